Source: an optimization exercise on an open RTL-to-GDS flow (aim: small area and a short achievable clock period). Production flows keep margins and buffers that such runs may drop.
Where RTL was checked, it was by simulation tests only, not by an equivalence proof against the original.
Runs are listed by start time; runs that overlapped did not see each other's results, and the first one shown may already differ from the original design.
Not every run is shown, and edits may drop behaviour that the tests do not exercise.
Only the layout flow was run in runs 2 to 7, 15, 17, 30, 46 and 47; the RTL was not checked for function there.
Power figures rest on the tool's default switching activity, not on a simulated workload.

==> flow/design.v <==
module  fir(
	input clk,
	input rst_n,			
	input enable,
	input [2:0] tap,		 
	input [15:0] data_in,		
	output [17:0] data_out,		
	output complete
);
localparam
a0 = 16'd1,	 
a1 = 16'd2,
a2 = 16'd2,
a3 = 16'd3,
a4 = 16'd3,
a5 = 16'd3;
reg [15:0] data_reg_0;	 
reg [15:0] data_reg_1;
reg [15:0] data_reg_2;
reg [15:0] data_reg_3;
reg [15:0] data_reg_4;
reg [15:0] data_reg_5;
reg [15:0] multiplication_0;	 
reg [15:0] multiplication_1;
reg [15:0] multiplication_2;
reg [15:0] multiplication_3;
reg [15:0] multiplication_4;
reg [15:0] multiplication_5;
reg [16:0] sum_1;	 
reg [16:0] sum_2;
reg [16:0] sum_3;
reg [17:0] result;  
reg mul_stage, add_stage1, add_stage2, output_stage;	 
always @ (posedge clk or negedge rst_n)
    begin
        if(!rst_n)
        	begin
        		mul_stage <= 1'b0;
        		add_stage1 <= 1'b0;
        		add_stage2 <= 1'b0;
				output_stage <= 1'b0;
        	end
        else
        	begin
        			mul_stage <= enable;
        			add_stage1 <= mul_stage;
        			add_stage2 <= add_stage1;
        			output_stage <= add_stage2;
        	end
    end
always @ (posedge clk or negedge rst_n)
    begin
        if(!rst_n)
        	begin
        		data_reg_0 <= 0;
        		data_reg_1 <= 0;
        		data_reg_2 <= 0;
        		data_reg_3 <= 0;
			data_reg_4 <= 0;
        		data_reg_5 <= 0;
        	end
        else
        	begin
				case (tap)
					3'd2:
					begin
						if (enable) 
							begin
								data_reg_0 <= data_in;
								data_reg_1 <= data_reg_0;
							end
						else 
							begin
								data_reg_0 <= data_reg_0;
								data_reg_1 <= data_reg_1;
							end
					end
					3'd3:
					begin
						if (enable) 
							begin
								data_reg_0 <= data_in;
								data_reg_1 <= data_reg_0;
								data_reg_2 <= data_reg_1;
							end
						else 
							begin
								data_reg_0 <= data_reg_0;
								data_reg_1 <= data_reg_1;
								data_reg_2 <= data_reg_2;
							end
					end
					3'd4:
					begin
						if (enable) 
							begin
								data_reg_0 <= data_in;
								data_reg_1 <= data_reg_0;
								data_reg_2 <= data_reg_1;
								data_reg_3 <= data_reg_2;
							end
						else 
							begin
								data_reg_0 <= data_reg_0;
								data_reg_1 <= data_reg_1;
								data_reg_2 <= data_reg_2;
								data_reg_3 <= data_reg_3;
							end
					end
					3'd5:
					begin
						if (enable) 
							begin
								data_reg_0 <= data_in;
								data_reg_1 <= data_reg_0;
								data_reg_2 <= data_reg_1;
								data_reg_3 <= data_reg_2;
								data_reg_4 <= data_reg_3;
							end
						else 
							begin
								data_reg_0 <= data_reg_0;
								data_reg_1 <= data_reg_1;
								data_reg_2 <= data_reg_2;
								data_reg_3 <= data_reg_3;
								data_reg_4 <= data_reg_4;
							end
					end
					3'd6:
					begin
						if (enable) 
							begin
								data_reg_0 <= data_in;
								data_reg_1 <= data_reg_0;
								data_reg_2 <= data_reg_1;
								data_reg_3 <= data_reg_2;
								data_reg_4 <= data_reg_3;
								data_reg_5 <= data_reg_4;
							end
						else 
							begin
								data_reg_0 <= data_reg_0;
								data_reg_1 <= data_reg_1;
								data_reg_2 <= data_reg_2;
								data_reg_3 <= data_reg_3;
								data_reg_4 <= data_reg_4;
								data_reg_5 <= data_reg_5;
							end
					end
				endcase
        	end
    end
always @ (posedge clk or negedge rst_n)
    begin
        if(!rst_n)
        	begin
        		multiplication_0 <= 0;
        		multiplication_1 <= 0;
        		multiplication_2 <= 0;
        		multiplication_3 <= 0;
			multiplication_4 <= 0;
        		multiplication_5 <= 0;
        	end
        else
        	begin
				case (tap)
					3'd2:
					begin
						if(mul_stage)
							begin
								multiplication_0 <= a0 * data_reg_0;
								multiplication_1 <= a1 * data_reg_1;
							end
						else 
							begin
								multiplication_0 <= multiplication_0;
								multiplication_1 <= multiplication_1;
							end
					end
					3'd3:
					begin
						if(mul_stage)
							begin
								multiplication_0 <= a0 * data_reg_0;
								multiplication_1 <= a1 * data_reg_1;
								multiplication_2 <= a2 * data_reg_2;
							end
						else 
							begin
								multiplication_0 <= multiplication_0;
								multiplication_1 <= multiplication_1;
								multiplication_2 <= multiplication_2;
							end
					end
					3'd4:
					begin
						if(mul_stage)
							begin
								multiplication_0 <= a0 * data_reg_0;
								multiplication_1 <= a1 * data_reg_1;
								multiplication_2 <= a2 * data_reg_2;
								multiplication_3 <= a3 * data_reg_3;
							end
						else 
							begin
								multiplication_0 <= multiplication_0;
								multiplication_1 <= multiplication_1;
								multiplication_2 <= multiplication_2;
								multiplication_3 <= multiplication_3;
							end
					end
					3'd5:
					begin
						if(mul_stage)
							begin
								multiplication_0 <= a0 * data_reg_0;
								multiplication_1 <= a1 * data_reg_1;
								multiplication_2 <= a2 * data_reg_2;
								multiplication_3 <= a3 * data_reg_3;
								multiplication_4 <= a4 * data_reg_4;
							end
						else 
							begin
								multiplication_0 <= multiplication_0;
								multiplication_1 <= multiplication_1;
								multiplication_2 <= multiplication_2;
								multiplication_3 <= multiplication_3;
								multiplication_4 <= multiplication_4;
							end
					end
					3'd6:
					begin
						if(mul_stage)
							begin
								multiplication_0 <= a0 * data_reg_0;
								multiplication_1 <= a1 * data_reg_1;
								multiplication_2 <= a2 * data_reg_2;
								multiplication_3 <= a3 * data_reg_3;
								multiplication_4 <= a4 * data_reg_4;
								multiplication_5 <= a5 * data_reg_5;
							end
						else 
							begin
								multiplication_0 <= multiplication_0;
								multiplication_1 <= multiplication_1;
								multiplication_2 <= multiplication_2;
								multiplication_3 <= multiplication_3;
								multiplication_4 <= multiplication_4;
								multiplication_5 <= multiplication_5;
							end
					end
				endcase
        	end
    end
always @ (posedge clk or negedge rst_n)
    begin
        if(!rst_n)
        	begin
        		sum_1 <= 0;
        		sum_2 <= 0;
			sum_3 <= 0;
        	end
        else
        	begin
				case (tap)
					3'd2:
					begin
						if (add_stage1) 
							begin
								sum_1 <= multiplication_0 + multiplication_1;
								sum_2 <= 0;
							end
						else 
							begin
								sum_1 <= sum_1;
								sum_2 <= sum_2;
							end
					end
					3'd3:
					begin
						if (add_stage1) 
							begin
								sum_1 <= multiplication_0 + multiplication_1;
								sum_2 <= multiplication_2; 
							end
						else 
							begin
								sum_1 <= sum_1;
								sum_2 <= sum_2;
							end
					end
					3'd4:
					begin
						if (add_stage1) 
							begin
								sum_1 <= multiplication_0 + multiplication_1;
								sum_2 <= multiplication_2 + multiplication_3; 
							end
						else 
							begin
								sum_1 <= sum_1;
								sum_2 <= sum_2;
							end
					end
					3'd5:
					begin
						if (add_stage1) 
							begin
								sum_1 <= multiplication_0 + multiplication_1;
								sum_2 <= multiplication_2 + multiplication_3; 
								sum_3 <= multiplication_4;
							end
						else 
							begin
								sum_1 <= sum_1;
								sum_2 <= sum_2;
								sum_3 <= sum_3;
							end
					end
					3'd6:
					begin
						if (add_stage1) 
							begin
								sum_1 <= multiplication_0 + multiplication_1;
								sum_2 <= multiplication_2 + multiplication_3; 
								sum_3 <= multiplication_4 + multiplication_5; 
							end
						else 
							begin
								sum_1 <= sum_1;
								sum_2 <= sum_2;
								sum_3 <= sum_3;
							end
					end
				endcase
        	end
    end
always @ (posedge clk or negedge rst_n)
      begin
          if(!rst_n)
          	begin
          		result <= 0;
          	end
          else
          	begin
				case (tap)
					3'd2:
					begin
						if (add_stage2) 
							begin
								result <= sum_2 + sum_1;
							end
						else 
							begin
								result <= result;
							end
					end
					3'd3:
					begin
						if (add_stage2) 
							begin
								result <= sum_2 + sum_1;
							end
						else 
							begin
								result <= result;
							end
					end
					3'd4:
					begin
						if (add_stage2) 
							begin
								result <= sum_2 + sum_1;
							end
						else 
							begin
								result <= result;
							end
					end
					3'd5:
					begin
						if (add_stage2) 
							begin
								result <= sum_2 + sum_1 + sum_3;
							end
						else 
							begin
								result <= result;
							end
					end
					3'd6:
					begin
						if (add_stage2) 
							begin
								result <= sum_2 + sum_1 + sum_3;
							end
						else 
							begin
								result <= result;
							end
					end
				endcase
          	end
      end
assign data_out = result;	 
assign complete = output_stage;
endmodule
==> flow/run.sh <==
#!/bin/bash
# synth_recipe.tcl (not shown) runs the flow's synth.tcl, then flattens the netlist and writes it again
# the make line also repeats each setting of config.mk as NAME=value (left out here)
make -C /OpenROAD-flow-scripts/flow DESIGN_CONFIG=/design/flow/config.mk WORK_HOME=/design/flow/orfs CLKGATE_MAP_FILE= SYNTH_SCRIPT=/design/flow/synth_recipe.tcl finish
==> flow/config.mk <==
export PLATFORM = sky130hd
export DESIGN_NAME = fir
export DESIGN_NICKNAME = fir
export VERILOG_FILES = /design/flow/design.v
export SDC_FILE = /design/flow/constraint.sdc
export NUM_CORES = 4
export LEC_CHECK = 0
export CAP_MARGIN = 20
export CORE_MARGIN = 2
export CORE_UTILIZATION = 40
export SLEW_MARGIN = 20
==> flow/constraint.sdc <==
create_clock -name core_clock -period 4.0 [get_ports {clk}]
set_input_delay 0.8000 -clock core_clock [delete_from_list [all_inputs] [get_ports {clk}]]
set_output_delay 0.8000 -clock core_clock [all_outputs]
set_load 0.01 [all_outputs]
==> results of run 1 <==
-- cell type report --
cell class                 instances  area (um^2)
fill                            3366        19600
clock buffer                      36          812
clock inverter                    18          298
inverter                          39          146
timing repair buffer              61          588
multi-input combinational       1059         8120
tap                              468          586
sequential                       263         6580
-- state kept, by name, summed over array words and instances (netlist names), 15 cells and up --
signal            count
data_reg_3           16
data_reg_2           16
result               18
sum_3                17
sum_1                17
sum_2                17
data_reg_5           16
multiplication_4     16
data_reg_0           16
multiplication_1     15
multiplication_2     15
multiplication_0     16
data_reg_4           16
multiplication_5     16
multiplication_3     16
data_reg_1           16
-- power breakdown --
part	internal (W)	leakage, nW	switching (W)
Clock	0.00190	0.535	0.00114
Sequential	0.00378	3.22	0.00104
Combinational	0.00424	3.98	0.00476
-- metal layers --
layer,vias to the layer above,global-route usage [%]
li1,5136,-
met2,147,28.7
met4,0,5.46
met5,-,0
met3,51,2.36
met1,4965,24.0
-- kinds of logic after synthesis --
kind of cell               after synthesis  share of synthesized area, %
adders and majority gates              130                          11.3
DFF                                    263                          44.0
AOI/OAI and AO/OA                      369                          15.8
muxes                                  157                          11.8
and+or+nand+nor                        302                          8.93
xor gates and xnor gates               101                          5.92
buffers and inverters                   84                          2.33
-- metrics by stage --
step | cell area, um^2 | TNS [ns] | instances | hold slack (ns)
final | 17100 | 0 | 1944 | 0.249
after global routing | 17100 | -0.0520 | 1944 | 0.306
after CTS | 17000 | 0 | 1942 | 0.272
after detailed placement | 15900 | -0.0663 | 1888 | 0.373
after global placement | 15900 | 0 | 1888 | 0.365
after floorplan | 15000 | 0 | 1406 | 0.354
-- worst register-to-register path: stages, from the launching register on --
cell	delay [ns]
dfrtp_1	0.42
ha_4	0.19
inv_1	0.07
fa_2	0.22
nor2b_2	0.05
o31a_2	0.33
o21ai_4	0.19
nor2b_4	0.16
xnor2_1	0.09
ha_2	0.20
or3_1	0.34
a311oi_4	0.37
o31ai_4	0.10
o41ai_4	0.33
buf_4	0.18
o21ai_1	0.08
xnor2_1	0.14
nor2_1	0.05
a21oi_1	0.15
o21ai_1	0.07
-- synth_stat cells, types with 15 or more instances --
cell type,count
nand2_1,145
dfrtp_1,263
a21o_1,31
nand2b_1,15
o21a_1,15
clkbuf_1,31
ha_1,122
o21ai_0,119
nor2_1,65
o21ai_1,27
mux2_2,149
a21oi_1,79
xnor2_1,47
xor2_1,54
inv_1,39
nor3_1,23
-- worst min path at each step --
stage | start | to | slack, ns
floorplan | add_stage2$_DFF_PN0_ | output_stage$_DFF_PN0_ | 0.35
global placement | add_stage2$_DFF_PN0_ | output_stage$_DFF_PN0_ | 0.36
detailed placement | add_stage2$_DFF_PN0_ | output_stage$_DFF_PN0_ | 0.37
CTS | rst_n | data_reg_3[5]$_DFFE_PN0P_ | 0.27
global route | rst_n | data_reg_5[7]$_DFFE_PN0P_ | 0.31
finish | rst_n | data_reg_5[7]$_DFFE_PN0P_ | 0.25
-- cell usage in the layout (no fill, tap or decap), types with 7 or more instances in the layout --
cell type        synthesis  routed
a21o_1                  31      31
a21oi_1                 79      78
a22oi_1                 10      10
a31oi_1                 11      11
buf_4                    0      19
bufinv_16                0       7
clkbuf_16                0      29
clkdlybuf4s50_1          0      39
dfrtp_1                263     263
fa_1                     8       7
ha_1                   122     120
inv_1                   39      39
mux2_2                 149     149
mux2i_1                  8       8
nand2_1                145     145
nand2b_1                15      15
nand3_1                 12      12
nor2_1                  65      64
nor2b_1                 13      12
nor3_1                  23      23
o21a_1                  15      15
o21ai_0                119     119
o21ai_1                 27      26
o21bai_1                14      14
xnor2_1                 47      47
xor2_1                  54      54
-- repair_timing --
item,4_1_cts,5_1_grt
pin swaps,0,7
setup buffers,0,2
hold buffers,0,0
gates resized for setup,1,17
endpoints found under the setup margin,2,8
==> notes.md, run 1 <==
outcome finished clean; Pleak 7.74 nW; worst skew pair latency 0.58 ns; Port Buffers 40; CTS tree yes; 1st-iter DRT viols 495; final setup vio count 0; area growth from synthesis to layout 14.6%; CTS H-tree depth 1; Power, Total 0.0169 W; Vias 10300; R2R Setup Slk 0.16 ns; max frequency 261 MHz; diodes inserted 0; die area 38900 um^2; CP top delay family compound AO/OA/AOI/OAI gates; clk root buf clkbuf_16; largest net degree at the start of global routing 91; nets 1605; Post-synth ARST share 100%; Buf/Inv on CP 2; cell type with the largest total area after synthesis dfrtp_1; clk sink count 263; worst hold path type in2async; post-detail-place hpwl 24.8 mm; Crit. path cell count 19; # DRC 0; slowest CP cell dfrtp_1; count of cell types in the netlist 68; core area 36700 um^2; Mapped Cells 1406; DRT met1 WL 15.5 mm; worst slew pin tran 0.755 ns; Synth Register Bits 263; reg2reg start sum_2[0]$_DFFE_PN0P_; top sig layer met4; Crit. Startpoint sum_2[0]$_DFFE_PN0P_; slowest stage delay, CP 0.42 ns; fin crit period 3.84 ns; critical path arrival 4.29 ns; GRT Total Usage 17.5%; clock slew seen by the registers of the worst setup and hold paths 0.06 ns; number of synthesized flops with an enable pin 0; max-slew violations 0; first-pass GRT wire length 54.8 mm; CTS max path bufs 3; drt first pass iters 5; Post-Syn Area 15000 um^2; worst slack, placed -0.0448 ns; number of synthesis warnings 1; final setup margin 0.162 ns; syn avg cell area 10.6 um^2; Post-Route Utilization 46.7%; CP max FO 3; power density cells 984 nW/um^2; share of layout cells above drive strength 1 17.7%; Row Count 70; critical path startpoint category register; crit-path cells ha_4, inv_1, fa_2, nor2b_2, o31a_2, o21ai_4, nor2b_4, xnor2_1, ha_2, or3_1, a311oi_4, o31ai_4, o41ai_4, buf_4, o21ai_1, xnor2_1, nor2_1, a21oi_1, o21ai_1; routed wire length 32.6 mm; Hold Violations, Final 0; CTS buffer count 29; die height 197 um; top_reg_cell synth dfrtp_1; routability cong. 0.854; sequential area share after synthesis 44.0%; Critical Path Sink result[16]$_DFFE_PN0P_; met2 wire len 15.1 mm; grt ovf 0; Worst Clk Skew 0.0318 ns; crit share post-route 96.0%; worst vdd ir 428 uV; Post-Syn Nets 1558; Initial Utilization 40.7%; antenna-violating nets left 0; Critical Path RT 4.46 ns; average wire per standard cell 16.8 um; Slew HR 49.5%; met3 WL 1.08 mm; routed vias/inst 5.30; Die X 197 um; vias in the first global route 10500; top-area cell type share of the netlist area 44.0%; crit path capture type register; FF-to-FF End result[16]$_DFFE_PN0P_; top cells by area, synth dfrtp_1 44%, mux2_2 11%, ha_1 10%, o21ai_0 4.0%, nand2_1 3.6%; I/O pins 41; initial antenna violation count 0; Max Cap Viol 0; Worst Reg2Reg Path Length in Cells 19; Setup CP Type reg2reg
==> run 2: changes to the inputs <==
==> flow/design.v (replaced) <==
module  fir(
	input clk,
	input rst_n,
	input enable,
	input [2:0] tap,		 
	input [15:0] data_in,
	output [17:0] data_out,
	output complete
);
reg [15:0] d1, d2, d3;		 
reg v1, v2, v3, done;		 
reg [17:0] z1, z2, z3;		 
reg [16:0] z4;
reg [15:0] z5;
reg [17:0] result;
always @(posedge clk) begin
	d1 <= data_in;
	d2 <= d1;
	d3 <= d2;
end
always @(posedge clk or negedge rst_n) begin
	if (!rst_n) begin
		v1 <= 1'b0;
		v2 <= 1'b0;
		v3 <= 1'b0;
		done <= 1'b0;
	end else begin
		v1 <= enable;
		v2 <= v1;
		v3 <= v2;
		done <= v3;
	end
end
wire [15:0] x2 = {d3[14:0], 1'b0};	 
wire [15:0] x3 = d3 + x2;		 
always @(posedge clk or negedge rst_n) begin
	if (!rst_n) begin
		z1 <= 0;
		z2 <= 0;
		z3 <= 0;
		z4 <= 0;
		z5 <= 0;
		result <= 0;
	end else if (v3) begin
		result <= d3 + z1;
		z1 <= x2 + z2;
		if (tap > 3'd2) z2 <= x2 + z3;
		if (tap > 3'd3) z3 <= x3 + z4;
		if (tap > 3'd4) z4 <= x3 + z5;
		if (tap > 3'd5) z5 <= x3;
	end
end
assign data_out = result;
assign complete = done;
endmodule
--- a/flow/config.mk
+++ b/flow/config.mk
@@ -7,2 +7,3 @@
 export LEC_CHECK = 0
+export ABC_CLOCK_PERIOD_IN_PS = 1500
 export CAP_MARGIN = 20
==> run 2 against run 1 <==
- still clean
- sequential cell count decreased by 106
- non-clock buffer count down 15
- power decreased by 52%
- core utilization decreased by 0.31 points
- register-to-register slack improved by 0.09 ns
- die area is 38% lower
- synthesized cell count is 35% lower
- sequential power fell by about 50%
- clock skew decreased by 0.019 ns
- cell count is 35% lower
- critical endpoint is now z4[15]$_DFFE_PN0P_
==> notes.md, run 2 <==
outcome finished clean; syn avg cell area 9.94 um^2 (-6.6%); Row Count 55 (-21%); postcts setup bufs 0 (unchanged); critical path arrival 4.04 ns (-0.25 ns); most frequent cells in the layout 108 x dfrtp_1, 93 x nand2_1, 93 x ha_1; Post-Syn Area 9100 um^2 (-39%); Hold Violations, Final 0 (unchanged); I/O pins 41 (unchanged); cell type with the largest total area after synthesis dfrtp_1; 1st-iter DRT viols 201 (-59%); Hold EP d2[2]$_DFF_P_; clk sink count 157 (-40%); Mapped Cells 916 (-35%); area growth from synthesis to layout 14.7% (about the same); CTS H-tree depth 4 (+3); die area 24000 um^2 (-38%); routed wire length 17.6 mm (-46%); final hold slack 0.321 ns (+0.0721 ns); FF-to-FF End z4[15]$_DFFE_PN0P_; Sequential Area 3690 um^2 (-44%); Multi-input gate area 5260 um^2 (-35%); min-delay src d1[2]$_DFF_P_; max frequency 267 MHz (+2.4%); average wire per standard cell 14.0 um (-17%); number of synthesized flops with an enable pin 0 (unchanged); antenna-violating nets left 0 (unchanged); top-area cell type share of the netlist area 30.0% (-14 points); largest net degree at the start of global routing 59 (-35%); core area 22500 um^2 (-39%); complex-gate fraction of the synthesized area 18.8% (+3.0 points); reg2reg start d3[1]$_DFF_P_; Critical Path RT 4.29 ns (-0.17 ns); most common cell after layout, fill and taps aside dfrtp_1; Port Buffers 40 (unchanged); worst slew pin tran 0.905 ns (+0.150 ns); count of cell types in the netlist 60 (-12%); most frequent cell after synthesis dfrtp_1; post-detail-place hpwl 13.5 mm (-45%); grt ovf 0 (unchanged); mux share of post-synthesis cell area 6.08% (-5.7 points); clk root buf clkbuf_16; sequential area share after synthesis 40.5% (-3.5 points); Pleak 4.57 nW (-41%); critical path startpoint category register; fin crit period 3.75 ns (-0.0886 ns); worst hold path type reg2reg; Post-synth ARST share 69.4% (-31 points); worst skew pair latency 0.43 ns (-0.15 ns); R2R Setup Slk 0.25 ns (+0.09 ns); CTS buffer count 17 (-41%); max-slew violations 0 (unchanged); number of synthesis warnings 1 (unchanged); drt first pass iters 4 (-1); Die X 155 um (-22%); routed vias/inst 5.13 (-3.1%); Initial Utilization 40.4% (-0.30 points); CTS tree yes; XOR/XNOR share of the synthesized area 7.31% (+1.4 points); hold buffer count at CTS 0 (unchanged); worst vdd ir 272 uV (-36%); final setup vio count 0 (unchanged); Setup CP Type reg2reg; RSZ-0062 raised after global routing false; routability cong. 0.873 (+2.3%); power density cells 775 nW/um^2 (-21%); nets 1081 (-33%); Worst Clk Skew 0.0128 ns (-0.0190 ns); initial antenna violation count 0 (unchanged); Vias 6456 (-37%); CP max FO 7 (+4); Max Cap Viol 0 (unchanged); CTS resizes 0 (-1); Slew HR 39.5% (-10 points); die height 155 um (-22%); Synth Register Bits 157 (-40%); Worst Reg2Reg Path Length in Cells 16 (-3); Cells on Worst Hold Path 0; share of layout cells above drive strength 1 12.4% (-5.2 points); CTS max path bufs 2 (-1); vias in the first global route 6276 (-40%); diodes inserted 0 (unchanged); first-pass GRT wire length 29.6 mm (-46%); top_reg_cell synth dfrtp_1; GRT Total Usage 15.4% (-2.0 points); Filler cells 2151 (-36%); Post-Syn Nets 1037 (-33%); Setup TNS Final 0 ns (unchanged); top cells by count, synth 109 x dfrtp_1, 94 x nand2_1, 93 x ha_1, 67 x a21oi_1; Post-Synth Adder-Cell Area 14.1% (+2.8 points); Post-Synth Simple-Gate Area 11.3% (+2.4 points); top cells by area, synth dfrtp_1 30%, ha_1 13%, dfxtp_1 11%, mux2_2 5.7%, xnor2_1 4.9%; crit share post-route 93.7% (-2.2 points); # DRC 0 (unchanged); largest family of logic cells by synthesized area compound AO/OA/AOI/OAI gates; crit path capture type register; clock slew seen by the registers of the worst setup and hold paths 0.07 ns (about the same)
-- run 2: cells by family after synthesis --
kind of cell	after synthesis
AND/OR/NAND/NOR	229
XOR/XNOR	76
adder cells (fa/ha/maj)	99
multiplexers	49
AO/OA/AOI/OAI	262
flip-flops	157
buffers and inverters	44
-- run 2: layer usage --
| metal | share of wire [%] | track usage (%) | up-vias |
|---|---|---|---|
| met5 | 0 | 0 | - |
| met3 | 2.0 | 3.11 | 22 |
| met1 | 49 | 19.6 | 2979 |
| met4 | 2.0 | 6.13 | 0 |
| li1 | - | - | 3388 |
| met2 | 47 | 25.8 | 67 |
-- run 2: power by group --
group	internal [W]	switching, W
Clock	0.000893	0.000707
Sequential	0.00210	0.000294
Combinational	0.00198	0.00212
-- run 2: worst max-delay path by stage --
stage / start / end / slack, ns
6_report: d3[1]$_DFF_P_ / z4[15]$_DFFE_PN0P_ / 0.25
3_5_place_dp: d3[1]$_DFF_P_ / z4[15]$_DFFE_PN0P_ / 0.17
3_3_place_gp: d3[1]$_DFF_P_ / z4[16]$_DFFE_PN0P_ / 0.26
4_1_cts: d3[1]$_DFF_P_ / z4[15]$_DFFE_PN0P_ / 0.17
2_1_floorplan: d3[1]$_DFF_P_ / z4[16]$_DFFE_PN0P_ / 0.57
5_1_grt: d3[1]$_DFF_P_ / z4[15]$_DFFE_PN0P_ / 0.005
-- run 2: cell type report --
| type | instances | share of cell area [%] |
|---|---|---|
| inverters | 23 | 0.827 |
| clock inverters | 13 | 1.10 |
| clock buffers | 19 | 4.56 |
| multi-input cells | 715 | 50.4 |
| well taps | 285 | 3.42 |
| repair buffers | 46 | 4.36 |
| flip-flops and latches | 157 | 35.4 |
-- run 2: stage by stage --
| stage | utilization [%] | instances | area, um^2 | worst slack [ns] | power [W] |
|---|---|---|---|---|---|
| floorplan | - | 916 | 9100 | 0.572 | 0.00560 |
| global placement | 43.7 | 1226 | 9830 | 0.259 | 0.00646 |
| detailed placement | 43.7 | 1226 | 9830 | 0.172 | 0.00653 |
| CTS | 46.3 | 1258 | 10400 | 0.169 | 0.00818 |
| global route | 46.4 | 1258 | 10400 | 0.00527 | 0.00881 |
| finish | 46.4 | 1258 | 10400 | 0.250 | 0.00809 |
-- run 2: critical path, stage by stage (launching register included) --
cell      delay (ns)
dfxtp_2         0.37
ha_1            0.25
fa_1            0.45
a211oi_2        0.25
o21bai_1        0.12
a21oi_2         0.18
o21bai_1        0.08
a21oi_1         0.18
xnor2_1         0.22
ha_1            0.34
nor3_1          0.20
nor2_1          0.09
a211oi_1        0.23
a21oi_1         0.13
o31ai_1         0.27
xor2_1          0.18
o21ai_0         0.09
==> run 3: changes to the inputs <==
--- a/flow/config.mk
+++ b/flow/config.mk
@@ -7,3 +7,2 @@
 export LEC_CHECK = 0
-export ABC_CLOCK_PERIOD_IN_PS = 1500
 export CAP_MARGIN = 20
==> run 3 against run 2 <==
- area after synthesis unchanged
- combinational power about the same
- sequential share of layout area unchanged
- first-iteration DRC count unchanged
- via count unchanged
- still clean
- register-to-register slack about the same
- global-route usage unchanged
- sequential power about the same
- die area unchanged
- fmax unchanged
- non-clock buffer count unchanged
- clock power about the same
- critical path type unchanged
==> notes.md, run 3 <==
1st-iter DRT viols 201 (unchanged); internal power 0.00497 W (unchanged); Sw Share 38.5% (unchanged); top_reg_cell synth dfrtp_1; Hold Violations, Final 0 (unchanged); max frequency 267 MHz (unchanged); power density cells 775 nW/um^2 (unchanged); top-area cell type share of the netlist area 30.0% (unchanged); worst slack, placed 0.172 ns (unchanged); sequential area share after synthesis 40.5% (unchanged); most common cell after layout, fill and taps aside dfrtp_1; CTS H-tree depth 4 (unchanged); vias in the first global route 6276 (unchanged); top sig layer met4; syn avg cell area 9.94 um^2 (unchanged); crit-path cells ha_1, fa_1, a211oi_2, o21bai_1, a21oi_2, o21bai_1, a21oi_1, xnor2_1, ha_1, nor3_1, nor2_1, a211oi_1, a21oi_1, o31ai_1, xor2_1, o21ai_0; # DRC 0 (unchanged); Worst Reg2Reg Path Length in Cells 16 (unchanged); cell type with the largest total area after synthesis dfrtp_1; die area 24000 um^2 (unchanged); number of synthesized flops with an enable pin 0 (unchanged); routed wire length 17.6 mm (unchanged); Critical Path RT 4.29 ns (about the same); slowest stage delay, CP 0.45 ns (about the same); max-slew violations 0 (unchanged); postcts setup bufs 0 (unchanged); Slew HR 39.5% (unchanged); Hold EP d2[2]$_DFF_P_; average wire per standard cell 14.0 um (unchanged); FF-to-FF End z4[15]$_DFFE_PN0P_; Buf/Inv on CP 0 (unchanged); critical path startpoint category register; Initial Utilization 40.4% (unchanged); largest net degree at the start of global routing 59 (unchanged); diodes inserted 0 (unchanged); drt first pass iters 4 (unchanged); Post-synth ARST share 69.4% (unchanged); CP top delay family compound AO/OA/AOI/OAI gates; CTS max path bufs 2 (unchanged); largest family of logic cells by synthesized area compound AO/OA/AOI/OAI gates; mux share of post-synthesis cell area 6.08% (unchanged); clk sink count 157 (unchanged); clock slew seen by the registers of the worst setup and hold paths 0.07 ns (about the same); count of cell types in the netlist 60 (unchanged); min-delay src d1[2]$_DFF_P_; reg2reg start d3[1]$_DFF_P_; GRT Total Usage 15.4% (unchanged); die height 155 um (unchanged); final setup margin 0.250 ns (unchanged); worst skew pair latency 0.43 ns (about the same); Post-Synth Simple-Gate Area 11.3% (unchanged); Max Cap Viol 0 (unchanged); RSZ-0062 raised after global routing false; Switch Pwr 0.00312 W (unchanged); nets 1081 (unchanged); post-detail-place hpwl 13.5 mm (unchanged); complex-gate fraction of the synthesized area 18.8% (unchanged); DRT met1 WL 8.67 mm (unchanged); antenna-violating nets left 0 (unchanged); Mapped Cells 916 (unchanged); CTS buffer count 17 (unchanged); Die X 155 um (unchanged); Vias 6456 (unchanged); CTS tree yes; DP Area 9830 um^2 (unchanged); outcome finished clean; Port Buffers 40 (unchanged); CP max FO 7 (unchanged); share of layout cells above drive strength 1 12.4% (unchanged); I/O pins 41 (unchanged); Power, Total 0.00809 W (unchanged); top cells by area, synth dfrtp_1 30%, ha_1 13%, dfxtp_1 11%, mux2_2 5.7%, xnor2_1 4.9%; critical path arrival 4.04 ns (about the same); top cells by count, synth 109 x dfrtp_1, 94 x nand2_1, 93 x ha_1, 67 x a21oi_1; slowest CP cell fa_1; Setup TNS Final 0 ns (unchanged); final setup vio count 0 (unchanged); R2R Setup Slk 0.25 ns (about the same); Row Count 55 (unchanged); Clk pwr share 19.8% (about the same); met3 WL 359 um (unchanged); routed vias/inst 5.13 (unchanged); number of synthesis warnings 1 (unchanged); grt ovf 0 (unchanged); initial antenna violation count 0 (unchanged); area growth from synthesis to layout 14.7% (unchanged); clk root buf clkbuf_16; worst slew pin tran 0.905 ns (unchanged); fin crit period 3.75 ns (unchanged); Cells on Worst Hold Path 0 (unchanged); core area 22500 um^2 (unchanged); Synth Register Bits 157 (unchanged); crit path capture type register; Logic pwr share 50.6% (about the same); XOR/XNOR share of the synthesized area 7.31% (unchanged); Pleak 4.57 nW (unchanged); Post-Syn Area 9100 um^2 (unchanged); Setup CP Type reg2reg; Crit. path cell count 16 (unchanged); worst hold path type reg2reg; Post-Synth Adder-Cell Area 14.1% (unchanged); most frequent cells in the layout 108 x dfrtp_1, 93 x nand2_1, 93 x ha_1; routability cong. 0.873 (unchanged); Post-Route Utilization 46.4% (unchanged); design area 10400 um^2 (unchanged); Worst Clk Skew 0.0128 ns (unchanged); first-pass GRT wire length 29.6 mm (unchanged); met2 wire len 8.25 mm (unchanged); Post-Syn Nets 1037 (unchanged); worst vdd ir 272 uV (unchanged); most frequent cell after synthesis dfrtp_1; sequential share of power 29.6% (about the same); crit share post-route 93.7% (unchanged)
## run 3: cell counts after synthesis
No cell type changed its count.
## run 3: final cells by class
class | instances | area (um^2)
well taps | 285 | 357
fillers | 2151 | 12100
flip-flops and latches | 157 | 3690
multi-input cells | 715 | 5260
repair buffers | 46 | 455
clock inverters | 13 | 115
clock buffers | 19 | 475
inverters | 23 | 86.3
## run 3: how the worst max path moves through the flow
stage,from,end,slack (ns)
CTS,d3[1]$_DFF_P_,z4[15]$_DFFE_PN0P_,0.17
global route,d3[1]$_DFF_P_,z4[15]$_DFFE_PN0P_,0.005
detailed placement,d3[1]$_DFF_P_,z4[15]$_DFFE_PN0P_,0.17
global placement,d3[1]$_DFF_P_,z4[16]$_DFFE_PN0P_,0.26
finish,d3[1]$_DFF_P_,z4[15]$_DFFE_PN0P_,0.25
floorplan,d3[1]$_DFF_P_,z4[16]$_DFFE_PN0P_,0.57
## run 3: cells by family (layout without fill, tap and decap cells)
family | after synthesis | count (layout)
and+or+nand+nor | 229 | 229
adders and majority gates | 99 | 99
DFF | 157 | 157
muxes | 49 | 49
AOI/OAI and AO/OA | 262 | 262
buffers and inverters | 44 | 101
xor gates and xnor gates | 76 | 76
## run 3: repair_timing
item                                    4_1_cts  5_1_grt
hold buffers                                  0        0
gates resized for setup                       0        2
endpoints found under the setup margin        0        4
## run 3: power groups by stage
stage	Sequential, W	Clock [W]	Combinational, W
detailed placement	0.00244	0	0.00409
CTS	0.00241	0.00166	0.00411
finish	0.00240	0.00160	0.00409
floorplan	0.00240	0	0.00320
global placement	0.00242	0	0.00404
global route	0.00247	0.00172	0.00461
## run 3: per-layer routing
metal  up-vias  track usage (%)
li1       3388                -
met1      2979             19.6
met2        67             25.8
met3        22             3.11
met4         0             6.13
met5         -                0
## run 3: per-stage QoR
stage | std cells | hold WS (ns)
2_1_floorplan | 916 | 0.310
3_3_place_gp | 1226 | 0.312
3_5_place_dp | 1226 | 0.312
4_1_cts | 1258 | 0.325
5_1_grt | 1258 | 0.327
6_report | 1258 | 0.321
==> run 4: changes to the inputs <==
--- a/flow/config.mk
+++ b/flow/config.mk
@@ -10,2 +10,3 @@
 export CORE_UTILIZATION = 40
+export SETUP_SLACK_MARGIN = 1.5
 export SLEW_MARGIN = 20
==> run 4 against run 3 <==
- still clean on timing, DRC and antenna
- cell count up 2.6%
- worst setup slack better by 0.30 ns
- sequential power up 2%
- count of clock-buffer cells in the layout unchanged
- area after synthesis unchanged
- global-route usage up 1.1 points
- critical path depth up 1
- worst hold slack better by 0.0051 ns
- power up 9.4%
- routed wire length up 11%
- fmax up 8.8%
==> notes.md, run 4 <==
top-area cell type share of the netlist area 30.0% (unchanged); crit path capture type register; diodes inserted 0 (unchanged); most common cell after layout, fill and taps aside dfrtp_1; Row Count 55 (unchanged); worst skew pair latency 0.44 ns (about the same); Hold Violations, Final 0 (unchanged); # DRC 0 (unchanged); 1st-iter DRT viols 228 (+13%); Max Cap Viol 0 (unchanged); routed wire length 19.5 mm (+11%); Post-Syn Area 9100 um^2 (unchanged); most frequent cells in the layout 108 x dfrtp_1, 92 x nand2_1, 76 x ha_1; initial antenna violation count 0 (unchanged); final setup vio count 0 (unchanged); Worst Clk Skew 0.0142 ns (+0.00139 ns); slowest CP cell dfxtp_4; critical path arrival 3.75 ns (-0.29 ns); grt ovf 0 (unchanged); most frequent CP cell a21oi_2; max-slew violations 0 (unchanged); final hold slack 0.326 ns (+0.00505 ns); Setup CP Type reg2reg; vias in the first global route 6766 (+7.8%); routability cong. 0.870 (-0.38%); cell type with the largest total area after synthesis dfrtp_1; crit share post-route 86.1% (-7.6 points); sequential area share after synthesis 40.5% (unchanged); worst vdd ir 313 uV (+15%); clk root buf clkbuf_16; critical path startpoint category register; share of layout cells above drive strength 1 23.9% (+11 points); fin crit period 3.45 ns (-0.304 ns); most frequent cell after synthesis dfrtp_1; CTS max path bufs 2 (unchanged); average wire per standard cell 15.1 um (+7.9%); number of synthesis warnings 1 (unchanged); Slew HR 37.8% (-1.7 points); number of synthesized flops with an enable pin 0 (unchanged); Setup TNS Final 0 ns (unchanged); Vias 6736 (+4.3%); top cells by count, synth 109 x dfrtp_1, 94 x nand2_1, 93 x ha_1, 67 x a21oi_1; CTS tree yes; Pleak 4.83 nW (+5.7%); Synth Register Bits 157 (unchanged); Post-Syn Nets 1037 (unchanged); drt first pass iters 4 (unchanged); outcome finished clean; CP max FO 4 (-3); area growth from synthesis to layout 24.0%; worst slew pin tran 0.931 ns (+0.0258 ns); clock slew seen by the registers of the worst setup and hold paths 0.06 ns (about the same); Initial Utilization 40.4% (unchanged); Mapped Cells 916 (unchanged); GRT Total Usage 16.6% (+1.1 points); routed vias/inst 5.22 (+1.7%); post-detail-place hpwl 14.1 mm (+4.2%); worst hold path type reg2reg; max frequency 290 MHz (+8.8%); die height 155 um (unchanged); top cells by area, synth dfrtp_1 30%, ha_1 13%, dfxtp_1 11%, mux2_2 5.7%, xnor2_1 4.9%; Die X 155 um (unchanged); core area 22500 um^2 (unchanged); CTS buffer count 17 (unchanged); largest net degree at the start of global routing 61 (+3.4%); RSZ-0062 raised after global routing true; Port Buffers 40 (unchanged); slowest stage delay, CP 0.37 ns (-0.08 ns); hold buffer count at CTS 0 (unchanged); nets 1114 (+3.1%); power density cells 784 nW/um^2 (+1.1%); antenna-violating nets left 0 (unchanged); Post-Route Utilization 50.2% (+3.8 points); syn avg cell area 9.94 um^2 (unchanged); count of cell types in the netlist 60 (unchanged); crit-path cells ha_4, fa_2, a211oi_4, o21bai_1, a21oi_2, o21bai_1, a21oi_2, xnor2_2, buf_4, ha_4, nand4_1, a31oi_1, o21ba_2, a211o_1, a21oi_2, xor2_1, o21ai_1; Critical Path RT 4.31 ns (+0.02 ns); I/O pins 41 (unchanged); die area 24000 um^2 (unchanged); Post-synth ARST share 69.4% (unchanged); first-pass GRT wire length 31.8 mm (+7.3%); top_reg_cell synth dfrtp_1; CTS H-tree depth 4 (unchanged); clk sink count 157 (unchanged)
==> run 4: worst max-delay path: cells and delay by family, from the launching register on <==
family / cells / cell delay, ns
xor gates and xnor gates: 2 / 0.35
AOI/OAI and AO/OA: 10 / 1.58
and+or+nand+nor: 1 / 0.11
buffers and inverters: 1 / 0.18
DFF: 1 / 0.37
adders and majority gates: 3 / 0.73
==> run 4: worst paths after layout <==
check,to,slack [ns],depth (start not counted),from
max reg2reg,z3[16]$_DFFE_PN0P_,0.55,17,d3[1]$_DFF_P_
min,d2[14]$_DFF_P_,0.33,0,d1[14]$_DFF_P_
min in group asynchronous,result[2]$_DFFE_PN0P_,0.42,1,rst_n
max,z3[16]$_DFFE_PN0P_,0.55,17,d3[1]$_DFF_P_
min reg2reg,d2[14]$_DFF_P_,0.33,0,d1[14]$_DFF_P_
max in group asynchronous,z2[13]$_DFFE_PN0P_,2.69,2,rst_n
==> run 4: cells by family after synthesis <==
family / synth area share (%)
simple gates: 11.3
compound gates: 18.8
flops: 40.5
fa+ha+maj: 14.1
mux: 6.08
buf+inv: 1.83
xor+xnor: 7.31
==> run 4: cell type report <==
class | instances | area, um^2
Tap cell | 285 | 357
Multi-Input combinational cell | 715 | 5840
Clock buffer | 19 | 453
Clock inverter | 13 | 129
Fill cell | 2042 | 11200
Inverter | 23 | 90.1
Timing Repair Buffer | 79 | 713
Sequential cell | 157 | 3710
==> run 4: stage by stage <==
stage | worst slack, ns | area, um^2 | instances | power, W
after floorplan | 0.758 | 9180 | 916 | 0.00566
after global placement | 0.489 | 9900 | 1226 | 0.00654
after detailed placement | 0.437 | 9900 | 1226 | 0.00661
after CTS | 0.645 | 10900 | 1276 | 0.00855
after global routing | 0.363 | 11300 | 1291 | 0.00957
final | 0.554 | 11300 | 1291 | 0.00885
==> run 4: repair_timing <==
| item | 4_1_cts | 5_1_grt |
|---|---|---|
| pin swaps | 34 | 40 |
| endpoints found under the hold margin | 0 | 0 |
| setup endpoints to repair | 28 | 37 |
| gates resized for setup | 55 | 57 |
| buffers inserted | 18 | 15 |
==> run 4: power breakdown <==
part | internal, W | switching (W) | leakage (nW)
Sequential | 0.00210 | 0.000343 | 1.71
Combinational | 0.00241 | 0.00240 | 2.83
Clock | 0.000902 | 0.000691 | 0.287
Total | 0.00541 | 0.00344 | 4.83
==> run 4: layer usage <==
| layer | global-route usage (%) | up-vias | wire length (um) |
|---|---|---|---|
| li1 | - | 3459 | - |
| met1 | 20.8 | 3172 | 9270 |
| met2 | 28.2 | 72 | 9400 |
| met3 | 2.86 | 33 | 366 |
| met4 | 6.92 | 0 | 481 |
| met5 | 0 | - | 0 |
==> run 5: changes to the inputs <==
--- a/flow/config.mk
+++ b/flow/config.mk
@@ -10,3 +10,3 @@
 export CORE_UTILIZATION = 40
-export SETUP_SLACK_MARGIN = 1.5
+export SETUP_SLACK_MARGIN = 2.2
 export SLEW_MARGIN = 20
==> run 5 against run 4 <==
- still clean on timing, DRC and antenna
- largest cell class unchanged
- register-to-register slack barely moved
- cell area increased by 7.7%
- power up 7.6%
==> notes.md, run 5 <==
core area 22500 um^2 (unchanged); fin crit period 3.44 ns (-0.00575 ns); Vias 7065 (+4.9%); CTS buffer count 17 (unchanged); worst skew pair latency 0.43 ns (about the same); first-pass GRT wire length 33.7 mm (+6.1%); Synth Register Bits 157 (unchanged); slowest CP cell dfxtp_4; reg2reg start d3[1]$_DFF_P_; routing usage on met3 2.83% (-0.028 points); crit-path cells ha_4, fa_2, a211oi_2, o21bai_1, a21oi_2, o21bai_1, a21oi_2, xnor2_4, ha_4, buf_12, nand2_4, o21ai_2, a21oi_2, o221ai_2, a31oi_2, o21bai_1, a31o_2; met1 Track Usage GR 21.6% (+0.78 points); die height 155 um (unchanged); top cells by count, synth 109 x dfrtp_1, 94 x nand2_1, 93 x ha_1, 67 x a21oi_1; Post-Route Utilization 54.0% (+3.9 points); CTS tree yes; syn avg cell area 9.94 um^2 (unchanged); most crowded layer after global routing met2; Row Count 55 (unchanged); Multi-input gate area 6400 um^2 (+9.7%); nets 1151 (+3.3%); Slew HR 58.6% (+21 points); Pleak 5.17 nW (+6.9%); Hold Violations, Final 0 (unchanged); Cells on Worst Hold Path 0 (unchanged); Worst Reg2Reg Path Length in Cells 17 (unchanged); min-delay src d2[15]$_DFF_P_; area growth from synthesis to layout 33.6%; critical path arrival 3.76 ns (about the same); 1st-iter DRT viols 239 (+4.8%); final setup vio count 0 (unchanged); Post-Syn Nets 1037 (unchanged); critical path startpoint category register; initial antenna violation count 0 (unchanged); CP max FO 4 (unchanged); most common cell after layout, fill and taps aside dfrtp_1; crit path capture type register; Filler cells 1959 (-4.1%); share of layout cells above drive strength 1 35.2% (+11 points); clock slew seen by the registers of the worst setup and hold paths 0.06 ns (about the same); antenna-violating nets left 0 (unchanged); Initial Utilization 40.4% (unchanged); post-detail-place hpwl 13.8 mm (-2.4%); top cells by area, synth dfrtp_1 30%, ha_1 13%, dfxtp_1 11%, mux2_2 5.7%, xnor2_1 4.9%; worst hold path type reg2reg; Post-synth ARST share 69.4% (unchanged); routed wire length 20.9 mm (+7.1%); largest net degree at the start of global routing 110 (+80%); CTS H-tree depth 4 (unchanged); Mapped Cells 916 (unchanged); clk root buf clkbuf_16; clk sink count 157 (unchanged); top_reg_cell synth dfrtp_1; cell type with the largest total area after synthesis dfrtp_1; routability cong. 0.864 (-0.68%); Die X 155 um (unchanged); GRT Total Usage 17.7% (+1.1 points); routed vias/inst 5.32 (+2.0%); Setup TNS Final 0 ns (unchanged); most frequent cells in the layout 108 x dfrtp_1, 88 x nand2_1, 62 x ha_1; diodes inserted 0 (unchanged); max-slew violations 0 (unchanged); top-area cell type share of the netlist area 30.0% (unchanged); power density cells 783 nW/um^2 (-0.11%); vias in the first global route 7068 (+4.5%); Max Cap Viol 0 (unchanged); Worst Clk Skew 0.0105 ns (-0.00368 ns); Setup CP Type reg2reg; max frequency 291 MHz (+0.17%); met2 usage 31.3% (+3.1 points); RSZ-0062 raised after global routing true; most frequent cell after synthesis dfrtp_1; slowest stage delay, CP 0.37 ns (about the same); Crit. Startpoint d3[1]$_DFF_P_; worst vdd ir 308 uV (-1.5%); die area 24000 um^2 (unchanged); Post-Syn Area 9100 um^2 (unchanged); sequential area share after synthesis 40.5% (unchanged); I/O pins 41 (unchanged); count of cell types in the netlist 60 (unchanged); crit share post-route 86.0% (-0.14 points); # DRC 0 (unchanged); worst slew pin tran 0.620 ns (-0.311 ns); average wire per standard cell 15.7 um (+4.1%); number of synthesis warnings 1 (unchanged); Critical Path RT 4.32 ns (about the same); number of synthesized flops with an enable pin 0 (unchanged); drt first pass iters 4 (unchanged); grt ovf 0 (unchanged); outcome finished clean; Port Buffers 40 (unchanged); CTS max path bufs 2 (unchanged); Sequential Area 3720 um^2 (+0.40%)
==> run 5: path summary, 6_finish.rpt <==
| check | endpoint | slack, ns |
|---|---|---|
| max | z4[16]$_DFFE_PN0P_ | 0.56 |
| min | d3[15]$_DFF_P_ | 0.32 |
| max in group asynchronous | v3$_DFF_PN0_ | 3.07 |
| min in group asynchronous | result[3]$_DFFE_PN0P_ | 0.43 |
| max reg2reg | z4[16]$_DFFE_PN0P_ | 0.56 |
| min reg2reg | d3[15]$_DFF_P_ | 0.32 |
==> run 5: per-layer routing <==
metal	wire length, um	up-vias
met5	0	-
met4	527	0
met3	358	33
met2	10400	86
met1	9600	3424
li1	-	3522
==> run 5: critical path: cells and delay by family, from the launching register on <==
| family | cells | cell delay (ns) |
|---|---|---|
| DFF | 1 | 0.37 |
| xor gates and xnor gates | 1 | 0.20 |
| and+or+nand+nor | 1 | 0.08 |
| AOI/OAI and AO/OA | 11 | 1.78 |
| buffers and inverters | 1 | 0.13 |
| adders and majority gates | 3 | 0.78 |
==> run 5: report_power, final <==
part | leakage, nW | switching (W) | internal [W]
logic | 3.18 | 0.00271 | 0.00278
clock network | 0.274 | 0.000675 | 0.000894
registers | 1.72 | 0.000360 | 0.00210
total | 5.17 | 0.00375 | 0.00577
==> run 5: logic make-up after synthesis <==
family	synth area share, %
flip-flops	40.5
AO/OA/AOI/OAI	18.8
adder cells (fa/ha/maj)	14.1
multiplexers	6.08
buffers and inverters	1.83
XOR/XNOR	7.31
AND/OR/NAND/NOR	11.3
==> run 5: final cells by class <==
cell class	instances	share of cell area (%)
multi-input cells	715	52.7
clock buffers	20	3.76
repair buffers	116	8.31
flip-flops and latches	157	30.6
inverters	23	0.762
well taps	285	2.93
clock inverters	12	0.916
==> run 5: what timing repair did <==
| action | 4_1_cts | 5_1_grt |
|---|---|---|
| cloned | 0 | 0 |
| hold buffers | 0 | 0 |
| resized for setup | 207 | 87 |
| setup endpoints to repair | 107 | 95 |
| pin swaps | 100 | 73 |
| setup buffers | 56 | 17 |
==> run 5: through the flow <==
step / setup WS, ns / cell area, um^2 / hold WS (ns) / power (W) / instances
after detailed placement: 0.433 / 10100 / 0.312 / 0.00676 / 1223
after floorplan: 0.758 / 9380 / 0.309 / 0.00581 / 916
final: 0.560 / 12200 / 0.323 / 0.00952 / 1328
after global routing: 0.418 / 12200 / 0.331 / 0.0102 / 1328
after CTS: 0.684 / 11600 / 0.322 / 0.00900 / 1311
after global placement: 0.474 / 10100 / 0.311 / 0.00670 / 1223
==> run 6: changes to the inputs <==
==> flow/design.v (replaced) <==
module  fir(
	input clk,
	input rst_n,
	input enable,
	input [2:0] tap,		 
	input [15:0] data_in,
	output [17:0] data_out,
	output complete
);
reg [15:0] d1, d2;		 
reg v1, v2, v3, done;		 
reg [15:0] h1, h2;		 
reg [15:0] h3, h4, h5;		 
reg [17:0] s3, c3;		 
reg [17:0] result;
always @(posedge clk) begin
	d1 <= data_in;
	d2 <= d1;
end
always @(posedge clk or negedge rst_n) begin
	if (!rst_n) begin
		v1 <= 1'b0;
		v2 <= 1'b0;
		v3 <= 1'b0;
		done <= 1'b0;
	end else begin
		v1 <= enable;
		v2 <= v1;
		v3 <= v2;
		done <= v3;
	end
end
wire [15:0] h2x3 = h2 + {h2[14:0], 1'b0};	 
always @(posedge clk or negedge rst_n) begin
	if (!rst_n) begin
		h1 <= 0;
		h2 <= 0;
		h3 <= 0;
		h4 <= 0;
		h5 <= 0;
	end else if (v2) begin
		h1 <= d2;
		if (tap > 3'd2) h2 <= h1;
		if (tap > 3'd3) h3 <= h2x3;
		if (tap > 3'd4) h4 <= h3;
		if (tap > 3'd5) h5 <= h4;
	end
end
wire [17:0] o0 = {2'b0, d2};
wire [17:0] o1 = {2'b0, h1[14:0], 1'b0};
wire [17:0] o2 = {2'b0, h2[14:0], 1'b0};
wire [17:0] o3 = {2'b0, h3};
wire [17:0] o4 = {2'b0, h4};
wire [17:0] o5 = {2'b0, h5};
wire [17:0] a_s = o0 ^ o1 ^ o2;
wire [17:0] a_c = ((o0 & o1) | (o0 & o2) | (o1 & o2)) << 1;
wire [17:0] b_s = o3 ^ o4 ^ o5;
wire [17:0] b_c = ((o3 & o4) | (o3 & o5) | (o4 & o5)) << 1;
wire [17:0] e_s = a_s ^ a_c ^ b_s;
wire [17:0] e_c = ((a_s & a_c) | (a_s & b_s) | (a_c & b_s)) << 1;
wire [17:0] f_s = e_s ^ e_c ^ b_c;
wire [17:0] f_c = ((e_s & e_c) | (e_s & b_c) | (e_c & b_c)) << 1;
always @(posedge clk) begin
	s3 <= f_s;
	c3 <= f_c;
end
always @(posedge clk or negedge rst_n) begin
	if (!rst_n)
		result <= 0;
	else if (v3)
		result <= s3 + c3;
end
assign data_out = result;
assign complete = done;
endmodule
--- a/flow/config.mk
+++ b/flow/config.mk
@@ -10,3 +10,2 @@
 export CORE_UTILIZATION = 40
-export SETUP_SLACK_MARGIN = 2.2
 export SLEW_MARGIN = 20
==> run 6 against run 5 <==
- cell count fell by 33%
- sequential cell count rose by 10
- global-route usage fell by 2.3 points
- die area fell by 15%
- clock power rose by 9%
- sequential power rose by 11%
- highest routed layer unchanged
- sequential share of layout area rose by 12 points
- largest power group unchanged
- area after synthesis fell by 15%
- count of clock-buffer cells in the layout fell by 3
- combinational power fell by 29%
- core utilization fell by 6.2 points
==> notes.md, run 6 <==
outcome finished clean; grt ovf 0 (unchanged); sequential area share after synthesis 50.0% (+9.5 points); cell type with the largest total area after synthesis dfrtp_1; critical path arrival 2.75 ns (-1.01 ns); sequential share of power 32.9% (+7.0 points); Post-Syn Area 7710 um^2 (-15%); worst slew pin tran 0.904 ns (+0.284 ns); Initial Utilization 40.9% (+0.50 points); clock slew seen by the registers of the worst setup and hold paths 0.06 ns (about the same); Sw Share 37.0% (-2.3 points); Top Registers result x18, s3 x17; power density cells 923 nW/um^2 (+18%); reg2reg start h2[1]$_DFFE_PN0P_; core area 18800 um^2 (-16%); top cells by area, synth dfrtp_1 33%, dfxtp_1 17%, fa_1 16%, mux2_2 11%, ha_1 5.0%; syn avg cell area 13.7 um^2 (+38%); # DRC 0 (unchanged); CTS resizes 0 (-100%); Worst Clk Skew 0.00707 ns (-0.00345 ns); Post-Syn Nets 679 (-35%); Mapped Cells 563 (-39%); crit share post-route 62.2% (-24 points); routability cong. 0.840 (-2.8%); largest net degree at the start of global routing 88 (-20%); average wire per standard cell 16.0 um (+1.9%); Switch Pwr 0.00308 W (-18%); share of layout cells above drive strength 1 18.9% (-16 points); Clk pwr share 20.5% (+4.0 points); CTS buffer count 17 (unchanged); count of cell types in the netlist 55 (-8.3%); Synth Register Bits 167 (+6.4%); top cells by count, synth 102 x dfrtp_1, 75 x mux2_2, 65 x dfxtp_1, 63 x fa_1, 34 x nand2_1; hold buffer count at CTS 0 (unchanged); worst vdd ir 413 uV (+34%); nets 728 (-37%); most frequent cell after synthesis dfrtp_1; number of synthesis warnings 1 (unchanged); Logic pwr share 46.6% (-11 points); top-area cell type share of the netlist area 33.1% (+3.1 points); postcts setup bufs 0 (-100%); CP max FO 5 (+1); most frequent cells in the layout 102 x dfrtp_1, 75 x mux2_2, 65 x dfxtp_1; min-delay src d1[0]$_DFF_P_; Setup CP Type reg2reg; Slew HR 39.6% (-19 points); Port Buffers 40 (unchanged); Post-synth ARST share 61.1% (-8.3 points); Critical Path RT 4.26 ns (-0.06 ns); Hold Violations, Final 0 (unchanged); Pleak 3.87 nW (-25%); critical path startpoint category register; design area 9010 um^2 (-26%); RSZ-0062 raised after global routing false; internal power 0.00524 W (-9.2%); I/O pins 41 (unchanged); clk root buf clkbuf_16; Vias 4443 (-37%); Crit. Startpoint h2[1]$_DFFE_PN0P_; initial antenna violation count 0 (unchanged); CTS H-tree depth 4 (unchanged); post-detail-place hpwl 10.4 mm (-24%); crit path capture type register; die area 20400 um^2 (-15%); antenna-violating nets left 0 (unchanged); Row Count 50 (-9.1%); clk sink count 167 (+6.4%); most common cell after layout, fill and taps aside dfrtp_1; fin crit period 2.49 ns (-0.951 ns); max frequency 402 MHz (+38%); Reg with most FFs result; CTS tree yes; GRT Total Usage 15.4% (-2.3 points); worst slack, placed 1.24 ns (+0.807 ns); Die X 143 um (-7.8%); Max Cap Viol 0 (unchanged); vias in the first global route 4649 (-34%); CTS max path bufs 2 (unchanged); first-pass GRT wire length 24.0 mm (-29%); worst hold path type reg2reg; final setup vio count 0 (unchanged); final setup margin 1.51 ns (+0.951 ns); max reg flops 18; die height 143 um (-7.8%); 1st-iter DRT viols 238 (-0.42%); diodes inserted 0 (unchanged); routed wire length 14.2 mm (-32%); area growth from synthesis to layout 16.9%; routed vias/inst 5.02 (-5.6%); worst skew pair latency 0.43 ns (about the same); top_reg_cell synth dfrtp_1; number of synthesized flops with an enable pin 0 (unchanged); Setup TNS Final 0 ns (unchanged); DP Area 8400 um^2 (-17%); drt first pass iters 4 (unchanged); max-slew violations 0 (unchanged)
run 6: layout make-up:
cell class / instances / area [um^2]
multi-input cells: 369 / 3740
repair buffers: 44 / 432
clock buffers: 17 / 425
flip-flops and latches: 167 / 3850
clock inverters: 15 / 189
well taps: 260 / 325
inverters: 13 / 48.8
fillers: 1688 / 9820
run 6: kinds of logic (layout without fill, tap and decap cells):
family / count (synthesis) / count (layout) / synth area share, %
mux: 77 / 77 / 11.2
flops: 167 / 167 / 50.0
compound gates: 92 / 92 / 7.98
simple gates: 87 / 87 / 5.76
buf+inv: 27 / 89 / 1.51
fa+ha+maj: 94 / 94 / 21.4
xor+xnor: 19 / 19 / 2.16
run 6: worst paths after layout:
| check | to | slack, ns | cells after the start |
|---|---|---|---|
| max | h3[9]$_DFFE_PN0P_ | 1.51 | 7 |
| min | d2[0]$_DFF_P_ | 0.33 | 0 |
| max reg2reg | h3[9]$_DFFE_PN0P_ | 1.51 | 7 |
| min reg2reg | d2[0]$_DFF_P_ | 0.33 | 0 |
| max in group asynchronous | result[9]$_DFFE_PN0P_ | 2.81 | 2 |
| min in group asynchronous | h4[3]$_DFFE_PN0P_ | 0.44 | 1 |
run 6: per-stage QoR:
step | instances | total power, W | hold WS, ns | utilization, %
2_1_floorplan | 563 | 0.00535 | 0.310 | -
3_3_place_gp | 853 | 0.00659 | 0.311 | 44.6
3_5_place_dp | 853 | 0.00668 | 0.312 | 44.6
4_1_cts | 885 | 0.00844 | 0.328 | 47.8
5_1_grt | 885 | 0.00909 | 0.331 | 47.9
6_report | 885 | 0.00832 | 0.328 | 47.9
run 6: power groups by stage:
stage | clock network, W | logic (W) | registers [W]
final | 0.00171 | 0.00388 | 0.00274
after global routing | 0.00183 | 0.00443 | 0.00283
after CTS | 0.00175 | 0.00393 | 0.00275
after detailed placement | 0 | 0.00390 | 0.00278
after global placement | 0 | 0.00383 | 0.00275
after floorplan | 0 | 0.00264 | 0.00271
run 6: critical path: stages (launching register included):
cell	delay [ns]
dfrtp_1	0.46
ha_1	0.26
fa_1	0.41
a21oi_1	0.28
o211ai_1	0.24
a311oi_1	0.38
xor2_1	0.18
o21ai_0	0.10
run 6: metal layers:
metal / track usage, % / vias to the layer above / wire, um
met3: 3.59 / 19 / 446
met4: 5.21 / 0 / 258
met5: 0 / - / 0
li1: - / 2092 / -
met2: 23.5 / 84 / 6490
met1: 21.7 / 2248 / 6990
==> run 7: changes to the inputs <==
--- a/flow/config.mk
+++ b/flow/config.mk
@@ -10,2 +10,3 @@
 export CORE_UTILIZATION = 40
+export SETUP_SLACK_MARGIN = 2.2
 export SLEW_MARGIN = 20
==> run 7 against run 6 <==
- global-route usage rose by 1.5 points
- core utilization rose by 5.8 points
- sequential power rose by 3%
- sequential share of layout area fell by 4.3 points
- combinational power rose by 27%
- critical path depth rose by 1
- cell count rose by 7.1%
- area after synthesis did not move
- clock skew fell by 0.0016 ns
- synthesized cell count did not move
- critical endpoint unchanged
==> notes.md, run 7 <==
outcome finished clean; Reg with most FFs result; sequential area share after synthesis 50.0% (unchanged); worst hold path type reg2reg; clock slew seen by the registers of the worst setup and hold paths 0.06 ns (about the same); CTS buffer count 17 (unchanged); worst vdd ir 393 uV (-4.9%); GRT Total Usage 16.9% (+1.5 points); Power, Total 0.00946 W (+14%); cell type with the largest total area after synthesis dfrtp_1; fin cells 948 (+7.1%); CTS tree yes; Vias 4701 (+5.8%); vias in the first global route 5001 (+7.6%); Cells after DPL 853 (unchanged); drt first pass iters 4 (unchanged); most frequent cells in the layout 87 x dfrtp_1, 72 x mux2_2, 58 x buf_4; Synth Register Bits 167 (unchanged); Die X 143 um (unchanged); Pleak 4.21 nW (+8.8%); share of layout cells above drive strength 1 44.8% (+26 points); hold buffer count at CTS 0 (unchanged); top cells by count, synth 102 x dfrtp_1, 75 x mux2_2, 65 x dfxtp_1, 63 x fa_1, 34 x nand2_1; I/O pins 41 (unchanged); FF-to-FF End h3[9]$_DFFE_PN0P_; Worst Clk Skew 0.00552 ns (-0.00155 ns); 1st-iter DRT viols 191 (-20%); Critical Path RT 4.29 ns (+0.03 ns); top_reg_cell synth dfrtp_1; Max Cap Viol 0 (unchanged); complex-gate fraction of the synthesized area 7.98% (unchanged); RSZ-0062 raised after global routing true; average wire per standard cell 17.4 um (+8.3%); critical path startpoint category register; max reg flops 18 (unchanged); Post-Syn Nets 679 (unchanged); clk root buf clkbuf_16; Setup TNS Final 0 ns (unchanged); area growth from synthesis to layout 31.0%; Initial Utilization 40.9% (unchanged); max frequency 436 MHz (+8.6%); Worst Reg2Reg Path Length in Cells 8 (+1); most frequent cell after synthesis dfrtp_1; Post-Synth Adder-Cell Area 21.4% (unchanged); Post-Route Utilization 53.6% (+5.8 points); antenna-violating nets left 0 (unchanged); Hold Violations, Final 0 (unchanged); Hold EP d2[2]$_DFF_P_; XOR/XNOR share of the synthesized area 2.16% (unchanged); R2R Setup Slk 1.71 ns (+0.20 ns); Buf/Inv on CP 2 (+2); initial antenna violation count 0 (unchanged); max-slew violations 0 (unchanged); die area 20400 um^2 (unchanged); routed vias/inst 4.96 (-1.2%); clk sink count 167 (unchanged); crit path capture type register; syn avg cell area 13.7 um^2 (unchanged); Post-Syn Area 7710 um^2 (unchanged); number of synthesis warnings 1 (unchanged); diodes inserted 0 (unchanged); slowest stage delay, CP 0.44 ns (-0.02 ns); Cells on Worst Hold Path 0 (unchanged); min-delay src d1[2]$_DFF_P_; power density cells 936 nW/um^2 (+1.4%); count of cell types in the netlist 55 (unchanged); most common cell after layout, fill and taps aside dfrtp_1; reg2reg start h2[1]$_DFFE_PN0P_; Post-Synth Simple-Gate Area 5.76% (unchanged); Slew HR 45.1% (+5.6 points); CTS H-tree depth 4 (unchanged); grt ovf 0 (unchanged); Setup CP Type reg2reg; final setup vio count 0 (unchanged); # DRC 0 (unchanged); largest net degree at the start of global routing 64 (-27%); crit share post-route 57.3% (-4.9 points); first-pass GRT wire length 26.2 mm (+9.0%); Row Count 50 (unchanged); core area 18800 um^2 (unchanged); top cells by area, synth dfrtp_1 33%, dfxtp_1 17%, fa_1 16%, mux2_2 11%, ha_1 5.0%; fin crit period 2.29 ns (-0.196 ns); worst skew pair latency 0.42 ns (about the same); top-area cell type share of the netlist area 33.1% (unchanged); worst slew pin tran 0.823 ns (-0.0813 ns); routed wire length 16.5 mm (+16%); Mapped Cells 563 (unchanged); DP Area 8480 um^2 (+1.0%); crit-path cells buf_6, fa_2, a21oi_2, o211ai_1, buf_4, a311oi_2, xor2_1, o21ai_1; post-detail-place hpwl 11.1 mm (+6.7%); CTS max path bufs 2 (unchanged); largest family of logic cells by synthesized area adder cells; critical path arrival 2.58 ns (-0.17 ns); CP top delay family compound AO/OA/AOI/OAI gates; design area 10100 um^2 (+12%); nets 791 (+8.7%); mux share of post-synthesis cell area 11.2% (unchanged); CP max FO 4 (-1); Top Registers result x18, s3 x17; die height 143 um (unchanged); Port Buffers 40 (unchanged); slowest CP cell dfrtp_2; number of synthesized flops with an enable pin 0 (unchanged); Post-synth ARST share 61.1% (unchanged); routability cong. 0.866 (+3.1%)
run 7: cell counts after synthesis:
No cell type changed its count.
run 7: worst max-delay path by stage:
stage,from,end,slack (ns),cells after the start
4_1_cts,h2[1]$_DFFE_PN0P_,h3[13]$_DFFE_PN0P_,1.72,7
5_1_grt,h2[1]$_DFFE_PN0P_,h3[13]$_DFFE_PN0P_,1.67,7
3_3_place_gp,tap[2],h3[12]$_DFFE_PN0P_,1.51,5
6_report,h2[1]$_DFFE_PN0P_,h3[9]$_DFFE_PN0P_,1.71,8
2_1_floorplan,s3[2]$_DFF_P_,result[12]$_DFFE_PN0P_,2.00,7
3_5_place_dp,tap[2],h3[12]$_DFFE_PN0P_,1.50,5
run 7: layout make-up:
cell class / count / area, um^2
Clock buffer: 21 / 450
Clock inverter: 11 / 174
Fill cell: 1536 / 8730
Inverter: 13 / 51.3
Multi-Input combinational cell: 370 / 4370
Sequential cell: 167 / 3890
Tap cell: 260 / 325
Timing Repair Buffer: 106 / 842
run 7: per-stage QoR:
step,hold WS [ns],setup WS (ns)
5_1_grt,0.332,1.67
6_report,0.322,1.71
3_5_place_dp,0.312,1.50
4_1_cts,0.322,1.72
3_3_place_gp,0.310,1.51
2_1_floorplan,0.310,2.00
run 7: kinds of logic after synthesis:
group	after synthesis
DFF	167
muxes	77
adders and majority gates	94
buffers and inverters	27
xor gates and xnor gates	19
AOI/OAI and AO/OA	92
and+or+nand+nor	87
run 7: routing by layer:
layer / share of wire, % / up-vias / wire length (um) / global-route usage [%]
li1: - / 2219 / - / -
met3: 3.0 / 20 / 496 / 3.09
met4: 1.8 / 0 / 298 / 5.89
met1: 48 / 2388 / 7940 / 23.8
met5: 0 / - / 0 / 0
met2: 47 / 74 / 7720 / 26.5
run 7: repair_timing:
item | in CTS | in global routing
cloned | 0 | 1
resized for setup | 176 | 27
buffers inserted | 42 | 20
pin swaps | 52 | 36
setup endpoints to repair | 123 | 88
run 7: worst register-to-register path: stages, from the launching register on:
cell	delay, ns
dfrtp_2	0.44
buf_6	0.14
fa_2	0.42
a21oi_2	0.20
o211ai_1	0.26
buf_4	0.24
a311oi_2	0.21
xor2_1	0.18
o21ai_1	0.07
run 7: power breakdown:
part           internal, W  total (W)  switching (W)
combinational      0.00262    0.00492        0.00230
clock              0.00106    0.00172       0.000652
sequential         0.00235    0.00282       0.000468
total              0.00603    0.00946        0.00342
==> run 8: changes to the inputs <==
--- a/flow/design.v
+++ b/flow/design.v
@@ -11,3 +11,5 @@
 reg v1, v2, v3, done;		 
+reg [5:2] ld;			 
 reg [15:0] h1, h2;		 
+reg [2:0] h2c;			 
 reg [15:0] h3, h4, h5;		 
@@ -25,2 +27,3 @@
 		done <= 1'b0;
+		ld <= 4'b0;
 	end else begin
@@ -30,5 +33,17 @@
 		done <= v3;
+		ld[2] <= v1 & (tap > 3'd2);
+		ld[3] <= v1 & (tap > 3'd3);
+		ld[4] <= v1 & (tap > 3'd4);
+		ld[5] <= v1 & (tap > 3'd5);
 	end
 end
-wire [15:0] h2x3 = h2 + {h2[14:0], 1'b0};	 
+wire [12:0] h1x3_lo = {1'b0, h1[11:0]} + {h1[10:0], 1'b0};
+wire [4:0] h1x3_c4 = {1'b0, h1[3:0]} + {h1[2:0], 1'b0};
+wire [8:0] h1x3_c8 = {1'b0, h1[7:0]} + {h1[6:0], 1'b0};
+wire [2:0] h1c = {h1x3_lo[12], h1x3_c8[8], h1x3_c4[4]};
+wire [3:0] t0 = h2[3:0] + {h2[2:0], 1'b0};
+wire [3:0] t1 = h2[7:4] + h2[6:3] + h2c[0];
+wire [3:0] t2 = h2[11:8] + h2[10:7] + h2c[1];
+wire [3:0] t3 = h2[15:12] + h2[14:11] + h2c[2];
+wire [15:0] h2x3 = {t3, t2, t1, t0};
 always @(posedge clk or negedge rst_n) begin
@@ -37,2 +52,3 @@
 		h2 <= 0;
+		h2c <= 0;
 		h3 <= 0;
@@ -40,8 +56,11 @@
 		h5 <= 0;
-	end else if (v2) begin
-		h1 <= d2;
-		if (tap > 3'd2) h2 <= h1;
-		if (tap > 3'd3) h3 <= h2x3;
-		if (tap > 3'd4) h4 <= h3;
-		if (tap > 3'd5) h5 <= h4;
+	end else begin
+		if (v2) h1 <= d2;
+		if (ld[2]) begin
+			h2 <= h1;
+			h2c <= h1c;
+		end
+		if (ld[3]) h3 <= h2x3;
+		if (ld[4]) h4 <= h3;
+		if (ld[5]) h5 <= h4;
 	end
--- a/flow/config.mk
+++ b/flow/config.mk
@@ -10,3 +10,2 @@
 export CORE_UTILIZATION = 40
-export SETUP_SLACK_MARGIN = 2.2
 export SLEW_MARGIN = 20
==> run 8 against run 7 <==
- die area up 2.9%
- worst hold slack improved by 0.0076 ns
- cell count fell by 5.6%
- worst setup slack better by 0.13 ns
- sequential cell count is 7 higher
- core utilization shrank 6.3 points
- cell area fell by 8.8%
- via count shrank 8.3%
- register-to-register slack gained 0.14 ns
- largest cell class is now flip-flops and latches
==> notes.md, run 8 <==
FF-to-FF End result[15]$_DFFE_PN0P_; Sequential Area 4030 um^2 (+3.7%); CTS tree yes; hold buffer count at CTS 0 (unchanged); CP max FO 3 (-1); drt first pass iters 5 (+1); cell type with the largest total area after synthesis dfrtp_1; most frequent cells in the layout 108 x dfrtp_1, 69 x fa_1, 68 x mux2_2; Post-Syn Nets 699 (+2.9%); Hold Violations, Final 0 (unchanged); CTS max path bufs 2 (unchanged); RSZ-0062 raised after global routing false; initial antenna violation count 0 (unchanged); area growth from synthesis to layout 16.1%; worst vdd ir 412 uV (+4.7%); most common cell after layout, fill and taps aside dfrtp_1; max reg flops 18 (unchanged); Top Registers result x18, s3 x17; largest family of logic cells by synthesized area adder cells; share of layout cells above drive strength 1 17.1% (-28 points); Row Count 51 (+2.0%); diodes inserted 0 (unchanged); worst slew pin tran 0.996 ns (+0.173 ns); Mapped Cells 574 (+2.0%); power density cells 879 nW/um^2 (-6.0%); crit share post-route 54.2% (-3.2 points); count of cell types in the netlist 49 (-11%); routability cong. 0.779 (-10%); XOR/XNOR share of the synthesized area 2.32% (+0.16 points); mux share of post-synthesis cell area 10.8% (-0.43 points); clock slew seen by the registers of the worst setup and hold paths 0.07 ns (about the same); top cells by area, synth dfrtp_1 34%, fa_1 17%, dfxtp_1 16%, mux2_2 9.6%, ha_1 5.4%; worst hold path type reg2reg; Initial Utilization 40.8% (-0.16 points); GRT Total Usage 14.9% (-2.0 points); complex-gate fraction of the synthesized area 6.72% (-1.3 points); final setup vio count 0 (unchanged); CP top delay family buffers and inverters; number of synthesized flops with an enable pin 0 (unchanged); clk sink count 174 (+4.2%); average wire per standard cell 15.7 um (-9.5%); top cells by count, synth 109 x dfrtp_1, 69 x fa_1, 68 x mux2_2, 65 x dfxtp_1, 35 x inv_1; Filler cells 1672 (+8.9%); core area 19500 um^2 (+3.4%); post-detail-place hpwl 10.2 mm (-8.3%); Setup TNS Final 0 ns (unchanged); first-pass GRT wire length 23.6 mm (-9.9%); Pleak 3.94 nW (-6.4%); Post-synth ARST share 62.6% (+1.6 points); min-delay src d1[5]$_DFF_P_; R2R Setup Slk 1.85 ns (+0.14 ns); crit-path cells clkdlybuf4s50_1; Cells after DPL 863 (+1.2%); CTS buffer count 17 (unchanged); Die X 145 um (+1.4%); grt ovf 0 (unchanged); Vias 4312 (-8.3%); crit path capture type primary output; die area 21000 um^2 (+2.9%); # DRC 0 (unchanged); I/O pins 41 (unchanged); Cells on Worst Hold Path 0 (unchanged); slowest stage delay, CP 0.56 ns (+0.12 ns); Worst Clk Skew 0.00833 ns (+0.00281 ns); Port Buffers 40 (unchanged); routed vias/inst 4.82 (-2.8%); Hold EP d2[5]$_DFF_P_; slowest CP cell clkdlybuf4s50_1; max frequency 461 MHz (+5.8%); DRT met1 WL 6.78 mm (-15%); max-slew violations 0 (unchanged); Post-Synth Simple-Gate Area 4.05% (-1.7 points); nets 742 (-6.2%); routed wire length 14.1 mm (-15%); CTS resizes 0 (-100%); critical path startpoint category register; Synth Register Bits 174 (+4.2%); met2 wire len 6.52 mm (-16%); Reg with most FFs result; met3 WL 424 um (-15%); worst skew pair latency 0.44 ns (+0.02 ns); largest net degree at the start of global routing 64 (unchanged); clk root buf clkbuf_16; Critical Path RT 3.20 ns (-1.09 ns); vias in the first global route 4695 (-6.1%); sequential area share after synthesis 50.8% (+0.77 points); number of synthesis warnings 1 (unchanged); reg2reg start s3[3]$_DFF_P_; Multi-input gate area 3700 um^2 (-15%); top-area cell type share of the netlist area 34.4% (+1.3 points); die height 145 um (+1.4%); outcome finished clean; Post-Syn Area 7940 um^2 (+3.0%); top sig layer met4; Setup CP Type reg2out; top_reg_cell synth dfrtp_1; fin crit period 2.17 ns (-0.126 ns); syn avg cell area 13.8 um^2 (+0.98%); antenna-violating nets left 0 (unchanged); critical path arrival 1.37 ns (-1.21 ns); Post-Synth Adder-Cell Area 22.8% (+1.4 points); Buf/Inv on CP 1 (-1); Slew HR 33.6% (-12 points); 1st-iter DRT viols 215 (+13%); Worst Reg2Reg Path Length in Cells 6 (-2); postcts setup bufs 0 (-100%); most frequent cell after synthesis dfrtp_1; fin cells 895 (-5.6%); Max Cap Viol 0 (unchanged); CTS H-tree depth 4 (unchanged)
-- run 8: cells by family after synthesis --
logic type	after synthesis
flip-flops	174
AO/OA/AOI/OAI	81
multiplexers	77
XOR/XNOR	21
buffers and inverters	53
AND/OR/NAND/NOR	65
adder cells (fa/ha/maj)	103
-- run 8: layer usage --
| layer | vias up | GRT usage, % |
|---|---|---|
| met5 | - | 0 |
| met4 | 0 | 6.49 |
| met3 | 27 | 3.09 |
| met2 | 79 | 23.6 |
| met1 | 2169 | 20.0 |
| li1 | 2037 | - |
-- run 8: power breakdown --
part           total, W  internal, W  switching, W
Clock           0.00168     0.000941      0.000739
Sequential      0.00284      0.00241      0.000428
Combinational   0.00359      0.00182       0.00176
Total           0.00811      0.00518       0.00293
-- run 8: worst max-delay path by stage --
stage	to	from	slack [ns]	cells past startpoint
after global placement	s3[6]$_DFF_P_	h1[5]$_DFFE_PN0P_	1.90	3
after global routing	data_out[14]	result[14]$_DFFE_PN0P_	1.77	1
after floorplan	s3[10]$_DFF_P_	h1[9]$_DFFE_PN0P_	2.00	3
after detailed placement	s3[6]$_DFF_P_	h1[5]$_DFFE_PN0P_	1.87	3
final	data_out[14]	result[14]$_DFFE_PN0P_	1.83	1
after CTS	data_out[14]	result[14]$_DFFE_PN0P_	1.81	1
-- run 8: stage by stage --
stage               area [um^2]  hold WS, ns  utilization, %  power [W]  setup slack [ns]
floorplan                  7940        0.310               -    0.00536              2.00
global placement           8620        0.312            44.3    0.00636              1.90
detailed placement         8620        0.313            44.3    0.00654              1.87
CTS                        9220        0.331            47.4    0.00825              1.81
global route               9220        0.332            47.4    0.00888              1.77
finish                     9220        0.330            47.4    0.00811              1.83
-- run 8: layout make-up --
| type | count | area share [%] |
|---|---|---|
| clock inverter | 15 | 1.87 |
| multi-input combinational | 347 | 40.2 |
| clock buffer | 17 | 4.62 |
| inverter | 35 | 1.43 |
| tap | 265 | 3.60 |
| sequential | 174 | 43.7 |
| timing repair buffer | 42 | 4.62 |
==> run 9: changes to the inputs <==
--- a/flow/config.mk
+++ b/flow/config.mk
@@ -10,2 +10,3 @@
 export CORE_UTILIZATION = 40
+export SETUP_SLACK_MARGIN = 1.9
 export SLEW_MARGIN = 20
==> run 9 against run 8 <==
- still clean
- worst setup slack gained 0.089 ns
- count of clock-buffer cells in the layout is the same
- sequential power is essentially flat
- cell count grew 0.89%
- global-route usage grew 0.083 points
- clock skew shrank 0.0013 ns
- combinational power grew 1%
- via count grew 0.79%
- sequential cell count is the same
- critical path type is now reg2reg
==> notes.md, run 9 <==
outcome finished clean; sequential share of power 34.8% (-0.2 points); Switch Pwr 0.00297 W (+1.5%); Setup CP Type reg2reg; fin crit period 2.08 ns (-0.0893 ns); first-pass GRT wire length 23.7 mm (+0.58%); core area 19500 um^2 (unchanged); top cells by area, synth dfrtp_1 34%, fa_1 17%, dfxtp_1 16%, mux2_2 9.6%, ha_1 5.4%; power density cells 876 nW/um^2 (-0.39%); number of synthesized flops with an enable pin 0 (unchanged); sequential area share after synthesis 50.8% (unchanged); Vias 4346 (+0.79%); Buf/Inv on CP 0 (-1); Multi-input gate area 3740 um^2 (+1.0%); worst skew pair latency 0.44 ns (about the same); Pleak 4.00 nW (+1.5%); diodes inserted 0 (unchanged); most frequent cells in the layout 96 x dfrtp_1, 68 x mux2_2, 68 x fa_1; top cells by count, synth 109 x dfrtp_1, 69 x fa_1, 68 x mux2_2, 65 x dfxtp_1, 35 x inv_1; Logic pwr share 44.5% (+0.3 points); Cells on Worst Hold Path 0 (unchanged); Mapped Cells 574 (unchanged); CTS max path bufs 2 (unchanged); reg2reg start h1[6]$_DFFE_PN0P_; most frequent CP cell fa_1; CTS buffer count 17 (unchanged); max-slew violations 0 (unchanged); RSZ-0062 raised after global routing true; clock slew seen by the registers of the worst setup and hold paths 0.07 ns (about the same); Hold EP d2[5]$_DFF_P_; Top Registers result x18, s3 x17; max reg flops 18 (unchanged); Port Buffers 40 (unchanged); most common cell after layout, fill and taps aside dfrtp_1; antenna-violating nets left 0 (unchanged); min-delay src d1[5]$_DFF_P_; Post-synth ARST share 62.6% (unchanged); Setup TNS Final 0 ns (unchanged); nets 750 (+1.1%); CP top delay family adder cells; share of layout cells above drive strength 1 21.6% (+4.5 points); clk root buf clkbuf_16; slowest CP cell fa_1; Worst Reg2Reg Path Length in Cells 3 (-3); Die X 145 um (unchanged); hold buffer count at CTS 0 (unchanged); worst hold path type reg2reg; die area 21000 um^2 (unchanged); Reg with most FFs result; Crit. path cell count 3 (+2); die height 145 um (unchanged); Synth Register Bits 174 (unchanged); most frequent cell after synthesis dfrtp_1; I/O pins 41 (unchanged); drt first pass iters 4 (-1); slowest stage delay, CP 0.59 ns (+0.03 ns); syn avg cell area 13.8 um^2 (unchanged); cell type with the largest total area after synthesis dfrtp_1; FF-to-FF End s3[7]$_DFF_P_; vias in the first global route 4703 (+0.17%); Max Cap Viol 0 (unchanged); Clk pwr share 20.6% (about the same); critical path startpoint category register; Sequential Area 4050 um^2 (+0.37%); number of synthesis warnings 1 (unchanged); GRT Total Usage 15.0% (+0.083 points); CTS tree yes; Power, Total 0.00816 W (+0.61%); average wire per standard cell 15.9 um (+1.0%); final setup vio count 0 (unchanged); Post-Route Utilization 47.8% (+0.48 points); routability cong. 0.779 (unchanged); count of cell types in the netlist 49 (unchanged); post-detail-place hpwl 10.2 mm (unchanged); Slew HR 32.0% (-1.6 points); Initial Utilization 40.8% (unchanged); largest net degree at the start of global routing 64 (unchanged); crit-path cells fa_1, fa_1, fa_1; Row Count 51 (unchanged); R2R Setup Slk 1.92 ns (+0.07 ns); CTS H-tree depth 4 (unchanged); Post-Syn Area 7940 um^2 (unchanged); internal power 0.00518 W (+0.12%); # DRC 0 (unchanged); Critical Path RT 4.31 ns (+1.11 ns); Sw Share 36.5% (+0.31 points); Crit. Startpoint h1[6]$_DFFE_PN0P_; initial antenna violation count 0 (unchanged); Worst Clk Skew 0.00708 ns (-0.00125 ns); Post-Syn Nets 699 (unchanged); routed wire length 14.3 mm (+1.9%); grt ovf 0 (unchanged); 1st-iter DRT viols 206 (-4.2%); critical path arrival 2.38 ns (+1.01 ns); Filler cells 1667 (-0.30%); Hold Violations, Final 0 (unchanged); top_reg_cell synth dfrtp_1; crit share post-route 51.9% (-2.2 points); worst vdd ir 415 uV (+0.74%); routed vias/inst 4.81 (-0.10%); worst slew pin tran 1.02 ns (+0.0242 ns); clk sink count 174 (unchanged); CP max FO 2 (-1); max frequency 481 MHz (+4.3%); crit path capture type register; top-area cell type share of the netlist area 34.4% (unchanged); area growth from synthesis to layout 17.3%
## run 9: cell counts after synthesis
Identical to the previous run, type by type.
## run 9: cell type report
cell class                      instances  area share, %
Timing Repair Buffer                   50           5.00
Clock buffer                           17           4.57
Tap cell                              265           3.56
Clock inverter                         15           1.85
Sequential cell                       174           43.4
Inverter                               35           1.41
Multi-Input combinational cell        347           40.2
## run 9: logic make-up after synthesis
kind of cell | after synthesis | synth area share, %
AOI/OAI and AO/OA | 81 | 6.72
xor gates and xnor gates | 21 | 2.32
adders and majority gates | 103 | 22.8
buffers and inverters | 53 | 2.62
DFF | 174 | 50.8
muxes | 77 | 10.8
and+or+nand+nor | 65 | 4.05
## run 9: repair_timing
item,CTS,global route
buffers inserted,3,5
setup endpoints to repair,23,23
hold endpoints to repair,0,0
pin swaps,5,26
gates resized for setup,23,19
## run 9: worst register-to-register path: stages (launching register included)
cell and delay (ns):
dfrtp_2 0.42, fa_1 0.59, fa_1 0.45, fa_1 0.49
## run 9: metrics by stage
step	hold WS (ns)	cells	instance area (um^2)	setup WS (ns)
2_1_floorplan	0.310	574	7940	2.00
3_3_place_gp	0.312	863	8620	1.90
3_5_place_dp	0.313	863	8620	1.87
4_1_cts	0.331	898	9220	1.90
5_1_grt	0.332	903	9310	1.86
6_report	0.330	903	9310	1.92
## run 9: how the worst max path moves through the flow
stage | to | slack [ns]
final | s3[7]$_DFF_P_ | 1.92
after global placement | s3[6]$_DFF_P_ | 1.90
after floorplan | s3[10]$_DFF_P_ | 2.00
after global routing | s3[7]$_DFF_P_ | 1.86
after CTS | s3[6]$_DFF_P_ | 1.90
after detailed placement | s3[6]$_DFF_P_ | 1.87
## run 9: power groups by stage
| stage | Clock [W] | Sequential [W] | Combinational [W] |
|---|---|---|---|
| 2_1_floorplan | 0 | 0.00280 | 0.00257 |
| 3_3_place_gp | 0 | 0.00285 | 0.00351 |
| 3_5_place_dp | 0 | 0.00289 | 0.00366 |
| 4_1_cts | 0.00172 | 0.00285 | 0.00363 |
| 5_1_grt | 0.00180 | 0.00293 | 0.00421 |
| 6_report | 0.00168 | 0.00284 | 0.00363 |
## run 9: per-layer routing
metal	wire (um)	GRT usage [%]	vias to the layer above	share of wire (%)
met1	6930	20.2	2191	48
met5	0	0	-	0
met4	330	6.49	0	2.3
li1	-	-	2054	-
met3	444	3.09	19	3.1
met2	6630	23.7	82	46
==> run 10: changes to the inputs <==
--- a/flow/config.mk
+++ b/flow/config.mk
@@ -10,2 +10,5 @@
 export CORE_UTILIZATION = 40
+export CTS_BUF_LIST = sky130_fd_sc_hd__clkbuf_8
+export CTS_CLUSTER_DIAMETER = 100
+export CTS_CLUSTER_SIZE = 40
 export SETUP_SLACK_MARGIN = 1.9
==> run 10 against run 9 <==
- still clean
- clock power fell by 24%
- worst hold slack barely moved
- power down 5.0%
- cell area down 1.6%
- area after synthesis did not move
- worst setup slack worse by 0.0085 ns
- die area did not move
- core utilization shrank 0.76 points
- sequential power barely moved
==> notes.md, run 10 <==
CTS H-tree depth 4 (unchanged); 1st-iter DRT viols 222 (+7.8%); min-delay src d1[0]$_DFF_P_; Reg with most FFs result; Setup TNS Final 0 ns (unchanged); number of synthesized flops with an enable pin 0 (unchanged); average wire per standard cell 15.7 um (-1.4%); max-slew violations 0 (unchanged); Initial Utilization 40.8% (unchanged); reg2reg start h1[5]$_DFFE_PN0P_; worst hold path type reg2reg; worst slew pin tran 1.01 ns (-0.0126 ns); max frequency 479 MHz (-0.41%); drt first pass iters 5 (+1); CP max FO 2 (unchanged); top-area cell type share of the netlist area 34.4% (unchanged); sequential area share after synthesis 50.8% (unchanged); Slew HR 32.8% (+0.84 points); Mapped Cells 574 (unchanged); Pleak 3.93 nW (-1.5%); routed vias/inst 4.78 (-0.61%); Row Count 51 (unchanged); Post-Syn Area 7940 um^2 (unchanged); Worst Clk Skew 0.00886 ns (+0.00178 ns); crit share post-route 52.2% (+0.21 points); grt ovf 0 (unchanged); final setup vio count 0 (unchanged); top cells by count, synth 109 x dfrtp_1, 69 x fa_1, 68 x mux2_2, 65 x dfxtp_1, 35 x inv_1; Cells after DPL 863 (unchanged); CTS max path bufs 2 (unchanged); critical path startpoint category register; # DRC 0 (unchanged); crit-path cells fa_1, fa_1, fa_1; share of layout cells above drive strength 1 22.5% (+0.89 points); critical path arrival 2.42 ns (+0.04 ns); fin cells 909 (+0.66%); count of cell types in the netlist 49 (unchanged); clk sink count 174 (unchanged); most frequent cell after synthesis dfrtp_1; initial antenna violation count 0 (unchanged); die area 21000 um^2 (unchanged); Max Cap Viol 0 (unchanged); Synth Register Bits 174 (unchanged); top_reg_cell synth dfrtp_1; Die X 145 um (unchanged); Power, Total 0.00775 W (-5.0%); fin crit period 2.09 ns (+0.00853 ns); diodes inserted 0 (unchanged); crit path capture type register; I/O pins 41 (unchanged); antenna-violating nets left 0 (unchanged); worst vdd ir 299 uV (-28%); vias in the first global route 4674 (-0.62%); Critical Path RT 4.34 ns (+0.03 ns); design area 9160 um^2 (-1.6%); RSZ-0062 raised after global routing true; Buf/Inv on CP 0 (unchanged); Port Buffers 40 (unchanged); area growth from synthesis to layout 15.4%; DP Area 8620 um^2 (unchanged); post-detail-place hpwl 10.2 mm (unchanged); slowest stage delay, CP 0.57 ns (-0.02 ns); most frequent CP cell fa_1; Hold EP d2[0]$_DFF_P_; Setup CP Type reg2reg; power density cells 845 nW/um^2 (-3.5%); cell type with the largest total area after synthesis dfrtp_1; max reg flops 18 (unchanged); nets 756 (+0.80%); Worst Reg2Reg Path Length in Cells 3 (unchanged); worst skew pair latency 0.48 ns (+0.04 ns); syn avg cell area 13.8 um^2 (unchanged); GRT Total Usage 15.0% (-0.066 points); Post-synth ARST share 62.6% (unchanged); final setup margin 1.91 ns (-0.00853 ns); core area 19500 um^2 (unchanged); slowest CP cell fa_1; Cells on Worst Hold Path 0 (unchanged); Hold Violations, Final 0 (unchanged); largest net degree at the start of global routing 64 (unchanged); Crit. Startpoint h1[5]$_DFFE_PN0P_; die height 145 um (unchanged); outcome finished clean; R2R Setup Slk 1.91 ns (about the same); clock slew seen by the registers of the worst setup and hold paths 0.09 ns (+0.02 ns); worst slack, placed 1.87 ns (unchanged); Post-Syn Nets 699 (unchanged); Vias 4348 (+0.046%); CTS tree yes; most frequent cells in the layout 96 x dfrtp_1, 68 x mux2_2, 67 x fa_1; first-pass GRT wire length 23.5 mm (-0.79%); top cells by area, synth dfrtp_1 34%, fa_1 17%, dfxtp_1 16%, mux2_2 9.6%, ha_1 5.4%; CP top delay family adder cells; CTS buffer count 17 (unchanged); number of synthesis warnings 1 (unchanged); FF-to-FF End s3[6]$_DFF_P_; routability cong. 0.779 (unchanged); routed wire length 14.2 mm (-0.71%); most common cell after layout, fill and taps aside dfrtp_1; Top Registers result x18, s3 x17; clk root buf clkbuf_8; Filler cells 1686 (+1.1%)
## run 10: cell counts after synthesis
No cell type changed its count.
## run 10: worst reg2reg max path, stage by stage, from the launching register on
cell     delay, ns
dfrtp_2       0.43
fa_1          0.49
fa_1          0.57
fa_1          0.46
## run 10: layer usage
metal  GRT usage, %  vias to the layer above  share of wire, %
met5              0                        -                 0
met4           5.88                        0               2.0
met3           3.78                       18               3.0
met2           23.6                       66                47
met1           20.0                     2196                48
li1               -                     2068                 -
## run 10: final cells by class
| type | instances | area [um^2] | area share (%) |
|---|---|---|---|
| multi-input cells | 347 | 3740 | 40.8 |
| well taps | 265 | 332 | 3.62 |
| inverters | 35 | 131 | 1.43 |
| flip-flops and latches | 174 | 4050 | 44.2 |
| clock inverters | 15 | 173 | 1.88 |
| repair buffers | 56 | 507 | 5.53 |
| clock buffers | 17 | 234 | 2.55 |
## run 10: report_power, final
part / internal, W / leakage, nW / switching, W
registers: 0.00241 / 1.83 / 0.000422
logic: 0.00183 / 1.91 / 0.00181
clock network: 0.000575 / 0.197 / 0.000690
## run 10: logic make-up (layout without fill, tap and decap cells)
kind of cell,Yosys count,count (layout),share of synthesized area [%]
simple gates,65,65,4.05
fa+ha+maj,103,103,22.8
mux,77,77,10.8
flops,174,174,50.8
xor+xnor,21,21,2.32
buf+inv,53,123,2.62
compound gates,81,81,6.72
## run 10: timing repair
item | in CTS | in global routing
setup buffers | 3 | 11
endpoints found under the setup margin | 24 | 23
pin swaps | 4 | 20
gates cloned | 0 | 0
hold buffers | 0 | 0
gates resized for setup | 24 | 21
## run 10: how the worst max path moves through the flow
stage / to / cells past startpoint
floorplan: s3[10]$_DFF_P_ / 3
global placement: s3[6]$_DFF_P_ / 3
detailed placement: s3[6]$_DFF_P_ / 3
CTS: s3[9]$_DFF_P_ / 3
global route: s3[7]$_DFF_P_ / 3
finish: s3[6]$_DFF_P_ / 3
## run 10: metrics by stage
step                hold slack [ns]  util (%)
global placement              0.312      44.3
global route                  0.339      47.1
finish                        0.329      47.1
floorplan                     0.310         -
CTS                           0.337      46.4
detailed placement            0.313      44.3
==> run 11: changes to the inputs <==
--- a/flow/config.mk
+++ b/flow/config.mk
@@ -9,3 +9,3 @@
 export CORE_MARGIN = 2
-export CORE_UTILIZATION = 40
+export CORE_UTILIZATION = 65
 export CTS_BUF_LIST = sky130_fd_sc_hd__clkbuf_8
==> run 11 against run 10 <==
- combinational power down 1%
- cell count down 13%
- first-iteration DRC count up 56%
==> notes.md, run 11 <==
Post-Synth Adder-Cell Area 22.8% (unchanged); clock slew seen by the registers of the worst setup and hold paths 0.08 ns (about the same); routed vias/inst 5.52 (+15%); Sw Share 37.6% (-0.20 points); post-detail-place hpwl 9.45 mm (-7.5%); Top Registers result x18, s3 x17; share of layout cells above drive strength 1 21.7% (-0.80 points); Reg with most FFs result; CTS H-tree depth 4 (unchanged); max frequency 475 MHz (-0.94%); CTS buffer count 17 (unchanged); top_reg_cell synth dfrtp_1; Row Count 40 (-22%); top cells by count, synth 109 x dfrtp_1, 69 x fa_1, 68 x mux2_2, 65 x dfxtp_1, 35 x inv_1; Worst Clk Skew 0.00867 ns (-0.000187 ns); worst hold path type reg2reg; fin crit period 2.11 ns (+0.0199 ns); max reg flops 18 (unchanged); most frequent cells in the layout 99 x dfrtp_1, 68 x mux2_2, 68 x fa_1; Buf/Inv on CP 1 (+1); Post-Synth Simple-Gate Area 4.05% (unchanged); final setup vio count 0 (unchanged); I/O pins 41 (unchanged); core area 12000 um^2 (-39%); worst vdd ir 507 uV (+69%); area growth from synthesis to layout 13.2%; clk sink count 174 (unchanged); Max Cap Viol 0 (unchanged); Hold Violations, Final 0 (unchanged); top cells by area, synth dfrtp_1 34%, fa_1 17%, dfxtp_1 16%, mux2_2 9.6%, ha_1 5.4%; first-pass GRT wire length 22.2 mm (-5.9%); crit path capture type register; Vias 4344 (-0.092%); cell type with the largest total area after synthesis dfrtp_1; design area 8980 um^2 (-2.0%); most common cell after layout, fill and taps aside dfrtp_1; Slew HR 28.8% (-4.1 points); crit-path cells ha_4, inv_2, fa_2, nor2b_2, o2111a_1, o31a_1, a221oi_2, mux2i_1; # DRC 0 (unchanged); DP Area 8460 um^2 (-1.8%); internal power 0.00476 W (-1.2%); Setup CP Type reg2reg; complex-gate fraction of the synthesized area 6.72% (unchanged); Mapped Cells 574 (unchanged); Clk pwr share 15.5% (-0.8 points); Initial Utilization 66.4% (+26 points); 1st-iter DRT viols 346 (+56%); most frequent cell after synthesis dfrtp_1; Die X 115 um (-21%); power density cells 849 nW/um^2 (+0.43%); vias in the first global route 4556 (-2.5%); routability cong. 0.875 (+12%); syn avg cell area 13.8 um^2 (unchanged); nets 752 (-0.53%); initial antenna violation count 0 (unchanged); Setup TNS Final 0 ns (unchanged); clk root buf clkbuf_8; Critical Path RT 4.38 ns (+0.04 ns); slowest CP cell o31a_1; critical path startpoint category register; crit share post-route 52.6% (+0.50 points); XOR/XNOR share of the synthesized area 2.32% (unchanged); Switch Pwr 0.00287 W (-2.1%); Post-Route Utilization 75.1% (+28 points); largest net degree at the start of global routing 63 (-1.6%); Pleak 3.92 nW (-0.39%); Port Buffers 40 (unchanged); Post-Syn Area 7940 um^2 (unchanged); Post-synth ARST share 62.6% (unchanged); grt ovf 0 (unchanged); Logic pwr share 47.2% (about the same); antenna-violating nets left 0 (unchanged); CP top delay family compound AO/OA/AOI/OAI gates; top-area cell type share of the netlist area 34.4% (unchanged); number of synthesized flops with an enable pin 0 (unchanged); count of cell types in the netlist 49 (unchanged); mux share of post-synthesis cell area 10.8% (unchanged); slowest stage delay, CP 0.39 ns (-0.18 ns); die height 115 um (-21%); worst skew pair latency 0.46 ns (-0.02 ns); die area 13100 um^2 (-38%); average wire per standard cell 17.3 um (+10%); max-slew violations 0 (unchanged); CP max FO 5 (+3); number of synthesis warnings 1 (unchanged); GRT Total Usage 22.7% (+7.7 points); Crit. Startpoint s3[2]$_DFF_P_; min-delay src d1[3]$_DFF_P_; reg2reg start s3[2]$_DFF_P_; critical path arrival 2.49 ns (+0.07 ns); outcome finished clean; CTS max path bufs 2 (unchanged); routed wire length 13.6 mm (-4.6%); Synth Register Bits 174 (unchanged); diodes inserted 0 (unchanged); worst slew pin tran 1.07 ns (+0.0611 ns); drt first pass iters 4 (-1); Post-Syn Nets 699 (unchanged); sequential area share after synthesis 50.8% (unchanged); RSZ-0062 raised after global routing true; CTS tree yes; sequential share of power 37.3% (+0.7 points); hold buffer count at CTS 0 (unchanged); largest family of logic cells by synthesized area adder cells
run 11: worst paths after layout:
kind	slack (ns)	end	depth (start not counted)
setup reg to reg	1.89	result[14]$_DFFE_PN0P_	8
hold / removal	0.33	d2[3]$_DFF_P_	0
hold reg to reg	0.33	d2[3]$_DFF_P_	0
setup / recovery	1.89	result[14]$_DFFE_PN0P_	8
max in group asynchronous	2.86	ld[2]$_DFF_PN0_	2
min in group asynchronous	0.36	result[0]$_DFFE_PN0P_	1
run 11: through the flow:
stage | cells | power [W] | hold slack, ns | setup WS [ns]
final | 787 | 0.00763 | 0.332 | 1.89
after global routing | 787 | 0.00834 | 0.338 | 1.86
after CTS | 778 | 0.00759 | 0.334 | 1.90
after detailed placement | 744 | 0.00644 | 0.313 | 1.89
after global placement | 744 | 0.00630 | 0.310 | 1.91
after floorplan | 574 | 0.00536 | 0.310 | 2.00
run 11: power groups by stage:
stage	clock [W]	combinational (W)	sequential, W
detailed placement	0	0.00356	0.00288
CTS	0.00122	0.00353	0.00284
global route	0.00128	0.00413	0.00293
finish	0.00118	0.00360	0.00285
floorplan	0	0.00257	0.00280
global placement	0	0.00345	0.00285
run 11: metal layers:
metal	part of all wire [%]	GRT usage, %	vias to the layer above	routed length, um
li1	-	-	2055	-
met1	49	32.4	2171	6590
met2	46	34.1	96	6240
met3	3.4	4.76	22	462
met4	2.1	9.67	0	286
met5	0	0	-	0
run 11: layout make-up:
class	count	area, um^2
clock inverter	13	126
timing repair buffer	52	477
tap	147	184
fill	799	2980
sequential	174	4040
inverter	35	131
multi-input combinational	347	3760
clock buffer	19	262
run 11: timing repair:
| action | CTS | global route |
|---|---|---|
| buffers inserted | 2 | 9 |
| setup endpoints to repair | 22 | 21 |
| pin swaps | 3 | 28 |
| resized for setup | 20 | 23 |
| cloned | 0 | 0 |
run 11: logic make-up after synthesis:
| kind of cell | Yosys count |
|---|---|
| buffers and inverters | 53 |
| and+or+nand+nor | 65 |
| muxes | 77 |
| AOI/OAI and AO/OA | 81 |
| adders and majority gates | 103 |
| xor gates and xnor gates | 21 |
| DFF | 174 |
==> run 12: changes to the inputs <==
--- a/flow/config.mk
+++ b/flow/config.mk
@@ -9,6 +9,4 @@
 export CORE_MARGIN = 2
-export CORE_UTILIZATION = 65
+export CORE_UTILIZATION = 40
 export CTS_BUF_LIST = sky130_fd_sc_hd__clkbuf_8
-export CTS_CLUSTER_DIAMETER = 100
-export CTS_CLUSTER_SIZE = 40
 export SETUP_SLACK_MARGIN = 1.9
==> run 12 against run 11 <==
- still clean on timing, DRC and antenna
- global-route usage down 7.7 points
- routed wire length increased by 4.8%
- largest cell class unchanged
- area after synthesis unchanged
- worst hold slack worse by 0.0029 ns
- count of clock-buffer cells in the layout is 2 lower
- sequential cell count did not move
- critical path depth shrank 5
- combinational power up 1%
- first-iteration DRC count is 36% lower
- sequential share of layout area is 0.82 points lower
==> notes.md, run 12 <==
outcome finished clean; Crit. Startpoint h1[5]$_DFFE_PN0P_; cell type with the largest total area after synthesis dfrtp_1; CTS max path bufs 2 (unchanged); area growth from synthesis to layout 15.4%; routed vias/inst 4.78 (-13%); clock slew seen by the registers of the worst setup and hold paths 0.09 ns (about the same); syn avg cell area 13.8 um^2 (unchanged); post-detail-place hpwl 10.2 mm (+8.1%); top cells by count, synth 109 x dfrtp_1, 69 x fa_1, 68 x mux2_2, 65 x dfxtp_1, 35 x inv_1; crit-path cells fa_1, fa_1, fa_1; 1st-iter DRT viols 222 (-36%); slowest stage delay, CP 0.57 ns (+0.18 ns); Buf/Inv on CP 0 (-1); antenna-violating nets left 0 (unchanged); CTS H-tree depth 4 (unchanged); Hold Violations, Final 0 (unchanged); Switch Pwr 0.00293 W (+2.1%); Synth Register Bits 174 (unchanged); fin crit period 2.09 ns (-0.0199 ns); CP max FO 2 (-3); diodes inserted 0 (unchanged); critical path startpoint category register; sequential area share after synthesis 50.8% (unchanged); grt ovf 0 (unchanged); Mapped Cells 574 (unchanged); die area 21000 um^2 (+60%); Worst Clk Skew 0.00886 ns (+0.000187 ns); most frequent cell after synthesis dfrtp_1; CTS tree yes; Vias 4348 (+0.092%); max reg flops 18 (unchanged); count of cell types in the netlist 49 (unchanged); Sw Share 37.8% (+0.20 points); CP top delay family adder cells; I/O pins 41 (unchanged); most frequent cells in the layout 96 x dfrtp_1, 68 x mux2_2, 67 x fa_1; internal power 0.00482 W (+1.2%); FF-to-FF End s3[6]$_DFF_P_; Post-Syn Nets 699 (unchanged); critical path arrival 2.42 ns (-0.07 ns); GRT Total Usage 15.0% (-7.7 points); clk sink count 174 (unchanged); min-delay src d1[0]$_DFF_P_; nets 756 (+0.53%); routed wire length 14.2 mm (+4.8%); Setup CP Type reg2reg; Initial Utilization 40.8% (-26 points); Worst Reg2Reg Path Length in Cells 3 (-5); RSZ-0062 raised after global routing true; initial antenna violation count 0 (unchanged); die height 145 um (+27%); top cells by area, synth dfrtp_1 34%, fa_1 17%, dfxtp_1 16%, mux2_2 9.6%, ha_1 5.4%; sequential share of power 36.6% (-0.7 points); Die X 145 um (+27%); drt first pass iters 5 (+1); max-slew violations 0 (unchanged); Setup TNS Final 0 ns (unchanged); Pleak 3.93 nW (+0.39%); max frequency 479 MHz (+0.95%); share of layout cells above drive strength 1 22.5% (+0.80 points); largest net degree at the start of global routing 64 (+1.6%); Clk pwr share 16.3% (+0.8 points); R2R Setup Slk 1.91 ns (+0.02 ns); most common cell after layout, fill and taps aside dfrtp_1; average wire per standard cell 15.7 um (-9.3%); Reg with most FFs result; Port Buffers 40 (unchanged); Top Registers result x18, s3 x17; routability cong. 0.779 (-11%); power density cells 845 nW/um^2 (-0.43%); worst hold path type reg2reg; Critical Path Sink s3[6]$_DFF_P_; Critical Path RT 4.34 ns (-0.04 ns); Crit. path cell count 3 (-5); Row Count 51 (+28%); Post-synth ARST share 62.6% (unchanged); Post-Route Utilization 47.1% (-28 points); CTS buffer count 17 (unchanged); reg2reg start h1[5]$_DFFE_PN0P_; number of synthesis warnings 1 (unchanged); clk root buf clkbuf_8; slowest CP cell fa_1; Logic pwr share 47.1% (about the same); crit share post-route 52.2% (-0.50 points); top-area cell type share of the netlist area 34.4% (unchanged); top_reg_cell synth dfrtp_1; hold buffer count at CTS 0 (unchanged); worst vdd ir 299 uV (-41%); worst slew pin tran 1.01 ns (-0.0611 ns); Slew HR 32.8% (+4.1 points); most frequent CP cell fa_1; final setup vio count 0 (unchanged); worst skew pair latency 0.48 ns (+0.02 ns); crit path capture type register; core area 19500 um^2 (+63%); # DRC 0 (unchanged); first-pass GRT wire length 23.5 mm (+6.2%); number of synthesized flops with an enable pin 0 (unchanged); Post-Syn Area 7940 um^2 (unchanged); vias in the first global route 4674 (+2.6%); Max Cap Viol 0 (unchanged)
[run 12: cell types whose count changed in the layout (fill, tap and decap cells not counted), moves of 3 or more]
cell / change
inv_6: +3
dfrtp_1: -3
dfrtp_2: +3
buf_4: +4
[run 12: logic make-up after synthesis]
kind of cell / count (synthesis) / share of synthesized area (%)
flip-flops: 174 / 50.8
adder cells (fa/ha/maj): 103 / 22.8
AO/OA/AOI/OAI: 81 / 6.72
multiplexers: 77 / 10.8
AND/OR/NAND/NOR: 65 / 4.05
buffers and inverters: 53 / 2.62
XOR/XNOR: 21 / 2.32
[run 12: stage by stage]
step / setup slack (ns) / power, W / instances / instance area (um^2) / hold WS [ns]
after floorplan: 2.00 / 0.00536 / 574 / 7940 / 0.310
after global placement: 1.90 / 0.00636 / 863 / 8620 / 0.312
after detailed placement: 1.87 / 0.00654 / 863 / 8620 / 0.313
final: 1.91 / 0.00775 / 909 / 9160 / 0.329
after CTS: 1.90 / 0.00777 / 898 / 9030 / 0.337
after global routing: 1.86 / 0.00853 / 909 / 9160 / 0.339
[run 12: area by class of cell]
cell class / count / area [um^2]
timing repair buffer: 56 / 507
inverter: 35 / 131
fill: 1686 / 10300
multi-input combinational: 347 / 3740
sequential: 174 / 4050
clock inverter: 15 / 173
tap: 265 / 332
clock buffer: 17 / 234
[run 12: routing by layer]
layer	wire length (um)	share of wire, %	vias up	global-route usage [%]
met5	0	0	-	0
met4	282	2.0	0	5.88
met3	427	3.0	18	3.78
met2	6640	47	66	23.6
met1	6880	48	2196	20.0
li1	-	-	2068	-
[run 12: power groups by stage]
stage               clock, W  combinational (W)  sequential (W)
floorplan                  0            0.00257         0.00280
global placement           0            0.00351         0.00285
detailed placement         0            0.00366         0.00289
CTS                  0.00130            0.00362         0.00284
global route         0.00138            0.00423         0.00293
finish               0.00127            0.00365         0.00283
[run 12: worst min-delay path by stage]
stage,slack (ns),end,depth (start not counted)
4_1_cts,0.34,d2[0]$_DFF_P_,0
3_3_place_gp,0.31,d2[12]$_DFF_P_,0
6_report,0.33,d2[0]$_DFF_P_,0
2_1_floorplan,0.31,d2[0]$_DFF_P_,0
5_1_grt,0.34,d2[11]$_DFF_P_,0
3_5_place_dp,0.31,d2[11]$_DFF_P_,0
[run 12: what timing repair did]
| item | 4_1_cts | 5_1_grt |
|---|---|---|
| gates cloned | 0 | 0 |
| setup endpoints to repair | 24 | 23 |
| pin swaps | 4 | 20 |
| setup buffers | 3 | 11 |
| gates resized for setup | 24 | 21 |
==> run 13: changes to the inputs <==
--- a/flow/config.mk
+++ b/flow/config.mk
@@ -11,3 +11,3 @@
 export CTS_BUF_LIST = sky130_fd_sc_hd__clkbuf_8
-export SETUP_SLACK_MARGIN = 1.9
+export SETUP_SLACK_MARGIN = 2.1
 export SLEW_MARGIN = 20
==> run 13 against run 12 <==
- sequential power about the same
- first-iteration DRC count decreased by 17%
- clock power decreased by 6%
- worst setup slack improved by 0.034 ns
- cell count increased by 4.3%
==> notes.md, run 13 <==
Max Cap Viol 0 (unchanged); Worst Clk Skew 0.0135 ns (+0.00468 ns); clk root buf clkbuf_8; max reg flops 18 (unchanged); clk sink count 174 (unchanged); Synth Register Bits 174 (unchanged); most frequent CP cell fa_2; Critical Path RT 4.35 ns (about the same); crit share post-route 51.3% (-0.85 points); CP max FO 2 (unchanged); slowest stage delay, CP 0.57 ns (about the same); Pleak 4.10 nW (+4.2%); most common cell after layout, fill and taps aside dfrtp_1; clock slew seen by the registers of the worst setup and hold paths 0.09 ns (about the same); top cells by area, synth dfrtp_1 34%, fa_1 17%, dfxtp_1 16%, mux2_2 9.6%, ha_1 5.4%; max frequency 487 MHz (+1.7%); vias in the first global route 4807 (+2.8%); count of cell types in the netlist 49 (unchanged); Filler cells 1674 (-0.71%); routed vias/inst 4.77 (-0.28%); Top Registers result x18, s3 x17; max-slew violations 0 (unchanged); Reg with most FFs result; CTS tree yes; post-detail-place hpwl 10.2 mm (+0.31%); worst hold path type reg2reg; GRT Total Usage 15.3% (+0.37 points); largest net degree at the start of global routing 70 (+9.4%); top-area cell type share of the netlist area 34.4% (unchanged); slowest CP cell fa_2; CTS buffer count 17 (unchanged); initial antenna violation count 0 (unchanged); Post-synth ARST share 62.6% (unchanged); I/O pins 41 (unchanged); die area 21000 um^2 (unchanged); sequential area share after synthesis 50.8% (unchanged); Post-Syn Area 7940 um^2 (unchanged); critical path arrival 2.40 ns (-0.02 ns); 1st-iter DRT viols 184 (-17%); worst skew pair latency 0.46 ns (-0.02 ns); top_reg_cell synth dfrtp_1; routability cong. 0.761 (-2.3%); first-pass GRT wire length 24.5 mm (+4.1%); core area 19500 um^2 (unchanged); Sequential Area 4050 um^2 (about the same); CTS max path bufs 2 (unchanged); final setup vio count 0 (unchanged); Port Buffers 40 (unchanged); average wire per standard cell 15.5 um (-0.73%); Initial Utilization 40.8% (unchanged); number of synthesis warnings 1 (unchanged); outcome finished clean; Setup CP Type reg2reg; Vias 4522 (+4.0%); critical path startpoint category register; hold buffer count at CTS 0 (unchanged); routed wire length 14.7 mm (+3.5%); crit-path cells fa_1, fa_2, fa_2; Slew HR 39.4% (+6.6 points); most frequent cell after synthesis dfrtp_1; antenna-violating nets left 0 (unchanged); most frequent cells in the layout 101 x dfrtp_1, 67 x mux2_2, 55 x dfxtp_1; RSZ-0062 raised after global routing true; worst slew pin tran 0.908 ns (-0.0991 ns); syn avg cell area 13.8 um^2 (unchanged); area growth from synthesis to layout 20.6%; power density cells 859 nW/um^2 (+1.7%); top cells by count, synth 109 x dfrtp_1, 69 x fa_1, 68 x mux2_2, 65 x dfxtp_1, 35 x inv_1; crit path capture type register; nets 795 (+5.2%); cell type with the largest total area after synthesis dfrtp_1; Multi-input gate area 3950 um^2 (+5.6%); diodes inserted 0 (unchanged); Row Count 51 (unchanged); number of synthesized flops with an enable pin 0 (unchanged); worst vdd ir 302 uV (+1.0%); Setup TNS Final 0 ns (unchanged); grt ovf 0 (unchanged); die height 145 um (unchanged); drt first pass iters 4 (-1); Mapped Cells 574 (unchanged); share of layout cells above drive strength 1 35.7% (+13 points); Post-Syn Nets 699 (unchanged); final hold slack 0.333 ns (+0.00349 ns); # DRC 0 (unchanged); Hold Violations, Final 0 (unchanged); CTS H-tree depth 4 (unchanged); Power, Total 0.00822 W (+6.2%); Die X 145 um (unchanged); fin crit period 2.05 ns (-0.0341 ns)
-- run 13: cell count changes in the layout (fill, tap and decap cells not counted), sizes merged --
cell,before,now
buf,17,68
clkinvlp,3,1
inv,44,42
clkdlybuf4s15,0,1
clkbuf,17,23
clkinv,1,5
dlygate4sd2,19,0
-- run 13: stage by stage --
stage / setup slack (ns) / utilization, % / area [um^2] / std cells
2_1_floorplan: 2.05 / - / 7950 / 574
3_3_place_gp: 1.96 / 44.3 / 8610 / 864
3_5_place_dp: 1.93 / 44.3 / 8610 / 864
4_1_cts: 1.96 / 48.6 / 9460 / 935
5_1_grt: 1.89 / 49.2 / 9570 / 948
6_report: 1.95 / 49.2 / 9570 / 948
-- run 13: cells by family (layout without fill, tap and decap cells) --
family / after synthesis / in the layout / synth area share [%]
AOI/OAI and AO/OA: 81 / 81 / 6.72
xor gates and xnor gates: 21 / 21 / 2.32
adders and majority gates: 103 / 103 / 22.8
buffers and inverters: 53 / 162 / 2.62
DFF: 174 / 174 / 50.8
muxes: 77 / 77 / 10.8
and+or+nand+nor: 65 / 65 / 4.05
-- run 13: worst paths after layout --
path / startpoint / end / slack [ns] / depth (start not counted)
min in group asynchronous: rst_n / h5[4]$_DFFE_PN0P_ / 0.46 / 1
setup reg to reg: h1[14]$_DFFE_PN0P_ / s3[15]$_DFF_P_ / 1.95 / 3
max in group asynchronous: rst_n / h1[2]$_DFFE_PN0P_ / 2.71 / 2
hold / removal: d1[2]$_DFF_P_ / d2[2]$_DFF_P_ / 0.33 / 0
setup / recovery: h1[14]$_DFFE_PN0P_ / s3[15]$_DFF_P_ / 1.95 / 3
hold reg to reg: d1[2]$_DFF_P_ / d2[2]$_DFF_P_ / 0.33 / 0
-- run 13: what timing repair did --
action                     CTS  global route
resized for setup          102            46
pin swaps                   41            28
buffers inserted            39            13
setup endpoints to repair   62            60
-- run 13: report_power, final --
group	switching, W	internal (W)
Combinational	0.00196	0.00220
Sequential	0.000441	0.00242
Clock	0.000645	0.000554
Total	0.00305	0.00518
-- run 13: cell type report --
class                           count  share of cell area [%]
Sequential cell                   174                    42.3
Clock buffer                       17                    2.45
Timing Repair Buffer               95                    7.61
Multi-Input combinational cell    347                    41.3
Tap cell                          265                    3.46
Clock inverter                     15                    1.52
Inverter                           35                    1.37
-- run 13: layer usage --
metal	track usage (%)	part of all wire [%]	up-vias
li1	-	-	2149
met1	21.7	50	2277
met2	23.3	45	74
met3	3.52	3.3	22
met4	5.16	1.7	0
met5	0	0	-
-- run 13: critical path, delay by kind of cell (launching register included) --
kind,cells,cell delay (ns)
adder cells (fa/ha/maj),3,1.53
flip-flops,1,0.42
==> run 14: changes to the inputs <==
--- a/flow/config.mk
+++ b/flow/config.mk
@@ -11,3 +11,3 @@
 export CTS_BUF_LIST = sky130_fd_sc_hd__clkbuf_8
-export SETUP_SLACK_MARGIN = 2.1
+export SETUP_SLACK_MARGIN = 1.7
 export SLEW_MARGIN = 20
==> run 14 against run 13 <==
- clock skew decreased by 0.0061 ns
- routed wire length decreased by 4.8%
- worst setup slack got worse by 0.13 ns
- power decreased by 6.6%
- area after synthesis unchanged
- sequential cell count unchanged
- sequential power about the same
==> notes.md, run 14 <==
outcome finished clean; Vias 4293 (-5.1%); Cells on Worst Hold Path 0 (unchanged); most frequent cell after synthesis dfrtp_1; antenna-violating nets left 0 (unchanged); CTS max path bufs 2 (unchanged); top_reg_cell synth dfrtp_1; min-delay src d1[0]$_DFF_P_; crit-path cells clkdlybuf4s50_1; Worst Reg2Reg Path Length in Cells 6 (+3); I/O pins 41 (unchanged); Reg with most FFs result; Mapped Cells 574 (unchanged); Synth Register Bits 174 (unchanged); sequential area share after synthesis 50.8% (unchanged); crit path capture type primary output; most frequent cells in the layout 108 x dfrtp_1, 69 x fa_1, 68 x mux2_2; reg2reg start s3[3]$_DFF_P_; CTS H-tree depth 4 (unchanged); worst hold path type reg2reg; number of synthesized flops with an enable pin 0 (unchanged); worst skew pair latency 0.47 ns (about the same); worst vdd ir 299 uV (-0.98%); clk sink count 174 (unchanged); Post-Route Utilization 46.4% (-2.8 points); final setup vio count 0 (unchanged); Initial Utilization 40.8% (unchanged); 1st-iter DRT viols 200 (+8.7%); Crit. path cell count 1 (-2); CTS buffer count 17 (unchanged); postcts setup bufs 0 (-100%); critical path startpoint category register; Buf/Inv on CP 1 (+1); area growth from synthesis to layout 13.7%; fin crit period 2.18 ns (+0.130 ns); largest net degree at the start of global routing 64 (-8.6%); CP top delay family buffers and inverters; Port Buffers 40 (unchanged); Critical Path RT 3.20 ns (-1.15 ns); crit share post-route 54.6% (+3.3 points); Row Count 51 (unchanged); RSZ-0062 raised after global routing false; die area 21000 um^2 (unchanged); GRT Total Usage 14.9% (-0.43 points); share of layout cells above drive strength 1 17.1% (-19 points); routed vias/inst 4.80 (+0.56%); Post-synth ARST share 62.6% (unchanged); routed wire length 14.0 mm (-4.8%); max reg flops 18 (unchanged); initial antenna violation count 0 (unchanged); Top Registers result x18, s3 x17; core area 19500 um^2 (unchanged); top-area cell type share of the netlist area 34.4% (unchanged); count of cell types in the netlist 49 (unchanged); power density cells 851 nW/um^2 (-0.98%); nets 742 (-6.7%); max frequency 458 MHz (-6.0%); routability cong. 0.779 (+2.4%); Post-Syn Area 7940 um^2 (unchanged); critical path arrival 1.38 ns (-1.02 ns); slowest stage delay, CP 0.54 ns (-0.03 ns); drt first pass iters 4 (unchanged); cell type with the largest total area after synthesis dfrtp_1; DP Area 8620 um^2 (about the same); diodes inserted 0 (unchanged); first-pass GRT wire length 23.5 mm (-4.3%); clk root buf clkbuf_8; Post-Syn Nets 699 (unchanged); post-detail-place hpwl 10.2 mm (-0.31%); Pleak 3.86 nW (-5.9%); most common cell after layout, fill and taps aside dfrtp_1; design area 9030 um^2 (-5.6%); Worst Clk Skew 0.00746 ns (-0.00608 ns); average wire per standard cell 15.7 um (+0.80%); die height 145 um (unchanged); Hold Violations, Final 0 (unchanged); final hold slack 0.332 ns (-0.00110 ns); Setup CP Type reg2out; hold buffer count at CTS 0 (unchanged); Power, Total 0.00768 W (-6.6%); Crit. Startpoint result[2]$_DFFE_PN0P_; slowest CP cell clkdlybuf4s50_1; clock slew seen by the registers of the worst setup and hold paths 0.09 ns (about the same); worst slew pin tran 1.02 ns (+0.108 ns); top cells by count, synth 109 x dfrtp_1, 69 x fa_1, 68 x mux2_2, 65 x dfxtp_1, 35 x inv_1; CTS resizes 0 (-100%); Slew HR 32.3% (-7.2 points); Die X 145 um (unchanged); Setup TNS Final 0 ns (unchanged); # DRC 0 (unchanged); Filler cells 1690 (+0.96%); top cells by area, synth dfrtp_1 34%, fa_1 17%, dfxtp_1 16%, mux2_2 9.6%, ha_1 5.4%; syn avg cell area 13.8 um^2 (unchanged); vias in the first global route 4669 (-2.9%); Max Cap Viol 0 (unchanged); max-slew violations 0 (unchanged); grt ovf 0 (unchanged); CTS tree yes; CP max FO 2 (unchanged); number of synthesis warnings 1 (unchanged)
[run 14: cell families (layout without fill, tap and decap cells)]
kind of cell / after synthesis / count (layout) / share of synthesized area [%]
fa+ha+maj: 103 / 103 / 22.8
buf+inv: 53 / 109 / 2.62
xor+xnor: 21 / 21 / 2.32
flops: 174 / 174 / 50.8
mux: 77 / 77 / 10.8
simple gates: 65 / 65 / 4.05
compound gates: 81 / 81 / 6.72
[run 14: path summary, 6_finish.rpt]
path	end	slack, ns
max in group asynchronous	h5[11]$_DFFE_PN0P_	2.89
min in group asynchronous	h3[4]$_DFFE_PN0P_	0.34
setup reg to reg	result[15]$_DFFE_PN0P_	1.86
hold / removal	d2[0]$_DFF_P_	0.33
setup / recovery	data_out[2]	1.82
hold reg to reg	d2[0]$_DFF_P_	0.33
[run 14: layout make-up]
type                            count  area, um^2  share of cell area, %
Clock buffer                       17         234                   2.59
Clock inverter                     15         173                   1.91
Inverter                           35         131                   1.46
Multi-Input combinational cell    347        3700                   41.0
Sequential cell                   174        4030                   44.6
Tap cell                          265         332                   3.67
Timing Repair Buffer               42         428                   4.74
[run 14: power by group]
| part | internal (W) | switching, W |
|---|---|---|
| combinational | 0.00182 | 0.00176 |
| sequential | 0.00241 | 0.000426 |
| clock | 0.000575 | 0.000689 |
| total | 0.00481 | 0.00288 |
[run 14: metal layers]
layer | vias up | routed length (um) | track usage [%]
met5 | - | 0 | 0
met4 | 0 | 271 | 5.88
met3 | 18 | 451 | 3.78
met2 | 75 | 6560 | 23.5
met1 | 2159 | 6740 | 19.8
li1 | 2041 | - | -
[run 14: through the flow]
step / worst slack (ns) / cells
global placement: 1.90 / 863
global route: 1.74 / 895
CTS: 1.75 / 895
detailed placement: 1.87 / 863
floorplan: 2.00 / 574
finish: 1.82 / 895
[run 14: worst register-to-register path: stages, from the launching register on]
cell and delay [ns]:
dfxtp_1 0.33, ha_1 0.31, a211oi_1 0.31, o211ai_1 0.22, a21boi_0 0.44, nor4_1 0.11, o32a_1 0.31
==> run 15: changes to the inputs <==
--- a/flow/design.v
+++ b/flow/design.v
@@ -13,3 +13,3 @@
 reg [15:0] h1, h2;		 
-reg [2:0] h2c;			 
+reg h2c;			 
 reg [15:0] h3, h4, h5;		 
@@ -39,11 +39,7 @@
 end
-wire [12:0] h1x3_lo = {1'b0, h1[11:0]} + {h1[10:0], 1'b0};
-wire [4:0] h1x3_c4 = {1'b0, h1[3:0]} + {h1[2:0], 1'b0};
-wire [8:0] h1x3_c8 = {1'b0, h1[7:0]} + {h1[6:0], 1'b0};
-wire [2:0] h1c = {h1x3_lo[12], h1x3_c8[8], h1x3_c4[4]};
-wire [3:0] t0 = h2[3:0] + {h2[2:0], 1'b0};
-wire [3:0] t1 = h2[7:4] + h2[6:3] + h2c[0];
-wire [3:0] t2 = h2[11:8] + h2[10:7] + h2c[1];
-wire [3:0] t3 = h2[15:12] + h2[14:11] + h2c[2];
-wire [15:0] h2x3 = {t3, t2, t1, t0};
+wire [8:0] h1x3_lo = {1'b0, h1[7:0]} + {h1[6:0], 1'b0};
+wire h1c = h1x3_lo[8];
+wire [7:0] t0 = h2[7:0] + {h2[6:0], 1'b0};
+wire [7:0] t1 = h2[15:8] + h2[14:7] + h2c;
+wire [15:0] h2x3 = {t1, t0};
 always @(posedge clk or negedge rst_n) begin
--- a/flow/config.mk
+++ b/flow/config.mk
@@ -11,3 +11,3 @@
 export CTS_BUF_LIST = sky130_fd_sc_hd__clkbuf_8
-export SETUP_SLACK_MARGIN = 1.7
+export SETUP_SLACK_MARGIN = 1.9
 export SLEW_MARGIN = 20
==> run 15 against run 14 <==
- first-iteration DRC count rose by 18%
- count of clock-buffer cells in the layout did not move
- highest routed layer unchanged
- routed wire length rose by 3.2%
- sequential share of layout area fell by 1.3 points
- worst hold slack improved by 0.00065 ns
- worst setup slack improved by 0.10 ns
==> notes.md, run 15 <==
GRT Total Usage 15.1% (+0.20 points); crit path capture type register; core area 19400 um^2 (-0.33%); worst vdd ir 360 uV (+20%); grt ovf 0 (unchanged); share of layout cells above drive strength 1 26.7% (+9.5 points); initial antenna violation count 0 (unchanged); max frequency 481 MHz (+5.0%); most frequent cells in the layout 92 x dfrtp_1, 79 x mux2_2, 63 x dfxtp_1; worst hold path type reg2reg; DP Area 8590 um^2 (-0.32%); worst slew pin tran 1.09 ns (+0.0744 ns); top cells by count, synth 107 x dfrtp_1, 80 x mux2_2, 65 x dfxtp_1, 65 x fa_1, 35 x ha_1; worst skew pair latency 0.46 ns (about the same); fin crit period 2.08 ns (-0.104 ns); CP max FO 2 (unchanged); Critical Path RT 4.34 ns (+1.14 ns); mux share of post-synthesis cell area 11.8% (+0.99 points); Post-Syn Area 7910 um^2 (-0.39%); XOR/XNOR share of the synthesized area 1.66% (-0.66 points); number of synthesized flops with an enable pin 0 (unchanged); average wire per standard cell 15.8 um (+1.1%); hold buffer count at CTS 0 (unchanged); Slew HR 27.3% (-5.0 points); outcome finished clean; largest net degree at the start of global routing 66 (+3.1%); first-pass GRT wire length 23.9 mm (+1.8%); most common cell after layout, fill and taps aside dfrtp_1; critical path startpoint category register; Worst Clk Skew 0.0117 ns (+0.00419 ns); routed wire length 14.5 mm (+3.2%); max reg flops 18 (unchanged); Post-Synth Adder-Cell Area 22.0% (-0.76 points); post-detail-place hpwl 10.2 mm (-0.24%); RSZ-0062 raised after global routing true; Hold Violations, Final 0 (unchanged); cell type with the largest total area after synthesis dfrtp_1; max-slew violations 0 (unchanged); Max Cap Viol 0 (unchanged); top cells by area, synth dfrtp_1 34%, dfxtp_1 16%, fa_1 16%, mux2_2 11%, ha_1 5.5%; clock slew seen by the registers of the worst setup and hold paths 0.09 ns (about the same); critical path arrival 2.42 ns (+1.04 ns); Filler cells 1728 (+2.2%); CTS H-tree depth 4 (unchanged); most frequent cell after synthesis dfrtp_1; sequential area share after synthesis 50.3% (-0.43 points); Setup CP Type reg2reg; Post-Synth Simple-Gate Area 5.03% (+0.98 points); Initial Utilization 40.8% (about the same); Mapped Cells 572 (-0.35%); nets 758 (+2.2%); final setup vio count 0 (unchanged); Post-synth ARST share 62.2% (-0.43 points); clk root buf clkbuf_8; Post-Syn Nets 694 (-0.72%); clk sink count 172 (-1.1%); Setup TNS Final 0 ns (unchanged); routability cong. 0.805 (+3.4%); die area 20900 um^2 (-0.39%); CTS buffer count 17 (unchanged); diodes inserted 0 (unchanged); complex-gate fraction of the synthesized area 7.60% (+0.88 points); Synth Register Bits 172 (-1.1%); die height 145 um (-0.19%); crit share post-route 51.9% (-2.6 points); top_reg_cell synth dfrtp_1; Die X 145 um (-0.19%); drt first pass iters 4 (unchanged); count of cell types in the netlist 57 (+16%); design area 9240 um^2 (+2.3%); Top Registers result x18, s3 x17; antenna-violating nets left 0 (unchanged); Vias 4532 (+5.6%); number of synthesis warnings 1 (unchanged); CTS max path bufs 2 (unchanged); # DRC 0 (unchanged); power density cells 885 nW/um^2 (+3.9%); CTS tree yes; Port Buffers 40 (unchanged); 1st-iter DRT viols 235 (+18%); top-area cell type share of the netlist area 33.9% (-0.50 points); I/O pins 41 (unchanged); largest family of logic cells by synthesized area adder cells; syn avg cell area 13.8 um^2 (about the same); Reg with most FFs result; area growth from synthesis to layout 16.8%; vias in the first global route 4625 (-0.94%); Row Count 51 (unchanged); routed vias/inst 4.96 (+3.4%); Pleak 3.88 nW (+0.56%)
[run 15: cell count changes in the layout (fill, tap and decap cells not counted), moves of 7 or more]
cell	before	now
buf_4	2	21
clkdlybuf4s50_1	38	20
dfrtp_1	108	92
dfrtp_2	1	15
dlygate4sd2_1	0	19
fa_1	69	60
inv_1	35	17
mux2_2	68	79
o21ai_0	22	12
xnor2_1	18	11
[run 15: where the power goes]
| group | total (W) | switching (W) | internal, W |
|---|---|---|---|
| Combinational | 0.00400 | 0.00203 | 0.00198 |
| Clock | 0.00135 | 0.000655 | 0.000691 |
| Sequential | 0.00282 | 0.000424 | 0.00240 |
[run 15: path summary, 6_finish.rpt]
check | slack (ns) | depth (start not counted) | endpoint | startpoint
min reg2reg | 0.33 | 0 | d2[14]$_DFF_P_ | d1[14]$_DFF_P_
max in group asynchronous | 2.69 | 2 | h2[9]$_DFFE_PN0P_ | rst_n
max | 1.92 | 3 | s3[3]$_DFF_P_ | h1[2]$_DFFE_PN0P_
min | 0.33 | 0 | d2[14]$_DFF_P_ | d1[14]$_DFF_P_
min in group asynchronous | 0.45 | 1 | v2$_DFF_PN0_ | rst_n
max reg2reg | 1.92 | 3 | s3[3]$_DFF_P_ | h1[2]$_DFFE_PN0P_
[run 15: worst max-delay path, cell delays in order, from the launching register on]
cell	delay, ns
dfrtp_1	0.41
fa_1	0.59
fa_1	0.46
fa_1	0.49
[run 15: area by class of cell]
cell class                      count  area (um^2)  area share (%)
Tap cell                          265          332            3.59
Timing Repair Buffer               60          524            5.68
Inverter                           18         67.6           0.731
Clock buffer                       17          234            2.53
Multi-Input combinational cell    367         3870            41.9
Sequential cell                   172         4000            43.3
Clock inverter                     15          209            2.26
[run 15: through the flow]
| step | util (%) | total power, W | setup slack (ns) | hold slack (ns) | std cells |
|---|---|---|---|---|---|
| final | 47.6 | 0.00817 | 1.92 | 0.332 | 914 |
| after CTS | 46.7 | 0.00810 | 1.90 | 0.334 | 901 |
| after detailed placement | 44.3 | 0.00673 | 1.81 | 0.312 | 864 |
| after global routing | 47.6 | 0.00893 | 1.85 | 0.339 | 914 |
| after floorplan | - | 0.00554 | 1.96 | 0.310 | 572 |
| after global placement | 44.3 | 0.00659 | 1.84 | 0.312 | 864 |
[run 15: routing by layer]
metal | vias to the layer above | GRT usage [%] | part of all wire [%]
li1 | 2131 | - | -
met1 | 2280 | 21.1 | 49
met2 | 96 | 23.4 | 45
met3 | 25 | 2.88 | 4.1
met4 | 0 | 5.88 | 1.9
met5 | - | 0 | 0
[run 15: what timing repair did]
action,in CTS,in global routing
pin swaps,11,37
buffers inserted,5,13
setup endpoints to repair,33,29
endpoints found under the hold margin,0,0
resized for setup,28,27
==> run 16: changes to the inputs <==
--- a/flow/design.v
+++ b/flow/design.v
@@ -13,3 +13,3 @@
 reg [15:0] h1, h2;		 
-reg h2c;			 
+reg [2:0] h2c;			 
 reg [15:0] h3, h4, h5;		 
@@ -39,7 +39,11 @@
 end
-wire [8:0] h1x3_lo = {1'b0, h1[7:0]} + {h1[6:0], 1'b0};
-wire h1c = h1x3_lo[8];
-wire [7:0] t0 = h2[7:0] + {h2[6:0], 1'b0};
-wire [7:0] t1 = h2[15:8] + h2[14:7] + h2c;
-wire [15:0] h2x3 = {t1, t0};
+wire [12:0] h1x3_lo = {1'b0, h1[11:0]} + {h1[10:0], 1'b0};
+wire [4:0] h1x3_c4 = {1'b0, h1[3:0]} + {h1[2:0], 1'b0};
+wire [8:0] h1x3_c8 = {1'b0, h1[7:0]} + {h1[6:0], 1'b0};
+wire [2:0] h1c = {h1x3_lo[12], h1x3_c8[8], h1x3_c4[4]};
+wire [3:0] t0 = h2[3:0] + {h2[2:0], 1'b0};
+wire [3:0] t1 = h2[7:4] + h2[6:3] + h2c[0];
+wire [3:0] t2 = h2[11:8] + h2[10:7] + h2c[1];
+wire [3:0] t3 = h2[15:12] + h2[14:11] + h2c[2];
+wire [15:0] h2x3 = {t3, t2, t1, t0};
 always @(posedge clk or negedge rst_n) begin
==> flow/flow/run.sh (new file) <==
#!/bin/bash
# The standard ORFS layout (same make targets and settings as standard.sh),
# except that the port buffers are buf_2 cells instead of the delay cells
# buffer_ports picks by itself.  Each tool's output goes to a log here.
set -euo pipefail
W=$(pwd)
make -C "$FLOW_HOME" DESIGN_CONFIG="$W/config.mk" WORK_HOME="$W/orfs" CLKGATE_MAP_FILE= \
  SYNTH_SCRIPT="$W/synth_recipe.tcl" \
  BUFFER_PORTS_ARGS="-buffer_cell sky130_fd_sc_hd__buf_2" \
  finish > "$W/make.log" 2>&1
R="$W/orfs/results/$FLOW_PLATFORM/fir/base"
: # left out here: write the final layout as DEF
==> flow/standard.sh (new file) <==
#!/bin/bash
# synth_recipe.tcl (not shown) runs the flow's synth.tcl, then flattens the netlist and writes it again
# the make line also repeats each setting of config.mk as NAME=value (left out here)
make -C /OpenROAD-flow-scripts/flow DESIGN_CONFIG=/design/flow/config.mk WORK_HOME=/design/flow/orfs CLKGATE_MAP_FILE= SYNTH_SCRIPT=/design/flow/synth_recipe.tcl "${@:-finish}"
removed: flow/run.sh
==> run 16 against run 15 <==
- still clean
- synthesized cell count is 0.35% higher
- count of clock-buffer cells in the layout stayed put
- combinational power fell by 8.5%
- die area is 0.39% higher
- highest routed layer unchanged
- area after synthesis increased by 0.40%
==> notes.md, run 16 <==
outcome finished clean; CTS H-tree depth 4 (unchanged); Setup CP Type reg2reg; top cells by count, synth 109 x dfrtp_1, 69 x fa_1, 68 x mux2_2, 65 x dfxtp_1, 35 x inv_1; crit share post-route 52.2% (+0.22 points); Port Buffers 40 (unchanged); top cells by area, synth dfrtp_1 34%, fa_1 17%, dfxtp_1 16%, mux2_2 9.6%, ha_1 5.4%; most frequent CP cell fa_1; routed vias/inst 4.82 (-2.8%); Sequential Area 4050 um^2 (+1.1%); Cells on Worst Hold Path 0 (unchanged); number of synthesized flops with an enable pin 0 (unchanged); nets 755 (-0.40%); Post-Syn Nets 699 (+0.72%); most frequent cells in the layout 98 x dfrtp_1, 68 x mux2_2, 67 x fa_1; average wire per standard cell 15.7 um (-1.1%); min-delay src d1[13]$_DFF_P_; GRT Total Usage 15.0% (-0.083 points); Top Registers result x18, s3 x17; Initial Utilization 40.8% (about the same); Logic pwr share 47.8% (-1.2 points); Post-synth ARST share 62.6% (+0.43 points); slowest CP cell fa_1; Multi-input gate area 3750 um^2 (-3.2%); largest net degree at the start of global routing 110 (+67%); die area 21000 um^2 (+0.39%); clock slew seen by the registers of the worst setup and hold paths 0.09 ns (about the same); Filler cells 1725 (-0.17%); slowest stage delay, CP 0.55 ns (-0.04 ns); area growth from synthesis to layout 12.8%; max-slew violations 0 (unchanged); final setup vio count 0 (unchanged); FF-to-FF End s3[14]$_DFF_P_; Row Count 51 (unchanged); crit-path cells fa_1, fa_1, fa_1; die height 145 um (+0.19%); worst slew pin tran 1.00 ns (-0.0865 ns); clk sink count 174 (+1.2%); Synth Register Bits 174 (+1.2%); routability cong. 0.803 (-0.35%); diodes inserted 0 (unchanged); first-pass GRT wire length 23.8 mm (-0.14%); # DRC 0 (unchanged); vias in the first global route 4627 (+0.043%); CTS tree yes; internal power 0.00474 W (-6.4%); Post-Syn Area 7940 um^2 (+0.40%); Vias 4378 (-3.4%); worst hold path type reg2reg; top-area cell type share of the netlist area 34.4% (+0.50 points); CP max FO 2 (unchanged); CTS max path bufs 2 (unchanged); fin crit period 2.09 ns (+0.00872 ns); max frequency 479 MHz (-0.42%); Clk pwr share 15.1% (-1.4 points); antenna-violating nets left 0 (unchanged); Hold EP d2[13]$_DFF_P_; sequential area share after synthesis 50.8% (+0.43 points); Setup TNS Final 0 ns (unchanged); Worst Clk Skew 0.0135 ns (+0.00183 ns); Critical Path RT 4.33 ns (about the same); R2R Setup Slk 1.91 ns (about the same); Sw Share 38.1% (+0.097 points); count of cell types in the netlist 49 (-14%); initial antenna violation count 0 (unchanged); top_reg_cell synth dfrtp_1; Post-Route Utilization 46.0% (-1.6 points); Worst Reg2Reg Path Length in Cells 3 (unchanged); critical path startpoint category register; power density cells 855 nW/um^2 (-3.3%); number of synthesis warnings 1 (unchanged); Mapped Cells 574 (+0.35%); Hold Violations, Final 0 (unchanged); Slew HR 33.1% (+5.8 points); CTS buffer count 17 (unchanged); routed wire length 14.2 mm (-1.7%); Die X 145 um (+0.19%); Reg with most FFs result; most frequent cell after synthesis dfrtp_1; worst skew pair latency 0.46 ns (about the same); worst vdd ir 239 uV (-34%); sequential share of power 37.1% (+2.6 points); post-detail-place hpwl 10.2 mm (about the same); cell type with the largest total area after synthesis dfrtp_1; syn avg cell area 13.8 um^2 (about the same); max reg flops 18 (unchanged); most common cell after layout, fill and taps aside dfrtp_1; RSZ-0062 raised after global routing true; core area 19500 um^2 (+0.33%); Switch Pwr 0.00292 W (-6.0%); reg2reg start h3[14]$_DFFE_PN0P_; share of layout cells above drive strength 1 28.5% (+1.8 points); I/O pins 41 (unchanged); Pleak 3.89 nW (+0.23%); crit path capture type register; critical path arrival 2.42 ns (about the same); Max Cap Viol 0 (unchanged); clk root buf clkbuf_8; 1st-iter DRT viols 281 (+20%); drt first pass iters 4 (unchanged); grt ovf 0 (unchanged)
run 16: cell count changes after synthesis, moves of 6 or more:
cell	before	now
nor3_1	8	2
o21ai_0	13	22
xnor2_1	11	18
inv_1	17	35
mux2_2	80	68
mux2i_1	3	9
run 16: timing repair:
| item | 4_1_cts | 5_1_grt |
|---|---|---|
| gates cloned | 0 | 0 |
| buffers inserted | 3 | 10 |
| setup endpoints to repair | 6 | 26 |
| hold buffers | 0 | 0 |
| pin swaps | 4 | 35 |
| resized for setup | 8 | 19 |
run 16: cell type report:
cell class | instances | share of cell area, %
Tap cell | 265 | 3.70
Inverter | 35 | 1.47
Clock inverter | 15 | 1.54
Clock buffer | 17 | 2.61
Multi-Input combinational cell | 347 | 41.9
Sequential cell | 174 | 45.2
Timing Repair Buffer | 55 | 3.66
run 16: stage by stage:
step	hold WS, ns	instance area (um^2)	total power, W	setup WS [ns]	std cells
after floorplan	0.310	7940	0.00536	2.00	574
after global placement	0.311	8420	0.00626	1.91	863
after detailed placement	0.312	8420	0.00644	1.87	863
after CTS	0.331	8840	0.00765	1.89	898
after global routing	0.338	8960	0.00846	1.87	908
final	0.333	8960	0.00766	1.91	908
run 16: logic make-up after synthesis:
logic type,after synthesis,share of synthesized area (%)
buf+inv,53,2.62
compound gates,81,6.72
mux,77,10.8
xor+xnor,21,2.32
fa+ha+maj,103,22.8
flops,174,50.8
simple gates,65,4.05
run 16: routing by layer:
metal  GRT usage (%)  up-vias  routed length [um]
met1            21.2     2211                7080
met5               0        -                   0
met3            2.90       14                 459
met4            6.13        0                 225
met2            22.8       88                6460
li1                -     2065                   -
run 16: worst max path at each step:
stage,startpoint,to,depth (start not counted)
after detailed placement,h1[9]$_DFFE_PN0P_,s3[10]$_DFF_P_,3
after floorplan,h1[9]$_DFFE_PN0P_,s3[10]$_DFF_P_,3
final,h3[14]$_DFFE_PN0P_,s3[14]$_DFF_P_,3
after global placement,h1[6]$_DFFE_PN0P_,s3[7]$_DFF_P_,3
after CTS,h1[9]$_DFFE_PN0P_,s3[10]$_DFF_P_,3
after global routing,h5[7]$_DFFE_PN0P_,s3[7]$_DFF_P_,3
run 16: critical path, delay by kind of cell, from the launching register on:
kind	cells	cell delay, ns
fa+ha+maj	3	1.55
flops	1	0.41
run 16: power groups by stage:
stage               logic [W]  clock network, W  registers, W
floorplan             0.00257                 0       0.00280
global route          0.00426           0.00127       0.00293
finish                0.00366           0.00115       0.00284
detailed placement    0.00356                 0       0.00288
CTS                   0.00360           0.00120       0.00285
global placement      0.00341                 0       0.00286
==> run 17: changes to the inputs <==
--- a/flow/design.v
+++ b/flow/design.v
@@ -15,3 +15,3 @@
 reg [15:0] h3, h4, h5;		 
-reg [17:0] s3, c3;		 
+reg [17:0] p3, g3;		 
 reg [17:0] result;
@@ -82,5 +82,17 @@
 always @(posedge clk) begin
-	s3 <= f_s;
-	c3 <= f_c;
+	p3 <= f_s ^ f_c;
+	g3 <= f_s & f_c;
 end
+wire [17:0] gg0 = g3;
+wire [17:0] pp0 = p3;
+wire [17:0] gg1 = gg0 | (pp0 & {gg0[16:0], 1'b0});
+wire [17:0] pp1 = pp0 & {pp0[16:0], 1'b0};
+wire [17:0] gg2 = gg1 | (pp1 & {gg1[15:0], 2'b0});
+wire [17:0] pp2 = pp1 & {pp1[15:0], 2'b0};
+wire [17:0] gg3 = gg2 | (pp2 & {gg2[13:0], 4'b0});
+wire [17:0] pp3 = pp2 & {pp2[13:0], 4'b0};
+wire [17:0] gg4 = gg3 | (pp3 & {gg3[9:0], 8'b0});
+wire [17:0] pp4 = pp3 & {pp3[9:0], 8'b0};
+wire [17:0] gg5 = gg4 | (pp4 & {gg4[1:0], 16'b0});
+wire [17:0] sum3 = p3 ^ {gg5[16:0], 1'b0};
 always @(posedge clk or negedge rst_n) begin
@@ -89,3 +101,3 @@
 	else if (v3)
-		result <= s3 + c3;
+		result <= sum3;
 end
==> flow/flow/run.sh (replaced) <==
#!/bin/bash
# The standard ORFS layout (same make targets and settings as standard.sh),
# with these changes: port buffers are buf_2 cells instead of the delay
# cells buffer_ports picks by itself; Yosys synth runs with -noabc, and full and half adders map to xor2/maj3/and2 gates (flow/adders_fast2.v) instead of fa/ha cells.
# Each tool's output goes to a log file here.
set -euo pipefail
W=$(pwd)
make -C "$FLOW_HOME" DESIGN_CONFIG="$W/config.mk" WORK_HOME="$W/orfs" CLKGATE_MAP_FILE= \
  SYNTH_SCRIPT="$W/synth_recipe.tcl" \
  BUFFER_PORTS_ARGS="-buffer_cell sky130_fd_sc_hd__buf_2" SYNTH_ARGS=-noabc ADDER_MAP_FILE="$W/flow/adders_fast2.v" \
  finish > "$W/make.log" 2>&1
R="$W/orfs/results/$FLOW_PLATFORM/fir/base"
: # left out here: write the final layout as DEF
==> flow/flow/adders_fast2.v (new file) <==
// $fa mapped to separate gates: SUM through two xor2, COUT through maj3;
// a half adder (one input tied to 0) to xor2 and and2.
(* techmap_celltype = "$fa" *)
module _tech_fa (A, B, C, X, Y);
  parameter WIDTH = 1;
  (* force_downto *)
  input [WIDTH-1 : 0] A, B, C;
  (* force_downto *)
  output [WIDTH-1 : 0] X, Y;

  parameter _TECHMAP_CONSTVAL_A_ = WIDTH'bx;
  parameter _TECHMAP_CONSTVAL_B_ = WIDTH'bx;
  parameter _TECHMAP_CONSTVAL_C_ = WIDTH'bx;

  genvar i;
  generate for (i = 0; i < WIDTH; i = i + 1) begin
    if (_TECHMAP_CONSTVAL_A_[i] === 1'b0 || _TECHMAP_CONSTVAL_B_[i] === 1'b0 || _TECHMAP_CONSTVAL_C_[i] === 1'b0) begin
      wire p, q;
      if (_TECHMAP_CONSTVAL_C_[i] === 1'b0) begin
        assign p = A[i]; assign q = B[i];
      end else if (_TECHMAP_CONSTVAL_B_[i] === 1'b0) begin
        assign p = A[i]; assign q = C[i];
      end else begin
        assign p = B[i]; assign q = C[i];
      end
      sky130_fd_sc_hd__xor2_1 hx (.A(p), .B(q), .X(Y[i]));
      sky130_fd_sc_hd__and2_1 ha (.A(p), .B(q), .X(X[i]));
    end else begin
      wire ab;
      sky130_fd_sc_hd__xor2_1 x1 (.A(A[i]), .B(B[i]), .X(ab));
      sky130_fd_sc_hd__xor2_1 x2 (.A(ab), .B(C[i]), .X(Y[i]));
      sky130_fd_sc_hd__maj3_1 m (.A(A[i]), .B(B[i]), .C(C[i]), .X(X[i]));
    end
  end endgenerate
endmodule
==> run 17 against run 16 <==
- still clean on timing, DRC and antenna
- core utilization increased by 0.73 points
- sequential power increased by 8.5%
- global-route usage decreased by 0.69 points
- routed wire length increased by 8.5%
- area after synthesis increased by 7.7%
- cell area increased by 9.7%
- first-iteration DRC count decreased by 30%
- critical path type unchanged
- largest cell class is now multi-input combinational cells
- largest power group unchanged
==> notes.md, run 17 <==
average wire per standard cell 14.0 um (-10%); Post-Syn Area 8550 um^2 (+7.7%); die area 22500 um^2 (+7.4%); cell type with the largest total area after synthesis dfrtp_1; CTS H-tree depth 4 (unchanged); nets 834 (+10%); die height 150 um (+3.7%); RSZ-0062 raised after global routing true; core area 21000 um^2 (+8.0%); worst slew pin tran 0.962 ns (-0.0423 ns); CTS buffer count 17 (unchanged); share of layout cells above drive strength 1 29.1% (+0.63 points); critical path startpoint category register; Setup TNS Final 0 ns (unchanged); most frequent cell after synthesis xor2_1; 1st-iter DRT viols 197 (-30%); sequential area share after synthesis 47.1% (-3.6 points); met3 WL 487 um (+6.1%); Cells after DPL 1028 (+19%); outcome finished clean; Crit. path cell count 6 (+3); Post-Route Utilization 46.7% (+0.73 points); fin crit period 2.03 ns (-0.0517 ns); max-slew violations 0 (unchanged); crit-path cells maj3_1, xor2_1, xor2_1, buf_4, maj3_1, and2_1; slowest CP cell dfrtp_2; Top Registers p3 x18, result x18; final setup vio count 0 (unchanged); CP max FO 6 (+4); met2 wire len 7.06 mm (+9.2%); number of synthesis warnings 1 (unchanged); routability cong. 0.822 (+2.4%); DRT met1 WL 7.61 mm (+7.5%); Initial Utilization 40.7% (-0.13 points); Cells on Worst Hold Path 0 (unchanged); worst vdd ir 325 uV (+36%); CTS max path bufs 2 (unchanged); Worst Clk Skew 0.0127 ns (-0.000758 ns); max frequency 491 MHz (+2.5%); Buf/Inv on CP 1 (+1); GRT Total Usage 14.3% (-0.69 points); slowest stage delay, CP 0.46 ns (-0.09 ns); top cells by count, synth 171 x xor2_1, 109 x dfrtp_1, 80 x mux2_2, 68 x maj3_1, 65 x dfxtp_1; top_reg_cell synth dfrtp_1; syn avg cell area 11.7 um^2 (-15%); power density cells 925 nW/um^2 (+8.1%); Worst Reg2Reg Path Length in Cells 6 (+3); largest net degree at the start of global routing 62 (-44%); Die X 150 um (+3.7%); # DRC 0 (unchanged); post-detail-place hpwl 10.9 mm (+6.6%); routed vias/inst 4.82 (about the same); Setup CP Type reg2reg; fin cells 1100 (+21%); Vias 5304 (+21%); Post-synth ARST share 62.6% (unchanged); count of cell types in the netlist 54 (+10%); Slew HR 35.9% (+2.8 points); I/O pins 41 (unchanged); Max Cap Viol 0 (unchanged); number of synthesized flops with an enable pin 0 (unchanged); Pleak 4.11 nW (+5.7%); top-area cell type share of the netlist area 31.9% (-2.4 points); worst hold path type reg2reg; clock slew seen by the registers of the worst setup and hold paths 0.10 ns (about the same); top cells by area, synth dfrtp_1 32%, xor2_1 18%, dfxtp_1 15%, mux2_2 11%, maj3_1 8.0%; Port Buffers 40 (unchanged); CTS tree yes; clk sink count 174 (unchanged); critical path arrival 2.41 ns (about the same); crit share post-route 50.9% (-1.3 points); vias in the first global route 5271 (+14%); worst skew pair latency 0.47 ns (about the same); most frequent cells in the layout 159 x xor2_1, 87 x dfrtp_1, 80 x mux2_2; antenna-violating nets left 0 (unchanged); Row Count 53 (+3.9%); routed wire length 15.4 mm (+8.5%); final setup margin 1.97 ns (+0.0517 ns); most common cell after layout, fill and taps aside xor2_1; diodes inserted 0 (unchanged); worst slack, placed 1.91 ns (+0.0380 ns); Synth Register Bits 174 (unchanged); top sig layer met4; Critical Path RT 4.37 ns (+0.04 ns); crit path capture type register; initial antenna violation count 0 (unchanged); CP top delay family adder cells; grt ovf 0 (unchanged); area growth from synthesis to layout 15.0%; drt first pass iters 4 (unchanged); Post-Syn Nets 750 (+7.3%); Mapped Cells 728 (+27%); first-pass GRT wire length 25.6 mm (+7.5%); Filler cells 1914 (+11%); clk root buf clkbuf_8; Hold Violations, Final 0 (unchanged)
[run 17: cell count changes in the layout (fill, tap and decap cells not counted), moves of 10 or more]
cell and change:
inv_1 -28, buf_4 +29, nor2_1 +10, ha_1 -29
maj3_1 +68, mux2_2 +12, o21ai_0 -15, xor2_1 +156
and2_1 +34, dfrtp_2 +11, fa_1 -67, dfrtp_1 -11
xor2_2 +12
[run 17: timing repair]
item | CTS | global route
resized for setup | 2 | 32
endpoints found under the hold margin | 0 | 0
hold buffers | 0 | 0
setup endpoints to repair | 4 | 28
setup buffers | 0 | 40
pin swaps | 0 | 34
[run 17: stage by stage]
step / hold slack, ns / power [W] / instance area, um^2
final: 0.334 / 0.00909 / 9830
after CTS: 0.335 / 0.00903 / 9410
after detailed placement: 0.312 / 0.00781 / 9030
after global placement: 0.310 / 0.00765 / 9030
after global routing: 0.342 / 0.00992 / 9830
after floorplan: 0.310 / 0.00697 / 8550
[run 17: power breakdown]
part	total [W]	switching [W]	internal [W]
Clock	0.00119	0.000726	0.000464
Combinational	0.00482	0.00234	0.00247
Sequential	0.00308	0.000633	0.00245
[run 17: worst paths after layout]
kind | from | to | slack, ns
max in group asynchronous | rst_n | h1[2]$_DFFE_PN0P_ | 2.73
min | d1[2]$_DFF_P_ | d2[2]$_DFF_P_ | 0.33
max reg2reg | h2[0]$_DFFE_PN0P_ | g3[3]$_DFF_P_ | 1.97
max | h2[0]$_DFFE_PN0P_ | g3[3]$_DFF_P_ | 1.97
min reg2reg | d1[2]$_DFF_P_ | d2[2]$_DFF_P_ | 0.33
min in group asynchronous | rst_n | h2[4]$_DFFE_PN0P_ | 0.41
[run 17: per-layer routing]
metal  GRT usage (%)  vias to the layer above
met1            19.4                     2538
met3            3.00                       22
met2            22.5                       85
met5               0                        -
met4            5.66                        0
li1                -                     2659
[run 17: layout make-up]
type	instances	area [um^2]	share of cell area (%)
clock buffers	17	234	2.38
clock inverters	15	143	1.45
repair buffers	83	526	5.35
inverters	6	22.5	0.229
well taps	275	344	3.50
flip-flops and latches	174	4060	41.3
multi-input cells	530	4500	45.8
[run 17: logic make-up (layout without fill, tap and decap cells)]
| logic type | Yosys count | after routing | synth area share, % |
|---|---|---|---|
| muxes | 85 | 85 | 11.1 |
| xor gates and xnor gates | 185 | 185 | 19.0 |
| AOI/OAI and AO/OA | 81 | 81 | 6.57 |
| DFF | 174 | 174 | 47.1 |
| adders and majority gates | 68 | 68 | 7.96 |
| and+or+nand+nor | 111 | 111 | 7.00 |
| buffers and inverters | 24 | 121 | 1.23 |
==> run 18: changes to the inputs <==
--- a/flow/design.v
+++ b/flow/design.v
@@ -15,3 +15,3 @@
 reg [15:0] h3, h4, h5;		 
-reg [17:0] p3, g3;		 
+reg [17:0] s3, c3;		 
 reg [17:0] result;
@@ -82,17 +82,5 @@
 always @(posedge clk) begin
-	p3 <= f_s ^ f_c;
-	g3 <= f_s & f_c;
+	s3 <= f_s;
+	c3 <= f_c;
 end
-wire [17:0] gg0 = g3;
-wire [17:0] pp0 = p3;
-wire [17:0] gg1 = gg0 | (pp0 & {gg0[16:0], 1'b0});
-wire [17:0] pp1 = pp0 & {pp0[16:0], 1'b0};
-wire [17:0] gg2 = gg1 | (pp1 & {gg1[15:0], 2'b0});
-wire [17:0] pp2 = pp1 & {pp1[15:0], 2'b0};
-wire [17:0] gg3 = gg2 | (pp2 & {gg2[13:0], 4'b0});
-wire [17:0] pp3 = pp2 & {pp2[13:0], 4'b0};
-wire [17:0] gg4 = gg3 | (pp3 & {gg3[9:0], 8'b0});
-wire [17:0] pp4 = pp3 & {pp3[9:0], 8'b0};
-wire [17:0] gg5 = gg4 | (pp4 & {gg4[1:0], 16'b0});
-wire [17:0] sum3 = p3 ^ {gg5[16:0], 1'b0};
 always @(posedge clk or negedge rst_n) begin
@@ -101,3 +89,3 @@
 	else if (v3)
-		result <= sum3;
+		result <= s3 + c3;
 end
==> flow/flow/run.sh (replaced) <==
#!/bin/bash
# The standard ORFS layout (same make targets and settings as standard.sh),
# with these changes: port buffers are buf_2 cells instead of the delay
# cells buffer_ports picks by itself; Yosys synth runs with -noabc, so its generic abc pass does not run before extract_fa.
# Each tool's output goes to a log file here.
set -euo pipefail
W=$(pwd)
make -C "$FLOW_HOME" DESIGN_CONFIG="$W/config.mk" WORK_HOME="$W/orfs" CLKGATE_MAP_FILE= \
  SYNTH_SCRIPT="$W/synth_recipe.tcl" \
  BUFFER_PORTS_ARGS="-buffer_cell sky130_fd_sc_hd__buf_2" SYNTH_ARGS=-noabc \
  finish > "$W/make.log" 2>&1
R="$W/orfs/results/$FLOW_PLATFORM/fir/base"
: # left out here: write the final layout as DEF
--- a/flow/config.mk
+++ b/flow/config.mk
@@ -7,3 +7,3 @@
 export LEC_CHECK = 0
-export CAP_MARGIN = 20
+export CAP_MARGIN = 5
 export CORE_MARGIN = 2
@@ -12,2 +12,2 @@
 export SETUP_SLACK_MARGIN = 1.9
-export SLEW_MARGIN = 20
+export SLEW_MARGIN = 5
removed: flow/flow/adders_fast2.v
==> run 18 against run 17 <==
- non-clock buffer count is 12 lower
- fmax is 1.6% lower
- first-iteration DRC count is 14% lower
- count of clock-buffer cells in the layout stayed put
- critical path type unchanged
- sequential cell count stayed put
- power is 13% lower
==> notes.md, run 18 <==
outcome finished clean; internal power 0.00491 W (-8.8%); sequential area share after synthesis 51.8% (+4.6 points); Power, Total 0.00787 W (-13%); Max Cap Viol 0 (unchanged); crit path capture type register; Switch Pwr 0.00296 W (-20%); Slew HR 31.9% (-4.0 points); reg2reg start h1[6]$_DFFE_PN0P_; largest family of logic cells by synthesized area adder cells; Sw Share 37.6% (-3.1 points); antenna-violating nets left 0 (unchanged); share of layout cells above drive strength 1 36.0% (+6.9 points); routed wire length 14.0 mm (-9.3%); Logic pwr share 47.1% (-5.9 points); CTS buffer count 17 (unchanged); Vias 4203 (-21%); complex-gate fraction of the synthesized area 5.84% (-0.74 points); Initial Utilization 40.4% (-0.26 points); Post-Synth Simple-Gate Area 3.30% (-3.7 points); worst vdd ir 355 uV (+9.2%); power density cells 876 nW/um^2 (-5.2%); mux share of post-synthesis cell area 12.7% (+1.6 points); Post-Synth Adder-Cell Area 23.2% (+15 points); Reg with most FFs result; # DRC 0 (unchanged); CTS max path bufs 2 (unchanged); Worst Clk Skew 0.0111 ns (-0.00162 ns); 1st-iter DRT viols 170 (-14%); R2R Setup Slk 1.93 ns (-0.03 ns); max reg flops 18; Post-synth ARST share 62.6% (unchanged); Mapped Cells 525 (-28%); top cells by area, synth dfrtp_1 35%, fa_1 18%, dfxtp_1 17%, mux2_2 13%, ha_1 5.5%; min-delay src d1[1]$_DFF_P_; I/O pins 41 (unchanged); core area 19300 um^2 (-8.3%); fin crit period 2.07 ns (+0.0340 ns); final hold slack 0.329 ns (-0.00528 ns); syn avg cell area 14.8 um^2 (+26%); count of cell types in the netlist 39 (-28%); Synth Register Bits 174 (unchanged); top-area cell type share of the netlist area 35.0% (+3.1 points); nets 726 (-13%); critical path arrival 2.41 ns (about the same); Hold EP d2[1]$_DFF_P_; post-detail-place hpwl 9.87 mm (-9.1%); top cells by count, synth 109 x dfrtp_1, 88 x mux2_2, 69 x fa_1, 65 x dfxtp_1, 34 x ha_1; largest net degree at the start of global routing 66 (+6.5%); max frequency 483 MHz (-1.6%); die area 20600 um^2 (-8.7%); GRT Total Usage 14.7% (+0.34 points); Post-Syn Nets 650 (-13%); number of synthesized flops with an enable pin 0 (unchanged); Worst Reg2Reg Path Length in Cells 3 (-3); area growth from synthesis to layout 15.4%; worst hold path type reg2reg; clock slew seen by the registers of the worst setup and hold paths 0.10 ns (about the same); Hold Violations, Final 0 (unchanged); hold buffer count at CTS 0 (unchanged); final setup margin 1.93 ns (-0.0340 ns); Critical Path RT 4.34 ns (-0.03 ns); Top Registers result x18, s3 x17; Cells after DPL 818 (-20%); Post-Syn Area 7780 um^2 (-8.9%); fin cells 879 (-20%); worst slack, placed 1.82 ns (-0.0945 ns); clk sink count 174 (unchanged); vias in the first global route 4520 (-14%); RSZ-0062 raised after global routing true; CTS H-tree depth 4 (unchanged); first-pass GRT wire length 23.2 mm (-9.6%); initial antenna violation count 0 (unchanged); number of synthesis warnings 1 (unchanged); most frequent cell after synthesis dfrtp_1; Die X 143 um (-4.4%); routed vias/inst 4.78 (-0.83%); drt first pass iters 4 (unchanged); crit share post-route 51.7% (+0.85 points); sequential share of power 36.4% (+2.5 points); Cells on Worst Hold Path 0 (unchanged); die height 143 um (-4.4%); Pleak 3.83 nW (-6.7%); cell type with the largest total area after synthesis dfrtp_1; grt ovf 0 (unchanged); Setup TNS Final 0 ns (unchanged); Clk pwr share 16.5% (+3.4 points); most frequent cells in the layout 91 x dfrtp_1, 87 x mux2_2, 68 x fa_1; Port Buffers 40 (unchanged); Row Count 51 (-3.8%); worst skew pair latency 0.46 ns (about the same); CP max FO 2 (-4); diodes inserted 0 (unchanged); final setup vio count 0 (unchanged); CTS tree yes; clk root buf clkbuf_8; average wire per standard cell 15.9 um (+14%); top_reg_cell synth dfrtp_1; critical path startpoint category register; XOR/XNOR share of the synthesized area 2.25% (-17 points); most common cell after layout, fill and taps aside dfrtp_1; FF-to-FF End s3[7]$_DFF_P_; Setup CP Type reg2reg; routability cong. 0.872 (+6.1%); worst slew pin tran 1.02 ns (+0.0599 ns); max-slew violations 0 (unchanged)
## run 18: cell types whose count changed in the layout (fill, tap and decap cells not counted), moves of 13 or more
cell / delta
xor2_1: -159
buf_4: -13
and2_1: -35
fa_1: +68
ha_1: +33
maj3_1: -68
## run 18: what timing repair did
item | CTS | global route
pin swaps | 5 | 26
buffers inserted | 6 | 23
resized for setup | 12 | 16
endpoints found under the hold margin | 0 | 0
endpoints found under the setup margin | 13 | 19
## run 18: per-layer routing
metal | up-vias | part of all wire (%) | global-route usage, %
li1 | 1990 | - | -
met1 | 2143 | 50 | 20.3
met2 | 59 | 46 | 23.0
met3 | 11 | 2.7 | 3.53
met4 | 0 | 1.2 | 4.64
met5 | - | 0 | 0
## run 18: metrics by stage
step / util (%) / instance area, um^2
4_1_cts: 45.5 / 8780
6_report: 46.6 / 8980
3_3_place_gp: 43.0 / 8290
3_5_place_dp: 43.0 / 8290
5_1_grt: 46.6 / 8980
2_1_floorplan: - / 7790
## run 18: worst max-delay path: stages, from the launching register on
cell and delay, ns:
dfrtp_2 0.43, fa_1 0.52, fa_1 0.59, fa_1 0.42
## run 18: cell type report
cell class / count / area [um^2]
Timing Repair Buffer: 71 / 448
Fill cell: 1756 / 10300
Clock buffer: 17 / 234
Sequential cell: 174 / 4050
Inverter: 3 / 11.3
Multi-Input combinational cell: 334 / 3710
Tap cell: 265 / 332
Clock inverter: 15 / 195
## run 18: how the worst max path moves through the flow
stage / startpoint / to / slack (ns) / cells after the start
floorplan: s3[2]$_DFF_P_ / result[10]$_DFFE_PN0P_ / 1.92 / 7
global placement: s3[2]$_DFF_P_ / result[10]$_DFFE_PN0P_ / 1.84 / 7
detailed placement: s3[2]$_DFF_P_ / result[10]$_DFFE_PN0P_ / 1.82 / 7
CTS: h2[13]$_DFFE_PN0P_ / s3[14]$_DFF_P_ / 1.90 / 3
global route: c3[2]$_DFF_P_ / result[12]$_DFFE_PN0P_ / 1.87 / 7
finish: h1[6]$_DFFE_PN0P_ / s3[7]$_DFF_P_ / 1.93 / 3
## run 18: power by group through the flow
stage	logic (W)	registers, W	clock network [W]
after global placement	0.00341	0.00289	0
final	0.00371	0.00287	0.00130
after global routing	0.00422	0.00296	0.00142
after CTS	0.00361	0.00289	0.00135
after detailed placement	0.00357	0.00293	0
after floorplan	0.00256	0.00284	0
==> run 19: changes to the inputs <==
--- a/flow/flow/run.sh
+++ b/flow/flow/run.sh
@@ -9,3 +9,3 @@
   SYNTH_SCRIPT="$W/synth_recipe.tcl" \
-  BUFFER_PORTS_ARGS="-buffer_cell sky130_fd_sc_hd__buf_2" SYNTH_ARGS=-noabc \
+  BUFFER_PORTS_ARGS="-buffer_cell sky130_fd_sc_hd__buf_2" SYNTH_ARGS=-noabc CTS_ARGS="-sink_clustering_enable -repair_clock_nets -buf_list sky130_fd_sc_hd__clkbuf_8 -sink_clustering_size 40 -sink_clustering_max_diameter 150 -sink_clustering_levels 1" \
   finish > "$W/make.log" 2>&1
--- a/flow/config.mk
+++ b/flow/config.mk
@@ -7,3 +7,3 @@
 export LEC_CHECK = 0
-export CAP_MARGIN = 5
+export CAP_MARGIN = 20
 export CORE_MARGIN = 2
@@ -12,2 +12,2 @@
 export SETUP_SLACK_MARGIN = 1.9
-export SLEW_MARGIN = 5
+export SLEW_MARGIN = 20
==> run 19 against run 18 <==
- sequential power about the same
- still clean on timing, DRC and antenna
- routed wire length unchanged
- cell area is the same
- worst hold slack stayed put
- combinational power barely moved
==> notes.md, run 19 <==
outcome finished clean; most frequent CP cell fa_1; Setup CP Type reg2reg; Worst Clk Skew 0.0111 ns (unchanged); I/O pins 41 (unchanged); RSZ-0062 raised after global routing true; number of synthesis warnings 1 (unchanged); Critical Path RT 4.34 ns (about the same); first-pass GRT wire length 23.2 mm (unchanged); Die X 143 um (unchanged); CTS buffer count 17 (unchanged); worst hold path type reg2reg; Post-Syn Nets 650 (unchanged); GRT Total Usage 14.7% (unchanged); slowest CP cell fa_1; Mapped Cells 525 (unchanged); Setup TNS Final 0 ns (unchanged); final setup margin 1.93 ns (unchanged); power density cells 876 nW/um^2 (unchanged); drt first pass iters 4 (unchanged); Logic pwr share 47.1% (about the same); Vias 4203 (unchanged); Slew HR 31.9% (unchanged); CP max FO 2 (unchanged); clk root buf clkbuf_8; internal power 0.00491 W (unchanged); R2R Setup Slk 1.93 ns (about the same); diodes inserted 0 (unchanged); max-slew violations 0 (unchanged); hold buffer count at CTS 0 (unchanged); CTS tree yes; Top Registers result x18, s3 x17; Reg with most FFs result; post-detail-place hpwl 9.87 mm (unchanged); die height 143 um (unchanged); Pleak 3.83 nW (unchanged); Switch Pwr 0.00296 W (unchanged); antenna-violating nets left 0 (unchanged); top-area cell type share of the netlist area 35.0% (unchanged); largest net degree at the start of global routing 66 (unchanged); routed vias/inst 4.78 (unchanged); syn avg cell area 14.8 um^2 (unchanged); final setup vio count 0 (unchanged); Max Cap Viol 0 (unchanged); most frequent cells in the layout 91 x dfrtp_1, 87 x mux2_2, 68 x fa_1; Synth Register Bits 174 (unchanged); clk sink count 174 (unchanged); critical path arrival 2.41 ns (about the same); worst slack, placed 1.82 ns (unchanged); sequential share of power 36.4% (about the same); grt ovf 0 (unchanged); most frequent cell after synthesis dfrtp_1; nets 726 (unchanged); Initial Utilization 40.4% (unchanged); CP top delay family adder cells; average wire per standard cell 15.9 um (unchanged); Buf/Inv on CP 0 (unchanged); final hold slack 0.329 ns (unchanged); worst skew pair latency 0.46 ns (about the same); slowest stage delay, CP 0.59 ns (about the same); initial antenna violation count 0 (unchanged); Power, Total 0.00787 W (unchanged); core area 19300 um^2 (unchanged); vias in the first global route 4520 (unchanged); number of synthesized flops with an enable pin 0 (unchanged); max reg flops 18 (unchanged); Row Count 51 (unchanged); most common cell after layout, fill and taps aside dfrtp_1; routed wire length 14.0 mm (unchanged); Post-Syn Area 7780 um^2 (unchanged); 1st-iter DRT viols 170 (unchanged); top cells by count, synth 109 x dfrtp_1, 88 x mux2_2, 69 x fa_1, 65 x dfxtp_1, 34 x ha_1; Post-synth ARST share 62.6% (unchanged); area growth from synthesis to layout 15.4% (unchanged); top cells by area, synth dfrtp_1 35%, fa_1 18%, dfxtp_1 17%, mux2_2 13%, ha_1 5.5%; worst slew pin tran 1.02 ns (unchanged); CTS max path bufs 2 (unchanged); max frequency 483 MHz (unchanged); critical path startpoint category register; die area 20600 um^2 (unchanged); CTS H-tree depth 4 (unchanged); Sw Share 37.6% (unchanged); routability cong. 0.872 (unchanged); crit share post-route 51.7% (unchanged); share of layout cells above drive strength 1 36.0% (unchanged); clock slew seen by the registers of the worst setup and hold paths 0.10 ns (about the same); fin crit period 2.07 ns (unchanged); crit path capture type register; top_reg_cell synth dfrtp_1; crit-path cells fa_1, fa_1, fa_1; # DRC 0 (unchanged); Hold Violations, Final 0 (unchanged); Clk pwr share 16.5% (about the same); worst vdd ir 355 uV (unchanged); Port Buffers 40 (unchanged); sequential area share after synthesis 51.8% (unchanged); count of cell types in the netlist 39 (unchanged); cell type with the largest total area after synthesis dfrtp_1
==> run 19: cell counts after synthesis <==
Identical to the previous run, type by type.
==> run 19: worst paths after layout <==
path / from / to / depth (start not counted)
max: h1[6]$_DFFE_PN0P_ / s3[7]$_DFF_P_ / 3
min: d1[1]$_DFF_P_ / d2[1]$_DFF_P_ / 0
max reg2reg: h1[6]$_DFFE_PN0P_ / s3[7]$_DFF_P_ / 3
min reg2reg: d1[1]$_DFF_P_ / d2[1]$_DFF_P_ / 0
max in group asynchronous: rst_n / h2[13]$_DFFE_PN0P_ / 2
min in group asynchronous: rst_n / h1[5]$_DFFE_PN0P_ / 1
==> run 19: cell families after synthesis <==
logic type	count (synthesis)	share of synthesized area (%)
xor+xnor	20	2.25
compound gates	70	5.84
flops	174	51.8
mux	88	12.7
buf+inv	17	0.916
fa+ha+maj	103	23.2
simple gates	53	3.30
==> run 19: power by group through the flow <==
stage               Combinational [W]  Sequential, W  Clock, W
global placement              0.00341        0.00289         0
CTS                           0.00361        0.00289   0.00135
detailed placement            0.00357        0.00293         0
finish                        0.00371        0.00287   0.00130
global route                  0.00422        0.00296   0.00142
floorplan                     0.00256        0.00284         0
==> run 19: timing repair <==
action                     4_1_cts  5_1_grt
pin swaps                        5       26
setup buffers                    6       23
resized for setup               12       16
setup endpoints to repair       13       19
==> run 19: area by class of cell <==
class                           instances  area [um^2]
Tap cell                              265          332
Sequential cell                       174         4050
Fill cell                            1756        10300
Multi-Input combinational cell        334         3710
Clock inverter                         15          195
Inverter                                3         11.3
Clock buffer                           17          234
Timing Repair Buffer                   71          448
==> run 19: stage by stage <==
step | instances | utilization [%] | instance area [um^2]
final | 879 | 46.6 | 8980
after global routing | 879 | 46.6 | 8980
after CTS | 856 | 45.5 | 8780
after detailed placement | 818 | 43.0 | 8290
after global placement | 818 | 43.0 | 8290
after floorplan | 525 | - | 7790
==> run 19: routing by layer <==
layer | global-route usage, % | vias up | wire, um
met3 | 3.53 | 11 | 377
met1 | 20.3 | 2143 | 7000
met2 | 23.0 | 59 | 6460
met4 | 4.64 | 0 | 168
li1 | - | 1990 | -
met5 | 0 | - | 0
==> run 20: changes to the inputs <==
--- a/flow/flow/run.sh
+++ b/flow/flow/run.sh
@@ -9,3 +9,3 @@
   SYNTH_SCRIPT="$W/synth_recipe.tcl" \
-  BUFFER_PORTS_ARGS="-buffer_cell sky130_fd_sc_hd__buf_2" SYNTH_ARGS=-noabc CTS_ARGS="-sink_clustering_enable -repair_clock_nets -buf_list sky130_fd_sc_hd__clkbuf_8 -sink_clustering_size 40 -sink_clustering_max_diameter 150 -sink_clustering_levels 1" \
+  BUFFER_PORTS_ARGS="-buffer_cell sky130_fd_sc_hd__buf_2" SYNTH_ARGS=-noabc \
   finish > "$W/make.log" 2>&1
==> run 20 against run 19 <==
- clock skew is the same
- count of clock-buffer cells in the layout stayed put
- synthesized cell count unchanged
- still clean
- critical path type unchanged
- critical endpoint unchanged
==> notes.md, run 20 <==
Setup CP Type reg2reg; share of layout cells above drive strength 1 36.0% (unchanged); Initial Utilization 40.4% (unchanged); max-slew violations 0 (unchanged); top cells by area, synth dfrtp_1 35%, fa_1 18%, dfxtp_1 17%, mux2_2 13%, ha_1 5.5%; Synth Register Bits 174 (unchanged); most common cell after layout, fill and taps aside dfrtp_1; fin crit period 2.07 ns (unchanged); largest net degree at the start of global routing 66 (unchanged); I/O pins 41 (unchanged); CTS buffer count 17 (unchanged); worst hold path type reg2reg; average wire per standard cell 15.9 um (unchanged); top cells by count, synth 109 x dfrtp_1, 88 x mux2_2, 69 x fa_1, 65 x dfxtp_1, 34 x ha_1; crit share post-route 51.7% (unchanged); Post-synth ARST share 62.6% (unchanged); Reg with most FFs result; sequential area share after synthesis 51.8% (unchanged); clock slew seen by the registers of the worst setup and hold paths 0.10 ns (about the same); crit-path cells fa_1, fa_1, fa_1; hold buffer count at CTS 0 (unchanged); antenna-violating nets left 0 (unchanged); max frequency 483 MHz (unchanged); CTS H-tree depth 4 (unchanged); Port Buffers 40 (unchanged); vias in the first global route 4520 (unchanged); RSZ-0062 raised after global routing true; worst skew pair latency 0.46 ns (about the same); grt ovf 0 (unchanged); Post-Syn Area 7780 um^2 (unchanged); count of cell types in the netlist 39 (unchanged); CP top delay family adder cells; CTS max path bufs 2 (unchanged); cell type with the largest total area after synthesis dfrtp_1; number of synthesized flops with an enable pin 0 (unchanged); GRT Total Usage 14.7% (unchanged); slowest CP cell fa_1; most frequent CP cell fa_1; syn avg cell area 14.8 um^2 (unchanged); CTS tree yes; clk sink count 174 (unchanged); initial antenna violation count 0 (unchanged); slowest stage delay, CP 0.59 ns (about the same); nets 726 (unchanged); Die X 143 um (unchanged); core area 19300 um^2 (unchanged); 1st-iter DRT viols 170 (unchanged); # DRC 0 (unchanged); Max Cap Viol 0 (unchanged); max reg flops 18 (unchanged); top_reg_cell synth dfrtp_1; Buf/Inv on CP 0 (unchanged); routed vias/inst 4.78 (unchanged); postcts setup bufs 6 (unchanged); drt first pass iters 4 (unchanged); Worst Clk Skew 0.0111 ns (unchanged); Pleak 3.83 nW (unchanged); outcome finished clean; number of synthesis warnings 1 (unchanged); diodes inserted 0 (unchanged); Mapped Cells 525 (unchanged); Setup TNS Final 0 ns (unchanged); final setup vio count 0 (unchanged); Row Count 51 (unchanged); area growth from synthesis to layout 15.4% (unchanged); die height 143 um (unchanged); CTS resizes 12 (unchanged); Top Registers result x18, s3 x17; first-pass GRT wire length 23.2 mm (unchanged); routed wire length 14.0 mm (unchanged); power density cells 876 nW/um^2 (unchanged); clk root buf clkbuf_8; Post-Syn Nets 650 (unchanged); routability cong. 0.872 (unchanged); Vias 4203 (unchanged); crit path capture type register; worst vdd ir 355 uV (unchanged); post-detail-place hpwl 9.87 mm (unchanged); Slew HR 31.9% (unchanged); CP max FO 2 (unchanged); critical path startpoint category register; top-area cell type share of the netlist area 35.0% (unchanged); most frequent cell after synthesis dfrtp_1; most frequent cells in the layout 91 x dfrtp_1, 87 x mux2_2, 68 x fa_1; critical path arrival 2.41 ns (about the same); Critical Path RT 4.34 ns (about the same); Hold Violations, Final 0 (unchanged); die area 20600 um^2 (unchanged); Power, Total 0.00787 W (unchanged); worst slew pin tran 1.02 ns (unchanged)
-- run 20: cell counts after synthesis --
Identical to the previous run, type by type.
-- run 20: area by class of cell --
| class | count | area, um^2 |
|---|---|---|
| Clock buffer | 17 | 234 |
| Clock inverter | 15 | 195 |
| Fill cell | 1756 | 10300 |
| Inverter | 3 | 11.3 |
| Multi-Input combinational cell | 334 | 3710 |
| Sequential cell | 174 | 4050 |
| Tap cell | 265 | 332 |
| Timing Repair Buffer | 71 | 448 |
-- run 20: cells by family (layout without fill, tap and decap cells) --
family	after synthesis	in the layout	share of synthesized area (%)
flip-flops	174	174	51.8
adder cells (fa/ha/maj)	103	103	23.2
multiplexers	88	88	12.7
AO/OA/AOI/OAI	70	70	5.84
AND/OR/NAND/NOR	53	53	3.30
XOR/XNOR	20	20	2.25
buffers and inverters	17	106	0.916
-- run 20: per-layer routing --
layer | wire [um] | track usage, % | vias to the layer above
li1 | - | - | 1990
met1 | 7000 | 20.3 | 2143
met2 | 6460 | 23.0 | 59
met3 | 377 | 3.53 | 11
met4 | 168 | 4.64 | 0
met5 | 0 | 0 | -
-- run 20: stage by stage --
step                      worst slack [ns]  instances  cell area [um^2]  utilization [%]  hold slack, ns
after floorplan                       1.92        525              7790                -           0.310
after CTS                             1.90        856              8780             45.5           0.334
final                                 1.93        879              8980             46.6           0.329
after detailed placement              1.82        818              8290             43.0           0.312
after global placement                1.84        818              8290             43.0           0.311
after global routing                  1.87        879              8980             46.6           0.342
-- run 20: worst register-to-register path, stage by stage (launching register included) --
cell     delay (ns)
dfrtp_2        0.43
fa_1           0.52
fa_1           0.59
fa_1           0.42
-- run 20: worst paths after layout --
kind                                       to  slack (ns)  depth (start not counted)               from
max                             s3[7]$_DFF_P_        1.93                          3  h1[6]$_DFFE_PN0P_
min                             d2[1]$_DFF_P_        0.33                          0      d1[1]$_DFF_P_
max reg2reg                     s3[7]$_DFF_P_        1.93                          3  h1[6]$_DFFE_PN0P_
min reg2reg                     d2[1]$_DFF_P_        0.33                          0      d1[1]$_DFF_P_
max in group asynchronous  h2[13]$_DFFE_PN0P_        2.80                          2              rst_n
min in group asynchronous   h1[5]$_DFFE_PN0P_        0.46                          1              rst_n
-- run 20: power breakdown --
group / internal [W] / total [W] / switching [W] / leakage (nW)
Sequential: 0.00243 / 0.00287 / 0.000433 / 1.81
Clock: 0.000590 / 0.00130 / 0.000709 / 0.213
Combinational: 0.00189 / 0.00371 / 0.00182 / 1.81
Total: 0.00491 / 0.00787 / 0.00296 / 3.83
==> run 21: changes to the inputs <==
--- a/flow/config.mk
+++ b/flow/config.mk
@@ -11,3 +11,3 @@
 export CTS_BUF_LIST = sky130_fd_sc_hd__clkbuf_8
-export SETUP_SLACK_MARGIN = 1.9
+export SETUP_SLACK_MARGIN = 2.0
 export SLEW_MARGIN = 20
==> run 21 against run 20 <==
- count of clock-buffer cells in the layout unchanged
- cell area increased by 1.3%
- synthesized cell count unchanged
- combinational power increased by 5.9%
- still clean on timing, DRC and antenna
- power increased by 2.2%
- area after synthesis unchanged
- cell count increased by 1.7%
- fmax increased by 0.41%
- sequential cell count unchanged
- non-clock buffer count increased by 15
- worst setup slack improved by 0.0084 ns
==> notes.md, run 21 <==
outcome finished clean; Row Count 51 (unchanged); area growth from synthesis to layout 17.0%; critical path startpoint category register; top-area cell type share of the netlist area 35.0% (unchanged); Pleak 3.89 nW (+1.5%); share of layout cells above drive strength 1 38.5% (+2.5 points); drt first pass iters 4 (unchanged); Post-Route Utilization 47.2% (+0.62 points); initial antenna violation count 0 (unchanged); Critical Path RT 4.34 ns (about the same); die height 143 um (unchanged); reg2reg start s3[2]$_DFF_P_; cell type with the largest total area after synthesis dfrtp_1; CTS H-tree depth 4 (unchanged); max frequency 485 MHz (+0.41%); Post-synth ARST share 62.6% (unchanged); most frequent cell after synthesis dfrtp_1; Initial Utilization 40.4% (unchanged); largest net degree at the start of global routing 63 (-4.5%); Hold Violations, Final 0 (unchanged); # DRC 0 (unchanged); fin crit period 2.06 ns (-0.00843 ns); clk sink count 174 (unchanged); hold buffer count at CTS 0 (unchanged); count of cell types in the netlist 39 (unchanged); top_reg_cell synth dfrtp_1; Vias 4277 (+1.8%); CP max FO 4 (+2); Max Cap Viol 0 (unchanged); routing usage on met3 3.30% (-0.23 points); Cells on Worst Hold Path 0 (unchanged); CTS buffer count 17 (unchanged); core area 19300 um^2 (unchanged); sequential area share after synthesis 51.8% (unchanged); worst vdd ir 291 uV (-18%); routed wire length 14.3 mm (+1.9%); fin cells 894 (+1.7%); worst skew pair latency 0.45 ns (about the same); RSZ-0062 raised after global routing true; average wire per standard cell 16.0 um (+0.16%); Worst Clk Skew 0.00979 ns (-0.00131 ns); routability cong. 0.848 (-2.7%); Top Registers result x18, s3 x17; met2 usage 23.6% (+0.60 points); CTS tree yes; antenna-violating nets left 0 (unchanged); worst slew pin tran 1.05 ns (+0.0270 ns); Mapped Cells 525 (unchanged); Synth Register Bits 174 (unchanged); post-detail-place hpwl 10.0 mm (+1.3%); final setup vio count 0 (unchanged); Port Buffers 40 (unchanged); 1st-iter DRT viols 217 (+28%); most frequent cells in the layout 96 x dfrtp_1, 88 x mux2_2, 63 x dfxtp_1; first-pass GRT wire length 24.1 mm (+4.1%); max reg flops 18 (unchanged); number of synthesis warnings 1 (unchanged); Power, Total 0.00805 W (+2.2%); CTS max path bufs 2 (unchanged); syn avg cell area 14.8 um^2 (unchanged); top cells by area, synth dfrtp_1 35%, fa_1 18%, dfxtp_1 17%, mux2_2 13%, ha_1 5.5%; routed vias/inst 4.78 (about the same); met1 Track Usage GR 21.5% (+1.2 points); nets 741 (+2.1%); I/O pins 41 (unchanged); Hold EP d2[1]$_DFF_P_; most common cell after layout, fill and taps aside dfrtp_1; min-delay src d1[1]$_DFF_P_; Post-Syn Nets 650 (unchanged); top cells by count, synth 109 x dfrtp_1, 88 x mux2_2, 69 x fa_1, 65 x dfxtp_1, 34 x ha_1; worst slack, placed 1.88 ns (+0.0656 ns); Slew HR 30.1% (-1.8 points); worst hold path type reg2reg; crit share post-route 51.5% (-0.21 points); FF-to-FF End result[10]$_DFFE_PN0P_; Post-Syn Area 7780 um^2 (unchanged); clock slew seen by the registers of the worst setup and hold paths 0.10 ns (about the same); crit path capture type register; die area 20600 um^2 (unchanged); Worst Reg2Reg Path Length in Cells 7 (+4); diodes inserted 0 (unchanged); vias in the first global route 4611 (+2.0%); R2R Setup Slk 1.94 ns (about the same); critical path arrival 2.40 ns (about the same); most crowded layer after global routing met2; Die X 143 um (unchanged); Setup TNS Final 0 ns (unchanged); grt ovf 0 (unchanged); Cells after DPL 818 (unchanged); power density cells 884 nW/um^2 (+0.88%); clk root buf clkbuf_8; Reg with most FFs result; number of synthesized flops with an enable pin 0 (unchanged); GRT Total Usage 15.2% (+0.54 points); final setup margin 1.94 ns (+0.00843 ns); Setup CP Type reg2reg; max-slew violations 0 (unchanged)
[run 21: changes by cell type in the layout (fill, tap and decap cells not counted), sizes merged]
cell / change
clkinv: -2
clkinvlp: +2
buf: +15
[run 21: worst max-delay path, cell delays in order (launching register included)]
cell and delay, ns:
dfxtp_2 0.34, ha_4 0.16, fa_2 0.33, a21o_1 0.19
a311o_2 0.38, a31oi_4 0.22, xnor2_2 0.07, mux2_2 0.26
[run 21: worst max-delay path by stage]
stage,from,slack [ns],cells after the start,endpoint
CTS,s3[2]$_DFF_P_,1.95,7,result[10]$_DFFE_PN0P_
global route,s3[2]$_DFF_P_,1.88,7,result[12]$_DFFE_PN0P_
finish,s3[2]$_DFF_P_,1.94,7,result[10]$_DFFE_PN0P_
detailed placement,s3[2]$_DFF_P_,1.88,7,result[10]$_DFFE_PN0P_
global placement,h2[12]$_DFFE_PN0P_,1.93,3,s3[13]$_DFF_P_
floorplan,h2[4]$_DFFE_PN0P_,2.01,3,s3[5]$_DFF_P_
[run 21: cell type report]
cell class                 instances  area, um^2
clock inverter                    15         178
tap                              265         332
multi-input combinational        334        3750
inverter                           3        11.3
timing repair buffer              86         548
sequential                       174        4050
clock buffer                      17         234
fill                            1711       10200
[run 21: per-layer routing]
metal / share of wire, % / vias to the layer above
li1: - / 2016
met1: 50 / 2185
met2: 46 / 68
met3: 2.7 / 8
met4: 0.88 / 0
met5: 0 / -
[run 21: power by group]
| part | switching [W] | internal, W |
|---|---|---|
| registers | 0.000421 | 0.00243 |
| logic | 0.00192 | 0.00201 |
| clock network | 0.000690 | 0.000579 |
[run 21: cells by family after synthesis]
kind of cell | count (synthesis) | share of synthesized area (%)
AO/OA/AOI/OAI | 70 | 5.84
multiplexers | 88 | 12.7
adder cells (fa/ha/maj) | 103 | 23.2
XOR/XNOR | 20 | 2.25
AND/OR/NAND/NOR | 53 | 3.30
buffers and inverters | 17 | 0.916
flip-flops | 174 | 51.8
[run 21: repair_timing]
item                       in CTS  in global routing
pin swaps                      40                 19
setup endpoints to repair      32                 31
setup buffers                  39                  5
gates resized for setup        15                 16
[run 21: through the flow]
stage               instance area, um^2  hold slack [ns]
global placement                   8280            0.311
CTS                                9000            0.332
floorplan                          7790            0.310
detailed placement                 8280            0.313
global route                       9100            0.341
finish                             9100            0.323
==> run 22: changes to the inputs <==
--- a/flow/config.mk
+++ b/flow/config.mk
@@ -11,3 +11,4 @@
 export CTS_BUF_LIST = sky130_fd_sc_hd__clkbuf_8
-export SETUP_SLACK_MARGIN = 2.0
+export SETUP_SLACK_MARGIN = 1.9
 export SLEW_MARGIN = 20
+export TNS_END_PERCENT = 20
==> run 22 against run 21 <==
- count of clock-buffer cells in the layout rose by 3
- sequential share of layout area grew 1.9 points
- largest cell class unchanged
- sequential power hardly changed
- fmax down 1.8%
- global-route usage is 1.1 points lower
==> notes.md, run 22 <==
Synth Register Bits 174 (unchanged); CTS H-tree depth 4 (unchanged); vias in the first global route 4422 (-4.1%); Port Buffers 40 (unchanged); fin crit period 2.10 ns (+0.0387 ns); Pleak 3.70 nW (-4.9%); clk root buf clkbuf_8; routed vias/inst 4.82 (+0.65%); routed wire length 13.4 mm (-6.4%); max frequency 476 MHz (-1.8%); number of synthesized flops with an enable pin 0 (unchanged); clk sink count 174 (unchanged); top sig layer met4; Crit. Startpoint h1[3]$_DFFE_PN0P_; largest net degree at the start of global routing 62 (-1.6%); GRT Total Usage 14.1% (-1.1 points); die height 143 um (unchanged); worst hold path type reg2reg; Filler cells 1776 (+3.8%); top_reg_cell synth dfrtp_1; clock slew seen by the registers of the worst setup and hold paths 0.09 ns (about the same); diodes inserted 0 (unchanged); top-area cell type share of the netlist area 35.0% (unchanged); most common cell after layout, fill and taps aside dfrtp_1; top cells by area, synth dfrtp_1 35%, fa_1 18%, dfxtp_1 17%, mux2_2 13%, ha_1 5.5%; Reg with most FFs result; nets 703 (-5.1%); post-detail-place hpwl 9.91 mm (-0.91%); Vias 4122 (-3.6%); Slew HR 34.7% (+4.6 points); critical path startpoint category register; 1st-iter DRT viols 131 (-40%); sequential area share after synthesis 51.8% (unchanged); worst skew pair latency 0.45 ns (about the same); I/O pins 41 (unchanged); FF-to-FF End s3[4]$_DFF_P_; Post-Route Utilization 45.2% (-2.0 points); max reg flops 18 (unchanged); RSZ-0062 raised after global routing true; average wire per standard cell 15.6 um (-2.3%); Die X 143 um (unchanged); Setup TNS Final 0 ns (unchanged); routability cong. 0.880 (+3.7%); R2R Setup Slk 1.90 ns (-0.04 ns); Clk pwr share 14.7% (-1.1 points); grt ovf 0 (unchanged); critical path arrival 2.43 ns (+0.03 ns); reg2reg start h1[3]$_DFFE_PN0P_; number of synthesis warnings 1 (unchanged); cell type with the largest total area after synthesis dfrtp_1; fin cells 856 (-4.3%); max-slew violations 0 (unchanged); Critical Path RT 4.33 ns (about the same); crit share post-route 52.5% (+0.97 points); final setup vio count 0 (unchanged); Max Cap Viol 0 (unchanged); worst vdd ir 322 uV (+11%); initial antenna violation count 0 (unchanged); Logic pwr share 47.1% (-1.7 points); core area 19300 um^2 (unchanged); # DRC 0 (unchanged); top cells by count, synth 109 x dfrtp_1, 88 x mux2_2, 69 x fa_1, 65 x dfxtp_1, 34 x ha_1; Hold EP d2[3]$_DFF_P_; die area 20600 um^2 (unchanged); hold buffer count at CTS 0 (unchanged); Mapped Cells 525 (unchanged); Cells after DPL 818 (unchanged); Switch Pwr 0.00284 W (-6.3%); Hold Violations, Final 0 (unchanged); CP max FO 5 (+1); worst slew pin tran 0.980 ns (-0.0684 ns); Worst Clk Skew 0.0135 ns (+0.00372 ns); outcome finished clean; Post-synth ARST share 62.6% (unchanged); drt first pass iters 4 (unchanged); first-pass GRT wire length 22.3 mm (-7.5%); Setup CP Type reg2reg; Post-Syn Nets 650 (unchanged); Worst Reg2Reg Path Length in Cells 3 (-4); CTS max path bufs 2 (unchanged); power density cells 866 nW/um^2 (-2.1%); CTS buffer count 17 (unchanged); syn avg cell area 14.8 um^2 (unchanged); Initial Utilization 40.4% (unchanged); sequential share of power 38.1% (+2.6 points); most frequent cells in the layout 101 x dfrtp_1, 88 x mux2_2, 68 x fa_1; Cells on Worst Hold Path 0 (unchanged); min-delay src d1[3]$_DFF_P_; met3 WL 434 um (+12%); internal power 0.00471 W (-6.2%); Sw Share 37.6% (about the same); antenna-violating nets left 0 (unchanged); count of cell types in the netlist 39 (unchanged); share of layout cells above drive strength 1 31.5% (-7.0 points); Row Count 51 (unchanged); area growth from synthesis to layout 11.9%; CTS tree yes; Top Registers result x18, s3 x17; DRT met1 WL 6.56 mm (-8.1%); met2 wire len 6.05 mm (-8.4%); most frequent cell after synthesis dfrtp_1; Post-Syn Area 7780 um^2 (unchanged); crit path capture type register
[run 22: layout make-up]
class | count | area (um^2) | share of cell area, %
flip-flops and latches | 174 | 4040 | 46.4
multi-input cells | 334 | 3710 | 42.5
well taps | 265 | 332 | 3.81
clock buffers | 20 | 275 | 3.16
repair buffers | 48 | 263 | 3.02
clock inverters | 12 | 87.6 | 1.01
inverters | 3 | 11.3 | 0.129
[run 22: power groups by stage]
| stage | logic [W] | clock network [W] | registers (W) |
|---|---|---|---|
| 2_1_floorplan | 0.00256 | 0 | 0.00284 |
| 3_3_place_gp | 0.00340 | 0 | 0.00289 |
| 3_5_place_dp | 0.00353 | 0 | 0.00293 |
| 4_1_cts | 0.00357 | 0.00116 | 0.00290 |
| 5_1_grt | 0.00410 | 0.00123 | 0.00297 |
| 6_report | 0.00356 | 0.00111 | 0.00288 |
[run 22: stage by stage]
step	hold slack, ns	cell area, um^2	total power [W]	setup WS [ns]
final	0.327	8710	0.00754	1.90
after global routing	0.328	8710	0.00830	1.84
after CTS	0.331	8650	0.00762	1.88
after detailed placement	0.312	8270	0.00646	1.76
after global placement	0.310	8270	0.00629	1.79
after floorplan	0.310	7780	0.00540	1.87
[run 22: cells by family after synthesis]
kind of cell,Yosys count,synth area share (%)
and+or+nand+nor,53,3.30
adders and majority gates,103,23.2
DFF,174,51.8
AOI/OAI and AO/OA,70,5.84
xor gates and xnor gates,20,2.25
muxes,88,12.7
buffers and inverters,17,0.916
[run 22: what timing repair did]
action,4_1_cts,5_1_grt
resized for setup,3,13
endpoints found under the setup margin,14,27
pin swaps,3,14
setup buffers,1,5
[run 22: critical path, cell delays in order, from the launching register on]
cell,delay (ns)
dfrtp_1,0.45
fa_1,0.52
fa_1,0.58
fa_1,0.42
[run 22: worst max path at each step]
stage / end / slack (ns) / depth (start not counted)
final: s3[4]$_DFF_P_ / 1.90 / 3
after global routing: s3[4]$_DFF_P_ / 1.84 / 3
after CTS: s3[9]$_DFF_P_ / 1.88 / 3
after detailed placement: result[10]$_DFFE_PN0P_ / 1.76 / 7
after global placement: result[10]$_DFFE_PN0P_ / 1.79 / 7
after floorplan: result[10]$_DFFE_PN0P_ / 1.87 / 7
[run 22: layer usage]
layer,vias up,track usage (%)
li1,1943,-
met1,2085,19.3
met2,71,22.3
met3,23,2.53
met4,0,5.99
met5,-,0
==> run 23: changes to the inputs <==
--- a/flow/flow/run.sh
+++ b/flow/flow/run.sh
@@ -9,3 +9,3 @@
   SYNTH_SCRIPT="$W/synth_recipe.tcl" \
-  BUFFER_PORTS_ARGS="-buffer_cell sky130_fd_sc_hd__buf_2" SYNTH_ARGS=-noabc \
+  BUFFER_PORTS_ARGS="-buffer_cell sky130_fd_sc_hd__buf_2" SYNTH_ARGS=-noabc CTS_ARGS="-sink_clustering_enable -repair_clock_nets -buf_list sky130_fd_sc_hd__clkbuf_8 -dont_use_dummy_load" \
   finish > "$W/make.log" 2>&1
--- a/flow/config.mk
+++ b/flow/config.mk
@@ -13,2 +13 @@
 export SLEW_MARGIN = 20
-export TNS_END_PERCENT = 20
==> run 23 against run 22 <==
- still clean
- critical endpoint is now result[12]$_DFFE_PN0P_
- global-route usage grew 0.38 points
- routed wire length grew 3.3%
- die area is the same
- cell count shrank 0.12%
- register-to-register slack is essentially flat
- clock skew grew 0.022 ns
- largest cell class unchanged
- sequential cell count is the same
==> notes.md, run 23 <==
number of synthesis warnings 1 (unchanged); clk root buf clkbuf_8; die height 143 um (unchanged); routability cong. 0.872 (-0.86%); slowest CP cell a311o_2; Hold Violations, Final 0 (unchanged); Synth Register Bits 174 (unchanged); initial antenna violation count 0 (unchanged); largest net degree at the start of global routing 66 (+6.5%); worst hold path type reg2reg; Worst Clk Skew 0.0359 ns (+0.0224 ns); crit share post-route 52.5% (about the same); worst vdd ir 349 uV (+8.3%); area growth from synthesis to layout 12.0% (about the same); I/O pins 41 (unchanged); Post-Syn Nets 650 (unchanged); power density cells 854 nW/um^2 (-1.4%); slowest stage delay, CP 0.38 ns (-0.20 ns); # DRC 0 (unchanged); CP max FO 5 (unchanged); DP Area 8290 um^2 (+0.18%); worst slew pin tran 1.01 ns (+0.0306 ns); Mapped Cells 525 (unchanged); Buf/Inv on CP 0 (unchanged); sequential area share after synthesis 51.8% (unchanged); top_reg_cell synth dfrtp_1; max-slew violations 0 (unchanged); syn avg cell area 14.8 um^2 (unchanged); CTS max path bufs 2 (unchanged); critical path startpoint category register; Top Registers result x18, s3 x17; hold buffer count at CTS 0 (unchanged); CP top delay family compound AO/OA/AOI/OAI gates; Reg with most FFs result; nets 717 (+2.0%); CTS H-tree depth 4 (unchanged); CTS buffer count 17 (unchanged); routed wire length 13.8 mm (+3.3%); routed vias/inst 4.81 (-0.15%); Vias 4111 (-0.27%); final setup vio count 0 (unchanged); CTS tree yes; diodes inserted 0 (unchanged); Slew HR 32.6% (-2.0 points); Die X 143 um (unchanged); average wire per standard cell 16.1 um (+3.4%); share of layout cells above drive strength 1 33.2% (+1.7 points); top cells by area, synth dfrtp_1 35%, fa_1 18%, dfxtp_1 17%, mux2_2 13%, ha_1 5.5%; worst skew pair latency 0.46 ns (about the same); Critical Path RT 4.31 ns (-0.02 ns); most common cell after layout, fill and taps aside dfrtp_1; critical path arrival 2.41 ns (-0.02 ns); Port Buffers 40 (unchanged); Post-synth ARST share 62.6% (unchanged); Post-Syn Area 7780 um^2 (unchanged); number of synthesized flops with an enable pin 0 (unchanged); fin crit period 2.10 ns (-0.000790 ns); Setup CP Type reg2reg; top cells by count, synth 109 x dfrtp_1, 88 x mux2_2, 69 x fa_1, 65 x dfxtp_1, 34 x ha_1; drt first pass iters 4 (unchanged); core area 19300 um^2 (unchanged); GRT Total Usage 14.5% (+0.38 points); Cells after DPL 818 (unchanged); count of cell types in the netlist 39 (unchanged); fin cells 855 (-0.12%); Setup TNS Final 0 ns (unchanged); Pleak 3.70 nW (about the same); cell type with the largest total area after synthesis dfrtp_1; Initial Utilization 40.4% (unchanged); antenna-violating nets left 0 (unchanged); crit-path cells ha_4, fa_2, a21o_1, a311o_2, a31oi_1, xnor2_1, mux2_4; design area 8720 um^2 (about the same); die area 20600 um^2 (unchanged); grt ovf 0 (unchanged); most frequent cells in the layout 92 x dfrtp_1, 87 x mux2_2, 68 x fa_1; RSZ-0062 raised after global routing true; crit path capture type register; clk sink count 174 (unchanged); clock slew seen by the registers of the worst setup and hold paths 0.10 ns (about the same); vias in the first global route 4479 (+1.3%); Max Cap Viol 0 (unchanged); 1st-iter DRT viols 168 (+28%); max reg flops 18 (unchanged); top-area cell type share of the netlist area 35.0% (unchanged); post-detail-place hpwl 9.87 mm (-0.38%); Row Count 51 (unchanged); most frequent cell after synthesis dfrtp_1; first-pass GRT wire length 23.0 mm (+2.8%); max frequency 477 MHz (about the same); outcome finished clean
## run 23: area by class of cell
type	instances	area [um^2]
clock buffer	17	234
fill	1766	10600
inverter	3	11.3
multi-input combinational	334	3710
sequential	174	4050
tap	265	332
timing repair buffer	62	380
## run 23: path summary, 6_finish.rpt
path	start	endpoint	slack, ns	cells after the start
worst max-delay path	c3[2]$_DFF_P_	result[12]$_DFFE_PN0P_	1.90	7
worst min-delay path	d1[0]$_DFF_P_	d2[0]$_DFF_P_	0.31	0
worst max register to register	c3[2]$_DFF_P_	result[12]$_DFFE_PN0P_	1.90	7
worst min register to register	d1[0]$_DFF_P_	d2[0]$_DFF_P_	0.31	0
max in group asynchronous	rst_n	h4[7]$_DFFE_PN0P_	2.77	2
min in group asynchronous	rst_n	h4[0]$_DFFE_PN0P_	0.47	1
## run 23: worst reg2reg max path, delay by kind of cell (launching register included)
family	cells	cell delay, ns
multiplexers	1	0.26
AO/OA/AOI/OAI	3	0.75
XOR/XNOR	1	0.09
flip-flops	1	0.35
adder cells (fa/ha/maj)	2	0.50
## run 23: cells by family (layout without fill, tap and decap cells)
family | count (synthesis) | count (layout) | share of synthesized area, %
flops | 174 | 174 | 51.8
fa+ha+maj | 103 | 103 | 23.2
mux | 88 | 88 | 12.7
compound gates | 70 | 70 | 5.84
simple gates | 53 | 53 | 3.30
xor+xnor | 20 | 20 | 2.25
buf+inv | 17 | 82 | 0.916
## run 23: metal layers
layer	GRT usage, %	up-vias	routed length, um
met5	0	-	0
met2	22.7	66	6290
met3	3.30	11	395
met1	20.1	2086	6920
met4	4.70	0	187
li1	-	1948	-
## run 23: per-stage QoR
stage | power (W) | hold WS (ns) | setup WS (ns) | utilization (%)
final | 0.00745 | 0.311 | 1.90 | 45.2
after global routing | 0.00816 | 0.323 | 1.83 | 45.2
after CTS | 0.00745 | 0.315 | 1.88 | 44.5
after detailed placement | 0.00650 | 0.312 | 1.82 | 43.0
after global placement | 0.00630 | 0.311 | 1.84 | 43.0
after floorplan | 0.00541 | 0.310 | 1.92 | -
## run 23: power by group
group          switching (W)  total [W]  leakage (nW)  internal (W)
combinational        0.00180    0.00366          1.77       0.00186
sequential          0.000436    0.00287          1.81       0.00244
clock               0.000537   0.000913         0.122      0.000376
total                0.00278    0.00745          3.70       0.00467
## run 23: repair_timing
action,in CTS,in global routing
buffers inserted,5,15
endpoints found under the setup margin,12,19
resized for setup,9,18
pin swaps,7,15
gates cloned,0,0
==> run 24: changes to the inputs <==
--- a/flow/config.mk
+++ b/flow/config.mk
@@ -13 +13,2 @@
 export SLEW_MARGIN = 20
+export TNS_END_PERCENT = 20
==> run 24 against run 23 <==
- worst hold slack better by 0.0070 ns
- non-clock buffer count fell by 13
- core utilization is 0.71 points lower
- area after synthesis stayed put
- critical endpoint is now s3[13]$_DFF_P_
- largest cell class unchanged
- power decreased by 1.9%
- highest routed layer unchanged
- cell area shrank 1.6%
- largest power group unchanged
==> notes.md, run 24 <==
most frequent CP cell fa_1; Slew HR 28.1% (-4.5 points); Top Registers result x18, s3 x17; area growth from synthesis to layout 10.3%; power density cells 851 nW/um^2 (-0.32%); crit-path cells fa_1, fa_1, fa_1; top-area cell type share of the netlist area 35.0% (unchanged); critical path arrival 2.41 ns (about the same); worst hold path type reg2reg; Synth Register Bits 174 (unchanged); top cells by count, synth 109 x dfrtp_1, 88 x mux2_2, 69 x fa_1, 65 x dfxtp_1, 34 x ha_1; Critical Path RT 4.31 ns (about the same); GRT Total Usage 14.2% (-0.32 points); number of synthesized flops with an enable pin 0 (unchanged); Setup TNS Final 0 ns (unchanged); routability cong. 0.880 (+0.87%); Mapped Cells 525 (unchanged); routed vias/inst 4.87 (+1.3%); CP max FO 5 (unchanged); Post-synth ARST share 62.6% (unchanged); Vias 4101 (-0.24%); 1st-iter DRT viols 141 (-16%); Pleak 3.64 nW (-1.6%); fin crit period 2.10 ns (+0.00458 ns); post-detail-place hpwl 9.91 mm (+0.38%); CTS H-tree depth 4 (unchanged); Max Cap Viol 0 (unchanged); die area 20600 um^2 (unchanged); Setup CP Type reg2reg; I/O pins 41 (unchanged); Reg with most FFs result; cell type with the largest total area after synthesis dfrtp_1; outcome finished clean; first-pass GRT wire length 22.4 mm (-2.6%); clk root buf clkbuf_8; share of layout cells above drive strength 1 29.5% (-3.8 points); most frequent cells in the layout 103 x dfrtp_1, 88 x mux2_2, 68 x fa_1; top cells by area, synth dfrtp_1 35%, fa_1 18%, dfxtp_1 17%, mux2_2 13%, ha_1 5.5%; CTS buffer count 17 (unchanged); count of cell types in the netlist 39 (unchanged); Post-Syn Nets 650 (unchanged); CTS tree yes; crit path capture type register; CP top delay family adder cells; # DRC 0 (unchanged); vias in the first global route 4408 (-1.6%); worst slew pin tran 1.08 ns (+0.0671 ns); crit share post-route 52.6% (+0.11 points); clk sink count 174 (unchanged); grt ovf 0 (unchanged); max reg flops 18 (unchanged); drt first pass iters 4 (unchanged); final setup vio count 0 (unchanged); initial antenna violation count 0 (unchanged); final setup margin 1.90 ns (-0.00458 ns); max-slew violations 0 (unchanged); R2R Setup Slk 1.90 ns (about the same); Row Count 51 (unchanged); Filler cells 1792 (+1.5%); Worst Clk Skew 0.0254 ns (-0.0105 ns); syn avg cell area 14.8 um^2 (unchanged); Power, Total 0.00731 W (-1.9%); RSZ-0062 raised after global routing true; worst slack, placed 1.76 ns (-0.0588 ns); average wire per standard cell 15.9 um (-1.7%); routed wire length 13.4 mm (-3.2%); worst skew pair latency 0.45 ns (about the same); Initial Utilization 40.4% (unchanged); clock slew seen by the registers of the worst setup and hold paths 0.08 ns (-0.02 ns); CTS max path bufs 2 (unchanged); die height 143 um (unchanged); max frequency 476 MHz (-0.22%); worst vdd ir 293 uV (-16%); Post-Syn Area 7780 um^2 (unchanged); core area 19300 um^2 (unchanged); most frequent cell after synthesis dfrtp_1; Buf/Inv on CP 0 (unchanged); critical path startpoint category register; Die X 143 um (unchanged); number of synthesis warnings 1 (unchanged); nets 704 (-1.8%); slowest CP cell fa_1; antenna-violating nets left 0 (unchanged); sequential area share after synthesis 51.8% (unchanged); diodes inserted 0 (unchanged); most common cell after layout, fill and taps aside dfrtp_1; slowest stage delay, CP 0.58 ns (+0.20 ns); top_reg_cell synth dfrtp_1; Port Buffers 40 (unchanged); Hold Violations, Final 0 (unchanged); largest net degree at the start of global routing 62 (-6.1%)
-- run 24: cell counts after synthesis --
Identical to the previous run, type by type.
-- run 24: layout make-up --
type	instances	area [um^2]	area share, %
Clock buffer	17	234	2.73
Inverter	3	11.3	0.131
Multi-Input combinational cell	334	3700	43.1
Sequential cell	174	4040	47.0
Tap cell	265	332	3.86
Timing Repair Buffer	49	270	3.15
-- run 24: final timing paths --
| path | startpoint | to | depth (start not counted) |
|---|---|---|---|
| setup / recovery | h2[12]$_DFFE_PN0P_ | s3[13]$_DFF_P_ | 3 |
| min in group asynchronous | rst_n | h4[14]$_DFFE_PN0P_ | 1 |
| max in group asynchronous | rst_n | h1[4]$_DFFE_PN0P_ | 2 |
| hold reg to reg | d1[14]$_DFF_P_ | d2[14]$_DFF_P_ | 0 |
| hold / removal | d1[14]$_DFF_P_ | d2[14]$_DFF_P_ | 0 |
| setup reg to reg | h2[12]$_DFFE_PN0P_ | s3[13]$_DFF_P_ | 3 |
-- run 24: layer usage --
layer / up-vias / routed length, um / share of wire (%) / global-route usage [%]
met2: 68 / 6210 / 46 / 22.7
met3: 16 / 338 / 2.5 / 2.73
li1: 1932 / - / - / -
met5: - / 0 / 0 / 0
met4: 0 / 244 / 1.8 / 5.47
met1: 2085 / 6560 / 49 / 19.2
-- run 24: metrics by stage --
stage                     hold WS (ns)  utilization, %  instances  cell area (um^2)
after global routing             0.315            44.5        842              8580
after floorplan                  0.310               -        525              7780
final                            0.318            44.5        842              8580
after global placement           0.310            42.9        818              8270
after detailed placement         0.312            42.9        818              8270
after CTS                        0.319            44.3        837              8530
-- run 24: logic make-up (layout without fill, tap and decap cells) --
kind of cell               after synthesis  count (layout)  synth area share, %
DFF                                    174             174                 51.8
adders and majority gates              103             103                 23.2
muxes                                   88              88                 12.7
AOI/OAI and AO/OA                       70              70                 5.84
and+or+nand+nor                         53              53                 3.30
xor gates and xnor gates                20              20                 2.25
buffers and inverters                   17              69                0.916
-- run 24: report_power, final --
part / total [W] / switching, W / internal [W]
Sequential: 0.00288 / 0.000451 / 0.00243
Combinational: 0.00353 / 0.00175 / 0.00179
Clock: 0.000893 / 0.000517 / 0.000376
-- run 24: repair_timing --
item                                    in CTS  in global routing
hold buffers                                 0                  0
endpoints found under the setup margin      11                 24
pin swaps                                    4                 10
buffers inserted                             2                  5
gates resized for setup                      4                  8
==> run 25: changes to the inputs <==
--- a/flow/config.mk
+++ b/flow/config.mk
@@ -13,2 +13,2 @@
 export SLEW_MARGIN = 20
-export TNS_END_PERCENT = 20
+export TNS_END_PERCENT = 0
==> run 25 against run 24 <==
- worst hold slack about the same
- sequential cell count unchanged
- die area unchanged
- first-iteration DRC count down 6.4%
- critical endpoint is now s3[10]$_DFF_P_
- largest power group unchanged
==> notes.md, run 25 <==
routed wire length 13.3 mm (-0.36%); GRT Total Usage 14.2% (unchanged); worst hold path type reg2reg; core area 19300 um^2 (unchanged); post-detail-place hpwl 9.91 mm (unchanged); CTS H-tree depth 4 (unchanged); number of synthesis warnings 1 (unchanged); Mapped Cells 525 (unchanged); routed vias/inst 4.85 (-0.36%); Post-Syn Area 7780 um^2 (unchanged); Vias 4062 (-0.95%); fin cells 837 (-0.59%); slowest CP cell fa_1; clock slew seen by the registers of the worst setup and hold paths 0.08 ns (about the same); diodes inserted 0 (unchanged); Worst Clk Skew 0.0255 ns (+0.000157 ns); drt first pass iters 5 (+1); Slew HR 29.3% (+1.2 points); share of layout cells above drive strength 1 28.5% (-0.97 points); I/O pins 41 (unchanged); Row Count 51 (unchanged); Reg with most FFs result; Top Registers result x18, s3 x17; Max Cap Viol 0 (unchanged); slowest stage delay, CP 0.58 ns (about the same); RSZ-0062 raised after global routing true; reg2reg start h1[9]$_DFFE_PN0P_; most common cell after layout, fill and taps aside dfrtp_1; grt ovf 0 (unchanged); sequential area share after synthesis 51.8% (unchanged); Critical Path RT 4.30 ns (about the same); crit path capture type register; max frequency 475 MHz (-0.11%); vias in the first global route 4408 (unchanged); Setup CP Type reg2reg; CTS max path bufs 2 (unchanged); Cells after DPL 818 (unchanged); worst slack, placed 1.76 ns (unchanged); Power, Total 0.00728 W (-0.36%); outcome finished clean; worst vdd ir 293 uV (about the same); clk root buf clkbuf_8; Setup TNS Final 0 ns (unchanged); Crit. Startpoint h1[9]$_DFFE_PN0P_; most frequent CP cell fa_1; syn avg cell area 14.8 um^2 (unchanged); Synth Register Bits 174 (unchanged); worst skew pair latency 0.44 ns (about the same); final setup margin 1.89 ns (-0.00223 ns); routability cong. 0.880 (unchanged); Hold Violations, Final 0 (unchanged); max-slew violations 0 (unchanged); top_reg_cell synth dfrtp_1; cell type with the largest total area after synthesis dfrtp_1; CP max FO 2 (-3); Port Buffers 40 (unchanged); number of synthesized flops with an enable pin 0 (unchanged); die height 143 um (unchanged); power density cells 852 nW/um^2 (+0.11%); largest net degree at the start of global routing 62 (unchanged); most frequent cells in the layout 105 x dfrtp_1, 88 x mux2_2, 68 x fa_1; top cells by count, synth 109 x dfrtp_1, 88 x mux2_2, 69 x fa_1, 65 x dfxtp_1, 34 x ha_1; clk sink count 174 (unchanged); top-area cell type share of the netlist area 35.0% (unchanged); Post-Syn Nets 650 (unchanged); CTS buffer count 17 (unchanged); 1st-iter DRT viols 132 (-6.4%); min-delay src d1[14]$_DFF_P_; final setup vio count 0 (unchanged); crit share post-route 52.6% (+0.056 points); top cells by area, synth dfrtp_1 35%, fa_1 18%, dfxtp_1 17%, mux2_2 13%, ha_1 5.5%; max reg flops 18 (unchanged); fin crit period 2.11 ns (+0.00223 ns); worst slew pin tran 1.06 ns (-0.0181 ns); critical path startpoint category register; most frequent cell after synthesis dfrtp_1; first-pass GRT wire length 22.4 mm (unchanged); Post-synth ARST share 62.6% (unchanged); count of cell types in the netlist 39 (unchanged); CTS tree yes; average wire per standard cell 15.9 um (+0.24%); Post-Route Utilization 44.3% (-0.21 points); Die X 143 um (unchanged); Initial Utilization 40.4% (unchanged); initial antenna violation count 0 (unchanged); critical path arrival 2.41 ns (about the same); hold buffer count at CTS 0 (unchanged); crit-path cells fa_1, fa_1, fa_1; antenna-violating nets left 0 (unchanged); nets 699 (-0.71%); die area 20600 um^2 (unchanged); area growth from synthesis to layout 9.76%; Pleak 3.62 nW (-0.61%); # DRC 0 (unchanged)
## run 25: critical path, delay by kind of cell, from the launching register on
kind                     cells  cell delay [ns]
adder cells (fa/ha/maj)      3             1.54
flip-flops                   1             0.43
## run 25: timing repair
action	CTS	global route
gates resized for setup	4	6
pin swaps	4	0
buffers inserted	2	0
endpoints found under the hold margin	0	0
setup endpoints to repair	11	24
## run 25: path summary, 6_finish.rpt
check | end | slack, ns | cells past startpoint
max in group asynchronous | h1[4]$_DFFE_PN0P_ | 2.68 | 2
worst min register to register | d2[14]$_DFF_P_ | 0.32 | 0
worst max-delay path | s3[10]$_DFF_P_ | 1.89 | 3
worst min-delay path | d2[14]$_DFF_P_ | 0.32 | 0
worst max register to register | s3[10]$_DFF_P_ | 1.89 | 3
min in group asynchronous | h4[14]$_DFFE_PN0P_ | 0.45 | 1
## run 25: logic make-up (layout without fill, tap and decap cells)
family	after synthesis	after routing	share of synthesized area [%]
AO/OA/AOI/OAI	70	70	5.84
XOR/XNOR	20	20	2.25
adder cells (fa/ha/maj)	103	103	23.2
buffers and inverters	17	64	0.916
flip-flops	174	174	51.8
multiplexers	88	88	12.7
AND/OR/NAND/NOR	53	53	3.30
## run 25: layout make-up
cell class              count  area (um^2)
well taps                 265          332
inverters                   3         11.3
clock buffers              17          234
multi-input cells         334         3700
repair buffers             44          233
fillers                  1793        10700
flip-flops and latches    174         4030
## run 25: power by group
part | switching, W | total [W] | internal (W)
Combinational | 0.00173 | 0.00351 | 0.00177
Sequential | 0.000453 | 0.00288 | 0.00243
Clock | 0.000517 | 0.000892 | 0.000376
Total | 0.00270 | 0.00728 | 0.00458
## run 25: routing by layer
layer	GRT usage [%]	wire, um	vias up
li1	-	-	1917
met1	19.2	6530	2062
met2	22.7	6150	67
met3	2.73	376	16
met4	5.47	244	0
met5	0	0	-
## run 25: stage by stage
stage	hold WS [ns]	cell area, um^2
after CTS	0.319	8530
after detailed placement	0.312	8270
after floorplan	0.310	7780
after global placement	0.310	8270
after global routing	0.315	8540
final	0.318	8540
==> run 26: changes to the inputs <==
--- a/flow/config.mk
+++ b/flow/config.mk
@@ -11,4 +11,4 @@
 export CTS_BUF_LIST = sky130_fd_sc_hd__clkbuf_8
-export SETUP_SLACK_MARGIN = 1.9
+export SETUP_SLACK_MARGIN = 2.1
 export SLEW_MARGIN = 20
-export TNS_END_PERCENT = 0
+export TNS_END_PERCENT = 5
==> run 26 against run 25 <==
- worst setup slack improved by 0.0041 ns
- core utilization rose by 0.10 points
- register-to-register slack barely moved
- highest routed layer unchanged
- first-iteration DRC count rose by 1.5%
- routed wire length rose by 4.0%
- critical path depth rose by 4
- largest cell class unchanged
- count of clock-buffer cells in the layout did not move
- cell count fell by 0.12%
- sequential cell count did not move
- sequential power barely moved
==> notes.md, run 26 <==
power density cells 867 nW/um^2 (+1.7%); Post-Syn Nets 650 (unchanged); Worst Reg2Reg Path Length in Cells 7 (+4); clk root buf clkbuf_8; CTS tree yes; Cells on Worst Hold Path 0 (unchanged); average wire per standard cell 16.5 um (+4.1%); top-area cell type share of the netlist area 35.0% (unchanged); Initial Utilization 40.4% (unchanged); CTS H-tree depth 4 (unchanged); antenna-violating nets left 0 (unchanged); Critical Path RT 4.32 ns (+0.02 ns); Reg with most FFs result; nets 698 (-0.14%); core area 19300 um^2 (unchanged); R2R Setup Slk 1.90 ns (about the same); Top Registers result x18, s3 x17; Worst Clk Skew 0.0406 ns (+0.0151 ns); CP top delay family compound AO/OA/AOI/OAI gates; Slew HR 25.3% (-4.1 points); Buf/Inv on CP 0 (unchanged); Hold EP d2[0]$_DFF_P_; max reg flops 18 (unchanged); number of synthesis warnings 1 (unchanged); CP max FO 5 (+3); slowest stage delay, CP 0.38 ns (-0.20 ns); fin crit period 2.10 ns (-0.00414 ns); sequential area share after synthesis 51.8% (unchanged); most frequent cell after synthesis dfrtp_1; Max Cap Viol 0 (unchanged); cell type with the largest total area after synthesis dfrtp_1; worst vdd ir 307 uV (+5.0%); Vias 4120 (+1.4%); max frequency 476 MHz (+0.20%); largest net degree at the start of global routing 85 (+37%); worst slack, placed 1.91 ns (+0.153 ns); clock slew seen by the registers of the worst setup and hold paths 0.11 ns (+0.03 ns); final setup vio count 0 (unchanged); die area 20600 um^2 (unchanged); GRT Total Usage 14.6% (+0.44 points); Die X 143 um (unchanged); crit-path cells ha_4, fa_2, a21o_1, a311o_2, a31oi_2, xnor2_1, mux2_2; routability cong. 0.860 (-2.2%); Post-synth ARST share 62.6% (unchanged); reg2reg start c3[2]$_DFF_P_; # DRC 0 (unchanged); max-slew violations 0 (unchanged); Crit. path cell count 7 (+4); grt ovf 0 (unchanged); RSZ-0062 raised after global routing true; worst hold path type reg2reg; critical path arrival 2.42 ns (about the same); Setup CP Type reg2reg; vias in the first global route 4398 (-0.23%); most common cell after layout, fill and taps aside dfrtp_1; area growth from synthesis to layout 10.0%; clk sink count 174 (unchanged); critical path startpoint category register; Hold Violations, Final 0 (unchanged); min-delay src d1[0]$_DFF_P_; top cells by area, synth dfrtp_1 35%, fa_1 18%, dfxtp_1 17%, mux2_2 13%, ha_1 5.5%; worst skew pair latency 0.47 ns (+0.03 ns); outcome finished clean; drt first pass iters 4 (-1); CTS max path bufs 2 (unchanged); initial antenna violation count 0 (unchanged); slowest CP cell a311o_2; Mapped Cells 525 (unchanged); crit share post-route 52.5% (-0.10 points); Pleak 3.62 nW (about the same); routed vias/inst 4.93 (+1.5%); CTS buffer count 17 (unchanged); worst slew pin tran 1.12 ns (+0.0610 ns); most frequent cells in the layout 106 x dfrtp_1, 88 x mux2_2, 68 x fa_1; syn avg cell area 14.8 um^2 (unchanged); top cells by count, synth 109 x dfrtp_1, 88 x mux2_2, 69 x fa_1, 65 x dfxtp_1, 34 x ha_1; Port Buffers 40 (unchanged); Synth Register Bits 174 (unchanged); share of layout cells above drive strength 1 28.7% (+0.23 points); FF-to-FF End result[12]$_DFFE_PN0P_; die height 143 um (unchanged); I/O pins 41 (unchanged); Row Count 51 (unchanged); hold buffer count at CTS 0 (unchanged); post-detail-place hpwl 9.98 mm (+0.75%); final setup margin 1.90 ns (+0.00414 ns); diodes inserted 0 (unchanged); routed wire length 13.8 mm (+4.0%); Setup TNS Final 0 ns (unchanged); number of synthesized flops with an enable pin 0 (unchanged); first-pass GRT wire length 23.0 mm (+2.8%); Post-Syn Area 7780 um^2 (unchanged); 1st-iter DRT viols 134 (+1.5%); crit path capture type register; count of cell types in the netlist 39 (unchanged); top_reg_cell synth dfrtp_1
## run 26: repair_timing
item	in CTS	in global routing
setup buffers	0	1
resized for setup	2	7
pin swaps	1	1
setup endpoints to repair	39	43
## run 26: layout make-up
| cell class | count | area, um^2 |
|---|---|---|
| Multi-Input combinational cell | 334 | 3720 |
| Tap cell | 265 | 332 |
| Sequential cell | 174 | 4030 |
| Fill cell | 1765 | 10700 |
| Clock buffer | 17 | 234 |
| Inverter | 3 | 11.3 |
| Timing Repair Buffer | 43 | 229 |
## run 26: where the power goes
part / switching [W] / total (W) / internal (W)
Sequential: 0.000466 / 0.00290 / 0.00243
Clock: 0.000528 / 0.000904 / 0.000376
Combinational: 0.00182 / 0.00363 / 0.00181
## run 26: cell families after synthesis
logic type,share of synthesized area (%)
xor gates and xnor gates,2.25
adders and majority gates,23.2
buffers and inverters,0.916
muxes,12.7
and+or+nand+nor,3.30
DFF,51.8
AOI/OAI and AO/OA,5.84
## run 26: worst max path at each step
stage / startpoint / slack [ns] / to
2_1_floorplan: s3[2]$_DFF_P_ / 2.03 / result[10]$_DFFE_PN0P_
3_3_place_gp: h1[1]$_DFFE_PN0P_ / 1.95 / h2c[1]$_DFFE_PN0P_
3_5_place_dp: s3[2]$_DFF_P_ / 1.91 / result[12]$_DFFE_PN0P_
4_1_cts: c3[2]$_DFF_P_ / 1.90 / result[10]$_DFFE_PN0P_
5_1_grt: c3[2]$_DFF_P_ / 1.82 / result[10]$_DFFE_PN0P_
6_report: c3[2]$_DFF_P_ / 1.90 / result[12]$_DFFE_PN0P_
## run 26: stage by stage
step	std cells	utilization, %	total power, W	area (um^2)	hold WS (ns)
after global placement	818	43.0	0.00640	8280	0.310
after detailed placement	818	43.0	0.00655	8280	0.313
after floorplan	525	-	0.00545	7790	0.310
after CTS	835	44.2	0.00750	8520	0.318
after global routing	836	44.4	0.00818	8560	0.322
final	836	44.4	0.00743	8560	0.317
## run 26: layer usage
layer | global-route usage, % | share of wire (%) | vias to the layer above
met5 | 0 | 0 | -
met4 | 5.62 | 1.8 | 0
met3 | 3.17 | 3.3 | 17
met2 | 22.0 | 45 | 72
met1 | 20.8 | 49 | 2114
li1 | - | - | 1917
==> run 27: changes to the inputs <==
--- a/flow/config.mk
+++ b/flow/config.mk
@@ -11,3 +11,3 @@
 export CTS_BUF_LIST = sky130_fd_sc_hd__clkbuf_8
-export SETUP_SLACK_MARGIN = 2.1
+export SETUP_SLACK_MARGIN = 1.9
 export SLEW_MARGIN = 20
==> run 27 against run 26 <==
- still clean
- sequential power barely moved
- power down 1.9%
- sequential share of layout area is 0.11 points higher
- clock skew down 0.015 ns
- clock power decreased by 1%
- combinational power fell by 3%
- cell area down 0.23%
- count of clock-buffer cells in the layout stayed put
- critical path type unchanged
- highest routed layer unchanged
==> notes.md, run 27 <==
Post-synth ARST share 62.6% (unchanged); max reg flops 18 (unchanged); Critical Path Sink s3[10]$_DFF_P_; Row Count 51 (unchanged); Worst Clk Skew 0.0255 ns (-0.0151 ns); CTS tree yes; most frequent cell after synthesis dfrtp_1; nets 699 (+0.14%); reg2reg start h1[9]$_DFFE_PN0P_; grt ovf 0 (unchanged); CTS H-tree depth 4 (unchanged); max frequency 475 MHz (-0.20%); routed wire length 13.3 mm (-3.8%); Initial Utilization 40.4% (unchanged); diodes inserted 0 (unchanged); top cells by count, synth 109 x dfrtp_1, 88 x mux2_2, 69 x fa_1, 65 x dfxtp_1, 34 x ha_1; number of synthesized flops with an enable pin 0 (unchanged); Switch Pwr 0.00270 W (-3.9%); Port Buffers 40 (unchanged); number of synthesis warnings 1 (unchanged); initial antenna violation count 0 (unchanged); Clk pwr share 12.3% (about the same); CTS max path bufs 2 (unchanged); antenna-violating nets left 0 (unchanged); die height 143 um (unchanged); sequential area share after synthesis 51.8% (unchanged); R2R Setup Slk 1.89 ns (about the same); routed vias/inst 4.85 (-1.5%); slowest CP cell fa_1; drt first pass iters 5 (+1); top cells by area, synth dfrtp_1 35%, fa_1 18%, dfxtp_1 17%, mux2_2 13%, ha_1 5.5%; power density cells 852 nW/um^2 (-1.7%); crit-path cells fa_1, fa_1, fa_1; crit share post-route 52.6% (+0.10 points); first-pass GRT wire length 22.4 mm (-2.7%); Top Registers result x18, s3 x17; fin crit period 2.11 ns (+0.00414 ns); worst skew pair latency 0.44 ns (-0.03 ns); area growth from synthesis to layout 9.76%; most frequent cells in the layout 105 x dfrtp_1, 88 x mux2_2, 68 x fa_1; slowest stage delay, CP 0.58 ns (+0.20 ns); FF-to-FF End s3[10]$_DFF_P_; final setup vio count 0 (unchanged); clock slew seen by the registers of the worst setup and hold paths 0.08 ns (-0.03 ns); Hold Violations, Final 0 (unchanged); Power, Total 0.00728 W (-1.9%); most frequent CP cell fa_1; count of cell types in the netlist 39 (unchanged); max-slew violations 0 (unchanged); Die X 143 um (unchanged); Setup TNS Final 0 ns (unchanged); crit path capture type register; 1st-iter DRT viols 132 (-1.5%); Slew HR 29.3% (+4.1 points); I/O pins 41 (unchanged); GRT Total Usage 14.2% (-0.44 points); Pleak 3.62 nW (about the same); clk root buf clkbuf_8; top-area cell type share of the netlist area 35.0% (unchanged); final hold slack 0.318 ns (+0.000774 ns); critical path arrival 2.41 ns (about the same); worst vdd ir 293 uV (-4.7%); core area 19300 um^2 (unchanged); share of layout cells above drive strength 1 28.5% (-0.23 points); clk sink count 174 (unchanged); Mapped Cells 525 (unchanged); die area 20600 um^2 (unchanged); Sw Share 37.1% (-0.77 points); internal power 0.00458 W (-0.73%); worst hold path type reg2reg; hold buffer count at CTS 0 (unchanged); outcome finished clean; post-detail-place hpwl 9.91 mm (-0.74%); Critical Path RT 4.30 ns (-0.02 ns); RSZ-0062 raised after global routing true; critical path startpoint category register; most common cell after layout, fill and taps aside dfrtp_1; final setup margin 1.89 ns (-0.00414 ns); Crit. Startpoint h1[9]$_DFFE_PN0P_; Worst Reg2Reg Path Length in Cells 3 (-4); routability cong. 0.880 (+2.3%); worst slew pin tran 1.06 ns (-0.0610 ns); vias in the first global route 4408 (+0.23%); top_reg_cell synth dfrtp_1; CTS buffer count 17 (unchanged); Setup CP Type reg2reg; worst slack, placed 1.76 ns (-0.153 ns); Synth Register Bits 174 (unchanged); Vias 4062 (-1.4%); Post-Syn Nets 650 (unchanged); Max Cap Viol 0 (unchanged); syn avg cell area 14.8 um^2 (unchanged); cell type with the largest total area after synthesis dfrtp_1; largest net degree at the start of global routing 62 (-27%); Reg with most FFs result; average wire per standard cell 15.9 um (-3.9%); sequential share of power 39.6% (+0.6 points); Post-Syn Area 7780 um^2 (unchanged); CP max FO 2 (-3); # DRC 0 (unchanged); min-delay src d1[14]$_DFF_P_; Post-Route Utilization 44.3% (-0.10 points); Logic pwr share 48.2% (-0.6 points)
## run 27: cell counts after synthesis
Identical to the previous run, type by type.
## run 27: timing repair
item,in CTS,in global routing
buffers inserted,2,0
setup endpoints to repair,11,24
gates resized for setup,4,6
pin swaps,4,0
hold endpoints to repair,0,0
## run 27: critical path, delay by kind of cell, from the launching register on
| family | cells | cell delay (ns) |
|---|---|---|
| adders and majority gates | 3 | 1.54 |
| DFF | 1 | 0.43 |
## run 27: metal layers
metal / global-route usage, % / up-vias / share of wire [%]
li1: - / 1917 / -
met1: 19.2 / 2062 / 49
met2: 22.7 / 67 / 46
met3: 2.73 / 16 / 2.8
met4: 5.47 / 0 / 1.8
met5: 0 / - / 0
## run 27: worst min-delay path by stage
stage                           endpoint  slack, ns  cells after the start
after global routing       d2[3]$_DFF_P_       0.31                      0
after floorplan            d2[0]$_DFF_P_       0.31                      0
after CTS                  d2[3]$_DFF_P_       0.32                      0
after global placement     d2[0]$_DFF_P_       0.31                      0
final                     d2[14]$_DFF_P_       0.32                      0
after detailed placement  d2[12]$_DFF_P_       0.31                      0
## run 27: final cells by class
type | count | area [um^2]
Sequential cell | 174 | 4030
Multi-Input combinational cell | 334 | 3700
Fill cell | 1793 | 10700
Inverter | 3 | 11.3
Clock buffer | 17 | 234
Timing Repair Buffer | 44 | 233
Tap cell | 265 | 332
## run 27: kinds of logic after synthesis
kind of cell,share of synthesized area [%]
mux,12.7
xor+xnor,2.25
flops,51.8
fa+ha+maj,23.2
buf+inv,0.916
compound gates,5.84
simple gates,3.30
## run 27: power groups by stage
stage | combinational (W) | clock [W] | sequential, W
finish | 0.00351 | 0.000892 | 0.00288
CTS | 0.00357 | 0.000944 | 0.00290
global route | 0.00405 | 0.00100 | 0.00298
detailed placement | 0.00353 | 0 | 0.00293
floorplan | 0.00256 | 0 | 0.00284
global placement | 0.00340 | 0 | 0.00289
## run 27: through the flow
step           cell area, um^2  std cells
5_1_grt                   8540        837
3_5_place_dp              8270        818
4_1_cts                   8530        837
2_1_floorplan             7780        525
6_report                  8540        837
3_3_place_gp              8270        818
==> run 28: changes to the inputs <==
--- a/flow/config.mk
+++ b/flow/config.mk
@@ -11,3 +11,3 @@
 export CTS_BUF_LIST = sky130_fd_sc_hd__clkbuf_8
-export SETUP_SLACK_MARGIN = 1.9
+export SETUP_SLACK_MARGIN = 1.5
 export SLEW_MARGIN = 20
==> run 28 against run 27 <==
- clock power up 1%
- still clean
- critical endpoint is now result[12]$_DFFE_PN0P_
- clock skew increased by 0.0028 ns
- synthesized cell count unchanged
- cell area shrank 0.42%
- critical path type unchanged
==> notes.md, run 28 <==
Power, Total 0.00725 W (-0.39%); Max Cap Viol 0 (unchanged); max reg flops 18 (unchanged); Post-Syn Nets 650 (unchanged); crit share post-route 57.1% (+4.4 points); crit-path cells ha_1, fa_1, a21o_1, a311o_2, a31oi_1, xnor2_1, mux2_2; clock slew seen by the registers of the worst setup and hold paths 0.10 ns (+0.02 ns); Setup TNS Final 0 ns (unchanged); Vias 4043 (-0.47%); most frequent cell after synthesis dfrtp_1; worst skew pair latency 0.45 ns (about the same); largest net degree at the start of global routing 62 (unchanged); Die X 143 um (unchanged); drt first pass iters 4 (-1); clk root buf clkbuf_8; Worst Clk Skew 0.0283 ns (+0.00279 ns); hold buffer count at CTS 0 (unchanged); Synth Register Bits 174 (unchanged); area growth from synthesis to layout 9.29%; syn avg cell area 14.8 um^2 (unchanged); most frequent cells in the layout 109 x dfrtp_1, 88 x mux2_2, 69 x fa_1; 1st-iter DRT viols 174 (+32%); max-slew violations 0 (unchanged); Sw Share 37.2% (+0.10 points); die height 143 um (unchanged); Reg with most FFs result; Slew HR 32.7% (+3.3 points); CTS tree yes; sequential share of power 39.7% (about the same); Setup CP Type reg2reg; post-detail-place hpwl 9.95 mm (+0.47%); Post-Syn Area 7780 um^2 (unchanged); CP top delay family compound AO/OA/AOI/OAI gates; Pleak 3.61 nW (-0.17%); CTS H-tree depth 4 (unchanged); # DRC 0 (unchanged); nets 697 (-0.29%); Mapped Cells 525 (unchanged); routability cong. 0.874 (-0.69%); CTS max path bufs 2 (unchanged); final hold slack 0.310 ns (-0.00731 ns); max frequency 438 MHz (-7.8%); crit path capture type register; vias in the first global route 4428 (+0.45%); Logic pwr share 47.8% (-0.4 points); Port Buffers 40 (unchanged); Critical Path RT 4.32 ns (+0.02 ns); core area 19300 um^2 (unchanged); Hold Violations, Final 0 (unchanged); top cells by area, synth dfrtp_1 35%, fa_1 18%, dfxtp_1 17%, mux2_2 13%, ha_1 5.5%; routed wire length 13.3 mm (-0.26%); first-pass GRT wire length 22.4 mm (+0.34%); top cells by count, synth 109 x dfrtp_1, 88 x mux2_2, 69 x fa_1, 65 x dfxtp_1, 34 x ha_1; Row Count 51 (unchanged); R2R Setup Slk 1.72 ns (-0.18 ns); grt ovf 0 (unchanged); most common cell after layout, fill and taps aside dfrtp_1; initial antenna violation count 0 (unchanged); postcts setup bufs 0 (-2); count of cell types in the netlist 39 (unchanged); internal power 0.00455 W (-0.56%); top_reg_cell synth dfrtp_1; GRT Total Usage 14.3% (+0.088 points); cell type with the largest total area after synthesis dfrtp_1; worst vdd ir 307 uV (+4.9%); diodes inserted 0 (unchanged); critical path startpoint category register; die area 20600 um^2 (unchanged); Buf/Inv on CP 0 (unchanged); routed vias/inst 4.84 (-0.23%); slowest stage delay, CP 0.44 ns (-0.14 ns); outcome finished clean; I/O pins 41 (unchanged); CP max FO 5 (+3); CTS resizes 0 (-4); final setup vio count 0 (unchanged); power density cells 853 nW/um^2 (about the same); slowest CP cell a311o_2; critical path arrival 2.60 ns (+0.19 ns); clk sink count 174 (unchanged); sequential area share after synthesis 51.8% (unchanged); Post-synth ARST share 62.6% (unchanged); share of layout cells above drive strength 1 26.8% (-1.7 points); Top Registers result x18, s3 x17; worst hold path type reg2reg; CTS buffer count 17 (unchanged); RSZ-0062 raised after global routing false; antenna-violating nets left 0 (unchanged); Switch Pwr 0.00270 W (-0.12%); fin crit period 2.28 ns (+0.178 ns); number of synthesis warnings 1 (unchanged); average wire per standard cell 15.9 um (about the same); Clk pwr share 12.5% (+0.2 points); top-area cell type share of the netlist area 35.0% (unchanged); Initial Utilization 40.4% (unchanged); number of synthesized flops with an enable pin 0 (unchanged); worst slew pin tran 1.01 ns (-0.0499 ns)
run 28: area by class of cell:
class / instances / area, um^2
Fill cell: 1782 / 10800
Clock buffer: 17 / 234
Sequential cell: 174 / 4030
Timing Repair Buffer: 42 / 218
Multi-Input combinational cell: 334 / 3680
Tap cell: 265 / 332
Inverter: 3 / 11.3
run 28: cell families after synthesis:
group,count (synthesis),share of synthesized area (%)
XOR/XNOR,20,2.25
multiplexers,88,12.7
buffers and inverters,17,0.916
adder cells (fa/ha/maj),103,23.2
flip-flops,174,51.8
AO/OA/AOI/OAI,70,5.84
AND/OR/NAND/NOR,53,3.30
run 28: metrics by stage:
step / utilization (%) / area (um^2) / cells / setup slack, ns
2_1_floorplan: - / 7780 / 525 / 1.87
5_1_grt: 44.1 / 8510 / 835 / 1.62
4_1_cts: 44.1 / 8510 / 835 / 1.71
3_3_place_gp: 42.9 / 8270 / 818 / 1.78
3_5_place_dp: 42.9 / 8270 / 818 / 1.76
6_report: 44.1 / 8510 / 835 / 1.72
run 28: final timing paths:
check	start	endpoint	depth (start not counted)
min in group asynchronous	rst_n	h2[14]$_DFFE_PN0P_	1
max in group asynchronous	rst_n	h3[4]$_DFFE_PN0P_	2
max	s3[2]$_DFF_P_	result[12]$_DFFE_PN0P_	7
min reg2reg	d1[13]$_DFF_P_	d2[13]$_DFF_P_	0
min	d1[13]$_DFF_P_	d2[13]$_DFF_P_	0
max reg2reg	s3[2]$_DFF_P_	result[12]$_DFFE_PN0P_	7
run 28: power by group through the flow:
stage	sequential (W)	clock, W	combinational, W
after global placement	0.00289	0	0.00340
after CTS	0.00289	0.000951	0.00355
after floorplan	0.00284	0	0.00256
after detailed placement	0.00293	0	0.00354
final	0.00288	0.000905	0.00347
after global routing	0.00297	0.00102	0.00398
run 28: layer usage:
metal,track usage [%],vias up,wire (um)
li1,-,1907,-
met1,19.6,2053,6650
met2,22.4,60,6000
met3,2.87,23,333
met4,5.68,0,285
met5,0,-,0
==> run 29: changes to the inputs <==
==> flow/flow/run.sh (replaced) <==
#!/bin/bash
# The standard ORFS layout (same make targets and settings as standard.sh),
# with these changes: port buffers are buf_1 cells instead of the delay
# cells buffer_ports picks by itself; Yosys synth runs with -noabc, so its generic abc pass does not run before extract_fa.
# Each tool's output goes to a log file here.
set -euo pipefail
W=$(pwd)
make -C "$FLOW_HOME" DESIGN_CONFIG="$W/config.mk" WORK_HOME="$W/orfs" CLKGATE_MAP_FILE= \
  SYNTH_SCRIPT="$W/synth_recipe.tcl" \
  BUFFER_PORTS_ARGS="-buffer_cell sky130_fd_sc_hd__buf_1" SYNTH_ARGS=-noabc CTS_ARGS="-sink_clustering_enable -repair_clock_nets -buf_list sky130_fd_sc_hd__clkbuf_8 -dont_use_dummy_load" \
  finish > "$W/make.log" 2>&1
R="$W/orfs/results/$FLOW_PLATFORM/fir/base"
: # left out here: write the final layout as DEF
--- a/flow/config.mk
+++ b/flow/config.mk
@@ -11,3 +11,3 @@
 export CTS_BUF_LIST = sky130_fd_sc_hd__clkbuf_8
-export SETUP_SLACK_MARGIN = 1.5
+export SETUP_SLACK_MARGIN = 1.9
 export SLEW_MARGIN = 20
==> run 29 against run 28 <==
- area after synthesis stayed put
- cell count increased by 0.12%
- fmax up 7.7%
- cell area hardly changed
- critical path depth did not move
- global-route usage down 0.18 points
- count of clock-buffer cells in the layout did not move
- worst hold slack got worse by 0.00091 ns
- routed wire length shrank 1.2%
- largest power group unchanged
- highest routed layer unchanged
==> notes.md, run 29 <==
share of layout cells above drive strength 1 21.4% (-5.5 points); CTS H-tree depth 4 (unchanged); DRT met1 WL 6.70 mm (+0.80%); fin crit period 2.12 ns (-0.164 ns); post-detail-place hpwl 9.64 mm (-3.2%); core area 19300 um^2 (unchanged); critical path startpoint category register; Post-Route Utilization 44.1% (about the same); clk root buf clkbuf_8; max frequency 472 MHz (+7.7%); routed vias/inst 4.86 (+0.42%); clk sink count 174 (unchanged); 1st-iter DRT viols 186 (+6.9%); Row Count 51 (unchanged); CTS max path bufs 2 (unchanged); syn avg cell area 14.8 um^2 (unchanged); Cells after DPL 817 (-0.12%); CTS buffer count 17 (unchanged); top cells by area, synth dfrtp_1 35%, fa_1 18%, dfxtp_1 17%, mux2_2 13%, ha_1 5.5%; drt first pass iters 6 (+2); die height 143 um (unchanged); top_reg_cell synth dfrtp_1; routed wire length 13.1 mm (-1.2%); die area 20600 um^2 (unchanged); count of cell types in the netlist 39 (unchanged); min-delay src d1[1]$_DFF_P_; RSZ-0062 raised after global routing true; Post-synth ARST share 62.6% (unchanged); power density cells 861 nW/um^2 (+1.0%); Setup CP Type reg2reg; slowest stage delay, CP 0.36 ns (-0.08 ns); I/O pins 41 (unchanged); met2 wire len 5.85 mm (-2.5%); outcome finished clean; Hold Violations, Final 0 (unchanged); top cells by count, synth 109 x dfrtp_1, 88 x mux2_2, 69 x fa_1, 65 x dfxtp_1, 34 x ha_1; diodes inserted 0 (unchanged); crit-path cells ha_2, fa_2, a21o_1, a311o_2, a31oi_1, xnor2_1, mux2_2; Post-Syn Nets 650 (unchanged); Initial Utilization 40.4% (unchanged); Crit. Startpoint s3[2]$_DFF_P_; most frequent cell after synthesis dfrtp_1; Reg with most FFs result; CP max FO 4 (-1); worst vdd ir 279 uV (-9.1%); worst slew pin tran 1.03 ns (+0.0156 ns); Critical Path RT 4.33 ns (about the same); max reg flops 18 (unchanged); first-pass GRT wire length 22.1 mm (-1.4%); number of synthesized flops with an enable pin 0 (unchanged); vias in the first global route 4317 (-2.5%); crit path capture type register; most frequent cells in the layout 107 x dfrtp_1, 88 x mux2_2, 68 x fa_1; most common cell after layout, fill and taps aside dfrtp_1; Buf/Inv on CP 0 (unchanged); Mapped Cells 525 (unchanged); fin cells 836 (+0.12%); Post-Syn Area 7780 um^2 (unchanged); GRT Total Usage 14.1% (-0.18 points); average wire per standard cell 15.7 um (-1.4%); top-area cell type share of the netlist area 35.0% (unchanged); design area 8500 um^2 (about the same); initial antenna violation count 0 (unchanged); Setup TNS Final 0 ns (unchanged); Top Registers result x18, s3 x17; Power, Total 0.00732 W (+0.96%); largest net degree at the start of global routing 66 (+6.5%); hold buffer count at CTS 0 (unchanged); Port Buffers 40 (unchanged); max-slew violations 0 (unchanged); nets 698 (+0.14%); routability cong. 0.857 (-1.9%); area growth from synthesis to layout 9.24% (about the same); worst skew pair latency 0.44 ns (about the same); antenna-violating nets left 0 (unchanged); clock slew seen by the registers of the worst setup and hold paths 0.09 ns (about the same); sequential area share after synthesis 51.8% (unchanged); critical path arrival 2.44 ns (-0.16 ns); crit share post-route 53.0% (-4.1 points); CTS tree yes; Pleak 3.51 nW (-2.8%); met3 WL 354 um (+6.3%); top sig layer met4; Worst Clk Skew 0.0252 ns (-0.00316 ns); worst hold path type reg2reg; reg2reg start s3[2]$_DFF_P_; Vias 4065 (+0.54%); slowest CP cell fa_2; final setup vio count 0 (unchanged); # DRC 0 (unchanged); Slew HR 31.6% (-1.0 points); CP top delay family compound AO/OA/AOI/OAI gates; number of synthesis warnings 1 (unchanged); grt ovf 0 (unchanged); Die X 143 um (unchanged); DP Area 8230 um^2 (-0.53%); Synth Register Bits 174 (unchanged); Max Cap Viol 0 (unchanged); cell type with the largest total area after synthesis dfrtp_1
==> run 29: cell types whose count changed in the layout (fill, tap and decap cells not counted), moves of 2 or more <==
cell / delta
buf_2: -39
o311ai_0: -2
buf_1: +39
dfrtp_2: +2
dfrtp_1: -2
==> run 29: routing by layer <==
| layer | track usage, % | vias to the layer above |
|---|---|---|
| li1 | - | 1924 |
| met5 | 0 | - |
| met2 | 21.0 | 61 |
| met4 | 4.39 | 0 |
| met3 | 3.60 | 15 |
| met1 | 20.3 | 2065 |
==> run 29: final cells by class <==
type | instances | area, um^2
inverters | 3 | 11.3
multi-input cells | 334 | 3710
fillers | 1760 | 10800
repair buffers | 43 | 189
well taps | 265 | 332
clock buffers | 17 | 234
flip-flops and latches | 174 | 4030
==> run 29: kinds of logic (layout without fill, tap and decap cells) <==
| logic type | Yosys count | in the layout | share of synthesized area, % |
|---|---|---|---|
| AOI/OAI and AO/OA | 70 | 70 | 5.84 |
| buffers and inverters | 17 | 63 | 0.916 |
| adders and majority gates | 103 | 103 | 23.2 |
| muxes | 88 | 88 | 12.7 |
| and+or+nand+nor | 53 | 53 | 3.30 |
| xor gates and xnor gates | 20 | 20 | 2.25 |
| DFF | 174 | 174 | 51.8 |
==> run 29: final timing paths <==
kind,cells after the start,endpoint,slack (ns)
min in group asynchronous,1,result[5]$_DFFE_PN0P_,0.41
worst max-delay path,7,result[10]$_DFFE_PN0P_,1.88
worst max register to register,7,result[10]$_DFFE_PN0P_,1.88
worst min-delay path,0,d2[1]$_DFF_P_,0.31
max in group asynchronous,2,h5[4]$_DFFE_PN0P_,2.82
worst min register to register,0,d2[1]$_DFF_P_,0.31
==> run 29: timing repair <==
item	in CTS	in global routing
endpoints found under the setup margin	10	23
pin swaps	2	1
buffers inserted	1	1
gates resized for setup	5	5
==> run 29: through the flow <==
stage	hold WS, ns	setup slack (ns)
final	0.309	1.88
after global routing	0.323	1.83
after CTS	0.317	1.86
after detailed placement	0.312	1.73
after global placement	0.311	1.79
after floorplan	0.310	1.87
==> run 29: report_power, final <==
part / switching (W) / total, W / internal (W)
Combinational: 0.00176 / 0.00354 / 0.00178
Clock: 0.000526 / 0.000902 / 0.000376
Sequential: 0.000455 / 0.00288 / 0.00243
==> run 30: changes to the inputs <==
--- a/flow/design.v
+++ b/flow/design.v
@@ -13,3 +13,3 @@
 reg [15:0] h1, h2;		 
-reg [2:0] h2c;			 
+reg h2c;			 
 reg [15:0] h3, h4, h5;		 
@@ -39,11 +39,7 @@
 end
-wire [12:0] h1x3_lo = {1'b0, h1[11:0]} + {h1[10:0], 1'b0};
-wire [4:0] h1x3_c4 = {1'b0, h1[3:0]} + {h1[2:0], 1'b0};
-wire [8:0] h1x3_c8 = {1'b0, h1[7:0]} + {h1[6:0], 1'b0};
-wire [2:0] h1c = {h1x3_lo[12], h1x3_c8[8], h1x3_c4[4]};
-wire [3:0] t0 = h2[3:0] + {h2[2:0], 1'b0};
-wire [3:0] t1 = h2[7:4] + h2[6:3] + h2c[0];
-wire [3:0] t2 = h2[11:8] + h2[10:7] + h2c[1];
-wire [3:0] t3 = h2[15:12] + h2[14:11] + h2c[2];
-wire [15:0] h2x3 = {t3, t2, t1, t0};
+wire [8:0] h1x3_lo = {1'b0, h1[7:0]} + {h1[6:0], 1'b0};
+wire h1c = h1x3_lo[8];
+wire [7:0] t0 = h2[7:0] + {h2[6:0], 1'b0};
+wire [7:0] t1 = h2[15:8] + h2[14:7] + h2c;
+wire [15:0] h2x3 = {t1, t0};
 always @(posedge clk or negedge rst_n) begin
==> flow/flow/run.sh (replaced) <==
#!/bin/bash
# The standard ORFS layout (same make targets and settings as standard.sh),
# with these changes: port buffers are buf_2 cells instead of the delay
# cells buffer_ports picks by itself; Yosys synth runs with -noabc, so its generic abc pass does not run before extract_fa.
# Each tool's output goes to a log file here.
set -euo pipefail
W=$(pwd)
make -C "$FLOW_HOME" DESIGN_CONFIG="$W/config.mk" WORK_HOME="$W/orfs" CLKGATE_MAP_FILE= \
  SYNTH_SCRIPT="$W/synth_recipe.tcl" \
  BUFFER_PORTS_ARGS="-buffer_cell sky130_fd_sc_hd__buf_2" SYNTH_ARGS=-noabc CTS_ARGS="-sink_clustering_enable -repair_clock_nets -buf_list sky130_fd_sc_hd__clkbuf_8 -dont_use_dummy_load" \
  finish > "$W/make.log" 2>&1
R="$W/orfs/results/$FLOW_PLATFORM/fir/base"
: # left out here: write the final layout as DEF
==> run 30 against run 29 <==
- sequential cell count down 2
- power rose by 2.2%
- area after synthesis is 0.37% lower
- critical path type unchanged
- highest routed layer unchanged
- non-clock buffer count is 1 lower
- routed wire length is 0.31% lower
- global-route usage about the same
- still clean on timing, DRC and antenna
==> notes.md, run 30 <==
diodes inserted 0 (unchanged); number of synthesized flops with an enable pin 0 (unchanged); most common cell after layout, fill and taps aside dfrtp_1; Initial Utilization 41.0% (+0.66 points); Synth Register Bits 172 (-1.1%); max reg flops 18 (unchanged); fin cells 825 (-1.3%); average wire per standard cell 15.8 um (+1.0%); most crowded layer after global routing met2; CP max FO 3 (-1); crit share post-route 58.7% (+5.8 points); Die X 143 um (-0.18%); max-slew violations 0 (unchanged); max frequency 426 MHz (-9.8%); 1st-iter DRT viols 165 (-11%); Worst Clk Skew 0.0202 ns (-0.00497 ns); worst slew pin tran 0.927 ns (-0.0989 ns); Multi-input gate area 3670 um^2 (-1.0%); Cells after DPL 808 (-1.1%); worst hold path type reg2reg; most frequent cells in the layout 106 x dfrtp_1, 89 x mux2_2, 65 x dfxtp_1; met1 Track Usage GR 19.4% (-0.86 points); antenna-violating nets left 0 (unchanged); critical path arrival 2.68 ns (+0.24 ns); Critical Path RT 4.33 ns (about the same); Port Buffers 40 (unchanged); nets 689 (-1.3%); reg2reg start s3[2]$_DFF_P_; count of cell types in the netlist 44 (+13%); routed wire length 13.1 mm (-0.31%); fin crit period 2.35 ns (+0.230 ns); critical path startpoint category register; Hold Violations, Final 0 (unchanged); area growth from synthesis to layout 9.13%; routed vias/inst 4.87 (+0.19%); worst vdd ir 283 uV (+1.3%); design area 8460 um^2 (-0.47%); syn avg cell area 14.9 um^2 (+0.59%); met2 usage 21.1% (+0.10 points); most frequent cell after synthesis dfrtp_1; initial antenna violation count 0 (unchanged); clk sink count 172 (-1.1%); CTS resizes 0 (-5); I/O pins 41 (unchanged); outcome finished clean; share of layout cells above drive strength 1 28.3% (+7.0 points); Reg with most FFs result; drt first pass iters 4 (-2); Row Count 50 (-2.0%); grt ovf 0 (unchanged); min-delay src d1[12]$_DFF_P_; sequential area share after synthesis 51.3% (-0.45 points); routability cong. 0.837 (-2.4%); core area 18900 um^2 (-2.0%); vias in the first global route 4252 (-1.5%); Post-synth ARST share 62.2% (-0.43 points); CTS H-tree depth 4 (unchanged); Post-Syn Area 7750 um^2 (-0.37%); crit path capture type register; top-area cell type share of the netlist area 34.5% (-0.52 points); Max Cap Viol 0 (unchanged); top_reg_cell synth dfrtp_1; RSZ-0062 raised after global routing true; Vias 4019 (-1.1%); Mapped Cells 520 (-0.95%); number of synthesis warnings 1 (unchanged); Sequential Area 3980 um^2 (-1.3%); CTS buffer count 17 (unchanged); largest net degree at the start of global routing 54 (-18%); post-detail-place hpwl 9.78 mm (+1.5%); top cells by count, synth 107 x dfrtp_1, 89 x mux2_2, 65 x dfxtp_1, 65 x fa_1, 35 x ha_1; Slew HR 38.2% (+6.6 points); clk root buf clkbuf_8; final setup vio count 0 (unchanged); cell type with the largest total area after synthesis dfrtp_1; DP Area 8230 um^2 (unchanged); power density cells 885 nW/um^2 (+2.7%); Top Registers result x18, s3 x17; die area 20500 um^2 (-0.36%); Post-Syn Nets 642 (-1.2%); Setup CP Type reg2reg; GRT Total Usage 14.1% (-0.039 points); first-pass GRT wire length 21.8 mm (-1.6%); CTS max path bufs 2 (unchanged); Filler cells 1732 (-1.6%); Crit. Startpoint s3[2]$_DFF_P_; worst skew pair latency 0.45 ns (about the same); # DRC 0 (unchanged); die height 143 um (-0.18%); routing usage on met3 4.06% (+0.46 points); postcts setup bufs 0 (-1); top cells by area, synth dfrtp_1 35%, dfxtp_1 17%, fa_1 17%, mux2_2 13%, ha_1 5.6%; Setup TNS Final 0 ns (unchanged); CTS tree yes; clock slew seen by the registers of the worst setup and hold paths 0.08 ns (about the same); Pleak 3.60 nW (+2.5%)
run 30: cell count changes in the layout (fill, tap and decap cells not counted), moves of 5 or more:
cell      change
fa_1          -6
nor2_1        -5
nand2_1       -7
buf_2        +39
o21bai_1      +6
inv_1         +7
buf_1        -39
run 30: cell families after synthesis:
| logic type | count (synthesis) | synth area share, % |
|---|---|---|
| buffers and inverters | 24 | 1.53 |
| AO/OA/AOI/OAI | 78 | 6.87 |
| AND/OR/NAND/NOR | 32 | 2.03 |
| XOR/XNOR | 24 | 2.71 |
| multiplexers | 90 | 13.1 |
| adder cells (fa/ha/maj) | 100 | 22.4 |
| flip-flops | 172 | 51.3 |
run 30: what timing repair did:
action,in CTS,in global routing
endpoints found under the setup margin,15,29
pin swaps,1,0
hold buffers,0,0
cloned,0,0
run 30: cell type report:
| type | count | area share, % |
|---|---|---|
| multi-input cells | 324 | 43.3 |
| inverters | 10 | 0.444 |
| flip-flops and latches | 172 | 47.0 |
| well taps | 260 | 3.84 |
| clock buffers | 17 | 2.76 |
| repair buffers | 42 | 2.57 |
run 30: metrics by stage:
stage / worst slack [ns] / utilization (%) / power [W] / hold WS [ns]
floorplan: 1.77 / - / 0.00555 / 0.310
global placement: 1.62 / 43.6 / 0.00656 / 0.311
detailed placement: 1.60 / 43.6 / 0.00669 / 0.312
CTS: 1.63 / 44.8 / 0.00761 / 0.322
global route: 1.52 / 44.8 / 0.00821 / 0.329
finish: 1.65 / 44.8 / 0.00749 / 0.320
run 30: final timing paths:
check / endpoint / slack (ns) / cells after the start
max: result[14]$_DFFE_PN0P_ / 1.65 / 8
max in group asynchronous: h5[6]$_DFFE_PN0P_ / 2.77 / 2
min: d2[12]$_DFF_P_ / 0.32 / 0
max reg2reg: result[14]$_DFFE_PN0P_ / 1.65 / 8
min reg2reg: d2[12]$_DFF_P_ / 0.32 / 0
min in group asynchronous: ld[5]$_DFF_PN0_ / 0.38 / 1
run 30: report_power, final:
part | internal, W | switching, W
logic | 0.00189 | 0.00186
registers | 0.00240 | 0.000427
clock network | 0.000376 | 0.000530
run 30: per-layer routing:
layer / vias up / routed length, um
li1: 1893 / -
met1: 2039 / 6550
met2: 67 / 5790
met3: 20 / 501
met4: 0 / 226
met5: - / 0
run 30: critical path: stages, from the launching register on:
cell and delay, ns:
dfxtp_1 0.31, ha_1 0.22, fa_2 0.37, a211o_1 0.31
a211oi_2 0.28, o31ai_2 0.13, a221oi_2 0.28, xnor2_1 0.09
mux2_4 0.26
==> run 31: changes to the inputs <==
--- a/flow/design.v
+++ b/flow/design.v
@@ -13,3 +13,3 @@
 reg [15:0] h1, h2;		 
-reg h2c;			 
+reg [2:0] h2c;			 
 reg [15:0] h3, h4, h5;		 
@@ -39,7 +39,11 @@
 end
-wire [8:0] h1x3_lo = {1'b0, h1[7:0]} + {h1[6:0], 1'b0};
-wire h1c = h1x3_lo[8];
-wire [7:0] t0 = h2[7:0] + {h2[6:0], 1'b0};
-wire [7:0] t1 = h2[15:8] + h2[14:7] + h2c;
-wire [15:0] h2x3 = {t1, t0};
+wire [12:0] h1x3_lo = {1'b0, h1[11:0]} + {h1[10:0], 1'b0};
+wire [4:0] h1x3_c4 = {1'b0, h1[3:0]} + {h1[2:0], 1'b0};
+wire [8:0] h1x3_c8 = {1'b0, h1[7:0]} + {h1[6:0], 1'b0};
+wire [2:0] h1c = {h1x3_lo[12], h1x3_c8[8], h1x3_c4[4]};
+wire [3:0] t0 = h2[3:0] + {h2[2:0], 1'b0};
+wire [3:0] t1 = h2[7:4] + h2[6:3] + h2c[0];
+wire [3:0] t2 = h2[11:8] + h2[10:7] + h2c[1];
+wire [3:0] t3 = h2[15:12] + h2[14:11] + h2c[2];
+wire [15:0] h2x3 = {t3, t2, t1, t0};
 always @(posedge clk or negedge rst_n) begin
--- a/flow/config.mk
+++ b/flow/config.mk
@@ -11,2 +11,3 @@
 export CTS_BUF_LIST = sky130_fd_sc_hd__clkbuf_8
+export PLACE_DENSITY = 0.8
 export SETUP_SLACK_MARGIN = 1.9
==> run 31 against run 30 <==
- core utilization down 0.40 points
- sequential cell count up 2
- die area up 0.36%
- register-to-register slack better by 0.25 ns
- fmax up 12%
- global-route usage down 0.96 points
- via count up 0.52%
- non-clock buffer count up 4
- highest routed layer unchanged
- first-iteration DRC count up 11%
- worst hold slack better by 0.0069 ns
- worst setup slack better by 0.25 ns
- still clean
==> notes.md, run 31 <==
top cells by area, synth dfrtp_1 35%, fa_1 18%, dfxtp_1 17%, mux2_2 13%, ha_1 5.5%; final setup vio count 0 (unchanged); top cells by count, synth 109 x dfrtp_1, 88 x mux2_2, 69 x fa_1, 65 x dfxtp_1, 34 x ha_1; worst slack, placed 1.75 ns (+0.144 ns); Mapped Cells 525 (+0.96%); GRT Total Usage 13.1% (-0.96 points); core area 19300 um^2 (+2.0%); crit path capture type register; crit-path cells ha_2, fa_2, a21o_1, a311o_2, and4_2, o21ai_0, o311ai_0; Post-synth ARST share 62.6% (+0.43 points); initial antenna violation count 0 (unchanged); area growth from synthesis to layout 9.92%; Worst Reg2Reg Path Length in Cells 7 (-1); CTS H-tree depth 4 (unchanged); average wire per standard cell 14.6 um (-7.7%); worst skew pair latency 0.45 ns (about the same); share of layout cells above drive strength 1 28.9% (+0.60 points); Critical Path RT 4.30 ns (-0.03 ns); nets 701 (+1.7%); routed wire length 12.3 mm (-6.1%); post-detail-place hpwl 9.29 mm (-5.0%); Setup CP Type reg2reg; crit share post-route 52.5% (-6.2 points); Row Count 51 (+2.0%); Post-Syn Nets 650 (+1.2%); # DRC 0 (unchanged); first-pass GRT wire length 21.0 mm (-3.6%); cell type with the largest total area after synthesis dfrtp_1; Die X 143 um (+0.18%); Post-Route Utilization 44.4% (-0.40 points); Slew HR 43.1% (+4.8 points); top-area cell type share of the netlist area 35.0% (+0.52 points); critical path arrival 2.40 ns (-0.28 ns); sequential area share after synthesis 51.8% (+0.45 points); max-slew violations 0 (unchanged); drt first pass iters 4 (unchanged); die height 143 um (+0.18%); slowest CP cell a311o_2; critical path startpoint category register; CTS buffer count 17 (unchanged); Worst Clk Skew 0.0184 ns (-0.00180 ns); worst hold path type reg2reg; Power, Total 0.00720 W (-3.8%); power density cells 842 nW/um^2 (-4.9%); fin crit period 2.10 ns (-0.248 ns); Hold Violations, Final 0 (unchanged); Pleak 3.62 nW (+0.71%); vias in the first global route 4279 (+0.63%); 1st-iter DRT viols 183 (+11%); Initial Utilization 40.4% (-0.66 points); max reg flops 18 (unchanged); Vias 4040 (+0.52%); Reg with most FFs result; syn avg cell area 14.8 um^2 (-0.58%); Buf/Inv on CP 0 (unchanged); I/O pins 41 (unchanged); most common cell after layout, fill and taps aside dfrtp_1; Cells on Worst Hold Path 0 (unchanged); clock slew seen by the registers of the worst setup and hold paths 0.08 ns (about the same); largest net degree at the start of global routing 53 (-1.9%); clk sink count 174 (+1.2%); die area 20600 um^2 (+0.36%); worst vdd ir 319 uV (+13%); CP max FO 4 (+1); max frequency 476 MHz (+12%); number of synthesized flops with an enable pin 0 (unchanged); top_reg_cell synth dfrtp_1; Crit. path cell count 7 (-1); clk root buf clkbuf_8; final setup margin 1.90 ns (+0.248 ns); routed vias/inst 4.82 (-1.2%); RSZ-0062 raised after global routing true; CTS max path bufs 2 (unchanged); CP top delay family compound AO/OA/AOI/OAI gates; Post-Syn Area 7780 um^2 (+0.37%); most frequent cell after synthesis dfrtp_1; routability cong. 0.828 (-1.1%); count of cell types in the netlist 39 (-11%); design area 8560 um^2 (+1.1%); antenna-violating nets left 0 (unchanged); number of synthesis warnings 1 (unchanged); grt ovf 0 (unchanged); slowest stage delay, CP 0.37 ns (about the same); Top Registers result x18, s3 x17; diodes inserted 0 (unchanged); Setup TNS Final 0 ns (unchanged); outcome finished clean; most frequent cells in the layout 103 x dfrtp_1, 88 x mux2_2, 68 x fa_1; Synth Register Bits 174 (+1.2%); worst slew pin tran 0.854 ns (-0.0727 ns); DP Area 8270 um^2 (+0.53%); Port Buffers 40 (unchanged); Max Cap Viol 0 (unchanged); CTS tree yes
[run 31: power by group]
group / internal (W) / leakage [nW] / switching (W)
combinational: 0.00175 / 1.68 / 0.00169
clock: 0.000375 / 0.122 / 0.000510
sequential: 0.00243 / 1.82 / 0.000449
[run 31: area by class of cell]
cell class / count / area (um^2)
repair buffers: 46 / 248
clock buffers: 17 / 234
well taps: 265 / 332
multi-input cells: 334 / 3690
inverters: 3 / 11.3
fillers: 1732 / 10700
flip-flops and latches: 174 / 4040
[run 31: path summary, 6_finish.rpt]
| kind | to | slack (ns) | start |
|---|---|---|---|
| max in group asynchronous | h2[2]$_DFFE_PN0P_ | 2.71 | rst_n |
| hold / removal | d2[1]$_DFF_P_ | 0.33 | d1[1]$_DFF_P_ |
| setup reg to reg | result[14]$_DFFE_PN0P_ | 1.90 | s3[2]$_DFF_P_ |
| hold reg to reg | d2[1]$_DFF_P_ | 0.33 | d1[1]$_DFF_P_ |
| min in group asynchronous | h1[14]$_DFFE_PN0P_ | 0.38 | rst_n |
| setup / recovery | result[14]$_DFFE_PN0P_ | 1.90 | s3[2]$_DFF_P_ |
[run 31: cell families after synthesis]
logic type / synth area share, %
xor gates and xnor gates: 2.25
muxes: 12.7
DFF: 51.8
buffers and inverters: 0.916
adders and majority gates: 23.2
AOI/OAI and AO/OA: 5.84
and+or+nand+nor: 3.30
[run 31: timing repair]
item                       in CTS  in global routing
resized for setup               3                  7
pin swaps                       3                  2
hold buffers                    0                  0
setup buffers                   2                  2
setup endpoints to repair       8                 19
[run 31: metal layers]
metal	track usage [%]	up-vias	part of all wire (%)
met5	0	-	0
met4	4.95	0	1.5
met3	3.57	15	3.8
met2	20.8	59	47
met1	17.3	2045	47
li1	-	1921	-
[run 31: stage by stage]
stage               hold slack [ns]  std cells
floorplan                     0.310        525
global placement              0.311        818
detailed placement            0.312        818
CTS                           0.330        837
global route                  0.338        839
finish                        0.327        839
==> run 32: changes to the inputs <==
--- a/flow/config.mk
+++ b/flow/config.mk
@@ -9,5 +9,4 @@
 export CORE_MARGIN = 2
-export CORE_UTILIZATION = 40
+export CORE_UTILIZATION = 60
 export CTS_BUF_LIST = sky130_fd_sc_hd__clkbuf_8
-export PLACE_DENSITY = 0.8
 export SETUP_SLACK_MARGIN = 1.9
==> run 32 against run 31 <==
- still clean
- critical path depth fell by 4
- power rose by 1.2%
- worst setup slack got worse by 0.0012 ns
- first-iteration DRC count rose by 2.2%
- via count rose by 2.3%
- critical endpoint is now s3[15]$_DFF_P_
==> notes.md, run 32 <==
outcome finished clean; clock slew seen by the registers of the worst setup and hold paths 0.09 ns (about the same); number of synthesized flops with an enable pin 0 (unchanged); antenna-violating nets left 0 (unchanged); DP Area 8170 um^2 (-1.3%); number of synthesis warnings 1 (unchanged); CTS H-tree depth 4 (unchanged); Port Buffers 40 (unchanged); Slew HR 30.0% (-13 points); Post-synth ARST share 62.6% (unchanged); FF-to-FF End s3[15]$_DFF_P_; crit-path cells fa_1, fa_1, fa_1; # DRC 0 (unchanged); Initial Utilization 61.7% (+21 points); largest net degree at the start of global routing 71 (+34%); die height 118 um (-18%); Pleak 3.65 nW (+0.78%); critical path startpoint category register; top cells by area, synth dfrtp_1 35%, fa_1 18%, dfxtp_1 17%, mux2_2 13%, ha_1 5.5%; clk sink count 174 (unchanged); syn avg cell area 14.8 um^2 (unchanged); Critical Path RT 4.31 ns (about the same); diodes inserted 0 (unchanged); max frequency 476 MHz (about the same); Reg with most FFs result; Die X 118 um (-18%); final setup vio count 0 (unchanged); Max Cap Viol 0 (unchanged); slowest stage delay, CP 0.58 ns (+0.21 ns); routed wire length 13.1 mm (+6.5%); Buf/Inv on CP 0 (unchanged); initial antenna violation count 0 (unchanged); I/O pins 41 (unchanged); CTS max path bufs 2 (unchanged); worst skew pair latency 0.45 ns (about the same); Setup TNS Final 0 ns (unchanged); Worst Clk Skew 0.0256 ns (+0.00718 ns); Critical Path Sink s3[15]$_DFF_P_; die area 13900 um^2 (-32%); slowest CP cell fa_1; design area 8500 um^2 (-0.69%); share of layout cells above drive strength 1 30.2% (+1.3 points); top-area cell type share of the netlist area 35.0% (unchanged); max reg flops 18 (unchanged); core area 12600 um^2 (-35%); cell type with the largest total area after synthesis dfrtp_1; worst slack, placed 1.75 ns (+0.00433 ns); critical path arrival 2.42 ns (+0.02 ns); nets 707 (+0.86%); max-slew violations 0 (unchanged); power density cells 857 nW/um^2 (+1.9%); routed vias/inst 5.50 (+14%); 1st-iter DRT viols 187 (+2.2%); routability cong. 0.864 (+4.4%); Post-Syn Nets 650 (unchanged); RSZ-0062 raised after global routing true; worst vdd ir 398 uV (+25%); post-detail-place hpwl 9.36 mm (+0.74%); final setup margin 1.90 ns (-0.00123 ns); top cells by count, synth 109 x dfrtp_1, 88 x mux2_2, 69 x fa_1, 65 x dfxtp_1, 34 x ha_1; hold buffer count at CTS 0 (unchanged); drt first pass iters 4 (unchanged); GRT Total Usage 20.5% (+7.4 points); Worst Reg2Reg Path Length in Cells 3 (-4); CP top delay family adder cells; reg2reg start h1[14]$_DFFE_PN0P_; average wire per standard cell 17.4 um (+19%); Vias 4134 (+2.3%); Top Registers result x18, s3 x17; grt ovf 0 (unchanged); vias in the first global route 4355 (+1.8%); worst hold path type reg2reg; crit path capture type register; CP max FO 3 (-1); CTS buffer count 17 (unchanged); count of cell types in the netlist 39 (unchanged); most frequent cells in the layout 100 x dfrtp_1, 88 x mux2_2, 67 x fa_1; sequential area share after synthesis 51.8% (unchanged); Mapped Cells 525 (unchanged); area growth from synthesis to layout 9.16%; Row Count 41 (-20%); clk root buf clkbuf_8; R2R Setup Slk 1.90 ns (about the same); Hold Violations, Final 0 (unchanged); Crit. Startpoint h1[14]$_DFFE_PN0P_; Setup CP Type reg2reg; first-pass GRT wire length 21.8 mm (+3.7%); most frequent CP cell fa_1; fin crit period 2.10 ns (+0.00123 ns); Crit. path cell count 3 (-4); most common cell after layout, fill and taps aside dfrtp_1; CTS tree yes; Synth Register Bits 174 (unchanged); top_reg_cell synth dfrtp_1; most frequent cell after synthesis dfrtp_1; worst slew pin tran 1.05 ns (+0.196 ns); Post-Syn Area 7780 um^2 (unchanged); crit share post-route 52.6% (about the same)
[run 32: cell counts after synthesis]
No cell type changed its count.
[run 32: timing repair]
| item | CTS | global route |
|---|---|---|
| endpoints found under the setup margin | 12 | 24 |
| setup buffers | 2 | 8 |
| pin swaps | 3 | 8 |
| gates resized for setup | 6 | 6 |
[run 32: cells by family after synthesis]
family	count (synthesis)	synth area share [%]
AOI/OAI and AO/OA	70	5.84
xor gates and xnor gates	20	2.25
adders and majority gates	103	23.2
buffers and inverters	17	0.916
DFF	174	51.8
muxes	88	12.7
and+or+nand+nor	53	3.30
[run 32: through the flow]
step / total power (W) / hold WS (ns) / utilization [%] / instances
detailed placement: 0.00641 / 0.312 / 64.7 / 725
global route: 0.00800 / 0.334 / 67.3 / 752
CTS: 0.00734 / 0.330 / 66.8 / 744
finish: 0.00728 / 0.328 / 67.3 / 752
global placement: 0.00624 / 0.310 / 64.7 / 725
floorplan: 0.00540 / 0.310 / - / 525
[run 32: area by class of cell]
cell class	instances	area, um^2
fillers	968	4120
repair buffers	52	305
flip-flops and latches	174	4040
multi-input cells	334	3690
inverters	3	11.3
clock buffers	17	234
well taps	172	215
[run 32: worst min-delay path by stage]
stage             startpoint               endpoint  cells past startpoint
3_5_place_dp   d1[3]$_DFF_P_          d2[3]$_DFF_P_                      0
3_3_place_gp   d1[0]$_DFF_P_          d2[0]$_DFF_P_                      0
6_report       d1[1]$_DFF_P_          d2[1]$_DFF_P_                      0
4_1_cts                rst_n  result[0]$_DFFE_PN0P_                      1
5_1_grt        d1[1]$_DFF_P_          d2[1]$_DFF_P_                      0
2_1_floorplan  d1[0]$_DFF_P_          d2[0]$_DFF_P_                      0
[run 32: report_power, final]
part           switching (W)  leakage (nW)  internal (W)
combinational        0.00174          1.71       0.00178
sequential          0.000444          1.82       0.00243
clock               0.000507         0.122      0.000375
[run 32: worst reg2reg max path: stages (launching register included)]
cell and delay, ns:
dfrtp_1 0.42, fa_1 0.54, fa_1 0.58, fa_1 0.42
[run 32: metal layers]
layer,GRT usage [%],vias to the layer above,share of wire [%]
li1,-,1929,-
met2,29.4,83,44
met5,0,-,0
met1,30.3,2114,52
met4,6.85,0,0.80
met3,5.72,8,3.8
==> run 33: changes to the inputs <==
--- a/flow/design.v
+++ b/flow/design.v
@@ -9,3 +9,3 @@
 );
-reg [15:0] d1, d2;		 
+reg [15:0] d1;			 
 reg v1, v2, v3, done;		 
@@ -15,8 +15,7 @@
 reg [15:0] h3, h4, h5;		 
-reg [17:0] s3, c3;		 
+reg [17:0] e2s, e2c, b2c;	 
+reg [17:0] p3, g3;		 
 reg [17:0] result;
-always @(posedge clk) begin
+always @(posedge clk)
 	d1 <= data_in;
-	d2 <= d1;
-end
 always @(posedge clk or negedge rst_n) begin
@@ -33,6 +32,6 @@
 		done <= v3;
-		ld[2] <= v1 & (tap > 3'd2);
-		ld[3] <= v1 & (tap > 3'd3);
-		ld[4] <= v1 & (tap > 3'd4);
-		ld[5] <= v1 & (tap > 3'd5);
+		ld[2] <= enable & (tap > 3'd2);
+		ld[3] <= enable & (tap > 3'd3);
+		ld[4] <= enable & (tap > 3'd4);
+		ld[5] <= enable & (tap > 3'd5);
 	end
@@ -57,3 +56,3 @@
 	end else begin
-		if (v2) h1 <= d2;
+		if (v1) h1 <= d1;
 		if (ld[2]) begin
@@ -67,3 +66,3 @@
 end
-wire [17:0] o0 = {2'b0, d2};
+wire [17:0] o0 = {2'b0, d1};
 wire [17:0] o1 = {2'b0, h1[14:0], 1'b0};
@@ -79,8 +78,23 @@
 wire [17:0] e_c = ((a_s & a_c) | (a_s & b_s) | (a_c & b_s)) << 1;
-wire [17:0] f_s = e_s ^ e_c ^ b_c;
-wire [17:0] f_c = ((e_s & e_c) | (e_s & b_c) | (e_c & b_c)) << 1;
 always @(posedge clk) begin
-	s3 <= f_s;
-	c3 <= f_c;
+	e2s <= e_s;
+	e2c <= e_c;
+	b2c <= b_c;
 end
+wire [17:0] f_s = e2s ^ e2c ^ b2c;
+wire [17:0] f_c = ((e2s & e2c) | (e2s & b2c) | (e2c & b2c)) << 1;
+always @(posedge clk) begin
+	p3 <= f_s ^ f_c;
+	g3 <= f_s & f_c;
+end
+wire [17:0] gg1 = g3 | (p3 & {g3[16:0], 1'b0});
+wire [17:0] pp1 = p3 & {p3[16:0], 1'b0};
+wire [17:0] gg2 = gg1 | (pp1 & {gg1[15:0], 2'b0});
+wire [17:0] pp2 = pp1 & {pp1[15:0], 2'b0};
+wire [17:0] gg3 = gg2 | (pp2 & {gg2[13:0], 4'b0});
+wire [17:0] pp3 = pp2 & {pp2[13:0], 4'b0};
+wire [17:0] gg4 = gg3 | (pp3 & {gg3[9:0], 8'b0});
+wire [17:0] pp4 = pp3 & {pp3[9:0], 8'b0};
+wire [17:0] gg5 = gg4 | (pp4 & {gg4[1:0], 16'b0});
+wire [17:0] sum = p3 ^ {gg5[16:0], 1'b0};
 always @(posedge clk or negedge rst_n) begin
@@ -89,3 +103,3 @@
 	else if (v3)
-		result <= s3 + c3;
+		result <= sum;
 end
--- a/flow/config.mk
+++ b/flow/config.mk
@@ -9,3 +9,3 @@
 export CORE_MARGIN = 2
-export CORE_UTILIZATION = 60
+export CORE_UTILIZATION = 40
 export CTS_BUF_LIST = sky130_fd_sc_hd__clkbuf_8
==> run 33 against run 32 <==
- routed wire length grew 5.5%
- sequential power grew 28%
- largest power group is now registers
- global-route usage shrank 7.4 points
- highest routed layer unchanged
- critical path depth shrank 2
- worst hold slack gained 0.0080 ns
- die area grew 62%
- fmax grew 16%
- critical path type is now reg2out
- clock power grew 66%
- register-to-register slack gained 0.33 ns
- still clean
- cell area grew 12%
==> notes.md, run 33 <==
Clk pwr share 19.4% (+7.3 points); Sw Share 33.1% (-3.9 points); drt first pass iters 4 (unchanged); Buf/Inv on CP 1 (+1); area growth from synthesis to layout 11.4%; worst hold path type reg2reg; outcome finished clean; top cells by count, synth 109 x dfrtp_1, 98 x dfxtp_1, 82 x mux2_2, 68 x fa_1, 35 x ha_1; sequential share of power 48.7% (+9.2 points); most common cell after layout, fill and taps aside dfrtp_1; internal power 0.00505 W (+10%); sequential area share after synthesis 54.9% (+3.1 points); CTS tree yes; Row Count 53 (+29%); hold buffer count at CTS 0 (unchanged); number of synthesized flops with an enable pin 0 (unchanged); max frequency 550 MHz (+16%); most frequent cells in the layout 108 x dfrtp_1, 98 x dfxtp_1, 82 x mux2_2; top-area cell type share of the netlist area 31.9% (-3.1 points); max-slew violations 0 (unchanged); slowest CP cell dfrtp_1; first-pass GRT wire length 23.5 mm (+7.8%); Max Cap Viol 0 (unchanged); 1st-iter DRT viols 119 (-36%); share of layout cells above drive strength 1 27.4% (-2.7 points); die area 22500 um^2 (+62%); RSZ-0062 raised after global routing false; Die X 150 um (+27%); Switch Pwr 0.00250 W (-7.1%); CP max FO 2 (-1); worst vdd ir 243 uV (-39%); Setup CP Type reg2out; Power, Total 0.00756 W (+3.8%); Post-synth ARST share 52.7% (-10 points); Initial Utilization 40.6% (-21 points); Synth Register Bits 207 (+19%); Logic pwr share 31.9% (-16 points); most crowded layer after global routing met2; met1 Track Usage GR 18.3% (-12 points); core area 21000 um^2 (+67%); power density cells 794 nW/um^2 (-7.4%); routability cong. 0.789 (-8.7%); Port Buffers 40 (unchanged); Hold Violations, Final 0 (unchanged); count of cell types in the netlist 50 (+28%); Vias 4426 (+7.1%); clock slew seen by the registers of the worst setup and hold paths 0.05 ns (-0.04 ns); worst slew pin tran 0.943 ns (-0.107 ns); most frequent cell after synthesis dfrtp_1; cell type with the largest total area after synthesis dfrtp_1; number of synthesis warnings 1 (unchanged); syn avg cell area 14.8 um^2 (-0.46%); final setup vio count 0 (unchanged); routing usage on met3 3.06% (-2.7 points); met2 usage 19.9% (-9.6 points); Post-Syn Area 8540 um^2 (+9.8%); CTS H-tree depth 2 (-2); Worst Clk Skew 0.0294 ns (+0.00385 ns); GRT Total Usage 13.1% (-7.4 points); crit path capture type primary output; # DRC 0 (unchanged); Slew HR 37.1% (+7.1 points); post-detail-place hpwl 10.0 mm (+7.1%); top cells by area, synth dfrtp_1 32%, dfxtp_1 23%, fa_1 16%, mux2_2 11%, ha_1 5.1%; crit share post-route 45.4% (-7.1 points); largest net degree at the start of global routing 110 (+55%); routed wire length 13.8 mm (+5.5%); fin crit period 1.82 ns (-0.286 ns); Critical Path RT 3.20 ns (-1.11 ns); slowest stage delay, CP 0.39 ns (-0.19 ns); CTS max path bufs 3 (+1); routed vias/inst 4.85 (-12%); critical path arrival 1.02 ns (-1.40 ns); top_reg_cell synth dfrtp_1; antenna-violating nets left 0 (unchanged); initial antenna violation count 0 (unchanged); clk sink count 207 (+19%); I/O pins 41 (unchanged); CP top delay family flip-flops; Setup TNS Final 0 ns (unchanged); Top Registers p3 x18, result x18, e2s x17; Post-Syn Nets 704 (+8.3%); die height 150 um (+27%); CTS buffer count 35 (+18); vias in the first global route 4735 (+8.7%); grt ovf 0 (unchanged); Mapped Cells 579 (+10%); critical path startpoint category register; worst skew pair latency 0.49 ns (+0.04 ns); clk root buf clkbuf_8; average wire per standard cell 15.1 um (-13%); nets 765 (+8.2%); postcts setup bufs 0 (-2); diodes inserted 0 (unchanged); Pleak 4.04 nW (+11%); crit-path cells buf_2
## run 33: cell count changes after synthesis, sizes merged, moves of 4 or more
cell,change
o21ai,+5
nand2,+6
buf,+6
xnor2,-4
nor2,+7
mux2,-5
dfxtp,+33
## run 33: final cells by class
cell class	count	area, um^2
Fill cell	1856	11500
Sequential cell	207	4690
Multi-Input combinational cell	354	3770
Clock buffer	35	482
Tap cell	275	344
Timing Repair Buffer	41	223
Inverter	1	5.00
## run 33: what timing repair did
item / 4_1_cts / 5_1_grt
gates resized for setup: 1 / 1
setup endpoints to repair: 1 / 1
hold endpoints to repair: 0 / 0
## run 33: power groups by stage
stage / combinational, W / clock, W / sequential, W
after floorplan: 0.00175 / 0 / 0.00357
after global placement: 0.00235 / 0 / 0.00370
after detailed placement: 0.00244 / 0 / 0.00374
after CTS: 0.00248 / 0.00154 / 0.00370
after global routing: 0.00286 / 0.00162 / 0.00383
final: 0.00241 / 0.00147 / 0.00368
## run 33: kinds of logic (layout without fill, tap and decap cells)
group / count (synthesis) / after routing / synth area share (%)
flip-flops: 207 / 207 / 54.9
adder cells (fa/ha/maj): 103 / 103 / 21.1
multiplexers: 86 / 86 / 11.3
AND/OR/NAND/NOR: 77 / 77 / 4.42
AO/OA/AOI/OAI: 72 / 72 / 5.70
buffers and inverters: 18 / 77 / 0.966
XOR/XNOR: 16 / 16 / 1.64
## run 33: worst paths after layout
path,slack (ns),from,endpoint,cells past startpoint
worst max-delay path,2.18,result[0]$_DFFE_PN0P_,data_out[0],1
worst min-delay path,0.34,e2s[0]$_DFF_P_,p3[0]$_DFF_P_,0
worst min register to register,0.34,e2s[0]$_DFF_P_,p3[0]$_DFF_P_,0
min in group asynchronous,0.37,rst_n,result[1]$_DFFE_PN0P_,2
max in group asynchronous,3.13,rst_n,h1[11]$_DFFE_PN0P_,2
worst max register to register,2.23,h2[8]$_DFFE_PN0P_,h3[9]$_DFFE_PN0P_,3
## run 33: per-stage QoR
step | cells | setup slack (ns) | cell area (um^2) | utilization (%) | hold WS [ns]
after CTS | 913 | 1.93 | 9520 | 45.3 | 0.337
after global routing | 913 | 2.09 | 9520 | 45.3 | 0.346
final | 913 | 2.18 | 9520 | 45.3 | 0.336
after floorplan | 579 | 2.33 | 8540 | - | 0.310
after detailed placement | 878 | 1.71 | 9030 | 43.0 | 0.318
after global placement | 878 | 1.79 | 9030 | 43.0 | 0.319
## run 33: layer usage
layer | wire length [um] | up-vias | part of all wire, %
met3 | 577 | 28 | 4.2
met2 | 6070 | 87 | 44
met4 | 338 | 0 | 2.5
li1 | - | 2105 | -
met5 | 0 | - | 0
met1 | 6800 | 2206 | 49
==> run 34: changes to the inputs <==
--- a/flow/config.mk
+++ b/flow/config.mk
@@ -11,3 +11,3 @@
 export CTS_BUF_LIST = sky130_fd_sc_hd__clkbuf_8
-export SETUP_SLACK_MARGIN = 1.9
+export SETUP_SLACK_MARGIN = 2.2
 export SLEW_MARGIN = 20
==> run 34 against run 33 <==
- via count decreased by 0.34%
- count of clock-buffer cells in the layout is the same
- sequential cell count unchanged
- critical endpoint unchanged
- cell area hardly changed
- synthesized cell count unchanged
- power hardly changed
- first-iteration DRC count up 13%
- fmax increased by 0.11%
- clock power about the same
- core utilization is essentially flat
- sequential share of layout area about the same
- worst hold slack about the same
==> notes.md, run 34 <==
CP top delay family flip-flops; final hold slack 0.336 ns (-0.0000230 ns); drt first pass iters 4 (unchanged); Initial Utilization 40.6% (unchanged); final setup vio count 0 (unchanged); Mapped Cells 579 (unchanged); critical path startpoint category register; most frequent cells in the layout 108 x dfrtp_1, 98 x dfxtp_1, 82 x mux2_2; first-pass GRT wire length 23.5 mm (unchanged); CP max FO 2 (unchanged); max frequency 551 MHz (+0.11%); met3 WL 574 um (-0.52%); top cells by area, synth dfrtp_1 32%, dfxtp_1 23%, fa_1 16%, mux2_2 11%, ha_1 5.1%; average wire per standard cell 15.1 um (about the same); die height 150 um (unchanged); largest net degree at the start of global routing 110 (unchanged); outcome finished clean; design area 9520 um^2 (about the same); cell type with the largest total area after synthesis dfrtp_1; number of synthesized flops with an enable pin 0 (unchanged); diodes inserted 0 (unchanged); share of layout cells above drive strength 1 27.7% (+0.31 points); worst hold path type reg2reg; number of synthesis warnings 1 (unchanged); clk root buf clkbuf_8; Synth Register Bits 207 (unchanged); top cells by count, synth 109 x dfrtp_1, 98 x dfxtp_1, 82 x mux2_2, 68 x fa_1, 35 x ha_1; worst slack, placed 1.71 ns (unchanged); sequential area share after synthesis 54.9% (unchanged); worst skew pair latency 0.49 ns (about the same); GRT Total Usage 13.1% (unchanged); antenna-violating nets left 0 (unchanged); Die X 150 um (unchanged); most frequent cell after synthesis dfrtp_1; syn avg cell area 14.8 um^2 (unchanged); Row Count 53 (unchanged); Pleak 4.04 nW (about the same); clk sink count 207 (unchanged); 1st-iter DRT viols 135 (+13%); crit path capture type primary output; Port Buffers 40 (unchanged); # DRC 0 (unchanged); Post-synth ARST share 52.7% (unchanged); vias in the first global route 4735 (unchanged); Post-Syn Area 8540 um^2 (unchanged); CTS max path bufs 3 (unchanged); RSZ-0062 raised after global routing true; fin crit period 1.81 ns (-0.00204 ns); Buf/Inv on CP 1 (unchanged); worst vdd ir 243 uV (about the same); routability cong. 0.789 (unchanged); routed vias/inst 4.83 (-0.34%); Hold Violations, Final 0 (unchanged); power density cells 793 nW/um^2 (about the same); hold buffer count at CTS 0 (unchanged); Top Registers p3 x18, result x18, e2s x17; grt ovf 0 (unchanged); Post-Syn Nets 704 (unchanged); die area 22500 um^2 (unchanged); count of cell types in the netlist 50 (unchanged); fin cells 913 (unchanged); Vias 4411 (-0.34%); CTS buffer count 35 (unchanged); Worst Clk Skew 0.0295 ns (+0.000120 ns); Max Cap Viol 0 (unchanged); worst slew pin tran 0.931 ns (-0.0119 ns); nets 765 (unchanged); final setup margin 2.19 ns (+0.00204 ns); Slew HR 37.9% (+0.80 points); post-detail-place hpwl 10.0 mm (unchanged); met2 wire len 6.05 mm (-0.23%); CTS H-tree depth 2 (unchanged); Setup TNS Final 0 ns (unchanged); most common cell after layout, fill and taps aside dfrtp_1; crit share post-route 45.4% (-0.051 points); top-area cell type share of the netlist area 31.9% (unchanged); slowest CP cell dfrtp_1; top_reg_cell synth dfrtp_1; clock slew seen by the registers of the worst setup and hold paths 0.05 ns (about the same); Critical Path RT 3.20 ns (about the same); core area 21000 um^2 (unchanged); DP Area 9030 um^2 (unchanged); CTS tree yes; slowest stage delay, CP 0.39 ns (about the same); critical path arrival 1.01 ns (about the same); initial antenna violation count 0 (unchanged); area growth from synthesis to layout 11.5% (about the same); Cells after DPL 878 (unchanged); routed wire length 13.8 mm (about the same); DRT met1 WL 6.84 mm (+0.66%); I/O pins 41 (unchanged); crit-path cells buf_2; max-slew violations 0 (unchanged); Setup CP Type reg2out; top sig layer met4
run 34: cell counts after synthesis:
No cell type changed its count.
run 34: cell type report:
type / instances / area [um^2]
clock buffer: 35 / 482
fill: 1856 / 11500
inverter: 1 / 5.00
multi-input combinational: 354 / 3780
sequential: 207 / 4690
tap: 275 / 344
timing repair buffer: 41 / 223
run 34: cell families after synthesis:
family,share of synthesized area (%)
multiplexers,11.3
flip-flops,54.9
buffers and inverters,0.966
AND/OR/NAND/NOR,4.42
AO/OA/AOI/OAI,5.70
adder cells (fa/ha/maj),21.1
XOR/XNOR,1.64
run 34: what timing repair did:
item / 4_1_cts / 5_1_grt
setup buffers: 0 / 0
pin swaps: 0 / 2
endpoints found under the setup margin: 28 / 28
endpoints found under the hold margin: 0 / 0
gates resized for setup: 2 / 2
run 34: through the flow:
step / total power, W / util [%]
3_5_place_dp: 0.00618 / 43.0
3_3_place_gp: 0.00605 / 43.0
6_report: 0.00756 / 45.3
2_1_floorplan: 0.00532 / -
4_1_cts: 0.00771 / 45.3
5_1_grt: 0.00831 / 45.3
run 34: where the power goes:
group	internal (W)	total, W	switching (W)
Combinational	0.00130	0.00241	0.00111
Sequential	0.00298	0.00368	0.000698
Clock	0.000771	0.00147	0.000694
Total	0.00505	0.00756	0.00250
run 34: worst paths after layout:
path                                        from               endpoint  slack, ns  cells after the start
setup / recovery           result[0]$_DFFE_PN0P_            data_out[0]       2.19                      1
hold / removal                    e2s[0]$_DFF_P_          p3[0]$_DFF_P_       0.34                      0
max in group asynchronous                  rst_n     h1[11]$_DFFE_PN0P_       3.13                      2
setup reg to reg               h2[8]$_DFFE_PN0P_      h3[9]$_DFFE_PN0P_       2.23                      3
min in group asynchronous                  rst_n  result[1]$_DFFE_PN0P_       0.37                      2
hold reg to reg                   e2s[0]$_DFF_P_          p3[0]$_DFF_P_       0.34                      0
run 34: routing by layer:
layer	vias up	GRT usage, %
li1	2101	-
met4	0	4.91
met3	26	3.06
met2	84	19.9
met5	-	0
met1	2200	18.3
==> run 35: changes to the inputs <==
--- a/flow/flow/run.sh
+++ b/flow/flow/run.sh
@@ -9,3 +9,3 @@
   SYNTH_SCRIPT="$W/synth_recipe.tcl" \
-  BUFFER_PORTS_ARGS="-buffer_cell sky130_fd_sc_hd__buf_2" SYNTH_ARGS=-noabc CTS_ARGS="-sink_clustering_enable -repair_clock_nets -buf_list sky130_fd_sc_hd__clkbuf_8 -dont_use_dummy_load" \
+  BUFFER_PORTS_ARGS="-buffer_cell sky130_fd_sc_hd__buf_2" SYNTH_ARGS=-noabc CTS_ARGS="-sink_clustering_enable -repair_clock_nets -buf_list sky130_fd_sc_hd__clkbuf_8 -dont_use_dummy_load -sink_clustering_size 20 -sink_clustering_max_diameter 100" \
   finish > "$W/make.log" 2>&1
--- a/flow/config.mk
+++ b/flow/config.mk
@@ -11,3 +11,3 @@
 export CTS_BUF_LIST = sky130_fd_sc_hd__clkbuf_8
-export SETUP_SLACK_MARGIN = 2.2
+export SETUP_SLACK_MARGIN = 1.9
 export SLEW_MARGIN = 20
==> run 35 against run 34 <==
- synthesized cell count did not move
- cell count decreased by 2.3%
- routed wire length is 2.6% lower
- sequential power is essentially flat
- first-iteration DRC count up 16%
- sequential share of layout area rose by 1.6 points
- power decreased by 7.8%
- cell area is 3.1% lower
- non-clock buffer count is the same
- via count is 2.8% lower
- largest power group unchanged
- still clean
- combinational power barely moved
- critical path type unchanged
==> notes.md, run 35 <==
Mapped Cells 579 (unchanged); clock slew seen by the registers of the worst setup and hold paths 0.11 ns (+0.06 ns); CTS resizes 1 (-1); outcome finished clean; 1st-iter DRT viols 157 (+16%); DP Area 9030 um^2 (unchanged); core area 21000 um^2 (unchanged); grt ovf 0 (unchanged); sequential area share after synthesis 54.9% (unchanged); CP top delay family flip-flops; Critical Path RT 3.20 ns (about the same); CTS tree yes; slowest CP cell dfrtp_1; Row Count 53 (unchanged); most frequent cells in the layout 108 x dfrtp_1, 98 x dfxtp_1, 82 x mux2_2; Multi-input gate area 3770 um^2 (-0.20%); Power, Total 0.00697 W (-7.8%); Pleak 3.89 nW (-3.7%); post-detail-place hpwl 10.0 mm (unchanged); CP max FO 2 (unchanged); design area 9230 um^2 (-3.1%); area growth from synthesis to layout 8.00%; number of synthesis warnings 1 (unchanged); Post-Syn Area 8540 um^2 (unchanged); largest net degree at the start of global routing 110 (unchanged); Setup CP Type reg2out; CTS max path bufs 3 (unchanged); critical path startpoint category register; postcts setup bufs 0 (unchanged); average wire per standard cell 15.0 um (-0.33%); Post-Route Utilization 43.9% (-1.4 points); top_reg_cell synth dfrtp_1; max frequency 544 MHz (-1.2%); Worst Clk Skew 0.0751 ns (+0.0455 ns); worst skew pair latency 0.50 ns (about the same); worst hold path type reg2reg; count of cell types in the netlist 50 (unchanged); Die X 150 um (unchanged); number of synthesized flops with an enable pin 0 (unchanged); reg2reg start h2[8]$_DFFE_PN0P_; Sequential Area 4690 um^2 (unchanged); Vias 4286 (-2.8%); RSZ-0062 raised after global routing false; Cells after DPL 878 (unchanged); die area 22500 um^2 (unchanged); first-pass GRT wire length 22.8 mm (-2.8%); crit path capture type primary output; initial antenna violation count 0 (unchanged); fin crit period 1.84 ns (+0.0228 ns); Synth Register Bits 207 (unchanged); crit share post-route 45.9% (+0.57 points); diodes inserted 0 (unchanged); fin cells 892 (-2.3%); GRT Total Usage 12.6% (-0.51 points); worst vdd ir 232 uV (-4.4%); CTS H-tree depth 1 (-1); top cells by area, synth dfrtp_1 32%, dfxtp_1 23%, fa_1 16%, mux2_2 11%, ha_1 5.1%; share of layout cells above drive strength 1 25.0% (-2.8 points); worst slew pin tran 0.954 ns (+0.0230 ns); Top Registers p3 x18, result x18, e2s x17; crit-path cells buf_2; clk root buf clkbuf_8; Max Cap Viol 0 (unchanged); nets 744 (-2.7%); cell type with the largest total area after synthesis dfrtp_1; most common cell after layout, fill and taps aside dfrtp_1; vias in the first global route 4501 (-4.9%); max-slew violations 0 (unchanged); final setup vio count 0 (unchanged); power density cells 755 nW/um^2 (-4.9%); Slew HR 36.4% (-1.5 points); hold buffer count at CTS 0 (unchanged); routed vias/inst 4.80 (-0.55%); Post-Syn Nets 704 (unchanged); drt first pass iters 4 (unchanged); routed wire length 13.4 mm (-2.6%); clk sink count 207 (unchanged); routability cong. 0.789 (unchanged); top cells by count, synth 109 x dfrtp_1, 98 x dfxtp_1, 82 x mux2_2, 68 x fa_1, 35 x ha_1; min-delay src e2s[0]$_DFF_P_; Hold Violations, Final 0 (unchanged); die height 150 um (unchanged); critical path arrival 1.04 ns (+0.03 ns); # DRC 0 (unchanged); CTS buffer count 14 (-60%); slowest stage delay, CP 0.41 ns (+0.02 ns); I/O pins 41 (unchanged); Setup TNS Final 0 ns (unchanged); Port Buffers 40 (unchanged); Initial Utilization 40.6% (unchanged); antenna-violating nets left 0 (unchanged); Buf/Inv on CP 1 (unchanged); syn avg cell area 14.8 um^2 (unchanged); Post-synth ARST share 52.7% (unchanged); most frequent cell after synthesis dfrtp_1; Crit. Startpoint result[0]$_DFFE_PN0P_; top-area cell type share of the netlist area 31.9% (unchanged); Filler cells 1894 (+2.0%)
-- run 35: cell counts after synthesis --
Identical to the previous run, type by type.
-- run 35: kinds of logic after synthesis --
| group | Yosys count | share of synthesized area [%] |
|---|---|---|
| multiplexers | 86 | 11.3 |
| flip-flops | 207 | 54.9 |
| AND/OR/NAND/NOR | 77 | 4.42 |
| adder cells (fa/ha/maj) | 103 | 21.1 |
| buffers and inverters | 18 | 0.966 |
| AO/OA/AOI/OAI | 72 | 5.70 |
| XOR/XNOR | 16 | 1.64 |
-- run 35: final cells by class --
cell class	instances	share of cell area (%)
sequential	207	50.8
inverter	1	0.0542
tap	275	3.73
clock buffer	14	2.09
multi-input combinational	354	40.9
timing repair buffer	41	2.41
-- run 35: per-layer routing --
metal,vias up,global-route usage [%],wire (um)
met5,-,0,0
met4,0,3.49,197
met3,13,1.64,363
met2,58,19.3,5930
met1,2153,18.8,6930
li1,2062,-,-
-- run 35: where the power goes --
part	internal [W]	switching [W]
registers	0.00297	0.000695
clock network	0.000319	0.000592
logic	0.00129	0.00110
total	0.00458	0.00239
-- run 35: path summary, 6_finish.rpt --
path	endpoint	cells after the start	slack [ns]
min in group asynchronous	result[1]$_DFFE_PN0P_	2	0.35
max in group asynchronous	h3[11]$_DFFE_PN0P_	2	3.10
setup / recovery	data_out[0]	1	2.16
hold reg to reg	p3[0]$_DFF_P_	0	0.34
hold / removal	p3[0]$_DFF_P_	0	0.34
setup reg to reg	h3[9]$_DFFE_PN0P_	3	2.22
-- run 35: per-stage QoR --
step                hold slack (ns)  setup slack (ns)
floorplan                     0.310              2.33
global placement              0.319              1.79
detailed placement            0.318              1.71
CTS                           0.346              1.91
global route                  0.345              2.07
finish                        0.342              2.16
==> run 36: changes to the inputs <==
--- a/flow/flow/run.sh
+++ b/flow/flow/run.sh
@@ -9,3 +9,3 @@
   SYNTH_SCRIPT="$W/synth_recipe.tcl" \
-  BUFFER_PORTS_ARGS="-buffer_cell sky130_fd_sc_hd__buf_2" SYNTH_ARGS=-noabc CTS_ARGS="-sink_clustering_enable -repair_clock_nets -buf_list sky130_fd_sc_hd__clkbuf_8 -dont_use_dummy_load -sink_clustering_size 20 -sink_clustering_max_diameter 100" \
+  BUFFER_PORTS_ARGS="-buffer_cell sky130_fd_sc_hd__buf_2" SYNTH_ARGS=-noabc CTS_ARGS="-sink_clustering_enable -repair_clock_nets -buf_list sky130_fd_sc_hd__clkbuf_8 -dont_use_dummy_load -sink_clustering_size 12 -sink_clustering_max_diameter 100" \
   finish > "$W/make.log" 2>&1
==> run 36 against run 35 <==
- still clean
- combinational power about the same
- critical path depth unchanged
- routed wire length grew 1.4%
- synthesized cell count did not move
- clock power increased by 21%
- area after synthesis did not move
- register-to-register slack about the same
- global-route usage up 0.16 points
- count of clock-buffer cells in the layout grew 7
- clock skew down 0.034 ns
- critical path type unchanged
==> notes.md, run 36 <==
worst slew pin tran 0.948 ns (-0.00565 ns); initial antenna violation count 0 (unchanged); postcts setup bufs 0 (unchanged); Hold Violations, Final 0 (unchanged); Initial Utilization 40.6% (unchanged); crit-path cells buf_2; Max Cap Viol 0 (unchanged); final hold slack 0.327 ns (-0.0145 ns); DP Area 9030 um^2 (unchanged); critical path startpoint category register; sequential area share after synthesis 54.9% (unchanged); top cells by area, synth dfrtp_1 32%, dfxtp_1 23%, fa_1 16%, mux2_2 11%, ha_1 5.1%; nets 751 (+0.94%); count of cell types in the netlist 50 (unchanged); Post-synth ARST share 52.7% (unchanged); Mapped Cells 579 (unchanged); routed wire length 13.6 mm (+1.4%); most common cell after layout, fill and taps aside dfrtp_1; vias in the first global route 4605 (+2.3%); number of synthesis warnings 1 (unchanged); crit share post-route 46.1% (+0.16 points); slowest stage delay, CP 0.40 ns (about the same); final setup vio count 0 (unchanged); worst skew pair latency 0.50 ns (about the same); outcome finished clean; Row Count 53 (unchanged); clk root buf clkbuf_8; Top Registers p3 x18, result x18, e2s x17; clock slew seen by the registers of the worst setup and hold paths 0.08 ns (-0.03 ns); post-detail-place hpwl 10.0 mm (unchanged); worst hold path type reg2reg; grt ovf 0 (unchanged); Setup TNS Final 0 ns (unchanged); cell type with the largest total area after synthesis dfrtp_1; number of synthesized flops with an enable pin 0 (unchanged); core area 21000 um^2 (unchanged); CP max FO 2 (unchanged); 1st-iter DRT viols 125 (-20%); RSZ-0062 raised after global routing false; share of layout cells above drive strength 1 25.8% (+0.84 points); GRT Total Usage 12.7% (+0.16 points); Die X 150 um (unchanged); worst vdd ir 235 uV (+1.1%); antenna-violating nets left 0 (unchanged); slowest CP cell dfrtp_1; top_reg_cell synth dfrtp_1; syn avg cell area 14.8 um^2 (unchanged); CTS tree yes; most frequent cell after synthesis dfrtp_1; max-slew violations 0 (unchanged); largest net degree at the start of global routing 110 (unchanged); max frequency 542 MHz (-0.34%); Synth Register Bits 207 (unchanged); die area 22500 um^2 (unchanged); top cells by count, synth 109 x dfrtp_1, 98 x dfxtp_1, 82 x mux2_2, 68 x fa_1, 35 x ha_1; I/O pins 41 (unchanged); Vias 4344 (+1.4%); Pleak 3.94 nW (+1.3%); Post-Route Utilization 44.4% (+0.46 points); Post-Syn Nets 704 (unchanged); design area 9320 um^2 (+1.0%); die height 150 um (unchanged); Post-Syn Area 8540 um^2 (unchanged); CTS H-tree depth 1 (unchanged); diodes inserted 0 (unchanged); crit path capture type primary output; critical path arrival 1.04 ns (about the same); most frequent cells in the layout 108 x dfrtp_1, 98 x dfxtp_1, 82 x mux2_2; fin crit period 1.84 ns (+0.00629 ns); Port Buffers 40 (unchanged); area growth from synthesis to layout 9.12%; power density cells 768 nW/um^2 (+1.8%); clk sink count 207 (unchanged); top-area cell type share of the netlist area 31.9% (unchanged); CTS buffer count 21 (+7); Slew HR 36.8% (+0.38 points); Buf/Inv on CP 1 (unchanged); average wire per standard cell 15.1 um (+0.60%); drt first pass iters 4 (unchanged); Worst Clk Skew 0.0407 ns (-0.0344 ns); Critical Path RT 3.20 ns (about the same); Setup CP Type reg2out; routability cong. 0.789 (unchanged); # DRC 0 (unchanged); CP top delay family flip-flops; routed vias/inst 4.83 (+0.56%); CTS max path bufs 3 (unchanged); first-pass GRT wire length 23.1 mm (+1.3%)
## run 36: timing repair
| action | 4_1_cts | 5_1_grt |
|---|---|---|
| hold buffers | 0 | 0 |
| hold endpoints to repair | 0 | 0 |
| endpoints found under the setup margin | 1 | 1 |
| resized for setup | 1 | 1 |
## run 36: power breakdown
part | switching [W] | total, W | leakage (nW) | internal [W]
combinational | 0.00110 | 0.00239 | 1.69 | 0.00129
clock | 0.000635 | 0.00110 | 0.151 | 0.000468
sequential | 0.000695 | 0.00367 | 2.10 | 0.00298
## run 36: final timing paths
path                                        start               endpoint  slack (ns)  cells past startpoint
setup / recovery           result[16]$_DFFE_PN0P_           data_out[16]        2.16                      1
hold / removal                     e2s[0]$_DFF_P_          p3[0]$_DFF_P_        0.33                      0
setup reg to reg                h2[8]$_DFFE_PN0P_      h3[9]$_DFFE_PN0P_        2.23                      3
hold reg to reg                    e2s[0]$_DFF_P_          p3[0]$_DFF_P_        0.33                      0
max in group asynchronous                   rst_n     h4[11]$_DFFE_PN0P_        3.12                      2
min in group asynchronous                   rst_n  result[1]$_DFFE_PN0P_        0.35                      2
## run 36: cell families after synthesis
group	share of synthesized area, %
flops	54.9
fa+ha+maj	21.1
mux	11.3
simple gates	4.42
compound gates	5.70
buf+inv	0.966
xor+xnor	1.64
## run 36: layer usage
layer	up-vias	GRT usage, %	part of all wire [%]
li1	2081	-	-
met1	2162	18.6	51
met2	74	19.6	43
met3	27	2.18	3.9
met4	0	3.63	1.9
met5	-	0	0
## run 36: metrics by stage
| stage | worst slack (ns) | total power [W] | instances |
|---|---|---|---|
| 2_1_floorplan | 2.33 | 0.00532 | 579 |
| 3_3_place_gp | 1.79 | 0.00605 | 878 |
| 3_5_place_dp | 1.71 | 0.00618 | 878 |
| 4_1_cts | 1.94 | 0.00732 | 899 |
| 5_1_grt | 2.10 | 0.00791 | 899 |
| 6_report | 2.16 | 0.00716 | 899 |
## run 36: cell type report
cell class	instances	area (um^2)
Clock buffer	21	289
Fill cell	1874	11700
Multi-Input combinational cell	354	3770
Inverter	1	5.00
Sequential cell	207	4690
Timing Repair Buffer	41	223
Tap cell	275	344
==> run 37: changes to the inputs <==
--- a/flow/flow/run.sh
+++ b/flow/flow/run.sh
@@ -9,3 +9,3 @@
   SYNTH_SCRIPT="$W/synth_recipe.tcl" \
-  BUFFER_PORTS_ARGS="-buffer_cell sky130_fd_sc_hd__buf_2" SYNTH_ARGS=-noabc CTS_ARGS="-sink_clustering_enable -repair_clock_nets -buf_list sky130_fd_sc_hd__clkbuf_8 -dont_use_dummy_load -sink_clustering_size 12 -sink_clustering_max_diameter 100" \
+  BUFFER_PORTS_ARGS="-buffer_cell sky130_fd_sc_hd__buf_2" SYNTH_ARGS=-noabc CTS_ARGS="-sink_clustering_enable -repair_clock_nets -buf_list sky130_fd_sc_hd__clkbuf_8 -dont_use_dummy_load -sink_clustering_size 15 -sink_clustering_max_diameter 100" \
   finish > "$W/make.log" 2>&1
==> run 37 against run 36 <==
- die area is the same
- still clean
- global-route usage hardly changed
- cell area down 0.59%
- critical path type unchanged
- first-iteration DRC count increased by 11%
- sequential share of layout area increased by 0.30 points
- area after synthesis did not move
- power decreased by 1.4%
- count of clock-buffer cells in the layout decreased by 4
==> notes.md, run 37 <==
outcome finished clean; R2R Setup Slk 2.22 ns (about the same); 1st-iter DRT viols 139 (+11%); initial antenna violation count 0 (unchanged); max frequency 540 MHz (-0.39%); Power, Total 0.00706 W (-1.4%); largest net degree at the start of global routing 110 (unchanged); CTS H-tree depth 1 (unchanged); worst hold path type in2async; routed vias/inst 4.80 (-0.76%); Post-Syn Nets 704 (unchanged); Setup TNS Final 0 ns (unchanged); count of cell types in the netlist 50 (unchanged); Multi-input gate area 3770 um^2 (unchanged); most frequent cells in the layout 108 x dfrtp_1, 98 x dfxtp_1, 82 x mux2_2; design area 9270 um^2 (-0.59%); final setup vio count 0 (unchanged); syn avg cell area 14.8 um^2 (unchanged); crit path capture type primary output; sequential area share after synthesis 54.9% (unchanged); Initial Utilization 40.6% (unchanged); DP Area 9030 um^2 (unchanged); crit-path cells buf_2; top cells by count, synth 109 x dfrtp_1, 98 x dfxtp_1, 82 x mux2_2, 68 x fa_1, 35 x ha_1; Vias 4292 (-1.2%); nets 747 (-0.53%); Critical Path Sink data_out[0]; die area 22500 um^2 (unchanged); Crit. path cell count 1 (unchanged); most frequent cell after synthesis dfrtp_1; worst vdd ir 218 uV (-7.0%); worst slew pin tran 0.942 ns (-0.00621 ns); top cells by area, synth dfrtp_1 32%, dfxtp_1 23%, fa_1 16%, mux2_2 11%, ha_1 5.1%; core area 21000 um^2 (unchanged); CP max FO 2 (unchanged); clk root buf clkbuf_8; Setup CP Type reg2out; Slew HR 37.2% (+0.41 points); clock slew seen by the registers of the worst setup and hold paths 0.09 ns (about the same); share of layout cells above drive strength 1 25.3% (-0.48 points); most common cell after layout, fill and taps aside dfrtp_1; routability cong. 0.789 (unchanged); FF-to-FF End h3[5]$_DFFE_PN0P_; critical path arrival 1.05 ns (about the same); CTS buffer count 17 (-19%); Die X 150 um (unchanged); CTS tree yes; critical path startpoint category register; first-pass GRT wire length 23.0 mm (-0.54%); RSZ-0062 raised after global routing false; die height 150 um (unchanged); Sequential Area 4690 um^2 (unchanged); max-slew violations 0 (unchanged); Critical Path RT 3.20 ns (about the same); worst skew pair latency 0.52 ns (+0.02 ns); area growth from synthesis to layout 8.48%; diodes inserted 0 (unchanged); cell type with the largest total area after synthesis dfrtp_1; Worst Clk Skew 0.0529 ns (+0.0122 ns); vias in the first global route 4563 (-0.91%); Crit. Startpoint result[0]$_DFFE_PN0P_; reg2reg start h2[4]$_DFFE_PN0P_; Post-synth ARST share 52.7% (unchanged); drt first pass iters 4 (unchanged); fin crit period 1.85 ns (+0.00724 ns); GRT Total Usage 12.7% (-0.013 points); post-detail-place hpwl 10.0 mm (unchanged); Port Buffers 40 (unchanged); slowest stage delay, CP 0.40 ns (about the same); Buf/Inv on CP 1 (unchanged); Mapped Cells 579 (unchanged); number of synthesis warnings 1 (unchanged); I/O pins 41 (unchanged); # DRC 0 (unchanged); slowest CP cell dfrtp_1; power density cells 762 nW/um^2 (-0.83%); Max Cap Viol 0 (unchanged); clk sink count 207 (unchanged); top_reg_cell synth dfrtp_1; number of synthesized flops with an enable pin 0 (unchanged); top-area cell type share of the netlist area 31.9% (unchanged); routed wire length 13.6 mm (-0.35%); Hold Violations, Final 0 (unchanged); fin cells 895 (-0.44%); Post-Syn Area 8540 um^2 (unchanged); Cells after DPL 878 (unchanged); Pleak 3.91 nW (-0.73%); Filler cells 1885 (+0.59%); crit share post-route 46.3% (+0.18 points); Top Registers p3 x18, result x18, e2s x17; CP top delay family flip-flops; average wire per standard cell 15.2 um (about the same); Worst Reg2Reg Path Length in Cells 3 (unchanged); CTS max path bufs 3 (unchanged); antenna-violating nets left 0 (unchanged); Row Count 53 (unchanged); grt ovf 0 (unchanged); Synth Register Bits 207 (unchanged)
-- run 37: cell type report --
| cell class | instances | area share (%) |
|---|---|---|
| sequential | 207 | 50.6 |
| inverter | 1 | 0.0540 |
| tap | 275 | 3.71 |
| clock buffer | 17 | 2.52 |
| timing repair buffer | 41 | 2.40 |
| multi-input combinational | 354 | 40.7 |
-- run 37: cells by family after synthesis --
family                   after synthesis  synth area share [%]
AO/OA/AOI/OAI                         72                  5.70
XOR/XNOR                              16                  1.64
adder cells (fa/ha/maj)              103                  21.1
buffers and inverters                 18                 0.966
flip-flops                           207                  54.9
multiplexers                          86                  11.3
AND/OR/NAND/NOR                       77                  4.42
-- run 37: repair_timing --
| action | 4_1_cts | 5_1_grt |
|---|---|---|
| buffers inserted | 0 | 0 |
| setup endpoints to repair | 1 | 1 |
| resized for setup | 1 | 1 |
| hold buffers | 0 | 0 |
-- run 37: worst min path at each step --
stage,slack [ns],cells past startpoint,start,to
after floorplan,0.31,0,e2s[0]$_DFF_P_,p3[0]$_DFF_P_
after global placement,0.32,0,e2s[0]$_DFF_P_,p3[0]$_DFF_P_
after detailed placement,0.32,0,e2s[0]$_DFF_P_,p3[0]$_DFF_P_
after CTS,0.34,1,data_in[8],d1[8]$_DFF_P_
after global routing,0.34,1,data_in[8],d1[8]$_DFF_P_
final,0.34,2,rst_n,result[1]$_DFFE_PN0P_
-- run 37: power by group --
part	switching [W]	internal (W)
clock network	0.000618	0.000384
logic	0.00110	0.00129
registers	0.000695	0.00297
total	0.00241	0.00465
-- run 37: layer usage --
| layer | GRT usage, % | vias to the layer above | share of wire, % |
|---|---|---|---|
| met4 | 4.15 | 0 | 2.1 |
| met3 | 1.82 | 20 | 3.1 |
| met1 | 18.8 | 2138 | 51 |
| li1 | - | 2073 | - |
| met2 | 19.4 | 61 | 43 |
| met5 | 0 | - | 0 |
-- run 37: metrics by stage --
stage	setup slack, ns	hold WS (ns)	util [%]
after global routing	2.08	0.339	44.1
after global placement	1.79	0.319	43.0
after CTS	1.91	0.335	44.1
after detailed placement	1.71	0.318	43.0
final	2.15	0.337	44.1
after floorplan	2.33	0.310	-
==> run 38: changes to the inputs <==
==> flow/flow/run.sh (replaced) <==
#!/bin/bash
# The standard ORFS layout (the same make call and settings as
# standard.sh, including its synthesis script), with these changes:
#  - port buffers are buf_2 cells (buffer_ports picks delay cells by itself);
#  - Yosys synth runs with -noabc, so no generic abc pass runs before
#    extract_fa (fewer inverters around the adder cells);
#  - clock tree: clkbuf_8 buffers, sinks clustered in groups of up to 15,
#    and no dummy load cells.
# make's output goes to make.log and ORFS keeps each step's log under
# orfs/logs; write_def.log holds the DEF export.
set -euo pipefail
W=$(pwd)
make -C "$FLOW_HOME" DESIGN_CONFIG="$W/config.mk" WORK_HOME="$W/orfs" CLKGATE_MAP_FILE= \
  SYNTH_SCRIPT="$W/synth_recipe.tcl" \
  BUFFER_PORTS_ARGS="-buffer_cell sky130_fd_sc_hd__buf_2" \
  SYNTH_ARGS=-noabc \
  CTS_ARGS="-sink_clustering_enable -repair_clock_nets -buf_list sky130_fd_sc_hd__clkbuf_8 -dont_use_dummy_load -sink_clustering_size 15 -sink_clustering_max_diameter 100" \
  finish > "$W/make.log" 2>&1
R="$W/orfs/results/$FLOW_PLATFORM/fir/base"
: # left out here: write the final layout as DEF
==> run 38 against run 37 <==
- die area stayed put
- core utilization stayed put
- critical path depth stayed put
- global-route usage stayed put
- sequential power hardly changed
- power stayed put
- worst setup slack stayed put
- combinational power hardly changed
- routed wire length stayed put
- fmax stayed put
==> notes.md, run 38 <==
outcome finished clean; Row Count 53 (unchanged); antenna-violating nets left 0 (unchanged); Max Cap Viol 0 (unchanged); Critical Path RT 3.20 ns (about the same); Power, Total 0.00706 W (unchanged); Setup TNS Final 0 ns (unchanged); cell type with the largest total area after synthesis dfrtp_1; Die X 150 um (unchanged); Post-Syn Nets 704 (unchanged); Top Registers p3 x18, result x18, e2s x17; Pleak 3.91 nW (unchanged); average wire per standard cell 15.2 um (unchanged); most common cell after layout, fill and taps aside dfrtp_1; GRT Total Usage 12.7% (unchanged); Port Buffers 40 (unchanged); final hold slack 0.337 ns (unchanged); routed vias/inst 4.80 (unchanged); Worst Clk Skew 0.0529 ns (unchanged); most frequent cells in the layout 108 x dfrtp_1, 98 x dfxtp_1, 82 x mux2_2; power density cells 762 nW/um^2 (unchanged); first-pass GRT wire length 23.0 mm (unchanged); top cells by area, synth dfrtp_1 32%, dfxtp_1 23%, fa_1 16%, mux2_2 11%, ha_1 5.1%; CP top delay family flip-flops; share of layout cells above drive strength 1 25.3% (unchanged); CTS tree yes; CTS max path bufs 3 (unchanged); final setup margin 2.15 ns (unchanged); max frequency 540 MHz (unchanged); number of synthesized flops with an enable pin 0 (unchanged); Switch Pwr 0.00241 W (unchanged); top_reg_cell synth dfrtp_1; largest net degree at the start of global routing 110 (unchanged); Post-synth ARST share 52.7% (unchanged); Vias 4292 (unchanged); Logic pwr share 33.9% (about the same); most frequent cell after synthesis dfrtp_1; syn avg cell area 14.8 um^2 (unchanged); critical path startpoint category register; initial antenna violation count 0 (unchanged); Clk pwr share 14.2% (about the same); crit share post-route 46.3% (unchanged); slowest CP cell dfrtp_1; postcts setup bufs 0 (unchanged); post-detail-place hpwl 10.0 mm (unchanged); # DRC 0 (unchanged); RSZ-0062 raised after global routing false; drt first pass iters 4 (unchanged); crit path capture type primary output; I/O pins 41 (unchanged); worst skew pair latency 0.52 ns (about the same); area growth from synthesis to layout 8.48% (unchanged); Initial Utilization 40.6% (unchanged); CP max FO 2 (unchanged); Buf/Inv on CP 1 (unchanged); reg2reg start h2[4]$_DFFE_PN0P_; core area 21000 um^2 (unchanged); hold buffer count at CTS 0 (unchanged); crit-path cells buf_2; critical path arrival 1.05 ns (about the same); clock slew seen by the registers of the worst setup and hold paths 0.09 ns (about the same); vias in the first global route 4563 (unchanged); fin crit period 1.85 ns (unchanged); Sw Share 34.2% (unchanged); R2R Setup Slk 2.22 ns (about the same); max-slew violations 0 (unchanged); CTS H-tree depth 1 (unchanged); Post-Syn Area 8540 um^2 (unchanged); Setup CP Type reg2out; worst vdd ir 218 uV (unchanged); number of synthesis warnings 1 (unchanged); diodes inserted 0 (unchanged); Slew HR 37.2% (unchanged); worst slack, placed 1.71 ns (unchanged); routability cong. 0.789 (unchanged); Worst Reg2Reg Path Length in Cells 3 (unchanged); Post-Route Utilization 44.1% (unchanged); Hold Violations, Final 0 (unchanged); die height 150 um (unchanged); 1st-iter DRT viols 139 (unchanged); sequential area share after synthesis 54.9% (unchanged); worst hold path type in2async; clk sink count 207 (unchanged); worst slew pin tran 0.942 ns (unchanged); CTS buffer count 17 (unchanged); slowest stage delay, CP 0.40 ns (about the same); nets 747 (unchanged); final setup vio count 0 (unchanged); sequential share of power 52.0% (about the same); Filler cells 1885 (unchanged); top-area cell type share of the netlist area 31.9% (unchanged); routed wire length 13.6 mm (unchanged); grt ovf 0 (unchanged); clk root buf clkbuf_8; Mapped Cells 579 (unchanged); internal power 0.00465 W (unchanged); die area 22500 um^2 (unchanged); FF-to-FF End h3[5]$_DFFE_PN0P_; count of cell types in the netlist 50 (unchanged); top cells by count, synth 109 x dfrtp_1, 98 x dfxtp_1, 82 x mux2_2, 68 x fa_1, 35 x ha_1; Synth Register Bits 207 (unchanged)
## run 38: cell counts after synthesis
No cell type changed its count.
## run 38: through the flow
stage | cells | cell area (um^2)
2_1_floorplan | 579 | 8540
3_3_place_gp | 878 | 9030
3_5_place_dp | 878 | 9030
4_1_cts | 895 | 9270
5_1_grt | 895 | 9270
6_report | 895 | 9270
## run 38: routing by layer
metal  track usage (%)  wire, um  vias up
met3              1.82       427       20
met2              19.4      5890       61
met5                 0         0        -
li1                  -         -     2073
met4              4.15       279        0
met1              18.8      6960     2138
## run 38: kinds of logic (layout without fill, tap and decap cells)
group                    after synthesis  count (layout)  synth area share (%)
XOR/XNOR                              16              16                  1.64
multiplexers                          86              86                  11.3
adder cells (fa/ha/maj)              103             103                  21.1
AO/OA/AOI/OAI                         72              72                  5.70
AND/OR/NAND/NOR                       77              77                  4.42
flip-flops                           207             207                  54.9
buffers and inverters                 18              59                 0.966
## run 38: worst max-delay path by stage
stage	start	to	slack, ns	cells past startpoint
final	result[0]$_DFFE_PN0P_	data_out[0]	2.15	1
after global routing	result[0]$_DFFE_PN0P_	data_out[0]	2.08	1
after CTS	v3$_DFF_PN0_	result[13]$_DFFE_PN0P_	1.91	3
after detailed placement	v3$_DFF_PN0_	result[13]$_DFFE_PN0P_	1.71	3
after global placement	v3$_DFF_PN0_	result[13]$_DFFE_PN0P_	1.79	3
after floorplan	h2[3]$_DFFE_PN0P_	h3[5]$_DFFE_PN0P_	2.33	3
## run 38: what timing repair did
action                                 CTS  global route
resized for setup                        1             1
endpoints found under the hold margin    0             0
setup endpoints to repair                1             1
## run 38: power groups by stage
stage          clock network [W]  registers, W  logic (W)
2_1_floorplan                  0       0.00357    0.00175
3_3_place_gp                   0       0.00370    0.00235
3_5_place_dp                   0       0.00374    0.00244
4_1_cts                  0.00106       0.00369    0.00247
5_1_grt                  0.00113       0.00381    0.00285
6_report                 0.00100       0.00367    0.00239
## run 38: cell type report
type                    count  area (um^2)  area share (%)
clock buffers              17          234            2.52
inverters                   1         5.00          0.0540
multi-input cells         354         3770            40.7
flip-flops and latches    207         4690            50.6
well taps                 275          344            3.71
repair buffers             41          223            2.40
==> run 39: changes to the inputs <==
--- a/flow/config.mk
+++ b/flow/config.mk
@@ -11,3 +11,3 @@
 export CTS_BUF_LIST = sky130_fd_sc_hd__clkbuf_8
-export SETUP_SLACK_MARGIN = 1.9
+export SETUP_SLACK_MARGIN = 2.25
 export SLEW_MARGIN = 20
==> run 39 against run 38 <==
- count of clock-buffer cells in the layout unchanged
- cell area unchanged
- sequential cell count is the same
- sequential share of layout area did not move
- global-route usage stayed put
- sequential power about the same
- cell count unchanged
- clock skew stayed put
- first-iteration DRC count did not move
- critical path depth unchanged
- still clean
- synthesized cell count unchanged
==> notes.md, run 39 <==
die height 150 um (unchanged); antenna-violating nets left 0 (unchanged); clk root buf clkbuf_8; slowest CP cell dfrtp_1; Hold Violations, Final 0 (unchanged); CTS H-tree depth 1 (unchanged); Slew HR 37.2% (unchanged); Cells after DPL 878 (unchanged); hold buffer count at CTS 0 (unchanged); slowest stage delay, CP 0.40 ns (about the same); top_reg_cell synth dfrtp_1; Top Registers p3 x18, result x18, e2s x17; drt first pass iters 4 (unchanged); GRT Total Usage 12.7% (unchanged); critical path arrival 1.05 ns (about the same); Initial Utilization 40.6% (unchanged); Filler cells 1885 (unchanged); routed wire length 13.6 mm (unchanged); Post-Syn Nets 704 (unchanged); CTS buffer count 17 (unchanged); power density cells 762 nW/um^2 (unchanged); Row Count 53 (unchanged); Power, Total 0.00706 W (unchanged); most common cell after layout, fill and taps aside dfrtp_1; Post-Syn Area 8540 um^2 (unchanged); crit share post-route 46.3% (unchanged); Pleak 3.91 nW (unchanged); Port Buffers 40 (unchanged); vias in the first global route 4563 (unchanged); Setup CP Type reg2out; clk sink count 207 (unchanged); CP top delay family flip-flops; worst hold path type in2async; # DRC 0 (unchanged); top cells by count, synth 109 x dfrtp_1, 98 x dfxtp_1, 82 x mux2_2, 68 x fa_1, 35 x ha_1; nets 747 (unchanged); 1st-iter DRT viols 139 (unchanged); largest net degree at the start of global routing 110 (unchanged); cell type with the largest total area after synthesis dfrtp_1; share of layout cells above drive strength 1 25.3% (unchanged); Die X 150 um (unchanged); number of synthesized flops with an enable pin 0 (unchanged); Post-Route Utilization 44.1% (unchanged); CTS tree yes; RSZ-0062 raised after global routing true; top cells by area, synth dfrtp_1 32%, dfxtp_1 23%, fa_1 16%, mux2_2 11%, ha_1 5.1%; diodes inserted 0 (unchanged); crit-path cells buf_2; routability cong. 0.789 (unchanged); number of synthesis warnings 1 (unchanged); Synth Register Bits 207 (unchanged); crit path capture type primary output; critical path startpoint category register; postcts setup bufs 0 (unchanged); max-slew violations 0 (unchanged); fin cells 895 (unchanged); core area 21000 um^2 (unchanged); initial antenna violation count 0 (unchanged); grt ovf 0 (unchanged); sequential area share after synthesis 54.9% (unchanged); CTS max path bufs 3 (unchanged); Vias 4292 (unchanged); count of cell types in the netlist 50 (unchanged); outcome finished clean; most frequent cell after synthesis dfrtp_1; Critical Path RT 3.20 ns (about the same); Worst Clk Skew 0.0529 ns (unchanged); syn avg cell area 14.8 um^2 (unchanged); die area 22500 um^2 (unchanged); worst skew pair latency 0.52 ns (about the same); CP max FO 2 (unchanged); top-area cell type share of the netlist area 31.9% (unchanged); average wire per standard cell 15.2 um (unchanged); worst slew pin tran 0.942 ns (unchanged); Setup TNS Final 0 ns (unchanged); worst vdd ir 218 uV (unchanged); most frequent cells in the layout 108 x dfrtp_1, 98 x dfxtp_1, 82 x mux2_2; clock slew seen by the registers of the worst setup and hold paths 0.09 ns (about the same); I/O pins 41 (unchanged); max frequency 540 MHz (unchanged); Max Cap Viol 0 (unchanged); fin crit period 1.85 ns (unchanged); Post-synth ARST share 52.7% (unchanged); area growth from synthesis to layout 8.48% (unchanged); first-pass GRT wire length 23.0 mm (unchanged); Mapped Cells 579 (unchanged); Buf/Inv on CP 1 (unchanged); routed vias/inst 4.80 (unchanged); post-detail-place hpwl 10.0 mm (unchanged); final setup vio count 0 (unchanged)
run 39: worst paths after layout:
| check | cells after the start | endpoint | start | slack (ns) |
|---|---|---|---|---|
| worst max-delay path | 1 | data_out[0] | result[0]$_DFFE_PN0P_ | 2.15 |
| worst min-delay path | 2 | result[1]$_DFFE_PN0P_ | rst_n | 0.34 |
| max in group asynchronous | 2 | h2[15]$_DFFE_PN0P_ | rst_n | 3.13 |
| worst max register to register | 3 | h3[5]$_DFFE_PN0P_ | h2[4]$_DFFE_PN0P_ | 2.22 |
| worst min register to register | 0 | p3[0]$_DFF_P_ | e2s[0]$_DFF_P_ | 0.34 |
| min in group core_clock | 0 | p3[0]$_DFF_P_ | e2s[0]$_DFF_P_ | 0.34 |
run 39: area by class of cell:
class / count / area, um^2 / area share (%)
clock buffers: 17 / 234 / 2.52
inverters: 1 / 5.00 / 0.0540
multi-input cells: 354 / 3770 / 40.7
flip-flops and latches: 207 / 4690 / 50.6
well taps: 275 / 344 / 3.71
repair buffers: 41 / 223 / 2.40
run 39: cell families (layout without fill, tap and decap cells):
family / Yosys count / after routing / synth area share, %
AND/OR/NAND/NOR: 77 / 77 / 4.42
adder cells (fa/ha/maj): 103 / 103 / 21.1
multiplexers: 86 / 86 / 11.3
buffers and inverters: 18 / 59 / 0.966
flip-flops: 207 / 207 / 54.9
XOR/XNOR: 16 / 16 / 1.64
AO/OA/AOI/OAI: 72 / 72 / 5.70
run 39: what timing repair did:
item	in CTS	in global routing
gates resized for setup	2	0
setup endpoints to repair	30	36
gates cloned	0	0
run 39: power by group:
group          total (W)  switching (W)  internal [W]
Clock            0.00100       0.000618      0.000384
Sequential       0.00367       0.000695       0.00297
Combinational    0.00239        0.00110       0.00129
run 39: worst register-to-register path: cells and delay by family (launching register included):
| kind | cells | cell delay, ns |
|---|---|---|
| flops | 1 | 0.48 |
| mux | 1 | 0.27 |
| fa+ha+maj | 2 | 0.92 |
run 39: metrics by stage:
stage	cell area (um^2)	hold slack [ns]	worst slack, ns
after floorplan	8540	0.310	2.33
after global placement	9030	0.319	1.79
after detailed placement	9030	0.318	1.71
after CTS	9270	0.335	2.10
after global routing	9270	0.339	2.08
final	9270	0.337	2.15
run 39: routing by layer:
| layer | GRT usage [%] | vias up | part of all wire [%] |
|---|---|---|---|
| met2 | 19.4 | 61 | 43 |
| met1 | 18.8 | 2138 | 51 |
| met3 | 1.82 | 20 | 3.1 |
| met5 | 0 | - | 0 |
| met4 | 4.15 | 0 | 2.1 |
| li1 | - | 2073 | - |
==> run 40: changes to the inputs <==
--- a/flow/flow/run.sh
+++ b/flow/flow/run.sh
@@ -16,3 +16,3 @@
   SYNTH_ARGS=-noabc \
-  CTS_ARGS="-sink_clustering_enable -repair_clock_nets -buf_list sky130_fd_sc_hd__clkbuf_8 -dont_use_dummy_load -sink_clustering_size 15 -sink_clustering_max_diameter 100" \
+  CTS_ARGS="-sink_clustering_enable -repair_clock_nets -buf_list sky130_fd_sc_hd__clkbuf_8 -dont_use_dummy_load -root_buf sky130_fd_sc_hd__clkbuf_16 -sink_clustering_size 15 -sink_clustering_max_diameter 100" \
   finish > "$W/make.log" 2>&1
--- a/flow/config.mk
+++ b/flow/config.mk
@@ -11,3 +11,3 @@
 export CTS_BUF_LIST = sky130_fd_sc_hd__clkbuf_8
-export SETUP_SLACK_MARGIN = 2.25
+export SETUP_SLACK_MARGIN = 1.9
 export SLEW_MARGIN = 20
==> run 40 against run 39 <==
- cell count unchanged
- worst hold slack about the same
- combinational power about the same
- clock power up 7%
- sequential power about the same
- still clean
==> notes.md, run 40 <==
Post-synth ARST share 52.7% (unchanged); routed wire length 13.6 mm (+0.48%); Post-Syn Area 8540 um^2 (unchanged); Initial Utilization 40.6% (unchanged); I/O pins 41 (unchanged); crit path capture type primary output; 1st-iter DRT viols 160 (+15%); clk sink count 207 (unchanged); core area 21000 um^2 (unchanged); complex-gate fraction of the synthesized area 5.70% (unchanged); max frequency 552 MHz (+2.1%); Synth Register Bits 207 (unchanged); CP max FO 2 (unchanged); routed vias/inst 4.81 (+0.30%); area growth from synthesis to layout 8.87%; clock slew seen by the registers of the worst setup and hold paths 0.09 ns (about the same); post-detail-place hpwl 10.0 mm (unchanged); postcts setup bufs 0 (unchanged); Post-Route Utilization 44.3% (+0.16 points); Mapped Cells 579 (unchanged); Max Cap Viol 0 (unchanged); worst skew pair latency 0.48 ns (-0.04 ns); hold buffer count at CTS 0 (unchanged); Die X 150 um (unchanged); mux share of post-synthesis cell area 11.3% (unchanged); Post-Syn Nets 704 (unchanged); slowest CP cell dfrtp_1; top_reg_cell synth dfrtp_1; vias in the first global route 4570 (+0.15%); outcome finished clean; sequential area share after synthesis 54.9% (unchanged); Setup CP Type reg2out; number of synthesized flops with an enable pin 0 (unchanged); die area 22500 um^2 (unchanged); diodes inserted 0 (unchanged); initial antenna violation count 0 (unchanged); cell type with the largest total area after synthesis dfrtp_1; top cells by count, synth 109 x dfrtp_1, 98 x dfxtp_1, 82 x mux2_2, 68 x fa_1, 35 x ha_1; CTS tree yes; Pleak 3.93 nW (+0.39%); die height 150 um (unchanged); worst hold path type reg2reg; CTS buffer count 17 (unchanged); most frequent cell after synthesis dfrtp_1; largest family of logic cells by synthesized area adder cells; crit-path cells buf_2; fin crit period 1.81 ns (-0.0386 ns); max-slew violations 0 (unchanged); RSZ-0062 raised after global routing false; Critical Path RT 3.20 ns (about the same); CP top delay family flip-flops; critical path arrival 1.01 ns (-0.04 ns); Multi-input gate area 3770 um^2 (unchanged); CTS H-tree depth 1 (unchanged); top-area cell type share of the netlist area 31.9% (unchanged); Row Count 53 (unchanged); count of cell types in the netlist 50 (unchanged); critical path startpoint category register; Setup TNS Final 0 ns (unchanged); top cells by area, synth dfrtp_1 32%, dfxtp_1 23%, fa_1 16%, mux2_2 11%, ha_1 5.1%; share of layout cells above drive strength 1 25.3% (unchanged); nets 747 (unchanged); most frequent cells in the layout 108 x dfrtp_1, 98 x dfxtp_1, 82 x mux2_2; Filler cells 1883 (-0.11%); Vias 4305 (+0.30%); Power, Total 0.00714 W (+1.2%); CTS max path bufs 3 (unchanged); syn avg cell area 14.8 um^2 (unchanged); Worst Clk Skew 0.0478 ns (-0.00510 ns); # DRC 0 (unchanged); worst slew pin tran 0.942 ns (+0.000157 ns); Port Buffers 40 (unchanged); first-pass GRT wire length 23.0 mm (+0.27%); Post-Synth Simple-Gate Area 4.42% (unchanged); design area 9300 um^2 (+0.36%); antenna-violating nets left 0 (unchanged); clk root buf clkbuf_16; crit share post-route 45.3% (-0.97 points); routability cong. 0.789 (unchanged); drt first pass iters 4 (unchanged); DP Area 9030 um^2 (unchanged); Sequential Area 4690 um^2 (unchanged); Post-Synth Adder-Cell Area 21.1% (unchanged); Slew HR 37.2% (about the same); Buf/Inv on CP 1 (unchanged); XOR/XNOR share of the synthesized area 1.64% (unchanged); slowest stage delay, CP 0.40 ns (about the same); final setup vio count 0 (unchanged); most common cell after layout, fill and taps aside dfrtp_1; average wire per standard cell 15.2 um (+0.48%); largest net degree at the start of global routing 110 (unchanged); worst vdd ir 234 uV (+7.3%); GRT Total Usage 12.8% (+0.078 points); power density cells 768 nW/um^2 (+0.78%); grt ovf 0 (unchanged); number of synthesis warnings 1 (unchanged); Hold Violations, Final 0 (unchanged); Top Registers p3 x18, result x18, e2s x17
==> run 40: cell count changes in the layout (fill, tap and decap cells not counted) <==
| cell | delta |
|---|---|
| clkbuf_16 | +3 |
| clkbuf_8 | -3 |
==> run 40: kinds of logic (layout without fill, tap and decap cells) <==
family | count (synthesis) | count (layout)
xor+xnor | 16 | 16
buf+inv | 18 | 59
mux | 86 | 86
simple gates | 77 | 77
flops | 207 | 207
compound gates | 72 | 72
fa+ha+maj | 103 | 103
==> run 40: worst paths after layout <==
kind                            slack [ns]                     to                  start  cells after the start
worst max-delay path                  2.19            data_out[0]  result[0]$_DFFE_PN0P_                      1
worst min-delay path                  0.34          p3[0]$_DFF_P_         e2s[0]$_DFF_P_                      0
worst max register to register        2.22      h3[5]$_DFFE_PN0P_      h2[4]$_DFFE_PN0P_                      3
worst min register to register        0.34          p3[0]$_DFF_P_         e2s[0]$_DFF_P_                      0
max in group asynchronous             3.11     h2[15]$_DFFE_PN0P_                  rst_n                      2
min in group asynchronous             0.38  result[1]$_DFFE_PN0P_                  rst_n                      2
==> run 40: report_power, final <==
part / switching [W] / leakage (nW) / total (W) / internal, W
Clock: 0.000624 / 0.138 / 0.00107 / 0.000451
Sequential: 0.000695 / 2.10 / 0.00367 / 0.00297
Combinational: 0.00111 / 1.69 / 0.00240 / 0.00129
==> run 40: cell type report <==
class | instances | share of cell area (%)
repair buffers | 41 | 2.39
flip-flops and latches | 207 | 50.4
well taps | 275 | 3.70
multi-input cells | 354 | 40.6
clock buffers | 17 | 2.88
inverters | 1 | 0.0538
==> run 40: what timing repair did <==
item | 4_1_cts | 5_1_grt
pin swaps | 0 | 0
gates resized for setup | 1 | 1
endpoints found under the hold margin | 0 | 0
setup endpoints to repair | 1 | 1
==> run 40: routing by layer <==
layer | up-vias | global-route usage [%] | part of all wire (%) | routed length (um)
met1 | 2152 | 18.8 | 51 | 6980
met4 | 0 | 4.20 | 2.1 | 283
li1 | 2074 | - | - | -
met3 | 20 | 1.85 | 2.9 | 397
met2 | 59 | 19.6 | 44 | 5970
met5 | - | 0 | 0 | 0
==> run 40: through the flow <==
step	instances	worst slack [ns]	hold slack, ns
final	895	2.19	0.337
after global routing	895	2.11	0.353
after CTS	895	1.92	0.339
after detailed placement	878	1.71	0.318
after global placement	878	1.79	0.319
after floorplan	579	2.33	0.310
==> run 41: changes to the inputs <==
--- a/flow/flow/run.sh
+++ b/flow/flow/run.sh
@@ -6,3 +6,4 @@
 #    extract_fa (fewer inverters around the adder cells);
-#  - clock tree: clkbuf_8 buffers, sinks clustered in groups of up to 15,
+#  - clock tree: clkbuf_8 buffers with a clkbuf_16 at the root, sinks
+#    clustered in groups of up to 15,
 #    and no dummy load cells.
==> run 41 against run 40 <==
- still clean on timing, DRC and antenna
- critical path depth is the same
- clock skew is the same
- worst hold slack is the same
- highest routed layer unchanged
- global-route usage is the same
- fmax is the same
==> notes.md, run 41 <==
nets 747 (unchanged); Port Buffers 40 (unchanged); antenna-violating nets left 0 (unchanged); routed wire length 13.6 mm (unchanged); slowest stage delay, CP 0.40 ns (about the same); critical path arrival 1.01 ns (about the same); Buf/Inv on CP 1 (unchanged); worst hold path type reg2reg; clk sink count 207 (unchanged); Max Cap Viol 0 (unchanged); syn avg cell area 14.8 um^2 (unchanged); 1st-iter DRT viols 160 (unchanged); count of cell types in the netlist 50 (unchanged); Pleak 3.93 nW (unchanged); Filler cells 1883 (unchanged); share of layout cells above drive strength 1 25.3% (unchanged); critical path startpoint category register; slowest CP cell dfrtp_1; Post-synth ARST share 52.7% (unchanged); Mapped Cells 579 (unchanged); Worst Clk Skew 0.0478 ns (unchanged); Initial Utilization 40.6% (unchanged); crit-path cells buf_2; Row Count 53 (unchanged); hold buffer count at CTS 0 (unchanged); die area 22500 um^2 (unchanged); largest net degree at the start of global routing 110 (unchanged); Die X 150 um (unchanged); most common cell after layout, fill and taps aside dfrtp_1; crit path capture type primary output; worst vdd ir 234 uV (unchanged); area growth from synthesis to layout 8.87% (unchanged); Post-Syn Area 8540 um^2 (unchanged); Setup TNS Final 0 ns (unchanged); RSZ-0062 raised after global routing false; final hold slack 0.337 ns (unchanged); GRT Total Usage 12.8% (unchanged); average wire per standard cell 15.2 um (unchanged); I/O pins 41 (unchanged); CTS H-tree depth 1 (unchanged); most frequent cells in the layout 108 x dfrtp_1, 98 x dfxtp_1, 82 x mux2_2; die height 150 um (unchanged); clock slew seen by the registers of the worst setup and hold paths 0.09 ns (about the same); outcome finished clean; reg2reg start h2[4]$_DFFE_PN0P_; number of synthesis warnings 1 (unchanged); max-slew violations 0 (unchanged); fin cells 895 (unchanged); Vias 4305 (unchanged); post-detail-place hpwl 10.0 mm (unchanged); Setup CP Type reg2out; Critical Path RT 3.20 ns (about the same); max frequency 552 MHz (unchanged); Slew HR 37.2% (unchanged); CP max FO 2 (unchanged); CTS tree yes; crit share post-route 45.3% (unchanged); power density cells 768 nW/um^2 (unchanged); Hold Violations, Final 0 (unchanged); first-pass GRT wire length 23.0 mm (unchanged); CTS buffer count 17 (unchanged); Post-Syn Nets 704 (unchanged); drt first pass iters 4 (unchanged); top cells by count, synth 109 x dfrtp_1, 98 x dfxtp_1, 82 x mux2_2, 68 x fa_1, 35 x ha_1; grt ovf 0 (unchanged); vias in the first global route 4570 (unchanged); Top Registers p3 x18, result x18, e2s x17; CP top delay family flip-flops; # DRC 0 (unchanged); Cells after DPL 878 (unchanged); Post-Route Utilization 44.3% (unchanged); fin crit period 1.81 ns (unchanged); top_reg_cell synth dfrtp_1; worst skew pair latency 0.48 ns (about the same); core area 21000 um^2 (unchanged); routed vias/inst 4.81 (unchanged); sequential area share after synthesis 54.9% (unchanged); Crit. Startpoint result[0]$_DFFE_PN0P_; top-area cell type share of the netlist area 31.9% (unchanged); most frequent cell after synthesis dfrtp_1; cell type with the largest total area after synthesis dfrtp_1; min-delay src e2s[0]$_DFF_P_; Synth Register Bits 207 (unchanged); top cells by area, synth dfrtp_1 32%, dfxtp_1 23%, fa_1 16%, mux2_2 11%, ha_1 5.1%; diodes inserted 0 (unchanged); worst slew pin tran 0.942 ns (unchanged); number of synthesized flops with an enable pin 0 (unchanged); final setup vio count 0 (unchanged); clk root buf clkbuf_16; routability cong. 0.789 (unchanged); initial antenna violation count 0 (unchanged); CTS max path bufs 3 (unchanged)
[run 41: cell counts after synthesis]
Identical to the previous run, type by type.
[run 41: report_power, final]
group	internal (W)	leakage, nW	switching, W
Combinational	0.00129	1.69	0.00111
Clock	0.000451	0.138	0.000624
Sequential	0.00297	2.10	0.000695
Total	0.00472	3.93	0.00242
[run 41: worst paths after layout]
path	to	slack [ns]	cells after the start
max	data_out[0]	2.19	1
min	p3[0]$_DFF_P_	0.34	0
max reg2reg	h3[5]$_DFFE_PN0P_	2.22	3
min reg2reg	p3[0]$_DFF_P_	0.34	0
max in group asynchronous	h2[15]$_DFFE_PN0P_	3.11	2
min in group asynchronous	result[1]$_DFFE_PN0P_	0.38	2
[run 41: timing repair]
item,4_1_cts,5_1_grt
gates resized for setup,1,1
buffers inserted,0,0
gates cloned,0,0
setup endpoints to repair,1,1
[run 41: kinds of logic after synthesis]
| kind of cell | count (synthesis) | synth area share [%] |
|---|---|---|
| xor gates and xnor gates | 16 | 1.64 |
| buffers and inverters | 18 | 0.966 |
| AOI/OAI and AO/OA | 72 | 5.70 |
| and+or+nand+nor | 77 | 4.42 |
| adders and majority gates | 103 | 21.1 |
| muxes | 86 | 11.3 |
| DFF | 207 | 54.9 |
[run 41: metrics by stage]
stage	setup WS (ns)	power (W)	cell area, um^2
floorplan	2.33	0.00532	8540
global placement	1.79	0.00605	9030
detailed placement	1.71	0.00618	9030
CTS	1.92	0.00730	9300
global route	2.11	0.00787	9300
finish	2.19	0.00714	9300
[run 41: cell type report]
| type | count | area (um^2) | area share, % |
|---|---|---|---|
| clock buffer | 17 | 268 | 2.88 |
| inverter | 1 | 5.00 | 0.0538 |
| multi-input combinational | 354 | 3770 | 40.6 |
| sequential | 207 | 4690 | 50.4 |
| tap | 275 | 344 | 3.70 |
| timing repair buffer | 41 | 223 | 2.39 |
[run 41: per-layer routing]
metal / GRT usage (%) / vias to the layer above / wire (um)
li1: - / 2074 / -
met1: 18.8 / 2152 / 6980
met2: 19.6 / 59 / 5970
met3: 1.85 / 20 / 397
met4: 4.20 / 0 / 283
met5: 0 / - / 0
==> run 42: changes to the inputs <==
==> flow/run.sh (new file) <==
#!/bin/bash
# synth_recipe.tcl (not shown) runs the flow's synth.tcl, then flattens the netlist and writes it again
# the make line also repeats each setting of config.mk as NAME=value (left out here)
make -C /OpenROAD-flow-scripts/flow DESIGN_CONFIG=/design/flow/config.mk WORK_HOME=/design/flow/orfs CLKGATE_MAP_FILE= SYNTH_SCRIPT=/design/flow/synth_recipe.tcl finish
removed: flow/flow/run.sh
removed: flow/standard.sh
==> run 42 against run 41 <==
- first-iteration DRC count up 44%
- register-to-register slack about the same
- clock skew down 0.037 ns
- combinational power is 7% lower
- critical path type unchanged
==> notes.md, run 42 <==
worst slew pin tran 0.863 ns (-0.0788 ns); CTS buffer count 35 (+18); Slew HR 42.4% (+5.3 points); outcome finished clean; critical path arrival 1.38 ns (+0.37 ns); worst skew pair latency 0.50 ns (+0.02 ns); cell type with the largest total area after synthesis dfrtp_1; most frequent cell after synthesis inv_1; Cells after DPL 1098 (+25%); postcts setup bufs 0 (unchanged); Max Cap Viol 0 (unchanged); CTS H-tree depth 2 (+1); complex-gate fraction of the synthesized area 9.96% (+4.3 points); slowest CP cell clkdlybuf4s50_1; fin crit period 2.18 ns (+0.368 ns); # DRC 0 (unchanged); Port Buffers 40 (unchanged); post-detail-place hpwl 10.9 mm (+9.0%); RSZ-0062 raised after global routing true; CTS max path bufs 3 (unchanged); worst vdd ir 203 uV (-13%); antenna-violating nets left 0 (unchanged); syn avg cell area 11.3 um^2 (-24%); max-slew violations 0 (unchanged); Setup TNS Final 0 ns (unchanged); Hold Violations, Final 0 (unchanged); mux share of post-synthesis cell area 2.45% (-8.9 points); Post-Synth Adder-Cell Area 20.1% (-1.0 points); number of synthesis warnings 1 (unchanged); share of layout cells above drive strength 1 9.20% (-16 points); drt first pass iters 4 (unchanged); CTS tree yes; largest family of logic cells by synthesized area adder cells; XOR/XNOR share of the synthesized area 1.66% (+0.019 points); grt ovf 0 (unchanged); crit path capture type primary output; vias in the first global route 5351 (+17%); largest net degree at the start of global routing 62 (-44%); Initial Utilization 41.0% (+0.34 points); hold buffer count at CTS 0 (unchanged); die area 23600 um^2 (+4.9%); Top Registers p3 x18, result x18, e2s x17; top sig layer met4; core area 21900 um^2 (+4.1%); Row Count 54 (+1.9%); number of synthesized flops with an enable pin 0 (unchanged); Post-Synth Simple-Gate Area 5.68% (+1.3 points); CP top delay family buffers and inverters; routed vias/inst 4.47 (-7.1%); Mapped Cells 796 (+37%); worst hold path type reg2reg; average wire per standard cell 12.6 um (-17%); crit-path cells clkdlybuf4s50_1; Vias 5181 (+20%); top-area cell type share of the netlist area 30.4% (-1.5 points); met3 WL 544 um (+37%); top cells by area, synth dfrtp_1 30%, dfxtp_1 22%, fa_1 15%, inv_1 6.9%, ha_1 4.9%; worst slack, placed 2.21 ns (+0.496 ns); first-pass GRT wire length 25.3 mm (+9.7%); nets 980 (+31%); most common cell after layout, fill and taps aside inv_1; final setup vio count 0 (unchanged); most frequent cells in the layout 177 x inv_1, 109 x dfrtp_1, 98 x dfxtp_1; Post-Syn Area 8970 um^2 (+5.0%); area growth from synthesis to layout 16.1%; max frequency 459 MHz (-17%); Pleak 5.02 nW (+28%); clock slew seen by the registers of the worst setup and hold paths 0.06 ns (-0.03 ns); CP max FO 2 (unchanged); Post-synth ARST share 52.7% (unchanged); sequential area share after synthesis 52.3% (-2.6 points); slowest stage delay, CP 0.54 ns (+0.14 ns); routability cong. 0.771 (-2.3%); die height 154 um (+2.4%); Synth Register Bits 207 (unchanged); Die X 154 um (+2.4%); R2R Setup Slk 2.22 ns (about the same); diodes inserted 0 (unchanged); top_reg_cell synth dfrtp_1; DRT met1 WL 7.51 mm (+7.7%); I/O pins 41 (unchanged); crit share post-route 54.5% (+9.2 points); 1st-iter DRT viols 230 (+44%); routed wire length 14.6 mm (+7.5%); clk root buf clkbuf_8; power density cells 713 nW/um^2 (-7.2%); count of cell types in the netlist 55 (+10%); Buf/Inv on CP 1 (unchanged); Setup CP Type reg2out; fin cells 1160 (+30%); Post-Syn Nets 921 (+31%); met2 wire len 6.21 mm (+4.1%); initial antenna violation count 0 (unchanged); Filler cells 2038 (+8.2%); final setup margin 1.82 ns (-0.368 ns); Worst Clk Skew 0.0113 ns (-0.0365 ns); critical path startpoint category register; Critical Path RT 3.20 ns (about the same); clk sink count 207 (unchanged); top cells by count, synth 165 x inv_1, 109 x dfrtp_1, 98 x dfxtp_1, 78 x nand2_1, 74 x o21ai_0; GRT Total Usage 13.0% (+0.20 points)
==> run 42: cell count changes after synthesis, sizes merged, moves of 4 or more <==
cell	change
nand3b	-4
nand4	-4
a21oi	-5
nor2	-9
clkbuf	+10
o311ai	+4
inv	+165
mux2	-67
o21ai	+65
nand2	+58
buf	-5
==> run 42: layout make-up <==
cell class | count | area, um^2 | share of cell area [%]
clock inverter | 14 | 80.1 | 0.769
inverter | 165 | 619 | 5.95
clock buffer | 48 | 661 | 6.34
sequential | 207 | 4690 | 45.0
multi-input combinational | 402 | 3570 | 34.3
timing repair buffer | 44 | 442 | 4.24
tap | 280 | 350 | 3.36
==> run 42: where the power goes <==
part           internal [W]  switching (W)  leakage [nW]
logic               0.00108        0.00115          2.43
registers           0.00283       0.000443          2.16
clock network       0.00113       0.000796         0.427
==> run 42: logic make-up (layout without fill, tap and decap cells) <==
kind of cell               Yosys count  after routing
AOI/OAI and AO/OA                  145            145
xor gates and xnor gates            17             17
adders and majority gates          103            103
buffers and inverters              187            271
DFF                                207            207
muxes                               20             20
and+or+nand+nor                    117            117
==> run 42: path summary, 6_finish.rpt <==
check | startpoint | endpoint | cells after the start
worst max register to register | h2[11]$_DFFE_PN0P_ | h3[14]$_DFFE_PN0P_ | 6
worst min-delay path | e2s[0]$_DFF_P_ | p3[0]$_DFF_P_ | 0
max in group asynchronous | rst_n | v1$_DFF_PN0_ | 2
min in group asynchronous | rst_n | h1[1]$_DFFE_PN0P_ | 1
worst min register to register | e2s[0]$_DFF_P_ | p3[0]$_DFF_P_ | 0
worst max-delay path | result[12]$_DFFE_PN0P_ | data_out[12] | 1
==> run 42: per-layer routing <==
layer | up-vias | track usage, %
met2 | 76 | 19.7
met1 | 2450 | 18.2
met4 | 0 | 4.89
met3 | 34 | 3.16
met5 | - | 0
li1 | 2621 | -
==> run 42: stage by stage <==
stage | total power (W) | hold WS [ns] | utilization, % | area (um^2)
6_report | 0.00742 | 0.325 | 47.6 | 10400
5_1_grt | 0.00815 | 0.348 | 47.6 | 10400
2_1_floorplan | 0.00481 | 0.310 | - | 8970
3_3_place_gp | 0.00547 | 0.314 | 44.2 | 9670
4_1_cts | 0.00759 | 0.324 | 47.6 | 10400
3_5_place_dp | 0.00562 | 0.314 | 44.2 | 9670
==> run 42: what timing repair did <==
| action | 4_1_cts | 5_1_grt |
|---|---|---|
| gates resized for setup | 1 | 1 |
| endpoints found under the setup margin | 19 | 18 |
| gates cloned | 0 | 0 |
| hold endpoints to repair | 0 | 0 |
==> run 43: changes to the inputs <==
--- a/flow/config.mk
+++ b/flow/config.mk
@@ -11,3 +11,5 @@
 export CTS_BUF_LIST = sky130_fd_sc_hd__clkbuf_8
-export SETUP_SLACK_MARGIN = 1.9
+export CTS_CLUSTER_DIAMETER = 100
+export CTS_CLUSTER_SIZE = 15
+export SETUP_SLACK_MARGIN = 2.2
 export SLEW_MARGIN = 20
==> run 43 against run 42 <==
- still clean
- clock power is 45% lower
- cell area is 4.4% lower
- critical path depth stayed put
- count of clock-buffer cells in the layout is 31 lower
- worst setup slack better by 0.35 ns
- cell count is 1.7% lower
- first-iteration DRC count is 19% higher
- global-route usage is 0.35 points lower
- clock skew is 0.010 ns higher
- power is 12% lower
- routed wire length is 1.3% lower
- sequential power hardly changed
- largest cell class unchanged
- largest power group unchanged
==> notes.md, run 43 <==
I/O pins 41 (unchanged); CP top delay family flip-flops; Synth Register Bits 207 (unchanged); CTS H-tree depth 1 (-1); CP max FO 2 (unchanged); Worst Clk Skew 0.0213 ns (+0.0100 ns); power density cells 658 nW/um^2 (-7.7%); Setup TNS Final 0 ns (unchanged); clk sink count 207 (unchanged); CTS max path bufs 3 (unchanged); final setup vio count 0 (unchanged); die height 154 um (unchanged); post-detail-place hpwl 10.9 mm (unchanged); first-pass GRT wire length 25.0 mm (-1.2%); Pleak 4.83 nW (-3.9%); Critical Path Sink data_out[2]; routed wire length 14.5 mm (-1.3%); CTS tree yes; sequential area share after synthesis 52.3% (unchanged); reg2reg start h2[11]$_DFFE_PN0P_; FF-to-FF End h3[14]$_DFFE_PN0P_; worst vdd ir 190 uV (-6.3%); GRT Total Usage 12.6% (-0.35 points); fin cells 1140 (-1.7%); Post-Syn Area 8970 um^2 (unchanged); Max Cap Viol 0 (unchanged); share of layout cells above drive strength 1 9.42% (+0.21 points); outcome finished clean; crit path capture type primary output; Setup CP Type reg2out; Vias 5087 (-1.8%); Post-synth ARST share 52.7% (unchanged); initial antenna violation count 0 (unchanged); average wire per standard cell 12.7 um (+0.46%); # DRC 0 (unchanged); final setup margin 2.17 ns (+0.351 ns); drt first pass iters 4 (unchanged); Row Count 54 (unchanged); Critical Path RT 3.20 ns (about the same); design area 9950 um^2 (-4.4%); routability cong. 0.771 (unchanged); critical path startpoint category register; DP Area 9670 um^2 (unchanged); Mapped Cells 796 (unchanged); worst skew pair latency 0.51 ns (about the same); top_reg_cell synth dfrtp_1; largest net degree at the start of global routing 62 (unchanged); top cells by area, synth dfrtp_1 30%, dfxtp_1 22%, fa_1 15%, inv_1 6.9%, ha_1 4.9%; Initial Utilization 41.0% (unchanged); worst slew pin tran 0.864 ns (+0.000133 ns); final hold slack 0.339 ns (+0.0133 ns); syn avg cell area 11.3 um^2 (unchanged); top cells by count, synth 165 x inv_1, 109 x dfrtp_1, 98 x dfxtp_1, 78 x nand2_1, 74 x o21ai_0; CTS buffer count 17 (-51%); number of synthesized flops with an enable pin 0 (unchanged); Crit. Startpoint result[2]$_DFFE_PN0P_; vias in the first global route 5210 (-2.6%); top-area cell type share of the netlist area 30.4% (unchanged); diodes inserted 0 (unchanged); fin crit period 1.83 ns (-0.351 ns); max frequency 547 MHz (+19%); Slew HR 42.4% (about the same); max-slew violations 0 (unchanged); crit share post-route 45.7% (-8.8 points); hold buffer count at CTS 0 (unchanged); count of cell types in the netlist 55 (unchanged); Cells after DPL 1098 (unchanged); most common cell after layout, fill and taps aside inv_1; grt ovf 0 (unchanged); most frequent cell after synthesis inv_1; cell type with the largest total area after synthesis dfrtp_1; routed vias/inst 4.46 (about the same); die area 23600 um^2 (unchanged); worst hold path type reg2reg; Port Buffers 40 (unchanged); slowest CP cell dfrtp_1; R2R Setup Slk 2.22 ns (about the same); crit-path cells buf_2; worst slack, placed 2.21 ns (unchanged); Worst Reg2Reg Path Length in Cells 6 (unchanged); Buf/Inv on CP 1 (unchanged); critical path arrival 1.03 ns (-0.35 ns); clk root buf clkbuf_8; Post-Syn Nets 921 (unchanged); most frequent cells in the layout 176 x inv_1, 109 x dfrtp_1, 98 x dfxtp_1; nets 974 (-0.61%); Die X 154 um (unchanged); slowest stage delay, CP 0.39 ns (-0.15 ns); antenna-violating nets left 0 (unchanged); Hold Violations, Final 0 (unchanged); Top Registers p3 x18, result x18, e2s x17; number of synthesis warnings 1 (unchanged); clock slew seen by the registers of the worst setup and hold paths 0.10 ns (+0.04 ns); 1st-iter DRT viols 273 (+19%); core area 21900 um^2 (unchanged); RSZ-0062 raised after global routing true; area growth from synthesis to layout 10.9%; Crit. path cell count 1 (unchanged)
## run 43: report_power, final
group          switching (W)  internal [W]
registers           0.000437       0.00282
clock network       0.000652      0.000403
logic                0.00117       0.00106
total                0.00226       0.00429
## run 43: logic make-up after synthesis
kind of cell	count (synthesis)	share of synthesized area [%]
compound gates	145	9.96
simple gates	117	5.68
fa+ha+maj	103	20.1
buf+inv	187	7.93
flops	207	52.3
mux	20	2.45
xor+xnor	17	1.66
## run 43: per-stage QoR
stage,power (W),util [%]
3_3_place_gp,0.00547,44.2
3_5_place_dp,0.00562,44.2
6_report,0.00655,45.5
5_1_grt,0.00726,45.5
4_1_cts,0.00669,45.4
2_1_floorplan,0.00481,-
## run 43: worst min-delay path by stage
stage	start	to	cells past startpoint
6_report	e2s[0]$_DFF_P_	p3[0]$_DFF_P_	0
4_1_cts	e2s[0]$_DFF_P_	p3[0]$_DFF_P_	0
5_1_grt	e2s[0]$_DFF_P_	p3[0]$_DFF_P_	0
3_5_place_dp	e2s[0]$_DFF_P_	p3[0]$_DFF_P_	0
3_3_place_gp	e2s[0]$_DFF_P_	p3[0]$_DFF_P_	0
2_1_floorplan	e2s[0]$_DFF_P_	p3[0]$_DFF_P_	0
## run 43: layout make-up
type / instances / area [um^2]
fillers: 2096 / 11900
flip-flops and latches: 207 / 4690
multi-input cells: 402 / 3570
inverters: 165 / 619
repair buffers: 56 / 435
well taps: 280 / 350
clock buffers: 17 / 234
clock inverters: 13 / 53.8
## run 43: layer usage
metal,track usage [%],wire length [um],up-vias
li1,-,-,2591
met1,18.6,7640,2415
met2,19.6,6150,67
met3,1.97,462,14
met4,3.41,210,0
met5,0,0,-
## run 43: timing repair
item / in CTS / in global routing
resized for setup: 76 / 0
endpoints found under the setup margin: 20 / 21
buffers inserted: 11 / 1
==> run 44: changes to the inputs <==
==> flow/flow/run.sh (new file) <==
#!/bin/bash
# The standard ORFS layout (the same make call and settings as
# standard.sh, including its synthesis script), with these changes:
#  - port buffers are buf_2 cells (buffer_ports picks delay cells by itself);
#  - Yosys synth runs with -noabc, so no generic abc pass runs before
#    extract_fa (fewer inverters around the adder cells);
#  - clock tree: clkbuf_8 buffers with a clkbuf_16 at the root, sinks
#    clustered in groups of up to 15,
#    and no dummy load cells.
# make's output goes to make.log and ORFS keeps each step's log under
# orfs/logs; write_def.log holds the DEF export.
set -euo pipefail
W=$(pwd)
make -C "$FLOW_HOME" DESIGN_CONFIG="$W/config.mk" WORK_HOME="$W/orfs" CLKGATE_MAP_FILE= \
  SYNTH_SCRIPT="$W/synth_recipe.tcl" \
  BUFFER_PORTS_ARGS="-buffer_cell sky130_fd_sc_hd__buf_2" \
  SYNTH_ARGS=-noabc \
  CTS_ARGS="-sink_clustering_enable -repair_clock_nets -buf_list sky130_fd_sc_hd__clkbuf_8 -dont_use_dummy_load -root_buf sky130_fd_sc_hd__clkbuf_16 -sink_clustering_size 15 -sink_clustering_max_diameter 100" \
  finish > "$W/make.log" 2>&1
R="$W/orfs/results/$FLOW_PLATFORM/fir/base"
: # left out here: write the final layout as DEF
==> flow/standard.sh (new file) <==
#!/bin/bash
# synth_recipe.tcl (not shown) runs the flow's synth.tcl, then flattens the netlist and writes it again
# the make line also repeats each setting of config.mk as NAME=value (left out here)
make -C /OpenROAD-flow-scripts/flow DESIGN_CONFIG=/design/flow/config.mk WORK_HOME=/design/flow/orfs CLKGATE_MAP_FILE= SYNTH_SCRIPT=/design/flow/synth_recipe.tcl "${@:-finish}"
--- a/flow/config.mk
+++ b/flow/config.mk
@@ -11,6 +11,4 @@
 export CTS_BUF_LIST = sky130_fd_sc_hd__clkbuf_8
-export CTS_CLUSTER_DIAMETER = 100
-export CTS_CLUSTER_SIZE = 15
-export SETUP_SLACK_MARGIN = 2.2
+export SETUP_SLACK_MARGIN = 2.3
 export SLEW_MARGIN = 20
-export TNS_END_PERCENT = 5
+export TNS_END_PERCENT = 20
removed: flow/run.sh
==> run 44 against run 43 <==
- count of clock-buffer cells in the layout is the same
- via count is 16% lower
- non-clock buffer count shrank 12
- critical path depth did not move
- power grew 9.8%
- clock power about the same
- sequential power rose by 13%
- cell area decreased by 6.0%
- sequential cell count stayed put
- worst setup slack improved by 0.017 ns
- combinational power rose by 9.4%
- sequential share of layout area is 3.0 points higher
- critical path type unchanged
- largest power group unchanged
==> notes.md, run 44 <==
area growth from synthesis to layout 9.52%; top_reg_cell synth dfrtp_1; drt first pass iters 4 (unchanged); routed wire length 13.7 mm (-5.6%); # DRC 0 (unchanged); diodes inserted 0 (unchanged); CTS max path bufs 3 (unchanged); CTS tree yes; max frequency 552 MHz (+0.94%); routed vias/inst 4.78 (+7.2%); Mapped Cells 579 (-27%); antenna-violating nets left 0 (unchanged); CP top delay family flip-flops; Pleak 3.95 nW (-18%); clk sink count 207 (unchanged); Die X 150 um (-2.4%); most frequent cells in the layout 107 x dfrtp_1, 97 x dfxtp_1, 82 x mux2_2; critical path arrival 1.01 ns (-0.02 ns); most frequent cell after synthesis dfrtp_1; final setup vio count 0 (unchanged); average wire per standard cell 15.2 um (+20%); Top Registers p3 x18, result x18, e2s x17; die area 22500 um^2 (-4.6%); RSZ-0062 raised after global routing true; sequential area share after synthesis 54.9% (+2.6 points); fin crit period 1.81 ns (-0.0171 ns); design area 9360 um^2 (-6.0%); grt ovf 0 (unchanged); 1st-iter DRT viols 149 (-45%); number of synthesis warnings 1 (unchanged); Max Cap Viol 0 (unchanged); syn avg cell area 14.8 um^2 (+31%); slowest stage delay, CP 0.40 ns (about the same); routability cong. 0.789 (+2.3%); Critical Path RT 3.20 ns (about the same); largest net degree at the start of global routing 110 (+77%); share of layout cells above drive strength 1 26.8% (+17 points); initial antenna violation count 0 (unchanged); Post-Syn Nets 704 (-24%); count of cell types in the netlist 50 (-9.1%); worst slew pin tran 0.946 ns (+0.0826 ns); Row Count 53 (-1.9%); number of synthesized flops with an enable pin 0 (unchanged); Synth Register Bits 207 (unchanged); cell type with the largest total area after synthesis dfrtp_1; worst vdd ir 234 uV (+23%); crit share post-route 45.3% (-0.43 points); crit path capture type primary output; CTS H-tree depth 1 (unchanged); worst hold path type reg2reg; clock slew seen by the registers of the worst setup and hold paths 0.09 ns (about the same); post-detail-place hpwl 10.0 mm (-8.3%); Hold Violations, Final 0 (unchanged); slowest CP cell dfrtp_1; top cells by area, synth dfrtp_1 32%, dfxtp_1 23%, fa_1 16%, mux2_2 11%, ha_1 5.1%; die height 150 um (-2.4%); Port Buffers 40 (unchanged); Buf/Inv on CP 1 (unchanged); Worst Clk Skew 0.0485 ns (+0.0272 ns); clk root buf clkbuf_16; core area 21000 um^2 (-4.0%); most common cell after layout, fill and taps aside dfrtp_1; Slew HR 36.9% (-5.5 points); worst skew pair latency 0.48 ns (-0.03 ns); outcome finished clean; Vias 4296 (-16%); GRT Total Usage 12.8% (+0.17 points); Post-synth ARST share 52.7% (unchanged); critical path startpoint category register; crit-path cells buf_2; CTS buffer count 17 (unchanged); Setup TNS Final 0 ns (unchanged); I/O pins 41 (unchanged); Initial Utilization 40.6% (-0.34 points); Post-Route Utilization 44.5% (-0.95 points); top cells by count, synth 109 x dfrtp_1, 98 x dfxtp_1, 82 x mux2_2, 68 x fa_1, 35 x ha_1; max-slew violations 0 (unchanged); DP Area 9030 um^2 (-6.6%); first-pass GRT wire length 23.1 mm (-7.6%); top-area cell type share of the netlist area 31.9% (+1.5 points); power density cells 768 nW/um^2 (+17%); vias in the first global route 4571 (-12%); nets 750 (-23%); CP max FO 2 (unchanged); Setup CP Type reg2out; Post-Syn Area 8540 um^2 (-4.8%)
[run 44: final timing paths]
path / startpoint / endpoint / slack [ns] / depth (start not counted)
worst max-delay path: result[0]$_DFFE_PN0P_ / data_out[0] / 2.19 / 1
worst min register to register: e2s[0]$_DFF_P_ / p3[0]$_DFF_P_ / 0.34 / 0
worst max register to register: h2[4]$_DFFE_PN0P_ / h3[5]$_DFFE_PN0P_ / 2.22 / 3
min in group asynchronous: rst_n / result[1]$_DFFE_PN0P_ / 0.38 / 2
worst min-delay path: e2s[0]$_DFF_P_ / p3[0]$_DFF_P_ / 0.34 / 0
max in group asynchronous: rst_n / h2[15]$_DFFE_PN0P_ / 3.11 / 2
[run 44: through the flow]
| step | instances | total power, W | hold WS (ns) | worst slack, ns |
|---|---|---|---|---|
| 2_1_floorplan | 579 | 0.00532 | 0.310 | 2.33 |
| 3_3_place_gp | 878 | 0.00605 | 0.319 | 1.79 |
| 3_5_place_dp | 878 | 0.00618 | 0.318 | 1.71 |
| 4_1_cts | 895 | 0.00731 | 0.339 | 2.15 |
| 5_1_grt | 898 | 0.00792 | 0.353 | 2.13 |
| 6_report | 898 | 0.00719 | 0.337 | 2.19 |
[run 44: final cells by class]
| class | count | area (um^2) |
|---|---|---|
| repair buffers | 44 | 258 |
| multi-input cells | 354 | 3790 |
| fillers | 1880 | 11700 |
| well taps | 275 | 344 |
| clock buffers | 17 | 268 |
| flip-flops and latches | 207 | 4690 |
| inverters | 1 | 5.00 |
[run 44: power breakdown]
| group | switching [W] | leakage [nW] | internal, W |
|---|---|---|---|
| Combinational | 0.00111 | 1.71 | 0.00133 |
| Clock | 0.000623 | 0.138 | 0.000451 |
| Sequential | 0.000697 | 2.10 | 0.00298 |
[run 44: per-layer routing]
metal	global-route usage (%)	share of wire (%)	up-vias
met5	0	0	-
met4	4.20	2.1	0
met3	1.85	2.9	20
met2	19.6	44	62
met1	18.8	51	2139
li1	-	-	2075
[run 44: kinds of logic after synthesis]
logic type	count (synthesis)	synth area share, %
flops	207	54.9
fa+ha+maj	103	21.1
mux	86	11.3
simple gates	77	4.42
compound gates	72	5.70
buf+inv	18	0.966
xor+xnor	16	1.64
[run 44: repair_timing]
action,in CTS,in global routing
resized for setup,5,7
pin swaps,3,1
endpoints found under the setup margin,37,36
buffers inserted,0,3
hold buffers,0,0
[run 44: worst register-to-register path: cells and delay by family, from the launching register on]
family / cells / cell delay [ns]
muxes: 1 / 0.27
adders and majority gates: 2 / 0.92
DFF: 1 / 0.48
==> run 45: changes to the inputs <==
--- a/flow/config.mk
+++ b/flow/config.mk
@@ -13,2 +13,2 @@
 export SLEW_MARGIN = 20
-export TNS_END_PERCENT = 20
+export TNS_END_PERCENT = 100
==> run 45 against run 44 <==
- still clean on timing, DRC and antenna
- sequential share of layout area shrank 1.5 points
- cell area up 3.2%
- core utilization rose by 1.4 points
- fmax hardly changed
- critical path depth stayed put
- highest routed layer unchanged
- largest cell class unchanged
- count of clock-buffer cells in the layout unchanged
- via count rose by 3.0%
- die area stayed put
- sequential cell count unchanged
- sequential power about the same
==> notes.md, run 45 <==
Initial Utilization 40.6% (unchanged); Synth Register Bits 207 (unchanged); top cells by area, synth dfrtp_1 32%, dfxtp_1 23%, fa_1 16%, mux2_2 11%, ha_1 5.1%; fin crit period 1.81 ns (-0.00102 ns); CTS H-tree depth 1 (unchanged); Post-Route Utilization 45.9% (+1.4 points); critical path arrival 1.01 ns (about the same); initial antenna violation count 0 (unchanged); clk sink count 207 (unchanged); Cells after DPL 878 (unchanged); crit share post-route 45.3% (about the same); CP top delay family flip-flops; hold buffer count at CTS 0 (unchanged); Post-Syn Area 8540 um^2 (unchanged); slowest stage delay, CP 0.40 ns (about the same); routed vias/inst 4.78 (about the same); first-pass GRT wire length 23.4 mm (+1.4%); number of synthesized flops with an enable pin 0 (unchanged); diodes inserted 0 (unchanged); Post-synth ARST share 52.7% (unchanged); RSZ-0062 raised after global routing true; I/O pins 41 (unchanged); worst hold path type reg2reg; count of cell types in the netlist 50 (unchanged); Setup TNS Final 0 ns (unchanged); most frequent cells in the layout 104 x dfrtp_1, 97 x dfxtp_1, 82 x mux2_2; critical path startpoint category register; CTS tree yes; die area 22500 um^2 (unchanged); Setup CP Type reg2out; Buf/Inv on CP 1 (unchanged); post-detail-place hpwl 10.0 mm (unchanged); most frequent cell after synthesis dfrtp_1; top_reg_cell synth dfrtp_1; top cells by count, synth 109 x dfrtp_1, 98 x dfxtp_1, 82 x mux2_2, 68 x fa_1, 35 x ha_1; max-slew violations 0 (unchanged); worst skew pair latency 0.48 ns (about the same); syn avg cell area 14.8 um^2 (unchanged); final setup vio count 0 (unchanged); 1st-iter DRT viols 151 (+1.3%); Max Cap Viol 0 (unchanged); die height 150 um (unchanged); Die X 150 um (unchanged); crit path capture type primary output; grt ovf 0 (unchanged); top-area cell type share of the netlist area 31.9% (unchanged); outcome finished clean; drt first pass iters 4 (unchanged); Vias 4425 (+3.0%); Critical Path RT 3.20 ns (about the same); crit-path cells buf_2; # DRC 0 (unchanged); number of synthesis warnings 1 (unchanged); worst slew pin tran 0.950 ns (+0.00424 ns); Top Registers p3 x18, result x18, e2s x17; clock slew seen by the registers of the worst setup and hold paths 0.09 ns (about the same); average wire per standard cell 15.0 um (-1.2%); routability cong. 0.789 (unchanged); Worst Clk Skew 0.0481 ns (-0.000366 ns); GRT Total Usage 13.0% (+0.16 points); Slew HR 36.6% (-0.28 points); worst vdd ir 235 uV (+0.21%); clk root buf clkbuf_16; cell type with the largest total area after synthesis dfrtp_1; Hold Violations, Final 0 (unchanged); largest net degree at the start of global routing 110 (unchanged); power density cells 770 nW/um^2 (+0.19%); Post-Syn Nets 704 (unchanged); share of layout cells above drive strength 1 30.9% (+4.1 points); Mapped Cells 579 (unchanged); nets 777 (+3.6%); Port Buffers 40 (unchanged); max frequency 552 MHz (about the same); area growth from synthesis to layout 13.0%; Pleak 4.09 nW (+3.7%); CTS buffer count 17 (unchanged); Filler cells 1864 (-0.85%); routed wire length 13.9 mm (+1.8%); CTS max path bufs 3 (unchanged); most common cell after layout, fill and taps aside dfrtp_1; vias in the first global route 4668 (+2.1%); Row Count 53 (unchanged); core area 21000 um^2 (unchanged); antenna-violating nets left 0 (unchanged); sequential area share after synthesis 54.9% (unchanged); fin cells 925 (+3.0%); slowest CP cell dfrtp_1; CP max FO 2 (unchanged)
## run 45: cell counts after synthesis
No cell type changed its count.
## run 45: path summary, 6_finish.rpt
path,slack [ns],startpoint,to,cells after the start
max reg2reg,2.32,h2[12]$_DFFE_PN0P_,e2s[13]$_DFF_P_,3
max in group asynchronous,3.08,rst_n,h2[11]$_DFFE_PN0P_,2
min,0.34,e2s[0]$_DFF_P_,p3[0]$_DFF_P_,0
max,2.19,result[0]$_DFFE_PN0P_,data_out[0],1
min in group asynchronous,0.38,rst_n,result[1]$_DFFE_PN0P_,2
min reg2reg,0.34,e2s[0]$_DFF_P_,p3[0]$_DFF_P_,0
## run 45: logic make-up (layout without fill, tap and decap cells)
kind of cell / after synthesis / count (layout) / synth area share [%]
flip-flops: 207 / 207 / 54.9
AND/OR/NAND/NOR: 77 / 77 / 4.42
XOR/XNOR: 16 / 16 / 1.64
multiplexers: 86 / 86 / 11.3
buffers and inverters: 18 / 89 / 0.966
adder cells (fa/ha/maj): 103 / 103 / 21.1
AO/OA/AOI/OAI: 72 / 72 / 5.70
## run 45: area by class of cell
type	instances	area (um^2)	share of cell area [%]
timing repair buffer	71	518	5.36
multi-input combinational	354	3820	39.6
clock buffer	17	268	2.77
sequential	207	4700	48.7
tap	275	344	3.56
inverter	1	5.00	0.0518
## run 45: through the flow
stage | hold WS (ns) | power [W] | instance area (um^2) | setup slack, ns
CTS | 0.339 | 0.00742 | 9480 | 2.15
detailed placement | 0.318 | 0.00618 | 9030 | 1.71
global route | 0.353 | 0.00818 | 9660 | 2.13
floorplan | 0.310 | 0.00532 | 8540 | 2.33
finish | 0.337 | 0.00743 | 9660 | 2.19
global placement | 0.319 | 0.00605 | 9030 | 1.79
## run 45: power by group
group / leakage (nW) / internal (W) / switching (W)
clock: 0.138 / 0.000451 / 0.000621
sequential: 2.10 / 0.00298 / 0.000700
combinational: 1.86 / 0.00151 / 0.00117
## run 45: repair_timing
action	CTS	global route
buffers inserted	19	11
endpoints found under the setup margin	37	35
hold endpoints to repair	0	0
pin swaps	4	9
gates resized for setup	15	23
## run 45: routing by layer
metal / up-vias / global-route usage (%) / part of all wire (%)
met2: 66 / 20.1 / 45
met4: 0 / 4.20 / 2.0
met1: 2210 / 18.9 / 50
met3: 20 / 1.85 / 3.0
met5: - / 0 / 0
li1: 2129 / - / -
==> run 46: changes to the inputs <==
--- a/flow/design.v
+++ b/flow/design.v
@@ -89,11 +89,41 @@
 end
-wire [17:0] gg1 = g3 | (p3 & {g3[16:0], 1'b0});
-wire [17:0] pp1 = p3 & {p3[16:0], 1'b0};
-wire [17:0] gg2 = gg1 | (pp1 & {gg1[15:0], 2'b0});
-wire [17:0] pp2 = pp1 & {pp1[15:0], 2'b0};
-wire [17:0] gg3 = gg2 | (pp2 & {gg2[13:0], 4'b0});
-wire [17:0] pp3 = pp2 & {pp2[13:0], 4'b0};
-wire [17:0] gg4 = gg3 | (pp3 & {gg3[9:0], 8'b0});
-wire [17:0] pp4 = pp3 & {pp3[9:0], 8'b0};
-wire [17:0] gg5 = gg4 | (pp4 & {gg4[1:0], 16'b0});
+wire [17:0] gg0 = g3, pp0 = p3;
+wire [17:0] gg1, pp1, gg2, pp2, gg3, pp3, gg4, pp4, gg5;
+genvar i;
+generate
+	for (i = 0; i < 18; i = i + 1) begin : pfx
+		if (i % 2 == 1) begin
+			assign gg1[i] = gg0[i] | (pp0[i] & gg0[i-1]);
+			assign pp1[i] = pp0[i] & pp0[i-1];
+		end else begin
+			assign gg1[i] = gg0[i];
+			assign pp1[i] = pp0[i];
+		end
+		if (i % 4 >= 2) begin
+			assign gg2[i] = gg1[i] | (pp1[i] & gg1[i - (i % 4) + 1]);
+			assign pp2[i] = pp1[i] & pp1[i - (i % 4) + 1];
+		end else begin
+			assign gg2[i] = gg1[i];
+			assign pp2[i] = pp1[i];
+		end
+		if (i % 8 >= 4) begin
+			assign gg3[i] = gg2[i] | (pp2[i] & gg2[i - (i % 8) + 3]);
+			assign pp3[i] = pp2[i] & pp2[i - (i % 8) + 3];
+		end else begin
+			assign gg3[i] = gg2[i];
+			assign pp3[i] = pp2[i];
+		end
+		if (i % 16 >= 8) begin
+			assign gg4[i] = gg3[i] | (pp3[i] & gg3[i - (i % 16) + 7]);
+			assign pp4[i] = pp3[i] & pp3[i - (i % 16) + 7];
+		end else begin
+			assign gg4[i] = gg3[i];
+			assign pp4[i] = pp3[i];
+		end
+		if (i >= 16)
+			assign gg5[i] = gg4[i] | (pp4[i] & gg4[15]);
+		else
+			assign gg5[i] = gg4[i];
+	end
+endgenerate
 wire [17:0] sum = p3 ^ {gg5[16:0], 1'b0};
--- a/flow/config.mk
+++ b/flow/config.mk
@@ -11,4 +11,4 @@
 export CTS_BUF_LIST = sky130_fd_sc_hd__clkbuf_8
-export SETUP_SLACK_MARGIN = 2.3
+export SETUP_SLACK_MARGIN = 1.9
 export SLEW_MARGIN = 20
-export TNS_END_PERCENT = 100
+export TNS_END_PERCENT = 5
==> run 46 against run 45 <==
- area after synthesis fell by 2.1%
- sequential share of layout area is 2.6 points higher
- combinational power is 12% lower
- routed wire length decreased by 1.7%
- cell count down 7.8%
- via count fell by 7.6%
- sequential power down 2%
- first-iteration DRC count grew 11%
- largest power group unchanged
- worst hold slack about the same
- sequential cell count stayed put
- highest routed layer unchanged
- fmax shrank 13%
- non-clock buffer count is 26 lower
==> notes.md, run 46 <==
Worst Clk Skew 0.0242 ns (-0.0239 ns); post-detail-place hpwl 10.0 mm (about the same); crit-path cells and3_1, a221o_1, a31oi_2, o21ai_0, a21o_1, ha_1, nor2_2, xnor2_1, mux2_2; CTS tree yes; Max Cap Viol 0 (unchanged); met2 wire len 6.30 mm (+1.5%); Cells after DPL 833 (-5.1%); Setup TNS Final 0 ns (unchanged); top cells by count, synth 109 x dfrtp_1, 98 x dfxtp_1, 86 x mux2_2, 68 x fa_1, 38 x ha_1; final setup margin 1.92 ns (-0.269 ns); Logic pwr share 33.5% (-2.6 points); 1st-iter DRT viols 167 (+11%); average wire per standard cell 16.0 um (+6.6%); vias in the first global route 4474 (-4.2%); I/O pins 41 (unchanged); die height 149 um (-1.0%); worst slew pin tran 0.970 ns (+0.0196 ns); routed wire length 13.7 mm (-1.7%); top cells by area, synth dfrtp_1 33%, dfxtp_1 23%, fa_1 16%, mux2_2 12%, ha_1 5.7%; critical path arrival 2.41 ns (+1.40 ns); Hold Violations, Final 0 (unchanged); grt ovf 0 (unchanged); most frequent cell after synthesis dfrtp_1; Power, Total 0.00706 W (-5.0%); worst skew pair latency 0.46 ns (-0.02 ns); Slew HR 35.3% (-1.3 points); Row Count 52 (-1.9%); design area 9150 um^2 (-5.2%); top_reg_cell synth dfrtp_1; worst vdd ir 238 uV (+1.2%); Post-Route Utilization 44.9% (-1.0 points); slowest CP cell dfxtp_2; crit path capture type register; antenna-violating nets left 0 (unchanged); final hold slack 0.337 ns (+0.000405 ns); Port Buffers 40 (unchanged); share of layout cells above drive strength 1 27.6% (-3.3 points); internal power 0.00471 W (-4.7%); max frequency 481 MHz (-13%); Synth Register Bits 207 (unchanged); DRT met1 WL 6.61 mm (-5.6%); count of cell types in the netlist 50 (unchanged); top-area cell type share of the netlist area 32.6% (+0.69 points); Mapped Cells 536 (-7.4%); hold buffer count at CTS 0 (unchanged); # DRC 0 (unchanged); Pleak 3.88 nW (-5.1%); crit share post-route 52.0% (+6.7 points); Initial Utilization 41.1% (+0.42 points); sequential share of power 51.3% (+1.8 points); max-slew violations 0 (unchanged); final setup vio count 0 (unchanged); critical path startpoint category register; fin cells 853 (-7.8%); power density cells 771 nW/um^2 (+0.22%); routability cong. 0.805 (+2.1%); clk sink count 207 (unchanged); met3 WL 466 um (+14%); Clk pwr share 15.2% (+0.8 points); area growth from synthesis to layout 9.46%; Setup CP Type reg2reg; Vias 4090 (-7.6%); Switch Pwr 0.00235 W (-5.7%); Post-Syn Area 8360 um^2 (-2.1%); nets 713 (-8.2%); top sig layer met4; CP max FO 7 (+5); Post-Syn Nets 664 (-5.7%); fin crit period 2.08 ns (+0.269 ns); most common cell after layout, fill and taps aside dfrtp_1; core area 20400 um^2 (-3.1%); clk root buf clkbuf_16; worst hold path type reg2reg; number of synthesis warnings 1 (unchanged); cell type with the largest total area after synthesis dfrtp_1; CTS buffer count 17 (unchanged); worst slack, placed 1.86 ns (+0.143 ns); number of synthesized flops with an enable pin 0 (unchanged); DP Area 8850 um^2 (-2.0%); Sw Share 33.3% (-0.24 points); most frequent cells in the layout 108 x dfrtp_1, 97 x dfxtp_1, 86 x mux2_2; diodes inserted 0 (unchanged); first-pass GRT wire length 23.1 mm (-1.1%); sequential area share after synthesis 56.1% (+1.2 points); Die X 149 um (-1.0%); CTS max path bufs 3 (unchanged); routed vias/inst 4.79 (+0.23%); slowest stage delay, CP 0.36 ns (-0.04 ns); GRT Total Usage 13.1% (+0.13 points); die area 22100 um^2 (-2.1%); syn avg cell area 15.6 um^2 (+5.7%); drt first pass iters 4 (unchanged); CTS H-tree depth 1 (unchanged); largest net degree at the start of global routing 82 (-25%); initial antenna violation count 0 (unchanged); outcome finished clean; clock slew seen by the registers of the worst setup and hold paths 0.09 ns (about the same); Top Registers p3 x18, result x18, e2s x17; RSZ-0062 raised after global routing true; Critical Path RT 4.33 ns (+1.13 ns); Post-synth ARST share 52.7% (unchanged)
## run 46: changes by cell type in the layout (fill, tap and decap cells not counted), sizes merged, moves of 3 or more
cell	change
nor2	-9
ha	+3
mux2i	-3
a21o	+3
o21a	-4
buf	-26
mux2	+3
a21oi	-6
nand3b	-3
nand2	-11
o21ai	-8
## run 46: final timing paths
path | startpoint | end | slack, ns | cells after the start
max reg2reg | p3[12]$_DFF_P_ | result[17]$_DFFE_PN0P_ | 1.92 | 9
min in group asynchronous | rst_n | h3[5]$_DFFE_PN0P_ | 0.38 | 1
min | e2s[0]$_DFF_P_ | p3[0]$_DFF_P_ | 0.34 | 0
max | p3[12]$_DFF_P_ | result[17]$_DFFE_PN0P_ | 1.92 | 9
min reg2reg | e2s[0]$_DFF_P_ | p3[0]$_DFF_P_ | 0.34 | 0
max in group asynchronous | rst_n | h4[15]$_DFFE_PN0P_ | 2.86 | 2
## run 46: power by group through the flow
stage	Combinational (W)	Sequential [W]	Clock, W
after floorplan	0.00163	0.00354	0
after global routing	0.00282	0.00375	0.00120
after detailed placement	0.00237	0.00369	0
after global placement	0.00231	0.00364	0
final	0.00237	0.00362	0.00107
after CTS	0.00244	0.00364	0.00113
## run 46: cell type report
class / instances / area, um^2
Fill cell: 1810 / 11200
Sequential cell: 207 / 4690
Multi-Input combinational cell: 312 / 3600
Tap cell: 270 / 338
Clock buffer: 17 / 268
Timing Repair Buffer: 45 / 244
Inverter: 2 / 7.51
## run 46: critical path, delay by kind of cell (launching register included)
kind            cells  cell delay [ns]
mux                 1             0.26
flops               1             0.36
compound gates      4             0.80
xor+xnor            1             0.07
simple gates        2             0.30
fa+ha+maj           1             0.18
## run 46: repair_timing
action                                 4_1_cts  5_1_grt
setup endpoints to repair                    1        4
gates resized for setup                      2        4
setup buffers                                2        1
pin swaps                                    2        2
endpoints found under the hold margin        0        0
## run 46: cell families (layout without fill, tap and decap cells)
| kind of cell | after synthesis | in the layout | synth area share [%] |
|---|---|---|---|
| adder cells (fa/ha/maj) | 106 | 106 | 22.0 |
| buffers and inverters | 17 | 64 | 0.928 |
| XOR/XNOR | 15 | 15 | 1.57 |
| AND/OR/NAND/NOR | 47 | 47 | 2.89 |
| multiplexers | 86 | 86 | 11.6 |
| AO/OA/AOI/OAI | 58 | 58 | 5.00 |
| flip-flops | 207 | 207 | 56.1 |
## run 46: metal layers
| layer | GRT usage (%) | vias up |
|---|---|---|
| li1 | - | 1934 |
| met1 | 18.5 | 2068 |
| met2 | 21.0 | 70 |
| met3 | 1.99 | 18 |
| met4 | 4.14 | 0 |
| met5 | 0 | - |
==> run 47: changes to the inputs <==
--- a/flow/design.v
+++ b/flow/design.v
@@ -85,30 +85,37 @@
 wire [17:0] f_c = ((e2s & e2c) | (e2s & b2c) | (e2c & b2c)) << 1;
-always @(posedge clk) begin
-	p3 <= f_s ^ f_c;
-	g3 <= f_s & f_c;
-end
-wire [17:0] gg0 = g3, pp0 = p3;
-wire [17:0] gg1, pp1, gg2, pp2, gg3, pp3, gg4, pp4, gg5;
+wire [17:0] fp = f_s ^ f_c;
+wire [17:0] fg = f_s & f_c;
+wire [17:0] fg1, fp1, fg2;
 genvar i;
 generate
-	for (i = 0; i < 18; i = i + 1) begin : pfx
+	for (i = 0; i < 18; i = i + 1) begin : pfx12
 		if (i % 2 == 1) begin
-			assign gg1[i] = gg0[i] | (pp0[i] & gg0[i-1]);
-			assign pp1[i] = pp0[i] & pp0[i-1];
+			assign fg1[i] = fg[i] | (fp[i] & fg[i-1]);
+			assign fp1[i] = fp[i] & fp[i-1];
 		end else begin
-			assign gg1[i] = gg0[i];
-			assign pp1[i] = pp0[i];
+			assign fg1[i] = fg[i];
+			assign fp1[i] = fp[i];
 		end
-		if (i % 4 >= 2) begin
-			assign gg2[i] = gg1[i] | (pp1[i] & gg1[i - (i % 4) + 1]);
-			assign pp2[i] = pp1[i] & pp1[i - (i % 4) + 1];
-		end else begin
-			assign gg2[i] = gg1[i];
-			assign pp2[i] = pp1[i];
-		end
+		if (i % 4 >= 2)
+			assign fg2[i] = fg1[i] | (fp1[i] & fg1[i - (i % 4) + 1]);
+		else
+			assign fg2[i] = fg1[i];
+	end
+endgenerate
+always @(posedge clk) begin
+	p3 <= fp;
+	g3 <= fg2;
+end
+wire [17:0] pp2, gg3, pp3, gg4, pp4, gg5;
+generate
+	for (i = 0; i < 18; i = i + 1) begin : pfx345
+		if (i % 4 == 0) assign pp2[i] = p3[i];
+		else if (i % 4 == 1) assign pp2[i] = &p3[i:i-1];
+		else if (i % 4 == 2) assign pp2[i] = &p3[i:i-2];
+		else assign pp2[i] = &p3[i:i-3];
 		if (i % 8 >= 4) begin
-			assign gg3[i] = gg2[i] | (pp2[i] & gg2[i - (i % 8) + 3]);
+			assign gg3[i] = g3[i] | (pp2[i] & g3[i - (i % 8) + 3]);
 			assign pp3[i] = pp2[i] & pp2[i - (i % 8) + 3];
 		end else begin
-			assign gg3[i] = gg2[i];
+			assign gg3[i] = g3[i];
 			assign pp3[i] = pp2[i];
==> run 47 against run 46 <==
- critical endpoint unchanged
- register-to-register slack gained 0.09 ns
- largest cell class unchanged
- fmax is 4.8% higher
- via count down 4.4%
- worst hold slack lost 0.0050 ns
==> notes.md, run 47 <==
Pleak 3.86 nW (-0.61%); Post-synth ARST share 52.7% (unchanged); initial antenna violation count 0 (unchanged); Crit. Startpoint g3[3]$_DFF_P_; worst skew pair latency 0.45 ns (about the same); Die X 148 um (-0.61%); postcts setup bufs 0 (-2); top_reg_cell synth dfrtp_1; Buf/Inv on CP 0 (unchanged); CTS max path bufs 3 (unchanged); Slew HR 36.1% (+0.81 points); area growth from synthesis to layout 9.36% (about the same); slowest stage delay, CP 0.34 ns (-0.02 ns); CTS resizes 0 (-2); die height 148 um (-0.61%); routability cong. 0.702 (-13%); clock slew seen by the registers of the worst setup and hold paths 0.09 ns (about the same); Row Count 52 (unchanged); FF-to-FF End result[17]$_DFFE_PN0P_; 1st-iter DRT viols 91 (-46%); cell type with the largest total area after synthesis dfrtp_1; number of synthesis warnings 1 (unchanged); I/O pins 41 (unchanged); Hold Violations, Final 0 (unchanged); count of cell types in the netlist 36 (-28%); post-detail-place hpwl 9.69 mm (-3.3%); top-area cell type share of the netlist area 33.0% (+0.41 points); most common cell after layout, fill and taps aside dfrtp_1; diodes inserted 0 (unchanged); crit share post-route 49.6% (-2.4 points); CTS tree yes; top cells by count, synth 109 x dfrtp_1, 98 x dfxtp_1, 87 x mux2_2, 68 x fa_1, 37 x ha_1; reg2reg start g3[3]$_DFF_P_; clk sink count 207 (unchanged); die area 21800 um^2 (-1.2%); vias in the first global route 4350 (-2.8%); share of layout cells above drive strength 1 26.7% (-0.94 points); CTS buffer count 17 (unchanged); CP max FO 8 (+1); Filler cells 1773 (-2.0%); crit path capture type register; number of synthesized flops with an enable pin 0 (unchanged); fin crit period 1.98 ns (-0.0950 ns); CTS H-tree depth 1 (unchanged); outcome finished clean; Worst Clk Skew 0.0179 ns (-0.00634 ns); R2R Setup Slk 2.02 ns (+0.09 ns); power density cells 797 nW/um^2 (+3.3%); Post-Syn Nets 646 (-2.7%); top cells by area, synth dfrtp_1 33%, dfxtp_1 24%, fa_1 16%, mux2_2 12%, ha_1 5.6%; Vias 3908 (-4.4%); max-slew violations 0 (unchanged); routed wire length 12.9 mm (-5.6%); most frequent cells in the layout 109 x dfrtp_1, 98 x dfxtp_1, 87 x mux2_2; # DRC 0 (unchanged); hold buffer count at CTS 0 (unchanged); Port Buffers 40 (unchanged); Initial Utilization 40.8% (-0.25 points); first-pass GRT wire length 22.0 mm (-4.8%); Mapped Cells 519 (-3.2%); final setup vio count 0 (unchanged); GRT Total Usage 12.5% (-0.62 points); drt first pass iters 4 (unchanged); core area 20200 um^2 (-0.64%); most frequent cell after synthesis dfrtp_1; routed vias/inst 4.67 (-2.5%); grt ovf 0 (unchanged); worst hold path type reg2reg; antenna-violating nets left 0 (unchanged); largest net degree at the start of global routing 67 (-18%); syn avg cell area 15.9 um^2 (+2.0%); worst slew pin tran 0.958 ns (-0.0122 ns); critical path arrival 2.33 ns (-0.08 ns); Synth Register Bits 207 (unchanged); clk root buf clkbuf_16; Post-Syn Area 8260 um^2 (-1.2%); critical path startpoint category register; RSZ-0062 raised after global routing false; crit-path cells and4_4, a21o_4, a22o_4, a41o_1, ha_1, nor2_1, xnor2_1, mux2_2; Crit. path cell count 8 (-1); max frequency 504 MHz (+4.8%); Critical Path Sink result[17]$_DFFE_PN0P_; Setup CP Type reg2reg; average wire per standard cell 15.4 um (-3.7%); slowest CP cell dfxtp_1; worst vdd ir 241 uV (+1.4%); Critical Path RT 4.34 ns (about the same); nets 695 (-2.5%); sequential area share after synthesis 56.8% (+0.71 points); Top Registers p3 x18, result x18, e2s x17; final hold slack 0.332 ns (-0.00499 ns); Max Cap Viol 0 (unchanged); Setup TNS Final 0 ns (unchanged); Worst Reg2Reg Path Length in Cells 8 (-1); CP top delay family compound AO/OA/AOI/OAI gates
## run 47: power breakdown
part | total [W] | internal, W | switching (W)
Combinational | 0.00253 | 0.00140 | 0.00113
Clock | 0.00106 | 0.000451 | 0.000609
Sequential | 0.00360 | 0.00299 | 0.000610
## run 47: metrics by stage
| step | area, um^2 | worst slack, ns | cells | total power, W | utilization (%) |
|---|---|---|---|---|---|
| 2_1_floorplan | 8260 | 2.11 | 519 | 0.00536 | - |
| 3_3_place_gp | 8760 | 2.02 | 819 | 0.00613 | 43.3 |
| 3_5_place_dp | 8760 | 2.01 | 819 | 0.00626 | 43.3 |
| 4_1_cts | 9030 | 2.01 | 836 | 0.00736 | 44.6 |
| 5_1_grt | 9030 | 1.91 | 836 | 0.00793 | 44.6 |
| 6_report | 9030 | 2.02 | 836 | 0.00720 | 44.6 |
## run 47: worst min-delay path by stage
| stage | depth (start not counted) | endpoint | slack, ns | from |
|---|---|---|---|---|
| after floorplan | 0 | p3[0]$_DFF_P_ | 0.31 | e2s[0]$_DFF_P_ |
| after global placement | 0 | p3[0]$_DFF_P_ | 0.31 | e2s[0]$_DFF_P_ |
| after detailed placement | 0 | p3[0]$_DFF_P_ | 0.31 | e2s[0]$_DFF_P_ |
| after CTS | 0 | p3[0]$_DFF_P_ | 0.34 | e2s[0]$_DFF_P_ |
| after global routing | 0 | p3[0]$_DFF_P_ | 0.36 | e2s[0]$_DFF_P_ |
| final | 0 | p3[0]$_DFF_P_ | 0.33 | e2s[0]$_DFF_P_ |
## run 47: worst register-to-register path: stages (launching register included)
cell     delay, ns
dfxtp_1       0.34
and4_4        0.20
a21o_4        0.23
a22o_4        0.25
a41o_1        0.25
ha_1          0.17
nor2_1        0.11
xnor2_1       0.07
mux2_2        0.26
## run 47: logic make-up after synthesis
group           Yosys count  synth area share (%)
compound gates           51                  4.38
xor+xnor                 19                  2.01
fa+ha+maj               105                  22.1
buf+inv                  13                 0.651
flops                   207                  56.8
mux                      87                  11.9
simple gates             37                  2.23
## run 47: cell type report
cell class / instances / area (um^2) / area share, %
inverters: 1 / 3.75 / 0.0416
clock buffers: 17 / 268 / 2.96
well taps: 270 / 338 / 3.74
flip-flops and latches: 207 / 4690 / 51.9
multi-input cells: 299 / 3520 / 38.9
repair buffers: 42 / 218 / 2.41
## run 47: metal layers
layer / vias to the layer above / global-route usage, % / share of wire, %
met5: - / 0 / 0
met4: 0 / 3.46 / 1.8
met3: 23 / 2.07 / 3.6
met2: 54 / 19.9 / 45
met1: 1971 / 17.8 / 50
li1: 1860 / - / -
==> run 48: changes to the inputs <==
--- a/flow/design.v
+++ b/flow/design.v
@@ -85,52 +85,15 @@
 wire [17:0] f_c = ((e2s & e2c) | (e2s & b2c) | (e2c & b2c)) << 1;
-wire [17:0] fp = f_s ^ f_c;
-wire [17:0] fg = f_s & f_c;
-wire [17:0] fg1, fp1, fg2;
-genvar i;
-generate
-	for (i = 0; i < 18; i = i + 1) begin : pfx12
-		if (i % 2 == 1) begin
-			assign fg1[i] = fg[i] | (fp[i] & fg[i-1]);
-			assign fp1[i] = fp[i] & fp[i-1];
-		end else begin
-			assign fg1[i] = fg[i];
-			assign fp1[i] = fp[i];
-		end
-		if (i % 4 >= 2)
-			assign fg2[i] = fg1[i] | (fp1[i] & fg1[i - (i % 4) + 1]);
-		else
-			assign fg2[i] = fg1[i];
-	end
-endgenerate
 always @(posedge clk) begin
-	p3 <= fp;
-	g3 <= fg2;
+	p3 <= f_s ^ f_c;
+	g3 <= f_s & f_c;
 end
-wire [17:0] pp2, gg3, pp3, gg4, pp4, gg5;
-generate
-	for (i = 0; i < 18; i = i + 1) begin : pfx345
-		if (i % 4 == 0) assign pp2[i] = p3[i];
-		else if (i % 4 == 1) assign pp2[i] = &p3[i:i-1];
-		else if (i % 4 == 2) assign pp2[i] = &p3[i:i-2];
-		else assign pp2[i] = &p3[i:i-3];
-		if (i % 8 >= 4) begin
-			assign gg3[i] = g3[i] | (pp2[i] & g3[i - (i % 8) + 3]);
-			assign pp3[i] = pp2[i] & pp2[i - (i % 8) + 3];
-		end else begin
-			assign gg3[i] = g3[i];
-			assign pp3[i] = pp2[i];
-		end
-		if (i % 16 >= 8) begin
-			assign gg4[i] = gg3[i] | (pp3[i] & gg3[i - (i % 16) + 7]);
-			assign pp4[i] = pp3[i] & pp3[i - (i % 16) + 7];
-		end else begin
-			assign gg4[i] = gg3[i];
-			assign pp4[i] = pp3[i];
-		end
-		if (i >= 16)
-			assign gg5[i] = gg4[i] | (pp4[i] & gg4[15]);
-		else
-			assign gg5[i] = gg4[i];
-	end
-endgenerate
+wire [17:0] gg1 = g3 | (p3 & {g3[16:0], 1'b0});
+wire [17:0] pp1 = p3 & {p3[16:0], 1'b0};
+wire [17:0] gg2 = gg1 | (pp1 & {gg1[15:0], 2'b0});
+wire [17:0] pp2 = pp1 & {pp1[15:0], 2'b0};
+wire [17:0] gg3 = gg2 | (pp2 & {gg2[13:0], 4'b0});
+wire [17:0] pp3 = pp2 & {pp2[13:0], 4'b0};
+wire [17:0] gg4 = gg3 | (pp3 & {gg3[9:0], 8'b0});
+wire [17:0] pp4 = pp3 & {pp3[9:0], 8'b0};
+wire [17:0] gg5 = gg4 | (pp4 & {gg4[1:0], 16'b0});
 wire [17:0] sum = p3 ^ {gg5[16:0], 1'b0};
--- a/flow/flow/run.sh
+++ b/flow/flow/run.sh
@@ -7,3 +7,3 @@
 #  - clock tree: clkbuf_8 buffers with a clkbuf_16 at the root, sinks
-#    clustered in groups of up to 15,
+#    clustered in groups of up to 18,
 #    and no dummy load cells.
@@ -17,3 +17,3 @@
   SYNTH_ARGS=-noabc \
-  CTS_ARGS="-sink_clustering_enable -repair_clock_nets -buf_list sky130_fd_sc_hd__clkbuf_8 -dont_use_dummy_load -root_buf sky130_fd_sc_hd__clkbuf_16 -sink_clustering_size 15 -sink_clustering_max_diameter 100" \
+  CTS_ARGS="-sink_clustering_enable -repair_clock_nets -buf_list sky130_fd_sc_hd__clkbuf_8 -dont_use_dummy_load -root_buf sky130_fd_sc_hd__clkbuf_16 -sink_clustering_size 18 -sink_clustering_max_diameter 100" \
   finish > "$W/make.log" 2>&1
==> run 48 against run 47 <==
- still clean
- routed wire length is 5.2% higher
- global-route usage is 0.25 points higher
- area after synthesis is 3.5% higher
- cell area is 2.7% higher
- clock power is 4% lower
- critical path type is now reg2out
- highest routed layer unchanged
==> notes.md, run 48 <==
initial antenna violation count 0 (unchanged); max-slew violations 0 (unchanged); Switch Pwr 0.00242 W (+2.6%); CTS buffer count 15 (-2); critical path arrival 1.01 ns (-1.32 ns); largest net degree at the start of global routing 110 (+64%); reg2reg start h2[8]$_DFFE_PN0P_; Pleak 3.91 nW (+1.4%); Max Cap Viol 0 (unchanged); crit share post-route 45.2% (-4.4 points); RSZ-0062 raised after global routing false; CTS H-tree depth 1 (unchanged); routed vias/inst 4.80 (+2.6%); post-detail-place hpwl 10.0 mm (+3.5%); Clk pwr share 14.4% (-0.3 points); min-delay src e2s[0]$_DFF_P_; CP max FO 2 (-6); sequential share of power 51.7% (+1.6 points); most frequent cells in the layout 108 x dfrtp_1, 98 x dfxtp_1, 82 x mux2_2; R2R Setup Slk 2.22 ns (+0.20 ns); 1st-iter DRT viols 131 (+44%); GRT Total Usage 12.7% (+0.25 points); Top Registers p3 x18, result x18, e2s x17; drt first pass iters 4 (unchanged); final hold slack 0.345 ns (+0.0121 ns); Row Count 53 (+1.9%); CTS tree yes; slowest CP cell dfrtp_1; fin crit period 1.81 ns (-0.178 ns); worst hold path type reg2reg; internal power 0.00468 W (-3.5%); top-area cell type share of the netlist area 31.9% (-1.1 points); vias in the first global route 4552 (+4.6%); count of cell types in the netlist 50 (+39%); die area 22500 um^2 (+3.4%); Setup CP Type reg2out; crit path capture type primary output; sequential area share after synthesis 54.9% (-1.9 points); routability cong. 0.789 (+12%); top_reg_cell synth dfrtp_1; die height 150 um (+1.7%); Port Buffers 40 (unchanged); Synth Register Bits 207 (unchanged); Crit. Startpoint result[16]$_DFFE_PN0P_; CP top delay family flip-flops; Filler cells 1882 (+6.1%); Setup TNS Final 0 ns (unchanged); cell type with the largest total area after synthesis dfrtp_1; area growth from synthesis to layout 8.55%; Logic pwr share 33.9% (-1.3 points); worst skew pair latency 0.47 ns (+0.02 ns); Hold Violations, Final 0 (unchanged); max frequency 553 MHz (+9.8%); worst slew pin tran 0.951 ns (-0.00631 ns); Initial Utilization 40.6% (-0.17 points); most common cell after layout, fill and taps aside dfrtp_1; power density cells 765 nW/um^2 (-4.0%); most frequent cell after synthesis dfrtp_1; clock slew seen by the registers of the worst setup and hold paths 0.11 ns (+0.02 ns); first-pass GRT wire length 22.9 mm (+4.3%); slowest stage delay, CP 0.40 ns (+0.06 ns); postcts setup bufs 0 (unchanged); Buf/Inv on CP 1 (+1); core area 21000 um^2 (+3.9%); # DRC 0 (unchanged); clk root buf clkbuf_16; Sw Share 34.1% (+1.4 points); Mapped Cells 579 (+12%); share of layout cells above drive strength 1 25.1% (-1.6 points); grt ovf 0 (unchanged); CTS max path bufs 3 (unchanged); final setup vio count 0 (unchanged); Post-Syn Area 8540 um^2 (+3.5%); I/O pins 41 (unchanged); crit-path cells buf_2; outcome finished clean; clk sink count 207 (unchanged); number of synthesis warnings 1 (unchanged); Post-synth ARST share 52.7% (unchanged); Slew HR 36.6% (+0.42 points); top cells by count, synth 109 x dfrtp_1, 98 x dfxtp_1, 82 x mux2_2, 68 x fa_1, 35 x ha_1; average wire per standard cell 15.2 um (-1.5%); syn avg cell area 14.8 um^2 (-7.3%); nets 745 (+7.2%); Critical Path RT 3.20 ns (-1.14 ns); Worst Clk Skew 0.0423 ns (+0.0244 ns); antenna-violating nets left 0 (unchanged); Post-Syn Nets 704 (+9.0%); number of synthesized flops with an enable pin 0 (unchanged); top cells by area, synth dfrtp_1 32%, dfxtp_1 23%, fa_1 16%, mux2_2 11%, ha_1 5.1%; Vias 4285 (+9.6%); diodes inserted 0 (unchanged); Die X 150 um (+1.7%); worst vdd ir 269 uV (+12%); critical path startpoint category register; hold buffer count at CTS 0 (unchanged); routed wire length 13.6 mm (+5.2%)
## run 48: cell count changes in the layout (fill, tap and decap cells not counted), sizes merged, moves of 4 or more
cell,change
a21o,-8
a21oi,+9
nor2,+8
o21ai,+10
nand3b,+4
nand4,+7
nand2,+16
mux2,-4
## run 48: power groups by stage
stage | registers (W) | logic, W | clock network, W
floorplan | 0.00357 | 0.00175 | 0
global placement | 0.00370 | 0.00235 | 0
detailed placement | 0.00374 | 0.00244 | 0
CTS | 0.00369 | 0.00248 | 0.00108
global route | 0.00381 | 0.00286 | 0.00115
finish | 0.00367 | 0.00240 | 0.00102
## run 48: routing by layer
layer | up-vias | track usage [%] | part of all wire [%]
li1 | 2064 | - | -
met1 | 2158 | 18.6 | 51
met2 | 56 | 19.9 | 45
met3 | 7 | 2.12 | 3.0
met4 | 0 | 3.25 | 1.0
met5 | - | 0 | 0
## run 48: timing repair
action	in CTS	in global routing
setup endpoints to repair	1	1
pin swaps	0	0
hold endpoints to repair	0	0
gates resized for setup	1	1
## run 48: area by class of cell
cell class                 count  area, um^2  area share, %
tap                          275         344           3.71
inverter                       1        5.00         0.0540
multi-input combinational    354        3770           40.7
sequential                   207        4690           50.6
clock buffer                  15         240           2.59
timing repair buffer          41         223           2.40
## run 48: metrics by stage
step | worst slack, ns | std cells | util, % | power, W | area (um^2)
finish | 2.19 | 893 | 44.1 | 0.00709 | 9280
CTS | 1.95 | 893 | 44.1 | 0.00724 | 9270
floorplan | 2.33 | 579 | - | 0.00532 | 8540
global route | 2.09 | 893 | 44.1 | 0.00782 | 9280
detailed placement | 1.71 | 878 | 43.0 | 0.00618 | 9030
global placement | 1.79 | 878 | 43.0 | 0.00605 | 9030
## run 48: final timing paths
kind | end | cells past startpoint
worst max-delay path | data_out[16] | 1
worst min-delay path | p3[0]$_DFF_P_ | 0
worst max register to register | h3[9]$_DFFE_PN0P_ | 3
worst min register to register | p3[0]$_DFF_P_ | 0
max in group asynchronous | h4[11]$_DFFE_PN0P_ | 2
min in group asynchronous | result[1]$_DFFE_PN0P_ | 2
## run 48: cells by family (layout without fill, tap and decap cells)
logic type | Yosys count | in the layout | synth area share, %
DFF | 207 | 207 | 54.9
adders and majority gates | 103 | 103 | 21.1
muxes | 86 | 86 | 11.3
and+or+nand+nor | 77 | 77 | 4.42
AOI/OAI and AO/OA | 72 | 72 | 5.70
buffers and inverters | 18 | 57 | 0.966
xor gates and xnor gates | 16 | 16 | 1.64
==> run 49: changes to the inputs <==
--- a/flow/flow/run.sh
+++ b/flow/flow/run.sh
@@ -7,3 +7,3 @@
 #  - clock tree: clkbuf_8 buffers with a clkbuf_16 at the root, sinks
-#    clustered in groups of up to 18,
+#    clustered in groups of up to 17,
 #    and no dummy load cells.
@@ -17,3 +17,3 @@
   SYNTH_ARGS=-noabc \
-  CTS_ARGS="-sink_clustering_enable -repair_clock_nets -buf_list sky130_fd_sc_hd__clkbuf_8 -dont_use_dummy_load -root_buf sky130_fd_sc_hd__clkbuf_16 -sink_clustering_size 18 -sink_clustering_max_diameter 100" \
+  CTS_ARGS="-sink_clustering_enable -repair_clock_nets -buf_list sky130_fd_sc_hd__clkbuf_8 -dont_use_dummy_load -root_buf sky130_fd_sc_hd__clkbuf_16 -sink_clustering_size 17 -sink_clustering_max_diameter 100" \
   finish > "$W/make.log" 2>&1
==> run 49 against run 48 <==
- still clean
- worst hold slack worse by 0.0080 ns
- sequential power hardly changed
- count of clock-buffer cells in the layout is 1 higher
- global-route usage is 0.10 points lower
- synthesized cell count stayed put
- largest cell class unchanged
- highest routed layer unchanged
==> notes.md, run 49 <==
Die X 150 um (unchanged); Post-Syn Area 8540 um^2 (unchanged); clock slew seen by the registers of the worst setup and hold paths 0.10 ns (about the same); Worst Clk Skew 0.0720 ns (+0.0297 ns); Combinational Power 0.00239 W (about the same); initial antenna violation count 0 (unchanged); antenna-violating nets left 0 (unchanged); average wire per standard cell 15.1 um (-0.47%); top_reg_cell synth dfrtp_1; top-area cell type share of the netlist area 31.9% (unchanged); Logic pwr share 33.7% (-0.2 points); top cells by area, synth dfrtp_1 32%, dfxtp_1 23%, fa_1 16%, mux2_2 11%, ha_1 5.1%; Top Registers p3 x18, result x18, e2s x17; max frequency 552 MHz (-0.18%); cell type with the largest total area after synthesis dfrtp_1; Setup CP Type reg2out; sequential area share after synthesis 54.9% (unchanged); most frequent cells in the layout 108 x dfrtp_1, 98 x dfxtp_1, 82 x mux2_2; hold buffer count at CTS 0 (unchanged); routed wire length 13.5 mm (-0.36%); Pleak 3.92 nW (+0.18%); most frequent cell after synthesis dfrtp_1; number of synthesized flops with an enable pin 0 (unchanged); Post-Route Utilization 44.2% (+0.065 points); crit share post-route 45.3% (+0.080 points); vias in the first global route 4561 (+0.20%); Power Sequential 0.00367 W (about the same); slowest CP cell dfrtp_1; final setup vio count 0 (unchanged); Slew HR 37.2% (+0.61 points); sequential share of power 51.7% (about the same); area growth from synthesis to layout 8.71%; largest net degree at the start of global routing 110 (unchanged); power density cells 764 nW/um^2 (-0.14%); Row Count 53 (unchanged); CTS H-tree depth 1 (unchanged); Port Buffers 40 (unchanged); crit-path cells buf_2; count of cell types in the netlist 50 (unchanged); Post-synth ARST share 52.7% (unchanged); Sw Share 33.9% (-0.20 points); top cells by count, synth 109 x dfrtp_1, 98 x dfxtp_1, 82 x mux2_2, 68 x fa_1, 35 x ha_1; 1st-iter DRT viols 135 (+3.1%); max-slew violations 0 (unchanged); slowest stage delay, CP 0.41 ns (about the same); fin crit period 1.81 ns (+0.00320 ns); heaviest power group registers; # DRC 0 (unchanged); clk pwr 0.00104 W (about the same); core area 21000 um^2 (unchanged); die height 150 um (unchanged); Hold Violations, Final 0 (unchanged); I/O pins 41 (unchanged); CP top delay family flip-flops; Buf/Inv on CP 1 (unchanged); Post-Syn Nets 704 (unchanged); number of synthesis warnings 1 (unchanged); Switch Pwr 0.00240 W (-0.58%); CTS buffer count 16 (+1); Synth Register Bits 207 (unchanged); Clk pwr share 14.6% (+0.2 points); critical path startpoint category register; most common cell after layout, fill and taps aside dfrtp_1; routed vias/inst 4.80 (+0.12%); worst slew pin tran 0.942 ns (-0.00908 ns); postcts setup bufs 0 (unchanged); GRT Total Usage 12.6% (-0.10 points); clk root buf clkbuf_16; Vias 4295 (+0.23%); first-pass GRT wire length 22.9 mm (-0.15%); CTS max path bufs 3 (unchanged); Critical Path RT 3.20 ns (about the same); drt first pass iters 4 (unchanged); CP max FO 2 (unchanged); clk sink count 207 (unchanged); outcome finished clean; crit path capture type primary output; Mapped Cells 579 (unchanged); share of layout cells above drive strength 1 25.2% (+0.12 points); nets 746 (+0.13%); final hold slack 0.337 ns (-0.00798 ns); diodes inserted 0 (unchanged); die area 22500 um^2 (unchanged); worst skew pair latency 0.47 ns (about the same); worst vdd ir 238 uV (-12%); routability cong. 0.789 (unchanged); grt ovf 0 (unchanged); Initial Utilization 40.6% (unchanged); Setup TNS Final 0 ns (unchanged); post-detail-place hpwl 10.0 mm (unchanged); syn avg cell area 14.8 um^2 (unchanged); internal power 0.00469 W (+0.31%); critical path arrival 1.01 ns (about the same); Filler cells 1873 (-0.48%); CTS tree yes; Max Cap Viol 0 (unchanged); worst hold path type reg2reg; RSZ-0062 raised after global routing false
[run 49: changes by cell type in the layout (fill, tap and decap cells not counted)]
cell	previous run	this run
clkbuf_8	12	13
[run 49: cell families (layout without fill, tap and decap cells)]
kind of cell / after synthesis / count (layout) / share of synthesized area (%)
buffers and inverters: 18 / 58 / 0.966
AND/OR/NAND/NOR: 77 / 77 / 4.42
adder cells (fa/ha/maj): 103 / 103 / 21.1
AO/OA/AOI/OAI: 72 / 72 / 5.70
flip-flops: 207 / 207 / 54.9
XOR/XNOR: 16 / 16 / 1.64
multiplexers: 86 / 86 / 11.3
[run 49: area by class of cell]
type	instances	area [um^2]	share of cell area, %
clock buffer	16	254	2.73
multi-input combinational	354	3770	40.6
tap	275	344	3.70
inverter	1	5.00	0.0539
sequential	207	4690	50.5
timing repair buffer	41	223	2.40
[run 49: worst paths after layout]
check | startpoint | endpoint | slack, ns | depth (start not counted)
setup / recovery | result[0]$_DFFE_PN0P_ | data_out[0] | 2.19 | 1
hold / removal | e2s[0]$_DFF_P_ | p3[0]$_DFF_P_ | 0.34 | 0
setup reg to reg | h2[8]$_DFFE_PN0P_ | h3[9]$_DFFE_PN0P_ | 2.23 | 3
hold reg to reg | e2s[0]$_DFF_P_ | p3[0]$_DFF_P_ | 0.34 | 0
max in group asynchronous | rst_n | v1$_DFF_PN0_ | 3.06 | 2
min in group asynchronous | rst_n | result[1]$_DFFE_PN0P_ | 0.38 | 2
[run 49: per-stage QoR]
step / setup WS [ns] / std cells / power, W / instance area [um^2]
final: 2.19 / 894 / 0.00709 / 9290
after global routing: 2.10 / 894 / 0.00783 / 9290
after CTS: 1.93 / 894 / 0.00725 / 9290
after detailed placement: 1.71 / 878 / 0.00618 / 9030
after global placement: 1.79 / 878 / 0.00605 / 9030
after floorplan: 2.33 / 579 / 0.00532 / 8540
[run 49: layer usage]
layer | share of wire, % | global-route usage [%] | up-vias | wire length [um]
li1 | - | - | 2070 | -
met1 | 51 | 18.5 | 2143 | 6950
met2 | 43 | 19.5 | 63 | 5870
met3 | 3.4 | 2.06 | 19 | 465
met4 | 1.7 | 3.58 | 0 | 234
met5 | 0 | 0 | - | 0
[run 49: worst register-to-register path: stages, from the launching register on]
cell     delay [ns]
dfrtp_1        0.47
fa_1           0.47
fa_1           0.46
mux2_2         0.27
[run 49: repair_timing]
action | CTS | global route
gates resized for setup | 1 | 1
endpoints found under the setup margin | 1 | 1
gates cloned | 0 | 0

[port drivers added, routing unchanged]
No port has a modelled driver above. Below, the same layouts with a new extraction and two added sets of constraints.
Step 1, drivers: a clkbuf_16 drives clk and a buf_2 each remaining input, both assumed.
Step 2 times the ports against the registers' clock, not the clock port: input delays grow and output delays shrink by t, the midpoint of the rising clock arrivals with the driver on.
Slacks: ideal ports / drivers / drivers and shift; pairs: ideal ports / drivers.
run	t, ns	slack for setup (ns)	latest minus earliest clock arrival (ns)	slew at the worst register clock pin (ns)
run 1	0.616	0.162 / 0.162 / 0.162	0.032 / 0.032	0.06 / 0.06
run 2	0.470	0.250 / 0.250 / 0.250	0.013 / 0.014	0.07 / 0.07
run 3	0.470	0.250 / 0.250 / 0.250	0.013 / 0.014	0.07 / 0.07
run 4	0.473	0.554 / 0.554 / 0.554	0.016 / 0.016	0.07 / 0.07
run 5	0.465	0.560 / 0.560 / 0.560	0.010 / 0.011	0.06 / 0.06
run 6	0.466	1.511 / 1.511 / 1.258	0.008 / 0.009	0.07 / 0.07
run 7	0.459	1.707 / 1.707 / 1.707	0.007 / 0.007	0.06 / 0.06
run 8	0.471	1.833 / 1.794 / 1.855	0.011 / 0.012	0.07 / 0.07
run 9	0.471	1.922 / 1.922 / 1.922	0.010 / 0.010	0.07 / 0.07
run 10	0.508	1.914 / 1.914 / 1.914	0.009 / 0.009	0.10 / 0.10
run 11	0.489	1.894 / 1.894 / 1.894	0.008 / 0.009	0.09 / 0.09
run 12	0.508	1.914 / 1.914 / 1.914	0.009 / 0.009	0.10 / 0.10
run 13	0.491	1.948 / 1.948 / 1.948	0.014 / 0.014	0.09 / 0.09
run 14	0.508	1.818 / 1.782 / 1.862	0.009 / 0.009	0.10 / 0.10
run 15	0.493	1.922 / 1.922 / 1.922	0.012 / 0.012	0.09 / 0.09
run 16	0.488	1.913 / 1.913 / 1.913	0.013 / 0.013	0.10 / 0.10
run 17	0.506	1.965 / 1.965 / 1.965	0.013 / 0.013	0.10 / 0.10
run 18	0.492	1.931 / 1.931 / 1.931	0.015 / 0.016	0.10 / 0.10
run 19	0.492	1.931 / 1.931 / 1.931	0.015 / 0.016	0.10 / 0.10
run 20	0.492	1.931 / 1.931 / 1.931	0.015 / 0.016	0.10 / 0.10
run 21	0.485	1.940 / 1.940 / 1.940	0.013 / 0.014	0.10 / 0.10
run 22	0.481	1.901 / 1.901 / 1.901	0.017 / 0.017	0.10 / 0.10
run 23	0.480	1.902 / 1.902 / 1.902	0.038 / 0.037	0.10 / 0.10
run 24	0.473	1.897 / 1.897 / 1.897	0.031 / 0.031	0.09 / 0.09
run 25	0.473	1.895 / 1.895 / 1.895	0.032 / 0.032	0.09 / 0.09
run 26	0.486	1.899 / 1.899 / 1.899	0.045 / 0.045	0.11 / 0.11
run 27	0.473	1.895 / 1.895 / 1.895	0.032 / 0.032	0.09 / 0.09
run 28	0.473	1.717 / 1.717 / 1.717	0.029 / 0.030	0.10 / 0.10
run 29	0.471	1.881 / 1.881 / 1.881	0.027 / 0.027	0.09 / 0.09
run 30	0.477	1.651 / 1.651 / 1.651	0.021 / 0.021	0.08 / 0.08
run 31	0.480	1.899 / 1.899 / 1.899	0.023 / 0.024	0.09 / 0.09
run 32	0.473	1.898 / 1.898 / 1.898	0.026 / 0.026	0.09 / 0.09
run 33	0.516	2.183 / 2.149 / 2.228	0.038 / 0.038	0.06 / 0.06
run 34	0.516	2.185 / 2.151 / 2.228	0.039 / 0.038	0.06 / 0.06
run 35	0.500	2.163 / 2.126 / 2.216	0.075 / 0.075	0.12 / 0.12
run 36	0.514	2.156 / 2.122 / 2.227	0.041 / 0.041	0.08 / 0.08
run 37	0.524	2.149 / 2.115 / 2.223	0.054 / 0.053	0.10 / 0.10
run 38	0.524	2.149 / 2.115 / 2.223	0.054 / 0.053	0.10 / 0.10
run 39	0.524	2.149 / 2.115 / 2.223	0.054 / 0.053	0.10 / 0.10
run 40	0.494	2.188 / 2.148 / 2.222	0.048 / 0.048	0.10 / 0.10
run 41	0.494	2.188 / 2.148 / 2.222	0.048 / 0.048	0.10 / 0.10
run 42	0.536	1.819 / 1.781 / 2.222	0.011 / 0.012	0.06 / 0.06
run 43	0.535	2.171 / 2.133 / 2.217	0.021 / 0.022	0.10 / 0.10
run 44	0.494	2.188 / 2.148 / 2.220	0.049 / 0.048	0.10 / 0.10
run 45	0.492	2.189 / 2.150 / 2.318	0.049 / 0.048	0.10 / 0.10
run 46	0.492	1.920 / 1.920 / 1.920	0.026 / 0.025	0.10 / 0.10
run 47	0.483	2.015 / 2.015 / 2.015	0.018 / 0.018	0.10 / 0.10
run 48	0.485	2.193 / 2.153 / 2.218	0.042 / 0.042	0.12 / 0.12
run 49	0.472	2.189 / 2.149 / 2.225	0.072 / 0.072	0.11 / 0.11
After both steps setup and hold are still met in every run listed. For run 6, which loses most, drivers alone change the setup slack by 0.000 ns; drivers and shift together by -0.253 ns.
